Context: an optimization exercise on an open-source flow, tuned for small area and a short achievable clock period. The choices shown serve that exercise and are no tape-out recipe. At most, simulation tests tie the RTL to the original design; equivalence was not proved. Runs are listed by start time; runs that overlapped did not see each other's results, and the first one shown may already differ from the original design. The series may have gaps, and a smaller design here may also do less where the tests do not look. For runs 3 to 6, 14 to 17, 27 and 28, only the layout was checked, not whether the RTL still works. The flow treats the clock pin as an ideal source. Dropping or thinning the clock tree relies on that and would not hold on a real chip.

==> flow/design.v <==
module SPI_RAM (din, dout ,rx_valid, tx_valid , clk, rst_n);
parameter MEM_DEPTH=256;
parameter ADDR_SIZE=8;
input clk, rst_n, rx_valid;
input [9:0] din;
output  reg tx_valid;
output reg [ADDR_SIZE-1:0] dout; 
reg [ADDR_SIZE-1:0]  read_address;  
reg [ADDR_SIZE-1:0] memory [MEM_DEPTH-1:0]; 
always @(posedge clk or negedge rst_n) begin
	if (~rst_n) begin
		dout<=0;
		tx_valid<=0;
	end
	else if (rx_valid) begin
		if (din[9:8] == 2'b11) begin
		    dout<= memory[read_address];
		    tx_valid<=1;
		end
	end
end
always @(posedge clk) begin
	if (rst_n && rx_valid) begin
		case ( din [9:8])
		  2'b00 : begin
		  read_address<= din[ADDR_SIZE-1:0];
          end 
		  2'b01: begin
		    memory[read_address] <= din [ADDR_SIZE-1:0];
          end
		  2'b10: begin
		    read_address<= din [ADDR_SIZE-1:0];
          end
		  default: begin
          end
		endcase        
	end
end
endmodule
module SPI_SLAVE (MOSI,MISO,SS_n,clk,rst_n,rx_data,rx_valid, tx_data, tx_valid);
input MOSI,SS_n,clk,rst_n,tx_valid;
input [7:0] tx_data;
output reg MISO;
output reg rx_valid;
output reg [9:0] rx_data; 
localparam [2:0] IDLE=3'd0, CHK_CMD=3'd1, WRITE=3'd2, READ_ADD=3'd3, READ_DATA=3'd4;
reg [2:0] cs,ns;
reg rd_flag;  
reg [3:0] state_countout;
reg[3:0] MISO_CountOut;
wire counter_enable;  
wire counter_done;  
reg MISO_CountEn; 
wire MISO_CountDone;
always@(posedge clk or negedge rst_n) begin
  if(~rst_n) begin
    cs<= IDLE;
  end
  else begin
    cs<=ns;
  end
end  
always@(*) begin
  case(cs)
  IDLE: begin 
    if(~SS_n) 
      ns=CHK_CMD;
    else 
      ns=IDLE;
  end
  CHK_CMD:
    if(~SS_n) begin
      if(MOSI && ~rd_flag) begin
         ns=READ_ADD;
        end
        else if(MOSI && rd_flag) begin
         ns=READ_DATA;
        end
        else begin
         ns=WRITE;
        end
    end
    else begin
      ns=IDLE;
    end
  READ_DATA:
    if(SS_n) begin
      ns=IDLE;
    end
    else begin
      ns=READ_DATA;
    end
  READ_ADD:
    if(SS_n) begin
      ns=IDLE;
    end
    else begin
      ns=READ_ADD;
    end
  WRITE:
     if(SS_n) begin
      ns=IDLE;
    end
    else begin
      ns=WRITE;
    end
default:begin 
  ns=IDLE;
end
    endcase
end
always@ (posedge clk or negedge  rst_n) begin
  if(!rst_n) begin
    rd_flag<=0;
  end
  else begin
    if(cs!=IDLE) begin
      if(cs==READ_ADD && counter_done) begin
        rd_flag<=1;
      end
      else if (cs==READ_DATA && counter_done && MISO_CountDone)begin
        rd_flag<=0;
      end
    end
  end
end
always@ (posedge clk) begin
  if(cs==IDLE) begin
    MISO<=0; 
    rx_data<=0;
  end
  else begin
  if(counter_enable) begin
    rx_data<={MOSI,rx_data[9:1]};
  end
  if(MISO_CountEn&&(cs==READ_DATA)) begin
    MISO<= tx_data[MISO_CountOut];
  end
end
end
always@(posedge clk or negedge rst_n) begin
  if(~rst_n) begin
    state_countout<=0;
    MISO_CountOut<=7;  
    MISO_CountEn<=0;
  end
  else begin
    if(cs==IDLE)begin
      state_countout<=0;
      MISO_CountOut<=7;
      MISO_CountEn<=0;
    end
    else if(counter_enable) begin
      state_countout<=state_countout+1;
    end
    if(counter_done) begin
      state_countout<=0;
      MISO_CountOut<=7;  
    end
    if(counter_done&&cs==READ_DATA)begin
    MISO_CountEn<=1;
    end
    if(MISO_CountEn) begin
      MISO_CountOut<=MISO_CountOut-1;
    end
    if (MISO_CountDone) begin
      MISO_CountOut<=7;
      MISO_CountEn<=0;
    end
  end  
end
assign counter_enable=(cs != IDLE && cs!=CHK_CMD && ~counter_done && ~MISO_CountEn)?1:0;
assign counter_done = (state_countout==4'b1010)?1:0;
assign MISO_CountDone = (MISO_CountOut== 0)?1:0;
always @(posedge clk ) begin
  if(counter_done)begin
    rx_valid<=1;
  end
  else begin
    rx_valid<=0;
  end
end
endmodule
module SPI_Wrapper(MISO, MOSI, SS_n, rst_n, clk);
input MOSI, SS_n, clk, rst_n;
output MISO;
wire [9:0] rxdata;
wire [7:0] txdata;
wire rx_valid,tx_valid;
SPI_RAM #(256,8) R (rxdata, txdata, rx_valid, tx_valid , clk, rst_n);
SPI_SLAVE  S (MOSI,MISO,SS_n,clk,rst_n,rxdata,rx_valid, txdata, tx_valid);
endmodule
==> flow/run.sh <==
#!/bin/bash
# synth_recipe.tcl (not shown) runs the flow's synth.tcl, then flattens the netlist and writes it again
# the make line also repeats each setting of config.mk as NAME=value (left out here)
make -C /OpenROAD-flow-scripts/flow DESIGN_CONFIG=/design/flow/config.mk WORK_HOME=/design/flow/orfs CLKGATE_MAP_FILE= SYNTH_SCRIPT=/design/flow/synth_recipe.tcl finish
==> flow/config.mk <==
export PLATFORM = sky130hd
export DESIGN_NAME = SPI_Wrapper
export DESIGN_NICKNAME = SPI_Wrapper
export VERILOG_FILES = /design/flow/design.v
export SDC_FILE = /design/flow/constraint.sdc
export NUM_CORES = 4
export LEC_CHECK = 0
export CAP_MARGIN = 20
export CORE_MARGIN = 2
export CORE_UTILIZATION = 40
export SLEW_MARGIN = 20
==> flow/constraint.sdc <==
create_clock -name core_clock -period 4.0 [get_ports {clk}]
set_input_delay 0.8000 -clock core_clock [delete_from_list [all_inputs] [get_ports {clk}]]
set_output_delay 0.8000 -clock core_clock [all_outputs]
set_load 0.01 [all_outputs]
==> results of run 1 <==
==> worst max-delay path, delay by kind of cell, from the launching register on <==
kind / cells / cell delay (ns)
AOI/OAI and AO/OA: 3 / 1.11
buffers and inverters: 4 / 1.10
muxes: 1 / 0.60
DFF: 1 / 0.44
and+or+nand+nor: 1 / 0.15
==> final timing paths <==
check,endpoint,slack [ns],cells after the start,start
min in group core_clock,S.MISO,0.47,2,S.MISO
worst max register to register,R.dout[3],0.39,9,R.read_address[0]
worst max-delay path,R.dout[3],0.39,9,R.read_address[0]
worst min-delay path,S.state_countout[0],0.41,2,rst_n
max in group asynchronous,S.MISO_CountOut[2],3.26,2,rst_n
worst min register to register,S.MISO,0.47,2,S.MISO
==> final cells by class <==
type	instances	share of cell area [%]
clock buffer	267	5.87
inverter	12	0.0517
sequential	2089	66.3
timing repair buffer	480	4.47
clock inverter	121	1.27
multi-input combinational	1638	18.5
tap	2672	3.54
==> flip-flops by register name, summed over array words and instances (netlist names) <==
name              flops
R.dout                8
R.memory           2048
R.read_address        8
S.MISO                1
S.MISO_CountEn        1
S.MISO_CountOut       4
S.cs                  3
S.rd_flag             1
S.rx_data            10
S.rx_valid            1
S.state_countout      4
==> Yosys cell counts, drive strengths merged, types with 7 or more instances <==
cell and instances:
o21ai 37, edfxtp 2056, mux2 38, a2111oi 7
nand2 185, and3 9, dfrtp 18, mux4 469
nor2 310, o221ai 14, nor2b 7, inv 12
a32oi 21, buf 136, nand2b 13, o22ai 60
a22oi 51, clkbuf 105, o211ai 9, nor4 8
mux2i 119, nand4 15, a31oi 16, a211oi 11
dfxtp 12, a21oi 69, nand3 35, a221oi 15
nor3 51
==> metal layers <==
| metal | share of wire [%] | vias up | GRT usage, % | wire (um) |
|---|---|---|---|---|
| met1 | 42 | 22700 | 29.8 | 89800 |
| met5 | 0 | - | 0 | 0 |
| met3 | 8.4 | 366 | 4.01 | 18100 |
| li1 | - | 17400 | - | - |
| met2 | 47 | 1946 | 32.3 | 101000 |
| met4 | 3.2 | 0 | 6.66 | 6870 |
==> per-stage QoR <==
step | util, % | instance area [sq um] | TNS (ns) | setup slack [ns]
after floorplan | - | 81300 | -68.71 | -0.267
after global placement | 43.3 | 87600 | 0 | 0.362
after detailed placement | 43.3 | 87600 | 0 | 0.373
after CTS | 46.7 | 94300 | 0 | 0.363
after global routing | 46.7 | 94400 | 0 | 0.287
final | 46.7 | 94400 | 0 | 0.385
==> kinds of logic after synthesis <==
family,synth area share (%)
compound gates,2.98
xor+xnor,0.0216
fa+ha+maj,0.0462
buf+inv,1.62
flops,76.9
mux,15.0
simple gates,3.40
==> run summary, run 1 <==
- The flow ran to the end and the layout has no timing, DRC or antenna violations.
- In this run the count of I/O pins placed on the die edge is 5.
- The detailed-route DRC error count is 0.
- Detailed routing inserted a total of 42400 vias.
- The number of enable-type register cells in the synthesized netlist is 2056.
- The tool flagged a number of max-cap violations equal to 0.
- The number of fill cells is 16600.
- Once the floorplan was initialized, standard cells occupied 40.2% of the core.
- The distinct cell type count of the synthesized netlist is 63.
- The clock-pin slew on the worst setup and hold paths is 0.06 ns.
- Setup violations remaining at the end of the flow were counted as 0.
- The first global-routing pass estimated 309000 um of wire.
- The number of global-route vias before repair is 41800.
- The most common cell after layout, fill and taps aside is sky130_fd_sc_hd__edfxtp_1.
- Entering global routing, the biggest net connects 164 pins.
- The die span in x is 455 um.
- Routability-driven placement finished with a final weighted congestion of 0.873.
- The placeable core area is 202000 sq um.
- The shortest period the worst path allows is 3.61 ns.
- The fraction of layout cells with a size suffix above 1 is 28.4%.
- The average wire per standard cell is 29.7 um.
- Across the routed clock network, the largest skew measured is 0.0536 ns.
- STA classifies the critical path endpoint as a flip-flop.
- After synthesis, the cell types taking the most area are sky130_fd_sc_hd__edfxtp_1 (76%), sky130_fd_sc_hd__mux4_2 (13%), sky130_fd_sc_hd__mux2i_1 (1.5%), sky130_fd_sc_hd__nor2_1 (1.4%), sky130_fd_sc_hd__nand2_1 (0.85%).
- Counting flops and latches in the post-synthesis netlist gives 2089.
- In the layout the commonest cells are sky130_fd_sc_hd__edfxtp_1 (2056), sky130_fd_sc_hd__mux4_2 (469), sky130_fd_sc_hd__buf_4 (428).
- The floorplan row count is 165.
- The worst hold margin is 0.405 ns.
- The post-route non-filler standard cell count is 7279.
- For this design, the slowest cell found on the critical path is sky130_fd_sc_hd__mux4_2.
- For this run, the leading register cell type out of synthesis is sky130_fd_sc_hd__edfxtp_1.
- The area of the die is 207000 sq um.
- The cell type with the highest aggregate area in the netlist is sky130_fd_sc_hd__edfxtp_1.
- The signal on the critical path passes through buf_12, buf_12, buf_4, mux4_2, a211oi_1, nor2_1, o32ai_1, buf_4, o221ai_1.
- Across the whole layout, storage elements account for 62500 sq um.
- The required time at the endpoint of the critical path is 4.70 ns.
- In this run the worst hold path is classified as in2async.
- In this run the mean area of a mapped cell was 20.4 sq um.
- The top-area cell type share of the netlist area is 76.0%.
- In the synthesized netlist the async set-or-reset flop fraction comes to 1.01%.
- The clock latency on the worst-skew pair is 0.86 ns.
- TritonCTS built the clock tree.
- The number of clock buffers added by TritonCTS is 209.
- The worst endpoint data arrival time is 4.31 ns.
- The synthesis warning total is 2.
- The number of instances in the synthesized netlist is 3980.
- Setup repair after global routing left no endpoint under its margin.
- The pre-antenna-repair detailed-routing pass consisted of 6 iterations.
- The DRC marker count from the first detailed-route iteration is 5533.
- Summing the sequential cell areas from Yosys gives 76.9% of the chip area.
- The clock tree buffer depth is 3.
- For this design, the CTS-stage hold fixing added 0 buffers.
- The number of failing hold endpoints at the final stage was 0.
- The post-placement cell count is 6890.
- The number of nets handed over by synthesis was 3987.
- The clock root buffer is sky130_fd_sc_hd__clkbuf_16.
- The total overflow left after global routing is 0.
- Compared with the post-synthesis result, the final layout area differs by 16.1%.
- In this run the worst path has a maximum fanout of 47.
- The die is 455 um tall.
- The type of the worst setup path is reg2reg.
- The final clock period utilization by the worst path is 90.4%.
- The critical path's largest stage delay is 0.60 ns.
- The number of max-slew violations in the final report is 0.
- The highest achievable clock rate is 277 MHz.
- The worst setup path is launched from a flip-flop.
- The headroom to the max-slew limit is 23.6%.
- Buffers added to address setup during post-CTS repair amount to 0.
- The clock sink count is 2089.
- Once detailed placement completed, the half-perimeter wirelength came to 136000 um.
- The number of antenna diodes in the final layout is 0.
- The initial antenna violation count is 4.
- Summed over all layers, the routed wires come to 216000 um.
- The aggregate global-route resource usage is 20.8%.
- Summing all multi-input logic gate instances after layout gives 17500 sq um.
- The final layout net count is 4437.
- The via density per instance is 5.82.
- The number of I/O port buffers is 4.
- The pin slew with the least headroom to its limit is 1.15 ns.
- After clock tree synthesis, the repair step resized 0 gates.
- The H-tree depth is 4.
- In this run the cell area of the synthesized design comes to 81200 sq um.
- The number of nets with antenna violations after detailed routing is 0.
Power of run 1 is not shown: the default activity estimate is doubtful for this run.
==> run 2: changes to the inputs <==
--- a/flow/design.v
+++ b/flow/design.v
@@ -5,7 +5,42 @@
 input [9:0] din;
 output  reg tx_valid;
-output reg [ADDR_SIZE-1:0] dout; 
-reg [ADDR_SIZE-1:0]  read_address;  
-reg [ADDR_SIZE-1:0] memory [MEM_DEPTH-1:0]; 
+output reg [ADDR_SIZE-1:0] dout;
+reg [7:0] read_address;
+reg [7:0] rdbuf;    
+reg       pend;     
+reg [2:0] ph;       
+wire [4:0] ra = read_address[7:3];
+wire       slot = (ph == read_address[2:0]);
+wire       cmd  = rst_n & rx_valid;
+wire [255:0] taps;
+wire [7:0]   tapsel = taps[ra*8 +: 8];
+genvar g;
+generate
+  for (g = 0; g < 32; g = g + 1) begin : rg
+    reg [63:0] s;
+    wire we = pend & slot & (ra == g);
+    always @(posedge clk)
+      s <= {s[55:0], we ? rdbuf : s[63:56]};
+    assign taps[g*8 +: 8] = s[63:56];
+  end
+endgenerate
+always @(posedge clk)
+  ph <= ph + 3'd1;
+always @(posedge clk) begin
+  if (cmd && ~din[8])
+    read_address <= din[7:0];
+end
+always @(posedge clk) begin
+  if (cmd && din[9:8] == 2'b01) begin
+    rdbuf <= din[7:0];
+    pend  <= 1'b1;
+  end
+  else if (slot) begin
+    if (pend)
+      pend <= 1'b0;
+    else
+      rdbuf <= tapsel;
+  end
+end
 always @(posedge clk or negedge rst_n) begin
 	if (~rst_n) begin
@@ -15,24 +50,7 @@
 	else if (rx_valid) begin
 		if (din[9:8] == 2'b11) begin
-		    dout<= memory[read_address];
+		    dout<= rdbuf;
 		    tx_valid<=1;
 		end
-	end
-end
-always @(posedge clk) begin
-	if (rst_n && rx_valid) begin
-		case ( din [9:8])
-		  2'b00 : begin
-		  read_address<= din[ADDR_SIZE-1:0];
-          end 
-		  2'b01: begin
-		    memory[read_address] <= din [ADDR_SIZE-1:0];
-          end
-		  2'b10: begin
-		    read_address<= din [ADDR_SIZE-1:0];
-          end
-		  default: begin
-          end
-		endcase        
 	end
 end
==> run 2 against run 1 <==
- largest cell class unchanged
- critical endpoint is now R.rdbuf[6]
- critical path depth decreased by 4
- cell area decreased by 39%
- still clean on timing, DRC and antenna
- utilization is 0.43 points higher
- clock skew fell by 0.0048 ns
- clock-buffer cell count shrank 5
==> run summary, run 2 <==
- The headroom to the max-slew limit came to 27.7% (+4.1 points).
- The worst setup slack for register-to-register paths came to 0.90 ns (+0.52 ns).
- The CTS tree is done.
- The required time at the endpoint of the critical path is 4.59 ns (-0.11 ns).
- The highest achievable clock rate is 323 MHz (+17%).
- The final wirelength is 75900 um (-65%).
- The clock-pin slew on the worst setup and hold paths is 0.06 ns (about the same).
- The critical path starts at R.read_address[3].
- The share of synthesized cell area in full adder, half adder and majority cells was 0.103% (+0.057 points).
- In the post-synthesis netlist, the cell with the most instances is sky130_fd_sc_hd__dfxtp_1.
- The via count is 19400 (-54%).
- By startpoint and endpoint, the worst setup path is classified as reg2reg.
- The predominant post-synthesis flop cell is sky130_fd_sc_hd__dfxtp_1.
- The fraction of registers with async set or reset after synthesis is 1.00% (-0.0057 points).
- The final clock period utilization by the worst path came to 77.4% (-13 points).
- The flop and latch count out of synthesis is 2101 (+0.57%).
- The most flop-heavy register is R.rg.s.
- The area growth from synthesis to layout is 17.3%.
- The setup skew after layout came to 0.0488 ns (-0.00485 ns).
- After synthesis, the largest family of logic cells by area is multiplexers.
- The pin slew with the least headroom to its limit came to 1.08 ns (-0.0619 ns).
- The first-pass iteration count of the detailed router is 7 (+1).
- The aggregate global-route resource usage is 12.3% (-8.5 points).
- The floorplan row count is 128 (-22%).
- The area fraction in and, or, nand and nor cells after synthesis is 1.68% (-1.7 points).
- The post-CTS repair timing setup buffer count came to 0 (unchanged).
- The H-tree depth is 4 (unchanged).
- The number of global-route vias before repair came to 19200 (-54%).
- The number of instances in the synthesized netlist is 2765 (-31%).
- The met3 wirelength from detailed routing was 3360 um (-81%).
- The worst hold path belongs to the class reg2reg.
- The shortest period the worst path allows is 3.10 ns (-0.519 ns).
- The top-level I/O count is 5 (unchanged).
- The endpoint identified for the worst register-to-register timing path is R.rdbuf[6].
- The met1 wire length is 38300 um (-57%).
- The amount of wire on met2 after detailed routing was 32000 um (-68%).
- The accumulated negative setup slack is 0 ns (unchanged).
- The critical path ends at R.rdbuf[6].
- The worst register-to-register path begins at R.read_address[3].
- The cell type with the highest aggregate area in the netlist is sky130_fd_sc_hd__dfxtp_1.
- The clock latency on the worst-skew pair was 0.77 ns (-0.09 ns).
- The number of enable-type register cells in the synthesized netlist is 16 (-99%).
- The detailed-route DRC error count is 0 (unchanged).
- The HPWL after detailed placement was 45600 um (-67%).
- The placeable core area is 121000 sq um (-40%).
- The top-area cell type share of the netlist area is 84.8% (+8.9 points).
- Setup repair after global routing left no endpoint under its margin.
- The via density per instance is 4.13 (-29%).
- The hold-fix buffer count after cts is 0 (unchanged).
- The pin count of the biggest net entering global routing is 42 (-74%).
- The xor and xnor area share after synthesis is 0.108% (+0.086 points).
- The logic depth of the worst register-to-register path is 5 (-4).
- The max-cap check violation count is 0 (unchanged).
- The synthesis warning total is 2 (unchanged).
- The final layout net count is 2916 (-34%).
- The wire length of the first global-routing pass is 116000 um (-62%).
- The fraction of synthesized area in multiplexers is 9.49% (-5.5 points).
- Clock tree synthesis selected as its root buffer the cell sky130_fd_sc_hd__clkbuf_16.
- The run finished with no timing, DRC or antenna violations.
- Ranked by total cell area, the synthesized netlist is headed by sky130_fd_sc_hd__dfxtp_1 (85%), sky130_fd_sc_hd__mux2_2 (6.6%), sky130_fd_sc_hd__mux4_2 (2.0%), sky130_fd_sc_hd__edfxtp_1 (0.99%), sky130_fd_sc_hd__dfrtp_1 (0.92%).
- Counting instances in the post-synthesis netlist gives the leading cell types as sky130_fd_sc_hd__dfxtp_1 (2064), sky130_fd_sc_hd__mux2_2 (287), sky130_fd_sc_hd__clkbuf_1 (43), sky130_fd_sc_hd__mux4_2 (43), sky130_fd_sc_hd__nand2_1 (41).
- The number of max-slew violations in the final report was 0 (unchanged).
- The last weighted congestion value of the routability-driven placer is 0.864 (-1.1%).
- The highest fanout seen on the critical path is 18 (-62%).
- The number of failing hold endpoints at the final stage is 0 (unchanged).
- The library cell used most frequently in the layout, excluding fill and tap cells, is sky130_fd_sc_hd__dfxtp_1.
- The initial core utilization is 40.2% (about the same).
- The fraction of layout cells with a size suffix above 1 is 23.0% (-5.3 points).
- The initial antenna violation count is 2 (-2).
- The number of I/O port buffers was 4 (unchanged).
- The net count after synthesis is 2773 (-30%).
- The worst endpoint data arrival time is 3.68 ns (-0.63 ns).
- The average wire per standard cell was 16.2 um (-45%).
- The distinct cell type count of the synthesized netlist came to 57 (-9.5%).
- STA classifies the critical path startpoint as a flip-flop.
- The post-cts sizing count is 0 (unchanged).
- The total congestion overflow came to 0 (unchanged).
- The number of nets with antenna violations after detailed routing was 0 (unchanged).
- The die span in x came to 353 um (-22%).
- The clock tree buffer depth is 3 (unchanged).
- The clock sink count is 2101 (+0.57%).
- The average cell area after synthesis is 17.6 sq um (-14%).
- The cell depth of the worst min-delay path is 0.
- The DRC marker count from the first detailed-route iteration is 1073 (-81%).
- The complex-gate fraction of the synthesized area is 1.07% (-1.9 points).
- The sequential fraction of the synthesis area is 86.9% (+10 points).
- The number of failing setup endpoints in the final timing report came to 0 (unchanged).
- The cell area after synthesis is 48700 sq um (-40%).
- The clock buffer count from CTS is 185 (-11%).
- The die boundary height is 353 um (-22%).
- After detailed routing, no signal wire sits above met4.
- The area of the die is 125000 sq um (-40%).
- The largest registers in the layout are R.rg.s (2048), S.rx_data (10).
- STA classifies the critical path endpoint as a flip-flop.
- The library cells used most frequently in the layout, excluding fill and tap cells, are sky130_fd_sc_hd__dfxtp_1 (2064), sky130_fd_sc_hd__mux2_2 (287), sky130_fd_sc_hd__clkbuf_16 (187).
- The number of flip-flops in the largest register is 2048 (unchanged).
[run 2: cell count changes after synthesis, moves of 39 or more]
cell,previous run,this run
sky130_fd_sc_hd__buf_2,56,17
sky130_fd_sc_hd__mux2_2,38,287
sky130_fd_sc_hd__clkbuf_1,105,43
sky130_fd_sc_hd__a21oi_1,69,13
sky130_fd_sc_hd__nand2_1,185,41
sky130_fd_sc_hd__edfxtp_1,2056,16
sky130_fd_sc_hd__o22ai_1,60,8
sky130_fd_sc_hd__nor3_1,51,5
sky130_fd_sc_hd__a22oi_1,51,1
sky130_fd_sc_hd__mux4_2,469,43
sky130_fd_sc_hd__dfxtp_1,12,2064
sky130_fd_sc_hd__nor2_1,310,18
sky130_fd_sc_hd__mux2i_1,119,33
[run 2: cell families after synthesis]
family          count (synthesis)
buf+inv                        73
xor+xnor                        6
simple gates                  142
compound gates                 68
fa+ha+maj                       4
flops                        2101
mux                           371
[run 2: area by class of cell]
| type | count | area, sq um |
|---|---|---|
| Fill cell | 10200 | 64100 |
| Tap cell | 1625 | 2030 |
| Multi-Input combinational cell | 591 | 6060 |
| Clock inverter | 79 | 1130 |
| Clock buffer | 262 | 5340 |
| Inverter | 8 | 30.0 |
| Timing Repair Buffer | 21 | 205 |
| Sequential cell | 2101 | 42300 |
| Antenna cell | 2 | 5.00 |
[run 2: worst min path at each step]
stage          slack (ns)        endpoint           start
2_1_floorplan        0.31   R.rg[0].s[10]    R.rg[0].s[2]
6_report             0.27  R.rg[22].s[44]  R.rg[22].s[36]
3_3_place_gp         0.31  R.rg[25].s[28]  R.rg[25].s[20]
5_1_grt              0.27  R.rg[16].s[26]  R.rg[16].s[18]
3_5_place_dp         0.31  R.rg[13].s[60]  R.rg[13].s[52]
4_1_cts              0.27  R.rg[22].s[44]  R.rg[22].s[36]
[run 2: routing by layer]
metal | up-vias | track usage, %
li1 | 9443 | -
met1 | 9379 | 17.5
met2 | 373 | 18.0
met3 | 186 | 2.97
met4 | 0 | 5.09
met5 | - | 0
[run 2: stage by stage]
| step | hold slack (ns) | instance area (sq um) | util [%] | std cells | worst slack, ns |
|---|---|---|---|---|---|
| floorplan | 0.310 | 48700 | - | 2765 | 1.99 |
| global placement | 0.309 | 50700 | 41.8 | 4346 | 0.958 |
| detailed placement | 0.312 | 50700 | 41.8 | 4346 | 0.951 |
| CTS | 0.274 | 57100 | 47.1 | 4687 | 0.873 |
| global route | 0.274 | 57100 | 47.1 | 4687 | 0.747 |
| finish | 0.275 | 57100 | 47.1 | 4689 | 0.904 |
[run 2: worst max-delay path, cell delays in order (launching register included)]
cell and delay (ns):
sky130_fd_sc_hd__edfxtp_1 0.89, sky130_fd_sc_hd__buf_4 0.42, sky130_fd_sc_hd__nand3b_1 0.41, sky130_fd_sc_hd__o22ai_1 0.71, sky130_fd_sc_hd__nor4_1 0.15, sky130_fd_sc_hd__a311oi_1 0.31
Power of run 2 is not shown: the default activity estimate is doubtful for this run.
==> run 3: changes to the inputs <==
--- a/flow/design.v
+++ b/flow/design.v
@@ -10,21 +10,32 @@
 reg       pend;     
 reg [2:0] ph;       
+reg       slot;     
+reg [7:0] tapreg;   
 wire [4:0] ra = read_address[7:3];
-wire       slot = (ph == read_address[2:0]);
 wire       cmd  = rst_n & rx_valid;
-wire [255:0] taps;
-wire [7:0]   tapsel = taps[ra*8 +: 8];
+wire       land = pend & slot;
+reg  [7:0] tap6;
+wire [7:0] s6 [0:31];
 genvar g;
 generate
   for (g = 0; g < 32; g = g + 1) begin : rg
     reg [63:0] s;
-    wire we = pend & slot & (ra == g);
+    wire we = land & (ra == g);
     always @(posedge clk)
       s <= {s[55:0], we ? rdbuf : s[63:56]};
-    assign taps[g*8 +: 8] = s[63:56];
+    assign s6[g] = s[55:48];
   end
 endgenerate
-always @(posedge clk)
-  ph <= ph + 3'd1;
+integer k;
+always @(*) begin
+  tap6 = 8'd0;
+  for (k = 0; k < 32; k = k + 1)
+    tap6 = tap6 | ({8{ra == k}} & s6[k]);
+end
+always @(posedge clk) begin
+  ph     <= ph + 3'd1;
+  slot   <= (ph + 3'd1) == read_address[2:0];
+  tapreg <= tap6;
+end
 always @(posedge clk) begin
   if (cmd && ~din[8])
@@ -40,5 +51,5 @@
       pend <= 1'b0;
     else
-      rdbuf <= tapsel;
+      rdbuf <= tapreg;
   end
 end
==> run 3 against run 2 <==
- still clean
- critical path depth up 1
- routed wire length up 8.3%
- worst setup slack better by 0.15 ns
- cell area up 0.58%
- area after synthesis up 1.2%
- synthesized cell count up 4.5%
- sequential share of layout area down 0.11 points
- final cell count up 2.7%
- critical path type unchanged
- critical endpoint is now R.tapreg[1]
==> run summary, run 3 <==
- The area added between synthesis and finish is 16.6%.
- In this run the worst hold path is classified as reg2reg.
- The worst setup path is captured at a flip-flop.
- The area of the die is 126000 sq um (+1.1%).
- The number of I/O port buffers is 4 (unchanged).
- The predominant post-synthesis flop cell is sky130_fd_sc_hd__dfxtp_1.
- The pin slew with the least headroom to its limit came to 1.14 ns (+0.0519 ns).
- By area the synthesized netlist is led by sky130_fd_sc_hd__dfxtp_1 (84%), sky130_fd_sc_hd__mux2_2 (6.6%), sky130_fd_sc_hd__edfxtp_1 (0.98%), sky130_fd_sc_hd__mux2i_1 (0.95%), sky130_fd_sc_hd__dfrtp_1 (0.91%).
- The average wire per standard cell is 17.1 um (+5.5%).
- The number of buffers and inverters on the critical path is 1 (unchanged).
- The cell area after synthesis is 49300 sq um (+1.2%).
- The net count after synthesis is 2898 (+4.5%).
- The initial core utilization is 40.4% (+0.20 points).
- The cell type with the highest aggregate area in the netlist is sky130_fd_sc_hd__dfxtp_1.
- The wire length of the first global-routing pass is 124000 um (+6.7%).
- The post-CTS repair timing setup buffer count is 0 (unchanged).
- The aggregate global-route resource usage is 13.2% (+0.88 points).
- The required time at the endpoint of the critical path came to 4.62 ns (+0.03 ns).
- The post-route non-filler standard cell count is 4816 (+2.7%).
- The via count is 20100 (+3.9%).
- The number of fill cells is 10300 (+0.74%).
- The clock-pin slew on the worst setup and hold paths is 0.06 ns (about the same).
- The slowest stage of the critical path is the sky130_fd_sc_hd__edfxtp_1 cell.
- The number of nets with antenna violations after detailed routing is 0 (unchanged).
- The number of failing hold endpoints at the final stage is 0 (unchanged).
- The clock latency on the worst-skew pair was 0.77 ns (about the same).
- TritonCTS built the clock tree.
- The highest fanout seen on the critical path is 21 (+3).
- The number of global-route vias before repair came to 20000 (+4.4%).
- The most common cell after layout, fill and taps aside is sky130_fd_sc_hd__dfxtp_1.
- The top-area cell type share of the netlist area came to 84.2% (-0.60 points).
- The flow ran to the end and the layout has no timing, DRC or antenna violations.
- The initial antenna violation count was 4 (+2).
- The type of the worst setup path is reg2reg.
- The clock tree buffer depth was 3 (unchanged).
- The critical path's largest stage delay is 0.95 ns (+0.06 ns).
- The leading cell type by number of instances after synthesis is sky130_fd_sc_hd__dfxtp_1.
- The die boundary height is 355 um (+0.57%).
- The synthesis warning total is 2 (unchanged).
- The total congestion overflow is 0 (unchanged).
- The die span in x was 355 um (+0.57%).
- The top-level I/O count came to 5 (unchanged).
- The flop and latch count out of synthesis is 2110 (+0.43%).
- The setup skew after layout is 0.0467 ns (-0.00213 ns).
- The worst setup slack for register-to-register paths came to 1.05 ns (+0.15 ns).
- The critical path goes through buf_4, nand4b_1, o22a_1, o221ai_1, a21oi_1, nand4_1.
- The cell sitting at the root of the clock tree is a sky130_fd_sc_hd__clkbuf_16.
- The worst setup slack before clock tree synthesis was 1.07 ns (+0.122 ns).
- The via density per instance came to 4.18 (+1.2%).
- The fraction of registers with async set or reset after synthesis came to 0.995% (-0.0043 points).
- The critical path startpoint category is a flip-flop.
- The slack of the critical path is 1.05 ns (+0.147 ns).
- The number of failing setup endpoints in the final timing report is 0 (unchanged).
- The distinct cell type count of the synthesized netlist is 73 (+28%).
- The top cell types in the final layout, fill and taps aside, are sky130_fd_sc_hd__dfxtp_1 (2073), sky130_fd_sc_hd__mux2_2 (289), sky130_fd_sc_hd__clkbuf_16 (187).
- The sequential fraction of the synthesis area is 86.3% (-0.63 points).
- The DRC marker count from the first detailed-route iteration is 1091 (+1.7%).
- The number of instances in the synthesized netlist is 2890 (+4.5%).
- The accumulated negative setup slack came to 0 ns (unchanged).
- The last weighted congestion value of the routability-driven placer is 0.764 (-12%).
- The first-pass iteration count of the detailed router is 6 (-1).
- The worst endpoint data arrival time is 3.57 ns (-0.11 ns).
- The placeable core area is 122000 sq um (+0.66%).
- The final layout net count was 3048 (+4.5%).
- The headroom to the max-slew limit is 24.3% (-3.5 points).
- The clock buffer count from CTS is 185 (unchanged).
- The max-cap check violation count is 0 (unchanged).
- Setup repair after global routing left no endpoint under its margin.
- The largest registers in the layout are R.rg.s (2048), S.rx_data (10).
- The final wirelength was 82300 um (+8.3%).
- The average cell area after synthesis is 17.0 sq um (-3.2%).
- The hold-fix buffer count after cts is 0 (unchanged).
- The clock sink count is 2110 (+0.43%).
- The highest achievable clock rate is 339 MHz (+5.0%).
- The floorplan row count came to 128 (unchanged).
- The detailed-route DRC error count was 0 (unchanged).
- The H-tree depth is 4 (unchanged).
- The number of max-slew violations in the final report is 0 (unchanged).
- The final clock period utilization by the worst path was 73.7% (-3.7 points).
- The shortest period the worst path allows came to 2.95 ns (-0.147 ns).
- The number of enable-type register cells in the synthesized netlist is 16 (unchanged).
- The HPWL after detailed placement is 50200 um (+9.9%).
- The post-placement cell count is 4478 (+3.0%).
- By count the netlist is led by sky130_fd_sc_hd__dfxtp_1 (2073), sky130_fd_sc_hd__mux2_2 (289), sky130_fd_sc_hd__nand2_1 (62).
- The post-cts sizing count is 0 (unchanged).
- More flip-flops sit in one register than any other, and that register is R.rg.s.
- The fraction of layout cells with a size suffix above 1 is 21.5% (-1.5 points).
- The family with the most delay on the worst path is flip-flops.
- The pin count of the biggest net entering global routing is 31 (-26%).
- The number of flip-flops in the largest register is 2048 (unchanged).
## run 3: cell count changes after synthesis, moves of 21 or more
| cell | delta |
|---|---|
| sky130_fd_sc_hd__a22oi_1 | +26 |
| sky130_fd_sc_hd__nand2_1 | +21 |
| sky130_fd_sc_hd__mux4_2 | -41 |
| sky130_fd_sc_hd__nor2_4 | +21 |
| sky130_fd_sc_hd__a21oi_1 | +21 |
## run 3: layout make-up
class                           count  area (sq um)  share of cell area, %
Sequential cell                  2110         42500                   74.0
Multi-Input combinational cell    704          6310                   11.0
Clock buffer                      267          5480                   9.54
Tap cell                         1625          2030                   3.54
Clock inverter                     70           802                   1.40
Timing Repair Buffer               28           277                  0.481
Inverter                           11          41.3                 0.0719
Antenna cell                        1          2.50                0.00436
## run 3: worst paths after layout
kind | from | endpoint | depth (start not counted)
max | R.read_address[3] | R.tapreg[1] | 6
min | R.rg[20].s[5] | R.rg[20].s[13] | 0
max reg2reg | R.read_address[3] | R.tapreg[1] | 6
min reg2reg | R.rg[20].s[5] | R.rg[20].s[13] | 0
max in group asynchronous | rst_n | S.MISO_CountOut[1] | 2
min in group asynchronous | rst_n | R.dout[0] | 2
## run 3: cells by family (layout without fill, tap and decap cells)
group,Yosys count,after routing,share of synthesized area [%]
DFF,2110,2110,86.3
muxes,352,352,7.98
xor gates and xnor gates,5,5,0.0889
buffers and inverters,76,376,0.891
adders and majority gates,4,4,0.102
other,0,1,0
and+or+nand+nor,210,210,2.76
AOI/OAI and AO/OA,133,133,1.89
## run 3: per-stage QoR
step                      hold WS (ns)  area, sq um  utilization, %
after floorplan                  0.310        49300               -
after global placement           0.309        51100            41.9
after detailed placement         0.312        51200            41.9
after CTS                        0.289        57500            47.1
after global routing             0.298        57500            47.1
final                            0.293        57500            47.1
## run 3: per-layer routing
| metal | vias up | GRT usage [%] | share of wire (%) |
|---|---|---|---|
| met1 | 9762 | 19.4 | 51 |
| met2 | 378 | 19.0 | 41 |
| met3 | 158 | 3.05 | 4.8 |
| met5 | - | 0 | 0 |
| li1 | 9840 | - | - |
| met4 | 0 | 4.92 | 2.6 |
## run 3: worst register-to-register path, cell delays in order, from the launching register on
cell                       delay, ns
sky130_fd_sc_hd__edfxtp_1       0.95
sky130_fd_sc_hd__buf_4          0.36
sky130_fd_sc_hd__nand4b_1       0.41
sky130_fd_sc_hd__o22a_1         0.38
sky130_fd_sc_hd__o221ai_1       0.16
sky130_fd_sc_hd__a21oi_1        0.38
sky130_fd_sc_hd__nand4_1        0.15
Power of run 3 is not shown: the default activity estimate is doubtful for this run.
==> run 4: changes to the inputs <==
--- a/flow/config.mk
+++ b/flow/config.mk
@@ -8,4 +8,7 @@
 export CAP_MARGIN = 20
 export CORE_MARGIN = 2
-export CORE_UTILIZATION = 40
+export CORE_UTILIZATION = 60
+export CTS_BUF_LIST = sky130_fd_sc_hd__clkbuf_8
+export CTS_CLUSTER_SIZE = 30
+export SETUP_SLACK_MARGIN = 1.5
 export SLEW_MARGIN = 20
==> run 4 against run 3 <==
- register-to-register slack improved by 0.52 ns
- synthesized cell count is the same
- clock-buffer cell count up 118
- routed wire length grew 7.6%
- cell area shrank 1.2%
- final cell count shrank 7.0%
- critical path depth is 2 lower
- fmax rose by 22%
- via count grew 5.5%
- worst hold slack lost 0.015 ns
- area after synthesis did not move
- non-clock buffer count grew 25
==> run summary, run 4 <==
- The initial core utilization is 60.3% (+20 points).
- The largest family of logic cells by synthesized area is multiplexers.
- The last weighted congestion value of the routability-driven placer is 0.915 (+20%).
- The number of instances in the synthesized netlist came to 2890 (unchanged).
- The post-route non-filler standard cell count came to 4479 (-7.0%).
- The sequential fraction of the synthesis area is 86.3% (unchanged).
- The number of max-slew violations in the final report was 0 (unchanged).
- The required time at the endpoint of the critical path was 4.73 ns (+0.11 ns).
- The worst endpoint data arrival time was 3.16 ns (-0.41 ns).
- The hold-fix buffer count after cts is 0 (unchanged).
- The pin slew with the least headroom to its limit was 1.11 ns (-0.0258 ns).
- More flip-flops sit in one register than any other, and that register is R.rg.s.
- The H-tree depth is 5 (+1).
- The synthesis warning total is 2 (unchanged).
- The logic depth of the worst register-to-register path was 4 (-2).
- The clock-pin slew on the worst setup and hold paths was 0.06 ns (about the same).
- The worst setup slack before clock tree synthesis is 0.998 ns (-0.0757 ns).
- The total congestion overflow was 0 (unchanged).
- The largest registers in the layout are R.rg.s (2048), S.rx_data (10).
- The via density per instance is 4.74 (+13%).
- The slack of the critical path is 1.57 ns (+0.523 ns).
- The fraction of registers with async set or reset after synthesis is 0.995% (unchanged).
- The initial antenna violation count is 4 (unchanged).
- The share of synthesized cell area in full adder, half adder and majority cells is 0.102% (unchanged).
- The post-placement cell count is 3927 (-12%).
- The pin count of the biggest net entering global routing came to 38 (+23%).
- The die boundary height came to 291 um (-18%).
- The detailed-route DRC error count is 0 (unchanged).
- The flop and latch count out of synthesis came to 2110 (unchanged).
- The clock tree buffer depth is 4 (+1).
- The worst setup path is captured at a flip-flop.
- The net count after synthesis came to 2898 (unchanged).
- The number of flip-flops in the largest register came to 2048 (unchanged).
- In the post-synthesis netlist, the cell with the most instances is sky130_fd_sc_hd__dfxtp_1.
- The most common cell after layout, fill and taps aside is sky130_fd_sc_hd__dfxtp_1.
- The xor and xnor area share after synthesis was 0.0889% (unchanged).
- The path category of the worst min-delay check is reg2reg.
- The die span in x is 291 um (-18%).
- In the layout the commonest cells are sky130_fd_sc_hd__dfxtp_1 (2073), sky130_fd_sc_hd__clkbuf_8 (385), sky130_fd_sc_hd__mux2_2 (289).
- The fraction of synthesized area in multiplexers came to 7.98% (unchanged).
- The run finished with no timing, DRC or antenna violations.
- The aggregate global-route resource usage is 21.4% (+8.1 points).
- The DRC marker count from the first detailed-route iteration is 1019 (-6.6%).
- The area fraction in and, or, nand and nor cells after synthesis was 2.76% (unchanged).
- The distinct cell type count of the synthesized netlist was 73 (unchanged).
- The number of enable-type register cells in the synthesized netlist is 16 (unchanged).
- The complex-gate fraction of the synthesized area is 1.89% (unchanged).
- The wire length of the first global-routing pass was 134000 um (+7.9%).
- The floorplan row count is 105 (-18%).
- sky130_fd_sc_hd__dfxtp_1 takes more of the synthesized area than any other cell.
- The via count was 21200 (+5.5%).
- The clock root buffer is sky130_fd_sc_hd__clkbuf_8.
- The top-level I/O count was 5 (unchanged).
- The highest achievable clock rate was 412 MHz (+22%).
- The final wirelength was 88500 um (+7.6%).
- The type of the worst setup path is reg2reg.
- The number of failing hold endpoints at the final stage is 0 (unchanged).
- The accumulated negative setup slack is 0 ns (unchanged).
- The worst setup path is launched from a flip-flop.
- The number of global-route vias before repair is 22400 (+12%).
- The number of failing setup endpoints in the final timing report is 0 (unchanged).
- Setup repair after global routing left no endpoint under its margin.
- In the synthesized netlist the dominant register cell turns out to be sky130_fd_sc_hd__dfxtp_1.
- The cell area after synthesis is 49300 sq um (unchanged).
- The headroom to the max-slew limit came to 26.0% (+1.7 points).
- The average cell area after synthesis is 17.0 sq um (unchanged).
- The HPWL after detailed placement is 54200 um (+8.0%).
- The shortest period the worst path allows is 2.43 ns (-0.523 ns).
- The cell depth of the worst min-delay path is 0 (unchanged).
- TritonCTS built the clock tree.
- The highest fanout seen on the critical path is 8 (-62%).
- The fraction of layout cells with a size suffix above 1 came to 24.4% (+2.9 points).
- The number of I/O port buffers is 4 (unchanged).
- The first-pass iteration count of the detailed router is 5 (-1).
- The clock latency on the worst-skew pair is 0.92 ns (+0.15 ns).
- The number of nets with antenna violations after detailed routing is 0 (unchanged).
- The final clock period utilization by the worst path is 60.6% (-13 points).
- The area of the die is 84400 sq um (-33%).
- The setup skew after layout came to 0.0710 ns (+0.0244 ns).
- The area added between synthesis and finish is 15.3%.
- Ranked by instance count, the synthesized netlist is headed by sky130_fd_sc_hd__dfxtp_1 (2073), sky130_fd_sc_hd__mux2_2 (289), sky130_fd_sc_hd__nand2_1 (62).
- The max-cap check violation count is 0 (unchanged).
- The average wire per standard cell is 19.8 um (+16%).
- The final layout net count is 3203 (+5.1%).
- The placeable core area is 81700 sq um (-33%).
- The clock buffer count from CTS came to 315 (+70%).
- The top-area cell type share of the netlist area was 84.2% (unchanged).
- By area the synthesized netlist is led by sky130_fd_sc_hd__dfxtp_1 (84%), sky130_fd_sc_hd__mux2_2 (6.6%), sky130_fd_sc_hd__edfxtp_1 (0.98%), sky130_fd_sc_hd__mux2i_1 (0.95%), sky130_fd_sc_hd__dfrtp_1 (0.91%).
- The clock sink count is 2110 (unchanged).
==> run 4: kinds of logic (layout without fill, tap and decap cells) <==
group                    count (synthesis)  in the layout
other                                    0              2
XOR/XNOR                                 5              5
adder cells (fa/ha/maj)                  4              4
AND/OR/NAND/NOR                        210            210
multiplexers                           352            352
buffers and inverters                   76            593
flip-flops                            2110           2110
AO/OA/AOI/OAI                          133            133
==> run 4: area by class of cell <==
type / count / area [sq um]
sequential: 2110 / 42500
fill: 5524 / 24900
multi-input combinational: 704 / 6360
clock buffer: 385 / 5300
tap: 1070 / 1340
clock inverter: 144 / 751
timing repair buffer: 53 / 488
inverter: 11 / 41.3
antenna: 2 / 5.00
==> run 4: final timing paths <==
path / slack, ns / endpoint / start
worst max-delay path: 1.57 / R.rg[6].s[5] / R.read_address[7]
worst min-delay path: 0.28 / R.rg[30].s[38] / R.rg[30].s[30]
worst max register to register: 1.57 / R.rg[6].s[5] / R.read_address[7]
worst min register to register: 0.28 / R.rg[30].s[38] / R.rg[30].s[30]
max in group asynchronous: 3.29 / S.MISO_CountOut[2] / rst_n
min in group asynchronous: 0.41 / R.dout[1] / rst_n
==> run 4: through the flow <==
stage                     instance area [sq um]  utilization [%]  hold WS, ns
final                                     56800             69.5        0.279
after global routing                      56800             69.5        0.286
after CTS                                 56700             69.3        0.284
after detailed placement                  50500             61.8        0.312
after global placement                    50500             61.8        0.310
after floorplan                           49300                -        0.310
==> run 4: metal layers <==
metal	up-vias	GRT usage (%)	share of wire [%]	routed length, um
met5	-	0	0	0
met1	10300	29.2	47	41500
met3	200	5.26	5.2	4620
met2	522	32.3	44	39400
met4	0	10.1	3.5	3090
li1	10200	-	-	-
==> run 4: worst max-delay path: stages (launching register included) <==
cell and delay, ns:
sky130_fd_sc_hd__edfxtp_1 0.53, sky130_fd_sc_hd__buf_2 0.24, sky130_fd_sc_hd__or3b_1 0.54, sky130_fd_sc_hd__nor2_2 0.58
sky130_fd_sc_hd__mux2_2 0.41
==> run 4: what timing repair did <==
item	in CTS	in global routing
cloned	0	0
buffers inserted	11	9
pin swaps	0	3
resized for setup	7	5
setup endpoints to repair	127	36
Power of run 4 is not shown: the default activity estimate is doubtful for this run.
==> run 5: changes to the inputs <==
--- a/flow/config.mk
+++ b/flow/config.mk
@@ -9,6 +9,7 @@
 export CORE_MARGIN = 2
 export CORE_UTILIZATION = 60
-export CTS_BUF_LIST = sky130_fd_sc_hd__clkbuf_8
-export CTS_CLUSTER_SIZE = 30
-export SETUP_SLACK_MARGIN = 1.5
+export CTS_BUF_LIST = sky130_fd_sc_hd__clkbuf_16
+export CTS_CLUSTER_DIAMETER = 70
+export CTS_CLUSTER_SIZE = 35
+export SETUP_SLACK_MARGIN = 2.2
 export SLEW_MARGIN = 20
==> run 5 against run 4 <==
- die area did not move
- clock skew fell by 0.047 ns
- area after synthesis did not move
- synthesized cell count did not move
- worst hold slack improved by 0.044 ns
- register-to-register slack improved by 0.09 ns
- global-route usage fell by 0.76 points
- critical endpoint is now R.tapreg[3]
- highest routed layer unchanged
- utilization fell by 2.4 points
==> run summary, run 5 <==
- Among all cell types in the netlist, the one instantiated most often is sky130_fd_sc_hd__dfxtp_1.
- The slowest stage of the critical path is the sky130_fd_sc_hd__edfxtp_1 cell.
- In this run the clock root is driven by a sky130_fd_sc_hd__clkbuf_16.
- The number of nets with antenna violations after detailed routing is 0 (unchanged).
- The clock-pin slew on the worst setup and hold paths is 0.12 ns (+0.06 ns).
- The setup skew after layout came to 0.0242 ns (-0.0468 ns).
- The critical path endpoint category is a flip-flop.
- Leaving out fill and tap cells, the most frequent cell in the layout is sky130_fd_sc_hd__dfxtp_1.
- Setup repair after global routing could not meet its margin everywhere.
- The HPWL after detailed placement came to 53600 um (-1.0%).
- The cell type with the highest aggregate area in the netlist is sky130_fd_sc_hd__dfxtp_1.
- Compared with the post-synthesis result, the final layout area differs by 11.3%.
- The aggregate global-route resource usage is 20.6% (-0.76 points).
- The floorplan row count is 105 (unchanged).
- The worst endpoint data arrival time is 2.87 ns (-0.29 ns).
- The number of failing hold endpoints at the final stage is 0 (unchanged).
- The clock sink count is 2110 (unchanged).
- After synthesis, the cell types taking the most area are sky130_fd_sc_hd__dfxtp_1 (84%), sky130_fd_sc_hd__mux2_2 (6.6%), sky130_fd_sc_hd__edfxtp_1 (0.98%), sky130_fd_sc_hd__mux2i_1 (0.95%), sky130_fd_sc_hd__dfrtp_1 (0.91%).
- The critical path's largest stage delay is 0.40 ns (-0.18 ns).
- The flop and latch count out of synthesis is 2110 (unchanged).
- The clock tree buffer depth is 3 (-1).
- The die span in x is 291 um (unchanged).
- The number of max-slew violations in the final report is 0 (unchanged).
- Counting stages on the worst path, the most repeated cell is sky130_fd_sc_hd__buf_6.
- The distinct cell type count of the synthesized netlist is 73 (unchanged).
- The final clock period utilization by the worst path came to 58.4% (-2.2 points).
- The fraction of layout cells with a size suffix above 1 is 20.9% (-3.5 points).
- The tightest min-delay check is of the reg2reg type.
- Ranked by flip-flop count, first place goes to R.rg.s.
- Traced cell by cell, the critical path runs through buf_6, buf_6, buf_12, buf_16, and4b_4, buf_6, a22oi_2, nand2_2, nor4_4, nand4_1.
- The H-tree depth is 3 (-2).
- The pin count of the biggest net entering global routing came to 37 (-2.6%).
- The run finished with no timing, DRC or antenna violations.
- The via density per instance is 4.86 (+2.4%).
- The detailed-route DRC error count is 0 (unchanged).
- The via count is 20000 (-5.7%).
- The required time at the endpoint of the critical path is 4.53 ns (-0.20 ns).
- The sequential fraction of the synthesis area was 86.3% (unchanged).
- The first-pass iteration count of the detailed router came to 5 (unchanged).
- The initial core utilization is 60.3% (unchanged).
- The number of flip-flops in the largest register is 2048 (unchanged).
- The area of the die came to 84400 sq um (unchanged).
- The number of failing setup endpoints in the final timing report is 0 (unchanged).
- The final layout net count is 3041 (-5.1%).
- The largest registers in the layout are R.rg.s (2048), S.rx_data (10).
- By count the netlist is led by sky130_fd_sc_hd__dfxtp_1 (2073), sky130_fd_sc_hd__mux2_2 (289), sky130_fd_sc_hd__nand2_1 (62).
- The headroom to the max-slew limit is 46.8% (+21 points).
- The predominant post-synthesis flop cell is sky130_fd_sc_hd__dfxtp_1.
- The average wire per standard cell was 21.1 um (+7.0%).
- The last weighted congestion value of the routability-driven placer is 0.868 (-5.1%).
- The shortest period the worst path allows was 2.34 ns (-0.0886 ns).
- The total congestion overflow was 0 (unchanged).
- The number of I/O port buffers is 4 (unchanged).
- The clock buffer count from CTS is 71 (-77%).
- The max-cap check violation count is 0 (unchanged).
- The worst setup path is launched from a flip-flop.
- The top-area cell type share of the netlist area is 84.2% (unchanged).
- The highest fanout seen on the critical path is 6 (-2).
- The synthesis warning total came to 2 (unchanged).
- The highest achievable clock rate is 428 MHz (+3.8%).
- The hold-fix buffer count after cts is 0 (unchanged).
- The wire length of the first global-routing pass is 128000 um (-3.9%).
- The cell area after synthesis was 49300 sq um (unchanged).
- The number of global-route vias before repair came to 20300 (-9.4%).
- The number of enable-type register cells in the synthesized netlist is 16 (unchanged).
- The library cells used most frequently in the layout, excluding fill and tap cells, are sky130_fd_sc_hd__dfxtp_1 (2070), sky130_fd_sc_hd__mux2_2 (194), sky130_fd_sc_hd__mux2_4 (99).
- The final wirelength is 87200 um (-1.5%).
- The top-level I/O count was 5 (unchanged).
- The placeable core area is 81700 sq um (unchanged).
- The initial antenna violation count was 2 (-2).
- The accumulated negative setup slack was 0 ns (unchanged).
- The fraction of registers with async set or reset after synthesis is 0.995% (unchanged).
- The DRC marker count from the first detailed-route iteration came to 1135 (+11%).
- The pin slew with the least headroom to its limit was 0.794 ns (-0.316 ns).
- The number of instances in the synthesized netlist was 2890 (unchanged).
- The die boundary height is 291 um (unchanged).
- The net count after synthesis came to 2898 (unchanged).
- The clock latency on the worst-skew pair is 0.66 ns (-0.26 ns).
- The average cell area after synthesis is 17.0 sq um (unchanged).
- The type of the worst setup path is reg2reg.
- The CTS tree is done.
==> run 5: layout make-up <==
class                   instances  area [sq um]
clock inverters                17           134
fillers                      5581         26900
diodes                          2          5.00
inverters                      11          41.3
multi-input cells             705          7230
flip-flops and latches       2110         42500
repair buffers                134          1700
clock buffers                  74          1850
well taps                    1070          1340
==> run 5: metal layers <==
| layer | wire [um] | track usage (%) | vias to the layer above |
|---|---|---|---|
| li1 | - | - | 9684 |
| met1 | 41900 | 29.6 | 9858 |
| met2 | 38100 | 31.6 | 333 |
| met3 | 4250 | 4.21 | 150 |
| met4 | 2920 | 6.82 | 0 |
| met5 | 0 | 0 | - |
==> run 5: kinds of logic (layout without fill, tap and decap cells) <==
kind of cell	after synthesis	after routing	synth area share, %
xor+xnor	5	5	0.0889
compound gates	133	133	1.89
simple gates	210	211	2.76
other cells	0	2	0
mux	352	352	7.98
fa+ha+maj	4	4	0.102
flops	2110	2110	86.3
buf+inv	76	236	0.891
==> run 5: timing repair <==
action	in CTS	in global routing
setup buffers	60	42
pin swaps	44	45
cloned	3	4
endpoints found under the setup margin	305	283
gates resized for setup	106	149
==> run 5: critical path, delay by kind of cell (launching register included) <==
kind                   cells  cell delay (ns)
buffers and inverters      5             0.69
flip-flops                 1             0.40
AO/OA/AOI/OAI              1             0.28
AND/OR/NAND/NOR            4             0.84
==> run 5: through the flow <==
step / hold slack (ns) / setup WS [ns] / utilization [%] / area [sq um] / instances
final: 0.323 / 1.66 / 67.1 / 54800 / 4123
after global routing: 0.330 / 1.63 / 67.1 / 54800 / 4122
after CTS: 0.320 / 1.76 / 65.8 / 53800 / 4075
after detailed placement: 0.312 / 1.06 / 61.7 / 50500 / 3921
after global placement: 0.310 / 1.14 / 61.7 / 50400 / 3920
after floorplan: 0.310 / 2.21 / - / 49300 / 2890
==> run 5: final timing paths <==
path	cells past startpoint	slack, ns	startpoint	endpoint
worst max-delay path	10	1.66	R.read_address[3]	R.tapreg[3]
worst max register to register	10	1.66	R.read_address[3]	R.tapreg[3]
worst min-delay path	0	0.32	R.rg[27].s[14]	R.rg[27].s[22]
min in group asynchronous	2	0.45	rst_n	R.dout[3]
worst min register to register	0	0.32	R.rg[27].s[14]	R.rg[27].s[22]
max in group asynchronous	2	3.27	rst_n	S.MISO_CountOut[2]
Power of run 5 is not shown: the default activity estimate is doubtful for this run.
==> run 6: changes to the inputs <==
--- a/flow/config.mk
+++ b/flow/config.mk
@@ -6,4 +6,5 @@
 export NUM_CORES = 4
 export LEC_CHECK = 0
+export ABC_CLOCK_PERIOD_IN_PS = 1800
 export CAP_MARGIN = 20
 export CORE_MARGIN = 2
==> run 6 against run 5 <==
- non-clock buffer count did not move
- final cell count unchanged
- area after synthesis is the same
- worst setup slack is the same
- still clean
- worst hold slack did not move
- cell area did not move
- utilization unchanged
- clock-buffer cell count unchanged
- critical path depth did not move
- largest cell class unchanged
- register-to-register slack barely moved
- sequential share of layout area unchanged
- highest routed layer unchanged
- via count unchanged
==> run summary, run 6 <==
- The H-tree depth is 3 (unchanged).
- The commonest cells after synthesis are sky130_fd_sc_hd__dfxtp_1 (2073), sky130_fd_sc_hd__mux2_2 (289), sky130_fd_sc_hd__nand2_1 (62).
- The clock buffer count from CTS is 71 (unchanged).
- The synthesis warning total is 2 (unchanged).
- Setup repair after global routing could not meet its margin everywhere.
- The tightest min-delay check is of the reg2reg type.
- The highest achievable clock rate is 428 MHz (unchanged).
- The storage element area is 42500 sq um (unchanged).
- The area of the die is 84400 sq um (unchanged).
- The number of enable-type register cells in the synthesized netlist came to 16 (unchanged).
- The worst endpoint data arrival time came to 2.87 ns (about the same).
- The pin count of the biggest net entering global routing is 37 (unchanged).
- The via density per instance was 4.86 (unchanged).
- The fraction of the core area covered by cells at the end of the flow is 67.1% (unchanged).
- The DRC marker count from the first detailed-route iteration was 1135 (unchanged).
- The signal on the critical path passes through buf_6, buf_6, buf_12, buf_16, and4b_4, buf_6, a22oi_2, nand2_2, nor4_4, nand4_1.
- The clock latency on the worst-skew pair came to 0.66 ns (about the same).
- The flow ran to the end and the layout has no timing, DRC or antenna violations.
- The hold-fix buffer count after cts came to 0 (unchanged).
- The cell type with the highest aggregate area in the netlist is sky130_fd_sc_hd__dfxtp_1.
- The average wire per standard cell was 21.1 um (unchanged).
- The clock root buffer is sky130_fd_sc_hd__clkbuf_16.
- The distinct cell type count of the synthesized netlist was 73 (unchanged).
- The clock sink count is 2110 (unchanged).
- The top-level I/O count is 5 (unchanged).
- The first-pass iteration count of the detailed router is 5 (unchanged).
- The final wirelength is 87200 um (unchanged).
- The required time at the endpoint of the critical path is 4.53 ns (about the same).
- The number of I/O port buffers came to 4 (unchanged).
- The slack of the critical path is 1.66 ns (unchanged).
- The number of failing hold endpoints at the final stage is 0 (unchanged).
- The wire length of the first global-routing pass is 128000 um (unchanged).
- The final layout net count is 3041 (unchanged).
- The placeable core area came to 81700 sq um (unchanged).
- The leading cell type by number of instances after synthesis is sky130_fd_sc_hd__dfxtp_1.
- The critical path's largest stage delay is 0.40 ns (about the same).
- The cell area after synthesis is 49300 sq um (unchanged).
- The slowest stage of the critical path is the sky130_fd_sc_hd__edfxtp_1 cell.
- The number of global-route vias before repair is 20300 (unchanged).
- The average cell area after synthesis came to 17.0 sq um (unchanged).
- The HPWL after detailed placement is 53600 um (unchanged).
- The number of nets with antenna violations after detailed routing was 0 (unchanged).
- The largest registers in the layout are R.rg.s (2048), S.rx_data (10).
- The most common cell after layout, fill and taps aside is sky130_fd_sc_hd__dfxtp_1.
- The clock tree buffer depth is 3 (unchanged).
- The accumulated negative setup slack came to 0 ns (unchanged).
- Among the stages of the critical path, the cell type that occurs most often is sky130_fd_sc_hd__buf_6.
- The via count came to 20000 (unchanged).
- The number of flip-flops in the largest register is 2048 (unchanged).
- The number of instances in the synthesized netlist is 2890 (unchanged).
- The number of buffers and inverters on the critical path is 5 (unchanged).
- The number of failing setup endpoints in the final timing report is 0 (unchanged).
- The worst setup path is captured at a flip-flop.
- The floorplan row count came to 105 (unchanged).
- The number of max-slew violations in the final report was 0 (unchanged).
- The most flop-heavy register is R.rg.s.
- The total congestion overflow came to 0 (unchanged).
- The pin slew with the least headroom to its limit is 0.794 ns (unchanged).
- The worst setup slack before clock tree synthesis was 1.06 ns (unchanged).
- The type of the worst setup path is reg2reg.
- The final clock period utilization by the worst path is 58.4% (unchanged).
- The sequential fraction of the synthesis area is 86.3% (unchanged).
- The CTS tree is done.
- The flop and latch count out of synthesis is 2110 (unchanged).
- The number of fill cells is 5581 (unchanged).
- The die span in x is 291 um (unchanged).
- The top-area cell type share of the netlist area is 84.2% (unchanged).
- The initial core utilization is 60.3% (unchanged).
- The setup skew after layout is 0.0242 ns (unchanged).
- The last weighted congestion value of the routability-driven placer was 0.868 (unchanged).
- The initial antenna violation count is 2 (unchanged).
- The family with the most delay on the worst path is simple AND/OR/NAND/NOR gates.
- The detailed-route DRC error count is 0 (unchanged).
- In the layout the commonest cells are sky130_fd_sc_hd__dfxtp_1 (2070), sky130_fd_sc_hd__mux2_2 (194), sky130_fd_sc_hd__mux2_4 (99).
- The area of combinational cells with multiple inputs is 7230 sq um (unchanged).
- The die boundary height is 291 um (unchanged).
- The fraction of layout cells with a size suffix above 1 is 20.9% (unchanged).
- The aggregate global-route resource usage is 20.6% (unchanged).
- The fraction of registers with async set or reset after synthesis is 0.995% (unchanged).
- In the post-synthesis netlist, the biggest area contributors are sky130_fd_sc_hd__dfxtp_1 (84%), sky130_fd_sc_hd__mux2_2 (6.6%), sky130_fd_sc_hd__edfxtp_1 (0.98%), sky130_fd_sc_hd__mux2i_1 (0.95%), sky130_fd_sc_hd__dfrtp_1 (0.91%).
- In the synthesized netlist the dominant register cell turns out to be sky130_fd_sc_hd__dfxtp_1.
- The shortest period the worst path allows came to 2.34 ns (unchanged).
- The area added between synthesis and finish came to 11.3% (unchanged).
- The critical path startpoint category is a flip-flop.
- The max-cap check violation count came to 0 (unchanged).
- The net count after synthesis is 2898 (unchanged).
- The highest fanout seen on the critical path is 6 (unchanged).
- The headroom to the max-slew limit was 46.8% (unchanged).
- The clock-pin slew on the worst setup and hold paths is 0.12 ns (about the same).
[run 6: cells by family after synthesis]
family | after synthesis | share of synthesized area [%]
muxes | 352 | 7.98
AOI/OAI and AO/OA | 133 | 1.89
xor gates and xnor gates | 5 | 0.0889
buffers and inverters | 76 | 0.891
DFF | 2110 | 86.3
adders and majority gates | 4 | 0.102
and+or+nand+nor | 210 | 2.76
[run 6: layer usage]
metal / vias to the layer above / share of wire [%] / GRT usage [%]
met4: 0 / 3.3 / 6.82
met1: 9858 / 48 / 29.6
li1: 9684 / - / -
met5: - / 0 / 0
met2: 333 / 44 / 31.6
met3: 150 / 4.9 / 4.21
[run 6: final timing paths]
kind	slack [ns]	startpoint	endpoint	depth (start not counted)
worst max-delay path	1.66	R.read_address[3]	R.tapreg[3]	10
worst min-delay path	0.32	R.rg[27].s[14]	R.rg[27].s[22]	0
worst max register to register	1.66	R.read_address[3]	R.tapreg[3]	10
worst min register to register	0.32	R.rg[27].s[14]	R.rg[27].s[22]	0
max in group asynchronous	3.27	rst_n	S.MISO_CountOut[2]	2
min in group asynchronous	0.45	rst_n	R.dout[3]	2
[run 6: repair_timing]
action | CTS | global route
pin swaps | 44 | 45
gates cloned | 3 | 4
buffers inserted | 60 | 42
resized for setup | 106 | 149
endpoints found under the hold margin | 0 | 0
setup endpoints to repair | 305 | 283
[run 6: worst register-to-register path: cells and delay by family, from the launching register on]
kind | cells | cell delay (ns)
AO/OA/AOI/OAI | 1 | 0.28
AND/OR/NAND/NOR | 4 | 0.84
flip-flops | 1 | 0.40
buffers and inverters | 5 | 0.70
[run 6: layout make-up]
cell class | count | share of cell area [%]
sequential | 2110 | 77.6
multi-input combinational | 705 | 13.2
clock buffer | 74 | 3.38
timing repair buffer | 134 | 3.10
tap | 1070 | 2.44
clock inverter | 17 | 0.244
inverter | 11 | 0.0753
antenna | 2 | 0.00913
[run 6: per-stage QoR]
step           hold slack (ns)  cell area, sq um  cells
2_1_floorplan            0.310             49300   2890
3_3_place_gp             0.310             50400   3920
3_5_place_dp             0.312             50500   3921
4_1_cts                  0.320             53800   4075
5_1_grt                  0.330             54800   4122
6_report                 0.323             54800   4123
Power of run 6 is not shown: the default activity estimate is doubtful for this run.
==> run 7: changes to the inputs <==
--- a/flow/design.v
+++ b/flow/design.v
@@ -6,5 +6,7 @@
 output  reg tx_valid;
 output reg [ADDR_SIZE-1:0] dout;
-reg [7:0] read_address;
+reg [2:0] ra_j;     
+reg [3:0] ra_hi;    
+reg [7:0] ra_lo;    
 reg [7:0] rdbuf;    
 reg       pend;     
@@ -12,14 +14,14 @@
 reg       slot;     
 reg [7:0] tapreg;   
-wire [4:0] ra = read_address[7:3];
 wire       cmd  = rst_n & rx_valid;
 wire       land = pend & slot;
+wire [7:0] s6 [0:31];
+reg  [7:0] grp [0:3];
 reg  [7:0] tap6;
-wire [7:0] s6 [0:31];
 genvar g;
 generate
   for (g = 0; g < 32; g = g + 1) begin : rg
     reg [63:0] s;
-    wire we = land & (ra == g);
+    wire we = land & ra_hi[g / 8] & ra_lo[g % 8];
     always @(posedge clk)
       s <= {s[55:0], we ? rdbuf : s[63:56]};
@@ -27,18 +29,26 @@
   end
 endgenerate
-integer k;
+integer h, l;
 always @(*) begin
+  for (h = 0; h < 4; h = h + 1) begin
+    grp[h] = 8'd0;
+    for (l = 0; l < 8; l = l + 1)
+      grp[h] = grp[h] | ({8{ra_lo[l]}} & s6[h*8 + l]);
+  end
   tap6 = 8'd0;
-  for (k = 0; k < 32; k = k + 1)
-    tap6 = tap6 | ({8{ra == k}} & s6[k]);
+  for (h = 0; h < 4; h = h + 1)
+    tap6 = tap6 | ({8{ra_hi[h]}} & grp[h]);
 end
 always @(posedge clk) begin
   ph     <= ph + 3'd1;
-  slot   <= (ph + 3'd1) == read_address[2:0];
+  slot   <= (ph + 3'd1) == ra_j;
   tapreg <= tap6;
 end
 always @(posedge clk) begin
-  if (cmd && ~din[8])
-    read_address <= din[7:0];
+  if (cmd && ~din[8]) begin
+    ra_j  <= din[2:0];
+    ra_hi <= 4'b1 << din[7:6];
+    ra_lo <= 8'b1 << din[5:3];
+  end
 end
 always @(posedge clk) begin
--- a/flow/config.mk
+++ b/flow/config.mk
@@ -6,5 +6,4 @@
 export NUM_CORES = 4
 export LEC_CHECK = 0
-export ABC_CLOCK_PERIOD_IN_PS = 1800
 export CAP_MARGIN = 20
 export CORE_MARGIN = 2
==> run 7 against run 6 <==
- still clean on timing, DRC and antenna
- via count shrank 4.8%
- fmax is 23% higher
- sequential share of layout area grew 4.3 points
- register-to-register slack better by 0.52 ns
- area after synthesis down 1.7%
- first-iteration DRC count decreased by 6.5%
- routed wire length down 8.2%
- clock skew about the same
- synthesized cell count shrank 2.6%
- utilization shrank 2.0 points
- sequential cell count up 7
- worst hold slack improved by 0.0012 ns
- critical path type is now reg2out
- highest routed layer unchanged
==> run summary, run 7 <==
- The distinct cell type count of the synthesized netlist came to 43 (-41%).
- The clock buffer count from CTS is 71 (unchanged).
- The wire length of the first global-routing pass is 119000 um (-7.2%).
- The top-level I/O count is 5 (unchanged).
- The cell depth of the worst min-delay path is 0 (unchanged).
- The flow ran to the end and the layout has no timing, DRC or antenna violations.
- The final clock period utilization by the worst path is 47.5% (-11 points).
- The initial core utilization is 60.4% (+0.10 points).
- The die span in x came to 288 um (-0.86%).
- The pin count of the biggest net entering global routing is 37 (unchanged).
- The highest achievable clock rate is 527 MHz (+23%).
- The placeable core area was 80200 sq um (-1.9%).
- The number of buffers and inverters on the critical path is 1 (-4).
- The cell area after synthesis is 48400 sq um (-1.7%).
- The flop and latch count out of synthesis is 2117 (+0.33%).
- The critical path goes through buf_6.
- The number of max-slew violations in the final report is 0 (unchanged).
- After synthesis, the cell types taking the most area are sky130_fd_sc_hd__dfxtp_1 (86%), sky130_fd_sc_hd__mux2_2 (6.4%), sky130_fd_sc_hd__a22oi_1 (2.2%), sky130_fd_sc_hd__edfxtp_1 (1.4%), sky130_fd_sc_hd__dfrtp_1 (0.93%).
- The largest registers in the layout are R.rg.s (2048), S.rx_data (10).
- The last weighted congestion value of the routability-driven placer is 0.786 (-9.5%).
- The critical path's largest stage delay came to 0.34 ns (-0.06 ns).
- The worst endpoint data arrival time is 1.10 ns (-1.77 ns).
- The startpoint identified for the worst register-to-register timing path is R.ra_lo[5].
- The first-pass iteration count of the detailed router is 7 (+2).
- The aggregate global-route resource usage is 19.5% (-1.1 points).
- The number of enable-type register cells in the synthesized netlist came to 23 (+7).
- The leading cell type by number of instances after synthesis is sky130_fd_sc_hd__dfxtp_1.
- The fraction of layout cells with a size suffix above 1 is 17.0% (-3.9 points).
- The number of failing hold endpoints at the final stage is 0 (unchanged).
- The sequential fraction of the synthesis area is 88.3% (+2.0 points).
- The most critical setup path has its startpoint at S.MISO.
- Counting flops per register, the top entry is R.rg.s.
- The via count is 19100 (-4.8%).
- The startpoint of the most critical hold path is R.rg[16].s[36].
- met2 is the most crowded layer.
- The number of flip-flops in the largest register was 2048 (unchanged).
- The clock sink count came to 2117 (+0.33%).
- The worst setup path is captured at an output pin.
- The clock-pin slew on the worst setup and hold paths is 0.12 ns (about the same).
- The die boundary height came to 288 um (-0.86%).
- The initial antenna violation count is 2 (unchanged).
- The required time at the endpoint of the critical path is 3.20 ns (-1.33 ns).
- The area added between synthesis and finish is 7.80%.
- The final wirelength is 80100 um (-8.2%).
- The critical path is of the reg2out type.
- The global routing met1 resource utilization was 28.6% (-0.94 points).
- The pin slew with the least headroom to its limit came to 0.884 ns (+0.0904 ns).
- The detailed-route DRC error count is 0 (unchanged).
- Setup repair after global routing could not meet its margin everywhere.
- The shortest period the worst path allows is 1.90 ns (-0.439 ns).
- The hold-fix buffer count after cts is 0 (unchanged).
- The critical path startpoint category is a flip-flop.
- The final layout net count is 2886 (-5.1%).
- The clock tree buffer depth is 3 (unchanged).
- The worst hold path belongs to the class reg2reg.
- The slowest stage of the critical path is the sky130_fd_sc_hd__dfxtp_2 cell.
- The post-route non-filler standard cell count is 3955 (-4.1%).
- The highest fanout seen on the critical path is 2 (-4).
- The total congestion overflow is 0 (unchanged).
- The HPWL after detailed placement is 48300 um (-10%).
- The fraction of registers with async set or reset after synthesis came to 0.992% (-0.0033 points).
- The synthesis warning total is 3 (+1).
- The net count after synthesis is 2823 (-2.6%).
- The setup skew after layout is 0.0245 ns (+0.000324 ns).
- The floorplan row count is 104 (-0.95%).
- The max-cap check violation count is 0 (unchanged).
- For this run, the leading register cell type out of synthesis is sky130_fd_sc_hd__dfxtp_1.
- The clock latency on the worst-skew pair came to 0.67 ns (about the same).
- The instance count on the critical path is 1 (-9).
- The headroom to the max-slew limit is 41.0% (-5.8 points).
- In the layout the commonest cells are sky130_fd_sc_hd__dfxtp_1 (2070), sky130_fd_sc_hd__mux2_2 (273), sky130_fd_sc_hd__a22oi_1 (122).
- The top-area cell type share of the netlist area is 85.7% (+1.5 points).
- The clock root buffer is sky130_fd_sc_hd__clkbuf_16.
- By count the netlist is led by sky130_fd_sc_hd__dfxtp_1 (2073), sky130_fd_sc_hd__mux2_2 (273), sky130_fd_sc_hd__a22oi_1 (144).
- The logic depth of the worst register-to-register path came to 6 (-4).
- The number of I/O port buffers is 4 (unchanged).
- The most common cell after layout, fill and taps aside is sky130_fd_sc_hd__dfxtp_1.
- The count of antenna diodes in the layout was 0 (-2).
- The H-tree depth was 3 (unchanged).
- The DRC marker count from the first detailed-route iteration was 1061 (-6.5%).
- The accumulated negative setup slack came to 0 ns (unchanged).
- The number of failing setup endpoints in the final timing report is 0 (unchanged).
- The average cell area after synthesis is 17.2 sq um (+0.87%).
- The number of nets with antenna violations after detailed routing is 0 (unchanged).
- The post-placement cell count is 3831 (-2.3%).
- The met2 track demand over resource is 30.4% (-1.1 points).
- The number of global-route vias before repair came to 19000 (-6.7%).
- The area of the die is 83000 sq um (-1.7%).
- The met3 track demand over resource is 2.69% (-1.5 points).
- The CTS tree is done.
- The number of instances in the synthesized netlist came to 2815 (-2.6%).
- The largest total area in the synthesized netlist belongs to sky130_fd_sc_hd__dfxtp_1.
- The via density per instance is 4.82 (-0.77%).
- The average wire per standard cell came to 20.2 um (-4.3%).
- Among cell families on the critical path, the largest total delay comes from flip-flops.
## run 7: metrics by stage
| stage | hold slack, ns | utilization, % | setup slack [ns] | area (sq um) |
|---|---|---|---|---|
| final | 0.324 | 65.1 | 2.10 | 52200 |
| after global routing | 0.322 | 65.1 | 2.06 | 52200 |
| after CTS | 0.322 | 64.8 | 2.00 | 51900 |
| after detailed placement | 0.312 | 62.0 | 1.25 | 49700 |
| after global placement | 0.310 | 62.0 | 1.26 | 49700 |
| after floorplan | 0.310 | - | 2.24 | 48400 |
## run 7: cells by family after synthesis
logic type,Yosys count,synth area share (%)
fa+ha+maj,4,0.103
flops,2117,88.3
xor+xnor,5,0.0905
simple gates,149,1.70
buf+inv,86,0.775
compound gates,178,2.63
mux,276,6.44
## run 7: path summary, 6_finish.rpt
path / slack, ns / to
worst max-delay path: 2.10 / MISO
worst min-delay path: 0.32 / R.rg[16].s[44]
worst max register to register: 2.18 / R.tapreg[2]
worst min register to register: 0.32 / R.rg[16].s[44]
max in group asynchronous: 3.09 / S.MISO_CountOut[2]
min in group asynchronous: 0.37 / R.dout[1]
## run 7: final cells by class
type	instances	area, sq um
clock buffer	74	1850
clock inverter	16	124
fill	5732	28000
inverter	11	41.3
multi-input combinational	612	5470
sequential	2117	42700
tap	1060	1330
timing repair buffer	65	643
## run 7: layer usage
metal  vias to the layer above  part of all wire (%)
li1                       9317                     -
met5                         -                     0
met3                       110                   2.9
met1                      9385                    50
met2                       249                    45
met4                         0                   2.5
## run 7: what timing repair did
action                     4_1_cts  5_1_grt
buffers inserted                25        8
setup endpoints to repair      309       46
gates cloned                     0        1
resized for setup               17       36
pin swaps                        3       21
Power of run 7 is not shown: the default activity estimate is doubtful for this run.
==> run 8: changes to the inputs <==
--- a/flow/config.mk
+++ b/flow/config.mk
@@ -6,4 +6,5 @@
 export NUM_CORES = 4
 export LEC_CHECK = 0
+export ABC_AREA = 1
 export CAP_MARGIN = 20
 export CORE_MARGIN = 2
==> run 8 against run 7 <==
- still clean
- clock-buffer cell count up 1
- worst setup slack worse by 0.0064 ns
- global-route usage up 0.44 points
- cell area down 0.43%
- die area down 0.45%
- first-iteration DRC count up 22%
- area after synthesis down 0.45%
- highest routed layer unchanged
==> run summary, run 8 <==
- The run finished with no timing, DRC or antenna violations.
- The detailed-route DRC error count is 0 (unchanged).
- The DRC marker count from the first detailed-route iteration is 1290 (+22%).
- The cell depth of the worst min-delay path is 0 (unchanged).
- The final layout net count is 3412 (+18%).
- The predominant post-synthesis flop cell is sky130_fd_sc_hd__dfxtp_1.
- The hold-fix buffer count after cts is 0 (unchanged).
- The number of failing setup endpoints in the final timing report came to 0 (unchanged).
- The flop and latch count out of synthesis is 2117 (unchanged).
- The critical path endpoint category is an output pin.
- The average cell area after synthesis is 14.4 sq um (-16%).
- The initial antenna violation count was 2 (unchanged).
- The shortest period the worst path allows is 1.90 ns (+0.00640 ns).
- The critical path startpoint category is a flip-flop.
- The CTS tree is done.
- The area of the die came to 82600 sq um (-0.45%).
- The clock root buffer is sky130_fd_sc_hd__clkbuf_16.
- By area the synthesized netlist is led by sky130_fd_sc_hd__dfxtp_1 (86%), sky130_fd_sc_hd__nand2_1 (4.9%), sky130_fd_sc_hd__o21ai_0 (3.2%), sky130_fd_sc_hd__edfxtp_1 (1.4%), sky130_fd_sc_hd__dfrtp_1 (0.93%).
- The wire length of the first global-routing pass was 124000 um (+3.8%).
- The most flop-heavy register is R.rg.s.
- The final wirelength came to 80800 um (+0.91%).
- The share of synthesized cell area in full adder, half adder and majority cells is 0.104% (+0.00047 points).
- The capture instance of the worst register-to-register path is R.tapreg[4].
- The largest registers in the layout are R.rg.s (2048), S.rx_data (10).
- Setup repair after global routing could not meet its margin everywhere.
- The average wire per standard cell is 18.1 um (-11%).
- The number of nets with antenna violations after detailed routing is 0 (unchanged).
- The worst endpoint data arrival time is 1.10 ns (about the same).
- The setup skew after layout is 0.0176 ns (-0.00698 ns).
- The top-level I/O count is 5 (unchanged).
- The number of I/O port buffers came to 4 (unchanged).
- The area added between synthesis and finish is 7.82% (about the same).
- The top-area cell type share of the netlist area is 86.1% (+0.39 points).
- The complex-gate fraction of the synthesized area is 3.43% (+0.80 points).
- The number of buffers and inverters on the critical path came to 1 (unchanged).
- The instance count on the critical path is 1 (unchanged).
- Counting instances in the post-synthesis netlist gives the leading cell types as sky130_fd_sc_hd__dfxtp_1 (2073), sky130_fd_sc_hd__nand2_1 (626), sky130_fd_sc_hd__o21ai_0 (311).
- The number of enable-type register cells in the synthesized netlist is 23 (unchanged).
- The family with the most delay on the worst path is flip-flops.
- The clock buffer count from CTS is 71 (unchanged).
- The reg-to-reg critical path startpoint is R.ra_lo[0].
- The critical path goes through buf_6.
- The via count came to 21000 (+10%).
- The via density per instance was 4.69 (-2.7%).
- The final clock period utilization by the worst path is 47.6% (+0.16 points).
- In this run the worst hold path is classified as reg2reg.
- The headroom to the max-slew limit is 52.8% (+12 points).
- The HPWL after detailed placement is 48900 um (+1.4%).
- The worst setup slack for register-to-register paths is 2.25 ns (+0.07 ns).
- The library cell contributing the largest single delay on the critical path is sky130_fd_sc_hd__dfxtp_2.
- The area fraction in and, or, nand and nor cells after synthesis is 6.30% (+4.6 points).
- The last weighted congestion value of the routability-driven placer is 0.814 (+3.6%).
- The max-cap check violation count is 0 (unchanged).
- The floorplan row count is 103 (-0.96%).
- The count of antenna diodes in the layout is 0 (unchanged).
- The number of global-route vias before repair is 21000 (+10%).
- The xor and xnor area share after synthesis was 0.127% (+0.037 points).
- The number of max-slew violations in the final report is 0 (unchanged).
- The H-tree depth came to 3 (unchanged).
- The accumulated negative setup slack came to 0 ns (unchanged).
- The first-pass iteration count of the detailed router is 5 (-2).
- The total congestion overflow is 0 (unchanged).
- The required time at the endpoint of the critical path was 3.20 ns (about the same).
- The fraction of registers with async set or reset after synthesis was 0.992% (unchanged).
- The critical path's largest stage delay is 0.34 ns (about the same).
- The number of failing hold endpoints at the final stage is 0 (unchanged).
- The net count after synthesis was 3360 (+19%).
- By area, the combinational part of the netlist is dominated by simple AND/OR/NAND/NOR gates.
- The clock latency on the worst-skew pair came to 0.67 ns (about the same).
- The die boundary height was 287 um (-0.22%).
- The aggregate global-route resource usage is 19.9% (+0.44 points).
- The number of flip-flops in the largest register is 2048 (unchanged).
- The fraction of layout cells with a size suffix above 1 is 6.60% (-10 points).
- The clock sink count came to 2117 (unchanged).
- The library cell used most frequently in the layout, excluding fill and tap cells, is sky130_fd_sc_hd__dfxtp_1.
- The number of instances in the synthesized netlist came to 3352 (+19%).
- The pin slew with the least headroom to its limit was 0.708 ns (-0.176 ns).
- The number of fill cells was 5851 (+2.1%).
- The critical path is of the reg2out type.
- The leading cell type by number of instances after synthesis is sky130_fd_sc_hd__dfxtp_1.
- The logic depth of the worst register-to-register path is 8 (+2).
- The initial core utilization was 60.8% (+0.41 points).
- The pin count of the biggest net entering global routing is 37 (unchanged).
- The placeable core area is 79300 sq um (-1.1%).
- The distinct cell type count of the synthesized netlist is 31 (-28%).
- The die span in x is 287 um (-0.22%).
- The startpoint of the most critical hold path is R.rg[8].s[9].
- The clock tree buffer depth came to 3 (unchanged).
- The highest fanout seen on the critical path came to 2 (unchanged).
- The synthesis warning total is 3 (unchanged).
- The fraction of synthesized area in multiplexers is 0.0701% (-6.4 points).
- The synthesized design spends more area on one cell type than any other, namely sky130_fd_sc_hd__dfxtp_1.
- For hold timing, the worst endpoint is R.rg[8].s[17].
- The clock-pin slew on the worst setup and hold paths is 0.12 ns (about the same).
- The sequential fraction of the synthesis area came to 88.7% (+0.40 points).
- The library cells used most frequently in the layout, excluding fill and tap cells, are sky130_fd_sc_hd__dfxtp_1 (2072), sky130_fd_sc_hd__nand2_1 (594), sky130_fd_sc_hd__o21ai_0 (287).
- The cell area after synthesis is 48200 sq um (-0.45%).
- The highest achievable clock rate is 525 MHz (-0.34%).
[run 8: changes by cell type after synthesis, moves of 28 or more]
cell,previous run,this run
sky130_fd_sc_hd__inv_1,11,55
sky130_fd_sc_hd__buf_2,12,40
sky130_fd_sc_hd__nand4_1,33,65
sky130_fd_sc_hd__nand2_1,42,626
sky130_fd_sc_hd__a22oi_1,144,0
sky130_fd_sc_hd__nand2_2,32,3
sky130_fd_sc_hd__mux2_2,273,3
sky130_fd_sc_hd__o21ai_0,9,311
[run 8: how the worst max path moves through the flow]
stage / endpoint / start / slack, ns
after floorplan: R.rdbuf[0] / rst_n / 2.23
after global placement: R.rdbuf[2] / rst_n / 1.12
after detailed placement: R.rdbuf[2] / rst_n / 1.03
after CTS: MISO / S.MISO / 2.05
after global routing: MISO / S.MISO / 2.04
final: MISO / S.MISO / 2.10
[run 8: area by class of cell]
type | instances | area [sq um] | share of cell area [%]
timing repair buffer | 71 | 632 | 1.22
tap | 1050 | 1310 | 2.53
sequential | 2117 | 42700 | 82.2
multi-input combinational | 1083 | 5020 | 9.67
inverter | 59 | 241 | 0.465
clock buffer | 75 | 1880 | 3.61
timing repair inverter | 1 | 7.51 | 0.0144
clock inverter | 17 | 139 | 0.267
[run 8: layer usage]
metal	GRT usage [%]	wire [um]	vias to the layer above
li1	-	-	10600
met1	29.0	40500	10000
met2	31.6	36100	250
met3	2.71	2460	106
met4	5.01	1750	0
met5	0	0	-
[run 8: logic make-up (layout without fill, tap and decap cells)]
logic type               count (synthesis)  after routing
AO/OA/AOI/OAI                          329            329
adder cells (fa/ha/maj)                  4              4
multiplexers                             3              3
AND/OR/NAND/NOR                        740            740
flip-flops                            2117           2117
XOR/XNOR                                 7              7
buffers and inverters                  152            223
[run 8: what timing repair did]
action | CTS | global route
gates resized for setup | 56 | 50
gates cloned | 1 | 1
pin swaps | 3 | 19
endpoints found under the setup margin | 276 | 162
buffers inserted | 26 | 13
[run 8: per-stage QoR]
step / utilization (%) / std cells / hold slack [ns] / worst slack [ns] / instance area [sq um]
6_report: 65.6 / 4473 / 0.326 / 2.10 / 52000
5_1_grt: 65.6 / 4473 / 0.330 / 2.04 / 52000
4_1_cts: 65.2 / 4459 / 0.324 / 2.05 / 51700
3_5_place_dp: 62.2 / 4340 / 0.312 / 1.03 / 49300
3_3_place_gp: 62.2 / 4340 / 0.310 / 1.12 / 49300
2_1_floorplan: - / 3352 / 0.310 / 2.23 / 48200
Power of run 8 is not shown: the default activity estimate is doubtful for this run.
==> run 9: changes to the inputs <==
--- a/flow/config.mk
+++ b/flow/config.mk
@@ -9,5 +9,5 @@
 export CAP_MARGIN = 20
 export CORE_MARGIN = 2
-export CORE_UTILIZATION = 60
+export CORE_UTILIZATION = 75
 export CTS_BUF_LIST = sky130_fd_sc_hd__clkbuf_16
 export CTS_CLUSTER_DIAMETER = 70
==> run 9 against run 8 <==
- still clean on timing, DRC and antenna
- clock skew increased by 0.0046 ns
- clock-buffer cell count decreased by 2
- largest cell class unchanged
- utilization increased by 16 points
- register-to-register slack got worse by 0.05 ns
- critical path type unchanged
- die area decreased by 20%
- synthesized cell count unchanged
==> run summary, run 9 <==
- The final layout net count is 3397 (-0.44%).
- In the final layout, the registers with the most flip-flops are R.rg.s (2048), S.rx_data (10).
- Yosys attributes the largest share of cell area to sky130_fd_sc_hd__dfxtp_1 (86%), sky130_fd_sc_hd__nand2_1 (4.9%), sky130_fd_sc_hd__o21ai_0 (3.2%), sky130_fd_sc_hd__edfxtp_1 (1.4%), sky130_fd_sc_hd__dfrtp_1 (0.93%).
- Walking the worst path, the cells encountered are buf_6.
- The critical path startpoint category is a flip-flop.
- The fraction of registers with async set or reset after synthesis was 0.992% (unchanged).
- The DRC marker count from the first detailed-route iteration is 1547 (+20%).
- The worst register-to-register path begins at R.ra_lo[3].
- The cell area after synthesis was 48200 sq um (unchanged).
- The path category of the worst min-delay check is in2async.
- The CTS tree is done.
- The library cell used most frequently in the layout, excluding fill and tap cells, is sky130_fd_sc_hd__dfxtp_1.
- The origin of the worst setup path is S.MISO.
- The highest achievable clock rate is 525 MHz (about the same).
- The family with the most delay on the worst path is flip-flops.
- The area added between synthesis and finish is 6.71%.
- The synthesis warning total was 3 (unchanged).
- The number of failing setup endpoints in the final timing report came to 0 (unchanged).
- The number of I/O port buffers came to 4 (unchanged).
- The headroom to the max-slew limit was 58.6% (+5.8 points).
- The critical path's largest stage delay is 0.34 ns (about the same).
- The most flop-heavy register is R.rg.s.
- The final wirelength is 83600 um (+3.6%).
- The number of max-slew violations in the final report is 0 (unchanged).
- The flop and latch count out of synthesis is 2117 (unchanged).
- The pin slew with the least headroom to its limit is 0.620 ns (-0.0882 ns).
- The H-tree depth is 3 (unchanged).
- The predominant post-synthesis flop cell is sky130_fd_sc_hd__dfxtp_1.
- The number of buffers and inverters on the critical path is 1 (unchanged).
- The HPWL after detailed placement is 48900 um (about the same).
- The fraction of layout cells with a size suffix above 1 was 5.80% (-0.80 points).
- The clock latency on the worst-skew pair is 0.66 ns (about the same).
- In the layout the commonest cells are sky130_fd_sc_hd__dfxtp_1 (2072), sky130_fd_sc_hd__nand2_1 (595), sky130_fd_sc_hd__o21ai_0 (286).
- The distinct cell type count of the synthesized netlist is 31 (unchanged).
- The die boundary height is 257 um (-10%).
- The last weighted congestion value of the routability-driven placer is 0.811 (-0.33%).
- On the critical path, the stage with the largest delay is an instance of sky130_fd_sc_hd__dfxtp_2.
- The type of the worst setup path is reg2out.
- The average cell area after synthesis is 14.4 sq um (unchanged).
- The first-pass iteration count of the detailed router came to 6 (+1).
- The pin count of the biggest net entering global routing is 37 (unchanged).
- The clock buffer count from CTS is 70 (-1.4%).
- The shortest period the worst path allows was 1.90 ns (-0.0000200 ns).
- Yosys instantiated no cell more often than sky130_fd_sc_hd__dfxtp_1.
- The number of failing hold endpoints at the final stage came to 0 (unchanged).
- The flow ran to the end and the layout has no timing, DRC or antenna violations.
- The area of the die is 66300 sq um (-20%).
- The highest fanout seen on the critical path was 2 (unchanged).
- Setup repair after global routing could not meet its margin everywhere.
- The top-area cell type share of the netlist area is 86.1% (unchanged).
- The count of antenna diodes in the layout is 0 (unchanged).
- The detailed-route DRC error count is 0 (unchanged).
- The number of enable-type register cells in the synthesized netlist is 23 (unchanged).
- The total congestion overflow came to 0 (unchanged).
- The number of flip-flops in the largest register was 2048 (unchanged).
- The initial core utilization was 76.1% (+15 points).
- The via count came to 21800 (+3.9%).
- The worst endpoint data arrival time is 1.10 ns (about the same).
- The floorplan row count is 92 (-11%).
- The cell type with the highest aggregate area in the netlist is sky130_fd_sc_hd__dfxtp_1.
- The clock sink count is 2117 (unchanged).
- The required time at the endpoint of the critical path came to 3.20 ns (about the same).
- By count the netlist is led by sky130_fd_sc_hd__dfxtp_1 (2073), sky130_fd_sc_hd__nand2_1 (626), sky130_fd_sc_hd__o21ai_0 (311).
- The final clock period utilization by the worst path is 47.6% (about the same).
- The number of instances in the synthesized netlist is 3352 (unchanged).
- The via density per instance was 5.14 (+9.6%).
- The clock-pin slew on the worst setup and hold paths is 0.12 ns (about the same).
- The die span in x is 257 um (-10%).
- The accumulated negative setup slack came to 0 ns (unchanged).
- The top-level I/O count is 5 (unchanged).
- The average wire per standard cell is 19.7 um (+9.1%).
- The number of global-route vias before repair is 22300 (+6.4%).
- The critical path endpoint category is an output pin.
- The max-cap check violation count is 0 (unchanged).
- The initial antenna violation count is 1 (-1).
- The number of nets with antenna violations after detailed routing came to 0 (unchanged).
- The sequential fraction of the synthesis area is 88.7% (unchanged).
- The clock tree buffer depth came to 3 (unchanged).
- The cell sitting at the root of the clock tree is a sky130_fd_sc_hd__clkbuf_16.
- The wire length of the first global-routing pass is 129000 um (+3.9%).
- The net count after synthesis is 3360 (unchanged).
- The setup skew after layout is 0.0222 ns (+0.00463 ns).
- The placeable core area is 63300 sq um (-20%).
- The aggregate global-route resource usage is 25.7% (+5.8 points).
## run 9: repair_timing
| action | 4_1_cts | 5_1_grt |
|---|---|---|
| buffers inserted | 21 | 12 |
| gates cloned | 0 | 0 |
| resized for setup | 53 | 38 |
| pin swaps | 1 | 8 |
| endpoints found under the setup margin | 284 | 175 |
| hold buffers | 0 | 0 |
## run 9: routing by layer
metal | share of wire (%) | wire [um] | vias up | global-route usage [%]
li1 | - | - | 10600 | -
met1 | 46 | 38100 | 10600 | 35.8
met2 | 47 | 39600 | 454 | 42.2
met3 | 4.1 | 3440 | 146 | 3.60
met4 | 3.0 | 2490 | 0 | 8.03
met5 | 0 | 0 | - | 0
## run 9: worst paths after layout
| path | cells after the start | slack (ns) | end |
|---|---|---|---|
| worst max register to register | 7 | 2.20 | R.tapreg[2] |
| max in group asynchronous | 2 | 3.16 | S.MISO_CountOut[1] |
| min in group core_clock | 0 | 0.32 | R.rg[1].s[19] |
| worst min register to register | 0 | 0.32 | R.rg[1].s[19] |
| worst min-delay path | 1 | 0.20 | R.dout[6] |
| worst max-delay path | 1 | 2.10 | MISO |
## run 9: per-stage QoR
stage	instances	setup slack, ns	instance area (sq um)	utilization, %	hold slack, ns
2_1_floorplan	3352	2.23	48200	-	0.310
3_3_place_gp	4130	1.10	49100	77.5	0.310
3_5_place_dp	4130	0.954	49100	77.5	0.312
4_1_cts	4232	2.06	51200	80.9	0.172
5_1_grt	4244	2.06	51400	81.2	0.213
6_report	4244	2.10	51400	81.2	0.196
## run 9: final cells by class
class                           instances  area, sq um
Tap cell                              846         1060
Sequential cell                      2117        42700
Inverter                               59          246
Fill cell                            3327        11900
Timing Repair Buffer                   58          532
Multi-Input combinational cell       1083         4990
Clock buffer                           73         1830
Clock inverter                          8         42.5
## run 9: cell families after synthesis
group                    after synthesis  synth area share [%]
AND/OR/NAND/NOR                      740                  6.30
XOR/XNOR                               7                 0.127
multiplexers                           3                0.0701
flip-flops                          2117                  88.7
buffers and inverters                152                  1.31
AO/OA/AOI/OAI                        329                  3.43
adder cells (fa/ha/maj)                4                 0.104
Power of run 9 is not shown: the default activity estimate is doubtful for this run.
==> run 10: changes to the inputs <==
--- a/flow/config.mk
+++ b/flow/config.mk
@@ -9,5 +9,5 @@
 export CAP_MARGIN = 20
 export CORE_MARGIN = 2
-export CORE_UTILIZATION = 75
+export CORE_UTILIZATION = 85
 export CTS_BUF_LIST = sky130_fd_sc_hd__clkbuf_16
 export CTS_CLUSTER_DIAMETER = 70
==> run 10 against run 9 <==
- the flow now stops in 3_5_place_dp
- synthesized cell count is the same
- area after synthesis is the same
==> run summary, run 10 <==
- The flow did not finish.
- It got as far as 3_5_place_dp and failed there.
- The tool reported: "[ERROR DPL-0033] detailed placement checks failed during check placement".
- The share of synthesized cell area in full adder, half adder and majority cells is 0.104% (unchanged).
- For this run, the leading register cell type out of synthesis is sky130_fd_sc_hd__dfxtp_1.
- The average cell area after synthesis was 14.4 sq um (unchanged).
- The largest family of logic cells by synthesized area is simple AND/OR/NAND/NOR gates.
- By area the synthesized netlist is led by sky130_fd_sc_hd__dfxtp_1 (86%), sky130_fd_sc_hd__nand2_1 (4.9%), sky130_fd_sc_hd__o21ai_0 (3.2%), sky130_fd_sc_hd__edfxtp_1 (1.4%), sky130_fd_sc_hd__dfrtp_1 (0.93%).
- The sequential fraction of the synthesis area was 88.7% (unchanged).
- The top-area cell type share of the netlist area is 86.1% (unchanged).
- The number of I/O port buffers is 4 (unchanged).
- The number of enable-type register cells in the synthesized netlist is 23 (unchanged).
- The cell area after synthesis is 48200 sq um (unchanged).
- The flop and latch count out of synthesis came to 2117 (unchanged).
- The fraction of synthesized area in multiplexers is 0.0701% (unchanged).
- The cell type with the highest aggregate area in the netlist is sky130_fd_sc_hd__dfxtp_1.
- The area fraction in and, or, nand and nor cells after synthesis was 6.30% (unchanged).
- The initial core utilization came to 85.8% (+9.7 points).
- The floorplan row count is 87 (-5.4%).
- The number of instances in the synthesized netlist is 3352 (unchanged).
- The synthesis warning total is 3 (unchanged).
- The complex-gate fraction of the synthesized area is 3.43% (unchanged).
- The fraction of registers with async set or reset after synthesis was 0.992% (unchanged).
- The last weighted congestion value of the routability-driven placer is 0.818 (+0.85%).
- Ranked by instance count, the synthesized netlist is headed by sky130_fd_sc_hd__dfxtp_1 (2073), sky130_fd_sc_hd__nand2_1 (626), sky130_fd_sc_hd__o21ai_0 (311).
- The xor and xnor area share after synthesis is 0.127% (unchanged).
- Among all cell types in the netlist, the one instantiated most often is sky130_fd_sc_hd__dfxtp_1.
- The die boundary height was 242 um (-6.0%).
- The die span in x is 242 um (-6.0%).
- The HPWL after detailed placement is 58500 um (+20%).
- The net count after synthesis is 3360 (unchanged).
- The top-level I/O count was 5 (unchanged).
- The distinct cell type count of the synthesized netlist is 31 (unchanged).
run 10: cell counts after synthesis:
No cell type changed its count.
run 10: cells by family after synthesis:
family                   Yosys count
multiplexers                       3
buffers and inverters            152
flip-flops                      2117
AO/OA/AOI/OAI                    329
adder cells (fa/ha/maj)            4
AND/OR/NAND/NOR                  740
XOR/XNOR                           7
run 10: worst min path at each step:
stage / depth (start not counted) / from / to / slack (ns)
floorplan: 0 / R.rg[0].s[2] / R.rg[0].s[10] / 0.31
global placement: 0 / R.rg[0].s[28] / R.rg[0].s[36] / 0.31
run 10: metrics by stage:
stage / hold WS (ns) / std cells / worst slack (ns) / instance area (sq um)
3_3_place_gp: 0.310 / 4042 / 1.17 / 48900
2_1_floorplan: 0.310 / 3352 / 2.23 / 48200
==> run 11: changes to the inputs <==
--- a/flow/config.mk
+++ b/flow/config.mk
@@ -9,8 +9,8 @@
 export CAP_MARGIN = 20
 export CORE_MARGIN = 2
-export CORE_UTILIZATION = 85
+export CORE_UTILIZATION = 75
 export CTS_BUF_LIST = sky130_fd_sc_hd__clkbuf_16
 export CTS_CLUSTER_DIAMETER = 70
 export CTS_CLUSTER_SIZE = 35
-export SETUP_SLACK_MARGIN = 2.2
+export SETUP_SLACK_MARGIN = 2.05
 export SLEW_MARGIN = 20
==> run 11 against run 10 <==
- now clean on timing, DRC and antenna
- area after synthesis did not move
- synthesized cell count did not move
==> run summary, run 11 <==
- The run finished with no timing, DRC or antenna violations.
- The flop and latch count out of synthesis is 2117 (unchanged).
- Measured against its own limit, the worst slew margin works out to 43.1%.
- Final hold analysis gives a worst-case slack of 0.324 ns.
- The top-level I/O count came to 5 (unchanged).
- The amount of wire on met2 after detailed routing is 39900 um.
- The cell area after synthesis came to 48200 sq um (unchanged).
- Entering global routing, the biggest net connects 37 pins.
- The fraction of registers with async set or reset after synthesis came to 0.992% (unchanged).
- The number of enable-type register cells in the synthesized netlist is 23 (unchanged).
- In the final layout, the registers with the most flip-flops are R.rg.s (2048), S.rx_data (10).
- The top-area cell type share of the netlist area came to 86.1% (unchanged).
- The wire length of the first global-routing pass is 130000 um.
- The initial antenna violation count is 5.
- The synthesis warning total came to 3 (unchanged).
- The reg-to-reg critical path startpoint is R.ra_lo[7].
- The last weighted congestion value of the routability-driven placer is 0.811 (-0.86%).
- The floorplan row count is 92 (+5.7%).
- The critical path endpoint category is a flip-flop.
- The most flop-heavy register is R.rg.s.
- In this run the worst hold path is classified as reg2reg.
- The predominant post-synthesis flop cell is sky130_fd_sc_hd__dfxtp_1.
- After clock tree synthesis, the flow added hold-fix buffers numbering 0.
- The worst register-to-register path ends at R.tapreg[7].
- The die span in x is 257 um (+6.4%).
- The final layout net count is 3387.
- The critical path's largest stage delay is 0.50 ns.
- The first TritonRoute pass finished after 6 iterations.
- The final route contains 21900 vias.
- The average cell area after synthesis came to 14.4 sq um (unchanged).
- The highest achievable clock rate is 517 MHz.
- The clock tree buffer depth is 3.
- The number of failing setup endpoints in the final timing report is 0.
- For this block, the routed nets add up to 85100 um of wire.
- The number of flip-flops in the largest register is 2048.
- The DRC marker count from the first detailed-route iteration is 1574.
- sky130_fd_sc_hd__dfxtp_1 takes more of the synthesized area than any other cell.
- The total overflow left after global routing is 0.
- Following the worst setup path forward leads to its endpoint at R.tapreg[7].
- The clock arrives with 0.0255 ns of skew.
- In this run the remaining antenna-violating nets after routing total 0.
- The clock drives 2117 sinks.
- Setup repair after global routing could not meet its margin everywhere.
- The number of antenna diodes in the final layout is 0.
- The worst endpoint data arrival time is 2.49 ns.
- The die covers 66300 sq um.
- The fraction of the core area covered by cells at the end of the flow is 80.9%.
- Ranked by instance count, the synthesized netlist is headed by sky130_fd_sc_hd__dfxtp_1 (2073), sky130_fd_sc_hd__nand2_1 (626), sky130_fd_sc_hd__o21ai_0 (311).
- The aggregate global-route resource usage is 26.1%.
- The library cell contributing the largest single delay on the critical path is sky130_fd_sc_hd__edfxtp_1.
- Leaving out fill and tap cells, the most frequent cell in the layout is sky130_fd_sc_hd__dfxtp_1.
- The met3 wirelength from detailed routing is 3820 um.
- The pin slew with the least headroom to its limit is 0.853 ns.
- Counting instances, the worst hold path has a depth of 0.
- The number of instances in the synthesized netlist was 3352 (unchanged).
- The met1 wire length is 38200 um.
- The HPWL after detailed placement came to 50100 um (-14%).
- The net count after synthesis is 3360 (unchanged).
- The worst setup path is launched from a flip-flop.
- The initial core utilization came to 76.1% (-9.7 points).
- For the finished layout, the period the worst path requires is 1.93 ns.
- The worst setup slack for register-to-register paths is 2.07 ns.
- The H-tree depth is 3.
- The clock-pin slew on the worst setup and hold paths is 0.12 ns.
- The number of failing hold endpoints at the final stage is 0.
- The critical path starts at R.ra_lo[7].
- The via density per instance is 5.18.
- From synthesis to final layout, the design area changed by 6.30%.
- Leaving out fill and tap cells, the most frequent cells in the layout are sky130_fd_sc_hd__dfxtp_1 (2072), sky130_fd_sc_hd__nand2_1 (604), sky130_fd_sc_hd__o21ai_0 (292).
- The highest fanout seen on the critical path is 8.
- The cell with the most instances on the worst path is sky130_fd_sc_hd__nand2_1.
- The number of global-route vias before repair is 22500.
- After detailed routing, the average wire length per cell comes to 20.1 um.
- The tree is rooted in a sky130_fd_sc_hd__clkbuf_16.
- Once placement completed, the tool counted placed cells totaling 4134.
- In this run the standard cell core region covers 63300 sq um.
- The worst path uses 48.4% of the clock period.
- The number of max-slew violations in the final report came to 0.
- Buffers inserted during clock tree synthesis total 70.
- For the final routed database, the setup TNS stands at 0 ns.
- The clock reaches the later pin of the worst-skew pair after 0.66 ns.
- The number of I/O port buffers is 4 (unchanged).
- By area the synthesized netlist is led by sky130_fd_sc_hd__dfxtp_1 (86%), sky130_fd_sc_hd__nand2_1 (4.9%), sky130_fd_sc_hd__o21ai_0 (3.2%), sky130_fd_sc_hd__edfxtp_1 (1.4%), sky130_fd_sc_hd__dfrtp_1 (0.93%).
- The logic depth of the worst register-to-register path is 8.
- Traced cell by cell, the critical path runs through buf_12, buf_12, nand2_1, nand4_1, o21ai_0, nand2_1, inv_1, nand2_1.
- The post-route non-filler standard cell count is 4235.
- For this run, design rule violations remaining after detail routing come to 0.
- Signal routing reaches up to met5.
- The sequential fraction of the synthesis area is 88.7% (unchanged).
- TritonCTS built the clock tree.
- The type of the worst setup path is reg2reg.
- By instance count, the leading cell after synthesis is sky130_fd_sc_hd__dfxtp_1.
- The die boundary height is 257 um (+6.4%).
- The distinct cell type count of the synthesized netlist was 31 (unchanged).
- The required time at the endpoint of the critical path is 4.56 ns.
- The post-route netlist has 5.05% of its cells at a drive strength greater than 1.
- The tool flagged a number of max-cap violations equal to 0.
## run 11: cell counts after synthesis
Identical to the previous run, type by type.
## run 11: critical path, delay by kind of cell (launching register included)
family | cells | cell delay (ns)
buf+inv | 3 | 0.44
compound gates | 1 | 0.41
simple gates | 4 | 0.48
flops | 1 | 0.50
## run 11: cell type report
cell class / instances / area, sq um
clock buffers: 73 / 1830
clock inverters: 9 / 42.5
fillers: 3409 / 12100
inverters: 59 / 240
multi-input cells: 1083 / 4900
flip-flops and latches: 2117 / 42700
well taps: 846 / 1060
repair buffers: 48 / 434
## run 11: stage by stage
| stage | setup slack (ns) | instance area, sq um |
|---|---|---|
| floorplan | 2.12 | 48200 |
| global placement | 1.16 | 49100 |
| detailed placement | 1.10 | 49100 |
| CTS | 1.93 | 51100 |
| global route | 1.96 | 51200 |
| finish | 2.07 | 51200 |
## run 11: how the worst min path moves through the flow
stage                         from        endpoint
floorplan             R.rg[0].s[2]   R.rg[0].s[10]
global placement     R.rg[1].s[20]   R.rg[1].s[28]
detailed placement    R.rg[1].s[7]   R.rg[1].s[15]
CTS                  R.rg[2].s[33]   R.rg[2].s[41]
global route        R.rg[31].s[42]  R.rg[31].s[50]
finish              R.rg[31].s[11]  R.rg[31].s[19]
## run 11: what timing repair did
item / CTS / global route
cloned: 0 / 0
pin swaps: 1 / 0
endpoints found under the setup margin: 152 / 123
gates resized for setup: 26 / 28
buffers inserted: 16 / 3
## run 11: logic make-up after synthesis
logic type,after synthesis,synth area share [%]
compound gates,329,3.43
simple gates,740,6.30
mux,3,0.0701
flops,2117,88.7
fa+ha+maj,4,0.104
xor+xnor,7,0.127
buf+inv,152,1.31
## run 11: layer usage
metal | vias up | track usage, %
met5 | - | 0
met4 | 6 | 9.17
met3 | 180 | 3.98
met2 | 532 | 42.6
met1 | 10700 | 36.2
li1 | 10600 | -
Power of run 11 is not shown: the default activity estimate is doubtful for this run.
==> run 12: changes to the inputs <==
==> flow/flow/run.sh (new file) <==
#!/bin/bash
# Standard ORFS layout, except that the combinational part of the standard
# synthesis netlist is mapped again for area (flip-flops, their names and
# cell types are kept as the standard synthesis made them).
set -euo pipefail
WORK=$(pwd)
R=$WORK/orfs/results/$FLOW_PLATFORM/SPI_Wrapper/base
YOSYS=$(command -v yosys || echo "$FLOW_HOME/../tools/install/yosys/bin/yosys")
LIB=$FLOW_HOME/platforms/$FLOW_PLATFORM/lib/sky130_fd_sc_hd__tt_025C_1v80.lib
DONT=$(sed -n '/DONT_USE_CELLS += \\/,/^$/p' "$FLOW_HOME/platforms/$FLOW_PLATFORM/config.mk" | grep -o 'sky130_fd_sc_hd__[a-z0-9_]*' | tr '\n' ' ')

# 1. the standard synthesis, unchanged
bash standard.sh synth > "$WORK/synth.log" 2>&1

# 2. remap the combinational logic
cp "$R/1_2_yosys.v" "$WORK/1_2_yosys_standard.v"
LIBFILE="$LIB" IN_V="$WORK/1_2_yosys_standard.v" OUT_V="$WORK/1_2_yosys_remap.v" \
  ABC_SCRIPT="$WORK/flow/area.abc" DONT_USE="$DONT" STAT="$WORK/remap_stat.txt" \
  "$YOSYS" -c "$WORK/flow/remap.tcl" > "$WORK/remap.log" 2>&1
cp "$WORK/1_2_yosys_remap.v" "$R/1_2_yosys.v"
rm -f "$R/1_synth.odb" "$R/1_synth.sdc"
touch "$R/1_2_yosys.v"

# 3. the rest of the standard layout
bash standard.sh > "$WORK/layout.log" 2>&1
==> flow/flow/area.abc (new file) <==
strash
dc2
dch -f
amap
topo
==> flow/flow/remap.tcl (new file) <==
yosys -import
set lib $::env(LIBFILE)
set in  $::env(IN_V)
set out $::env(OUT_V)
set script $::env(ABC_SCRIPT)
read_liberty -overwrite -ignore_miss_func -setattr liberty_cell $lib
read_verilog -overwrite $in
hierarchy -top SPI_Wrapper
# keep every sequential cell as a black box; flatten the combinational ones
foreach m [split [string trim [tee -q -s result.string select -list-mod =A:liberty_cell]] "\n"] {
  if {[regexp {__(df|edf|sdf|dl|sedf)} $m]} { blackbox $m }
}
flatten
opt_clean -purge
set dont {}
foreach c $::env(DONT_USE) { lappend dont -dont_use $c }
abc -script $script -liberty $lib {*}$dont
splitnets
opt_clean -purge
hilomap -singleton -hicell sky130_fd_sc_hd__conb_1 HI -locell sky130_fd_sc_hd__conb_1 LO
insbuf -buf sky130_fd_sc_hd__buf_4 A X
opt_clean -purge
hierarchy -top SPI_Wrapper
tee -o $::env(STAT) stat -liberty $lib
write_verilog -noattr -nohex -nodec -selected $out
==> flow/standard.sh (new file) <==
#!/bin/bash
# synth_recipe.tcl (not shown) runs the flow's synth.tcl, then flattens the netlist and writes it again
# the make line also repeats each setting of config.mk as NAME=value (left out here)
make -C /OpenROAD-flow-scripts/flow DESIGN_CONFIG=/design/flow/config.mk WORK_HOME=/design/flow/orfs CLKGATE_MAP_FILE= SYNTH_SCRIPT=/design/flow/synth_recipe.tcl "${@:-finish}"
--- a/flow/config.mk
+++ b/flow/config.mk
@@ -12,5 +12,5 @@
 export CTS_BUF_LIST = sky130_fd_sc_hd__clkbuf_16
 export CTS_CLUSTER_DIAMETER = 70
-export CTS_CLUSTER_SIZE = 35
-export SETUP_SLACK_MARGIN = 2.05
+export CTS_CLUSTER_SIZE = 32
+export SETUP_SLACK_MARGIN = 2.2
 export SLEW_MARGIN = 20
removed: flow/run.sh
==> run 12 against run 11 <==
- still clean
- fmax fell by 17%
- die area fell by 2.1%
- worst hold slack worse by 0.051 ns
- area after synthesis shrank 2.1%
- final cell count decreased by 4.6%
- first-iteration DRC count grew 42%
- critical path depth shrank 4
- critical endpoint is now R.tapreg[0]
- highest routed layer is now met4
==> run summary, run 12 <==
- The number of flip-flops in the largest register is 2048 (unchanged).
- The met1 wire length is 41600 um (+9.1%).
- Relative to the synthesized area, the layout overhead comes to 10.2%.
- The highest layer used for signal routing is met4.
- The number of failing setup endpoints in the final timing report is 0 (unchanged).
- The setup skew after layout is 0.0260 ns (+0.000427 ns).
- The top-level I/O count was 5 (unchanged).
- The floorplan row count was 91 (-1.1%).
- The flow ran to the end and the layout has no timing, DRC or antenna violations.
- The HPWL after detailed placement is 51100 um (+2.2%).
- The met3 wirelength from detailed routing is 5740 um (+50%).
- The H-tree depth is 3 (unchanged).
- The worst hold margin came to 0.272 ns (-0.0515 ns).
- The initial core utilization is 76.2% (about the same).
- The via density per instance is 5.49 (+6.0%).
- The cell area after synthesis is 47200 sq um (-2.1%).
- The critical path startpoint category is a flip-flop.
- The startpoint identified for the worst register-to-register timing path is R.ra_lo[7].
- The first-pass iteration count of the detailed router is 7 (+1).
- The die span in x is 255 um (-1.0%).
- The required time at the endpoint of the critical path came to 4.53 ns (-0.03 ns).
- The aggregate global-route resource usage is 28.7% (+2.6 points).
- The clock latency on the worst-skew pair was 0.66 ns (about the same).
- The clock buffer count from CTS came to 76 (+8.6%).
- The fraction of layout cells with a size suffix above 1 is 8.83% (+3.8 points).
- The number of failing hold endpoints at the final stage came to 0 (unchanged).
- The worst endpoint data arrival time is 2.86 ns (+0.37 ns).
- The final clock period utilization by the worst path is 58.3% (+10 points).
- The clock root buffer is sky130_fd_sc_hd__clkbuf_16.
- The number of instances in the synthesized netlist is 3005 (-10%).
- The average wire per standard cell is 23.5 um (+17%).
- The number of global-route vias before repair is 22100 (-2.2%).
- The final wirelength is 94900 um (+12%).
- Setup repair after global routing could not meet its margin everywhere.
- The worst setup slack for register-to-register paths came to 1.67 ns (-0.40 ns).
- The slack of the critical path is 1.67 ns (-0.398 ns).
- The via count was 22200 (+1.2%).
- In the layout the commonest cells are sky130_fd_sc_hd__dfxtp_1 (2071), sky130_fd_sc_hd__nor2_1 (303), sky130_fd_sc_hd__a21oi_1 (278).
- The number of nets with antenna violations after detailed routing is 0 (unchanged).
- The tightest min-delay check is of the in2async type.
- The detailed-route DRC error count is 0 (unchanged).
- The clock tree buffer depth is 3 (unchanged).
- The average cell area after synthesis is 15.7 sq um (+9.2%).
- The synthesis warning total was 3 (unchanged).
- The accumulated negative setup slack is 0 ns (unchanged).
- The count of antenna diodes in the layout is 0 (unchanged).
- The die boundary height was 255 um (-1.0%).
- The logic depth of the worst register-to-register path was 4 (-4).
- The largest registers in the layout are R.rg.s (2048), S.rx_data (10).
- The net count after synthesis came to 3009 (-10%).
- The critical path endpoint category is a flip-flop.
- The placeable core area was 61900 sq um (-2.2%).
- The DRC marker count from the first detailed-route iteration is 2229 (+42%).
- The worst setup slack before clock tree synthesis is 1.28 ns (+0.187 ns).
- The pin count of the biggest net entering global routing came to 34 (-8.1%).
- The headroom to the max-slew limit came to 26.9% (-16 points).
- The clock sink count is 2117 (unchanged).
- TritonCTS built the clock tree.
- The number of I/O port buffers came to 4 (unchanged).
- The clock-pin slew on the worst setup and hold paths is 0.12 ns (about the same).
- The type of the worst setup path is reg2reg.
- The max-cap check violation count was 0 (unchanged).
- The highest achievable clock rate was 429 MHz (-17%).
- The register with the most flip-flops in the final layout is R.rg.s.
- The number of max-slew violations in the final report is 0 (unchanged).
- The final layout net count is 3198 (-5.6%).
- The area of the die is 64900 sq um (-2.1%).
- The pin slew with the least headroom to its limit is 1.10 ns (+0.242 ns).
- The worst register-to-register path ends at R.tapreg[0].
- The total congestion overflow was 0 (unchanged).
- The amount of wire on met2 after detailed routing is 43400 um (+8.8%).
- The initial antenna violation count came to 0 (-5).
- The shortest period the worst path allows is 2.33 ns (+0.398 ns).
- The wire length of the first global-routing pass came to 136000 um (+4.2%).
- The highest fanout seen on the critical path is 4 (-4).
- The hold-fix buffer count after cts came to 0 (unchanged).
- The most common cell after layout, fill and taps aside is sky130_fd_sc_hd__dfxtp_1.
- The last weighted congestion value of the routability-driven placer came to 0.854 (+5.3%).
==> run 12: cell type report <==
cell class	count	area, sq um
Clock inverter	10	65.1
Clock buffer	79	1980
Tap cell	837	1050
Timing Repair inverter	2	21.3
Inverter	46	214
Sequential cell	2117	42700
Timing Repair Buffer	109	1170
Multi-Input combinational cell	842	4780
Fill cell	2987	9940
==> run 12: layer usage <==
| metal | global-route usage, % | up-vias |
|---|---|---|
| met1 | 40.7 | 10900 |
| met3 | 4.74 | 236 |
| met4 | 10.7 | 0 |
| met2 | 45.4 | 801 |
| li1 | - | 10200 |
| met5 | 0 | - |
==> run 12: critical path: stages, from the launching register on <==
cell and delay (ns):
sky130_fd_sc_hd__edfxtp_1 0.53, sky130_fd_sc_hd__buf_6 0.20, sky130_fd_sc_hd__a222oi_1 0.56, sky130_fd_sc_hd__a31oi_2 0.32
sky130_fd_sc_hd__or4_1 0.59
==> run 12: worst max path at each step <==
stage | startpoint | to | slack [ns] | depth (start not counted)
after detailed placement | rst_n | R.rdbuf[0] | 1.28 | 6
after floorplan | R.ra_lo[3] | R.rg[11].s[0] | 2.08 | 3
after global routing | R.ra_lo[7] | R.tapreg[0] | 1.67 | 4
after CTS | R.ra_lo[7] | R.tapreg[0] | 1.78 | 4
final | R.ra_lo[7] | R.tapreg[0] | 1.67 | 4
after global placement | rst_n | R.rdbuf[0] | 1.34 | 6
==> run 12: through the flow <==
stage          util (%)  std cells  area [sq um]
2_1_floorplan         -       3005         47200
3_3_place_gp       78.6       3892         48700
3_5_place_dp       78.6       3893         48700
4_1_cts            83.2       4025         51500
5_1_grt            83.9       4042         52000
6_report           83.9       4042         52000
==> run 12: timing repair <==
item	CTS	global route
setup buffers	39	13
pin swaps	21	34
endpoints found under the hold margin	0	0
endpoints found under the setup margin	311	104
resized for setup	91	73
cloned	4	4
Power of run 12 is not shown: the default activity estimate is doubtful for this run.
==> run 13: changes to the inputs <==
==> flow/run.sh (new file) <==
#!/bin/bash
# synth_recipe.tcl (not shown) runs the flow's synth.tcl, then flattens the netlist and writes it again
# the make line also repeats each setting of config.mk as NAME=value (left out here)
make -C /OpenROAD-flow-scripts/flow DESIGN_CONFIG=/design/flow/config.mk WORK_HOME=/design/flow/orfs CLKGATE_MAP_FILE= SYNTH_SCRIPT=/design/flow/synth_recipe.tcl finish
removed: flow/flow/run.sh
removed: flow/flow/area.abc
removed: flow/flow/remap.tcl
removed: flow/standard.sh
==> run 13 against run 12 <==
- clock-buffer cell count stayed put
- utilization is 2.4 points lower
- first-iteration DRC count shrank 30%
- critical path depth fell by 3
==> run summary, run 13 <==
- The flow ran to the end and the layout has no timing, DRC or antenna violations.
- The top-area cell type share of the netlist area is 86.1%.
- The number of failing setup endpoints in the final timing report is 0 (unchanged).
- The critical path goes through buf_6.
- The initial core utilization is 76.1% (about the same).
- Counting flops per register, the top entry is R.rg.s.
- The max-cap check violation count was 0 (unchanged).
- The final layout net count is 3403 (+6.4%).
- The accumulated negative setup slack is 0 ns (unchanged).
- The setup skew after layout came to 0.0163 ns (-0.00970 ns).
- The cell type with the highest aggregate area in the netlist is sky130_fd_sc_hd__dfxtp_1.
- The number of nets with antenna violations after detailed routing is 0 (unchanged).
- The family with the most delay on the worst path is flip-flops.
- The sequential fraction of the synthesis area is 88.7%.
- The clock-pin slew on the worst setup and hold paths is 0.11 ns (about the same).
- The number of flip-flops in the largest register is 2048 (unchanged).
- The number of buffers and inverters on the critical path is 1 (unchanged).
- The clock tree buffer depth is 3 (unchanged).
- The top-level I/O count is 5 (unchanged).
- The shortest period the worst path allows is 1.91 ns (-0.421 ns).
- The clock root buffer is sky130_fd_sc_hd__clkbuf_16.
- After synthesis, the share of flip-flops with an asynchronous set or reset is 0.992%.
- The final clock period utilization by the worst path is 47.8% (-11 points).
- The net count after synthesis is 3360 (+12%).
- The first-pass iteration count of the detailed router came to 5 (-2).
- The number of instances in the synthesized netlist was 3352 (+12%).
- The commonest cells after synthesis are sky130_fd_sc_hd__dfxtp_1 (2073), sky130_fd_sc_hd__nand2_1 (626), sky130_fd_sc_hd__o21ai_0 (311).
- The most common cell after layout, fill and taps aside is sky130_fd_sc_hd__dfxtp_1.
- The required time at the endpoint of the critical path was 3.20 ns (-1.33 ns).
- The clock latency on the worst-skew pair is 0.66 ns (about the same).
- The floorplan row count was 92 (+1.1%).
- Setup repair after global routing could not meet its margin everywhere.
- The headroom to the max-slew limit was 56.5% (+30 points).
- The placed cell area is 49100 sq um (+0.79%).
- The cell area after synthesis is 48200 sq um (+2.1%).
- The capture instance of the worst register-to-register path is R.tapreg[5].
- The average wire per standard cell came to 19.8 um (-16%).
- The worst setup path is launched from a flip-flop.
- The area of combinational cells with multiple inputs was 4980 sq um (+4.3%).
- The area growth from synthesis to layout is 7.08%.
- The met3 track demand over resource is 3.58% (-1.2 points).
- The instance count on the critical path came to 1 (-3).
- The number of global-route vias before repair came to 22500 (+2.0%).
- In this run, distinct cell masters in the synthesized netlist total 31.
- The highest fanout seen on the critical path is 2 (-2).
- The via density per instance is 5.16 (-6.0%).
- The final wirelength is 84400 um (-11%).
- The worst setup slack for register-to-register paths came to 2.19 ns (+0.52 ns).
- The storage element area came to 42700 sq um (about the same).
- The detailed-route DRC error count is 0 (unchanged).
- The library cell contributing the largest single delay on the critical path is sky130_fd_sc_hd__dfxtp_2.
- The global routing met1 resource utilization came to 35.8% (-4.9 points).
- The layer with the highest usage is met2.
- The clock sink count is 2117 (unchanged).
- The HPWL after detailed placement is 48900 um (-4.4%).
- The number of I/O port buffers is 4 (unchanged).
- The pin count of the biggest net entering global routing was 37 (+8.8%).
- Yosys instantiated no cell more often than sky130_fd_sc_hd__dfxtp_1.
- The last weighted congestion value of the routability-driven placer is 0.811 (-5.0%).
- The area of the die is 66300 sq um (+2.1%).
- The placeable core area is 63300 sq um (+2.2%).
- The fraction of layout cells with a size suffix above 1 came to 6.02% (-2.8 points).
- The initial antenna violation count was 1 (+1).
- The library cells used most frequently in the layout, excluding fill and tap cells, are sky130_fd_sc_hd__dfxtp_1 (2072), sky130_fd_sc_hd__nand2_1 (594), sky130_fd_sc_hd__o21ai_0 (287).
- In this run the critical register-to-register path is launched from R.ra_lo[4].
- The CTS tree is done.
- The flop and latch count out of synthesis is 2117.
- The worst setup path is captured at an output pin.
- The predominant post-synthesis flop cell is sky130_fd_sc_hd__dfxtp_1.
- The aggregate global-route resource usage was 25.9% (-2.8 points).
- Tracing the worst setup path back leads to its startpoint at S.MISO.
- The H-tree depth was 3 (unchanged).
- Yosys attributes the largest share of cell area to sky130_fd_sc_hd__dfxtp_1 (86%), sky130_fd_sc_hd__nand2_1 (4.9%), sky130_fd_sc_hd__o21ai_0 (3.2%), sky130_fd_sc_hd__edfxtp_1 (1.4%), sky130_fd_sc_hd__dfrtp_1 (0.93%).
- In this run, synthesis inferred 23 flip-flops with an integrated enable.
- The via count came to 21900 (-1.1%).
- The post-route standard cell area excluding fillers is 51600 sq um (-0.77%).
- The logic depth of the worst register-to-register path is 7 (+3).
- The pin slew with the least headroom to its limit came to 0.652 ns (-0.443 ns).
- The die span in x was 257 um (+1.0%).
- The met2 track demand over resource came to 43.3% (-2.1 points).
- The critical path's largest stage delay is 0.34 ns (-0.25 ns).
- The hold-fix buffer count after cts was 0 (unchanged).
- The average cell area after synthesis was 14.4 sq um (-8.4%).
- The synthesis warning total is 3 (unchanged).
- The endpoint of the most critical setup path is MISO.
- The DRC marker count from the first detailed-route iteration is 1569 (-30%).
- The wire length of the first global-routing pass was 130000 um (-4.3%).
- The total congestion overflow is 0 (unchanged).
- The highest achievable clock rate is 523 MHz (+22%).
- The clock buffer count from CTS is 76 (unchanged).
- The number of max-slew violations in the final report is 0 (unchanged).
- The setup path with the least slack is of type reg2out.
- The worst endpoint data arrival time is 1.11 ns (-1.75 ns).
- The die boundary height is 257 um (+1.0%).
- The number of fill cells is 3307 (+11%).
- The count of antenna diodes in the layout is 0 (unchanged).
- In this run the worst hold path is classified as in2async.
- The number of failing hold endpoints at the final stage is 0 (unchanged).
- The largest registers in the layout are R.rg.s (2048), S.rx_data (10).
## run 13: cell count changes in the layout (fill, tap and decap cells not counted), sizes merged, moves of 14 or more
cell and change:
a21oi -270, a221oi -21, a222oi -52, a22oi -14
buf -47, clkinv -41, inv +46, nand2 +579
nand4 +59, nor2 -299, o21ai +293
## run 13: cells by family (layout without fill, tap and decap cells)
logic type / count (synthesis) / after routing / share of synthesized area [%]
simple gates: 740 / 740 / 6.30
flops: 2117 / 2117 / 88.7
buf+inv: 152 / 205 / 1.31
mux: 3 / 3 / 0.0701
xor+xnor: 7 / 7 / 0.127
compound gates: 329 / 329 / 3.43
fa+ha+maj: 4 / 4 / 0.104
## run 13: how the worst min path moves through the flow
stage	depth (start not counted)	to	from	slack (ns)
floorplan	0	R.rg[0].s[10]	R.rg[0].s[2]	0.31
global placement	0	R.rg[23].s[12]	R.rg[23].s[4]	0.31
detailed placement	0	R.rg[25].s[49]	R.rg[25].s[41]	0.31
CTS	1	R.dout[6]	rst_n	0.18
global route	1	R.dout[6]	rst_n	0.21
finish	1	R.dout[6]	rst_n	0.21
## run 13: area by class of cell
class                      count  area share, %
sequential                  2117           82.8
multi-input combinational   1083           9.66
clock buffer                  79           3.83
tap                          846           2.05
timing repair buffer          58           1.07
inverter                      59          0.478
clock inverter                 9          0.114
## run 13: what timing repair did
item / CTS / global route
setup endpoints to repair: 290 / 165
pin swaps: 1 / 8
gates resized for setup: 49 / 39
setup buffers: 21 / 12
## run 13: through the flow
step	cells	utilization, %	hold WS, ns	setup WS, ns
2_1_floorplan	3352	-	0.310	2.23
3_3_place_gp	4130	77.5	0.310	1.10
3_5_place_dp	4130	77.5	0.312	0.954
4_1_cts	4239	81.1	0.176	2.06
5_1_grt	4251	81.5	0.212	2.05
6_report	4251	81.5	0.206	2.09
## run 13: layer usage
metal  vias to the layer above  part of all wire [%]  routed length (um)
met1                     10700                    45               37900
met3                       155                   4.1                3440
li1                      10600                     -                   -
met4                         0                   3.1                2610
met5                         -                     0                   0
met2                       501                    48               40400
Power of run 13 is not shown: the default activity estimate is doubtful for this run.
==> run 14: changes to the inputs <==
--- a/flow/design.v
+++ b/flow/design.v
@@ -11,12 +11,11 @@
 reg [7:0] rdbuf;    
 reg       pend;     
-reg [2:0] ph;       
+reg [3:0] ph;       
 reg       slot;     
-reg [7:0] tapreg;   
 wire       cmd  = rst_n & rx_valid;
 wire       land = pend & slot;
-wire [7:0] s6 [0:31];
+wire [7:0] s7 [0:31];
 reg  [7:0] grp [0:3];
-reg  [7:0] tap6;
+reg  [7:0] tap;
 genvar g;
 generate
@@ -25,6 +24,6 @@
     wire we = land & ra_hi[g / 8] & ra_lo[g % 8];
     always @(posedge clk)
-      s <= {s[55:0], we ? rdbuf : s[63:56]};
-    assign s6[g] = s[55:48];
+      s <= {s[55:0], we ? (rdbuf ^ {8{ph[3]}}) : ~s[63:56]};
+    assign s7[g] = s[63:56];
   end
 endgenerate
@@ -34,14 +33,13 @@
     grp[h] = 8'd0;
     for (l = 0; l < 8; l = l + 1)
-      grp[h] = grp[h] | ({8{ra_lo[l]}} & s6[h*8 + l]);
-  end
-  tap6 = 8'd0;
+      grp[h] = grp[h] | ({8{ra_lo[l]}} & s7[h*8 + l]);
+  end
+  tap = 8'd0;
   for (h = 0; h < 4; h = h + 1)
-    tap6 = tap6 | ({8{ra_hi[h]}} & grp[h]);
+    tap = tap | ({8{ra_hi[h]}} & grp[h]);
 end
 always @(posedge clk) begin
-  ph     <= ph + 3'd1;
-  slot   <= (ph + 3'd1) == ra_j;
-  tapreg <= tap6;
+  ph     <= ph + 4'd1;
+  slot   <= (ph[2:0] + 3'd1) == ra_j;
 end
 always @(posedge clk) begin
@@ -61,5 +59,5 @@
       pend <= 1'b0;
     else
-      rdbuf <= tapreg;
+      rdbuf <= tap ^ {8{~ph[3]}};
   end
 end
--- a/flow/config.mk
+++ b/flow/config.mk
@@ -6,5 +6,4 @@
 export NUM_CORES = 4
 export LEC_CHECK = 0
-export ABC_AREA = 1
 export CAP_MARGIN = 20
 export CORE_MARGIN = 2
==> run 14 against run 13 <==
- still clean
- register-to-register slack lost 0.38 ns
- fmax is 13% lower
- first-iteration DRC count increased by 32%
- clock skew increased by 0.014 ns
- sequential cell count shrank 7
- non-clock buffer count grew 27
- critical path depth grew 6
- area after synthesis down 0.61%
- worst setup slack got worse by 0.28 ns
- worst hold slack better by 0.11 ns
- sequential share of layout area down 1.1 points
- clock-buffer cell count stayed put
- critical endpoint is now R.rdbuf[7]
==> run summary, run 14 <==
- The largest registers in the layout are R.rg.s (2048), S.rx_data (10).
- The setup skew after layout is 0.0304 ns (+0.0142 ns).
- The number of failing setup endpoints in the final timing report is 0 (unchanged).
- The last weighted congestion value of the routability-driven placer was 0.899 (+11%).
- The die span in x is 257 um (-0.30%).
- The endpoint identified for the worst register-to-register timing path is R.rdbuf[7].
- The total congestion overflow is 0 (unchanged).
- The number of flip-flops in the largest register came to 2048 (unchanged).
- The hold-fix buffer count after cts was 0 (unchanged).
- The die boundary height is 257 um (-0.30%).
- The distinct cell type count of the synthesized netlist is 44 (+42%).
- In the layout the commonest cells are sky130_fd_sc_hd__dfxtp_1 (2063), sky130_fd_sc_hd__nor2_1 (274), sky130_fd_sc_hd__a21oi_1 (274).
- The clock latency on the worst-skew pair is 0.66 ns (about the same).
- The max-cap check violation count is 0 (unchanged).
- The synthesis warning total is 3 (unchanged).
- The accumulated negative setup slack is 0 ns (unchanged).
- The first-pass iteration count of the detailed router is 5 (unchanged).
- The placeable core area is 63100 sq um (-0.36%).
- The HPWL after detailed placement came to 56300 um (+15%).
- The flop and latch count out of synthesis is 2110 (-0.33%).
- The number of nets with antenna violations after detailed routing was 0 (unchanged).
- The number of instances in the synthesized netlist was 3102 (-7.5%).
- The fraction of the core area covered by cells at the end of the flow was 82.7% (+1.2 points).
- The worst setup path is captured at a flip-flop.
- The type of the worst setup path is reg2reg.
- The highest fanout seen on the critical path is 5 (+3).
- The clock sink count is 2110 (-0.33%).
- The shortest period the worst path allows came to 2.19 ns (+0.278 ns).
- The predominant post-synthesis flop cell is sky130_fd_sc_hd__dfxtp_1.
- The floorplan row count is 92 (unchanged).
- The count of antenna diodes in the layout came to 0 (unchanged).
- The area of combinational cells with multiple inputs is 5510 sq um (+11%).
- The detailed-route DRC error count was 0 (unchanged).
- The initial core utilization came to 75.9% (-0.18 points).
- TritonCTS built the clock tree.
- The clock buffer count from CTS is 75 (-1.3%).
- The worst hold path terminates at R.rg[8].s[52].
- By count the netlist is led by sky130_fd_sc_hd__dfxtp_1 (2066), sky130_fd_sc_hd__a21oi_1 (279), sky130_fd_sc_hd__nor2_1 (276).
- The cell type with the highest aggregate area in the netlist is sky130_fd_sc_hd__dfxtp_1.
- The placed cell area is 48900 sq um (-0.41%).
- The top-area cell type share of the netlist area is 86.4% (+0.23 points).
- The sequential fraction of the synthesis area came to 88.9% (+0.25 points).
- Setup repair after global routing could not meet its margin everywhere.
- The number of failing hold endpoints at the final stage was 0 (unchanged).
- The initial antenna violation count was 0 (-1).
- The path category of the worst min-delay check is reg2reg.
- The wire length of the first global-routing pass is 134000 um (+3.2%).
- The worst setup slack for register-to-register paths is 1.81 ns (-0.38 ns).
- Yosys instantiated no cell more often than sky130_fd_sc_hd__dfxtp_1.
- The flow ran to the end and the layout has no timing, DRC or antenna violations.
- The headroom to the max-slew limit is 61.3% (+4.8 points).
- The number of fill cells was 3128 (-5.4%).
- The clock-pin slew on the worst setup and hold paths came to 0.12 ns (about the same).
- The area added between synthesis and finish is 8.89%.
- The cell area after synthesis is 47900 sq um (-0.61%).
- The reg-to-reg critical path startpoint is R.ra_lo[7].
- The final clock period utilization by the worst path is 54.8% (+7.0 points).
- The aggregate global-route resource usage is 27.5% (+1.6 points).
- The required time at the endpoint of the critical path is 4.41 ns (+1.21 ns).
- The number of global-route vias before repair was 21600 (-3.7%).
- The H-tree depth is 3 (unchanged).
- The via count was 21800 (-0.62%).
- The worst hold margin is 0.316 ns (+0.111 ns).
- The fraction of layout cells with a size suffix above 1 is 9.51% (+3.5 points).
- The net count after synthesis is 3110 (-7.4%).
- The top-level I/O count is 5 (unchanged).
- Leaving out fill and tap cells, the most frequent cell in the layout is sky130_fd_sc_hd__dfxtp_1.
- The clock tree buffer depth is 3 (unchanged).
- The highest achievable clock rate was 457 MHz (-13%).
- The number of I/O port buffers came to 4 (unchanged).
- The average cell area after synthesis is 15.4 sq um (+7.4%).
- The startpoint of the most critical hold path is R.rg[8].s[44].
- The fraction of registers with async set or reset after synthesis is 0.995% (+0.0033 points).
- The average wire per standard cell is 22.6 um (+14%).
- The pin count of the biggest net entering global routing is 37 (unchanged).
- The final wirelength is 91000 um (+7.9%).
- The final layout net count is 3169 (-6.9%).
- The post-route standard cell area excluding fillers came to 52100 sq um (+1.1%).
- The worst endpoint data arrival time is 2.60 ns (+1.49 ns).
- The clock root buffer is sky130_fd_sc_hd__clkbuf_16.
- Ranked by total cell area, the synthesized netlist is headed by sky130_fd_sc_hd__dfxtp_1 (86%), sky130_fd_sc_hd__a21oi_1 (2.9%), sky130_fd_sc_hd__nor2_1 (2.2%), sky130_fd_sc_hd__a22oi_1 (1.9%), sky130_fd_sc_hd__edfxtp_1 (1.4%).
- The number of max-slew violations in the final report was 0 (unchanged).
- The area of the die is 65900 sq um (-0.60%).
- The DRC marker count from the first detailed-route iteration is 2077 (+32%).
- Along the worst hold path, the cell count comes to 0.
- The via density per instance is 5.42 (+5.0%).
- The logic depth of the worst register-to-register path is 7 (unchanged).
- The number of enable-type register cells in the synthesized netlist was 23 (unchanged).
- The pin slew with the least headroom to its limit is 0.572 ns (-0.0794 ns).
- The worst setup path is launched from a flip-flop.
- Counting flops per register, the top entry is R.rg.s.
- The storage element area is 42600 sq um (-0.32%).
==> run 14: changes by cell type in the layout (fill, tap and decap cells not counted), sizes merged, moves of 9 or more <==
| cell | delta |
|---|---|
| a2111oi | +9 |
| nand2 | -560 |
| a22oi | +128 |
| buf | +25 |
| inv | -39 |
| nand3 | -13 |
| o21ai | -303 |
| nand4 | -56 |
| a41oi | +24 |
| a21oi | +265 |
| xnor2 | +9 |
| nor2 | +259 |
==> run 14: worst max path at each step <==
| stage | startpoint | to | cells past startpoint |
|---|---|---|---|
| 2_1_floorplan | S.state_countout[0] | S.state_countout[0] | 9 |
| 3_3_place_gp | rst_n | R.rdbuf[1] | 4 |
| 3_5_place_dp | rst_n | R.rdbuf[4] | 4 |
| 4_1_cts | R.ra_lo[6] | R.rdbuf[6] | 7 |
| 5_1_grt | R.ra_lo[7] | R.rdbuf[7] | 7 |
| 6_report | R.ra_lo[7] | R.rdbuf[7] | 7 |
==> run 14: cell type report <==
type                            count  share of cell area, %
Clock inverter                     13                  0.103
Timing Repair Buffer               85                   1.73
Tap cell                          846                   2.03
Sequential cell                  2110                   81.7
Multi-Input combinational cell    876                   10.6
Clock buffer                       79                   3.79
Inverter                           13                  0.113
==> run 14: kinds of logic after synthesis <==
group,synth area share [%]
AOI/OAI and AO/OA,5.83
xor gates and xnor gates,0.421
adders and majority gates,0.105
buffers and inverters,1.21
DFF,88.9
muxes,0.303
and+or+nand+nor,3.23
==> run 14: worst max-delay path, stage by stage (launching register included) <==
cell and delay, ns:
sky130_fd_sc_hd__edfxtp_1 0.43, sky130_fd_sc_hd__buf_6 0.17, sky130_fd_sc_hd__buf_12 0.14, sky130_fd_sc_hd__a22oi_1 0.20, sky130_fd_sc_hd__nand4_1 0.32, sky130_fd_sc_hd__a2111oi_4 0.42, sky130_fd_sc_hd__xnor2_1 0.16, sky130_fd_sc_hd__a21oi_1 0.09
==> run 14: metrics by stage <==
step           std cells  worst slack, ns
5_1_grt             4022             1.78
3_3_place_gp        3873             1.11
4_1_cts             4008             1.88
3_5_place_dp        3873             1.01
2_1_floorplan       3102             2.20
6_report            4022             1.81
==> run 14: metal layers <==
layer  track usage, %  wire length [um]
met1             39.9             40800
met2             41.8             41200
met3             5.13              5910
met4             10.1              3130
met5                0                 0
==> run 14: what timing repair did <==
item / CTS / global route
setup endpoints to repair: 303 / 173
resized for setup: 71 / 80
gates cloned: 0 / 2
setup buffers: 43 / 12
pin swaps: 28 / 33
Power of run 14 is not shown: the default activity estimate is doubtful for this run.
==> run 15: changes to the inputs <==
--- a/flow/config.mk
+++ b/flow/config.mk
@@ -6,4 +6,5 @@
 export NUM_CORES = 4
 export LEC_CHECK = 0
+export ABC_AREA = 1
 export CAP_MARGIN = 20
 export CORE_MARGIN = 2
==> run 15 against run 14 <==
- area after synthesis grew 1.3%
- non-clock buffer count increased by 33
- clock skew fell by 0.012 ns
- utilization rose by 0.84 points
- routed wire length up 7.7%
- sequential share of layout area decreased by 2.3 points
- clock-buffer cell count decreased by 2
- final cell count is 11% higher
- highest routed layer unchanged
==> run summary, run 15 <==
- Setup repair after global routing could not meet its margin everywhere.
- In the layout the commonest cells are sky130_fd_sc_hd__dfxtp_1 (2062), sky130_fd_sc_hd__nand2_1 (675), sky130_fd_sc_hd__o21ai_0 (275).
- The endpoint of the most critical setup path is MISO.
- Relative to the synthesized area, the layout overhead comes to 10.6%.
- The highest fanout seen on the critical path came to 2 (-3).
- The required time at the endpoint of the critical path was 3.20 ns (-1.21 ns).
- The clock-pin slew on the worst setup and hold paths came to 0.12 ns (about the same).
- Grouping stages by cell kind, the critical path spends the most delay in flip-flops.
- The fraction of registers with async set or reset after synthesis came to 0.995% (unchanged).
- The type of the worst setup path is reg2out.
- The headroom to the max-slew limit is 50.3% (-11 points).
- The signal on the critical path passes through buf_6.
- The origin of the worst setup path is S.MISO.
- The post-placement cell count is 4306 (+11%).
- The number of failing setup endpoints in the final timing report is 0 (unchanged).
- The clock sink count came to 2110 (unchanged).
- TritonCTS built the clock tree.
- The final wirelength is 98000 um (+7.7%).
- The critical path endpoint category is an output pin.
- The initial antenna violation count came to 0 (unchanged).
- The capture instance of the worst register-to-register path is R.rdbuf[2].
- The clock tree buffer depth is 3 (unchanged).
- The library cell used most frequently in the layout, excluding fill and tap cells, is sky130_fd_sc_hd__dfxtp_1.
- The number of flip-flops in the largest register is 2048 (unchanged).
- The shortest period the worst path allows was 1.95 ns (-0.238 ns).
- The largest registers in the layout are R.rg.s (2048), S.rx_data (10).
- The last weighted congestion value of the routability-driven placer came to 0.896 (-0.33%).
- The wire length of the first global-routing pass is 146000 um (+9.5%).
- In the post-synthesis netlist, the biggest area contributors are sky130_fd_sc_hd__dfxtp_1 (85%), sky130_fd_sc_hd__nand2_1 (5.9%), sky130_fd_sc_hd__o21ai_0 (2.9%), sky130_fd_sc_hd__edfxtp_1 (1.4%), sky130_fd_sc_hd__dfrtp_1 (0.93%).
- The via count is 23600 (+8.1%).
- The final clock period utilization by the worst path came to 48.8% (-5.9 points).
- The cell type with the highest aggregate area in the netlist is sky130_fd_sc_hd__dfxtp_1.
- The max-cap check violation count is 0 (unchanged).
- The worst setup slack for register-to-register paths is 2.07 ns (+0.26 ns).
- The clock latency on the worst-skew pair was 0.66 ns (about the same).
- The top-level I/O count was 5 (unchanged).
- Ranked by flip-flop count, first place goes to R.rg.s.
- The area of the die is 66700 sq um (+1.2%).
- In the post-synthesis netlist, the cell with the most instances is sky130_fd_sc_hd__dfxtp_1.
- The library cell contributing the largest single delay on the critical path is sky130_fd_sc_hd__dfxtp_4.
- The aggregate global-route resource usage is 29.6% (+2.1 points).
- The flop and latch count out of synthesis is 2110 (unchanged).
- The run finished with no timing, DRC or antenna violations.
- The pin count of the biggest net entering global routing came to 34 (-8.1%).
- The commonest cells after synthesis are sky130_fd_sc_hd__dfxtp_1 (2066), sky130_fd_sc_hd__nand2_1 (768), sky130_fd_sc_hd__o21ai_0 (283).
- The fraction of the core area covered by cells at the end of the flow is 83.5% (+0.84 points).
- The H-tree depth came to 3 (unchanged).
- The number of global-route vias before repair is 24500 (+13%).
- The net count after synthesis came to 3519 (+13%).
- The detailed-route DRC error count is 0 (unchanged).
- The initial core utilization is 75.5% (-0.42 points).
- The worst endpoint data arrival time is 1.15 ns (-1.45 ns).
- The DRC marker count from the first detailed-route iteration is 1944 (-6.4%).
- The number of enable-type register cells in the synthesized netlist is 23 (unchanged).
- The cell area after synthesis is 48500 sq um (+1.3%).
- The first-pass iteration count of the detailed router is 5 (unchanged).
- The number of buffers and inverters on the critical path is 1 (-1).
- The number of nets with antenna violations after detailed routing is 0 (unchanged).
- The total congestion overflow came to 0 (unchanged).
- The highest achievable clock rate came to 512 MHz (+12%).
- The sequential fraction of the synthesis area is 87.8% (-1.1 points).
- The pin slew with the least headroom to its limit is 0.746 ns (+0.173 ns).
- The floorplan row count is 93 (+1.1%).
- The reg-to-reg critical path startpoint is R.ra_lo[0].
- The logic depth of the worst register-to-register path is 11 (+4).
- The most used flip-flop cell after synthesis is sky130_fd_sc_hd__dfxtp_1.
- The placeable core area was 64200 sq um (+1.8%).
- The number of instances in the synthesized netlist is 3511 (+13%).
- The number of max-slew violations in the final report is 0 (unchanged).
- The count of antenna diodes in the layout is 0 (unchanged).
- The average wire per standard cell is 21.9 um (-3.3%).
- The fraction of layout cells with a size suffix above 1 came to 11.2% (+1.7 points).
- The die boundary height came to 258 um (+0.62%).
- The via density per instance was 5.27 (-2.9%).
- The die span in x is 258 um (+0.62%).
- The instance count on the critical path is 1 (-6).
- The worst hold path belongs to the class in2async.
- The HPWL after detailed placement is 53400 um (-5.0%).
- The setup skew after layout is 0.0186 ns (-0.0118 ns).
- The critical path startpoint category is a flip-flop.
- The synthesis warning total came to 3 (unchanged).
- The clock buffer count from CTS is 75 (unchanged).
- The placed cell area came to 49600 sq um (+1.5%).
- The accumulated negative setup slack is 0 ns (unchanged).
- The post-route standard cell area excluding fillers is 53600 sq um (+2.9%).
- The top-area cell type share of the netlist area is 85.3% (-1.1 points).
- The number of I/O port buffers came to 4 (unchanged).
- The number of failing hold endpoints at the final stage is 0 (unchanged).
- The average cell area after synthesis is 13.8 sq um (-11%).
- The distinct cell type count of the synthesized netlist is 32 (-27%).
- The clock root buffer is sky130_fd_sc_hd__clkbuf_16.
- The post-route non-filler standard cell count is 4478 (+11%).
- The critical path's largest stage delay is 0.38 ns (-0.05 ns).
- The final layout net count came to 3618 (+14%).
[run 15: cell count changes in the layout (fill, tap and decap cells not counted), sizes merged, moves of 5 or more]
cell     change
a2111oi      -9
a21oi      -259
a22oi      -128
a41oi       -23
buf         +34
inv         +29
mux2         -5
nand2      +703
nand3       +19
nand4        -8
nor2       -155
o21ai      +275
xnor2       -10
[run 15: per-stage QoR]
stage,worst slack [ns],hold slack (ns)
2_1_floorplan,2.21,0.310
3_3_place_gp,1.21,0.309
3_5_place_dp,1.16,0.312
4_1_cts,2.02,0.278
5_1_grt,2.00,0.248
6_report,2.05,0.294
[run 15: cell families (layout without fill, tap and decap cells)]
kind of cell             count (synthesis)  count (layout)  share of synthesized area [%]
AO/OA/AOI/OAI                          311             311                           3.26
flip-flops                            2110            2110                           87.8
XOR/XNOR                                13              13                          0.235
multiplexers                             3               3                         0.0697
buffers and inverters                  139             249                           1.20
adder cells (fa/ha/maj)                  4               4                          0.103
AND/OR/NAND/NOR                        931             933                           7.34
[run 15: metal layers]
metal / track usage (%) / vias up / routed length [um]
li1: - / 11100 / -
met1: 40.2 / 11500 / 42200
met3: 4.41 / 248 / 5060
met2: 48.8 / 796 / 46700
met4: 11.4 / 0 / 4030
met5: 0 / - / 0
[run 15: how the worst min path moves through the flow]
stage,to,cells after the start
after floorplan,R.rg[0].s[10],0
after global placement,R.rg[3].s[30],0
after detailed placement,R.rg[9].s[47],0
after CTS,R.dout[0],2
after global routing,R.dout[2],2
final,R.dout[2],2
[run 15: worst reg2reg max path: stages (launching register included)]
cell and delay [ns]:
sky130_fd_sc_hd__edfxtp_1 0.47, sky130_fd_sc_hd__buf_6 0.18, sky130_fd_sc_hd__buf_8 0.15, sky130_fd_sc_hd__nand2_1 0.09
sky130_fd_sc_hd__nand2_2 0.07, sky130_fd_sc_hd__nor2_4 0.19, sky130_fd_sc_hd__nand2_2 0.08, sky130_fd_sc_hd__nand2_1 0.08
sky130_fd_sc_hd__nand2_2 0.09, sky130_fd_sc_hd__o21ai_0 0.25, sky130_fd_sc_hd__nand3_2 0.10, sky130_fd_sc_hd__nand2_1 0.07
[run 15: repair_timing]
item / 4_1_cts / 5_1_grt
buffers inserted: 59 / 14
pin swaps: 92 / 35
cloned: 7 / 2
endpoints found under the setup margin: 301 / 55
hold buffers: 0 / 0
resized for setup: 258 / 63
[run 15: area by class of cell]
cell class | count | area [sq um]
fill | 2989 | 10600
clock buffer | 77 | 1930
multi-input combinational | 1264 | 6410
inverter | 41 | 166
tap | 855 | 1070
timing repair buffer | 118 | 1420
sequential | 2110 | 42600
clock inverter | 13 | 58.8
Power of run 15 is not shown: the default activity estimate is doubtful for this run.
==> run 16: changes to the inputs <==
--- a/flow/design.v
+++ b/flow/design.v
@@ -13,7 +13,8 @@
 reg [3:0] ph;       
 reg       slot;     
+reg [7:0] tapreg;   
 wire       cmd  = rst_n & rx_valid;
 wire       land = pend & slot;
-wire [7:0] s7 [0:31];
+wire [7:0] s6 [0:31];
 reg  [7:0] grp [0:3];
 reg  [7:0] tap;
@@ -25,5 +26,5 @@
     always @(posedge clk)
       s <= {s[55:0], we ? (rdbuf ^ {8{ph[3]}}) : ~s[63:56]};
-    assign s7[g] = s[63:56];
+    assign s6[g] = s[55:48];
   end
 endgenerate
@@ -33,5 +34,5 @@
     grp[h] = 8'd0;
     for (l = 0; l < 8; l = l + 1)
-      grp[h] = grp[h] | ({8{ra_lo[l]}} & s7[h*8 + l]);
+      grp[h] = grp[h] | ({8{ra_lo[l]}} & s6[h*8 + l]);
   end
   tap = 8'd0;
@@ -42,4 +43,5 @@
   ph     <= ph + 4'd1;
   slot   <= (ph[2:0] + 3'd1) == ra_j;
+  tapreg <= tap;
 end
 always @(posedge clk) begin
@@ -59,5 +61,5 @@
       pend <= 1'b0;
     else
-      rdbuf <= tap ^ {8{~ph[3]}};
+      rdbuf <= tapreg ^ {8{~ph[3]}};
   end
 end
--- a/flow/config.mk
+++ b/flow/config.mk
@@ -6,5 +6,4 @@
 export NUM_CORES = 4
 export LEC_CHECK = 0
-export ABC_AREA = 1
 export CAP_MARGIN = 20
 export CORE_MARGIN = 2
==> run 16 against run 15 <==
- still clean on timing, DRC and antenna
- final cell count fell by 8.8%
- sequential share of layout area rose by 1.6 points
- via count down 5.0%
- critical path type unchanged
==> run summary, run 16 <==
- The headroom to the max-slew limit is 52.2% (+1.9 points).
- The via density per instance was 5.49 (+4.1%).
- The number of max-slew violations in the final report is 0 (unchanged).
- After synthesis, the most frequently instantiated cells are sky130_fd_sc_hd__dfxtp_1 (2074), sky130_fd_sc_hd__a21oi_1 (280), sky130_fd_sc_hd__nor2_1 (269).
- The critical path endpoint category is an output pin.
- The CTS tree is done.
- The clock tree buffer depth is 3 (unchanged).
- The clock buffer count from CTS is 76 (+1.3%).
- Leaving out fill and tap cells, the most frequent cell in the layout is sky130_fd_sc_hd__dfxtp_1.
- The shortest period the worst path allows was 1.92 ns (-0.0334 ns).
- The clock root buffer is sky130_fd_sc_hd__clkbuf_16.
- The first-pass iteration count of the detailed router is 5 (unchanged).
- The required time at the endpoint of the critical path is 3.20 ns (about the same).
- The fraction of registers with async set or reset after synthesis is 0.992% (-0.0038 points).
- The post-route non-filler standard cell count is 4083 (-8.8%).
- The run finished with no timing, DRC or antenna violations.
- The aggregate global-route resource usage is 28.6% (-0.99 points).
- The via count is 22400 (-5.0%).
- By instance count, the leading cell after synthesis is sky130_fd_sc_hd__dfxtp_1.
- By area the synthesized netlist is led by sky130_fd_sc_hd__dfxtp_1 (86%), sky130_fd_sc_hd__a21oi_1 (2.9%), sky130_fd_sc_hd__nor2_1 (2.1%), sky130_fd_sc_hd__a22oi_1 (1.8%), sky130_fd_sc_hd__edfxtp_1 (1.4%).
- The number of global-route vias before repair is 22200 (-9.5%).
- The fraction of layout cells with a size suffix above 1 is 11.0% (-0.15 points).
- The highest fanout seen on the critical path is 2 (unchanged).
- The final wirelength is 96700 um (-1.3%).
- The most flop-heavy register is R.rg.s.
- The highest achievable clock rate is 521 MHz (+1.7%).
- The HPWL after detailed placement is 58400 um (+9.3%).
- The accumulated negative setup slack is 0 ns (unchanged).
- The logic depth of the worst register-to-register path was 4 (-7).
- The area of the die came to 66500 sq um (-0.35%).
- The final layout net count is 3221 (-11%).
- On the critical path, the stage with the largest delay is an instance of sky130_fd_sc_hd__dfxtp_2.
- The die boundary height is 258 um (-0.18%).
- The final clock period utilization by the worst path is 48.0% (-0.83 points).
- The number of enable-type register cells in the synthesized netlist is 23 (unchanged).
- The clock-pin slew on the worst setup and hold paths is 0.12 ns (about the same).
- The worst setup slack before clock tree synthesis is 1.29 ns (+0.122 ns).
- The number of I/O port buffers is 4 (unchanged).
- The number of flip-flops in the largest register is 2048 (unchanged).
- The net count after synthesis is 3128 (-11%).
- The setup skew after layout is 0.0306 ns (+0.0120 ns).
- Leaving out fill and tap cells, the most frequent cells in the layout are sky130_fd_sc_hd__dfxtp_1 (2070), sky130_fd_sc_hd__a21oi_1 (280), sky130_fd_sc_hd__nor2_1 (268).
- The average cell area after synthesis is 15.5 sq um (+12%).
- The number of instances in the synthesized netlist is 3120 (-11%).
- The synthesis warning total is 3 (unchanged).
- The DRC marker count from the first detailed-route iteration was 1979 (+1.8%).
- The type of the worst setup path is reg2out.
- The critical path's largest stage delay came to 0.35 ns (-0.03 ns).
- The detailed-route DRC error count came to 0 (unchanged).
- The pin count of the biggest net entering global routing was 34 (unchanged).
- The pin slew with the least headroom to its limit is 0.717 ns (-0.0281 ns).
- The max-cap check violation count is 0 (unchanged).
- In this design, the largest share of critical-path delay is due to flip-flops.
- The last weighted congestion value of the routability-driven placer is 0.969 (+8.2%).
- The clock latency on the worst-skew pair is 0.67 ns (about the same).
- The area added between synthesis and finish is 9.23%.
- Setup repair after global routing could not meet its margin everywhere.
- The top-area cell type share of the netlist area is 85.9% (+0.64 points).
- The cell area after synthesis is 48300 sq um (-0.36%).
- The fraction of the core area covered by cells at the end of the flow was 82.3% (-1.2 points).
- The wire length of the first global-routing pass is 139000 um (-4.8%).
- The distinct cell type count of the synthesized netlist came to 48 (+50%).
- The path category of the worst min-delay check is reg2reg.
- The sequential fraction of the synthesis area is 88.4% (+0.65 points).
- The average wire per standard cell is 23.7 um (+8.2%).
- The clock sink count is 2118 (+0.38%).
- The floorplan row count is 93 (unchanged).
- The number of failing setup endpoints in the final timing report is 0 (unchanged).
- The worst endpoint data arrival time is 1.12 ns (-0.03 ns).
- The slack of the critical path is 2.08 ns (+0.0334 ns).
- The number of failing hold endpoints at the final stage came to 0 (unchanged).
- The largest registers in the layout are R.rg.s (2048), S.rx_data (10).
- The number of buffers and inverters on the critical path is 1 (unchanged).
- The top-level I/O count is 5 (unchanged).
- The initial antenna violation count is 1 (+1).
- The cell type with the highest aggregate area in the netlist is sky130_fd_sc_hd__dfxtp_1.
- The H-tree depth is 3 (unchanged).
- STA classifies the critical path startpoint as a flip-flop.
- The post-placement cell count is 3895 (-9.5%).
- The signal on the critical path passes through buf_6.
- The die span in x came to 258 um (-0.18%).
- The flop and latch count out of synthesis is 2118 (+0.38%).
- The worst hold path passes through 0 cells.
- The initial core utilization is 75.4% (-0.13 points).
- The total congestion overflow is 0 (unchanged).
- The instance count on the critical path is 1 (unchanged).
- Among all flip-flop cells after synthesis, the most frequent one is sky130_fd_sc_hd__dfxtp_1.
- The placeable core area is 64100 sq um (-0.18%).
- The number of nets with antenna violations after detailed routing was 0 (unchanged).
run 16: cell types whose count changed after synthesis, sizes merged, moves of 8 or more:
cell / before / now
inv: 40 / 15
a22oi: 0 / 128
nand2: 770 / 9
nand4: 1 / 34
dfxtp: 2066 / 2074
nor2: 121 / 269
nand3: 24 / 14
a41oi: 1 / 32
buf: 45 / 67
o21ai: 283 / 16
or4: 0 / 10
a21oi: 20 / 280
run 16: area by class of cell:
class | count | area [sq um]
sequential | 2118 | 42800
fill | 3113 | 11300
multi-input combinational | 871 | 5570
clock buffer | 78 | 1950
timing repair buffer | 131 | 1250
tap | 855 | 1070
clock inverter | 14 | 126
inverter | 15 | 58.8
antenna | 1 | 2.50
run 16: cell families after synthesis:
| group | share of synthesized area [%] |
|---|---|
| flops | 88.4 |
| compound gates | 5.97 |
| simple gates | 3.29 |
| buf+inv | 1.52 |
| xor+xnor | 0.414 |
| mux | 0.256 |
| fa+ha+maj | 0.104 |
run 16: per-layer routing:
layer | global-route usage [%] | wire length, um
met1 | 39.8 | 41700
met2 | 45.0 | 44500
met3 | 5.42 | 6400
met4 | 11.6 | 4100
met5 | 0 | 13
run 16: timing repair:
action / 4_1_cts / 5_1_grt
setup buffers: 81 / 8
cloned: 0 / 6
resized for setup: 45 / 87
hold buffers: 0 / 0
setup endpoints to repair: 301 / 28
pin swaps: 26 / 37
run 16: per-stage QoR:
step	area [sq um]	hold slack [ns]
2_1_floorplan	48300	0.310
3_3_place_gp	49200	0.310
3_5_place_dp	49200	0.312
4_1_cts	52200	0.327
5_1_grt	52800	0.331
6_report	52800	0.321
run 16: worst paths after layout:
check	slack, ns	end	start
max	2.08	MISO	S.MISO
min	0.32	R.rg[23].s[22]	R.rg[23].s[14]
max reg2reg	2.16	R.tapreg[2]	R.ra_lo[4]
min reg2reg	0.32	R.rg[23].s[22]	R.rg[23].s[14]
max in group asynchronous	3.11	S.MISO_CountOut[0]	rst_n
min in group asynchronous	0.60	R.dout[4]	rst_n
Power of run 16 is not shown: the default activity estimate is doubtful for this run.
==> run 17: changes to the inputs <==
--- a/flow/config.mk
+++ b/flow/config.mk
@@ -6,4 +6,5 @@
 export NUM_CORES = 4
 export LEC_CHECK = 0
+export ABC_AREA = 1
 export CAP_MARGIN = 20
 export CORE_MARGIN = 2
==> run 17 against run 16 <==
- critical path depth did not move
- cell area fell by 0.13%
- register-to-register slack barely moved
- utilization shrank 0.11 points
- first-iteration DRC count decreased by 2.3%
- sequential cell count unchanged
- worst hold slack lost 0.0043 ns
- non-clock buffer count fell by 14
- fmax grew 0.64%
- sequential share of layout area rose by 0.098 points
- routed wire length is 3.5% lower
==> run summary, run 17 <==
- The flow ran to the end and the layout has no timing, DRC or antenna violations.
- The via density per instance is 5.22 (-4.8%).
- The met1 wire length is 42500 um (+1.9%).
- The most flop-heavy register is R.rg.s.
- The pin count of the biggest net entering global routing is 34 (unchanged).
- The critical path's largest stage delay is 0.37 ns (+0.02 ns).
- The library cells used most frequently in the layout, excluding fill and tap cells, are sky130_fd_sc_hd__dfxtp_1 (2070), sky130_fd_sc_hd__nand2_1 (598), sky130_fd_sc_hd__o21ai_0 (279).
- The critical path startpoint category is a flip-flop.
- The cell area after synthesis is 48300 sq um (about the same).
- The met3 wirelength from detailed routing is 4860 um (-24%).
- The initial core utilization is 75.4% (about the same).
- Among all cell types in the netlist, the one instantiated most often is sky130_fd_sc_hd__dfxtp_1.
- The worst hold margin is 0.317 ns (-0.00428 ns).
- The number of failing setup endpoints in the final timing report was 0 (unchanged).
- The number of nets with antenna violations after detailed routing is 0 (unchanged).
- The clock latency on the worst-skew pair is 0.67 ns (about the same).
- Relative to the synthesized area, the layout overhead comes to 9.04%.
- The fraction of registers with async set or reset after synthesis is 0.992% (unchanged).
- The number of buffers and inverters on the critical path is 1 (unchanged).
- The wire length of the first global-routing pass is 137000 um (-1.5%).
- The max-cap check violation count is 0 (unchanged).
- The headroom to the max-slew limit was 52.9% (+0.69 points).
- The final layout net count came to 3494 (+8.5%).
- The amount of wire on met2 after detailed routing is 43000 um (-3.4%).
- Tracing the worst setup path back leads to its startpoint at S.MISO.
- The fraction of layout cells with a size suffix above 1 is 7.18% (-3.9 points).
- The number of failing hold endpoints at the final stage is 0 (unchanged).
- The last weighted congestion value of the routability-driven placer came to 0.851 (-12%).
- The clock tree buffer depth is 3 (unchanged).
- The sequential fraction of the synthesis area is 88.4% (about the same).
- The total congestion overflow is 0 (unchanged).
- Leaving out fill and tap cells, the most frequent cell in the layout is sky130_fd_sc_hd__dfxtp_1.
- The clock-pin slew on the worst setup and hold paths came to 0.11 ns (about the same).
- The net count after synthesis is 3390 (+8.4%).
- The critical path goes through buf_6.
- The number of fill cells came to 3132 (+0.61%).
- The DRC marker count from the first detailed-route iteration is 1933 (-2.3%).
- The setup path with the least slack is of type reg2out.
- The initial antenna violation count is 1 (unchanged).
- The average wire per standard cell came to 21.4 um (-9.4%).
- The clock sink count is 2118 (unchanged).
- The highest fanout seen on the critical path was 2 (unchanged).
- The die span in x is 258 um (about the same).
- The synthesis warning total was 3 (unchanged).
- The flop and latch count out of synthesis is 2118 (unchanged).
- The die boundary height is 258 um (about the same).
- The hold-fix buffer count after cts is 0 (unchanged).
- Among all flip-flop cells after synthesis, the most frequent one is sky130_fd_sc_hd__dfxtp_1.
- The required time at the endpoint of the critical path came to 3.20 ns (about the same).
- The number of flip-flops in the largest register is 2048 (unchanged).
- The pin slew with the least headroom to its limit is 0.706 ns (-0.0115 ns).
- The via count is 22700 (+1.5%).
- The family with the most delay on the worst path is flip-flops.
- In the final layout, the registers with the most flip-flops are R.rg.s (2048), S.rx_data (10).
- The fraction of the core area covered by cells at the end of the flow is 82.2% (-0.11 points).
- The worst endpoint data arrival time is 1.11 ns (about the same).
- The floorplan row count is 93 (unchanged).
- The clock root buffer is sky130_fd_sc_hd__clkbuf_16.
- The storage element area is 42700 sq um (about the same).
- The cell type with the highest aggregate area in the netlist is sky130_fd_sc_hd__dfxtp_1.
- The clock buffer count from CTS came to 76 (unchanged).
- In this run the most critical hold path is launched from R.rg[13].s[41].
- The path class of the tightest hold or removal check is reg2reg.
- The number of global-route vias before repair is 23100 (+3.9%).
- The setup skew after layout is 0.0344 ns (+0.00376 ns).
- The distinct cell type count of the synthesized netlist is 25 (-48%).
- Setup repair after global routing could not meet its margin everywhere.
- The number of I/O port buffers is 4 (unchanged).
- The HPWL after detailed placement was 50400 um (-14%).
- In the synthesized netlist, the cells that appear most often are sky130_fd_sc_hd__dfxtp_1 (2074), sky130_fd_sc_hd__nand2_1 (601), sky130_fd_sc_hd__o21ai_0 (302).
- The first-pass iteration count of the detailed router is 5 (unchanged).
- The final wirelength came to 93300 um (-3.5%).
- The shortest period the worst path allows is 1.91 ns (-0.0122 ns).
- The highest achievable clock rate is 524 MHz (+0.64%).
- The aggregate global-route resource usage came to 27.7% (-0.84 points).
- The library cell contributing the largest single delay on the critical path is sky130_fd_sc_hd__dfxtp_2.
- The reg-to-reg critical path startpoint is R.slot.
- The placeable core area is 64100 sq um (unchanged).
- The highest layer used for signal routing is met5.
- The number of instances in the synthesized netlist is 3382 (+8.4%).
- Sorting the synthesized cells by area gives the leading types as sky130_fd_sc_hd__dfxtp_1 (86%), sky130_fd_sc_hd__nand2_1 (4.7%), sky130_fd_sc_hd__o21ai_0 (3.1%), sky130_fd_sc_hd__edfxtp_1 (1.4%), sky130_fd_sc_hd__dfrtp_1 (0.93%).
- The H-tree depth is 3 (unchanged).
- The average cell area after synthesis is 14.3 sq um (-7.7%).
- The count of antenna diodes in the layout came to 0 (-1).
- The number of enable-type register cells in the synthesized netlist is 23 (unchanged).
- The final clock period utilization by the worst path is 47.7% (-0.30 points).
- The worst setup path is captured at an output pin.
- The top-level I/O count is 5 (unchanged).
- The top-area cell type share of the netlist area came to 85.9% (about the same).
- The CTS tree is done.
- The detailed-route DRC error count is 0 (unchanged).
- The area of the die is 66500 sq um (about the same).
- The accumulated negative setup slack is 0 ns (unchanged).
- The area of combinational cells with multiple inputs is 5360 sq um (-3.8%).
- The number of max-slew violations in the final report is 0 (unchanged).
[run 17: cell types whose count changed after synthesis, moves of 26 or more]
cell	before	now
sky130_fd_sc_hd__a41oi_1	32	0
sky130_fd_sc_hd__nor2_1	269	53
sky130_fd_sc_hd__a21oi_1	280	22
sky130_fd_sc_hd__inv_1	14	58
sky130_fd_sc_hd__a22oi_1	119	1
sky130_fd_sc_hd__o21ai_0	16	302
sky130_fd_sc_hd__nand2_1	9	601
sky130_fd_sc_hd__nand4_1	34	60
[run 17: cell type report]
type	count	area share (%)
Tap cell	855	2.03
Sequential cell	2118	81.1
Clock buffer	77	3.66
Clock inverter	12	0.152
Multi-Input combinational cell	1114	10.2
Timing Repair inverter	1	0.0142
Inverter	58	0.427
Timing Repair Buffer	117	2.47
[run 17: per-layer routing]
| layer | up-vias | track usage, % |
|---|---|---|
| met1 | 11100 | 39.8 |
| met3 | 172 | 3.68 |
| met2 | 632 | 44.7 |
| li1 | 10800 | - |
| met4 | 2 | 8.78 |
| met5 | - | 0 |
[run 17: path summary, 6_finish.rpt]
kind / endpoint / slack [ns] / cells past startpoint
hold / removal: R.rg[13].s[49] / 0.32 / 0
min in group asynchronous: S.state_countout[0] / 0.48 / 2
setup / recovery: MISO / 2.09 / 1
hold reg to reg: R.rg[13].s[49] / 0.32 / 0
setup reg to reg: R.rg[4].s[5] / 2.17 / 5
max in group asynchronous: S.MISO_CountOut[1] / 3.27 / 2
[run 17: cells by family after synthesis]
| group | count (synthesis) | synth area share (%) |
|---|---|---|
| xor+xnor | 24 | 0.435 |
| compound gates | 329 | 3.42 |
| buf+inv | 153 | 1.35 |
| fa+ha+maj | 4 | 0.104 |
| flops | 2118 | 88.4 |
| simple gates | 754 | 6.28 |
[run 17: stage by stage]
step,area (sq um),std cells,setup slack [ns]
after floorplan,48400,3382,2.27
after global placement,49600,4197,1.24
after detailed placement,49600,4197,1.16
after CTS,52300,4327,1.89
after global routing,52700,4352,2.05
final,52700,4352,2.09
[run 17: timing repair]
item	in CTS	in global routing
buffers inserted	37	18
endpoints found under the hold margin	0	0
gates cloned	4	7
setup endpoints to repair	300	117
resized for setup	40	68
pin swaps	13	7
Power of run 17 is not shown: the default activity estimate is doubtful for this run.
==> run 18: changes to the inputs <==
--- a/flow/design.v
+++ b/flow/design.v
@@ -11,5 +11,5 @@
 reg [7:0] rdbuf;    
 reg       pend;     
-reg [3:0] ph;       
+reg [2:0] ph;       
 reg       slot;     
 reg [7:0] tapreg;   
@@ -18,5 +18,5 @@
 wire [7:0] s6 [0:31];
 reg  [7:0] grp [0:3];
-reg  [7:0] tap;
+reg  [7:0] tap6;
 genvar g;
 generate
@@ -25,5 +25,5 @@
     wire we = land & ra_hi[g / 8] & ra_lo[g % 8];
     always @(posedge clk)
-      s <= {s[55:0], we ? (rdbuf ^ {8{ph[3]}}) : ~s[63:56]};
+      s <= {s[55:0], we ? rdbuf : s[63:56]};
     assign s6[g] = s[55:48];
   end
@@ -36,12 +36,12 @@
       grp[h] = grp[h] | ({8{ra_lo[l]}} & s6[h*8 + l]);
   end
-  tap = 8'd0;
+  tap6 = 8'd0;
   for (h = 0; h < 4; h = h + 1)
-    tap = tap | ({8{ra_hi[h]}} & grp[h]);
+    tap6 = tap6 | ({8{ra_hi[h]}} & grp[h]);
 end
 always @(posedge clk) begin
-  ph     <= ph + 4'd1;
-  slot   <= (ph[2:0] + 3'd1) == ra_j;
-  tapreg <= tap;
+  ph     <= ph + 3'd1;
+  slot   <= (ph + 3'd1) == ra_j;
+  tapreg <= tap6;
 end
 always @(posedge clk) begin
@@ -61,5 +61,5 @@
       pend <= 1'b0;
     else
-      rdbuf <= tapreg ^ {8{~ph[3]}};
+      rdbuf <= tapreg;
   end
 end
--- a/flow/config.mk
+++ b/flow/config.mk
@@ -13,4 +13,4 @@
 export CTS_CLUSTER_DIAMETER = 70
 export CTS_CLUSTER_SIZE = 32
-export SETUP_SLACK_MARGIN = 2.2
+export SETUP_SLACK_MARGIN = 2.12
 export SLEW_MARGIN = 20
==> run 18 against run 17 <==
- critical endpoint is now R.tapreg[6]
- register-to-register slack worse by 0.13 ns
- non-clock buffer count is 68 lower
- sequential cell count fell by 1
- sequential share of layout area grew 2.0 points
- routed wire length decreased by 10%
- still clean on timing, DRC and antenna
- first-iteration DRC count down 13%
- area after synthesis down 0.33%
- clock-buffer cell count is 2 higher
- worst hold slack worse by 0.12 ns
- utilization shrank 0.98 points
- final cell count fell by 2.5%
- fmax fell by 2.8%
==> run summary, run 18 <==
- The floorplan row count is 92 (-1.1%).
- The most flop-heavy register is R.rg.s.
- The highest achievable clock rate came to 510 MHz (-2.8%).
- By startpoint and endpoint, the worst setup path is classified as reg2reg.
- The clock-pin slew on the worst setup and hold paths is 0.11 ns (about the same).
- The headroom to the max-slew limit was 42.0% (-11 points).
- The reg-to-reg critical path startpoint is R.ra_lo[0].
- The area of the die is 66300 sq um (-0.33%).
- The most common cell after layout, fill and taps aside is sky130_fd_sc_hd__dfxtp_1.
- The number of failing setup endpoints in the final timing report is 0 (unchanged).
- The fraction of the core area covered by cells at the end of the flow is 81.2% (-0.98 points).
- The number of I/O port buffers is 4 (unchanged).
- The average wire per standard cell came to 19.7 um (-8.1%).
- The run finished with no timing, DRC or antenna violations.
- The via count is 21900 (-3.7%).
- The HPWL after detailed placement was 48900 um (-3.0%).
- The hold-fix buffer count after cts is 0 (unchanged).
- The top-level I/O count is 5 (unchanged).
- The clock tree buffer depth is 3 (unchanged).
- The final wirelength is 83600 um (-10%).
- The largest registers in the layout are R.rg.s (2048), S.rx_data (10).
- The pin count of the biggest net entering global routing is 37 (+8.8%).
- In the layout the commonest cells are sky130_fd_sc_hd__dfxtp_1 (2072), sky130_fd_sc_hd__nand2_1 (598), sky130_fd_sc_hd__o21ai_0 (289).
- The setup skew after layout is 0.0170 ns (-0.0174 ns).
- The most used flip-flop cell after synthesis is sky130_fd_sc_hd__dfxtp_1.
- The detailed-route DRC error count was 0 (unchanged).
- The worst setup path is captured at a flip-flop.
- The number of enable-type register cells in the synthesized netlist is 23 (unchanged).
- The clock latency on the worst-skew pair came to 0.66 ns (about the same).
- The fraction of registers with async set or reset after synthesis is 0.992% (about the same).
- The wire length of the first global-routing pass is 129000 um (-6.1%).
- The clock root buffer is sky130_fd_sc_hd__clkbuf_16.
- The worst setup slack for register-to-register paths is 2.04 ns (-0.13 ns).
- By count the netlist is led by sky130_fd_sc_hd__dfxtp_1 (2073), sky130_fd_sc_hd__nand2_1 (626), sky130_fd_sc_hd__o21ai_0 (311).
- The initial core utilization is 76.1% (+0.70 points).
- The synthesis warning total is 3 (unchanged).
- The number of flip-flops in the largest register was 2048 (unchanged).
- The total congestion overflow is 0 (unchanged).
- The number of nets with antenna violations after detailed routing came to 0 (unchanged).
- The cell area after synthesis came to 48200 sq um (-0.33%).
- The final clock period utilization by the worst path is 49.0% (+1.4 points).
- The origin of the worst setup path is R.ra_lo[0].
- The number of global-route vias before repair is 22400 (-2.8%).
- The first-pass iteration count of the detailed router is 5 (unchanged).
- The top-area cell type share of the netlist area is 86.1% (+0.25 points).
- The path category of the worst min-delay check is in2async.
- The post-route standard cell area excluding fillers was 51400 sq um (-2.4%).
- In the post-synthesis netlist, the cell with the most instances is sky130_fd_sc_hd__dfxtp_1.
- The fraction of layout cells with a size suffix above 1 is 5.51% (-1.7 points).
- TritonCTS built the clock tree.
- The sequential fraction of the synthesis area came to 88.7% (+0.25 points).
- The die boundary height is 257 um (-0.16%).
- The worst hold margin is 0.197 ns (-0.120 ns).
- The pin slew with the least headroom to its limit came to 0.869 ns (+0.163 ns).
- The shortest period the worst path allows is 1.96 ns (+0.0550 ns).
- The clock sink count is 2117 (-0.047%).
- The net count after synthesis is 3360 (-0.88%).
- The distinct cell type count of the synthesized netlist was 31 (+24%).
- The number of max-slew violations in the final report is 0 (unchanged).
- The worst endpoint data arrival time is 2.51 ns (+1.40 ns).
- The critical path startpoint category is a flip-flop.
- The average cell area after synthesis came to 14.4 sq um (+0.56%).
- The H-tree depth is 3 (unchanged).
- The accumulated negative setup slack is 0 ns (unchanged).
- The DRC marker count from the first detailed-route iteration came to 1675 (-13%).
- The required time at the endpoint of the critical path is 4.55 ns (+1.35 ns).
- The flop and latch count out of synthesis is 2117 (-0.047%).
- The max-cap check violation count is 0 (unchanged).
- The count of antenna diodes in the layout was 0 (unchanged).
- The placed cell area is 49100 sq um (-1.2%).
- The number of instances in the synthesized netlist was 3352 (-0.89%).
- The highest fanout seen on the critical path came to 8 (+6).
- The final layout net count is 3394 (-2.9%).
- The clock buffer count from CTS is 76 (unchanged).
- The biggest area contributor in the post-synthesis netlist is sky130_fd_sc_hd__dfxtp_1.
- The number of failing hold endpoints at the final stage is 0 (unchanged).
- The via density per instance is 5.16 (-1.2%).
- Setup repair after global routing could not meet its margin everywhere.
- The aggregate global-route resource usage is 25.8% (-2.0 points).
- In the post-synthesis netlist, the biggest area contributors are sky130_fd_sc_hd__dfxtp_1 (86%), sky130_fd_sc_hd__nand2_1 (4.9%), sky130_fd_sc_hd__o21ai_0 (3.2%), sky130_fd_sc_hd__edfxtp_1 (1.4%), sky130_fd_sc_hd__dfrtp_1 (0.93%).
- The last weighted congestion value of the routability-driven placer is 0.811 (-4.7%).
- The placeable core area is 63300 sq um (-1.3%).
- The die span in x is 257 um (-0.16%).
- The initial antenna violation count is 1 (unchanged).
- Compared with the post-synthesis result, the final layout area differs by 6.74%.
-- run 18: changes by cell type after synthesis, moves of 9 or more --
cell	change
sky130_fd_sc_hd__nand2_1	+25
sky130_fd_sc_hd__xor2_1	-9
sky130_fd_sc_hd__nor2_1	-42
sky130_fd_sc_hd__nand3_1	-9
sky130_fd_sc_hd__buf_4	-11
sky130_fd_sc_hd__o21ai_0	+9
sky130_fd_sc_hd__buf_2	+13
-- run 18: worst paths after layout --
check                                endpoint  cells past startpoint
min in group core_clock        R.rg[13].s[33]                      0
hold reg to reg                R.rg[13].s[33]                      0
setup reg to reg                  R.tapreg[6]                      7
hold / removal                      R.dout[6]                      1
setup / recovery                  R.tapreg[6]                      7
max in group asynchronous  S.MISO_CountOut[1]                      2
-- run 18: final cells by class --
type                    instances  area [sq um]
clock buffers                  79          1980
clock inverters                 9          58.8
well taps                     846          1060
repair buffers                 49           448
flip-flops and latches       2117         42700
fillers                      3339         11900
multi-input cells            1083          4930
inverters                      59           243
-- run 18: kinds of logic after synthesis --
group                    synth area share [%]
flip-flops                               88.7
AND/OR/NAND/NOR                          6.30
AO/OA/AOI/OAI                            3.43
buffers and inverters                    1.31
XOR/XNOR                                0.127
adder cells (fa/ha/maj)                 0.104
multiplexers                           0.0701
-- run 18: metal layers --
| metal | vias to the layer above | share of wire, % | global-route usage (%) |
|---|---|---|---|
| li1 | 10600 | - | - |
| met1 | 10700 | 45 | 35.8 |
| met3 | 142 | 4.1 | 3.45 |
| met2 | 454 | 48 | 42.7 |
| met5 | - | 0 | 0 |
| met4 | 0 | 3.0 | 7.84 |
-- run 18: stage by stage --
step	setup slack (ns)	std cells
floorplan	2.23	3352
global placement	1.10	4130
detailed placement	0.954	4130
CTS	1.89	4237
global route	1.97	4242
finish	2.04	4242
-- run 18: timing repair --
| action | 4_1_cts | 5_1_grt |
|---|---|---|
| resized for setup | 34 | 37 |
| pin swaps | 1 | 2 |
| setup buffers | 19 | 5 |
| setup endpoints to repair | 241 | 136 |
-- run 18: worst max-delay path: stages (launching register included) --
cell,delay (ns)
sky130_fd_sc_hd__edfxtp_1,0.55
sky130_fd_sc_hd__buf_4,0.24
sky130_fd_sc_hd__nand2_1,0.08
sky130_fd_sc_hd__nand4_1,0.19
sky130_fd_sc_hd__o21ai_1,0.45
sky130_fd_sc_hd__nand2_1,0.19
sky130_fd_sc_hd__inv_1,0.09
sky130_fd_sc_hd__nand2_1,0.06
Power of run 18 is not shown: the default activity estimate is doubtful for this run.
==> run 19: changes to the inputs <==
--- a/flow/config.mk
+++ b/flow/config.mk
@@ -13,4 +13,4 @@
 export CTS_CLUSTER_DIAMETER = 70
 export CTS_CLUSTER_SIZE = 32
-export SETUP_SLACK_MARGIN = 2.12
+export SETUP_SLACK_MARGIN = 2.3
 export SLEW_MARGIN = 20
==> run 19 against run 18 <==
- worst setup slack improved by 0.053 ns
- final cell count rose by 1.2%
- die area did not move
- still clean
- clock-buffer cell count rose by 1
- synthesized cell count did not move
- largest cell class unchanged
==> run summary, run 19 <==
- The fraction of registers with async set or reset after synthesis was 0.992% (unchanged).
- The area added between synthesis and finish is 8.70%.
- The H-tree depth is 3 (unchanged).
- The floorplan row count was 92 (unchanged).
- In this run the critical register-to-register path is captured at R.tapreg[5].
- The predominant post-synthesis flop cell is sky130_fd_sc_hd__dfxtp_1.
- The count of antenna diodes in the layout is 0 (unchanged).
- The fraction of synthesized area in multiplexers is 0.0701% (unchanged).
- The number of nets with antenna violations after detailed routing is 0 (unchanged).
- The max-cap check violation count is 0 (unchanged).
- The final clock period utilization by the worst path came to 47.7% (-1.3 points).
- The average wire per standard cell is 20.7 um (+5.2%).
- The clock root buffer is sky130_fd_sc_hd__clkbuf_16.
- The pin count of the biggest net entering global routing came to 34 (-8.1%).
- In the final layout, the registers with the most flip-flops are R.rg.s (2048), S.rx_data (10).
- The CTS tree is done.
- The clock buffer count from CTS is 76 (unchanged).
- By area the synthesized netlist is led by sky130_fd_sc_hd__dfxtp_1 (86%), sky130_fd_sc_hd__nand2_1 (4.9%), sky130_fd_sc_hd__o21ai_0 (3.2%), sky130_fd_sc_hd__edfxtp_1 (1.4%), sky130_fd_sc_hd__dfrtp_1 (0.93%).
- The clock tree buffer depth is 3 (unchanged).
- The via density per instance is 5.21 (+1.0%).
- The headroom to the max-slew limit was 49.1% (+7.1 points).
- The signal on the critical path passes through buf_6.
- The worst setup path is launched from a flip-flop.
- The pin slew with the least headroom to its limit is 0.762 ns (-0.106 ns).
- The average cell area after synthesis is 14.4 sq um (unchanged).
- The HPWL after detailed placement is 50300 um (+2.8%).
- The accumulated negative setup slack is 0 ns (unchanged).
- The number of failing hold endpoints at the final stage is 0 (unchanged).
- The worst setup slack for register-to-register paths came to 2.23 ns (+0.19 ns).
- The cell type with the highest aggregate area in the netlist is sky130_fd_sc_hd__dfxtp_1.
- The highest fanout seen on the critical path is 2 (-6).
- The share of synthesized cell area in full adder, half adder and majority cells is 0.104% (unchanged).
- The total congestion overflow came to 0 (unchanged).
- The highest achievable clock rate is 524 MHz (+2.8%).
- The cell area after synthesis is 48200 sq um (unchanged).
- The number of enable-type register cells in the synthesized netlist is 23 (unchanged).
- The instance count on the critical path came to 1 (-6).
- The logic depth of the worst register-to-register path came to 9 (+2).
- The number of flip-flops in the largest register is 2048 (unchanged).
- The number of I/O port buffers was 4 (unchanged).
- The family with the most delay on the worst path is flip-flops.
- The wire length of the first global-routing pass is 133000 um (+3.0%).
- The number of buffers and inverters on the critical path was 1 (-1).
- The last weighted congestion value of the routability-driven placer is 0.829 (+2.1%).
- The clock-pin slew on the worst setup and hold paths came to 0.12 ns (about the same).
- The initial core utilization came to 76.1% (unchanged).
- The critical path endpoint category is an output pin.
- The clock sink count was 2117 (unchanged).
- The sequential fraction of the synthesis area is 88.7% (unchanged).
- The startpoint identified for the worst register-to-register timing path is R.ra_lo[6].
- The number of global-route vias before repair came to 22700 (+1.2%).
- The final wirelength is 89000 um (+6.5%).
- The clock latency on the worst-skew pair is 0.66 ns (about the same).
- The xor and xnor area share after synthesis is 0.127% (unchanged).
- The area fraction in and, or, nand and nor cells after synthesis is 6.30% (unchanged).
- The hold-fix buffer count after cts is 0 (unchanged).
- The area of the die is 66300 sq um (unchanged).
- The top-level I/O count is 5 (unchanged).
- The distinct cell type count of the synthesized netlist is 31 (unchanged).
- The DRC marker count from the first detailed-route iteration is 1856 (+11%).
- The complex-gate fraction of the synthesized area was 3.43% (unchanged).
- The first-pass iteration count of the detailed router was 6 (+1).
- The net count after synthesis is 3360 (unchanged).
- The endpoint of the most critical setup path is MISO.
- The flop and latch count out of synthesis came to 2117 (unchanged).
- Counting flops per register, the top entry is R.rg.s.
- The synthesis warning total is 3 (unchanged).
- Setup repair after global routing could not meet its margin everywhere.
- The type of the worst setup path is reg2out.
- The setup skew after layout came to 0.0181 ns (+0.00111 ns).
- The die span in x is 257 um (unchanged).
- The number of failing setup endpoints in the final timing report is 0 (unchanged).
- The number of instances in the synthesized netlist came to 3352 (unchanged).
- Leaving out fill and tap cells, the most frequent cells in the layout are sky130_fd_sc_hd__dfxtp_1 (2071), sky130_fd_sc_hd__nand2_1 (577), sky130_fd_sc_hd__o21ai_0 (264).
- In this run the worst setup path begins at S.MISO.
- Among all stages on the critical path, the largest delay is contributed by sky130_fd_sc_hd__dfxtp_2.
- The leading cell type by number of instances after synthesis is sky130_fd_sc_hd__dfxtp_1.
- The flow ran to the end and the layout has no timing, DRC or antenna violations.
- In this run the worst hold path is classified as in2async.
- The top-area cell type share of the netlist area is 86.1% (unchanged).
- The worst endpoint data arrival time was 1.11 ns (-1.40 ns).
- The die boundary height is 257 um (unchanged).
- The final layout net count is 3445 (+1.5%).
- The placeable core area is 63300 sq um (unchanged).
- The via count was 22400 (+2.2%).
- The number of max-slew violations in the final report is 0 (unchanged).
- Leaving out fill and tap cells, the most frequent cell in the layout is sky130_fd_sc_hd__dfxtp_1.
- The fraction of layout cells with a size suffix above 1 came to 8.15% (+2.6 points).
- The initial antenna violation count was 1 (unchanged).
- Sorting the synthesized cells by how often they occur yields sky130_fd_sc_hd__dfxtp_1 (2073), sky130_fd_sc_hd__nand2_1 (626), sky130_fd_sc_hd__o21ai_0 (311).
- The critical path's largest stage delay is 0.34 ns (-0.21 ns).
- The required time at the endpoint of the critical path was 3.20 ns (-1.35 ns).
- The aggregate global-route resource usage came to 26.7% (+0.90 points).
- The detailed-route DRC error count is 0 (unchanged).
- The largest family of logic cells by synthesized area is simple AND/OR/NAND/NOR gates.
- The shortest period the worst path allows is 1.91 ns (-0.0530 ns).
==> run 19: how the worst min path moves through the flow <==
stage                               from             end  slack, ns
final                              rst_n       R.dout[1]       0.16
after global routing               rst_n       R.dout[1]       0.17
after CTS                  R.rg[11].s[9]  R.rg[11].s[17]       0.32
after detailed placement   R.rg[15].s[1]   R.rg[15].s[9]       0.31
after global placement    R.rg[13].s[25]  R.rg[13].s[33]       0.31
after floorplan             R.rg[0].s[2]   R.rg[0].s[10]       0.31
==> run 19: layout make-up <==
class	count	area [sq um]
fill	3118	10900
timing repair buffer	100	1150
multi-input combinational	1083	5140
tap	846	1060
clock buffer	80	2000
clock inverter	8	55.1
sequential	2117	42700
inverter	59	248
==> run 19: layer usage <==
metal | up-vias | wire length (um) | track usage [%]
met2 | 515 | 42800 | 44.2
met3 | 191 | 3630 | 3.39
met4 | 0 | 3110 | 10.0
met5 | - | 0 | 0
li1 | 10700 | - | -
met1 | 11000 | 39400 | 36.5
==> run 19: repair_timing <==
action,4_1_cts,5_1_grt
pin swaps,8,29
endpoints found under the setup margin,311,118
buffers inserted,32,35
cloned,1,5
resized for setup,90,103
==> run 19: per-stage QoR <==
| stage | hold slack (ns) | area, sq um | setup slack (ns) | util (%) | cells |
|---|---|---|---|---|---|
| floorplan | 0.310 | 48200 | 2.31 | - | 3352 |
| global placement | 0.309 | 49100 | 1.23 | 77.5 | 4132 |
| detailed placement | 0.312 | 49100 | 1.09 | 77.5 | 4132 |
| CTS | 0.325 | 51600 | 2.07 | 81.5 | 4253 |
| global route | 0.169 | 52400 | 2.05 | 82.7 | 4293 |
| finish | 0.164 | 52400 | 2.09 | 82.7 | 4293 |
==> run 19: kinds of logic after synthesis <==
group | after synthesis
mux | 3
xor+xnor | 7
flops | 2117
simple gates | 740
fa+ha+maj | 4
buf+inv | 152
compound gates | 329
Power of run 19 is not shown: the default activity estimate is doubtful for this run.
==> run 20: changes to the inputs <==
==> flow/flow/run.sh (new file) <==
#!/bin/bash
# The standard layout, with one change after CTS: the levels of the clock
# tree between the clock port and CTS's leaf buffers are replaced by four
# clkbuf_16 buffers that the port drives directly (flow/ctsfix.tcl).
set -euo pipefail
WORK=$(pwd)
R=$WORK/orfs/results/$FLOW_PLATFORM/SPI_Wrapper/base

# 1. standard synthesis, floorplan, placement and CTS
bash standard.sh cts > "$WORK/std_to_cts.log" 2>&1

# 2. rebuild the top of the clock tree
cp "$R/4_cts.odb" "$WORK/4_cts_standard.odb"
FLOW_HOME="$FLOW_HOME" FLOW_PLATFORM="$FLOW_PLATFORM" \
  IN_ODB="$WORK/4_cts_standard.odb" IN_SDC="$R/4_cts.sdc" OUT_ODB="$WORK/4_cts_fixed.odb" \
  NROOT=4 CLK_PORT=clk \
  openroad -no_init -exit "$WORK/flow/ctsfix.tcl" > "$WORK/ctsfix.log" 2>&1
cp "$WORK/4_cts_fixed.odb" "$R/4_cts.odb"
touch "$R/4_cts.odb" "$R/4_cts.sdc"

# 3. the rest of the standard layout
bash standard.sh > "$WORK/std_route_finish.log" 2>&1
==> flow/flow/ctsfix.tcl (new file) <==
# Rebuild the top of the clock tree that ORFS's CTS made: the clock port
# drives NROOT clkbuf_16 buffers directly, each placed at the centre of a
# group of CTS's leaf buffers (the buffers that drive flip-flops), which it
# drives.  The leaf level is kept as CTS made it; only the levels between the
# port and the leaves are replaced, so the tree stays balanced and one level
# shallower.
set flow $::env(FLOW_HOME)
set plat $::env(FLOW_PLATFORM)
read_db $::env(IN_ODB)
read_liberty $flow/platforms/$plat/lib/sky130_fd_sc_hd__tt_025C_1v80.lib
read_sdc $::env(IN_SDC)
source $flow/platforms/$plat/setRC.tcl
set_propagated_clock [all_clocks]
estimate_parasitics -placement
puts "before:"
report_clock_latency -digits 3

set NROOT $::env(NROOT)
set block [ord::get_db_block]
set clk [$block findNet $::env(CLK_PORT)]

proc out_net {inst} {
  foreach it [$inst getITerms] { if {[[$it getMTerm] getIoType] eq "OUTPUT"} { return [$it getNet] } }
  return "NULL"
}
proc loads {net} {
  set l {}
  foreach it [$net getITerms] { if {[[$it getMTerm] getIoType] eq "INPUT"} { lappend l $it } }
  return $l
}

# walk the tree.  A leaf is a buffer that drives a flip-flop; any buffers it
# also drives are taken off it and walked in turn.  Upper buffers drive only
# buffers.
set upper {}; set upper_nets {}; set leaves {}; set dummies {}; set moved {}
set front [list $clk]
while {[llength $front]} {
  set next {}
  foreach net $front {
    foreach it [loads $net] {
      set inst [$it getInst]
      if {[[$it getMTerm] getName] eq "CLK"} { continue }
      set on [out_net $inst]
      if {$on eq "NULL"} { lappend dummies $inst; continue }
      set has_ff 0
      foreach l [loads $on] {
        if {[[$l getMTerm] getName] eq "CLK"} { set has_ff 1 }
      }
      if {$has_ff} {
        lappend leaves $it
        # buffers below a leaf: detach them from it and walk them too
        foreach l [loads $on] {
          set li [$l getInst]
          if {[[$l getMTerm] getName] ne "CLK" && [out_net $li] ne "NULL"} { lappend moved $l }
        }
      } else {
        lappend upper $inst; lappend upper_nets $on; lappend next $on
      }
    }
  }
  # buffers that hung below a leaf become leaves or upper buffers themselves
  foreach l $moved {
    set li [$l getInst]
    set on [out_net $li]
    set has_ff 0
    foreach x [loads $on] { if {[[$x getMTerm] getName] eq "CLK"} { set has_ff 1 } }
    if {$has_ff} { lappend leaves $l } else { lappend upper $li; lappend upper_nets $on; lappend next $on }
  }
  set moved {}
  set front $next
}
# dummy loads hanging on the upper nets go with them
set gone_nets [concat [list $clk] $upper_nets]
foreach d $dummies {
  set a [$d findITerm A]
  set n [$a getNet]
  if {$n ne "NULL" && [lsearch -exact $gone_nets $n] >= 0} { $a disconnect; odb::dbInst_destroy $d }
}

# group the leaves: equal-sized sectors by angle around their centre
set sx 0; set sy 0
foreach it $leaves { set loc [[$it getInst] getLocation]; set sx [expr $sx+[lindex $loc 0]]; set sy [expr $sy+[lindex $loc 1]] }
set cx [expr double($sx)/[llength $leaves]]; set cy [expr double($sy)/[llength $leaves]]
set ang {}
set i 0
foreach it $leaves {
  set loc [[$it getInst] getLocation]
  lappend ang [list $i [expr atan2([lindex $loc 1]-$cy, [lindex $loc 0]-$cx)]]
  incr i
}
set ang [lsort -real -index 1 $ang]
set N [llength $leaves]
set asg [lrepeat $N 0]
set k 0
foreach e $ang { lset asg [lindex $e 0] [expr ($k * $NROOT) / $N]; incr k }
set cents {}
for {set k 0} {$k < $NROOT} {incr k} {
  set sx 0; set sy 0; set n 0
  foreach it $leaves a $asg {
    if {$a == $k} { set loc [[$it getInst] getLocation]; set sx [expr $sx+[lindex $loc 0]]; set sy [expr $sy+[lindex $loc 1]]; incr n }
  }
  lappend cents [list [expr $sx/$n] [expr $sy/$n]]
}

# take the old upper tree apart
foreach it $leaves { $it disconnect }
foreach it $moved { }
foreach inst $upper {
  foreach it [$inst getITerms] { if {[$it getNet] ne "NULL" && ![[$it getNet] isSpecial]} { $it disconnect } }
  odb::dbInst_destroy $inst
}
foreach n $upper_nets { odb::dbNet_destroy $n }

# the new top level
set master [[ord::get_db] findMaster sky130_fd_sc_hd__clkbuf_16]
for {set k 0} {$k < $NROOT} {incr k} {
  set b [odb::dbInst_create $block $master "clkroot_$k"]
  set c [lindex $cents $k]
  $b setLocation [expr int([lindex $c 0])] [expr int([lindex $c 1])]
  $b setPlacementStatus PLACED
  [$b findITerm A] connect $clk
  set on [odb::dbNet_create $block "clknet_root_$k"]
  $on setSigType CLOCK
  [$b findITerm X] connect $on
  set n 0
  foreach it $leaves a $asg { if {$a == $k} { $it connect $on; incr n } }
  puts "root $k drives $n leaf buffers"
}
detailed_placement
check_placement
estimate_parasitics -placement
puts "after:"
report_clock_latency -digits 3
report_clock_skew -digits 3
write_db $::env(OUT_ODB)
==> flow/standard.sh (new file) <==
#!/bin/bash
# synth_recipe.tcl (not shown) runs the flow's synth.tcl, then flattens the netlist and writes it again
# the make line also repeats each setting of config.mk as NAME=value (left out here)
make -C /OpenROAD-flow-scripts/flow DESIGN_CONFIG=/design/flow/config.mk WORK_HOME=/design/flow/orfs CLKGATE_MAP_FILE= SYNTH_SCRIPT=/design/flow/synth_recipe.tcl "${@:-finish}"
--- a/flow/config.mk
+++ b/flow/config.mk
@@ -13,4 +13,4 @@
 export CTS_CLUSTER_DIAMETER = 70
 export CTS_CLUSTER_SIZE = 32
-export SETUP_SLACK_MARGIN = 2.3
+export SETUP_SLACK_MARGIN = 2.2
 export SLEW_MARGIN = 20
removed: flow/run.sh
==> run 20 against run 19 <==
- routed wire length down 5.2%
- synthesized cell count is the same
- sequential cell count unchanged
- die area is the same
- clock skew rose by 0.020 ns
- fmax increased by 8.1%
- via count fell by 2.0%
- register-to-register slack barely moved
- utilization shrank 1.6 points
- worst hold slack worse by 0.023 ns
- largest cell class unchanged
==> run summary, run 20 <==
- The number of failing hold endpoints at the final stage is 0 (unchanged).
- The worst setup path is of the reg2out kind.
- The library cell contributing the largest single delay on the critical path is sky130_fd_sc_hd__dfxtp_2.
- The top-level I/O count is 5 (unchanged).
- The via count came to 21900 (-2.0%).
- The area added between synthesis and finish is 6.62%.
- The endpoint of the most critical setup path is MISO.
- The detailed-route DRC error count came to 0 (unchanged).
- The DRC marker count from the first detailed-route iteration was 1691 (-8.9%).
- The worst endpoint data arrival time was 0.97 ns (-0.14 ns).
- The fraction of registers with async set or reset after synthesis is 0.992% (unchanged).
- The die span in x was 257 um (unchanged).
- The final clock period utilization by the worst path was 44.2% (-3.6 points).
- The clock-pin slew on the worst setup and hold paths is 0.11 ns (about the same).
- The average wire per standard cell is 19.9 um (-4.0%).
- The count of antenna diodes in the layout is 0 (unchanged).
- The predominant post-synthesis flop cell is sky130_fd_sc_hd__dfxtp_1.
- The HPWL after detailed placement is 48900 um (-2.7%).
- The number of buffers and inverters on the critical path is 1 (unchanged).
- The distinct cell type count of the synthesized netlist was 31 (unchanged).
- Yosys attributes the largest share of cell area to sky130_fd_sc_hd__dfxtp_1 (86%), sky130_fd_sc_hd__nand2_1 (4.9%), sky130_fd_sc_hd__o21ai_0 (3.2%), sky130_fd_sc_hd__edfxtp_1 (1.4%), sky130_fd_sc_hd__dfrtp_1 (0.93%).
- The initial antenna violation count is 3 (+2).
- The worst setup slack for register-to-register paths is 2.24 ns (about the same).
- The pin count of the biggest net entering global routing came to 37 (+8.8%).
- The total congestion overflow is 0 (unchanged).
- The floorplan row count is 92 (unchanged).
- The family with the most delay on the worst path is flip-flops.
- The number of flip-flops in the largest register was 2048 (unchanged).
- The first-pass iteration count of the detailed router is 5 (-1).
- The origin of the worst setup path is S.MISO.
- The shortest period the worst path allows came to 1.77 ns (-0.143 ns).
- The post-placement cell count is 4130 (-0.048%).
- The top-area cell type share of the netlist area is 86.1% (unchanged).
- The number of global-route vias before repair came to 22500 (-1.0%).
- The last weighted congestion value of the routability-driven placer is 0.811 (-2.1%).
- The most common cell after layout, fill and taps aside is sky130_fd_sc_hd__dfxtp_1.
- The required time at the endpoint of the critical path came to 3.20 ns (about the same).
- The net count after synthesis came to 3360 (unchanged).
- The number of instances in the synthesized netlist is 3352 (unchanged).
- The aggregate global-route resource usage came to 25.7% (-0.92 points).
- The fraction of layout cells with a size suffix above 1 is 5.75% (-2.4 points).
- Walking the worst path, the cells encountered are buf_6.
- The clock latency on the worst-skew pair came to 0.51 ns (-0.15 ns).
- More flip-flops sit in one register than any other, and that register is R.rg.s.
- The post-route non-filler standard cell count is 4238 (-1.3%).
- The headroom to the max-slew limit was 55.3% (+6.2 points).
- The placeable core area is 63300 sq um (unchanged).
- The commonest cells after synthesis are sky130_fd_sc_hd__dfxtp_1 (2073), sky130_fd_sc_hd__nand2_1 (626), sky130_fd_sc_hd__o21ai_0 (311).
- The number of I/O port buffers is 4 (unchanged).
- The final layout net count came to 3394 (-1.5%).
- The number of nets with antenna violations after detailed routing is 0 (unchanged).
- The via density per instance came to 5.17 (-0.74%).
- The setup skew after layout is 0.0383 ns (+0.0203 ns).
- The final wirelength is 84400 um (-5.2%).
- The highest achievable clock rate is 566 MHz (+8.1%).
- The leading cell type by number of instances after synthesis is sky130_fd_sc_hd__dfxtp_1.
- The synthesis warning total is 3 (unchanged).
- The min-delay analysis places its worst path in the category in2async.
- The accumulated negative setup slack was 0 ns (unchanged).
- The wire length of the first global-routing pass came to 130000 um (-2.5%).
- The flop and latch count out of synthesis is 2117 (unchanged).
- The initial core utilization is 76.1% (unchanged).
- Setup repair after global routing could not meet its margin everywhere.
- The critical path startpoint category is a flip-flop.
- The largest total area in the synthesized netlist belongs to sky130_fd_sc_hd__dfxtp_1.
- STA classifies the critical path endpoint as an output pin.
- The top cell types in the final layout, fill and taps aside, are sky130_fd_sc_hd__dfxtp_1 (2072), sky130_fd_sc_hd__nand2_1 (592), sky130_fd_sc_hd__o21ai_0 (282).
- The pin slew with the least headroom to its limit is 0.670 ns (-0.0926 ns).
- The number of max-slew violations in the final report is 0 (unchanged).
- The average cell area after synthesis is 14.4 sq um (unchanged).
- The instance count on the critical path was 1 (unchanged).
- The clock sink count is 2117 (unchanged).
- The number of failing setup endpoints in the final timing report is 0 (unchanged).
- The reg-to-reg critical path startpoint is R.rdbuf[1].
- The sequential fraction of the synthesis area is 88.7% (unchanged).
- The max-cap check violation count came to 0 (unchanged).
- The highest fanout seen on the critical path came to 2 (unchanged).
- The largest registers in the layout are R.rg.s (2048), S.rx_data (10).
- The area of the die is 66300 sq um (unchanged).
- The run finished with no timing, DRC or antenna violations.
- The critical path's largest stage delay is 0.34 ns (about the same).
- The worst register-to-register path ends at R.rg[15].s[1].
- The number of enable-type register cells in the synthesized netlist is 23 (unchanged).
- The logic depth of the worst register-to-register path is 3 (-6).
- The cell area after synthesis is 48200 sq um (unchanged).
- The die boundary height is 257 um (unchanged).
## run 20: cell counts after synthesis
Identical to the previous run, type by type.
## run 20: through the flow
| step | hold WS, ns | setup slack, ns | area (sq um) | utilization [%] |
|---|---|---|---|---|
| floorplan | 0.310 | 2.23 | 48200 | - |
| global placement | 0.310 | 1.10 | 49100 | 77.5 |
| detailed placement | 0.312 | 0.954 | 49100 | 77.5 |
| CTS | 0.176 | 2.06 | 51400 | 81.1 |
| global route | 0.142 | 2.16 | 51400 | 81.1 |
| finish | 0.141 | 2.23 | 51400 | 81.1 |
## run 20: how the worst min path moves through the flow
stage,start,endpoint,slack (ns),cells past startpoint
after floorplan,R.rg[0].s[2],R.rg[0].s[10],0.31,0
after global placement,R.rg[23].s[4],R.rg[23].s[12],0.31,0
after detailed placement,R.rg[25].s[41],R.rg[25].s[49],0.31,0
after CTS,rst_n,R.dout[6],0.18,1
after global routing,rst_n,R.dout[6],0.14,1
final,rst_n,R.dout[6],0.14,1
## run 20: per-layer routing
layer  GRT usage [%]  wire [um]  vias up
met5               0         32        -
met2            43.3      40300      454
met3            3.62       3780      155
met4            6.68       2340        4
li1                -          -    10600
met1            35.7      37900    10700
## run 20: logic make-up (layout without fill, tap and decap cells)
group / count (synthesis) / in the layout / share of synthesized area (%)
flops: 2117 / 2117 / 88.7
buf+inv: 152 / 192 / 1.31
xor+xnor: 7 / 7 / 0.127
simple gates: 740 / 740 / 6.30
mux: 3 / 3 / 0.0701
compound gates: 329 / 329 / 3.43
fa+ha+maj: 4 / 4 / 0.104
## run 20: what timing repair did
| action | in CTS | in global routing |
|---|---|---|
| buffers inserted | 21 | 8 |
| hold buffers | 0 | 0 |
| endpoints found under the setup margin | 290 | 195 |
| gates resized for setup | 49 | 53 |
| gates cloned | 0 | 0 |
| hold endpoints to repair | 0 | 0 |
| pin swaps | 1 | 9 |
## run 20: final cells by class
class,instances,area [sq um]
timing repair buffer,54,519
sequential,2117,42700
clock inverter,8,50.0
tap,846,1060
inverter,59,246
clock buffer,67,1680
fill,3342,11900
multi-input combinational,1083,5000
buffer,4,100
Power of run 20 is not shown: the default activity estimate is doubtful for this run.
==> run 21: changes to the inputs <==
--- a/flow/config.mk
+++ b/flow/config.mk
@@ -13,4 +13,4 @@
 export CTS_CLUSTER_DIAMETER = 70
 export CTS_CLUSTER_SIZE = 32
-export SETUP_SLACK_MARGIN = 2.2
+export SETUP_SLACK_MARGIN = 2.35
 export SLEW_MARGIN = 20
==> run 21 against run 20 <==
- sequential cell count unchanged
- clock skew increased by 0.0062 ns
- worst setup slack got worse by 0.013 ns
- sequential share of layout area decreased by 0.39 points
- via count increased by 0.65%
- highest routed layer is now met4
- clock-buffer cell count unchanged
- synthesized cell count unchanged
- non-clock buffer count increased by 9
- area after synthesis unchanged
- worst hold slack improved by 0.17 ns
==> run summary, run 21 <==
- The critical path's largest stage delay is 0.46 ns (+0.12 ns).
- By count the netlist is led by sky130_fd_sc_hd__dfxtp_1 (2073), sky130_fd_sc_hd__nand2_1 (626), sky130_fd_sc_hd__o21ai_0 (311).
- The pin count of the biggest net entering global routing is 37 (unchanged).
- The detailed-route DRC error count is 0 (unchanged).
- The sequential fraction of the synthesis area is 88.7% (unchanged).
- The DRC marker count from the first detailed-route iteration came to 1495 (-12%).
- The placeable core area came to 63300 sq um (unchanged).
- The first-pass iteration count of the detailed router is 7 (+2).
- The number of nets with antenna violations after detailed routing came to 0 (unchanged).
- The number of global-route vias before repair is 22600 (+0.59%).
- The highest fanout seen on the critical path is 5 (+3).
- The placed cell area is 49100 sq um (about the same).
- The via count came to 22100 (+0.65%).
- The top-area cell type share of the netlist area is 86.1% (unchanged).
- Yosys attributes the largest share of cell area to sky130_fd_sc_hd__dfxtp_1 (86%), sky130_fd_sc_hd__nand2_1 (4.9%), sky130_fd_sc_hd__o21ai_0 (3.2%), sky130_fd_sc_hd__edfxtp_1 (1.4%), sky130_fd_sc_hd__dfrtp_1 (0.93%).
- The accumulated negative setup slack is 0 ns (unchanged).
- The cell area after synthesis is 48200 sq um (unchanged).
- The total congestion overflow is 0 (unchanged).
- The startpoint of the most critical hold path is R.rg[4].s[41].
- The number of I/O port buffers came to 4 (unchanged).
- The clock-pin slew on the worst setup and hold paths was 0.12 ns (about the same).
- The distinct cell type count of the synthesized netlist was 31 (unchanged).
- The top-level I/O count is 5 (unchanged).
- The wire length of the first global-routing pass is 131000 um (+1.3%).
- The max-cap check violation count is 0 (unchanged).
- The critical path startpoint category is a flip-flop.
- The most common cell after layout, fill and taps aside is sky130_fd_sc_hd__dfxtp_1.
- The flow ran to the end and the layout has no timing, DRC or antenna violations.
- The clock sink count came to 2117 (unchanged).
- The path category of the worst min-delay check is reg2reg.
- The worst setup slack before clock tree synthesis came to 1.11 ns (+0.151 ns).
- The number of max-slew violations in the final report is 0 (unchanged).
- The floorplan row count is 92 (unchanged).
- Setup repair after global routing could not meet its margin everywhere.
- The capture instance of the worst register-to-register path is R.tapreg[2].
- The shortest period the worst path allows is 1.78 ns (+0.0130 ns).
- The highest achievable clock rate was 562 MHz (-0.73%).
- The number of flip-flops in the largest register is 2048 (unchanged).
- In the final layout, the registers with the most flip-flops are R.rg.s (2048), S.rx_data (10).
- The fraction of layout cells with a size suffix above 1 is 6.32% (+0.57 points).
- In the layout the commonest cells are sky130_fd_sc_hd__dfxtp_1 (2072), sky130_fd_sc_hd__nand2_1 (590), sky130_fd_sc_hd__o21ai_0 (264).
- The clock latency on the worst-skew pair is 0.52 ns (about the same).
- The post-route standard cell area excluding fillers came to 51600 sq um (+0.47%).
- The startpoint identified for the worst register-to-register timing path is R.ra_lo[7].
- The number of fill cells is 3255 (-2.6%).
- The initial core utilization is 76.1% (unchanged).
- The critical path goes through buf_4, buf_4, nand2_1, nand4_1, o21ai_1, nand2_1, inv_1, nand2_1.
- By instance count, the leading cell after synthesis is sky130_fd_sc_hd__dfxtp_1.
- The type of the worst setup path is reg2reg.
- The worst setup slack for register-to-register paths is 2.22 ns (-0.02 ns).
- The final wirelength is 85700 um (+1.5%).
- The net count after synthesis was 3360 (unchanged).
- The required time at the endpoint of the critical path is 4.39 ns (+1.19 ns).
- The last weighted congestion value of the routability-driven placer is 0.783 (-3.5%).
- The number of instances in the synthesized netlist is 3352 (unchanged).
- The aggregate global-route resource usage is 26.1% (+0.35 points).
- The final layout net count is 3404 (+0.29%).
- Relative to the synthesized area, the layout overhead comes to 7.11%.
- The setup skew after layout came to 0.0445 ns (+0.00616 ns).
- The area of the die is 66300 sq um (unchanged).
- The count of antenna diodes in the layout was 0 (unchanged).
- The synthesis warning total is 3 (unchanged).
- The number of failing hold endpoints at the final stage is 0 (unchanged).
- The die boundary height was 257 um (unchanged).
- The pin slew with the least headroom to its limit came to 0.530 ns (-0.140 ns).
- The slack of the critical path was 2.22 ns (-0.0130 ns).
- The average cell area after synthesis is 14.4 sq um (unchanged).
- The fraction of the core area covered by cells at the end of the flow is 81.5% (+0.38 points).
- The die span in x is 257 um (unchanged).
- The number of buffers and inverters on the critical path is 3 (+2).
- The fraction of registers with async set or reset after synthesis is 0.992% (unchanged).
- The final clock period utilization by the worst path came to 44.5% (+0.32 points).
- The most used flip-flop cell after synthesis is sky130_fd_sc_hd__dfxtp_1.
- The endpoint with the worst hold slack is R.rg[4].s[49].
- The library cell contributing the largest single delay on the critical path is sky130_fd_sc_hd__o21ai_1.
- The headroom to the max-slew limit is 64.5% (+9.2 points).
- The worst endpoint data arrival time came to 2.17 ns (+1.20 ns).
- The number of enable-type register cells in the synthesized netlist is 23 (unchanged).
- The most flop-heavy register is R.rg.s.
- The average wire per standard cell was 20.2 um (+1.3%).
- The via density per instance is 5.19 (+0.43%).
- Counting stages on the worst path, the most repeated cell is sky130_fd_sc_hd__nand2_1.
- The flop and latch count out of synthesis is 2117 (unchanged).
- The origin of the worst setup path is R.ra_lo[7].
- The HPWL after detailed placement is 49000 um (+0.26%).
- The family with the most delay on the worst path is compound AO/OA/AOI/OAI gates.
- The initial antenna violation count is 1 (-2).
- STA classifies the critical path endpoint as a flip-flop.
- The number of failing setup endpoints in the final timing report came to 0 (unchanged).
- The logic depth of the worst register-to-register path was 8 (+5).
- Counting instances, the worst hold path has a depth of 0.
- The biggest area contributor in the post-synthesis netlist is sky130_fd_sc_hd__dfxtp_1.
-- run 21: repair_timing --
item	CTS	global route
buffers inserted	25	8
hold buffers	0	0
gates cloned	3	1
gates resized for setup	102	54
pin swaps	6	8
setup endpoints to repair	312	131
-- run 21: layer usage --
| layer | GRT usage [%] | wire length (um) |
|---|---|---|
| met1 | 36.2 | 38500 |
| met2 | 43.5 | 41300 |
| met3 | 3.72 | 3600 |
| met4 | 7.19 | 2200 |
| met5 | 0 | 0 |
-- run 21: layout make-up --
cell class	count	area (sq um)	share of cell area (%)
timing repair inverter	1	7.51	0.0145
buffer	4	100	0.194
clock buffer	67	1680	3.25
clock inverter	7	53.8	0.104
tap	846	1060	2.05
inverter	59	248	0.480
sequential	2117	42700	82.8
timing repair buffer	63	654	1.27
multi-input combinational	1083	5090	9.87
-- run 21: metrics by stage --
step | std cells | hold slack (ns)
after global placement | 4131 | 0.309
after floorplan | 3352 | 0.310
after global routing | 4247 | 0.309
after detailed placement | 4132 | 0.312
after CTS | 4246 | 0.225
final | 4247 | 0.308
-- run 21: worst max-delay path by stage --
| stage | endpoint | slack, ns | cells past startpoint |
|---|---|---|---|
| detailed placement | R.rdbuf[2] | 1.11 | 4 |
| finish | R.tapreg[2] | 2.22 | 8 |
| floorplan | R.ra_hi[0] | 2.36 | 2 |
| global route | R.tapreg[2] | 2.17 | 8 |
| global placement | R.rdbuf[2] | 1.18 | 4 |
| CTS | MISO | 2.06 | 1 |
-- run 21: cells by family (layout without fill, tap and decap cells) --
family	Yosys count	in the layout	share of synthesized area, %
AO/OA/AOI/OAI	329	329	3.43
XOR/XNOR	7	7	0.127
adder cells (fa/ha/maj)	4	4	0.104
buffers and inverters	152	201	1.31
flip-flops	2117	2117	88.7
multiplexers	3	3	0.0701
AND/OR/NAND/NOR	740	740	6.30
-- run 21: worst reg2reg max path, delay by kind of cell, from the launching register on --
| kind | cells | cell delay, ns |
|---|---|---|
| buffers and inverters | 3 | 0.43 |
| and+or+nand+nor | 4 | 0.34 |
| AOI/OAI and AO/OA | 1 | 0.46 |
| DFF | 1 | 0.43 |
Power of run 21 is not shown: the default activity estimate is doubtful for this run.
==> run 22: changes to the inputs <==
--- a/flow/config.mk
+++ b/flow/config.mk
@@ -13,4 +13,4 @@
 export CTS_CLUSTER_DIAMETER = 70
 export CTS_CLUSTER_SIZE = 32
-export SETUP_SLACK_MARGIN = 2.35
+export SETUP_SLACK_MARGIN = 2.28
 export SLEW_MARGIN = 20
==> run 22 against run 21 <==
- routed wire length up 2.1%
- critical path type unchanged
- worst hold slack improved by 0.0055 ns
- register-to-register slack lost 0.05 ns
- fmax shrank 2.8%
- final cell count grew 0.52%
- sequential share of layout area decreased by 0.34 points
- worst setup slack lost 0.051 ns
- still clean on timing, DRC and antenna
- first-iteration DRC count up 19%
==> run summary, run 22 <==
- The flow ran to the end and the layout has no timing, DRC or antenna violations.
- The clock sink count came to 2117 (unchanged).
- The synthesis warning total came to 3 (unchanged).
- By count the netlist is led by sky130_fd_sc_hd__dfxtp_1 (2073), sky130_fd_sc_hd__nand2_1 (626), sky130_fd_sc_hd__o21ai_0 (311).
- The number of flip-flops in the largest register is 2048 (unchanged).
- Counting flops per register, the top entry is R.rg.s.
- The pin count of the biggest net entering global routing is 34 (-8.1%).
- The most common cell after layout, fill and taps aside is sky130_fd_sc_hd__dfxtp_1.
- The most used flip-flop cell after synthesis is sky130_fd_sc_hd__dfxtp_1.
- The clock latency on the worst-skew pair is 0.50 ns (-0.02 ns).
- The floorplan row count is 92 (unchanged).
- The number of failing setup endpoints in the final timing report is 0 (unchanged).
- The wire length of the first global-routing pass came to 132000 um (+0.94%).
- In this run the critical register-to-register path is captured at R.tapreg[2].
- The distinct cell type count of the synthesized netlist is 31 (unchanged).
- The final layout net count was 3425 (+0.62%).
- Tracing the worst setup path back leads to its startpoint at R.ra_lo[4].
- The area of the die is 66300 sq um (unchanged).
- The average wire per standard cell is 20.5 um (+1.6%).
- The hold-fix buffer count after cts is 0 (unchanged).
- The final wirelength is 87500 um (+2.1%).
- The max-cap check violation count was 0 (unchanged).
- Following the worst setup path forward leads to its endpoint at R.tapreg[2].
- The required time at the endpoint of the critical path is 4.40 ns (about the same).
- The fraction of layout cells with a size suffix above 1 is 6.92% (+0.60 points).
- The worst hold path belongs to the class in2async.
- In this run the critical register-to-register path is launched from R.ra_lo[4].
- The number of max-slew violations in the final report is 0 (unchanged).
- The pin slew with the least headroom to its limit is 0.751 ns (+0.221 ns).
- The top-level I/O count was 5 (unchanged).
- The setup skew after layout was 0.0243 ns (-0.0202 ns).
- The fraction of registers with async set or reset after synthesis was 0.992% (unchanged).
- The worst setup slack for register-to-register paths is 2.17 ns (-0.05 ns).
- The number of fill cells is 3211 (-1.4%).
- The area of combinational cells with multiple inputs is 5060 sq um (-0.69%).
- The number of nets with antenna violations after detailed routing is 0 (unchanged).
- The storage element area came to 42700 sq um (unchanged).
- The largest registers in the layout are R.rg.s (2048), S.rx_data (10).
- The top-area cell type share of the netlist area came to 86.1% (unchanged).
- The sequential fraction of the synthesis area is 88.7% (unchanged).
- The via count is 22200 (+0.83%).
- The flop and latch count out of synthesis came to 2117 (unchanged).
- The HPWL after detailed placement is 50300 um (+2.5%).
- Yosys instantiated no cell more often than sky130_fd_sc_hd__dfxtp_1.
- The aggregate global-route resource usage is 26.4% (+0.33 points).
- The final clock period utilization by the worst path came to 45.7% (+1.3 points).
- The net count after synthesis was 3360 (unchanged).
- The number of instances in the synthesized netlist was 3352 (unchanged).
- The average cell area after synthesis is 14.4 sq um (unchanged).
- The DRC marker count from the first detailed-route iteration is 1773 (+19%).
- The critical path is of the reg2reg type.
- The clock-pin slew on the worst setup and hold paths was 0.11 ns (about the same).
- The total congestion overflow is 0 (unchanged).
- The placeable core area is 63300 sq um (unchanged).
- The area added between synthesis and finish is 7.56%.
- The die span in x is 257 um (unchanged).
- The highest fanout seen on the critical path is 9 (+4).
- The highest achievable clock rate is 546 MHz (-2.8%).
- The shortest period the worst path allows is 1.83 ns (+0.0505 ns).
- The worst endpoint data arrival time is 2.23 ns (+0.06 ns).
- The cell area after synthesis was 48200 sq um (unchanged).
- The first-pass iteration count of the detailed router is 5 (-2).
- The critical path endpoint category is a flip-flop.
- Setup repair after global routing could not meet its margin everywhere.
- The number of global-route vias before repair is 22600 (-0.11%).
- The number of failing hold endpoints at the final stage is 0 (unchanged).
- The accumulated negative setup slack is 0 ns (unchanged).
- The headroom to the max-slew limit was 49.9% (-15 points).
- The initial core utilization was 76.1% (unchanged).
- The last weighted congestion value of the routability-driven placer is 0.829 (+5.8%).
- STA classifies the critical path startpoint as a flip-flop.
- The die boundary height is 257 um (unchanged).
- The via density per instance is 5.21 (+0.31%).
- The number of I/O port buffers is 4 (unchanged).
- The number of enable-type register cells in the synthesized netlist came to 23 (unchanged).
- In the post-synthesis netlist, the biggest area contributors are sky130_fd_sc_hd__dfxtp_1 (86%), sky130_fd_sc_hd__nand2_1 (4.9%), sky130_fd_sc_hd__o21ai_0 (3.2%), sky130_fd_sc_hd__edfxtp_1 (1.4%), sky130_fd_sc_hd__dfrtp_1 (0.93%).
- The initial antenna violation count is 2 (+1).
- In the layout the commonest cells are sky130_fd_sc_hd__dfxtp_1 (2072), sky130_fd_sc_hd__nand2_1 (590), sky130_fd_sc_hd__o21ai_0 (267).
- The cell type with the highest aggregate area in the netlist is sky130_fd_sc_hd__dfxtp_1.
- The logic depth of the worst register-to-register path came to 8 (unchanged).
- The count of antenna diodes in the layout was 0 (unchanged).
- The detailed-route DRC error count is 0 (unchanged).
[run 22: changes by cell type in the layout (fill, tap and decap cells not counted), sizes merged]
cell	change
buf	+19
bufbuf	-2
clkbuf	+6
dlygate4sd2	-1
dlymetal6s2s	+1
inv	-1
[run 22: how the worst min path moves through the flow]
stage	start	endpoint	slack (ns)	cells after the start
final	rst_n	R.dout[2]	0.31	2
after global routing	rst_n	R.dout[2]	0.32	2
after CTS	R.rg[11].s[9]	R.rg[11].s[17]	0.32	0
after detailed placement	R.rg[15].s[1]	R.rg[15].s[9]	0.31	0
after global placement	R.rg[13].s[25]	R.rg[13].s[33]	0.31	0
after floorplan	R.rg[0].s[2]	R.rg[0].s[10]	0.31	0
[run 22: through the flow]
| step | util [%] | hold WS (ns) | std cells | setup slack [ns] | area (sq um) |
|---|---|---|---|---|---|
| 2_1_floorplan | - | 0.310 | 3352 | 2.31 | 48200 |
| 3_3_place_gp | 77.5 | 0.309 | 4132 | 1.23 | 49100 |
| 3_5_place_dp | 77.5 | 0.312 | 4132 | 1.09 | 49100 |
| 4_1_cts | 81.4 | 0.325 | 4250 | 2.07 | 51500 |
| 5_1_grt | 81.9 | 0.317 | 4269 | 2.12 | 51800 |
| 6_report | 81.9 | 0.314 | 4269 | 2.17 | 51800 |
[run 22: cell type report]
| class | instances | share of cell area [%] |
|---|---|---|
| sequential | 2117 | 82.4 |
| multi-input combinational | 1083 | 9.76 |
| clock buffer | 68 | 3.28 |
| tap | 846 | 2.04 |
| timing repair buffer | 85 | 1.72 |
| inverter | 59 | 0.483 |
| buffer | 4 | 0.193 |
| clock inverter | 7 | 0.0893 |
[run 22: critical path, stage by stage (launching register included)]
cell and delay (ns):
sky130_fd_sc_hd__edfxtp_1 0.40, sky130_fd_sc_hd__buf_4 0.18, sky130_fd_sc_hd__buf_4 0.19, sky130_fd_sc_hd__nand2_1 0.07, sky130_fd_sc_hd__nand4_1 0.25, sky130_fd_sc_hd__o21ai_4 0.33, sky130_fd_sc_hd__nand2_1 0.14, sky130_fd_sc_hd__inv_1 0.09
sky130_fd_sc_hd__nand2_1 0.07
[run 22: what timing repair did]
action	in CTS	in global routing
hold endpoints to repair	0	0
pin swaps	6	14
gates resized for setup	88	56
gates cloned	0	5
buffers inserted	30	23
endpoints found under the setup margin	307	206
[run 22: logic make-up after synthesis]
kind of cell               Yosys count  share of synthesized area, %
DFF                               2117                          88.7
AOI/OAI and AO/OA                  329                          3.43
muxes                                3                        0.0701
xor gates and xnor gates             7                         0.127
buffers and inverters              152                          1.31
adders and majority gates            4                         0.104
and+or+nand+nor                    740                          6.30
[run 22: per-layer routing]
metal	wire [um]	vias to the layer above	part of all wire, %	global-route usage, %
met1	38800	10900	44	36.5
li1	-	10600	-	-
met5	0	-	0	0
met3	3890	175	4.4	3.63
met4	2820	0	3.2	7.23
met2	41900	570	48	44.4
Power of run 22 is not shown: the default activity estimate is doubtful for this run.
==> run 23: changes to the inputs <==
--- a/flow/flow/run.sh
+++ b/flow/flow/run.sh
@@ -2,5 +2,6 @@
 # The standard layout, with one change after CTS: the levels of the clock
 # tree between the clock port and CTS's leaf buffers are replaced by four
-# clkbuf_16 buffers that the port drives directly (flow/ctsfix.tcl).
+# buf_16 buffers that the port drives directly, and the leaf buffers become
+# buf_12 (flow/ctsfix.tcl).
 set -euo pipefail
 WORK=$(pwd)
@@ -14,5 +15,5 @@
 FLOW_HOME="$FLOW_HOME" FLOW_PLATFORM="$FLOW_PLATFORM" \
   IN_ODB="$WORK/4_cts_standard.odb" IN_SDC="$R/4_cts.sdc" OUT_ODB="$WORK/4_cts_fixed.odb" \
-  NROOT=4 CLK_PORT=clk \
+  NROOT=4 CLK_PORT=clk ROOT_CELL=sky130_fd_sc_hd__buf_16 LEAF_CELL=sky130_fd_sc_hd__buf_12 \
   openroad -no_init -exit "$WORK/flow/ctsfix.tcl" > "$WORK/ctsfix.log" 2>&1
 cp "$WORK/4_cts_fixed.odb" "$R/4_cts.odb"
--- a/flow/flow/ctsfix.tcl
+++ b/flow/flow/ctsfix.tcl
@@ -113,5 +113,7 @@
 
 # the new top level
-set master [[ord::get_db] findMaster sky130_fd_sc_hd__clkbuf_16]
+set root_cell sky130_fd_sc_hd__clkbuf_16
+if {[info exists ::env(ROOT_CELL)]} { set root_cell $::env(ROOT_CELL) }
+set master [[ord::get_db] findMaster $root_cell]
 for {set k 0} {$k < $NROOT} {incr k} {
   set b [odb::dbInst_create $block $master "clkroot_$k"]
@@ -127,4 +129,8 @@
   puts "root $k drives $n leaf buffers"
 }
+if {[info exists ::env(LEAF_CELL)]} {
+  set lm [[ord::get_db] findMaster $::env(LEAF_CELL)]
+  foreach it $leaves { [$it getInst] swapMaster $lm }
+}
 detailed_placement
 check_placement
@@ -133,3 +139,6 @@
 report_clock_latency -digits 3
 report_clock_skew -digits 3
+set mx 0
+foreach p [get_pins -hierarchical */CLK] { foreach k {slew_max_rise slew_max_fall} { set v [get_property $p $k]; if {$v > $mx} {set mx $v} } }
+puts "largest clock pin slew (estimate): $mx"
 write_db $::env(OUT_ODB)
--- a/flow/config.mk
+++ b/flow/config.mk
@@ -13,4 +13,4 @@
 export CTS_CLUSTER_DIAMETER = 70
 export CTS_CLUSTER_SIZE = 32
-export SETUP_SLACK_MARGIN = 2.28
+export SETUP_SLACK_MARGIN = 2.35
 export SLEW_MARGIN = 20
==> run 23 against run 22 <==
- worst hold slack worse by 0.055 ns
- critical endpoint is now R.tapreg[4]
- area after synthesis unchanged
- clock skew up 0.019 ns
==> run summary, run 23 <==
- The cell type with the highest aggregate area in the netlist is sky130_fd_sc_hd__dfxtp_1.
- The top-area cell type share of the netlist area is 86.1% (unchanged).
- The most common cell after layout, fill and taps aside is sky130_fd_sc_hd__dfxtp_1.
- The max-cap check violation count is 0 (unchanged).
- The reg-to-reg critical path startpoint is R.ra_lo[5].
- The HPWL after detailed placement is 49000 um (-2.5%).
- The wire length of the first global-routing pass is 131000 um (-0.94%).
- The most used flip-flop cell after synthesis is sky130_fd_sc_hd__dfxtp_1.
- The initial antenna violation count is 1 (-1).
- The aggregate global-route resource usage came to 26.1% (-0.31 points).
- The fraction of registers with async set or reset after synthesis is 0.992% (unchanged).
- The shortest period the worst path allows is 1.76 ns (-0.0709 ns).
- The capture instance of the worst register-to-register path is R.tapreg[4].
- The last weighted congestion value of the routability-driven placer came to 0.783 (-5.5%).
- The number of global-route vias before repair is 22600 (-0.049%).
- The average cell area after synthesis was 14.4 sq um (unchanged).
- Counting flops per register, the top entry is R.rg.s.
- The path category of the worst min-delay check is in2async.
- The worst setup slack for register-to-register paths is 2.24 ns (+0.07 ns).
- The clock latency on the worst-skew pair is 0.48 ns (-0.02 ns).
- The flow ran to the end and the layout has no timing, DRC or antenna violations.
- The die boundary height was 257 um (unchanged).
- The pin slew with the least headroom to its limit is 0.505 ns (-0.246 ns).
- The critical path startpoint category is a flip-flop.
- The library cells used most frequently in the layout, excluding fill and tap cells, are sky130_fd_sc_hd__dfxtp_1 (2072), sky130_fd_sc_hd__nand2_1 (586), sky130_fd_sc_hd__o21ai_0 (260).
- The setup skew after layout is 0.0434 ns (+0.0191 ns).
- The DRC marker count from the first detailed-route iteration is 1486 (-16%).
- The total congestion overflow is 0 (unchanged).
- The placeable core area came to 63300 sq um (unchanged).
- The number of failing hold endpoints at the final stage is 0 (unchanged).
- The sequential fraction of the synthesis area is 88.7% (unchanged).
- The number of I/O port buffers came to 4 (unchanged).
- The flop and latch count out of synthesis is 2117 (unchanged).
- The number of nets with antenna violations after detailed routing is 0 (unchanged).
- The clock-pin slew on the worst setup and hold paths was 0.12 ns (about the same).
- The endpoint of the most critical setup path is R.tapreg[4].
- The top-level I/O count is 5 (unchanged).
- The detailed-route DRC error count is 0 (unchanged).
- The slack of the critical path is 2.24 ns (+0.0709 ns).
- The logic depth of the worst register-to-register path is 8 (unchanged).
- Sorting the synthesized cells by area gives the leading types as sky130_fd_sc_hd__dfxtp_1 (86%), sky130_fd_sc_hd__nand2_1 (4.9%), sky130_fd_sc_hd__o21ai_0 (3.2%), sky130_fd_sc_hd__edfxtp_1 (1.4%), sky130_fd_sc_hd__dfrtp_1 (0.93%).
- The average wire per standard cell is 20.3 um (-0.78%).
- The worst setup slack before clock tree synthesis was 1.11 ns (+0.0153 ns).
- The area added between synthesis and finish is 6.75%.
- Setup repair after global routing could not meet its margin everywhere.
- In the synthesized netlist, the cells that appear most often are sky130_fd_sc_hd__dfxtp_1 (2073), sky130_fd_sc_hd__nand2_1 (626), sky130_fd_sc_hd__o21ai_0 (311).
- The highest fanout seen on the critical path came to 8 (-1).
- The distinct cell type count of the synthesized netlist came to 31 (unchanged).
- The largest registers in the layout are R.rg.s (2048), S.rx_data (10).
- The area of the die is 66300 sq um (unchanged).
- The highest achievable clock rate was 569 MHz (+4.0%).
- The number of fill cells is 3277 (+2.1%).
- The headroom to the max-slew limit came to 66.3% (+16 points).
- The origin of the worst setup path is R.ra_lo[5].
- The initial core utilization is 76.1% (unchanged).
- The pin count of the biggest net entering global routing is 37 (+8.8%).
- The synthesis warning total is 3 (unchanged).
- The number of failing setup endpoints in the final timing report is 0 (unchanged).
- The final wirelength came to 86500 um (-1.1%).
- By startpoint and endpoint, the worst setup path is classified as reg2reg.
- The critical path endpoint category is a flip-flop.
- The hold-fix buffer count after cts is 0 (unchanged).
- The number of flip-flops in the largest register came to 2048 (unchanged).
- The number of max-slew violations in the final report was 0 (unchanged).
- The net count after synthesis was 3360 (unchanged).
- The final layout net count is 3410 (-0.44%).
- The number of enable-type register cells in the synthesized netlist is 23 (unchanged).
- The accumulated negative setup slack was 0 ns (unchanged).
- The required time at the endpoint of the critical path is 4.37 ns (-0.03 ns).
- The leading cell type by number of instances after synthesis is sky130_fd_sc_hd__dfxtp_1.
- The worst endpoint data arrival time was 2.13 ns (-0.10 ns).
- The die span in x is 257 um (unchanged).
- The floorplan row count is 92 (unchanged).
- The via count came to 22200 (-0.28%).
- The final clock period utilization by the worst path is 44.0% (-1.8 points).
- The fraction of layout cells with a size suffix above 1 is 6.75% (-0.17 points).
- The first-pass iteration count of the detailed router is 5 (unchanged).
- The number of instances in the synthesized netlist is 3352 (unchanged).
- The via density per instance is 5.21 (about the same).
- The cell area after synthesis is 48200 sq um (unchanged).
- The clock sink count is 2117 (unchanged).
[run 23: final cells by class]
| class | count | area [sq um] | area share, % |
|---|---|---|---|
| sequential | 2117 | 42700 | 83.1 |
| multi-input combinational | 1083 | 5110 | 9.94 |
| clock buffer | 67 | 1340 | 2.61 |
| tap | 846 | 1060 | 2.06 |
| timing repair buffer | 69 | 779 | 1.52 |
| inverter | 59 | 250 | 0.486 |
| buffer | 4 | 110 | 0.214 |
| clock inverter | 7 | 53.8 | 0.105 |
| timing repair inverter | 1 | 7.51 | 0.0146 |
| antenna | 1 | 2.50 | 0.00486 |
[run 23: routing by layer]
metal | vias to the layer above | track usage [%] | wire length (um)
met5 | - | 0 | 0
met4 | 0 | 6.66 | 2200
met3 | 155 | 3.45 | 3790
met2 | 488 | 43.8 | 41900
met1 | 10900 | 36.5 | 38600
li1 | 10600 | - | -
[run 23: worst max-delay path, cell delays in order, from the launching register on]
cell and delay (ns):
sky130_fd_sc_hd__edfxtp_1 0.44, sky130_fd_sc_hd__buf_6 0.18, sky130_fd_sc_hd__buf_16 0.17, sky130_fd_sc_hd__nand2_1 0.07, sky130_fd_sc_hd__nand4_1 0.25, sky130_fd_sc_hd__o21ai_4 0.33, sky130_fd_sc_hd__nand2_1 0.09, sky130_fd_sc_hd__inv_1 0.06
sky130_fd_sc_hd__nand2_1 0.05
[run 23: stage by stage]
stage                     instances  hold slack (ns)  cell area [sq um]  util (%)
after floorplan                3352            0.310              48200         -
after global placement         4131            0.309              49100      77.5
after detailed placement       4132            0.312              49100      77.5
after CTS                      4246            0.225              51600      81.4
after global routing           4253            0.252              51400      81.2
final                          4254            0.258              51400      81.2
[run 23: worst min-delay path by stage]
stage | endpoint | depth (start not counted) | slack, ns
final | S.rd_flag | 2 | 0.26
after global routing | S.cs[0] | 2 | 0.25
after CTS | S.cs[0] | 2 | 0.22
after detailed placement | R.rg[10].s[42] | 0 | 0.31
after global placement | R.rg[16].s[19] | 0 | 0.31
after floorplan | R.rg[0].s[10] | 0 | 0.31
[run 23: repair_timing]
| item | CTS | global route |
|---|---|---|
| resized for setup | 102 | 77 |
| buffers inserted | 25 | 12 |
| gates cloned | 3 | 3 |
| pin swaps | 6 | 20 |
| endpoints found under the setup margin | 312 | 133 |
| hold endpoints to repair | 0 | 0 |
[run 23: cell families after synthesis]
group,after synthesis,synth area share [%]
AOI/OAI and AO/OA,329,3.43
and+or+nand+nor,740,6.30
buffers and inverters,152,1.31
adders and majority gates,4,0.104
DFF,2117,88.7
xor gates and xnor gates,7,0.127
muxes,3,0.0701
Power of run 23 is not shown: the default activity estimate is doubtful for this run.
==> run 24: changes to the inputs <==
--- a/flow/flow/run.sh
+++ b/flow/flow/run.sh
@@ -2,6 +2,5 @@
 # The standard layout, with one change after CTS: the levels of the clock
 # tree between the clock port and CTS's leaf buffers are replaced by four
-# buf_16 buffers that the port drives directly, and the leaf buffers become
-# buf_12 (flow/ctsfix.tcl).
+# clkbuf_16 buffers that the port drives directly (flow/ctsfix.tcl).
 set -euo pipefail
 WORK=$(pwd)
@@ -15,5 +14,5 @@
 FLOW_HOME="$FLOW_HOME" FLOW_PLATFORM="$FLOW_PLATFORM" \
   IN_ODB="$WORK/4_cts_standard.odb" IN_SDC="$R/4_cts.sdc" OUT_ODB="$WORK/4_cts_fixed.odb" \
-  NROOT=4 CLK_PORT=clk ROOT_CELL=sky130_fd_sc_hd__buf_16 LEAF_CELL=sky130_fd_sc_hd__buf_12 \
+  NROOT=4 CLK_PORT=clk \
   openroad -no_init -exit "$WORK/flow/ctsfix.tcl" > "$WORK/ctsfix.log" 2>&1
 cp "$WORK/4_cts_fixed.odb" "$R/4_cts.odb"
--- a/flow/config.mk
+++ b/flow/config.mk
@@ -13,4 +13,4 @@
 export CTS_CLUSTER_DIAMETER = 70
 export CTS_CLUSTER_SIZE = 32
-export SETUP_SLACK_MARGIN = 2.35
+export SETUP_SLACK_MARGIN = 2.2
 export SLEW_MARGIN = 20
==> run 24 against run 23 <==
- worst hold slack lost 0.12 ns
- worst setup slack lost 0.0074 ns
- global-route usage shrank 0.37 points
- largest cell class unchanged
- register-to-register slack is essentially flat
- critical path type is now reg2out
- non-clock buffer count shrank 15
- still clean on timing, DRC and antenna
- critical path depth shrank 7
==> run summary, run 24 <==
- The flow ran to the end and the layout has no timing, DRC or antenna violations.
- The fraction of synthesized area in multiplexers is 0.0701% (unchanged).
- The critical path startpoint category is a flip-flop.
- The sequential fraction of the synthesis area was 88.7% (unchanged).
- The accumulated negative setup slack came to 0 ns (unchanged).
- The flop and latch count out of synthesis is 2117 (unchanged).
- The shortest period the worst path allows came to 1.77 ns (+0.00744 ns).
- The placed cell area is 49100 sq um (about the same).
- The first-pass iteration count of the detailed router is 5 (unchanged).
- The synthesis warning total is 3 (unchanged).
- The number of flip-flops in the largest register came to 2048 (unchanged).
- The largest registers in the layout are R.rg.s (2048), S.rx_data (10).
- The number of enable-type register cells in the synthesized netlist is 23 (unchanged).
- Among all stages on the critical path, the largest delay is contributed by sky130_fd_sc_hd__dfxtp_2.
- The post-route standard cell area excluding fillers is 51400 sq um (-0.13%).
- The highest fanout seen on the critical path was 2 (-6).
- The xor and xnor area share after synthesis is 0.127% (unchanged).
- The worst endpoint data arrival time was 0.97 ns (-1.16 ns).
- sky130_fd_sc_hd__dfxtp_1 is the most common cell in the netlist.
- The cell type with the highest aggregate area in the netlist is sky130_fd_sc_hd__dfxtp_1.
- The family with the most delay on the worst path is flip-flops.
- The reg-to-reg critical path startpoint is R.rdbuf[1].
- The count of antenna diodes in the layout is 0 (-1).
- The clock latency on the worst-skew pair is 0.51 ns (+0.03 ns).
- The share of synthesized cell area in full adder, half adder and majority cells is 0.104% (unchanged).
- The via count was 21900 (-1.2%).
- The initial core utilization is 76.1% (unchanged).
- The fraction of layout cells with a size suffix above 1 was 5.75% (-1.0 points).
- The fraction of registers with async set or reset after synthesis is 0.992% (unchanged).
- The instance count on the critical path is 1 (-7).
- The number of failing setup endpoints in the final timing report is 0 (unchanged).
- The critical path starts at S.MISO.
- The type of the worst setup path is reg2out.
- The net count after synthesis is 3360 (unchanged).
- The final wirelength came to 84400 um (-2.4%).
- The required time at the endpoint of the critical path was 3.20 ns (-1.17 ns).
- Relative to the synthesized area, the layout overhead comes to 6.62%.
- The last weighted congestion value of the routability-driven placer is 0.811 (+3.6%).
- The pin count of the biggest net entering global routing was 37 (unchanged).
- Leaving out fill and tap cells, the most frequent cells in the layout are sky130_fd_sc_hd__dfxtp_1 (2072), sky130_fd_sc_hd__nand2_1 (592), sky130_fd_sc_hd__o21ai_0 (282).
- The initial antenna violation count was 3 (+2).
- The post-route non-filler standard cell count was 4238 (-0.38%).
- For this run, the leading register cell type out of synthesis is sky130_fd_sc_hd__dfxtp_1.
- The pin slew with the least headroom to its limit came to 0.670 ns (+0.165 ns).
- The final clock period utilization by the worst path is 44.2% (+0.19 points).
- The setup skew after layout came to 0.0383 ns (-0.00506 ns).
- The average cell area after synthesis was 14.4 sq um (unchanged).
- The register with the most flip-flops in the final layout is R.rg.s.
- The max-cap check violation count is 0 (unchanged).
- Setup repair after global routing could not meet its margin everywhere.
- The aggregate global-route resource usage is 25.7% (-0.37 points).
- The distinct cell type count of the synthesized netlist is 31 (unchanged).
- The top-area cell type share of the netlist area is 86.1% (unchanged).
- The clock sink count is 2117 (unchanged).
- The die boundary height came to 257 um (unchanged).
- The final layout net count is 3394 (-0.47%).
- The post-placement cell count came to 4130 (-0.048%).
- After synthesis, the most frequently instantiated cells are sky130_fd_sc_hd__dfxtp_1 (2073), sky130_fd_sc_hd__nand2_1 (626), sky130_fd_sc_hd__o21ai_0 (311).
- In this run the worst hold path is classified as in2async.
- The number of max-slew violations in the final report is 0 (unchanged).
- The most common cell after layout, fill and taps aside is sky130_fd_sc_hd__dfxtp_1.
- The via density per instance is 5.17 (-0.81%).
- The floorplan row count is 92 (unchanged).
- The die span in x is 257 um (unchanged).
- The number of buffers and inverters on the critical path is 1 (-2).
- The critical path's largest stage delay is 0.34 ns (-0.10 ns).
- The headroom to the max-slew limit is 55.3% (-11 points).
- The average wire per standard cell is 19.9 um (-2.1%).
- The detailed-route DRC error count is 0 (unchanged).
- The area of the die is 66300 sq um (unchanged).
- The number of nets with antenna violations after detailed routing was 0 (unchanged).
- The largest family of logic cells by synthesized area is simple AND/OR/NAND/NOR gates.
- The number of failing hold endpoints at the final stage is 0 (unchanged).
- The wire length of the first global-routing pass was 130000 um (-1.2%).
- The fraction of the core area covered by cells at the end of the flow is 81.1% (-0.10 points).
- The highest achievable clock rate is 566 MHz (-0.42%).
- The number of instances in the synthesized netlist came to 3352 (unchanged).
- The placeable core area is 63300 sq um (unchanged).
- The number of global-route vias before repair is 22500 (-0.43%).
- The logic depth of the worst register-to-register path came to 3 (-5).
- The cell area after synthesis is 48200 sq um (unchanged).
- The number of I/O port buffers is 4 (unchanged).
- The clock-pin slew on the worst setup and hold paths is 0.11 ns (about the same).
- The area fraction in and, or, nand and nor cells after synthesis is 6.30% (unchanged).
- The HPWL after detailed placement was 48900 um (-0.25%).
- The complex-gate fraction of the synthesized area is 3.43% (unchanged).
- The top-level I/O count was 5 (unchanged).
- The total congestion overflow is 0 (unchanged).
- Ranked by total cell area, the synthesized netlist is headed by sky130_fd_sc_hd__dfxtp_1 (86%), sky130_fd_sc_hd__nand2_1 (4.9%), sky130_fd_sc_hd__o21ai_0 (3.2%), sky130_fd_sc_hd__edfxtp_1 (1.4%), sky130_fd_sc_hd__dfrtp_1 (0.93%).
- Traced cell by cell, the critical path runs through buf_6.
- STA classifies the critical path endpoint as an output pin.
- The DRC marker count from the first detailed-route iteration came to 1691 (+14%).
-- run 24: routing by layer --
metal | wire length (um) | global-route usage [%]
met5 | 32 | 0
met1 | 37900 | 35.7
met4 | 2340 | 6.68
met2 | 40300 | 43.3
met3 | 3780 | 3.62
-- run 24: layout make-up --
class / count / area [sq um]
well taps: 846 / 1060
repair buffers: 54 / 519
fillers: 3342 / 11900
inverters: 59 / 246
plain buffers: 4 / 100
clock inverters: 8 / 50.0
flip-flops and latches: 2117 / 42700
multi-input cells: 1083 / 5000
clock buffers: 67 / 1680
-- run 24: kinds of logic after synthesis --
group	after synthesis
flip-flops	2117
AND/OR/NAND/NOR	740
AO/OA/AOI/OAI	329
buffers and inverters	152
XOR/XNOR	7
adder cells (fa/ha/maj)	4
multiplexers	3
-- run 24: what timing repair did --
action | CTS | global route
hold buffers | 0 | 0
gates resized for setup | 49 | 53
buffers inserted | 21 | 8
pin swaps | 1 | 9
endpoints found under the setup margin | 290 | 195
-- run 24: per-stage QoR --
step,setup WS (ns),hold WS (ns)
5_1_grt,2.16,0.142
2_1_floorplan,2.23,0.310
4_1_cts,2.06,0.176
3_5_place_dp,0.954,0.312
6_report,2.23,0.141
3_3_place_gp,1.10,0.310
-- run 24: path summary, 6_finish.rpt --
check	slack, ns	endpoint
setup / recovery	2.23	MISO
hold / removal	0.14	R.dout[6]
setup reg to reg	2.24	R.rg[15].s[1]
hold reg to reg	0.31	R.rg[4].s[52]
max in group asynchronous	3.32	S.MISO_CountOut[0]
min in group core_clock	0.31	R.rg[4].s[52]
Power of run 24 is not shown: the default activity estimate is doubtful for this run.
==> run 25: changes to the inputs <==
--- a/flow/design.v
+++ b/flow/design.v
@@ -13,7 +13,7 @@
 reg [2:0] ph;       
 reg       slot;     
+reg       land;     
 reg [7:0] tapreg;   
 wire       cmd  = rst_n & rx_valid;
-wire       land = pend & slot;
 wire [7:0] s6 [0:31];
 reg  [7:0] grp [0:3];
@@ -52,6 +52,10 @@
   end
 end
+wire      wr_cmd  = cmd && din[9:8] == 2'b01;
+wire      pend_nx = wr_cmd | (pend & ~slot);
+always @(posedge clk)
+  land <= pend_nx & ((ph + 3'd1) == ra_j);
 always @(posedge clk) begin
-  if (cmd && din[9:8] == 2'b01) begin
+  if (wr_cmd) begin
     rdbuf <= din[7:0];
     pend  <= 1'b1;
--- a/flow/flow/run.sh
+++ b/flow/flow/run.sh
@@ -2,5 +2,5 @@
 # The standard layout, with one change after CTS: the levels of the clock
 # tree between the clock port and CTS's leaf buffers are replaced by four
-# clkbuf_16 buffers that the port drives directly (flow/ctsfix.tcl).
+# buf_16 buffers that the port drives directly (flow/ctsfix.tcl).
 set -euo pipefail
 WORK=$(pwd)
@@ -14,5 +14,5 @@
 FLOW_HOME="$FLOW_HOME" FLOW_PLATFORM="$FLOW_PLATFORM" \
   IN_ODB="$WORK/4_cts_standard.odb" IN_SDC="$R/4_cts.sdc" OUT_ODB="$WORK/4_cts_fixed.odb" \
-  NROOT=4 CLK_PORT=clk \
+  NROOT=4 CLK_PORT=clk ROOT_CELL=sky130_fd_sc_hd__buf_16 \
   openroad -no_init -exit "$WORK/flow/ctsfix.tcl" > "$WORK/ctsfix.log" 2>&1
 cp "$WORK/4_cts_fixed.odb" "$R/4_cts.odb"
--- a/flow/config.mk
+++ b/flow/config.mk
@@ -13,4 +13,4 @@
 export CTS_CLUSTER_DIAMETER = 70
 export CTS_CLUSTER_SIZE = 32
-export SETUP_SLACK_MARGIN = 2.2
+export SETUP_SLACK_MARGIN = 2.35
 export SLEW_MARGIN = 20
==> run 25 against run 24 <==
- highest routed layer is now met4
- critical endpoint unchanged
- still clean on timing, DRC and antenna
- critical path type unchanged
- clock skew increased by 0.010 ns
- non-clock buffer count grew 16
- worst hold slack better by 0.16 ns
- critical path depth unchanged
- register-to-register slack gained 0.05 ns
==> run summary, run 25 <==
- The last weighted congestion value of the routability-driven placer is 0.847 (+4.4%).
- The number of instances in the synthesized netlist is 3347 (-0.15%).
- The family with the most delay on the worst path is flip-flops.
- Setup repair after global routing could not meet its margin everywhere.
- The wire length of the first global-routing pass is 133000 um (+2.5%).
- The aggregate global-route resource usage came to 26.3% (+0.60 points).
- The flop and latch count out of synthesis came to 2118 (+0.047%).
- The number of buffers and inverters on the critical path is 1 (unchanged).
- The detailed-route DRC error count is 0 (unchanged).
- The headroom to the max-slew limit was 56.8% (+1.5 points).
- The signal on the critical path passes through buf_6.
- The flow ran to the end and the layout has no timing, DRC or antenna violations.
- The hold-fix buffer count after cts was 0 (unchanged).
- Buffers inserted during clock tree synthesis total 76.
- The average cell area after synthesis came to 14.6 sq um (+1.8%).
- The number of enable-type register cells in the synthesized netlist is 23 (unchanged).
- The number of nets with antenna violations after detailed routing was 0 (unchanged).
- The sequential fraction of the synthesis area came to 87.3% (-1.4 points).
- The highest achievable clock rate is 572 MHz (+1.0%).
- In this run the deepest clock path goes through 3 buffers.
- The final layout net count came to 3407 (+0.38%).
- The largest registers in the layout are R.rg.s (2048), S.rx_data (10).
- The placeable core area is 64500 sq um (+1.8%).
- Yosys attributes the largest share of cell area to sky130_fd_sc_hd__dfxtp_1 (85%), sky130_fd_sc_hd__nand2_1 (4.4%), sky130_fd_sc_hd__o21ai_1 (2.2%), sky130_fd_sc_hd__edfxtp_1 (1.4%), sky130_fd_sc_hd__buf_6 (1.2%).
- The required time at the endpoint of the critical path is 3.20 ns (about the same).
- Ranked by instance count, the synthesized netlist is headed by sky130_fd_sc_hd__dfxtp_1 (2074), sky130_fd_sc_hd__nand2_1 (579), sky130_fd_sc_hd__o21ai_1 (218).
- The endpoint of the most critical setup path is MISO.
- The final wirelength is 89000 um (+5.5%).
- The first-pass iteration count of the detailed router came to 6 (+1).
- The area of the die is 67300 sq um (+1.6%).
- The type of the worst setup path is reg2out.
- In the layout the commonest cells are sky130_fd_sc_hd__dfxtp_1 (2073), sky130_fd_sc_hd__nand2_1 (573), sky130_fd_sc_hd__o21ai_1 (221).
- The max-cap check violation count is 0 (unchanged).
- The net count after synthesis is 3355 (-0.15%).
- The H-tree was split into 3 levels.
- The total congestion overflow is 0 (unchanged).
- The setup skew after layout is 0.0486 ns (+0.0103 ns).
- The number of global-route vias before repair came to 22200 (-1.1%).
- The count of antenna diodes in the layout is 0 (unchanged).
- The number of failing hold endpoints at the final stage is 0 (unchanged).
- The shortest period the worst path allows is 1.75 ns (-0.0178 ns).
- The worst setup slack for register-to-register paths is 2.29 ns (+0.05 ns).
- The instance count on the critical path is 1 (unchanged).
- The worst endpoint data arrival time came to 0.95 ns (-0.02 ns).
- The pin slew with the least headroom to its limit was 0.648 ns (-0.0217 ns).
- The top-area cell type share of the netlist area is 84.8% (-1.3 points).
- The most used flip-flop cell after synthesis is sky130_fd_sc_hd__dfxtp_1.
- STA classifies the critical path startpoint as a flip-flop.
- The cell sitting at the root of the clock tree is a sky130_fd_sc_hd__clkbuf_16.
- The pin count of the biggest net entering global routing is 34 (-8.1%).
- The cell type with the highest aggregate area in the netlist is sky130_fd_sc_hd__dfxtp_1.
- The top-level I/O count came to 5 (unchanged).
- The final clock period utilization by the worst path came to 43.7% (-0.44 points).
- The number of max-slew violations in the final report is 0 (unchanged).
- The clock-pin slew on the worst setup and hold paths is 0.11 ns (about the same).
- The number of fill cells is 3384 (+1.3%).
- The fraction of registers with async set or reset after synthesis is 0.992% (about the same).
- The worst hold margin is 0.301 ns (+0.160 ns).
- In this run the critical register-to-register path is captured at R.rg[31].s[6].
- The clock latency on the worst-skew pair was 0.50 ns (about the same).
- The most common cell after layout, fill and taps aside is sky130_fd_sc_hd__dfxtp_1.
- The initial antenna violation count is 1 (-2).
- The most critical setup path has its startpoint at S.MISO.
- The clock sink count is 2118 (+0.047%).
- The critical path's largest stage delay was 0.34 ns (about the same).
- The distinct cell type count of the synthesized netlist is 37 (+19%).
- By instance count, the leading cell after synthesis is sky130_fd_sc_hd__dfxtp_1.
- The number of failing setup endpoints in the final timing report came to 0 (unchanged).
- The startpoint of the most critical hold path is R.rg[15].s[37].
- The number of flip-flops in the largest register is 2048 (unchanged).
- Compared with the post-synthesis result, the final layout area differs by 6.28%.
- The tightest min-delay check is of the reg2reg type.
- The synthesis warning total is 3 (unchanged).
- The via density per instance came to 5.19 (+0.43%).
- The via count is 22100 (+0.99%).
- The cell area after synthesis is 49000 sq um (+1.6%).
- The post-route standard cell area excluding fillers is 52000 sq um (+1.3%).
- For this design, the slowest cell found on the critical path is sky130_fd_sc_hd__dfxtp_2.
- The number of I/O port buffers is 4 (unchanged).
- The HPWL after detailed placement is 51400 um (+5.0%).
- The accumulated negative setup slack came to 0 ns (unchanged).
- The floorplan row count was 93 (+1.1%).
- The average wire per standard cell came to 20.9 um (+4.9%).
- The die boundary height is 260 um (+0.79%).
- The placed cell area was 49500 sq um (+0.80%).
- The startpoint identified for the worst register-to-register timing path is R.ra_hi[3].
- The most flop-heavy register is R.rg.s.
- The logic depth of the worst register-to-register path came to 5 (+2).
- The highest fanout seen on the critical path came to 2 (unchanged).
- The CTS tree is done.
- The worst setup path is captured at an output pin.
- The initial core utilization is 76.0% (-0.15 points).
- The DRC marker count from the first detailed-route iteration is 1796 (+6.2%).
- The die span in x is 260 um (+0.79%).
- The fraction of the core area covered by cells at the end of the flow is 80.7% (-0.42 points).
- The fraction of layout cells with a size suffix above 1 is 8.13% (+2.4 points).
## run 25: cell types whose count changed in the layout (fill, tap and decap cells not counted), sizes merged, moves of 6 or more
| cell | delta |
|---|---|
| buf | +18 |
| nand2 | -14 |
| o21ai | +12 |
| inv | +9 |
| clkinvlp | -6 |
| nor2 | -6 |
## run 25: how the worst min path moves through the flow
stage | endpoint | slack, ns | cells past startpoint
2_1_floorplan | R.rg[0].s[10] | 0.31 | 0
3_3_place_gp | R.rg[13].s[26] | 0.31 | 0
3_5_place_dp | R.rg[15].s[49] | 0.31 | 0
4_1_cts | R.rg[8].s[33] | 0.31 | 0
5_1_grt | R.rg[8].s[33] | 0.31 | 0
6_report | R.rg[15].s[45] | 0.30 | 0
## run 25: area by class of cell
cell class,count,area (sq um),share of cell area [%]
Sequential cell,2118,42700,82.1
Multi-Input combinational cell,1075,5370,10.3
Clock buffer,67,1680,3.22
Tap cell,855,1070,2.06
Timing Repair Buffer,70,727,1.40
Inverter,63,282,0.541
Buffer,4,110,0.212
Clock inverter,10,63.8,0.123
## run 25: per-layer routing
| layer | up-vias | part of all wire [%] | GRT usage, % |
|---|---|---|---|
| li1 | 10600 | - | - |
| met1 | 10800 | 46 | 37.5 |
| met2 | 505 | 47 | 42.8 |
| met3 | 192 | 3.9 | 2.70 |
| met4 | 0 | 3.6 | 9.18 |
| met5 | - | 0 | 0 |
## run 25: stage by stage
| step | setup WS (ns) | cells |
|---|---|---|
| after floorplan | 2.36 | 3347 |
| after global placement | 1.38 | 4134 |
| after detailed placement | 1.29 | 4134 |
| after CTS | 2.08 | 4253 |
| after global routing | 2.22 | 4262 |
| final | 2.25 | 4262 |
## run 25: timing repair
action,4_1_cts,5_1_grt
pin swaps,4,17
gates cloned,1,3
resized for setup,51,52
setup endpoints to repair,240,56
setup buffers,28,15
## run 25: logic make-up after synthesis
family                   Yosys count  synth area share, %
XOR/XNOR                           6                0.107
flip-flops                      2118                 87.3
buffers and inverters            156                 2.16
AND/OR/NAND/NOR                  719                 6.49
adder cells (fa/ha/maj)            4                0.102
AO/OA/AOI/OAI                    344                 3.86
Power of run 25 is not shown: the default activity estimate is doubtful for this run.
==> run 26: changes to the inputs <==
--- a/flow/flow/run.sh
+++ b/flow/flow/run.sh
@@ -2,5 +2,6 @@
 # The standard layout, with one change after CTS: the levels of the clock
 # tree between the clock port and CTS's leaf buffers are replaced by four
-# buf_16 buffers that the port drives directly (flow/ctsfix.tcl).
+# buf_16 buffers that the port drives directly, and the leaf buffers become
+# buf_12 (flow/ctsfix.tcl).
 set -euo pipefail
 WORK=$(pwd)
@@ -14,5 +15,5 @@
 FLOW_HOME="$FLOW_HOME" FLOW_PLATFORM="$FLOW_PLATFORM" \
   IN_ODB="$WORK/4_cts_standard.odb" IN_SDC="$R/4_cts.sdc" OUT_ODB="$WORK/4_cts_fixed.odb" \
-  NROOT=4 CLK_PORT=clk ROOT_CELL=sky130_fd_sc_hd__buf_16 \
+  NROOT=4 CLK_PORT=clk ROOT_CELL=sky130_fd_sc_hd__buf_16 LEAF_CELL=sky130_fd_sc_hd__buf_12 \
   openroad -no_init -exit "$WORK/flow/ctsfix.tcl" > "$WORK/ctsfix.log" 2>&1
 cp "$WORK/4_cts_fixed.odb" "$R/4_cts.odb"
--- a/flow/config.mk
+++ b/flow/config.mk
@@ -12,5 +12,5 @@
 export CTS_BUF_LIST = sky130_fd_sc_hd__clkbuf_16
 export CTS_CLUSTER_DIAMETER = 70
-export CTS_CLUSTER_SIZE = 32
+export CTS_CLUSTER_SIZE = 28
 export SETUP_SLACK_MARGIN = 2.35
 export SLEW_MARGIN = 20
==> run 26 against run 25 <==
- still clean on timing, DRC and antenna
- worst setup slack improved by 0.023 ns
- synthesized cell count unchanged
- non-clock buffer count rose by 2
- global-route usage up 0.55 points
- worst hold slack better by 0.016 ns
- fmax is 1.3% higher
- clock-buffer cell count is 9 higher
- sequential share of layout area grew 0.21 points
- cell area shrank 0.25%
- via count rose by 0.69%
- die area did not move
==> run summary, run 26 <==
- The number of global-route vias before repair is 22700 (+2.0%).
- The leading cell type by number of instances after synthesis is sky130_fd_sc_hd__dfxtp_1.
- The last weighted congestion value of the routability-driven placer is 0.847 (unchanged).
- The final layout net count is 3419 (+0.35%).
- The initial antenna violation count is 0 (-1).
- The clock tree buffer depth is 3 (unchanged).
- The slack of the critical path came to 2.27 ns (+0.0231 ns).
- The number of failing setup endpoints in the final timing report is 0 (unchanged).
- The most common cell after layout, fill and taps aside is sky130_fd_sc_hd__dfxtp_1.
- The critical path endpoint category is an output pin.
- The worst setup slack before clock tree synthesis is 1.29 ns (unchanged).
- The average wire per standard cell is 21.1 um (+0.92%).
- The max-cap check violation count is 0 (unchanged).
- The clock latency on the worst-skew pair is 0.48 ns (-0.02 ns).
- The distinct cell type count of the synthesized netlist is 37 (unchanged).
- The final clock period utilization by the worst path was 43.1% (-0.58 points).
- The fraction of layout cells with a size suffix above 1 is 8.42% (+0.29 points).
- The pin count of the biggest net entering global routing was 30 (-12%).
- The via count is 22300 (+0.69%).
- The synthesis warning total is 3 (unchanged).
- The via density per instance is 5.21 (+0.38%).
- The floorplan row count is 93 (unchanged).
- The biggest area contributor in the post-synthesis netlist is sky130_fd_sc_hd__dfxtp_1.
- In this run the worst hold path is classified as reg2reg.
- The cell area after synthesis is 49000 sq um (unchanged).
- The predominant post-synthesis flop cell is sky130_fd_sc_hd__dfxtp_1.
- The number of max-slew violations in the final report came to 0 (unchanged).
- The first-pass iteration count of the detailed router is 8 (+2).
- The worst setup path is launched from a flip-flop.
- The area growth from synthesis to layout is 6.02%.
- The H-tree depth came to 3 (unchanged).
- The number of buffers and inverters on the critical path is 1 (unchanged).
- The most flop-heavy register is R.rg.s.
- The highest achievable clock rate is 580 MHz (+1.3%).
- The shortest period the worst path allows is 1.73 ns (-0.0231 ns).
- The critical path's largest stage delay is 0.34 ns (about the same).
- The sequential fraction of the synthesis area was 87.3% (unchanged).
- Tracing the worst setup path back leads to its startpoint at S.MISO.
- The net count after synthesis is 3355 (unchanged).
- Broken down by cell family, the worst path's largest delay share belongs to flip-flops.
- The HPWL after detailed placement is 51400 um (unchanged).
- The flow ran to the end and the layout has no timing, DRC or antenna violations.
- The headroom to the max-slew limit was 56.7% (about the same).
- The number of failing hold endpoints at the final stage is 0 (unchanged).
- The largest registers in the layout are R.rg.s (2048), S.rx_data (10).
- The final wirelength was 90100 um (+1.2%).
- The accumulated negative setup slack is 0 ns (unchanged).
- The fraction of registers with async set or reset after synthesis came to 0.992% (unchanged).
- The placeable core area is 64500 sq um (unchanged).
- The number of flip-flops in the largest register came to 2048 (unchanged).
- The library cell contributing the largest single delay on the critical path is sky130_fd_sc_hd__dfxtp_2.
- The total congestion overflow is 0 (unchanged).
- In the layout the commonest cells are sky130_fd_sc_hd__dfxtp_1 (2073), sky130_fd_sc_hd__nand2_1 (574), sky130_fd_sc_hd__o21ai_1 (224).
- The highest fanout seen on the critical path came to 2 (unchanged).
- The pin slew with the least headroom to its limit is 0.649 ns (+0.000826 ns).
- The initial core utilization came to 76.0% (unchanged).
- Traced cell by cell, the critical path runs through buf_6.
- The worst endpoint data arrival time came to 0.93 ns (-0.02 ns).
- The die span in x is 260 um (unchanged).
- The setup skew after layout came to 0.0214 ns (-0.0272 ns).
- The number of instances in the synthesized netlist is 3347 (unchanged).
- The hold-fix buffer count after cts is 0 (unchanged).
- The worst setup slack for register-to-register paths was 2.35 ns (+0.06 ns).
- The required time at the endpoint of the critical path is 3.20 ns (about the same).
- The number of I/O port buffers came to 4 (unchanged).
- The number of nets with antenna violations after detailed routing is 0 (unchanged).
- The die boundary height is 260 um (unchanged).
- By count the netlist is led by sky130_fd_sc_hd__dfxtp_1 (2074), sky130_fd_sc_hd__nand2_1 (579), sky130_fd_sc_hd__o21ai_1 (218).
- The top-level I/O count is 5 (unchanged).
- The detailed-route DRC error count came to 0 (unchanged).
- The clock root buffer is sky130_fd_sc_hd__clkbuf_16.
- The critical path in this run is classified as reg2out.
- The count of antenna diodes in the layout is 0 (unchanged).
- The startpoint identified for the worst register-to-register timing path is R.ra_lo[7].
- The aggregate global-route resource usage is 26.9% (+0.55 points).
- The DRC marker count from the first detailed-route iteration is 1988 (+11%).
- The flop and latch count out of synthesis is 2118 (unchanged).
- The top-area cell type share of the netlist area is 84.8% (unchanged).
- The clock sink count is 2118 (unchanged).
- The area of the die is 67300 sq um (unchanged).
- The average cell area after synthesis is 14.6 sq um (unchanged).
- By area the synthesized netlist is led by sky130_fd_sc_hd__dfxtp_1 (85%), sky130_fd_sc_hd__nand2_1 (4.4%), sky130_fd_sc_hd__o21ai_1 (2.2%), sky130_fd_sc_hd__edfxtp_1 (1.4%), sky130_fd_sc_hd__buf_6 (1.2%).
- The startpoint of the most critical hold path is R.rg[9].s[47].
- The wire length of the first global-routing pass came to 135000 um (+1.9%).
- The clock-pin slew on the worst setup and hold paths is 0.12 ns (about the same).
- The number of enable-type register cells in the synthesized netlist is 23 (unchanged).
- TritonCTS built the clock tree.
- Setup repair after global routing could not meet its margin everywhere.
- The clock buffer count from CTS is 85 (+12%).
==> run 26: cells by family after synthesis <==
logic type      count (synthesis)  synth area share [%]
fa+ha+maj                       4                 0.102
simple gates                  719                  6.49
flops                        2118                  87.3
buf+inv                       156                  2.16
compound gates                344                  3.86
xor+xnor                        6                 0.107
==> run 26: timing repair <==
action,CTS,global route
pin swaps,4,24
gates cloned,1,6
gates resized for setup,52,52
setup buffers,28,15
endpoints found under the setup margin,236,74
==> run 26: worst paths after layout <==
path	endpoint	depth (start not counted)
max reg2reg	R.tapreg[2]	8
max	MISO	1
min in group asynchronous	S.state_countout[2]	2
min	R.rg[9].s[55]	0
max in group asynchronous	S.MISO_CountOut[1]	2
min reg2reg	R.rg[9].s[55]	0
==> run 26: final cells by class <==
| cell class | instances | area (sq um) |
|---|---|---|
| Sequential cell | 2118 | 42700 |
| Fill cell | 3411 | 12600 |
| Multi-Input combinational cell | 1076 | 5380 |
| Clock buffer | 76 | 1520 |
| Tap cell | 855 | 1070 |
| Timing Repair Buffer | 72 | 757 |
| Inverter | 63 | 282 |
| Buffer | 4 | 110 |
| Clock inverter | 11 | 48.8 |
==> run 26: per-layer routing <==
metal  GRT usage (%)  part of all wire (%)
met1            37.6                    45
met2            43.9                    46
met3            3.55                   4.6
met4            9.29                   3.7
met5               0                     0
==> run 26: per-stage QoR <==
step	utilization (%)	area, sq um	std cells	hold WS (ns)
2_1_floorplan	-	49000	3347	0.310
3_3_place_gp	76.7	49500	4134	0.310
3_5_place_dp	76.7	49500	4134	0.312
4_1_cts	80.9	52100	4266	0.317
5_1_grt	80.5	51900	4275	0.324
6_report	80.5	51900	4275	0.317
Power of run 26 is not shown: the default activity estimate is doubtful for this run.
==> run 27: changes to the inputs <==
--- a/flow/design.v
+++ b/flow/design.v
@@ -10,6 +10,7 @@
 reg [7:0] ra_lo;    
 reg [7:0] rdbuf;    
+reg       rinv;
 reg       pend;     
-reg [2:0] ph;       
+reg [3:0] ph;       
 reg       slot;     
 reg       land;     
@@ -25,5 +26,5 @@
     wire we = land & ra_hi[g / 8] & ra_lo[g % 8];
     always @(posedge clk)
-      s <= {s[55:0], we ? rdbuf : s[63:56]};
+      s <= {s[55:0], we ? rdbuf : ~s[63:56]};
     assign s6[g] = s[55:48];
   end
@@ -41,6 +42,6 @@
 end
 always @(posedge clk) begin
-  ph     <= ph + 3'd1;
-  slot   <= (ph + 3'd1) == ra_j;
+  ph     <= ph + 4'd1;
+  slot   <= (ph[2:0] + 3'd1) == ra_j;
   tapreg <= tap6;
 end
@@ -55,8 +56,13 @@
 wire      pend_nx = wr_cmd | (pend & ~slot);
 always @(posedge clk)
-  land <= pend_nx & ((ph + 3'd1) == ra_j);
+  land <= pend_nx & ((ph[2:0] + 3'd1) == ra_j);
+reg        land_pol;
+wire [3:0] ph_nx = ph + 4'd1;
+always @(posedge clk)
+  land_pol <= ph_nx[3] ^ (ra_j <= ph_nx[2:0]);
 always @(posedge clk) begin
   if (wr_cmd) begin
-    rdbuf <= din[7:0];
+    rdbuf <= din[7:0] ^ {8{land_pol}};
+    rinv  <= land_pol;
     pend  <= 1'b1;
   end
@@ -64,6 +70,8 @@
     if (pend)
       pend <= 1'b0;
-    else
+    else begin
       rdbuf <= tapreg;
+      rinv  <= ~ph[3];
+    end
   end
 end
@@ -75,5 +83,5 @@
 	else if (rx_valid) begin
 		if (din[9:8] == 2'b11) begin
-		    dout<= rdbuf;
+		    dout<= rdbuf ^ {8{rinv}};
 		    tx_valid<=1;
 		end
@@ -91,5 +99,5 @@
 reg rd_flag;  
 reg [3:0] state_countout;
-reg[3:0] MISO_CountOut;
+reg[2:0] MISO_CountOut;  
 wire counter_enable;  
 wire counter_done;  
@@ -162,7 +170,4 @@
         rd_flag<=1;
       end
-      else if (cs==READ_DATA && counter_done && MISO_CountDone)begin
-        rd_flag<=0;
-      end
     end
   end
@@ -177,5 +182,5 @@
     rx_data<={MOSI,rx_data[9:1]};
   end
-  if(MISO_CountEn&&(cs==READ_DATA)) begin
+  if(MISO_CountEn) begin
     MISO<= tx_data[MISO_CountOut];
   end
--- a/flow/flow/run.sh
+++ b/flow/flow/run.sh
@@ -3,5 +3,5 @@
 # tree between the clock port and CTS's leaf buffers are replaced by four
 # buf_16 buffers that the port drives directly, and the leaf buffers become
-# buf_12 (flow/ctsfix.tcl).
+# buf_12 if the clock slew at the flip-flops stays low (flow/ctsfix.tcl).
 set -euo pipefail
 WORK=$(pwd)
@@ -15,5 +15,5 @@
 FLOW_HOME="$FLOW_HOME" FLOW_PLATFORM="$FLOW_PLATFORM" \
   IN_ODB="$WORK/4_cts_standard.odb" IN_SDC="$R/4_cts.sdc" OUT_ODB="$WORK/4_cts_fixed.odb" \
-  NROOT=4 CLK_PORT=clk ROOT_CELL=sky130_fd_sc_hd__buf_16 LEAF_CELL=sky130_fd_sc_hd__buf_12 \
+  NROOT=4 CLK_PORT=clk ROOT_CELL=sky130_fd_sc_hd__buf_16 LEAF_CELL=sky130_fd_sc_hd__buf_12 LEAF_SLEW=0.115 \
   openroad -no_init -exit "$WORK/flow/ctsfix.tcl" > "$WORK/ctsfix.log" 2>&1
 cp "$WORK/4_cts_fixed.odb" "$R/4_cts.odb"
--- a/flow/flow/ctsfix.tcl
+++ b/flow/flow/ctsfix.tcl
@@ -129,7 +129,25 @@
   puts "root $k drives $n leaf buffers"
 }
+# the leaf buffers become a smaller cell (LEAF_CELL) if the slew at every
+# flip-flop stays low with it (estimate under LEAF_SLEW ns); otherwise they
+# all keep the cell CTS gave them
 if {[info exists ::env(LEAF_CELL)]} {
   set lm [[ord::get_db] findMaster $::env(LEAF_CELL)]
-  foreach it $leaves { [$it getInst] swapMaster $lm }
+  set orig [dict create]
+  foreach it $leaves { set i [$it getInst]; dict set orig [$i getName] [$i getMaster]; $i swapMaster $lm }
+  estimate_parasitics -placement
+  set mx 0
+  foreach it $leaves {
+    foreach l [loads [out_net [$it getInst]]] {
+      set pin [get_pins [$l getName]]
+      foreach k {slew_max_rise slew_max_fall} { set v [get_property $pin $k]; if {$v > $mx} { set mx $v } }
+    }
+  }
+  if {$mx > $::env(LEAF_SLEW)} {
+    foreach it $leaves { set i [$it getInst]; $i swapMaster [dict get $orig [$i getName]] }
+    puts "leaf buffers kept: slew $mx with $::env(LEAF_CELL)"
+  } else {
+    puts "leaf buffers are $::env(LEAF_CELL): slew $mx"
+  }
 }
 detailed_placement
--- a/flow/config.mk
+++ b/flow/config.mk
@@ -6,5 +6,4 @@
 export NUM_CORES = 4
 export LEC_CHECK = 0
-export ABC_AREA = 1
 export CAP_MARGIN = 20
 export CORE_MARGIN = 2
==> run 27 against run 26 <==
- routed wire length decreased by 1.8%
- critical path depth rose by 5
- worst setup slack lost 0.17 ns
- cell area shrank 0.17%
- global-route usage increased by 0.14 points
- critical endpoint is now R.tapreg[7]
- highest routed layer is now met5
==> run summary, run 27 <==
- The die span in x was 257 um (-0.90%).
- The sequential fraction of the synthesis area came to 89.0% (+1.7 points).
- The number of global-route vias before repair was 22300 (-1.5%).
- The number of flip-flops in the largest register is 2048 (unchanged).
- The die boundary height is 257 um (-0.90%).
- The via count is 21600 (-3.1%).
- The number of max-slew violations in the final report is 0 (unchanged).
- The final wirelength is 88500 um (-1.8%).
- The post-route non-filler standard cell count is 4061 (-5.0%).
- The final clock period utilization by the worst path is 47.4% (+4.3 points).
- The worst setup slack before clock tree synthesis is 0.922 ns (-0.365 ns).
- The number of instances in the synthesized netlist was 3149 (-5.9%).
- The number of I/O port buffers is 4 (unchanged).
- The aggregate global-route resource usage is 27.0% (+0.14 points).
- The placeable core area was 63200 sq um (-2.0%).
- The top-area cell type share of the netlist area was 86.4% (+1.6 points).
- In the layout the commonest cells are sky130_fd_sc_hd__dfxtp_1 (2072), sky130_fd_sc_hd__a21oi_1 (271), sky130_fd_sc_hd__nor2_1 (264).
- The slack of the critical path is 2.10 ns (-0.172 ns).
- The initial core utilization is 76.1% (+0.12 points).
- Sorting the synthesized cells by area gives the leading types as sky130_fd_sc_hd__dfxtp_1 (86%), sky130_fd_sc_hd__a21oi_1 (2.8%), sky130_fd_sc_hd__a22oi_1 (2.2%), sky130_fd_sc_hd__nor2_1 (2.1%), sky130_fd_sc_hd__edfxtp_1 (1.5%).
- The critical path in this run is classified as reg2reg.
- The critical path endpoint category is a flip-flop.
- The DRC marker count from the first detailed-route iteration is 1412 (-29%).
- The net count after synthesis was 3161 (-5.8%).
- The cell area after synthesis is 48100 sq um (-1.8%).
- The total congestion overflow came to 0 (unchanged).
- More flip-flops sit in one register than any other, and that register is R.rg.s.
- The highest achievable clock rate is 527 MHz (-9.1%).
- The met3 wirelength from detailed routing was 4020 um (-2.0%).
- The accumulated negative setup slack is 0 ns (unchanged).
- The pin count of the biggest net entering global routing is 33 (+10%).
- The final layout net count is 3221 (-5.8%).
- The setup skew after layout came to 0.0251 ns (+0.00363 ns).
- sky130_fd_sc_hd__dfxtp_1 takes more of the synthesized area than any other cell.
- The top-level I/O count was 5 (unchanged).
- The average cell area after synthesis came to 15.3 sq um (+4.4%).
- The first-pass iteration count of the detailed router is 5 (-3).
- The initial antenna violation count is 1 (+1).
- In the post-synthesis netlist, the cell with the most instances is sky130_fd_sc_hd__dfxtp_1.
- The floorplan row count came to 92 (-1.1%).
- The area of the die was 66100 sq um (-1.8%).
- The number of failing hold endpoints at the final stage is 0 (unchanged).
- By count the netlist is led by sky130_fd_sc_hd__dfxtp_1 (2076), sky130_fd_sc_hd__a21oi_1 (272), sky130_fd_sc_hd__nor2_1 (265).
- The number of enable-type register cells in the synthesized netlist is 24 (+4.3%).
- The post-placement cell count was 3912 (-5.4%).
- The last weighted congestion value of the routability-driven placer is 0.808 (-4.5%).
- The shortest period the worst path allows came to 1.90 ns (+0.172 ns).
- The synthesis warning total came to 3 (unchanged).
- The flow ran to the end and the layout has no timing, DRC or antenna violations.
- The via density per instance came to 5.32 (+2.0%).
- The critical path startpoint category is a flip-flop.
- The clock latency on the worst-skew pair is 0.48 ns (about the same).
- The area added between synthesis and finish is 7.79%.
- The number of fill cells came to 3081 (-9.7%).
- The count of antenna diodes in the layout is 0 (unchanged).
- Setup repair after global routing could not meet its margin everywhere.
- The pin slew with the least headroom to its limit is 0.652 ns (+0.00330 ns).
- The wire length of the first global-routing pass is 134000 um (-0.92%).
- The storage element area is 42800 sq um (+0.11%).
- The required time at the endpoint of the critical path was 4.35 ns (+1.15 ns).
- The flop and latch count out of synthesis is 2120 (+0.094%).
- The post-route standard cell area excluding fillers is 51800 sq um (-0.17%).
- The max-cap check violation count is 0 (unchanged).
- The fraction of layout cells with a size suffix above 1 is 9.18% (+0.75 points).
- The clock-pin slew on the worst setup and hold paths is 0.11 ns (about the same).
- The fraction of registers with async set or reset after synthesis is 0.943% (-0.048 points).
- The distinct cell type count of the synthesized netlist is 42 (+14%).
- The headroom to the max-slew limit is 56.5% (-0.22 points).
- The area of combinational cells with multiple inputs is 5240 sq um (-2.7%).
- The library cell used most frequently in the layout, excluding fill and tap cells, is sky130_fd_sc_hd__dfxtp_1.
- The clock sink count is 2120 (+0.094%).
- The number of failing setup endpoints in the final timing report came to 0 (unchanged).
- The average wire per standard cell is 21.8 um (+3.4%).
- The HPWL after detailed placement was 50000 um (-2.6%).
- The detailed-route DRC error count is 0 (unchanged).
- The hold-fix buffer count after cts is 0 (unchanged).
- The amount of wire on met2 after detailed routing is 41700 um (-0.43%).
- The number of nets with antenna violations after detailed routing is 0 (unchanged).
- The met1 wire length is 39700 um (-2.6%).
- The highest fanout seen on the critical path is 6 (+4).
- The worst endpoint data arrival time came to 2.24 ns (+1.31 ns).
- The path class of the tightest hold or removal check is in2async.
- In the final layout, the registers with the most flip-flops are R.rg.s (2048), S.rx_data (10).
- The placed cell area was 48900 sq um (-1.1%).
- The highest layer used for signal routing is met5.
- In the synthesized netlist the dominant register cell turns out to be sky130_fd_sc_hd__dfxtp_1.
## run 27: cell count changes in the layout (fill, tap and decap cells not counted), moves of 87 or more
cell / change
sky130_fd_sc_hd__nor2_1: +257
sky130_fd_sc_hd__o21ai_1: -224
sky130_fd_sc_hd__a21oi_1: +256
sky130_fd_sc_hd__nand2_1: -520
sky130_fd_sc_hd__a22oi_1: +87
## run 27: path summary, 6_finish.rpt
path | from | endpoint | slack [ns] | cells past startpoint
worst max-delay path | R.ra_lo[2] | R.tapreg[7] | 2.10 | 6
worst min-delay path | rst_n | R.dout[0] | 0.18 | 1
worst max register to register | R.ra_lo[2] | R.tapreg[7] | 2.10 | 6
worst min register to register | R.rg[6].s[27] | R.rg[6].s[35] | 0.32 | 0
max in group asynchronous | rst_n | S.MISO_CountOut[2] | 3.28 | 2
min in group core_clock | R.rg[6].s[27] | R.rg[6].s[35] | 0.32 | 0
## run 27: what timing repair did
item | 4_1_cts | 5_1_grt
setup buffers | 45 | 11
pin swaps | 57 | 25
gates cloned | 5 | 0
resized for setup | 137 | 28
endpoints found under the setup margin | 314 | 129
## run 27: worst max-delay path, cell delays in order, from the launching register on
cell and delay, ns:
sky130_fd_sc_hd__edfxtp_1 0.49, sky130_fd_sc_hd__buf_6 0.19, sky130_fd_sc_hd__buf_6 0.15, sky130_fd_sc_hd__a22oi_1 0.21, sky130_fd_sc_hd__nand4_1 0.24, sky130_fd_sc_hd__a22oi_2 0.36
sky130_fd_sc_hd__nand2_1 0.12
## run 27: metal layers
layer  up-vias  track usage, %
li1      10200               -
met1     10700            38.3
met2       515            44.0
met3       173            3.56
met4         2            8.51
met5         -               0
## run 27: cells by family after synthesis
group / share of synthesized area [%]
adders and majority gates: 0.208
and+or+nand+nor: 3.66
buffers and inverters: 1.17
muxes: 0.135
AOI/OAI and AO/OA: 5.47
DFF: 89.0
xor gates and xnor gates: 0.364
## run 27: final cells by class
| cell class | count | area share (%) |
|---|---|---|
| Inverter | 12 | 0.0869 |
| Tap cell | 846 | 2.04 |
| Clock buffer | 76 | 2.94 |
| Timing Repair Buffer | 94 | 1.98 |
| Clock inverter | 8 | 0.0676 |
| Buffer | 4 | 0.212 |
| Multi-Input combinational cell | 901 | 10.1 |
| Sequential cell | 2120 | 82.6 |
## run 27: per-stage QoR
| step | hold slack (ns) | utilization, % |
|---|---|---|
| floorplan | 0.310 | - |
| global placement | 0.310 | 77.3 |
| detailed placement | 0.312 | 77.4 |
| CTS | 0.192 | 82.6 |
| global route | 0.174 | 82.0 |
| finish | 0.180 | 82.0 |
Power of run 27 is not shown: the default activity estimate is doubtful for this run.
==> run 28: changes to the inputs <==
--- a/flow/config.mk
+++ b/flow/config.mk
@@ -10,5 +10,5 @@
 export CORE_UTILIZATION = 75
 export CTS_BUF_LIST = sky130_fd_sc_hd__clkbuf_16
-export CTS_CLUSTER_DIAMETER = 70
+export CTS_CLUSTER_DIAMETER = 60
 export CTS_CLUSTER_SIZE = 28
 export SETUP_SLACK_MARGIN = 2.35
==> run 28 against run 27 <==
- still clean on timing, DRC and antenna
- critical path depth rose by 1
- routed wire length is 0.30% lower
- clock-buffer cell count grew 1
- register-to-register slack improved by 0.03 ns
- global-route usage about the same
- sequential share of layout area shrank 0.22 points
- via count fell by 0.60%
- final cell count is 0.12% higher
- worst setup slack better by 0.030 ns
- clock skew is 0.0010 ns lower
- highest routed layer is now met4
- first-iteration DRC count up 1.7%
- critical endpoint is now R.tapreg[0]
- non-clock buffer count unchanged
==> run summary, run 28 <==
- The min-delay analysis places its worst path in the category in2async.
- The cell type with the highest aggregate area in the netlist is sky130_fd_sc_hd__dfxtp_1.
- By count the netlist is led by sky130_fd_sc_hd__dfxtp_1 (2076), sky130_fd_sc_hd__a21oi_1 (272), sky130_fd_sc_hd__nor2_1 (265).
- The required time at the endpoint of the critical path is 4.37 ns (+0.02 ns).
- The first-pass iteration count of the detailed router is 5 (unchanged).
- The number of flip-flops in the largest register is 2048 (unchanged).
- The most common cell after layout, fill and taps aside is sky130_fd_sc_hd__dfxtp_1.
- The number of I/O port buffers was 4 (unchanged).
- The clock tree synthesis step divided the H-tree into 3 levels.
- The number of max-slew violations in the final report was 0 (unchanged).
- The via count is 21500 (-0.60%).
- The critical path's largest stage delay is 0.41 ns (-0.08 ns).
- The total congestion overflow came to 0 (unchanged).
- The highest achievable clock rate is 536 MHz (+1.6%).
- The number of failing hold endpoints at the final stage was 0 (unchanged).
- The final layout net count came to 3222 (+0.031%).
- The die span in x was 257 um (unchanged).
- STA classifies the critical path endpoint as a flip-flop.
- The synthesis warning total came to 3 (unchanged).
- The average cell area after synthesis is 15.3 sq um (unchanged).
- The detailed-route DRC error count is 0 (unchanged).
- The clock root buffer is sky130_fd_sc_hd__clkbuf_16.
- The setup skew after layout came to 0.0241 ns (-0.00101 ns).
- The number of fill cells is 3022 (-1.9%).
- The initial core utilization is 76.1% (unchanged).
- The fraction of layout cells with a size suffix above 1 is 9.29% (+0.11 points).
- The flop and latch count out of synthesis came to 2120 (unchanged).
- The pin count of the biggest net entering global routing was 33 (unchanged).
- The shortest period the worst path allows is 1.87 ns (-0.0305 ns).
- The post-placement cell count was 3912 (unchanged).
- The number of enable-type register cells in the synthesized netlist was 24 (unchanged).
- Leaving out fill and tap cells, the most frequent cells in the layout are sky130_fd_sc_hd__dfxtp_1 (2072), sky130_fd_sc_hd__a21oi_1 (272), sky130_fd_sc_hd__nor2_1 (264).
- Setup repair after global routing could not meet its margin everywhere.
- The HPWL after detailed placement is 50000 um (unchanged).
- By area the synthesized netlist is led by sky130_fd_sc_hd__dfxtp_1 (86%), sky130_fd_sc_hd__a21oi_1 (2.8%), sky130_fd_sc_hd__a22oi_1 (2.2%), sky130_fd_sc_hd__nor2_1 (2.1%), sky130_fd_sc_hd__edfxtp_1 (1.5%).
- The storage element area is 42800 sq um (unchanged).
- The number of instances in the synthesized netlist is 3149 (unchanged).
- The slack of the critical path is 2.13 ns (+0.0305 ns).
- The predominant post-synthesis flop cell is sky130_fd_sc_hd__dfxtp_1.
- The net count after synthesis was 3161 (unchanged).
- The clock latency on the worst-skew pair is 0.48 ns (about the same).
- The area added between synthesis and finish is 8.08%.
- The via density per instance is 5.28 (-0.72%).
- The fraction of registers with async set or reset after synthesis is 0.943% (unchanged).
- The max-cap check violation count is 0 (unchanged).
- The run finished with no timing, DRC or antenna violations.
- The sequential fraction of the synthesis area is 89.0% (unchanged).
- The top-area cell type share of the netlist area is 86.4% (unchanged).
- The number of failing setup endpoints in the final timing report is 0 (unchanged).
- The most flop-heavy register is R.rg.s.
- The count of antenna diodes in the layout is 0 (unchanged).
- sky130_fd_sc_hd__dfxtp_1 is the most common cell in the netlist.
- The highest fanout seen on the critical path was 11 (+5).
- The critical path is of the reg2reg type.
- The number of global-route vias before repair is 22300 (-0.26%).
- The pin slew with the least headroom to its limit is 0.645 ns (-0.00758 ns).
- The area of combinational cells with multiple inputs is 5250 sq um (+0.26%).
- The clock sink count is 2120 (unchanged).
- The CTS tree is done.
- The DRC marker count from the first detailed-route iteration was 1436 (+1.7%).
- The clock-pin slew on the worst setup and hold paths came to 0.11 ns (about the same).
- The average wire per standard cell is 21.7 um (-0.42%).
- The final wirelength is 88200 um (-0.30%).
- The signal on the critical path passes through buf_6, buf_4, buf_12, a22oi_1, nand4_1, a22oi_2, nand2_1.
- The worst endpoint data arrival time is 2.24 ns (about the same).
- The accumulated negative setup slack came to 0 ns (unchanged).
- The area of the die is 66100 sq um (unchanged).
- The largest individual stage delay along the critical path comes from the cell sky130_fd_sc_hd__edfxtp_1.
- The clock buffer count from CTS is 86.
- The headroom to the max-slew limit is 57.0% (+0.51 points).
- The hold-fix buffer count after cts is 0 (unchanged).
- The floorplan row count is 92 (unchanged).
- The cell area after synthesis is 48100 sq um (unchanged).
- The largest registers in the layout are R.rg.s (2048), S.rx_data (10).
- The number of nets with antenna violations after detailed routing was 0 (unchanged).
- The die boundary height is 257 um (unchanged).
- The top-level I/O count came to 5 (unchanged).
- The distinct cell type count of the synthesized netlist is 42 (unchanged).
- The initial antenna violation count is 0 (-1).
- The clock tree buffer depth is 3.
- The worst setup slack before clock tree synthesis is 0.922 ns (unchanged).
- The critical path startpoint category is a flip-flop.
- The final clock period utilization by the worst path is 46.7% (-0.76 points).
- The aggregate global-route resource usage is 27.0% (-0.034 points).
- The placeable core area came to 63200 sq um (unchanged).
- The wire length of the first global-routing pass is 134000 um (about the same).
- The post-route non-filler standard cell count is 4066 (+0.12%).
- The last weighted congestion value of the routability-driven placer is 0.808 (unchanged).
[run 28: cell types whose count changed in the layout (fill, tap and decap cells not counted), sizes merged]
cell and delta:
clkinv +1, clkinvlp +1, buf +1, inv +1
bufinv +1
[run 28: what timing repair did]
item | 4_1_cts | 5_1_grt
setup buffers | 48 | 6
cloned | 6 | 1
resized for setup | 149 | 26
endpoints found under the hold margin | 0 | 0
setup endpoints to repair | 314 | 208
pin swaps | 54 | 24
[run 28: logic make-up (layout without fill, tap and decap cells)]
kind of cell	after synthesis	count (layout)	synth area share, %
AOI/OAI and AO/OA	447	447	5.47
xor gates and xnor gates	20	20	0.364
adders and majority gates	8	8	0.208
buffers and inverters	130	199	1.17
DFF	2120	2120	89.0
muxes	4	4	0.135
and+or+nand+nor	420	422	3.66
[run 28: cell type report]
| class | count | area share (%) |
|---|---|---|
| well taps | 846 | 2.04 |
| flip-flops and latches | 2120 | 82.3 |
| multi-input cells | 901 | 10.1 |
| clock inverters | 12 | 0.178 |
| inverters | 12 | 0.0867 |
| repair buffers | 94 | 2.07 |
| clock buffers | 77 | 2.97 |
| plain buffers | 4 | 0.212 |
[run 28: path summary, 6_finish.rpt]
kind | cells after the start | end | slack [ns] | start
max reg2reg | 7 | R.tapreg[0] | 2.13 | R.ra_lo[3]
min in group core_clock | 0 | R.rg[11].s[13] | 0.32 | R.rg[11].s[5]
min | 1 | R.dout[2] | 0.18 | rst_n
max in group asynchronous | 2 | S.MISO_CountOut[0] | 3.28 | rst_n
min reg2reg | 0 | R.rg[11].s[13] | 0.32 | R.rg[11].s[5]
max | 7 | R.tapreg[0] | 2.13 | R.ra_lo[3]
[run 28: routing by layer]
| metal | share of wire (%) | routed length, um | track usage (%) | vias to the layer above |
|---|---|---|---|---|
| met4 | 3.4 | 3040 | 9.21 | 0 |
| met5 | 0 | 0 | 0 | - |
| met1 | 45 | 40000 | 38.2 | 10600 |
| li1 | - | - | - | 10300 |
| met2 | 47 | 41200 | 43.1 | 479 |
| met3 | 4.6 | 4020 | 4.28 | 162 |
[run 28: through the flow]
step	utilization [%]	area, sq um	hold slack (ns)
floorplan	-	48100	0.310
global placement	77.3	48900	0.310
detailed placement	77.4	48900	0.312
CTS	82.9	52400	0.193
global route	82.2	52000	0.177
finish	82.2	52000	0.178
[run 28: critical path, delay by kind of cell, from the launching register on]
family	cells	cell delay [ns]
simple gates	2	0.37
flops	1	0.41
compound gates	2	0.52
buf+inv	3	0.44
Power of run 28 is not shown: the default activity estimate is doubtful for this run.
==> run 29: changes to the inputs <==
--- a/flow/design.v
+++ b/flow/design.v
@@ -10,7 +10,6 @@
 reg [7:0] ra_lo;    
 reg [7:0] rdbuf;    
-reg       rinv;
 reg       pend;     
-reg [3:0] ph;       
+reg [2:0] ph;       
 reg       slot;     
 reg       land;     
@@ -26,5 +25,5 @@
     wire we = land & ra_hi[g / 8] & ra_lo[g % 8];
     always @(posedge clk)
-      s <= {s[55:0], we ? rdbuf : ~s[63:56]};
+      s <= {s[55:0], we ? rdbuf : s[63:56]};
     assign s6[g] = s[55:48];
   end
@@ -42,6 +41,6 @@
 end
 always @(posedge clk) begin
-  ph     <= ph + 4'd1;
-  slot   <= (ph[2:0] + 3'd1) == ra_j;
+  ph     <= ph + 3'd1;
+  slot   <= (ph + 3'd1) == ra_j;
   tapreg <= tap6;
 end
@@ -56,13 +55,8 @@
 wire      pend_nx = wr_cmd | (pend & ~slot);
 always @(posedge clk)
-  land <= pend_nx & ((ph[2:0] + 3'd1) == ra_j);
-reg        land_pol;
-wire [3:0] ph_nx = ph + 4'd1;
-always @(posedge clk)
-  land_pol <= ph_nx[3] ^ (ra_j <= ph_nx[2:0]);
+  land <= pend_nx & ((ph + 3'd1) == ra_j);
 always @(posedge clk) begin
   if (wr_cmd) begin
-    rdbuf <= din[7:0] ^ {8{land_pol}};
-    rinv  <= land_pol;
+    rdbuf <= din[7:0];
     pend  <= 1'b1;
   end
@@ -70,8 +64,6 @@
     if (pend)
       pend <= 1'b0;
-    else begin
+    else
       rdbuf <= tapreg;
-      rinv  <= ~ph[3];
-    end
   end
 end
@@ -83,5 +75,5 @@
 	else if (rx_valid) begin
 		if (din[9:8] == 2'b11) begin
-		    dout<= rdbuf ^ {8{rinv}};
+		    dout<= rdbuf;
 		    tx_valid<=1;
 		end
--- a/flow/flow/run.sh
+++ b/flow/flow/run.sh
@@ -3,5 +3,5 @@
 # tree between the clock port and CTS's leaf buffers are replaced by four
 # buf_16 buffers that the port drives directly, and the leaf buffers become
-# buf_12 if the clock slew at the flip-flops stays low (flow/ctsfix.tcl).
+# buf_12 (flow/ctsfix.tcl).
 set -euo pipefail
 WORK=$(pwd)
@@ -15,5 +15,5 @@
 FLOW_HOME="$FLOW_HOME" FLOW_PLATFORM="$FLOW_PLATFORM" \
   IN_ODB="$WORK/4_cts_standard.odb" IN_SDC="$R/4_cts.sdc" OUT_ODB="$WORK/4_cts_fixed.odb" \
-  NROOT=4 CLK_PORT=clk ROOT_CELL=sky130_fd_sc_hd__buf_16 LEAF_CELL=sky130_fd_sc_hd__buf_12 LEAF_SLEW=0.115 \
+  NROOT=4 CLK_PORT=clk ROOT_CELL=sky130_fd_sc_hd__buf_16 LEAF_CELL=sky130_fd_sc_hd__buf_12 \
   openroad -no_init -exit "$WORK/flow/ctsfix.tcl" > "$WORK/ctsfix.log" 2>&1
 cp "$WORK/4_cts_fixed.odb" "$R/4_cts.odb"
--- a/flow/flow/ctsfix.tcl
+++ b/flow/flow/ctsfix.tcl
@@ -129,25 +129,7 @@
   puts "root $k drives $n leaf buffers"
 }
-# the leaf buffers become a smaller cell (LEAF_CELL) if the slew at every
-# flip-flop stays low with it (estimate under LEAF_SLEW ns); otherwise they
-# all keep the cell CTS gave them
 if {[info exists ::env(LEAF_CELL)]} {
   set lm [[ord::get_db] findMaster $::env(LEAF_CELL)]
-  set orig [dict create]
-  foreach it $leaves { set i [$it getInst]; dict set orig [$i getName] [$i getMaster]; $i swapMaster $lm }
-  estimate_parasitics -placement
-  set mx 0
-  foreach it $leaves {
-    foreach l [loads [out_net [$it getInst]]] {
-      set pin [get_pins [$l getName]]
-      foreach k {slew_max_rise slew_max_fall} { set v [get_property $pin $k]; if {$v > $mx} { set mx $v } }
-    }
-  }
-  if {$mx > $::env(LEAF_SLEW)} {
-    foreach it $leaves { set i [$it getInst]; $i swapMaster [dict get $orig [$i getName]] }
-    puts "leaf buffers kept: slew $mx with $::env(LEAF_CELL)"
-  } else {
-    puts "leaf buffers are $::env(LEAF_CELL): slew $mx"
-  }
+  foreach it $leaves { [$it getInst] swapMaster $lm }
 }
 detailed_placement
--- a/flow/config.mk
+++ b/flow/config.mk
@@ -6,9 +6,10 @@
 export NUM_CORES = 4
 export LEC_CHECK = 0
+export ABC_AREA = 1
 export CAP_MARGIN = 20
 export CORE_MARGIN = 2
 export CORE_UTILIZATION = 75
 export CTS_BUF_LIST = sky130_fd_sc_hd__clkbuf_16
-export CTS_CLUSTER_DIAMETER = 60
+export CTS_CLUSTER_DIAMETER = 70
 export CTS_CLUSTER_SIZE = 28
 export SETUP_SLACK_MARGIN = 2.35
==> run 29 against run 28 <==
- critical path depth fell by 6
- die area up 1.4%
- synthesized cell count up 11%
==> run summary, run 29 <==
- The run finished with no timing, DRC or antenna violations.
- sky130_fd_sc_hd__dfxtp_1 is the most common cell in the netlist.
- The share of synthesized cell area in full adder, half adder and majority cells is 0.128% (-0.080 points).
- The pin count of the biggest net entering global routing is 30 (-9.1%).
- The final layout net count was 3528 (+9.5%).
- The cell area after synthesis is 48700 sq um (+1.4%).
- The number of fill cells is 3486 (+15%).
- The synthesis warning total is 3 (unchanged).
- The setup skew after layout came to 0.0158 ns (-0.00825 ns).
- By area, the combinational part of the netlist is dominated by simple AND/OR/NAND/NOR gates.
- The final wirelength is 87000 um (-1.4%).
- The fraction of layout cells with a size suffix above 1 is 5.87% (-3.4 points).
- The tightest min-delay check is of the reg2reg type.
- The critical path's largest stage delay is 0.35 ns (-0.06 ns).
- The largest registers in the layout are R.rg.s (2048), S.rx_data (10).
- The highest fanout seen on the critical path is 2 (-9).
- The commonest cells after synthesis are sky130_fd_sc_hd__dfxtp_1 (2074), sky130_fd_sc_hd__nand2_1 (774), sky130_fd_sc_hd__o21ai_0 (265).
- The type of the worst setup path is reg2out.
- The max-cap check violation count is 0 (unchanged).
- The top-area cell type share of the netlist area is 85.2% (-1.3 points).
- The wire length of the first global-routing pass is 133000 um (-1.1%).
- The die span in x came to 259 um (+0.67%).
- The number of failing hold endpoints at the final stage was 0 (unchanged).
- The last weighted congestion value of the routability-driven placer is 0.822 (+1.7%).
- The highest achievable clock rate came to 578 MHz (+8.0%).
- Sorting the synthesized cells by area gives the leading types as sky130_fd_sc_hd__dfxtp_1 (85%), sky130_fd_sc_hd__nand2_1 (6.0%), sky130_fd_sc_hd__o21ai_0 (2.7%), sky130_fd_sc_hd__edfxtp_1 (1.4%), sky130_fd_sc_hd__dfrtp_1 (0.87%).
- The average cell area after synthesis is 14.0 sq um (-8.3%).
- The number of global-route vias before repair is 22700 (+2.0%).
- The post-route standard cell area excluding fillers is 51500 sq um (-0.85%).
- The clock sink count is 2117 (-0.14%).
- The sequential fraction of the synthesis area is 87.6% (-1.4 points).
- The number of nets with antenna violations after detailed routing came to 0 (unchanged).
- The number of enable-type register cells in the synthesized netlist is 23 (-4.2%).
- The final clock period utilization by the worst path is 43.2% (-3.4 points).
- The top-level I/O count is 5 (unchanged).
- The H-tree depth is 3 (unchanged).
- The clock-pin slew on the worst setup and hold paths was 0.11 ns (about the same).
- The placed cell area was 49400 sq um (+1.0%).
- The clock buffer count from CTS is 85 (-1.2%).
- The most common cell after layout, fill and taps aside is sky130_fd_sc_hd__dfxtp_1.
- The headroom to the max-slew limit came to 59.8% (+2.8 points).
- The number of max-slew violations in the final report is 0 (unchanged).
- The fraction of registers with async set or reset after synthesis is 0.945% (+0.0013 points).
- The fraction of synthesized area in multiplexers is 0% (-0.14 points).
- The flop and latch count out of synthesis was 2117 (-0.14%).
- The die boundary height is 259 um (+0.67%).
- The initial core utilization is 75.7% (-0.33 points).
- The family with the most delay on the worst path is flip-flops.
- The required time at the endpoint of the critical path is 3.20 ns (-1.17 ns).
- The total congestion overflow was 0 (unchanged).
- The clock latency on the worst-skew pair is 0.48 ns (about the same).
- The area growth from synthesis to layout is 5.71%.
- The critical path endpoint category is an output pin.
- The number of buffers and inverters on the critical path is 1 (-2).
- Setup repair after global routing could not meet its margin everywhere.
- The via density per instance came to 5.10 (-3.3%).
- The area fraction in and, or, nand and nor cells after synthesis was 7.21% (+3.5 points).
- The clock root buffer is sky130_fd_sc_hd__clkbuf_16.
- The DRC marker count from the first detailed-route iteration was 1621 (+13%).
- The floorplan row count came to 93 (+1.1%).
- The initial antenna violation count is 2 (+2).
- The number of instances in the synthesized netlist was 3481 (+11%).
- The average wire per standard cell is 19.8 um (-8.5%).
- The critical path startpoint category is a flip-flop.
- The complex-gate fraction of the synthesized area is 3.19% (-2.3 points).
- The xor and xnor area share after synthesis came to 0.0539% (-0.31 points).
- The clock tree buffer depth came to 3 (unchanged).
- The hold-fix buffer count after cts is 0 (unchanged).
- The placeable core area came to 64300 sq um (+1.8%).
- Summed over all instances, the cell type with the most area after synthesis is sky130_fd_sc_hd__dfxtp_1.
- The accumulated negative setup slack is 0 ns (unchanged).
- The aggregate global-route resource usage is 26.3% (-0.71 points).
- The most flop-heavy register is R.rg.s.
- Walking the worst path, the cells encountered are buf_6.
- The number of failing setup endpoints in the final timing report is 0 (unchanged).
- The shortest period the worst path allows is 1.73 ns (-0.138 ns).
- The net count after synthesis is 3490 (+10%).
- The number of flip-flops in the largest register is 2048 (unchanged).
- The detailed-route DRC error count was 0 (unchanged).
- The worst endpoint data arrival time is 0.93 ns (-1.31 ns).
- The HPWL after detailed placement is 51600 um (+3.1%).
- The number of I/O port buffers is 4 (unchanged).
- The distinct cell type count of the synthesized netlist is 30 (-29%).
- The first-pass iteration count of the detailed router came to 5 (unchanged).
- The via count is 22400 (+4.2%).
- The area of the die is 67000 sq um (+1.4%).
- Among all flip-flop cells after synthesis, the most frequent one is sky130_fd_sc_hd__dfxtp_1.
- The pin slew with the least headroom to its limit was 0.602 ns (-0.0422 ns).
- The slowest stage of the critical path belongs to the cell sky130_fd_sc_hd__dfxtp_2.
- In the layout the commonest cells are sky130_fd_sc_hd__dfxtp_1 (2073), sky130_fd_sc_hd__nand2_1 (746), sky130_fd_sc_hd__o21ai_0 (257).
- TritonCTS built the clock tree.
==> run 29: cell types whose count changed after synthesis, moves of 33 or more <==
cell | previous run | this run
sky130_fd_sc_hd__o21ai_0 | 20 | 265
sky130_fd_sc_hd__a21oi_1 | 272 | 14
sky130_fd_sc_hd__a22oi_1 | 144 | 0
sky130_fd_sc_hd__nand2_1 | 86 | 774
sky130_fd_sc_hd__clkbuf_1 | 62 | 25
sky130_fd_sc_hd__nor2_1 | 265 | 80
sky130_fd_sc_hd__inv_1 | 12 | 45
==> run 29: through the flow <==
stage / cells / hold slack (ns) / utilization, % / worst slack [ns]
floorplan: 3481 / 0.310 / - / 2.35
global placement: 4267 / 0.310 / 76.8 / 1.57
detailed placement: 4268 / 0.312 / 76.8 / 1.55
CTS: 4387 / 0.331 / 80.7 / 2.05
global route: 4382 / 0.329 / 80.1 / 2.20
finish: 4382 / 0.329 / 80.1 / 2.27
==> run 29: path summary, 6_finish.rpt <==
kind,start,to,slack (ns),depth (start not counted)
max in group asynchronous,rst_n,S.MISO_CountOut[0],3.24,2
worst max-delay path,S.MISO,MISO,2.27,1
worst min register to register,R.rg[28].s[40],R.rg[28].s[48],0.33,0
worst max register to register,R.land,R.rg[0].s[0],2.30,4
min in group asynchronous,rst_n,S.cs[0],0.49,2
worst min-delay path,R.rg[28].s[40],R.rg[28].s[48],0.33,0
==> run 29: cell families (layout without fill, tap and decap cells) <==
logic type | after synthesis | after routing
buffers and inverters | 147 | 191
and+or+nand+nor | 900 | 901
other | 0 | 1
adders and majority gates | 5 | 5
DFF | 2117 | 2117
AOI/OAI and AO/OA | 309 | 309
xor gates and xnor gates | 3 | 3
==> run 29: cell type report <==
type | count | area [sq um] | area share (%)
diodes | 1 | 2.50 | 0.00486
clock inverters | 9 | 40.0 | 0.0777
inverters | 49 | 213 | 0.413
well taps | 855 | 1070 | 2.08
plain buffers | 4 | 110 | 0.214
repair buffers | 53 | 455 | 0.884
clock buffers | 76 | 1520 | 2.95
multi-input cells | 1218 | 5400 | 10.5
flip-flops and latches | 2117 | 42700 | 82.9
==> run 29: timing repair <==
item,in CTS,in global routing
setup buffers,20,3
gates resized for setup,39,45
cloned,1,0
endpoints found under the setup margin,243,153
pin swaps,1,3
==> run 29: per-layer routing <==
metal	part of all wire (%)	GRT usage, %	up-vias
li1	-	-	10800
met1	47	38.0	11000
met2	47	43.2	430
met3	3.8	2.90	144
met4	2.5	6.82	0
met5	0	0	-
Power of run 29 is not shown: the default activity estimate is doubtful for this run.
==> run 30: changes to the inputs <==
--- a/flow/config.mk
+++ b/flow/config.mk
@@ -9,5 +9,5 @@
 export CAP_MARGIN = 20
 export CORE_MARGIN = 2
-export CORE_UTILIZATION = 75
+export CORE_UTILIZATION = 80
 export CTS_BUF_LIST = sky130_fd_sc_hd__clkbuf_16
 export CTS_CLUSTER_DIAMETER = 70
==> run 30 against run 29 <==
- the run now fails in 4_1_cts
- synthesized cell count stayed put
- area after synthesis stayed put
==> run summary, run 30 <==
- The number of enable-type register cells in the synthesized netlist is 23 (unchanged).
- The sequential fraction of the synthesis area is 87.6% (unchanged).
- The number of I/O port buffers was 4 (unchanged).
- The clock tree buffer depth is 3 (unchanged).
- The cell area after synthesis is 48700 sq um (unchanged).
- The die boundary height came to 251 um (-3.1%).
- It got as far as 4_1_cts and failed there.
- The net count after synthesis is 3490 (unchanged).
- The fraction of registers with async set or reset after synthesis is 0.945% (unchanged).
- The clock sink count came to 2117 (unchanged).
- The biggest area contributor in the post-synthesis netlist is sky130_fd_sc_hd__dfxtp_1.
- By area the synthesized netlist is led by sky130_fd_sc_hd__dfxtp_1 (85%), sky130_fd_sc_hd__nand2_1 (6.0%), sky130_fd_sc_hd__o21ai_0 (2.7%), sky130_fd_sc_hd__edfxtp_1 (1.4%), sky130_fd_sc_hd__dfrtp_1 (0.87%).
- By count the netlist is led by sky130_fd_sc_hd__dfxtp_1 (2074), sky130_fd_sc_hd__nand2_1 (774), sky130_fd_sc_hd__o21ai_0 (265).
- The hold-fix buffer count after cts came to 0 (unchanged).
- The flop and latch count out of synthesis is 2117 (unchanged).
- The H-tree depth is 3 (unchanged).
- The post-CTS repair timing setup buffer count came to 39 (+95%).
- The average cell area after synthesis is 14.0 sq um (unchanged).
- For this run, the leading register cell type out of synthesis is sky130_fd_sc_hd__dfxtp_1.
- The top-area cell type share of the netlist area came to 85.2% (unchanged).
- The worst setup slack before clock tree synthesis was 1.34 ns (-0.209 ns).
- The distinct cell type count of the synthesized netlist came to 30 (unchanged).
- The floorplan row count is 90 (-3.2%).
- The initial core utilization came to 80.9% (+5.2 points).
- The post-cts sizing count is 58 (+49%).
- The synthesis warning total came to 3 (unchanged).
- The last weighted congestion value of the routability-driven placer is 0.826 (+0.46%).
- The clock buffer count from CTS was 85 (unchanged).
- The clock root buffer is sky130_fd_sc_hd__clkbuf_16.
- The die span in x is 251 um (-3.1%).
- The number of instances in the synthesized netlist is 3481 (unchanged).
- The HPWL after detailed placement was 50900 um (-1.4%).
- The run stopped with a tool error.
- The most common cell in the synthesized netlist is sky130_fd_sc_hd__dfxtp_1.
- The top-level I/O count came to 5 (unchanged).
- The tool reported: "[ERROR DPL-0033] detailed placement checks failed during check placement".
[run 30: cell counts after synthesis]
Identical to the previous run, type by type.
[run 30: worst max path at each step]
stage	startpoint	slack (ns)	endpoint	cells past startpoint
detailed placement	rst_n	1.34	R.ra_hi[2]	4
floorplan	rst_n	2.35	R.rdbuf[0]	5
global placement	rst_n	1.45	R.ra_hi[0]	4
[run 30: kinds of logic after synthesis]
group,share of synthesized area [%]
and+or+nand+nor,7.21
buffers and inverters,1.79
adders and majority gates,0.128
AOI/OAI and AO/OA,3.19
xor gates and xnor gates,0.0539
DFF,87.6
[run 30: metrics by stage]
stage                     hold WS (ns)  instance area (sq um)  std cells
after global placement           0.310                  49300       4191
after detailed placement         0.312                  49300       4192
after floorplan                  0.310                  48800       3481
==> run 31: changes to the inputs <==
--- a/flow/config.mk
+++ b/flow/config.mk
@@ -9,8 +9,8 @@
 export CAP_MARGIN = 20
 export CORE_MARGIN = 2
-export CORE_UTILIZATION = 80
+export CORE_UTILIZATION = 75
 export CTS_BUF_LIST = sky130_fd_sc_hd__clkbuf_16
 export CTS_CLUSTER_DIAMETER = 70
 export CTS_CLUSTER_SIZE = 28
-export SETUP_SLACK_MARGIN = 2.35
+export SETUP_SLACK_MARGIN = 2.3
 export SLEW_MARGIN = 20
==> run 31 against run 30 <==
- the run now finishes clean
- synthesized cell count is the same
- area after synthesis is the same
==> run summary, run 31 <==
- The flow ran to the end and the layout has no timing, DRC or antenna violations.
- The signal on the critical path passes through buf_6.
- The predominant post-synthesis flop cell is sky130_fd_sc_hd__dfxtp_1.
- The critical path endpoint category is an output pin.
- The number of max-slew violations in the final report was 0.
- The die boundary height is 259 um (+3.2%).
- The initial core utilization is 75.7% (-5.2 points).
- The last weighted congestion value of the routability-driven placer is 0.828 (+0.34%).
- The top-area cell type share of the netlist area was 85.2% (unchanged).
- The net count after synthesis was 3490 (unchanged).
- Entering global routing, the biggest net connects 30 pins.
- The cell area after synthesis is 48700 sq um (unchanged).
- The library cell contributing the largest single delay on the critical path is sky130_fd_sc_hd__dfxtp_2.
- The HPWL after detailed placement came to 49200 um (-3.3%).
- The worst endpoint data arrival time is 0.93 ns.
- The clock sink count was 2117 (unchanged).
- The flop and latch count out of synthesis is 2117 (unchanged).
- The max-cap check violation count is 0.
- The headroom to the max-slew limit is 64.6%.
- The via count is 22200.
- The tree is rooted in a sky130_fd_sc_hd__clkbuf_16.
- After the last flow step, the layout net total stands at 3531.
- The CTS tree is done.
- sky130_fd_sc_hd__dfxtp_1 is the most common cell in the netlist.
- The DRC marker count from the first detailed-route iteration is 1559.
- The worst register-to-register path has a depth of 8.
- The number of instances in the synthesized netlist is 3481 (unchanged).
- The startpoint identified for the worst register-to-register timing path is R.ra_lo[0].
- Counting flops per register, the top entry is R.rg.s.
- The multi-input combinational cells in the finished layout cover a total of 5360 sq um.
- The initial antenna violation count is 0.
- In this run the number of cells on the critical path is 1.
- The first global-routing pass estimated 131000 um of wire.
- Static timing analysis puts the maximum clock frequency at 577 MHz.
- The fraction of layout cells with a size suffix above 1 is 6.09%.
- STA puts the critical path data required time at 3.20 ns.
- The number of nets with antenna violations after detailed routing is 0.
- The register with the most flip-flops in the layout has 2048 of them.
- In the layout the commonest cells are sky130_fd_sc_hd__dfxtp_1 (2073), sky130_fd_sc_hd__nand2_1 (745), sky130_fd_sc_hd__o21ai_0 (259).
- The path category of the worst min-delay check is in2async.
- The number of I/O port buffers is 4 (unchanged).
- The total congestion overflow is 0.
- The number of global-route vias before repair is 22800.
- The average cell area after synthesis is 14.0 sq um (unchanged).
- The H-tree depth is 3 (unchanged).
- The accumulated negative setup slack is 0 ns.
- Registers take 42700 sq um.
- The synthesis warning total is 3 (unchanged).
- The capture instance of the worst register-to-register path is R.tapreg[7].
- The top-level I/O count is 5 (unchanged).
- The filler cells instantiated in the layout total 3441.
- The worst setup path is of the reg2out kind.
- The clock-pin slew on the worst setup and hold paths is 0.11 ns.
- The area added between synthesis and finish is 5.77%.
- The via density per instance is 5.07.
- The highest fanout seen on the critical path is 2.
- The cell type with the highest aggregate area in the netlist is sky130_fd_sc_hd__dfxtp_1.
- At the pin with the least slew margin, the transition time is 0.529 ns.
- The most common cell after layout, fill and taps aside is sky130_fd_sc_hd__dfxtp_1.
- The largest registers in the layout are R.rg.s (2048), S.rx_data (10).
- The commonest cells after synthesis are sky130_fd_sc_hd__dfxtp_1 (2074), sky130_fd_sc_hd__nand2_1 (774), sky130_fd_sc_hd__o21ai_0 (265).
- The floorplan row count is 93 (+3.3%).
- In the routed design, unresolved DRC markers number 0.
- The clock arrives with 0.0216 ns of skew.
- The count of antenna diodes in the layout is 0.
- The sequential fraction of the synthesis area is 87.6% (unchanged).
- Counting I/O delays and the setup requirement, the final critical path takes 1.73 ns.
- The critical path startpoint category is a flip-flop.
- The aggregate global-route resource usage is 25.5%.
- The family with the most delay on the worst path is flip-flops.
- In the final routed layout, each cell accounts on average for 19.2 um.
- The placeable core area is 64300 sq um.
- The number of failing setup endpoints in the final timing report is 0.
- The final clock period utilization by the worst path is 43.3%.
- The endpoint of the most critical setup path is MISO.
- The distinct cell type count of the synthesized netlist is 30 (unchanged).
- On the worst path, the slowest cell contributes a delay of 0.34 ns.
- The hold-fix buffer count after cts was 0 (unchanged).
- The origin of the worst setup path is S.MISO.
- Setup repair after global routing could not meet its margin everywhere.
- The worst setup slack for register-to-register paths is 2.35 ns.
- Yosys attributes the largest share of cell area to sky130_fd_sc_hd__dfxtp_1 (85%), sky130_fd_sc_hd__nand2_1 (6.0%), sky130_fd_sc_hd__o21ai_0 (2.7%), sky130_fd_sc_hd__edfxtp_1 (1.4%), sky130_fd_sc_hd__dfrtp_1 (0.87%).
- The fraction of registers with async set or reset after synthesis is 0.945% (unchanged).
- The number of enable-type register cells in the synthesized netlist is 23 (unchanged).
- The final wirelength is 84200 um.
- Counting both buffers and inverters, the worst setup path holds a total of 1.
- The die span in x is 259 um (+3.2%).
- The clock buffer count from CTS is 85 (unchanged).
- The first detailed-routing pass took 5 iterations.
- The clock tree buffer depth is 3 (unchanged).
- The area of the die is 67000 sq um.
- The clock reaches the later pin of the worst-skew pair after 0.48 ns.
- The number of failing hold endpoints at the final stage is 0.
[run 31: cell counts after synthesis]
No cell type changed its count.
[run 31: cells by family after synthesis]
| logic type | share of synthesized area, % |
|---|---|
| AO/OA/AOI/OAI | 3.19 |
| XOR/XNOR | 0.0539 |
| adder cells (fa/ha/maj) | 0.128 |
| buffers and inverters | 1.79 |
| flip-flops | 87.6 |
| AND/OR/NAND/NOR | 7.21 |
[run 31: worst min path at each step]
stage	endpoint	slack, ns	start	cells past startpoint
finish	S.cs[0]	0.26	rst_n	2
global route	R.dout[7]	0.24	rst_n	2
CTS	R.dout[0]	0.24	rst_n	2
detailed placement	R.rg[14].s[42]	0.31	R.rg[14].s[34]	0
global placement	R.rg[16].s[54]	0.31	R.rg[16].s[46]	0
floorplan	R.rg[0].s[10]	0.31	R.rg[0].s[2]	0
[run 31: metal layers]
| metal | part of all wire [%] | GRT usage [%] |
|---|---|---|
| met5 | 0 | 0 |
| met1 | 46 | 36.5 |
| met4 | 2.6 | 6.54 |
| met3 | 4.2 | 3.37 |
| met2 | 47 | 41.9 |
[run 31: what timing repair did]
item / CTS / global route
gates resized for setup: 34 / 54
pin swaps: 2 / 2
setup buffers: 22 / 4
setup endpoints to repair: 254 / 162
gates cloned: 2 / 0
[run 31: through the flow]
step | area, sq um | instances | utilization [%] | setup WS [ns] | hold slack, ns
floorplan | 48800 | 3481 | - | 2.33 | 0.310
global placement | 49400 | 4267 | 76.7 | 1.36 | 0.309
detailed placement | 49400 | 4267 | 76.7 | 1.33 | 0.312
CTS | 51900 | 4388 | 80.7 | 1.90 | 0.236
global route | 51600 | 4384 | 80.1 | 2.20 | 0.241
finish | 51600 | 4384 | 80.1 | 2.27 | 0.265
[run 31: final cells by class]
cell class              count  share of cell area (%)
plain buffers               4                   0.214
clock buffers              76                    2.95
clock inverters             9                   0.126
inverters                  49                   0.430
multi-input cells        1217                    10.4
flip-flops and latches   2117                    82.9
well taps                 855                    2.08
repair buffers             56                   0.939
repair inverters            1                  0.0146
Power of run 31 is not shown: the default activity estimate is doubtful for this run.

## afterwards: timing with drivers on the ports
How much do the figures lean on ideal ports? The routed layouts below were timed once more, with nothing changed but the port constraints. Step 1 sets driving cells, clkbuf_16 on the clock port and buf_2 on the other inputs (assumed; they add their load-dependent delay and slew). Step 2 moves the port delays by t, midway between the first and last clock arrival at a register: inputs arrive t later, outputs are due t later. That takes back most of the time a late clock gives input paths. a / b / c = no drivers / after step 1 / after step 2; a / b = the first two.
run | shift t [ns] | slack for setup (ns) | worst hold slack (ns) | worst setup path at the end | latest minus earliest clock arrival (ns)
run 1 | 0.936 | 0.385 / 0.385 / 0.373 | 0.405 / 0.340 / 0.471 | input to register | 0.066 / 0.066
run 2 | 0.824 | 0.904 / 0.904 / 0.904 | 0.275 / 0.275 / 0.275 | register to register | 0.066 / 0.066
run 3 | 0.816 | 1.051 / 1.051 / 1.051 | 0.293 / 0.293 / 0.293 | register to register | 0.055 / 0.055
run 4 | 0.940 | 1.574 / 1.574 / 1.158 | 0.279 / 0.279 / 0.279 | input to register | 0.074 / 0.074
run 5 | 0.716 | 1.663 / 1.663 / 1.612 | 0.323 / 0.323 / 0.323 | input to register | 0.029 / 0.029
run 6 | 0.716 | 1.663 / 1.663 / 1.612 | 0.323 / 0.323 / 0.323 | input to register | 0.029 / 0.029
run 7 | 0.726 | 2.102 / 2.030 / 1.637 | 0.324 / 0.324 / 0.324 | input to register | 0.025 / 0.025
run 8 | 0.718 | 2.095 / 2.029 / 1.645 | 0.326 / 0.326 / 0.326 | input to register | 0.027 / 0.027
run 9 | 0.714 | 2.095 / 2.031 / 1.677 | 0.196 / 0.151 / 0.325 | input to register | 0.028 / 0.027
run 11 | 0.710 | 2.066 / 2.021 / 1.519 | 0.324 / 0.324 / 0.324 | input to register | 0.029 / 0.028
run 12 | 0.710 | 1.667 / 1.667 / 1.611 | 0.272 / 0.240 / 0.316 | input to register | 0.031 / 0.031
run 13 | 0.715 | 2.088 / 2.025 / 1.674 | 0.206 / 0.163 / 0.326 | input to register | 0.022 / 0.022
run 14 | 0.710 | 1.810 / 1.810 / 1.556 | 0.316 / 0.316 / 0.316 | input to register | 0.033 / 0.033
run 15 | 0.715 | 2.047 / 1.983 / 1.658 | 0.294 / 0.273 / 0.320 | input to register | 0.022 / 0.022
run 16 | 0.720 | 2.081 / 2.016 / 1.661 | 0.321 / 0.321 / 0.321 | input to register | 0.031 / 0.031
run 17 | 0.715 | 2.093 / 2.027 / 1.665 | 0.317 / 0.317 / 0.317 | input to register | 0.034 / 0.034
run 18 | 0.715 | 2.038 / 2.024 / 1.621 | 0.197 / 0.155 / 0.326 | input to register | 0.021 / 0.022
run 19 | 0.715 | 2.091 / 2.027 / 1.932 | 0.164 / 0.126 / 0.320 | input to register | 0.027 / 0.026
run 20 | 0.631 | 2.234 / 2.099 / 1.979 | 0.141 / 0.032 / 0.314 | input to register | 0.042 / 0.042
run 21 | 0.633 | 2.221 / 2.092 / 1.864 | 0.308 / 0.285 / 0.308 | input to register | 0.045 / 0.045
run 22 | 0.627 | 2.170 / 2.099 / 1.947 | 0.314 / 0.205 / 0.321 | input to register | 0.030 / 0.031
run 23 | 0.611 | 2.241 / 2.110 / 2.009 | 0.258 / 0.132 / 0.309 | input to register | 0.044 / 0.045
run 24 | 0.631 | 2.234 / 2.099 / 1.979 | 0.141 / 0.032 / 0.314 | input to register | 0.042 / 0.042
run 25 | 0.625 | 2.251 / 2.101 / 1.998 | 0.301 / 0.264 / 0.302 | input to register | 0.050 / 0.049
run 26 | 0.614 | 2.274 / 2.127 / 2.049 | 0.317 / 0.268 / 0.317 | input to register | 0.025 / 0.026
run 27 | 0.617 | 2.103 / 2.103 / 2.033 | 0.180 / 0.056 / 0.317 | input to register | 0.029 / 0.029
run 28 | 0.621 | 2.133 / 2.123 / 1.990 | 0.178 / 0.056 / 0.321 | input to register | 0.028 / 0.027
run 29 | 0.615 | 2.271 / 2.123 / 2.008 | 0.329 / 0.329 / 0.329 | input to register | 0.020 / 0.020
run 31 | 0.619 | 2.267 / 2.118 / 1.880 | 0.265 / 0.149 / 0.320 | input to register | 0.026 / 0.026
After both steps every run listed still meets setup and hold. The setup slack of run 11, which loses most, moves by -0.045 ns with the drivers and by -0.547 ns with both steps.
